From an optimization exercise on the open Yosys and OpenROAD flow, aimed at small area, a short achievable clock period and few clock cycles per item; shortcuts taken in it are not production practice. RTL that was checked went through simulation tests only; none was proved equivalent to the original. Order is by start time. A run may have started before the one above it ended, and the first run may already hold edits. Not every run is shown, and edits may drop behaviour that the tests do not exercise. For runs 1 to 5, 9, 10, 15, 18 to 20 and 26, only the layout was checked, not whether the RTL still works. No activity file was given, so power comes from the tool's default toggle rates.

--- flow/config.mk ---
export PLATFORM = sky130hd
export DESIGN_NAME = add_up
export DESIGN_NICKNAME = add_up
export VERILOG_FILES = /design/flow/design.v
export SDC_FILE = /design/flow/constraint.sdc
export NUM_CORES = 8
export LEC_CHECK = 0
export CAP_MARGIN = 50
export CORE_MARGIN = 2
export CORE_UTILIZATION = 25
export SLEW_MARGIN = 50
--- flow/constraint.sdc ---
create_clock -name core_clock -period 9.0 [get_ports {clk}]
set_input_delay 1.8000 -clock core_clock [delete_from_list [all_inputs] [get_ports {clk}]]
set_output_delay 1.8000 -clock core_clock [all_outputs]
set_load 0.01 [all_outputs]
--- flow/design.v ---
module tab0_0(input [3:0] a, output [13:0] c);
  localparam [15:0] Tc0 = 16'h0116;
  assign c[0] = Tc0[a];
  localparam [15:0] Tc1 = 16'h0116;
  assign c[1] = Tc1[a];
  localparam [15:0] Tc2 = 16'h6880;
  assign c[2] = Tc2[a];
  localparam [15:0] Tc3 = 16'h7ee8;
  assign c[3] = Tc3[a];
  localparam [15:0] Tc4 = 16'he996;
  assign c[4] = Tc4[a];
  localparam [15:0] Tc5 = 16'h7ee8;
  assign c[5] = Tc5[a];
  localparam [15:0] Tc6 = 16'he996;
  assign c[6] = Tc6[a];
  localparam [15:0] Tc7 = 16'h177e;
  assign c[7] = Tc7[a];
  localparam [15:0] Tc8 = 16'h9668;
  assign c[8] = Tc8[a];
  localparam [15:0] Tc9 = 16'h8116;
  assign c[9] = Tc9[a];
  localparam [15:0] Tc10 = 16'h1668;
  assign c[10] = Tc10[a];
  localparam [15:0] Tc11 = 16'he880;
  assign c[11] = Tc11[a];
  localparam [15:0] Tc12 = 16'h0000;
  assign c[12] = Tc12[a];
  localparam [15:0] Tc13 = 16'h0000;
  assign c[13] = Tc13[a];
endmodule
module tab0_1(input [3:0] a, output [13:0] c);
  localparam [15:0] Tc0 = 16'h381c;
  assign c[0] = Tc0[a];
  localparam [15:0] Tc1 = 16'h65ba;
  assign c[1] = Tc1[a];
  localparam [15:0] Tc2 = 16'h20ba;
  assign c[2] = Tc2[a];
  localparam [15:0] Tc3 = 16'h1c86;
  assign c[3] = Tc3[a];
  localparam [15:0] Tc4 = 16'h5924;
  assign c[4] = Tc4[a];
  localparam [15:0] Tc5 = 16'h5d04;
  assign c[5] = Tc5[a];
  localparam [15:0] Tc6 = 16'h08ae;
  assign c[6] = Tc6[a];
  localparam [15:0] Tc7 = 16'h6138;
  assign c[7] = Tc7[a];
  localparam [15:0] Tc8 = 16'h7130;
  assign c[8] = Tc8[a];
  localparam [15:0] Tc9 = 16'h4d0c;
  assign c[9] = Tc9[a];
  localparam [15:0] Tc10 = 16'h18a6;
  assign c[10] = Tc10[a];
  localparam [15:0] Tc11 = 16'h08ae;
  assign c[11] = Tc11[a];
  localparam [15:0] Tc12 = 16'h08ae;
  assign c[12] = Tc12[a];
  localparam [15:0] Tc13 = 16'h08ae;
  assign c[13] = Tc13[a];
endmodule
module tab0_2(input [3:0] a, output [13:0] c);
  localparam [15:0] Tc0 = 16'h6996;
  assign c[0] = Tc0[a];
  localparam [15:0] Tc1 = 16'h2902;
  assign c[1] = Tc1[a];
  localparam [15:0] Tc2 = 16'h4094;
  assign c[2] = Tc2[a];
  localparam [15:0] Tc3 = 16'h42d4;
  assign c[3] = Tc3[a];
  localparam [15:0] Tc4 = 16'h2942;
  assign c[4] = Tc4[a];
  localparam [15:0] Tc5 = 16'h4294;
  assign c[5] = Tc5[a];
  localparam [15:0] Tc6 = 16'h2942;
  assign c[6] = Tc6[a];
  localparam [15:0] Tc7 = 16'h2b02;
  assign c[7] = Tc7[a];
  localparam [15:0] Tc8 = 16'h4294;
  assign c[8] = Tc8[a];
  localparam [15:0] Tc9 = 16'h2942;
  assign c[9] = Tc9[a];
  localparam [15:0] Tc10 = 16'h4294;
  assign c[10] = Tc10[a];
  localparam [15:0] Tc11 = 16'h40d4;
  assign c[11] = Tc11[a];
  localparam [15:0] Tc12 = 16'h40d4;
  assign c[12] = Tc12[a];
  localparam [15:0] Tc13 = 16'h40d4;
  assign c[13] = Tc13[a];
endmodule
module tab0_3(input [3:0] a, output [13:0] c);
  localparam [15:0] Tc0 = 16'h45a2;
  assign c[0] = Tc0[a];
  localparam [15:0] Tc1 = 16'h793c;
  assign c[1] = Tc1[a];
  localparam [15:0] Tc2 = 16'h7130;
  assign c[2] = Tc2[a];
  localparam [15:0] Tc3 = 16'h249a;
  assign c[3] = Tc3[a];
  localparam [15:0] Tc4 = 16'h1c86;
  assign c[4] = Tc4[a];
  localparam [15:0] Tc5 = 16'h0c8e;
  assign c[5] = Tc5[a];
  localparam [15:0] Tc6 = 16'h30b2;
  assign c[6] = Tc6[a];
  localparam [15:0] Tc7 = 16'h5924;
  assign c[7] = Tc7[a];
  localparam [15:0] Tc8 = 16'h5d04;
  assign c[8] = Tc8[a];
  localparam [15:0] Tc9 = 16'h08ae;
  assign c[9] = Tc9[a];
  localparam [15:0] Tc10 = 16'h3492;
  assign c[10] = Tc10[a];
  localparam [15:0] Tc11 = 16'h30b2;
  assign c[11] = Tc11[a];
  localparam [15:0] Tc12 = 16'h30b2;
  assign c[12] = Tc12[a];
  localparam [15:0] Tc13 = 16'h30b2;
  assign c[13] = Tc13[a];
endmodule
module tab2_0(input [3:0] a, output [13:0] c);
  localparam [15:0] Tc0 = 16'h3432;
  assign c[0] = Tc0[a];
  localparam [15:0] Tc1 = 16'h3032;
  assign c[1] = Tc1[a];
  localparam [15:0] Tc2 = 16'h3fc2;
  assign c[2] = Tc2[a];
  localparam [15:0] Tc3 = 16'h5964;
  assign c[3] = Tc3[a];
  localparam [15:0] Tc4 = 16'h52b4;
  assign c[4] = Tc4[a];
  localparam [15:0] Tc5 = 16'h5f04;
  assign c[5] = Tc5[a];
  localparam [15:0] Tc6 = 16'hc992;
  assign c[6] = Tc6[a];
  localparam [15:0] Tc7 = 16'h0b42;
  assign c[7] = Tc7[a];
  localparam [15:0] Tc8 = 16'h5158;
  assign c[8] = Tc8[a];
  localparam [15:0] Tc9 = 16'h9d9c;
  assign c[9] = Tc9[a];
  localparam [15:0] Tc10 = 16'h1ee0;
  assign c[10] = Tc10[a];
  localparam [15:0] Tc11 = 16'he000;
  assign c[11] = Tc11[a];
  localparam [15:0] Tc12 = 16'h0000;
  assign c[12] = Tc12[a];
  localparam [15:0] Tc13 = 16'h0000;
  assign c[13] = Tc13[a];
endmodule
module tab2_1(input [3:0] a, output [13:0] c);
  localparam [15:0] Tc0 = 16'h0ff0;
  assign c[0] = Tc0[a];
  localparam [15:0] Tc1 = 16'h0f00;
  assign c[1] = Tc1[a];
  localparam [15:0] Tc2 = 16'h3ccc;
  assign c[2] = Tc2[a];
  localparam [15:0] Tc3 = 16'h9a5a;
  assign c[3] = Tc3[a];
  localparam [15:0] Tc4 = 16'h239c;
  assign c[4] = Tc4[a];
  localparam [15:0] Tc5 = 16'hcc10;
  assign c[5] = Tc5[a];
  localparam [15:0] Tc6 = 16'ha54a;
  assign c[6] = Tc6[a];
  localparam [15:0] Tc7 = 16'h500a;
  assign c[7] = Tc7[a];
  localparam [15:0] Tc8 = 16'h0ffa;
  assign c[8] = Tc8[a];
  localparam [15:0] Tc9 = 16'h5550;
  assign c[9] = Tc9[a];
  localparam [15:0] Tc10 = 16'hcc36;
  assign c[10] = Tc10[a];
  localparam [15:0] Tc11 = 16'hccfe;
  assign c[11] = Tc11[a];
  localparam [15:0] Tc12 = 16'hccfe;
  assign c[12] = Tc12[a];
  localparam [15:0] Tc13 = 16'hccfe;
  assign c[13] = Tc13[a];
endmodule
module tab2_2(input [3:0] a, output [13:0] c);
  localparam [15:0] Tc0 = 16'h6666;
  assign c[0] = Tc0[a];
  localparam [15:0] Tc1 = 16'heeee;
  assign c[1] = Tc1[a];
  localparam [15:0] Tc2 = 16'hb4b4;
  assign c[2] = Tc2[a];
  localparam [15:0] Tc3 = 16'h37c8;
  assign c[3] = Tc3[a];
  localparam [15:0] Tc4 = 16'h6d5a;
  assign c[4] = Tc4[a];
  localparam [15:0] Tc5 = 16'h85a0;
  assign c[5] = Tc5[a];
  localparam [15:0] Tc6 = 16'h9c66;
  assign c[6] = Tc6[a];
  localparam [15:0] Tc7 = 16'h2644;
  assign c[7] = Tc7[a];
  localparam [15:0] Tc8 = 16'h6222;
  assign c[8] = Tc8[a];
  localparam [15:0] Tc9 = 16'hdd22;
  assign c[9] = Tc9[a];
  localparam [15:0] Tc10 = 16'h5a78;
  assign c[10] = Tc10[a];
  localparam [15:0] Tc11 = 16'h5070;
  assign c[11] = Tc11[a];
  localparam [15:0] Tc12 = 16'h5070;
  assign c[12] = Tc12[a];
  localparam [15:0] Tc13 = 16'h5070;
  assign c[13] = Tc13[a];
endmodule
module tab2_3(input [3:0] a, output [13:0] c);
  localparam [15:0] Tc0 = 16'h33cc;
  assign c[0] = Tc0[a];
  localparam [15:0] Tc1 = 16'hffcc;
  assign c[1] = Tc1[a];
  localparam [15:0] Tc2 = 16'h99aa;
  assign c[2] = Tc2[a];
  localparam [15:0] Tc3 = 16'h1ef0;
  assign c[3] = Tc3[a];
  localparam [15:0] Tc4 = 16'h8666;
  assign c[4] = Tc4[a];
  localparam [15:0] Tc5 = 16'he888;
  assign c[5] = Tc5[a];
  localparam [15:0] Tc6 = 16'hc33c;
  assign c[6] = Tc6[a];
  localparam [15:0] Tc7 = 16'hf330;
  assign c[7] = Tc7[a];
  localparam [15:0] Tc8 = 16'hc0fc;
  assign c[8] = Tc8[a];
  localparam [15:0] Tc9 = 16'h300c;
  assign c[9] = Tc9[a];
  localparam [15:0] Tc10 = 16'h969a;
  assign c[10] = Tc10[a];
  localparam [15:0] Tc11 = 16'hb2ba;
  assign c[11] = Tc11[a];
  localparam [15:0] Tc12 = 16'hb2ba;
  assign c[12] = Tc12[a];
  localparam [15:0] Tc13 = 16'hb2ba;
  assign c[13] = Tc13[a];
endmodule
module tab1_0(input [7:0] a, output [13:0] c);
  wire [13:0] h, l;
  localparam [15:0] Th0 = 16'h6996;
  assign h[0] = Th0[a[7:4]];
  localparam [15:0] Th1 = 16'h177e;
  assign h[1] = Th1[a[7:4]];
  localparam [15:0] Th2 = 16'hf00e;
  assign h[2] = Th2[a[7:4]];
  localparam [15:0] Th3 = 16'h9968;
  assign h[3] = Th3[a[7:4]];
  localparam [15:0] Th4 = 16'h4bda;
  assign h[4] = Th4[a[7:4]];
  localparam [15:0] Th5 = 16'ha1a0;
  assign h[5] = Th5[a[7:4]];
  localparam [15:0] Th6 = 16'hf1f0;
  assign h[6] = Th6[a[7:4]];
  localparam [15:0] Th7 = 16'h3d3c;
  assign h[7] = Th7[a[7:4]];
  localparam [15:0] Th8 = 16'h5756;
  assign h[8] = Th8[a[7:4]];
  localparam [15:0] Th9 = 16'hfffe;
  assign h[9] = Th9[a[7:4]];
  localparam [15:0] Th10 = 16'h9668;
  assign h[10] = Th10[a[7:4]];
  localparam [15:0] Th11 = 16'he880;
  assign h[11] = Th11[a[7:4]];
  localparam [15:0] Th12 = 16'h0000;
  assign h[12] = Th12[a[7:4]];
  localparam [15:0] Th13 = 16'h0000;
  assign h[13] = Th13[a[7:4]];
  localparam [15:0] Tl0 = 16'h33cc;
  assign l[0] = Tl0[a[3:0]];
  localparam [15:0] Tl1 = 16'h3cf0;
  assign l[1] = Tl1[a[3:0]];
  localparam [15:0] Tl2 = 16'h6aaa;
  assign l[2] = Tl2[a[3:0]];
  localparam [15:0] Tl3 = 16'hb3cc;
  assign l[3] = Tl3[a[3:0]];
  localparam [15:0] Tl4 = 16'hcc00;
  assign l[4] = Tl4[a[3:0]];
  localparam [15:0] Tl5 = 16'h9696;
  assign l[5] = Tl5[a[3:0]];
  localparam [15:0] Tl6 = 16'hb2b2;
  assign l[6] = Tl6[a[3:0]];
  localparam [15:0] Tl7 = 16'he718;
  assign l[7] = Tl7[a[3:0]];
  localparam [15:0] Tl8 = 16'hc4dc;
  assign l[8] = Tl8[a[3:0]];
  localparam [15:0] Tl9 = 16'h07e0;
  assign l[9] = Tl9[a[3:0]];
  localparam [15:0] Tl10 = 16'hf800;
  assign l[10] = Tl10[a[3:0]];
  localparam [15:0] Tl11 = 16'h0000;
  assign l[11] = Tl11[a[3:0]];
  localparam [15:0] Tl12 = 16'h0000;
  assign l[12] = Tl12[a[3:0]];
  localparam [15:0] Tl13 = 16'h0000;
  assign l[13] = Tl13[a[3:0]];
  assign c = h + l;
endmodule
module tab1_1(input [7:0] a, output [13:0] c);
  wire [13:0] h, l;
  localparam [15:0] Th0 = 16'h9966;
  assign h[0] = Th0[a[7:4]];
  localparam [15:0] Th1 = 16'h1188;
  assign h[1] = Th1[a[7:4]];
  localparam [15:0] Th2 = 16'h4b5a;
  assign h[2] = Th2[a[7:4]];
  localparam [15:0] Th3 = 16'h38c6;
  assign h[3] = Th3[a[7:4]];
  localparam [15:0] Th4 = 16'h6ea8;
  assign h[4] = Th4[a[7:4]];
  localparam [15:0] Th5 = 16'h1696;
  assign h[5] = Th5[a[7:4]];
  localparam [15:0] Th6 = 16'h54d4;
  assign h[6] = Th6[a[7:4]];
  localparam [15:0] Th7 = 16'h5b24;
  assign h[7] = Th7[a[7:4]];
  localparam [15:0] Th8 = 16'h93c8;
  assign h[8] = Th8[a[7:4]];
  localparam [15:0] Th9 = 16'h1300;
  assign h[9] = Th9[a[7:4]];
  localparam [15:0] Th10 = 16'h8a66;
  assign h[10] = Th10[a[7:4]];
  localparam [15:0] Th11 = 16'h8aee;
  assign h[11] = Th11[a[7:4]];
  localparam [15:0] Th12 = 16'h8aee;
  assign h[12] = Th12[a[7:4]];
  localparam [15:0] Th13 = 16'h8aee;
  assign h[13] = Th13[a[7:4]];
  localparam [15:0] Tl0 = 16'hc33c;
  assign l[0] = Tl0[a[3:0]];
  localparam [15:0] Tl1 = 16'h65a6;
  assign l[1] = Tl1[a[3:0]];
  localparam [15:0] Tl2 = 16'h89c8;
  assign l[2] = Tl2[a[3:0]];
  localparam [15:0] Tl3 = 16'hc23c;
  assign l[3] = Tl3[a[3:0]];
  localparam [15:0] Tl4 = 16'hcf0c;
  assign l[4] = Tl4[a[3:0]];
  localparam [15:0] Tl5 = 16'h9aa6;
  assign l[5] = Tl5[a[3:0]];
  localparam [15:0] Tl6 = 16'h75ae;
  assign l[6] = Tl6[a[3:0]];
  localparam [15:0] Tl7 = 16'h0f5e;
  assign l[7] = Tl7[a[3:0]];
  localparam [15:0] Tl8 = 16'hf00e;
  assign l[8] = Tl8[a[3:0]];
  localparam [15:0] Tl9 = 16'ha554;
  assign l[9] = Tl9[a[3:0]];
  localparam [15:0] Tl10 = 16'hc968;
  assign l[10] = Tl10[a[3:0]];
  localparam [15:0] Tl11 = 16'h0180;
  assign l[11] = Tl11[a[3:0]];
  localparam [15:0] Tl12 = 16'h0100;
  assign l[12] = Tl12[a[3:0]];
  localparam [15:0] Tl13 = 16'h0100;
  assign l[13] = Tl13[a[3:0]];
  assign c = h + l;
endmodule
module tab1_2(input [7:0] a, output [13:0] c);
  wire [13:0] h, l;
  localparam [15:0] Th0 = 16'h6996;
  assign h[0] = Th0[a[7:4]];
  localparam [15:0] Th1 = 16'h188e;
  assign h[1] = Th1[a[7:4]];
  localparam [15:0] Th2 = 16'ha224;
  assign h[2] = Th2[a[7:4]];
  localparam [15:0] Th3 = 16'h6992;
  assign h[3] = Th3[a[7:4]];
  localparam [15:0] Th4 = 16'he87e;
  assign h[4] = Th4[a[7:4]];
  localparam [15:0] Th5 = 16'h2432;
  assign h[5] = Th5[a[7:4]];
  localparam [15:0] Th6 = 16'hecfe;
  assign h[6] = Th6[a[7:4]];
  localparam [15:0] Th7 = 16'he30e;
  assign h[7] = Th7[a[7:4]];
  localparam [15:0] Th8 = 16'hdcc2;
  assign h[8] = Th8[a[7:4]];
  localparam [15:0] Th9 = 16'h33ce;
  assign h[9] = Th9[a[7:4]];
  localparam [15:0] Th10 = 16'h5a94;
  assign h[10] = Th10[a[7:4]];
  localparam [15:0] Th11 = 16'h50d4;
  assign h[11] = Th11[a[7:4]];
  localparam [15:0] Th12 = 16'h50d4;
  assign h[12] = Th12[a[7:4]];
  localparam [15:0] Th13 = 16'h50d4;
  assign h[13] = Th13[a[7:4]];
  localparam [15:0] Tl0 = 16'h5a5a;
  assign l[0] = Tl0[a[3:0]];
  localparam [15:0] Tl1 = 16'hc6c6;
  assign l[1] = Tl1[a[3:0]];
  localparam [15:0] Tl2 = 16'h0df2;
  assign l[2] = Tl2[a[3:0]];
  localparam [15:0] Tl3 = 16'h5558;
  assign l[3] = Tl3[a[3:0]];
  localparam [15:0] Tl4 = 16'h0f0a;
  assign l[4] = Tl4[a[3:0]];
  localparam [15:0] Tl5 = 16'h669c;
  assign l[5] = Tl5[a[3:0]];
  localparam [15:0] Tl6 = 16'hb42c;
  assign l[6] = Tl6[a[3:0]];
  localparam [15:0] Tl7 = 16'hfb0c;
  assign l[7] = Tl7[a[3:0]];
  localparam [15:0] Tl8 = 16'h55a6;
  assign l[8] = Tl8[a[3:0]];
  localparam [15:0] Tl9 = 16'h3362;
  assign l[9] = Tl9[a[3:0]];
  localparam [15:0] Tl10 = 16'h6978;
  assign l[10] = Tl10[a[3:0]];
  localparam [15:0] Tl11 = 16'h7170;
  assign l[11] = Tl11[a[3:0]];
  localparam [15:0] Tl12 = 16'h7170;
  assign l[12] = Tl12[a[3:0]];
  localparam [15:0] Tl13 = 16'h7170;
  assign l[13] = Tl13[a[3:0]];
  assign c = h + l;
endmodule
module tab1_3(input [7:0] a, output [13:0] c);
  wire [13:0] h, l;
  localparam [15:0] Th0 = 16'h6996;
  assign h[0] = Th0[a[7:4]];
  localparam [15:0] Th1 = 16'hb224;
  assign h[1] = Th1[a[7:4]];
  localparam [15:0] Th2 = 16'hccc8;
  assign h[2] = Th2[a[7:4]];
  localparam [15:0] Th3 = 16'h6996;
  assign h[3] = Th3[a[7:4]];
  localparam [15:0] Th4 = 16'h188e;
  assign h[4] = Th4[a[7:4]];
  localparam [15:0] Th5 = 16'h077e;
  assign h[5] = Th5[a[7:4]];
  localparam [15:0] Th6 = 16'h00fe;
  assign h[6] = Th6[a[7:4]];
  localparam [15:0] Th7 = 16'haa54;
  assign h[7] = Th7[a[7:4]];
  localparam [15:0] Th8 = 16'h0fa4;
  assign h[8] = Th8[a[7:4]];
  localparam [15:0] Th9 = 16'hf004;
  assign h[9] = Th9[a[7:4]];
  localparam [15:0] Th10 = 16'h9692;
  assign h[10] = Th10[a[7:4]];
  localparam [15:0] Th11 = 16'hb2b2;
  assign h[11] = Th11[a[7:4]];
  localparam [15:0] Th12 = 16'hb2b2;
  assign h[12] = Th12[a[7:4]];
  localparam [15:0] Th13 = 16'hb2b2;
  assign h[13] = Th13[a[7:4]];
  localparam [15:0] Tl0 = 16'h6666;
  assign l[0] = Tl0[a[3:0]];
  localparam [15:0] Tl1 = 16'h11ee;
  assign l[1] = Tl1[a[3:0]];
  localparam [15:0] Tl2 = 16'h5ab4;
  assign l[2] = Tl2[a[3:0]];
  localparam [15:0] Tl3 = 16'h6cc8;
  assign l[3] = Tl3[a[3:0]];
  localparam [15:0] Tl4 = 16'he666;
  assign l[4] = Tl4[a[3:0]];
  localparam [15:0] Tl5 = 16'h4bb4;
  assign l[5] = Tl5[a[3:0]];
  localparam [15:0] Tl6 = 16'h155e;
  assign l[6] = Tl6[a[3:0]];
  localparam [15:0] Tl7 = 16'hc3c2;
  assign l[7] = Tl7[a[3:0]];
  localparam [15:0] Tl8 = 16'hcfce;
  assign l[8] = Tl8[a[3:0]];
  localparam [15:0] Tl9 = 16'hfc02;
  assign l[9] = Tl9[a[3:0]];
  localparam [15:0] Tl10 = 16'h6664;
  assign l[10] = Tl10[a[3:0]];
  localparam [15:0] Tl11 = 16'h4444;
  assign l[11] = Tl11[a[3:0]];
  localparam [15:0] Tl12 = 16'h4444;
  assign l[12] = Tl12[a[3:0]];
  localparam [15:0] Tl13 = 16'h4444;
  assign l[13] = Tl13[a[3:0]];
  assign c = h + l;
endmodule
module tab3_0(input [7:0] a, output [13:0] c);
  wire [13:0] h, l;
  localparam [15:0] Th0 = 16'h0ff0;
  assign h[0] = Th0[a[7:4]];
  localparam [15:0] Th1 = 16'ha5aa;
  assign h[1] = Th1[a[7:4]];
  localparam [15:0] Th2 = 16'h9c66;
  assign h[2] = Th2[a[7:4]];
  localparam [15:0] Th3 = 16'hb0d2;
  assign h[3] = Th3[a[7:4]];
  localparam [15:0] Th4 = 16'hbf02;
  assign h[4] = Th4[a[7:4]];
  localparam [15:0] Th5 = 16'h2664;
  assign h[5] = Th5[a[7:4]];
  localparam [15:0] Th6 = 16'hfb44;
  assign h[6] = Th6[a[7:4]];
  localparam [15:0] Th7 = 16'hc378;
  assign h[7] = Th7[a[7:4]];
  localparam [15:0] Th8 = 16'h0380;
  assign h[8] = Th8[a[7:4]];
  localparam [15:0] Th9 = 16'h595a;
  assign h[9] = Th9[a[7:4]];
  localparam [15:0] Th10 = 16'hf40a;
  assign h[10] = Th10[a[7:4]];
  localparam [15:0] Th11 = 16'h000a;
  assign h[11] = Th11[a[7:4]];
  localparam [15:0] Th12 = 16'h000a;
  assign h[12] = Th12[a[7:4]];
  localparam [15:0] Th13 = 16'h000a;
  assign h[13] = Th13[a[7:4]];
  localparam [15:0] Tl0 = 16'h6996;
  assign l[0] = Tl0[a[3:0]];
  localparam [15:0] Tl1 = 16'hd442;
  assign l[1] = Tl1[a[3:0]];
  localparam [15:0] Tl2 = 16'hf0f2;
  assign l[2] = Tl2[a[3:0]];
  localparam [15:0] Tl3 = 16'h9964;
  assign l[3] = Tl3[a[3:0]];
  localparam [15:0] Tl4 = 16'hbb22;
  assign l[4] = Tl4[a[3:0]];
  localparam [15:0] Tl5 = 16'hdd44;
  assign l[5] = Tl5[a[3:0]];
  localparam [15:0] Tl6 = 16'h77ee;
  assign l[6] = Tl6[a[3:0]];
  localparam [15:0] Tl7 = 16'h00ee;
  assign l[7] = Tl7[a[3:0]];
  localparam [15:0] Tl8 = 16'h6688;
  assign l[8] = Tl8[a[3:0]];
  localparam [15:0] Tl9 = 16'h22aa;
  assign l[9] = Tl9[a[3:0]];
  localparam [15:0] Tl10 = 16'he196;
  assign l[10] = Tl10[a[3:0]];
  localparam [15:0] Tl11 = 16'h1f7e;
  assign l[11] = Tl11[a[3:0]];
  localparam [15:0] Tl12 = 16'hfffe;
  assign l[12] = Tl12[a[3:0]];
  localparam [15:0] Tl13 = 16'hfffe;
  assign l[13] = Tl13[a[3:0]];
  assign c = h + l;
endmodule
module tab3_1(input [7:0] a, output [13:0] c);
  wire [13:0] h, l;
  localparam [15:0] Th0 = 16'h33cc;
  assign h[0] = Th0[a[7:4]];
  localparam [15:0] Th1 = 16'hc3f0;
  assign h[1] = Th1[a[7:4]];
  localparam [15:0] Th2 = 16'h9596;
  assign h[2] = Th2[a[7:4]];
  localparam [15:0] Th3 = 16'h2ad4;
  assign h[3] = Th3[a[7:4]];
  localparam [15:0] Th4 = 16'h3318;
  assign h[4] = Th4[a[7:4]];
  localparam [15:0] Th5 = 16'h5a86;
  assign h[5] = Th5[a[7:4]];
  localparam [15:0] Th6 = 16'hc642;
  assign h[6] = Th6[a[7:4]];
  localparam [15:0] Th7 = 16'ha8a8;
  assign h[7] = Th7[a[7:4]];
  localparam [15:0] Th8 = 16'hff00;
  assign h[8] = Th8[a[7:4]];
  localparam [15:0] Th9 = 16'h0ff0;
  assign h[9] = Th9[a[7:4]];
  localparam [15:0] Th10 = 16'hcc3c;
  assign h[10] = Th10[a[7:4]];
  localparam [15:0] Th11 = 16'hccfc;
  assign h[11] = Th11[a[7:4]];
  localparam [15:0] Th12 = 16'hccfc;
  assign h[12] = Th12[a[7:4]];
  localparam [15:0] Th13 = 16'hccfc;
  assign h[13] = Th13[a[7:4]];
  localparam [15:0] Tl0 = 16'h6996;
  assign l[0] = Tl0[a[3:0]];
  localparam [15:0] Tl1 = 16'h2b42;
  assign l[1] = Tl1[a[3:0]];
  localparam [15:0] Tl2 = 16'hd402;
  assign l[2] = Tl2[a[3:0]];
  localparam [15:0] Tl3 = 16'h6994;
  assign l[3] = Tl3[a[3:0]];
  localparam [15:0] Tl4 = 16'he78e;
  assign l[4] = Tl4[a[3:0]];
  localparam [15:0] Tl5 = 16'h1f7e;
  assign l[5] = Tl5[a[3:0]];
  localparam [15:0] Tl6 = 16'h0f0e;
  assign l[6] = Tl6[a[3:0]];
  localparam [15:0] Tl7 = 16'h6968;
  assign l[7] = Tl7[a[3:0]];
  localparam [15:0] Tl8 = 16'hdbda;
  assign l[8] = Tl8[a[3:0]];
  localparam [15:0] Tl9 = 16'ha1a0;
  assign l[9] = Tl9[a[3:0]];
  localparam [15:0] Tl10 = 16'h9866;
  assign l[10] = Tl10[a[3:0]];
  localparam [15:0] Tl11 = 16'h88ee;
  assign l[11] = Tl11[a[3:0]];
  localparam [15:0] Tl12 = 16'h88ee;
  assign l[12] = Tl12[a[3:0]];
  localparam [15:0] Tl13 = 16'h88ee;
  assign l[13] = Tl13[a[3:0]];
  assign c = h + l;
endmodule
module tab3_2(input [7:0] a, output [13:0] c);
  wire [13:0] h, l;
  localparam [15:0] Th0 = 16'h9696;
  assign h[0] = Th0[a[7:4]];
  localparam [15:0] Th1 = 16'h17e8;
  assign h[1] = Th1[a[7:4]];
  localparam [15:0] Th2 = 16'h18f0;
  assign h[2] = Th2[a[7:4]];
  localparam [15:0] Th3 = 16'h8666;
  assign h[3] = Th3[a[7:4]];
  localparam [15:0] Th4 = 16'he888;
  assign h[4] = Th4[a[7:4]];
  localparam [15:0] Th5 = 16'h55aa;
  assign h[5] = Th5[a[7:4]];
  localparam [15:0] Th6 = 16'h5500;
  assign h[6] = Th6[a[7:4]];
  localparam [15:0] Th7 = 16'h99cc;
  assign h[7] = Th7[a[7:4]];
  localparam [15:0] Th8 = 16'hbbaa;
  assign h[8] = Th8[a[7:4]];
  localparam [15:0] Th9 = 16'h22cc;
  assign h[9] = Th9[a[7:4]];
  localparam [15:0] Th10 = 16'h3cf0;
  assign h[10] = Th10[a[7:4]];
  localparam [15:0] Th11 = 16'h30f0;
  assign h[11] = Th11[a[7:4]];
  localparam [15:0] Th12 = 16'h30f0;
  assign h[12] = Th12[a[7:4]];
  localparam [15:0] Th13 = 16'h30f0;
  assign h[13] = Th13[a[7:4]];
  localparam [15:0] Tl0 = 16'ha55a;
  assign l[0] = Tl0[a[3:0]];
  localparam [15:0] Tl1 = 16'h0a50;
  assign l[1] = Tl1[a[3:0]];
  localparam [15:0] Tl2 = 16'h339c;
  assign l[2] = Tl2[a[3:0]];
  localparam [15:0] Tl3 = 16'h694a;
  assign l[3] = Tl3[a[3:0]];
  localparam [15:0] Tl4 = 16'h24fa;
  assign l[4] = Tl4[a[3:0]];
  localparam [15:0] Tl5 = 16'he3c6;
  assign l[5] = Tl5[a[3:0]];
  localparam [15:0] Tl6 = 16'h10ce;
  assign l[6] = Tl6[a[3:0]];
  localparam [15:0] Tl7 = 16'h66a8;
  assign l[7] = Tl7[a[3:0]];
  localparam [15:0] Tl8 = 16'h78f0;
  assign l[8] = Tl8[a[3:0]];
  localparam [15:0] Tl9 = 16'h70f0;
  assign l[9] = Tl9[a[3:0]];
  localparam [15:0] Tl10 = 16'hd5aa;
  assign l[10] = Tl10[a[3:0]];
  localparam [15:0] Tl11 = 16'hffaa;
  assign l[11] = Tl11[a[3:0]];
  localparam [15:0] Tl12 = 16'hffaa;
  assign l[12] = Tl12[a[3:0]];
  localparam [15:0] Tl13 = 16'hffaa;
  assign l[13] = Tl13[a[3:0]];
  assign c = h + l;
endmodule
module tab3_3(input [7:0] a, output [13:0] c);
  wire [13:0] h, l;
  localparam [15:0] Th0 = 16'h5a5a;
  assign h[0] = Th0[a[7:4]];
  localparam [15:0] Th1 = 16'h3636;
  assign h[1] = Th1[a[7:4]];
  localparam [15:0] Th2 = 16'hcd32;
  assign h[2] = Th2[a[7:4]];
  localparam [15:0] Th3 = 16'h5a68;
  assign h[3] = Th3[a[7:4]];
  localparam [15:0] Th4 = 16'hfada;
  assign h[4] = Th4[a[7:4]];
  localparam [15:0] Th5 = 16'h39c6;
  assign h[5] = Th5[a[7:4]];
  localparam [15:0] Th6 = 16'h073e;
  assign h[6] = Th6[a[7:4]];
  localparam [15:0] Th7 = 16'haa54;
  assign h[7] = Th7[a[7:4]];
  localparam [15:0] Th8 = 16'h5a0e;
  assign h[8] = Th8[a[7:4]];
  localparam [15:0] Th9 = 16'h9c98;
  assign h[9] = Th9[a[7:4]];
  localparam [15:0] Th10 = 16'hbaba;
  assign h[10] = Th10[a[7:4]];
  localparam [15:0] Th11 = 16'hbaba;
  assign h[11] = Th11[a[7:4]];
  localparam [15:0] Th12 = 16'hbaba;
  assign h[12] = Th12[a[7:4]];
  localparam [15:0] Th13 = 16'hbaba;
  assign h[13] = Th13[a[7:4]];
  localparam [15:0] Tl0 = 16'h6996;
  assign l[0] = Tl0[a[3:0]];
  localparam [15:0] Tl1 = 16'h4d24;
  assign l[1] = Tl1[a[3:0]];
  localparam [15:0] Tl2 = 16'h2b62;
  assign l[2] = Tl2[a[3:0]];
  localparam [15:0] Tl3 = 16'h8e78;
  assign l[3] = Tl3[a[3:0]];
  localparam [15:0] Tl4 = 16'h33bc;
  assign l[4] = Tl4[a[3:0]];
  localparam [15:0] Tl5 = 16'hcc30;
  assign l[5] = Tl5[a[3:0]];
  localparam [15:0] Tl6 = 16'hccfc;
  assign l[6] = Tl6[a[3:0]];
  localparam [15:0] Tl7 = 16'h3c0c;
  assign l[7] = Tl7[a[3:0]];
  localparam [15:0] Tl8 = 16'hf30c;
  assign l[8] = Tl8[a[3:0]];
  localparam [15:0] Tl9 = 16'hff0c;
  assign l[9] = Tl9[a[3:0]];
  localparam [15:0] Tl10 = 16'h969a;
  assign l[10] = Tl10[a[3:0]];
  localparam [15:0] Tl11 = 16'hb2ba;
  assign l[11] = Tl11[a[3:0]];
  localparam [15:0] Tl12 = 16'hb2ba;
  assign l[12] = Tl12[a[3:0]];
  localparam [15:0] Tl13 = 16'hb2ba;
  assign l[13] = Tl13[a[3:0]];
  assign c = h + l;
endmodule
`timescale 1ns / 1ps
module add_up(
    input [14:0] in,
    output [17:0] out1,output [17:0] out2,
    output [17:0] out4,output [17:0] out3,
    input clk,
    input rst,
    input in_valid,
    output in_ready,
    output out_valid
    );
assign in_ready = 1'b1;
reg [14:0] in_r;
reg        v_r;
always @(posedge clk) begin
    in_r <= in;
    v_r  <= in_valid & ~rst;
end
reg  [3:0] cnt;      
reg        dir;      
reg        pact;     
reg  [3:0] pj;       
wire       shift = v_r | (pact & (cnt == 4'd0));
wire       pv    = shift & pact;
always @(posedge clk) begin
    if (rst) begin
        cnt <= 4'd0; dir <= 1'b0; pact <= 1'b0; pj <= 4'd0;
    end else begin
        if (pv) begin
            pj <= pj + 4'd1;
            if (pj == 4'd15) pact <= 1'b0;
        end
        if (v_r) begin
            cnt <= cnt + 4'd1;
            if (cnt == 4'd15) begin
                dir <= ~dir; pact <= 1'b1; pj <= 4'd0;
            end
        end
    end
end
reg  [15:0] M [0:15];
wire [15:0] inb;                   
genvar r, c;
generate
    for (c = 0; c < 16; c = c + 1) begin : ib
        if (c == 0) begin : z
            assign inb[c] = 1'b0;
        end else begin : b
            assign inb[c] = in_r[15 - c];
        end
    end
    for (r = 0; r < 16; r = r + 1) begin : row
        for (c = 0; c < 16; c = c + 1) begin : col
            wire dn = (r == 0) ? inb[c] : M[(r == 0) ? 0 : r - 1][c];
            wire rt = (c == 0) ? inb[r] : M[r][(c == 0) ? 0 : c - 1];
            always @(posedge clk)
                if (shift) M[r][c] <= dir ? rt : dn;
        end
    end
endgenerate
wire [15:0] p;
generate
    for (c = 0; c < 16; c = c + 1) begin : pl
        assign p[c] = dir ? M[15 - c][15] : M[15][15 - c];
    end
endgenerate
wire first_p = (pj == 4'd0);
reg  [7:0] cs, cd;           
reg  [3:0] c0, c2;           
wire [7:0] sb, db;
wire [7:0] cs_in = first_p ? 8'h00 : cs;
wire [7:0] cd_in = first_p ? 8'hff : cd;
wire [3:0] c0_in = first_p ? 4'h0 : c0;
wire [3:0] c2_in = first_p ? 4'hf : c2;
wire [3:0] x0b, x2b;
wire [7:0] ncs, ncd;
wire [3:0] nc0, nc2;
generate
    for (c = 0; c < 8; c = c + 1) begin : sa
        wire a = p[c], b = p[15 - c];
        assign sb[c]  = a ^ b ^ cs_in[c];
        assign ncs[c] = (a & b) | (a & cs_in[c]) | (b & cs_in[c]);
        assign db[c]  = a ^ ~b ^ cd_in[c];
        assign ncd[c] = (a & ~b) | (a & cd_in[c]) | (~b & cd_in[c]);
    end
    for (c = 0; c < 4; c = c + 1) begin : sb2
        wire a = sb[c], b = sb[7 - c];
        assign x0b[c] = a ^ b ^ c0_in[c];
        assign nc0[c] = (a & b) | (a & c0_in[c]) | (b & c0_in[c]);
        assign x2b[c] = a ^ ~b ^ c2_in[c];
        assign nc2[c] = (a & ~b) | (a & c2_in[c]) | (~b & c2_in[c]);
    end
endgenerate
always @(posedge clk)
    if (pv) begin
        cs <= ncs; cd <= ncd; c0 <= nc0; c2 <= nc2;
    end
wire [3:0] a0 = {x0b[0], x0b[1], x0b[2], x0b[3]};
wire [3:0] a2 = {x2b[0], x2b[1], x2b[2], x2b[3]};
wire [7:0] a1 = {db[0], db[1], db[2], db[3], db[4], db[5], db[6], db[7]};
reg  [7:0] XO [0:3];         
reg  [7:0] XE [0:4];         
reg  [4:0] V;                
reg  [3:0] J [0:4];          
integer i;
always @(posedge clk) begin
    XO[0] <= a1; XE[0] <= {a0, a2}; J[0] <= pj;
    for (i = 1; i < 4; i = i + 1) XO[i] <= XO[i - 1];
    for (i = 1; i < 5; i = i + 1) begin XE[i] <= XE[i - 1]; J[i] <= J[i - 1]; end
    if (rst) V <= 5'd0;
    else     V <= {V[3:0], pv};
end
wire [12:0] res [0:15];      
reg  [3:0]  fin;             
genvar k;
generate
    for (k = 0; k < 4; k = k + 1) begin : grp
        wire [13:0] c0w, c1w, c2w, c3w;
        reg  [13:0] c1r, c3r;
        if (k == 0) begin : t0
            tab0_0 u0(XE[1][7:4], c0w); tab1_0 u1(XO[0], c1w);
            tab2_0 u2(XE[1][3:0], c2w); tab3_0 u3(XO[0], c3w);
        end else if (k == 1) begin : t1
            tab0_1 u0(XE[2][7:4], c0w); tab1_1 u1(XO[1], c1w);
            tab2_1 u2(XE[2][3:0], c2w); tab3_1 u3(XO[1], c3w);
        end else if (k == 2) begin : t2
            tab0_2 u0(XE[3][7:4], c0w); tab1_2 u1(XO[2], c1w);
            tab2_2 u2(XE[3][3:0], c2w); tab3_2 u3(XO[2], c3w);
        end else begin : t3
            tab0_3 u0(XE[4][7:4], c0w); tab1_3 u1(XO[3], c1w);
            tab2_3 u2(XE[4][3:0], c2w); tab3_3 u3(XO[3], c3w);
        end
        always @(posedge clk) begin c1r <= c1w; c3r <= c3w; end
        wire        v     = V[k + 1];
        wire [3:0]  j     = J[k + 1];
        wire        first = (j == 4'd0);
        wire        last  = (j == 4'd15);
        wire [15:0] mask  = ~((16'd1 << (4'd15 - j)) - 16'd1);
        wire [13:0] cv [0:3];
        assign cv[0] = c0w; assign cv[1] = c1r; assign cv[2] = c2w; assign cv[3] = c3r;
        genvar l;
        for (l = 0; l < 4; l = l + 1) begin : ln
            reg  [15:0] R;
            wire [15:0] cx   = {{2{cv[l][13]}}, cv[l]};
            wire [15:0] opnd = last ? ~cx : (cx & mask);
            wire [15:0] base = first ? 16'd0 : {R[15], R[15:1]};
            wire [16:0] sum  = {base, last} + {opnd, last};    
            always @(posedge clk)
                if (v) R <= sum[16:1];
            assign res[4 * k + l] = R[12:0];
        end
        always @(posedge clk)
            if (rst) fin[k] <= 1'b0;
            else     fin[k] <= v & last;
    end
endgenerate
reg [12:0] o1, o2, o3, o4;
reg        ov;
always @(posedge clk) begin
    if (rst) ov <= 1'b0;
    else     ov <= |fin;
    o1 <= ({13{fin[0]}} & res[0])  | ({13{fin[1]}} & res[4])  | ({13{fin[2]}} & res[8])  | ({13{fin[3]}} & res[12]);
    o2 <= ({13{fin[0]}} & res[1])  | ({13{fin[1]}} & res[5])  | ({13{fin[2]}} & res[9])  | ({13{fin[3]}} & res[13]);
    o3 <= ({13{fin[0]}} & res[2])  | ({13{fin[1]}} & res[6])  | ({13{fin[2]}} & res[10]) | ({13{fin[3]}} & res[14]);
    o4 <= ({13{fin[0]}} & res[3])  | ({13{fin[1]}} & res[7])  | ({13{fin[2]}} & res[11]) | ({13{fin[3]}} & res[15]);
end
assign out_valid = ov;
assign out1 = {o1, 5'd0};
assign out2 = {o2, 5'd0};
assign out3 = {o3, 5'd0};
assign out4 = {o4, 5'd0};
endmodule
--- flow/run.sh ---
#!/bin/bash
# synth_recipe.tcl (not shown) runs the flow's synth.tcl, then flattens the netlist and writes it again
# the make line also repeats each setting of config.mk as NAME=value (left out here)
make -C /OpenROAD-flow-scripts/flow DESIGN_CONFIG=/design/flow/config.mk WORK_HOME=/design/flow/orfs CLKGATE_MAP_FILE= SYNTH_SCRIPT=/design/flow/synth_recipe.tcl finish
==> impl_results.md, run 1 <==
- Slowest cell delay on critical path: 710 ps
- Worst setup margin: 3350 ps
- Post-CTS sizing: 0
- Clock Path Buffers: 3
- HP Class: flop to flop
- Average cell area after synthesis: 10.0 um2
- Fin crit period: 5650 ps
- Critical path class: flop to flop
- Share of cells above drive strength 1: 10.5%
- Synth Register Bits: 821
- RSZ-0062 raised after global routing: false
- Worst Tran Pin Value: 741 ps
- Gpl congestion: 0.875
- Largest fanout on the critical path: 27
- DR pass1 iterations: 5
- Die ar.: 215000 um2
- Ant. Diodes: 0
- H-tree depth: 3
- Vias per inst: 4.71
- # IOs: 92
- Cells after Synth: 5287
- Yosys cell types: 83
- Num rows: 168
- Area leader, netlist: edfxtp_1
- Clock slew at reported path FFs: 70 ps
- Inst Count DP: 7970
- Slew HR: 50.5%
- Root buffer cell: clkbuf_16
- Antenna-violating nets left: 0
- First-pass GRT wire length: 214 mm
- Slowest CP cell: dfxtp_1
- Die Y: 464 um
- Vias in the first global route: 36900
- Outcome: finished clean
- Drt total wl: 138 mm
- Final slew viol count: 0
- Clock Skews: 43.6 ps
- Place WS: 3420 ps
- Average wire per standard cell: 17.0 um
- Worst Path Arrival: 6100 ps
- Post-synth top area share: 30.3%
- Ys flop type: edfxtp_1
- Worst-skew pair later-pin latency: 720 ps
- Leak: 24.2 nW
- Nets: 5770
- Core region area: 210000 um2
- Total track usage: 12.4%
- Max Cap Violations: 0
- Port Buffers: 70
- Final hold violations: 0
- Post-route setup TNS: 0 ps
- Power Density: 169 nW/um2
- Starting Density: 25.2%
- WP data required: 9450 ps
- Antenna violations before repair: 7
- Die width: 464 um
- VDD IR max: 0.145 mV
- Top cells by area, synth: edfxtp_1, dfxtp_1, ha_1
- TritonCTS Buffers: 90
- Area delta synth->final: 12.7%
- Crit path cell chain: and4_4 > clkinv_1 > ha_1 > a211o_1 > a31oi_1 > a21oi_1 > ha_1 > and2_1 > a221o_1 > a21oi_1 > o21ai_0 > a221o_1 > a21oi_1 > xnor2_1
- Crit path top cell by count: a21oi_1
- Mapped Area: 52900 um2
- CP Capture Type: flop
- Overflow after GRT: 0
- Post-synth ARST share: 0%
- DR vias: 38300
- TritonCTS Sinks: 821
- Fin cells: 8137
- Largest net degree at the start of global routing: 94
- DRC: 0
- Number of synthesized flops with an enable pin: 535
- Postcts setup bufs: 0
- Period utilization: 62.8%
- Yosys warnings: 9
- CP Launch Type: flop
- Max Freq: 177 MHz
- Register area share after synthesis: 41.2%
- Violation count after the first detailed-route iteration: 3122
- Detailed placer's ending HPWL: 102 mm
- Post-cts hold buffer count: 0
- Final setup viols: 0
- CTS tree: built
- Overall Power: 10.1 mW
-- Yosys cell counts, drive strengths merged, types with 49 or more instances --
cell and count:
edfxtp 535, ha 447, a21oi 386, nand2 380
nor2 377, o21ai 315, dfxtp 286, xnor2 285
mux2 275, inv 227, and2 200, clkbuf 193
a21o 127, xor2 125, nor2b 121, a22oi 112
mux2i 91, nand3 91, nand2b 73, buf 64
a211oi 49
-- sequential cells by signal, summed over array words and instances, names as in the netlist, 13 cells and up --
signal,cells
XO,32
J,20
o4,13
o1,13
o2,13
grp.ln.R,256
grp.c1r,53
M,255
o3,13
XE,40
in_r,15
grp.c3r,53
-- critical path, delay by kind of cell, from the launching register on --
kind                       cells  cell delay (ps)
DFF                            1              710
adders and majority gates      2              860
AOI/OAI and AO/OA              8             2410
buffers and inverters          1              530
xor gates and xnor gates       1               80
and+or+nand+nor                2              790
-- routing by layer --
| layer | GRT usage (%) | routed length (um) |
|---|---|---|
| met1 | 16.9 | 64200 |
| met2 | 20.1 | 62900 |
| met3 | 1.65 | 6260 |
| met4 | 4.55 | 4890 |
| met5 | 0 | 0 |
-- layout make-up --
type,count,area [um2]
Inverter,231,870
Fill cell,21700,150000
Sequential cell,821,21800
Tap cell,2805,3510
Multi-Input combinational cell,3997,29300
Timing Repair Buffer,116,1190
Clock buffer,119,2520
Clock inverter,48,413
-- through the flow --
| stage | cell area, um2 | util (%) | hold slack (ps) |
|---|---|---|---|
| 6_report | 59700 | 28.4 | 331 |
| 5_1_grt | 59700 | 28.4 | 342 |
| 4_1_cts | 59700 | 28.4 | 336 |
| 3_5_place_dp | 56700 | 27.0 | 321 |
| 3_3_place_gp | 56500 | 26.9 | 311 |
| 2_1_floorplan | 53000 | - | 310 |
-- cell usage in the layout, fill, tap and decap left out, types with 73 or more instances in the layout --
master / n
nand3_1: 91
nor2b_1: 121
xnor2_1: 285
clkbuf_16: 93
ha_1: 447
o21ai_0: 308
nor2_1: 377
xor2_1: 125
and2_1: 200
nand2_1: 378
a21o_1: 127
mux2i_1: 88
nand2b_1: 73
a21oi_1: 385
edfxtp_1: 535
inv_1: 224
dfxtp_1: 259
mux2_2: 275
a22oi_1: 112
-- kinds of logic (layout without fill, tap and decap cells) --
| family | Yosys count | count (layout) | synth area share, % |
|---|---|---|---|
| other cells | 2 | 21 | 0.0142 |
| xor+xnor | 410 | 410 | 6.78 |
| compound gates | 1313 | 1313 | 15.6 |
| buf+inv | 488 | 514 | 3.63 |
| mux | 372 | 372 | 7.82 |
| flops | 821 | 821 | 41.2 |
| simple gates | 1385 | 1385 | 12.6 |
| fa+ha+maj | 496 | 496 | 12.4 |
-- final timing paths --
check,start,slack (ps),cells past startpoint,endpoint
worst max-delay path,J[3][0],3350,14,grp[2].ln[2].R[15]
worst min-delay path,XE[0][0],330,0,XE[1][0]
worst min register to register,XE[0][0],330,0,XE[1][0]
worst max register to register,J[3][0],3350,14,grp[2].ln[2].R[15]
-- where the power goes --
group	switching, mW	internal, mW	total [mW]
Combinational	0.906	0.757	1.66
Sequential	0.380	4.33	4.71
Clock	1.63	2.10	3.74
==> run 2, diff against run 1 <==
--- a/flow/design.v
+++ b/flow/design.v
@@ -239,6 +239,5 @@
   assign c[13] = Tc13[a];
 endmodule
-module tab1_0(input [7:0] a, output [13:0] c);
-  wire [13:0] h, l;
+module tab1_0(input [7:0] a, output [13:0] h, output [13:0] l);
   localparam [15:0] Th0 = 16'h6996;
   assign h[0] = Th0[a[7:4]];
@@ -297,8 +296,6 @@
   localparam [15:0] Tl13 = 16'h0000;
   assign l[13] = Tl13[a[3:0]];
-  assign c = h + l;
 endmodule
-module tab1_1(input [7:0] a, output [13:0] c);
-  wire [13:0] h, l;
+module tab1_1(input [7:0] a, output [13:0] h, output [13:0] l);
   localparam [15:0] Th0 = 16'h9966;
   assign h[0] = Th0[a[7:4]];
@@ -357,8 +354,6 @@
   localparam [15:0] Tl13 = 16'h0100;
   assign l[13] = Tl13[a[3:0]];
-  assign c = h + l;
 endmodule
-module tab1_2(input [7:0] a, output [13:0] c);
-  wire [13:0] h, l;
+module tab1_2(input [7:0] a, output [13:0] h, output [13:0] l);
   localparam [15:0] Th0 = 16'h6996;
   assign h[0] = Th0[a[7:4]];
@@ -417,8 +412,6 @@
   localparam [15:0] Tl13 = 16'h7170;
   assign l[13] = Tl13[a[3:0]];
-  assign c = h + l;
 endmodule
-module tab1_3(input [7:0] a, output [13:0] c);
-  wire [13:0] h, l;
+module tab1_3(input [7:0] a, output [13:0] h, output [13:0] l);
   localparam [15:0] Th0 = 16'h6996;
   assign h[0] = Th0[a[7:4]];
@@ -477,8 +470,6 @@
   localparam [15:0] Tl13 = 16'h4444;
   assign l[13] = Tl13[a[3:0]];
-  assign c = h + l;
 endmodule
-module tab3_0(input [7:0] a, output [13:0] c);
-  wire [13:0] h, l;
+module tab3_0(input [7:0] a, output [13:0] h, output [13:0] l);
   localparam [15:0] Th0 = 16'h0ff0;
   assign h[0] = Th0[a[7:4]];
@@ -537,8 +528,6 @@
   localparam [15:0] Tl13 = 16'hfffe;
   assign l[13] = Tl13[a[3:0]];
-  assign c = h + l;
 endmodule
-module tab3_1(input [7:0] a, output [13:0] c);
-  wire [13:0] h, l;
+module tab3_1(input [7:0] a, output [13:0] h, output [13:0] l);
   localparam [15:0] Th0 = 16'h33cc;
   assign h[0] = Th0[a[7:4]];
@@ -597,8 +586,6 @@
   localparam [15:0] Tl13 = 16'h88ee;
   assign l[13] = Tl13[a[3:0]];
-  assign c = h + l;
 endmodule
-module tab3_2(input [7:0] a, output [13:0] c);
-  wire [13:0] h, l;
+module tab3_2(input [7:0] a, output [13:0] h, output [13:0] l);
   localparam [15:0] Th0 = 16'h9696;
   assign h[0] = Th0[a[7:4]];
@@ -657,8 +644,6 @@
   localparam [15:0] Tl13 = 16'hffaa;
   assign l[13] = Tl13[a[3:0]];
-  assign c = h + l;
 endmodule
-module tab3_3(input [7:0] a, output [13:0] c);
-  wire [13:0] h, l;
+module tab3_3(input [7:0] a, output [13:0] h, output [13:0] l);
   localparam [15:0] Th0 = 16'h5a5a;
   assign h[0] = Th0[a[7:4]];
@@ -717,5 +702,4 @@
   localparam [15:0] Tl13 = 16'hb2ba;
   assign l[13] = Tl13[a[3:0]];
-  assign c = h + l;
 endmodule
 `timescale 1ns / 1ps
@@ -731,34 +715,118 @@
     );
 assign in_ready = 1'b1;
-reg [14:0] in_r;
-reg        v_r;
+reg  [14:0] in_r;
+reg         v_r;         
+reg  [3:0]  cnt;         
+reg         dir;         
+reg         pact;        
+reg  [3:0]  pj;          
+reg         shift;       
+reg         pv;          
+reg  [3:0]  cnt_n, pj_n;
+reg         dir_n, pact_n, v_n;
+always @(*) begin
+    cnt_n = cnt; pj_n = pj; dir_n = dir; pact_n = pact;
+    v_n = in_valid & ~rst;
+    if (pv) begin
+        pj_n = pj + 4'd1;
+        if (pj == 4'd15) pact_n = 1'b0;
+    end
+    if (v_r) begin
+        cnt_n = cnt + 4'd1;
+        if (cnt == 4'd15) begin
+            dir_n = ~dir; pact_n = 1'b1; pj_n = 4'd0;
+        end
+    end
+    if (rst) begin
+        cnt_n = 4'd0; pj_n = 4'd0; dir_n = 1'b0; pact_n = 1'b0;
+    end
+end
+wire shift_n = v_n | (pact_n & (cnt_n == 4'd0));
 always @(posedge clk) begin
-    in_r <= in;
-    v_r  <= in_valid & ~rst;
+    in_r  <= in;
+    v_r   <= v_n;
+    cnt   <= cnt_n; pj <= pj_n; dir <= dir_n; pact <= pact_n;
+    shift <= shift_n;
+    pv    <= shift_n & pact_n;
 end
-reg  [3:0] cnt;      
-reg        dir;      
-reg        pact;     
-reg  [3:0] pj;       
-wire       shift = v_r | (pact & (cnt == 4'd0));
-wire       pv    = shift & pact;
+wire [15:0] p;           
+dct_array ua(.clk(clk), .shift(shift), .dir(dir), .smp(in_r), .p(p));
+wire [3:0] x0b, x2b;     
+wire [7:0] db;           
+dct_serial us(.clk(clk), .pv(pv), .first(pj == 4'd0), .p(p), .x0b(x0b), .x2b(x2b), .db(db));
+wire [3:0] a0 = {x0b[0], x0b[1], x0b[2], x0b[3]};      
+wire [3:0] a2 = {x2b[0], x2b[1], x2b[2], x2b[3]};
+wire [7:0] a1 = {db[0], db[1], db[2], db[3], db[4], db[5], db[6], db[7]};
+reg  [7:0] XO [0:3];     
+reg  [7:0] XE [0:3];     
+reg  [3:0] V;            
+reg  [3:0] J [0:3];      
+integer i;
 always @(posedge clk) begin
-    if (rst) begin
-        cnt <= 4'd0; dir <= 1'b0; pact <= 1'b0; pj <= 4'd0;
-    end else begin
-        if (pv) begin
-            pj <= pj + 4'd1;
-            if (pj == 4'd15) pact <= 1'b0;
+    XO[0] <= a1; XE[0] <= {a0, a2}; J[0] <= pj;
+    for (i = 1; i < 4; i = i + 1) begin XO[i] <= XO[i - 1]; XE[i] <= XE[i - 1]; J[i] <= J[i - 1]; end
+    if (rst) V <= 4'd0;
+    else     V <= {V[2:0], pv};
+end
+wire [12:0] res [0:15];  
+reg  [3:0]  fin;         
+genvar k;
+generate
+    for (k = 0; k < 4; k = k + 1) begin : grp
+        wire [13:0] c0w, c2w, h1, l1, h3, l3;
+        reg         first, last;
+        reg  [15:0] mask;                    
+        wire [3:0]  jp = (k == 0) ? pj : J[(k == 0) ? 0 : k - 1];
+        if (k == 0) begin : t0
+            tab0_0 u0(XE[0][7:4], c0w); tab1_0 u1(XO[0], h1, l1);
+            tab2_0 u2(XE[0][3:0], c2w); tab3_0 u3(XO[0], h3, l3);
+        end else if (k == 1) begin : t1
+            tab0_1 u0(XE[1][7:4], c0w); tab1_1 u1(XO[1], h1, l1);
+            tab2_1 u2(XE[1][3:0], c2w); tab3_1 u3(XO[1], h3, l3);
+        end else if (k == 2) begin : t2
+            tab0_2 u0(XE[2][7:4], c0w); tab1_2 u1(XO[2], h1, l1);
+            tab2_2 u2(XE[2][3:0], c2w); tab3_2 u3(XO[2], h3, l3);
+        end else begin : t3
+            tab0_3 u0(XE[3][7:4], c0w); tab1_3 u1(XO[3], h1, l1);
+            tab2_3 u2(XE[3][3:0], c2w); tab3_3 u3(XO[3], h3, l3);
         end
-        if (v_r) begin
-            cnt <= cnt + 4'd1;
-            if (cnt == 4'd15) begin
-                dir <= ~dir; pact <= 1'b1; pj <= 4'd0;
-            end
+        genvar b;
+        for (b = 0; b < 16; b = b + 1) begin : mk
+            always @(posedge clk) mask[b] <= (jp >= 15 - b);
         end
+        always @(posedge clk) begin
+            first <= (jp == 4'd0);
+            last  <= (jp == 4'd15);
+            if (rst) fin[k] <= 1'b0;
+            else     fin[k] <= V[k] & last;
+        end
+        dct_acc1 r0(.clk(clk), .v(V[k]), .first(first), .last(last), .mask(mask), .c(c0w), .res(res[4 * k + 0]));
+        dct_acc2 r1(.clk(clk), .v(V[k]), .first(first), .last(last), .mask(mask), .h(h1), .l(l1), .res(res[4 * k + 1]));
+        dct_acc1 r2(.clk(clk), .v(V[k]), .first(first), .last(last), .mask(mask), .c(c2w), .res(res[4 * k + 2]));
+        dct_acc2 r3(.clk(clk), .v(V[k]), .first(first), .last(last), .mask(mask), .h(h3), .l(l3), .res(res[4 * k + 3]));
     end
+endgenerate
+reg [12:0] o1, o2, o3, o4;
+reg        ov;
+always @(posedge clk) begin
+    if (rst) ov <= 1'b0;
+    else     ov <= |fin;
+    o1 <= ({13{fin[0]}} & res[0])  | ({13{fin[1]}} & res[4])  | ({13{fin[2]}} & res[8])  | ({13{fin[3]}} & res[12]);
+    o2 <= ({13{fin[0]}} & res[1])  | ({13{fin[1]}} & res[5])  | ({13{fin[2]}} & res[9])  | ({13{fin[3]}} & res[13]);
+    o3 <= ({13{fin[0]}} & res[2])  | ({13{fin[1]}} & res[6])  | ({13{fin[2]}} & res[10]) | ({13{fin[3]}} & res[14]);
+    o4 <= ({13{fin[0]}} & res[3])  | ({13{fin[1]}} & res[7])  | ({13{fin[2]}} & res[11]) | ({13{fin[3]}} & res[15]);
 end
+assign out_valid = ov;
+assign out1 = {o1, 5'd0};
+assign out2 = {o2, 5'd0};
+assign out3 = {o3, 5'd0};
+assign out4 = {o4, 5'd0};
+endmodule
+module dct_array(
+    input clk, input shift, input dir, input [14:0] smp,
+    output [15:0] p
+    );
 reg  [15:0] M [0:15];
-wire [15:0] inb;                   
+wire [15:0] inb;
 genvar r, c;
 generate
@@ -767,5 +835,5 @@
             assign inb[c] = 1'b0;
         end else begin : b
-            assign inb[c] = in_r[15 - c];
+            assign inb[c] = smp[15 - c];
         end
     end
@@ -778,36 +846,37 @@
         end
     end
-endgenerate
-wire [15:0] p;
-generate
     for (c = 0; c < 16; c = c + 1) begin : pl
         assign p[c] = dir ? M[15 - c][15] : M[15][15 - c];
     end
 endgenerate
-wire first_p = (pj == 4'd0);
-reg  [7:0] cs, cd;           
-reg  [3:0] c0, c2;           
-wire [7:0] sb, db;
-wire [7:0] cs_in = first_p ? 8'h00 : cs;
-wire [7:0] cd_in = first_p ? 8'hff : cd;
-wire [3:0] c0_in = first_p ? 4'h0 : c0;
-wire [3:0] c2_in = first_p ? 4'hf : c2;
-wire [3:0] x0b, x2b;
+endmodule
+module dct_serial(
+    input clk, input pv, input first, input [15:0] p,
+    output [3:0] x0b, output [3:0] x2b, output [7:0] db
+    );
+reg  [7:0] cs, cd;
+reg  [3:0] c0, c2;
+wire [7:0] sb;
+wire [7:0] cs_in = first ? 8'h00 : cs;
+wire [7:0] cd_in = first ? 8'hff : cd;
+wire [3:0] c0_in = first ? 4'h0 : c0;
+wire [3:0] c2_in = first ? 4'hf : c2;
 wire [7:0] ncs, ncd;
 wire [3:0] nc0, nc2;
+genvar m;
 generate
-    for (c = 0; c < 8; c = c + 1) begin : sa
-        wire a = p[c], b = p[15 - c];
-        assign sb[c]  = a ^ b ^ cs_in[c];
-        assign ncs[c] = (a & b) | (a & cs_in[c]) | (b & cs_in[c]);
-        assign db[c]  = a ^ ~b ^ cd_in[c];
-        assign ncd[c] = (a & ~b) | (a & cd_in[c]) | (~b & cd_in[c]);
+    for (m = 0; m < 8; m = m + 1) begin : sa
+        wire a = p[m], b = p[15 - m];
+        assign sb[m]  = a ^ b ^ cs_in[m];
+        assign ncs[m] = (a & b) | (a & cs_in[m]) | (b & cs_in[m]);
+        assign db[m]  = a ^ ~b ^ cd_in[m];
+        assign ncd[m] = (a & ~b) | (a & cd_in[m]) | (~b & cd_in[m]);
     end
-    for (c = 0; c < 4; c = c + 1) begin : sb2
-        wire a = sb[c], b = sb[7 - c];
-        assign x0b[c] = a ^ b ^ c0_in[c];
-        assign nc0[c] = (a & b) | (a & c0_in[c]) | (b & c0_in[c]);
-        assign x2b[c] = a ^ ~b ^ c2_in[c];
-        assign nc2[c] = (a & ~b) | (a & c2_in[c]) | (~b & c2_in[c]);
+    for (m = 0; m < 4; m = m + 1) begin : sb2
+        wire a = sb[m], b = sb[7 - m];
+        assign x0b[m] = a ^ b ^ c0_in[m];
+        assign nc0[m] = (a & b) | (a & c0_in[m]) | (b & c0_in[m]);
+        assign x2b[m] = a ^ ~b ^ c2_in[m];
+        assign nc2[m] = (a & ~b) | (a & c2_in[m]) | (~b & c2_in[m]);
     end
 endgenerate
@@ -816,77 +885,52 @@
         cs <= ncs; cd <= ncd; c0 <= nc0; c2 <= nc2;
     end
-wire [3:0] a0 = {x0b[0], x0b[1], x0b[2], x0b[3]};
-wire [3:0] a2 = {x2b[0], x2b[1], x2b[2], x2b[3]};
-wire [7:0] a1 = {db[0], db[1], db[2], db[3], db[4], db[5], db[6], db[7]};
-reg  [7:0] XO [0:3];         
-reg  [7:0] XE [0:4];         
-reg  [4:0] V;                
-reg  [3:0] J [0:4];          
-integer i;
-always @(posedge clk) begin
-    XO[0] <= a1; XE[0] <= {a0, a2}; J[0] <= pj;
-    for (i = 1; i < 4; i = i + 1) XO[i] <= XO[i - 1];
-    for (i = 1; i < 5; i = i + 1) begin XE[i] <= XE[i - 1]; J[i] <= J[i - 1]; end
-    if (rst) V <= 5'd0;
-    else     V <= {V[3:0], pv};
-end
-wire [12:0] res [0:15];      
-reg  [3:0]  fin;             
-genvar k;
-generate
-    for (k = 0; k < 4; k = k + 1) begin : grp
-        wire [13:0] c0w, c1w, c2w, c3w;
-        reg  [13:0] c1r, c3r;
-        if (k == 0) begin : t0
-            tab0_0 u0(XE[1][7:4], c0w); tab1_0 u1(XO[0], c1w);
-            tab2_0 u2(XE[1][3:0], c2w); tab3_0 u3(XO[0], c3w);
-        end else if (k == 1) begin : t1
-            tab0_1 u0(XE[2][7:4], c0w); tab1_1 u1(XO[1], c1w);
-            tab2_1 u2(XE[2][3:0], c2w); tab3_1 u3(XO[1], c3w);
-        end else if (k == 2) begin : t2
-            tab0_2 u0(XE[3][7:4], c0w); tab1_2 u1(XO[2], c1w);
-            tab2_2 u2(XE[3][3:0], c2w); tab3_2 u3(XO[2], c3w);
-        end else begin : t3
-            tab0_3 u0(XE[4][7:4], c0w); tab1_3 u1(XO[3], c1w);
-            tab2_3 u2(XE[4][3:0], c2w); tab3_3 u3(XO[3], c3w);
+endmodule
+module dct_acc1(
+    input clk, input v, input first, input last, input [15:0] mask,
+    input [13:0] c, output [12:0] res
+    );
+reg  [15:0] R;
+wire [15:0] cx   = {{2{c[13]}}, c} ^ {16{last}};
+wire [15:0] sum;
+dct_add16 ad(.a({R[15], R[15:1]}), .b(cx), .cin(last), .s(sum));
+always @(posedge clk)
+    if (v) R <= {first ? c[13] : sum[15], sum[14:0] & mask[14:0]};
+assign res = R[12:0];
+endmodule
+module dct_acc2(
+    input clk, input v, input first, input last, input [15:0] mask,
+    input [13:0] h, input [13:0] l, output [12:0] res
+    );
+reg  [15:0] R;
+wire [15:0] hx   = {{2{h[13]}}, h} ^ {16{last}};
+wire [15:0] lx   = {{2{l[13]}}, l} ^ {16{last}};
+wire [15:0] base = first ? 16'd0 : {R[15], R[15:1]};
+wire [15:0] s1   = base ^ hx ^ lx;
+wire [15:0] c1   = (base & hx) | (base & lx) | (hx & lx);
+wire [15:0] sum;
+dct_add16 ad(.a(s1), .b({c1[14:0], last}), .cin(last), .s(sum));    
+always @(posedge clk)
+    if (v) R <= sum & mask;
+assign res = R[12:0];
+endmodule
+module dct_add16(input [15:0] a, input [15:0] b, input cin, output [15:0] s);
+reg [15:0] g, pp;
+wire [15:0] p = a ^ b;
+integer i, d;
+always @(*) begin
+    g  = a & b;
+    g[0] = g[0] | (p[0] & cin);
+    pp = p;
+    for (d = 1; d < 16; d = d * 2)
+        for (i = 2 * d - 1; i < 16; i = i + 2 * d) begin
+            g[i]  = g[i] | (pp[i] & g[i - d]);
+            pp[i] = pp[i] & pp[i - d];
         end
-        always @(posedge clk) begin c1r <= c1w; c3r <= c3w; end
-        wire        v     = V[k + 1];
-        wire [3:0]  j     = J[k + 1];
-        wire        first = (j == 4'd0);
-        wire        last  = (j == 4'd15);
-        wire [15:0] mask  = ~((16'd1 << (4'd15 - j)) - 16'd1);
-        wire [13:0] cv [0:3];
-        assign cv[0] = c0w; assign cv[1] = c1r; assign cv[2] = c2w; assign cv[3] = c3r;
-        genvar l;
-        for (l = 0; l < 4; l = l + 1) begin : ln
-            reg  [15:0] R;
-            wire [15:0] cx   = {{2{cv[l][13]}}, cv[l]};
-            wire [15:0] opnd = last ? ~cx : (cx & mask);
-            wire [15:0] base = first ? 16'd0 : {R[15], R[15:1]};
-            wire [16:0] sum  = {base, last} + {opnd, last};    
-            always @(posedge clk)
-                if (v) R <= sum[16:1];
-            assign res[4 * k + l] = R[12:0];
+    for (d = 4; d >= 1; d = d / 2)
+        for (i = 3 * d - 1; i < 16; i = i + 2 * d) begin
+            g[i]  = g[i] | (pp[i] & g[i - d]);
+            pp[i] = pp[i] & pp[i - d];
         end
-        always @(posedge clk)
-            if (rst) fin[k] <= 1'b0;
-            else     fin[k] <= v & last;
-    end
-endgenerate
-reg [12:0] o1, o2, o3, o4;
-reg        ov;
-always @(posedge clk) begin
-    if (rst) ov <= 1'b0;
-    else     ov <= |fin;
-    o1 <= ({13{fin[0]}} & res[0])  | ({13{fin[1]}} & res[4])  | ({13{fin[2]}} & res[8])  | ({13{fin[3]}} & res[12]);
-    o2 <= ({13{fin[0]}} & res[1])  | ({13{fin[1]}} & res[5])  | ({13{fin[2]}} & res[9])  | ({13{fin[3]}} & res[13]);
-    o3 <= ({13{fin[0]}} & res[2])  | ({13{fin[1]}} & res[6])  | ({13{fin[2]}} & res[10]) | ({13{fin[3]}} & res[14]);
-    o4 <= ({13{fin[0]}} & res[3])  | ({13{fin[1]}} & res[7])  | ({13{fin[2]}} & res[11]) | ({13{fin[3]}} & res[15]);
 end
-assign out_valid = ov;
-assign out1 = {o1, 5'd0};
-assign out2 = {o2, 5'd0};
-assign out3 = {o3, 5'd0};
-assign out4 = {o4, 5'd0};
+assign s = p ^ {g[14:0], cin};
 endmodule
==> run 2 against run 1 <==
Compared with the run above: combinational power is 58% higher; critical path type unchanged; largest cell class unchanged; global-route usage is 0.55 points lower; total power is 1.3% higher; count of clock-buffer cells in the layout stayed put; critical endpoint is now grp[1].r1.R[13]; largest power group unchanged.
==> impl_results.md, run 2 <==
- Post-cts hold buffer count: 0 (unchanged)
- Cells after Synth: 4267 (was 5287)
- Ant. Diodes: 0 (unchanged)
- Core region area: 195000 um2 (was 210000 um2)
- Critical path class: flop to flop (unchanged)
- Yosys cell types: 63 (was 83)
- Reg with most FFs: ua.M (was grp.ln.R)
- HP Class: flop to flop (unchanged)
- Slew HR: 50.6% (was 50.5%)
- Area used by multi-input combinational logic: 26400 um2 (was 29300 um2)
- Max Cap Violations: 0 (unchanged)
- Drt total wl: 120 mm (was 138 mm)
- Synth Register Bits: 764 (was 821)
- Total track usage: 11.9% (was 12.4%)
- Violation count after the first detailed-route iteration: 2280 (was 3122)
- Num rows: 162 (was 168)
- Count leader, synth: edfxtp_1 (unchanged)
- Storage cell area: 20700 um2 (was 21800 um2)
- Post-synth top area share: 32.7% (was 30.3%)
- TritonCTS Sinks: 764 (was 821)
- Die ar.: 200000 um2 (was 215000 um2)
- Worst Path Arrival: 5450 ps (was 6100 ps)
- CP Capture Type: flop (unchanged)
- Period utilization: 55.7% (was 62.8%)
- Power Density: 184 nW/um2 (was 169 nW/um2)
- Average wire per standard cell: 17.2 um (was 17.0 um)
- Most frequent cells in the layout: edfxtp_1, xnor2_1, ha_1, inv_1, fa_1 (was edfxtp_1, ha_1, a21oi_1, nand2_1, nor2_1)
- Vias per inst: 4.38 (was 4.71)
- Nets: 4902 (was 5770)
- TritonCTS Buffers: 88 (was 90)
- Most common cell after layout, fill and taps aside: edfxtp_1 (unchanged)
- Post-route setup TNS: 0 ps (unchanged)
- Clock Skews: 42.1 ps (was 43.6 ps)
- Overall Power: 10.2 mW (was 10.1 mW)
- Clock Path Buffers: 3 (unchanged)
- Commonest cells in the netlist: edfxtp_1, xnor2_1, ha_1 (was edfxtp_1, ha_1, a21oi_1)
- Area delta synth->final: 13.1% (was 12.7%)
- CP Launch Type: flop (unchanged)
- Worst Tran Pin Value: 741 ps (about the same)
- Max Freq: 200 MHz (was 177 MHz)
- VDD IR max: 0.149 mV (was 0.145 mV)
- Postcts setup bufs: 0 (unchanged)
- Share of cells above drive strength 1: 11.7% (was 10.5%)
- Largest fanout on the critical path: 11 (was 27)
- # IOs: 92 (unchanged)
- Outcome: finished clean (unchanged)
- Number of synthesized flops with an enable pin: 535 (unchanged)
- Overflow after GRT: 0 (unchanged)
- H-tree depth: 3 (unchanged)
- Fin crit period: 5010 ps (was 5650 ps)
- Leak: 20.6 nW (was 24.2 nW)
- Die width: 447 um (was 464 um)
- Register area share after synthesis: 42.0% (was 41.2%)
- DRC: 0 (unchanged)
- CTS tree: built (unchanged)
- Port Buffers: 70 (unchanged)
- RSZ-0062 raised after global routing: false (unchanged)
- Final hold violations: 0 (unchanged)
- Clock slew at reported path FFs: 60 ps (was 70 ps)
- Worst-skew pair later-pin latency: 720 ps (about the same)
- WP data required: 9440 ps (was 9450 ps)
- Die Y: 447 um (was 464 um)
- Detailed placer's ending HPWL: 90.1 mm (was 102 mm)
- Largest register FFs: 255 (was 256)
- Antenna-violating nets left: 0 (unchanged)
- FILL cells: 20000 (was 21700)
- Post-synth ARST share: 0% (unchanged)
- Antenna violations before repair: 4 (was 7)
- Final slew viol count: 0 (unchanged)
- Gpl congestion: 0.884 (was 0.875)
- Final setup viols: 0 (unchanged)
- Mapped Area: 49100 um2 (was 52900 um2)
- Root buffer cell: clkbuf_16 (unchanged)
- Largest net degree at the start of global routing: 90 (was 94)
- DR vias: 30500 (was 38300)
- First-pass GRT wire length: 184 mm (was 214 mm)
- DR pass1 iterations: 6 (was 5)
- Area leader, netlist: edfxtp_1 (unchanged)
- Starting Density: 25.2% (about the same)
- Yosys warnings: 13 (was 9)
- Vias in the first global route: 31100 (was 36900)
- Post-CTS sizing: 0 (unchanged)
- Ys flop type: edfxtp_1 (unchanged)
- Average cell area after synthesis: 11.5 um2 (was 10.0 um2)
- Top cells by area, synth: edfxtp_1, fa_1, dfxtp_1 (was edfxtp_1, dfxtp_1, ha_1)
## run 2: per-stage QoR
step / worst slack [ps] / hold slack [ps] / std cells / util, % / cell area (um2)
after floorplan: 2500 / 326 / 4286 / - / 49200
after global placement: 4120 / 420 / 6802 / 26.9 / 52400
after detailed placement: 4050 / 421 / 6804 / 26.9 / 52500
after CTS: 4040 / 412 / 6968 / 28.4 / 55500
after global routing: 3590 / 439 / 6970 / 28.5 / 55500
final: 3990 / 413 / 6970 / 28.5 / 55500
## run 2: cell families after synthesis
kind of cell	count (synthesis)	synth area share, %
xor gates and xnor gates	427	7.64
and+or+nand+nor	938	9.96
DFF	764	42.0
AOI/OAI and AO/OA	673	8.41
adders and majority gates	612	19.7
buffers and inverters	511	4.42
other	2	0.0153
muxes	340	7.78
## run 2: worst paths after layout
kind / startpoint / end / slack (ps) / depth (start not counted)
max reg2reg: XO[1][5] / grp[1].r1.R[13] / 3990 / 16
min: XE[0][4] / XE[1][4] / 410 / 0
min reg2reg: XE[0][4] / XE[1][4] / 410 / 0
max: XO[1][5] / grp[1].r1.R[13] / 3990 / 16
## run 2: report_power, final
part	total, mW	switching, mW	internal (mW)	leakage, nW
Sequential	3.98	0.147	3.83	6.61
Clock	3.64	1.56	2.08	1.44
Combinational	2.62	1.45	1.18	12.5
Total	10.2	3.15	7.09	20.6
## run 2: worst max-delay path, cell delays in order, from the launching register on
cell and delay, ps:
dfxtp_1 660, inv_1 250, ha_1 440, nor2_1 350, a211oi_1 100, a21oi_1 180
xnor2_1 100, fa_1 530, inv_1 40, ha_1 330, a21oi_1 170, a21oi_1 120
a31oi_1 510, o21ai_0 220, fa_1 410, xor2_1 170, and2_1 150
## run 2: per-layer routing
metal	track usage, %	wire length (um)
met1	15.2	52200
met2	19.9	57300
met3	1.77	4610
met4	5.15	5540
met5	0	0
## run 2: area by class of cell
class                      count  share of cell area [%]
inverter                     301                    2.03
multi-input combinational   3011                    47.6
tap                         2624                    5.91
timing repair buffer         106                    1.94
clock buffer                 119                    4.47
clock inverter                45                   0.824
sequential                   764                    37.2
==> run 3, diff against run 2 <==
--- a/flow/config.mk
+++ b/flow/config.mk
@@ -6,6 +6,8 @@
 export NUM_CORES = 8
 export LEC_CHECK = 0
+export ABC_CLOCK_PERIOD_IN_PS = 3500
 export CAP_MARGIN = 50
 export CORE_MARGIN = 2
-export CORE_UTILIZATION = 25
+export CORE_UTILIZATION = 40
+export SETUP_SLACK_MARGIN = 5
 export SLEW_MARGIN = 50
==> run 3 against run 2 <==
Compared with the run above: synthesized cell count unchanged; design area increased by 2.4%; still clean on timing, DRC and antenna; total power is 4.3% higher; first-iteration DRC count grew 28%; sequential share of layout area decreased by 0.68 points; global-route usage is 7.4 points higher; clock skew down 5.3 ps; register-to-register slack improved by 970 ps; clock power is 3% higher; count of clock-buffer cells in the layout fell by 4.
==> impl_results.md, run 3 <==
- RSZ-0062 raised after global routing: true (was false)
- HP Class: flop to flop (unchanged)
- DR WL met3: 6.80 mm (was 4.61 mm)
- Outcome: finished clean (unchanged)
- Hold slack: 412 ps (was 413 ps)
- DR vias: 31400 (was 30500)
- Seq pwr share: 37.2% (was 38.9%)
- Sw Ratio: 31.5% (was 30.8%)
- Vias per inst: 5.17 (was 4.38)
- Area delta synth->final: 15.8% (was 13.1%)
- Core region area: 122000 um2 (was 195000 um2)
- Leak: 21.4 nW (was 20.6 nW)
- Critical path class: flop to flop (unchanged)
- Largest register FFs: 255 (unchanged)
- Vias in the first global route: 31000 (was 31100)
- Final slew viol count: 0 (unchanged)
- TritonCTS Buffers: 88 (unchanged)
- Synth Register Bits: 764 (unchanged)
- Top cells by area, synth: edfxtp_1, fa_1, dfxtp_1 (unchanged)
- Power Internal: 7.32 mW (was 7.09 mW)
- Largest fanout on the critical path: 4 (was 11)
- Die ar.: 126000 um2 (was 200000 um2)
- Area leader, netlist: edfxtp_1 (unchanged)
- Worst Tran Pin Value: 766 ps (was 741 ps)
- Yosys cell types: 63 (unchanged)
- Yosys warnings: 13 (unchanged)
- CTS tree: built (unchanged)
- Mapped Area: 49100 um2 (unchanged)
- Die Y: 354 um (was 447 um)
- Final setup viols: 0 (unchanged)
- FILL cells: 11000 (was 20000)
- Post-synth ARST share: 0% (unchanged)
- DRC: 0 (unchanged)
- Overflow after GRT: 0 (unchanged)
- Antenna violations before repair: 6 (was 4)
- Post-cts hold buffer count: 0 (unchanged)
- Ys flop type: edfxtp_1 (unchanged)
- Post-synth top area share: 32.7% (unchanged)
- Power Density: 188 nW/um2 (was 184 nW/um2)
- Detailed placer's ending HPWL: 88.1 mm (was 90.1 mm)
- Average cell area after synthesis: 11.5 um2 (unchanged)
- Fin crit period: 4040 ps (was 5010 ps)
- Most frequent cells in the layout: edfxtp_1, xnor2_1, ha_1, inv_1, mux2_2 (was edfxtp_1, xnor2_1, ha_1, inv_1, fa_1)
- Commonest cells in the netlist: edfxtp_1, xnor2_1, ha_1 (unchanged)
- Drt total wl: 122 mm (was 120 mm)
- DR pass1 iterations: 5 (was 6)
- WP data required: 9440 ps (about the same)
- Register area share after synthesis: 42.0% (unchanged)
- Inst Count DP: 5807 (was 6804)
- Place WS: 4250 ps (was 4050 ps)
- Fin cells: 6079 (was 6970)
- Count leader, synth: edfxtp_1 (unchanged)
- Violation count after the first detailed-route iteration: 2923 (was 2280)
- Most common cell after layout, fill and taps aside: edfxtp_1 (unchanged)
- Root buffer cell: clkbuf_16 (unchanged)
- Overall Power: 10.7 mW (was 10.2 mW)
- Port Buffers: 70 (unchanged)
- Max Freq: 248 MHz (was 200 MHz)
- Num rows: 128 (was 162)
- Reg with most FFs: ua.M (unchanged)
- Final hold violations: 0 (unchanged)
- Clock slew at reported path FFs: 70 ps (was 60 ps)
- Number of synthesized flops with an enable pin: 535 (unchanged)
- Starting Density: 40.3% (was 25.2%)
- Gpl congestion: 0.859 (was 0.884)
- Antenna-violating nets left: 0 (unchanged)
- Worst-skew pair later-pin latency: 690 ps (was 720 ps)
- Clock Skews: 36.8 ps (was 42.1 ps)
- VDD IR max: 0.150 mV (was 0.149 mV)
- Routed wl met2: 55.7 mm (was 57.3 mm)
- TritonCTS Sinks: 764 (unchanged)
- Clock Path Buffers: 3 (unchanged)
- Slew HR: 48.9% (was 50.6%)
- CP Launch Type: flop (unchanged)
- Total track usage: 19.3% (was 11.9%)
- H-tree depth: 3 (unchanged)
- Average wire per standard cell: 20.1 um (was 17.2 um)
- Period utilization: 44.9% (was 55.7%)
- Top layer in use: met4 (unchanged)
- Cells after Synth: 4267 (unchanged)
- Max Cap Violations: 0 (unchanged)
- Post-Route M1 WL: 56.3 mm (was 52.2 mm)
- Share of cells above drive strength 1: 19.1% (was 11.7%)
- Largest net degree at the start of global routing: 96 (was 90)
- Nets: 5010 (was 4902)
- Comb pwr share: 27.8% (was 25.6%)
- Switching power: 3.36 mW (was 3.15 mW)
- Worst setup margin: 4960 ps (was 3990 ps)
- # IOs: 92 (unchanged)
- Clock power share: 35.0% (was 35.5%)
- Ant. Diodes: 0 (unchanged)
- Die width: 354 um (was 447 um)
- Worst Path Arrival: 4480 ps (was 5450 ps)
- Post-route setup TNS: 0 ps (unchanged)
- CP Capture Type: flop (unchanged)
- First-pass GRT wire length: 187 mm (was 184 mm)
==> run 3: cell count changes in the layout (fill, tap and decap cells not counted), sizes merged <==
cell           delta
clkinvlp         +10
buf             +105
bufbuf            +1
clkdlybuf4s50     +1
clkinv            -4
inv               -4
bufinv            +2
clkbuf            -3
==> run 3: worst max-delay path, cell delays in order, from the launching register on <==
cell	delay, ps
dfxtp_4	390
clkinvlp_4	190
ha_4	310
buf_6	120
buf_6	120
nor3_4	190
a21oi_2	70
xnor2_2	180
fa_1	570
inv_2	50
ha_4	300
nand2_4	50
a21oi_4	160
a31oi_4	150
o31a_1	280
fa_1	370
xor2_1	160
xnor2_1	130
==> run 3: per-layer routing <==
layer	up-vias	track usage (%)
met5	-	0
met2	788	30.3
met3	166	3.08
met1	15600	27.5
met4	0	5.37
li1	14900	-
==> run 3: logic make-up (layout without fill, tap and decap cells) <==
family	Yosys count	in the layout	synth area share [%]
buffers and inverters	511	679	4.42
AND/OR/NAND/NOR	938	938	9.96
adder cells (fa/ha/maj)	612	612	19.7
multiplexers	340	340	7.78
AO/OA/AOI/OAI	673	673	8.41
XOR/XNOR	427	427	7.64
other	2	21	0.0153
flip-flops	764	764	42.0
==> run 3: worst paths after layout <==
path            start               to  slack (ps)  cells after the start
max          XO[1][0]  grp[1].r1.R[15]        4960                     17
min          XE[0][5]         XE[1][5]         410                      0
max reg2reg  XO[1][0]  grp[1].r1.R[15]        4960                     17
min reg2reg  XE[0][5]         XE[1][5]         410                      0
==> run 3: final cells by class <==
cell class                 count  area (um2)  area share [%]
multi-input combinational   3011       27700            48.7
sequential                   764       20800            36.6
clock buffer                 115        2430            4.27
timing repair buffer         214        2140            3.76
tap                         1625        2030            3.57
inverter                     301        1180            2.07
clock inverter                49         611            1.07
==> run 3: repair_timing <==
item                       4_1_cts  5_1_grt
setup endpoints to repair       95       86
gates cloned                     1        0
resized for setup              177      177
buffers inserted                58       47
pin swaps                       30       62
hold endpoints to repair         0        0
==> run 3: per-stage QoR <==
step	util, %	cell area (um2)
after floorplan	-	49300
after global placement	42.0	51200
after detailed placement	42.2	51400
after CTS	45.7	55700
after global routing	46.7	56900
final	46.7	56900
==> run 3: power groups by stage <==
stage	clock network, mW	logic (mW)	registers, mW
6_report	3.74	2.97	3.98
3_3_place_gp	0	2.53	4.06
4_1_cts	3.83	2.77	3.97
2_1_floorplan	0	2.12	3.98
5_1_grt	3.96	3.36	3.99
3_5_place_dp	0	2.59	4.06
==> run 4, diff against run 3 <==
--- a/flow/config.mk
+++ b/flow/config.mk
@@ -6,5 +6,5 @@
 export NUM_CORES = 8
 export LEC_CHECK = 0
-export ABC_CLOCK_PERIOD_IN_PS = 3500
+export ABC_CLOCK_PERIOD_IN_PS = 2500
 export CAP_MARGIN = 50
 export CORE_MARGIN = 2
==> run 4 against run 3 <==
Compared with the run above: still clean on timing, DRC and antenna; total power stayed put; via count stayed put; design area stayed put; die area stayed put; clock skew stayed put; non-clock buffer count stayed put; register-to-register slack hardly changed; cell count stayed put; critical endpoint unchanged.
==> impl_results.md, run 4 <==
- Port Buffers: 70 (unchanged)
- First-pass GRT wire length: 187 mm (unchanged)
- Violation count after the first detailed-route iteration: 2923 (unchanged)
- Post-synth top area share: 32.7% (unchanged)
- Drt total wl: 122 mm (unchanged)
- Starting Density: 40.3% (unchanged)
- Most frequent cells in the layout: edfxtp_1, xnor2_1, ha_1, inv_1, mux2_2 (unchanged)
- FILL cells: 11000 (unchanged)
- Fin crit period: 4040 ps (unchanged)
- CTS tree: built (unchanged)
- HP Class: flop to flop (unchanged)
- Storage cell area: 20800 um2 (unchanged)
- Met2 GRT Util: 30.3% (unchanged)
- Die ar.: 126000 um2 (unchanged)
- Place WS: 4250 ps (unchanged)
- Detailed placer's ending HPWL: 88.1 mm (unchanged)
- Hold path start: XE[0][5] (unchanged)
- TritonCTS Sinks: 764 (unchanged)
- Worst Reg-to-Reg Cells: 17 (unchanged)
- Top Usage Layer GRT: met2 (unchanged)
- DR vias: 31400 (unchanged)
- Cells after Synth: 4267 (unchanged)
- Largest fanout on the critical path: 4 (unchanged)
- Share of cells above drive strength 1: 19.1% (unchanged)
- Num rows: 128 (unchanged)
- Average wire per standard cell: 20.1 um (unchanged)
- Clock slew at reported path FFs: 70 ps (about the same)
- TritonCTS Buffers: 88 (unchanged)
- Area used by multi-input combinational logic: 27700 um2 (unchanged)
- Nets: 5010 (unchanged)
- Antenna-violating nets left: 0 (unchanged)
- Clock Skews: 36.8 ps (unchanged)
- Register area share after synthesis: 42.0% (unchanged)
- Area delta synth->final: 15.8% (unchanged)
- Reg with most FFs: ua.M (unchanged)
- Commonest cells in the netlist: edfxtp_1, xnor2_1, ha_1 (unchanged)
- Outcome: finished clean (unchanged)
- # IOs: 92 (unchanged)
- Period utilization: 44.9% (unchanged)
- Met3 usage: 3.08% (unchanged)
- Final setup viols: 0 (unchanged)
- Critical path class: flop to flop (unchanged)
- WP data required: 9440 ps (about the same)
- RSZ-0062 raised after global routing: true (unchanged)
- Met1 GRT Util: 27.5% (unchanged)
- Final core area utilization: 46.7% (unchanged)
- Clock Path Buffers: 3 (unchanged)
- Ys flop type: edfxtp_1 (unchanged)
- Final hold violations: 0 (unchanged)
- CP Capture Type: flop (unchanged)
- Post-route setup TNS: 0 ps (unchanged)
- Max Freq: 248 MHz (unchanged)
- DRC: 0 (unchanged)
- Reg-to-reg critical path endpoint: grp[1].r1.R[15] (unchanged)
- Worst Tran Pin Value: 766 ps (unchanged)
- CP Launch Type: flop (unchanged)
- Area leader, netlist: edfxtp_1 (unchanged)
- Average cell area after synthesis: 11.5 um2 (unchanged)
- Largest net degree at the start of global routing: 96 (unchanged)
- Die Y: 354 um (unchanged)
- Worst setup margin: 4960 ps (unchanged)
- Worst Path Arrival: 4480 ps (about the same)
- Number of synthesized flops with an enable pin: 535 (unchanged)
- Vias in the first global route: 31000 (unchanged)
- Gpl congestion: 0.859 (unchanged)
- Top cells by area, synth: edfxtp_1, fa_1, dfxtp_1 (unchanged)
- Worst R2R Start: XO[1][0] (unchanged)
- Synth Register Bits: 764 (unchanged)
- Root buffer cell: clkbuf_16 (unchanged)
- Yosys cell types: 63 (unchanged)
- Largest register FFs: 255 (unchanged)
- Die width: 354 um (unchanged)
- R2r setup slk: 4960 ps (about the same)
- Total track usage: 19.3% (unchanged)
- Leak: 21.4 nW (unchanged)
- Vias per inst: 5.17 (unchanged)
- Most common cell after layout, fill and taps aside: edfxtp_1 (unchanged)
- Count leader, synth: edfxtp_1 (unchanged)
- Final Cell Area: 56900 um2 (unchanged)
- DR pass1 iterations: 5 (unchanged)
- Mapped Area: 49100 um2 (unchanged)
- Final slew viol count: 0 (unchanged)
- Power Density: 188 nW/um2 (unchanged)
- VDD IR max: 0.150 mV (unchanged)
- Antenna violations before repair: 6 (unchanged)
- Max Cap Violations: 0 (unchanged)
- H-tree depth: 3 (unchanged)
- Core region area: 122000 um2 (unchanged)
- Hold EP: XE[1][5] (unchanged)
- Overflow after GRT: 0 (unchanged)
- Area post-placement: 51400 um2 (unchanged)
- Ant. Diodes: 0 (unchanged)
- Slew HR: 48.9% (unchanged)
- Hold path cells: 0 (unchanged)
- Yosys warnings: 13 (unchanged)
- Post-synth ARST share: 0% (unchanged)
- Worst-skew pair later-pin latency: 690 ps (about the same)
run 4: cell counts in the layout (fill, tap and decap cells not counted):
No cell type changed its count.
run 4: area by class of cell:
class                           count  share of cell area (%)
Clock inverter                     49                    1.07
Tap cell                         1625                    3.57
Timing Repair Buffer              214                    3.76
Clock buffer                      115                    4.27
Sequential cell                   764                    36.6
Inverter                          301                    2.07
Multi-Input combinational cell   3011                    48.7
run 4: critical path, stage by stage, from the launching register on:
cell and delay [ps]:
dfxtp_4 390, clkinvlp_4 190, ha_4 310, buf_6 120
buf_6 120, nor3_4 190, a21oi_2 70, xnor2_2 180
fa_1 570, inv_2 50, ha_4 300, nand2_4 50
a21oi_4 160, a31oi_4 150, o31a_1 280, fa_1 370
xor2_1 160, xnor2_1 130
run 4: worst max path at each step:
stage / from / endpoint / slack [ps] / cells after the start
floorplan: XO[1][5] / grp[1].r1.R[15] / 5000 / 16
global placement: XO[0][6] / grp[0].r3.R[15] / 4240 / 14
detailed placement: XO[1][5] / grp[1].r3.R[13] / 4250 / 16
CTS: XO[1][1] / grp[1].r3.R[13] / 4900 / 16
global route: XO[1][0] / grp[1].r1.R[15] / 4830 / 17
finish: XO[1][0] / grp[1].r1.R[15] / 4960 / 17
run 4: what timing repair did:
item                                    in CTS  in global routing
resized for setup                          177                177
setup buffers                               58                 47
pin swaps                                   30                 62
endpoints found under the setup margin      95                 86
gates cloned                                 1                  0
hold buffers                                 0                  0
run 4: cell families (layout without fill, tap and decap cells):
kind of cell             after synthesis  in the layout  synth area share, %
other                                  2             21               0.0153
buffers and inverters                511            679                 4.42
adder cells (fa/ha/maj)              612            612                 19.7
AO/OA/AOI/OAI                        673            673                 8.41
multiplexers                         340            340                 7.78
AND/OR/NAND/NOR                      938            938                 9.96
flip-flops                           764            764                 42.0
XOR/XNOR                             427            427                 7.64
run 4: report_power, final:
part / leakage [nW] / switching (mW) / internal, mW / total, mW
registers: 6.62 / 0.146 / 3.83 / 3.98
clock network: 1.47 / 1.61 / 2.13 / 3.74
logic: 13.3 / 1.61 / 1.36 / 2.97
run 4: metal layers:
layer	share of wire [%]	wire [um]	vias to the layer above
met5	0	0	-
met4	2.8	3460	0
met3	5.6	6800	166
met2	46	55700	788
met1	46	56300	15600
li1	-	-	14900
run 4: stage by stage:
step                      hold WS [ps]  total power, mW  cells
final                              412             10.7   6079
after global routing               429             11.3   6079
after CTS                          427             10.6   6030
after detailed placement           424             6.66   5807
after global placement             418             6.60   5798
after floorplan                    326             6.10   4286
==> run 5, diff against run 4 <==
--- a/flow/design.v
+++ b/flow/design.v
@@ -915,22 +915,5 @@
 endmodule
 module dct_add16(input [15:0] a, input [15:0] b, input cin, output [15:0] s);
-reg [15:0] g, pp;
-wire [15:0] p = a ^ b;
-integer i, d;
-always @(*) begin
-    g  = a & b;
-    g[0] = g[0] | (p[0] & cin);
-    pp = p;
-    for (d = 1; d < 16; d = d * 2)
-        for (i = 2 * d - 1; i < 16; i = i + 2 * d) begin
-            g[i]  = g[i] | (pp[i] & g[i - d]);
-            pp[i] = pp[i] & pp[i - d];
-        end
-    for (d = 4; d >= 1; d = d / 2)
-        for (i = 3 * d - 1; i < 16; i = i + 2 * d) begin
-            g[i]  = g[i] | (pp[i] & g[i - d]);
-            pp[i] = pp[i] & pp[i - d];
-        end
-end
-assign s = p ^ {g[14:0], cin};
+wire [16:0] t = {a, cin} + {b, cin};
+assign s = t[16:1];
 endmodule
--- a/flow/config.mk
+++ b/flow/config.mk
@@ -6,5 +6,5 @@
 export NUM_CORES = 8
 export LEC_CHECK = 0
-export ABC_CLOCK_PERIOD_IN_PS = 2500
+export ABC_CLOCK_PERIOD_IN_PS = 3500
 export CAP_MARGIN = 50
 export CORE_MARGIN = 2
==> run 5 against run 4 <==
Compared with the run above: critical path depth down 1; count of clock-buffer cells in the layout up 2; die area rose by 4.4%; global-route usage is 0.39 points higher; non-clock buffer count is 6 lower; area after synthesis rose by 4.5%; sequential power barely moved; cell count grew 11%; worst hold slack got worse by 18 ps; sequential cell count is the same; combinational power up 19%.
==> impl_results.md, run 5 <==
- Outcome: finished clean (unchanged)
- Largest fanout on the critical path: 5 (was 4)
- HP Class: flop to flop (unchanged)
- Total track usage: 19.7% (was 19.3%)
- Port Buffers: 70 (unchanged)
- Critical path class: flop to flop (unchanged)
- Yosys cell types: 81 (was 63)
- Clock Skews: 46.0 ps (was 36.8 ps)
- Compound-cell area share of the yosys netlist: 13.1% (was 8.41%)
- CP Capture Type: flop (unchanged)
- Number of synthesized flops with an enable pin: 535 (unchanged)
- Vias in the first global route: 34000 (was 31000)
- Die Y: 362 um (was 354 um)
- VDD IR max: 0.152 mV (was 0.150 mV)
- Slew HR: 48.3% (was 48.9%)
- DRC: 0 (unchanged)
- Violation count after the first detailed-route iteration: 2918 (was 2923)
- Vias per inst: 5.34 (was 5.17)
- Simple-gate share of the synthesized area: 11.4% (was 9.96%)
- Overflow after GRT: 0 (unchanged)
- Max Cap Violations: 0 (unchanged)
- TritonCTS Sinks: 764 (unchanged)
- Critical Path Source: XO[2][1] (was XO[1][0])
- Worst Path Arrival: 4420 ps (was 4480 ps)
- RSZ-0062 raised after global routing: true (unchanged)
- Area delta synth->final: 14.8% (was 15.8%)
- Fin crit period: 3970 ps (was 4040 ps)
- Die ar.: 131000 um2 (was 126000 um2)
- Detailed placer's ending HPWL: 96.5 mm (was 88.1 mm)
- Max Freq: 252 MHz (was 248 MHz)
- Num rows: 131 (was 128)
- Starting Density: 40.3% (about the same)
- Worst setup margin: 5030 ps (was 4960 ps)
- DR vias: 36000 (was 31400)
- Clock Path Buffers: 3 (unchanged)
- Ys flop type: edfxtp_1 (unchanged)
- # IOs: 92 (unchanged)
- CTS tree: built (unchanged)
- Top cells by area, synth: edfxtp_1, ha_1, dfxtp_1 (was edfxtp_1, fa_1, dfxtp_1)
- Cells after Synth: 4886 (was 4267)
- Reg with most FFs: ua.M (unchanged)
- Synth Register Bits: 764 (unchanged)
- Post-synth top area share: 31.3% (was 32.7%)
- H-tree depth: 3 (unchanged)
- Crit path cell chain: clkinvlp_4 > buf_4 > ha_2 > mux2i_1 > mux2i_1 > xnor2_1 > fa_1 > inv_1 > ha_1 > or3_4 > a211oi_4 > o31ai_2 > a21o_1 > o41ai_2 > xnor2_1 > and2_1 (was clkinvlp_4 > ha_4 > buf_6 > buf_6 > nor3_4 > a21oi_2 > xnor2_2 > fa_1 > inv_2 > ha_4 > nand2_4 > a21oi_4 > a31oi_4 > o31a_1 > fa_1 > xor2_1 > xnor2_1)
- Mapped Area: 51300 um2 (was 49100 um2)
- Antenna violations before repair: 1 (was 6)
- XOR/XNOR share of the synthesized area: 7.92% (was 7.64%)
- Commonest cells in the netlist: edfxtp_1, ha_1, inv_1 (was edfxtp_1, xnor2_1, ha_1)
- TritonCTS Buffers: 89 (was 88)
- Clock slew at reported path FFs: 70 ps (about the same)
- Most frequent cells in the layout: edfxtp_1, ha_1, inv_1, nand2_1, xnor2_1 (was edfxtp_1, xnor2_1, ha_1, inv_1, mux2_2)
- Period utilization: 44.1% (was 44.9%)
- Core region area: 128000 um2 (was 122000 um2)
- Worst R2R Start: XO[2][1] (was XO[1][0])
- Slowest CP cell: fa_1 (unchanged)
- Power Density: 191 nW/um2 (was 188 nW/um2)
- CP Launch Type: flop (unchanged)
- Final setup viols: 0 (unchanged)
- Nets: 5558 (was 5010)
- Mux contribution to synthesized area: 7.64% (was 7.78%)
- Largest register FFs: 255 (unchanged)
- Area leader, netlist: edfxtp_1 (unchanged)
- Register area share after synthesis: 40.2% (was 42.0%)
- Root buffer cell: clkbuf_16 (unchanged)
- Area post-placement: 53700 um2 (was 51400 um2)
- Worst-skew pair later-pin latency: 700 ps (was 690 ps)
- Largest family of logic cells by synthesized area: adder cells (unchanged)
- Slowest cell delay on critical path: 500 ps (was 570 ps)
- Count leader, synth: edfxtp_1 (unchanged)
- Average wire per standard cell: 19.8 um (was 20.1 um)
- Gpl congestion: 0.930 (was 0.859)
- Final hold violations: 0 (unchanged)
- First-pass GRT wire length: 200 mm (was 187 mm)
- Place WS: 4030 ps (was 4250 ps)
- Final slew viol count: 0 (unchanged)
- Worst Tran Pin Value: 775 ps (was 766 ps)
- Share of cells above drive strength 1: 15.7% (was 19.1%)
- Adder-Cell Fraction of Synth Area: 15.3% (was 19.7%)
- DR pass1 iterations: 7 (was 5)
- Average cell area after synthesis: 10.5 um2 (was 11.5 um2)
- Largest net degree at the start of global routing: 93 (was 96)
- Leak: 23.5 nW (was 21.4 nW)
- Post-route setup TNS: 0 ps (unchanged)
- Most common cell after layout, fill and taps aside: edfxtp_1 (unchanged)
- Antenna-violating nets left: 0 (unchanged)
- Drt total wl: 133 mm (was 122 mm)
- Hold path start: XE[2][5] (was XE[0][5])
- Die width: 362 um (was 354 um)
- Post-synth ARST share: 0% (unchanged)
- WP data required: 9450 ps (was 9440 ps)
- Final Cell Area: 58900 um2 (was 56900 um2)
- Yosys warnings: 12 (was 13)
## run 5: timing repair
action / in CTS / in global routing
buffers inserted: 28 / 71
pin swaps: 8 / 64
resized for setup: 132 / 182
setup endpoints to repair: 90 / 63
cloned: 0 / 1
hold buffers: 0 / 0
## run 5: routing by layer
layer | wire length [um] | up-vias | track usage [%]
li1 | - | 17400 | -
met1 | 60500 | 17400 | 27.5
met2 | 60700 | 946 | 31.1
met3 | 7720 | 212 | 3.00
met4 | 4520 | 0 | 6.39
met5 | 0 | - | 0
## run 5: critical path: cells and delay by family, from the launching register on
kind | cells | cell delay [ps]
AO/OA/AOI/OAI | 4 | 930
XOR/XNOR | 2 | 310
adder cells (fa/ha/maj) | 3 | 910
buffers and inverters | 3 | 340
flip-flops | 1 | 360
multiplexers | 2 | 330
AND/OR/NAND/NOR | 2 | 570
## run 5: final timing paths
kind	end	slack (ps)	cells after the start
worst min-delay path	XE[3][5]	390	0
worst min register to register	XE[3][5]	390	0
worst max-delay path	grp[2].r3.R[12]	5030	16
worst max register to register	grp[2].r3.R[12]	5030	16
## run 5: per-stage QoR
| step | std cells | total power [mW] | hold slack, ps | utilization [%] |
|---|---|---|---|---|
| floorplan | 4905 | 6.60 | 326 | - |
| global placement | 6461 | 7.20 | 401 | 42.0 |
| detailed placement | 6464 | 7.23 | 398 | 42.1 |
| CTS | 6658 | 11.1 | 394 | 45.0 |
| global route | 6733 | 11.9 | 400 | 46.2 |
| finish | 6734 | 11.2 | 393 | 46.2 |
## run 5: cell families (layout without fill, tap and decap cells)
kind of cell               Yosys count  after routing
DFF                                764            764
AOI/OAI and AO/OA                 1056           1056
buffers and inverters              574            740
adders and majority gates          544            544
and+or+nand+nor                   1126           1126
xor gates and xnor gates           462            462
other                                2             22
muxes                              358            358
## run 5: report_power, final
part | internal [mW] | switching (mW) | leakage [nW] | total (mW)
combinational | 1.57 | 1.97 | 15.4 | 3.54
sequential | 3.83 | 0.129 | 6.61 | 3.96
clock | 2.13 | 1.60 | 1.48 | 3.73
## run 5: final cells by class
cell class | count | area (um2)
Fill cell | 11700 | 68600
Multi-Input combinational cell | 3567 | 29600
Sequential cell | 764 | 20800
Clock buffer | 117 | 2530
Tap cell | 1662 | 2080
Timing Repair Buffer | 208 | 2010
Inverter | 366 | 1440
Clock inverter | 49 | 502
Antenna cell | 1 | 2.50
==> run 6, diff against run 5 <==
--- a/flow/design.v
+++ b/flow/design.v
@@ -471,4 +471,7 @@
   assign l[13] = Tl13[a[3:0]];
 endmodule
+module kfix1(input [3:0] sel, output [12:0] v);
+  assign v = ({13{sel[0]}} & 13'd2971) | ({13{sel[1]}} & 13'd7105) | ({13{sel[2]}} & 13'd7529) | ({13{sel[3]}} & 13'd7657);
+endmodule
 module tab3_0(input [7:0] a, output [13:0] h, output [13:0] l);
   localparam [15:0] Th0 = 16'h0ff0;
@@ -703,4 +706,7 @@
   assign l[13] = Tl13[a[3:0]];
 endmodule
+module kfix3(input [3:0] sel, output [12:0] v);
+  assign v = ({13{sel[0]}} & 13'd1763) | ({13{sel[1]}} & 13'd805) | ({13{sel[2]}} & 13'd581) | ({13{sel[3]}} & 13'd515);
+endmodule
 `timescale 1ns / 1ps
 module add_up(
@@ -715,41 +721,29 @@
     );
 assign in_ready = 1'b1;
-reg  [14:0] in_r;
-reg         v_r;         
 reg  [3:0]  cnt;         
 reg         dir;         
 reg         pact;        
 reg  [3:0]  pj;          
-reg         shift;       
-reg         pv;          
-reg  [3:0]  cnt_n, pj_n;
-reg         dir_n, pact_n, v_n;
-always @(*) begin
-    cnt_n = cnt; pj_n = pj; dir_n = dir; pact_n = pact;
-    v_n = in_valid & ~rst;
-    if (pv) begin
-        pj_n = pj + 4'd1;
-        if (pj == 4'd15) pact_n = 1'b0;
-    end
-    if (v_r) begin
-        cnt_n = cnt + 4'd1;
-        if (cnt == 4'd15) begin
-            dir_n = ~dir; pact_n = 1'b1; pj_n = 4'd0;
-        end
-    end
+wire        take  = in_valid & ~rst;
+wire        shift = take | (pact & (cnt == 4'd0));    
+wire        pv    = shift & pact;                     
+always @(posedge clk) begin
     if (rst) begin
-        cnt_n = 4'd0; pj_n = 4'd0; dir_n = 1'b0; pact_n = 1'b0;
+        cnt <= 4'd0; pj <= 4'd0; dir <= 1'b0; pact <= 1'b0;
+    end else begin
+        if (pv) begin
+            pj <= pj + 4'd1;
+            if (pj == 4'd15) pact <= 1'b0;
+        end
+        if (take) begin
+            cnt <= cnt + 4'd1;
+            if (cnt == 4'd15) begin
+                dir <= ~dir; pact <= 1'b1; pj <= 4'd0;
+            end
+        end
     end
 end
-wire shift_n = v_n | (pact_n & (cnt_n == 4'd0));
-always @(posedge clk) begin
-    in_r  <= in;
-    v_r   <= v_n;
-    cnt   <= cnt_n; pj <= pj_n; dir <= dir_n; pact <= pact_n;
-    shift <= shift_n;
-    pv    <= shift_n & pact_n;
-end
 wire [15:0] p;           
-dct_array ua(.clk(clk), .shift(shift), .dir(dir), .smp(in_r), .p(p));
+dct_array ua(.clk(clk), .shift(shift), .dir(dir), .smp(in), .p(p));
 wire [3:0] x0b, x2b;     
 wire [7:0] db;           
@@ -764,5 +758,5 @@
 integer i;
 always @(posedge clk) begin
-    XO[0] <= a1; XE[0] <= {a0, a2}; J[0] <= pj;
+    XO[0] <= (pj == 4'd15) ? ~a1 : a1; XE[0] <= {a0, a2}; J[0] <= pj;
     for (i = 1; i < 4; i = i + 1) begin XO[i] <= XO[i - 1]; XE[i] <= XE[i - 1]; J[i] <= J[i - 1]; end
     if (rst) V <= 4'd0;
@@ -775,6 +769,6 @@
     for (k = 0; k < 4; k = k + 1) begin : grp
         wire [13:0] c0w, c2w, h1, l1, h3, l3;
-        reg         first, last;
-        reg  [15:0] mask;                    
+        reg         first, ns, last;
+        wire [14:0] mask;
         wire [3:0]  jp = (k == 0) ? pj : J[(k == 0) ? 0 : k - 1];
         if (k == 0) begin : t0
@@ -792,19 +786,29 @@
         end
         genvar b;
-        for (b = 0; b < 16; b = b + 1) begin : mk
-            always @(posedge clk) mask[b] <= (jp >= 15 - b);
+        for (b = 0; b < 13; b = b + 1) begin : mk
+            assign mask[b] = (J[k] >= 15 - b);
         end
+        assign mask[13] = 1'b1;
+        assign mask[14] = (J[k] != 4'd0);
         always @(posedge clk) begin
             first <= (jp == 4'd0);
+            ns    <= (jp == 4'd1) | (jp == 4'd2);
             last  <= (jp == 4'd15);
             if (rst) fin[k] <= 1'b0;
             else     fin[k] <= V[k] & last;
         end
-        dct_acc1 r0(.clk(clk), .v(V[k]), .first(first), .last(last), .mask(mask), .c(c0w), .res(res[4 * k + 0]));
-        dct_acc2 r1(.clk(clk), .v(V[k]), .first(first), .last(last), .mask(mask), .h(h1), .l(l1), .res(res[4 * k + 1]));
-        dct_acc1 r2(.clk(clk), .v(V[k]), .first(first), .last(last), .mask(mask), .c(c2w), .res(res[4 * k + 2]));
-        dct_acc2 r3(.clk(clk), .v(V[k]), .first(first), .last(last), .mask(mask), .h(h3), .l(l3), .res(res[4 * k + 3]));
+        dct_acc_e r0(.clk(clk), .v(V[k]), .first(first), .ns(ns), .last(last), .mask(mask), .c(c0w), .res(res[4 * k + 0]));
+        dct_acc_o r1(.clk(clk), .v(V[k]), .first(first), .ns(ns), .mask(mask), .h(h1), .l(l1), .res(res[4 * k + 1]));
+        dct_acc_e r2(.clk(clk), .v(V[k]), .first(first), .ns(ns), .last(last), .mask(mask), .c(c2w), .res(res[4 * k + 2]));
+        dct_acc_o r3(.clk(clk), .v(V[k]), .first(first), .ns(ns), .mask(mask), .h(h3), .l(l3), .res(res[4 * k + 3]));
     end
 endgenerate
+wire [12:0] kf1, kf3;
+kfix1 uk1(fin, kf1);
+kfix3 uk3(fin, kf3);
+wire [12:0] r0 = ({13{fin[0]}} & res[0])  | ({13{fin[1]}} & res[4])  | ({13{fin[2]}} & res[8])  | ({13{fin[3]}} & res[12]);
+wire [12:0] r1 = ({13{fin[0]}} & res[1])  | ({13{fin[1]}} & res[5])  | ({13{fin[2]}} & res[9])  | ({13{fin[3]}} & res[13]);
+wire [12:0] r2 = ({13{fin[0]}} & res[2])  | ({13{fin[1]}} & res[6])  | ({13{fin[2]}} & res[10]) | ({13{fin[3]}} & res[14]);
+wire [12:0] r3 = ({13{fin[0]}} & res[3])  | ({13{fin[1]}} & res[7])  | ({13{fin[2]}} & res[11]) | ({13{fin[3]}} & res[15]);
 reg [12:0] o1, o2, o3, o4;
 reg        ov;
@@ -812,8 +816,8 @@
     if (rst) ov <= 1'b0;
     else     ov <= |fin;
-    o1 <= ({13{fin[0]}} & res[0])  | ({13{fin[1]}} & res[4])  | ({13{fin[2]}} & res[8])  | ({13{fin[3]}} & res[12]);
-    o2 <= ({13{fin[0]}} & res[1])  | ({13{fin[1]}} & res[5])  | ({13{fin[2]}} & res[9])  | ({13{fin[3]}} & res[13]);
-    o3 <= ({13{fin[0]}} & res[2])  | ({13{fin[1]}} & res[6])  | ({13{fin[2]}} & res[10]) | ({13{fin[3]}} & res[14]);
-    o4 <= ({13{fin[0]}} & res[3])  | ({13{fin[1]}} & res[7])  | ({13{fin[2]}} & res[11]) | ({13{fin[3]}} & res[15]);
+    o1 <= r0;
+    o2 <= r1 + kf1;
+    o3 <= r2;
+    o4 <= r3 + kf3;
 end
 assign out_valid = ov;
@@ -840,6 +844,7 @@
     for (r = 0; r < 16; r = r + 1) begin : row
         for (c = 0; c < 16; c = c + 1) begin : col
-            wire dn = (r == 0) ? inb[c] : M[(r == 0) ? 0 : r - 1][c];
-            wire rt = (c == 0) ? inb[r] : M[r][(c == 0) ? 0 : c - 1];
+            localparam P = (r + c) % 2;
+            wire dn = (r == 0) ? inb[c] ^ P : ~M[(r == 0) ? 0 : r - 1][c];
+            wire rt = (c == 0) ? inb[r] ^ P : ~M[r][(c == 0) ? 0 : c - 1];
             always @(posedge clk)
                 if (shift) M[r][c] <= dir ? rt : dn;
@@ -847,5 +852,6 @@
     end
     for (c = 0; c < 16; c = c + 1) begin : pl
-        assign p[c] = dir ? M[15 - c][15] : M[15][15 - c];
+        localparam P = c % 2;            
+        assign p[c] = (dir ? M[15 - c][15] : M[15][15 - c]) ^ P;
     end
 endgenerate
@@ -886,34 +892,55 @@
     end
 endmodule
-module dct_acc1(
-    input clk, input v, input first, input last, input [15:0] mask,
+module dct_base(input [14:0] R, input ns, output [14:0] base);
+assign base = {ns & R[14], ns ? R[13] : R[14], ~ns & R[13], R[12:1]};
+endmodule
+module dct_acc_e(
+    input clk, input v, input first, input ns, input last, input [14:0] mask,
     input [13:0] c, output [12:0] res
     );
-reg  [15:0] R;
-wire [15:0] cx   = {{2{c[13]}}, c} ^ {16{last}};
-wire [15:0] sum;
-dct_add16 ad(.a({R[15], R[15:1]}), .b(cx), .cin(last), .s(sum));
+reg  [14:0] R;
+wire [14:0] base, sum;
+dct_base bs(R, ns, base);
+wire [14:0] op = {1'b0, ~c[13], c[12:0] ^ {13{last}}};
+dct_add15 ad(.a(base), .b(op), .s(sum));
 always @(posedge clk)
-    if (v) R <= {first ? c[13] : sum[15], sum[14:0] & mask[14:0]};
+    if (v) R <= {sum[14] & mask[14], first ? ~c[13] : sum[13], sum[12:0] & mask[12:0]};
 assign res = R[12:0];
 endmodule
-module dct_acc2(
-    input clk, input v, input first, input last, input [15:0] mask,
+module dct_acc_o(
+    input clk, input v, input first, input ns, input [14:0] mask,
     input [13:0] h, input [13:0] l, output [12:0] res
     );
-reg  [15:0] R;
-wire [15:0] hx   = {{2{h[13]}}, h} ^ {16{last}};
-wire [15:0] lx   = {{2{l[13]}}, l} ^ {16{last}};
-wire [15:0] base = first ? 16'd0 : {R[15], R[15:1]};
-wire [15:0] s1   = base ^ hx ^ lx;
-wire [15:0] c1   = (base & hx) | (base & lx) | (hx & lx);
-wire [15:0] sum;
-dct_add16 ad(.a(s1), .b({c1[14:0], last}), .cin(last), .s(sum));    
+reg  [14:0] R;
+wire [14:0] bs0, sum;
+dct_base bs(R, ns, bs0);
+wire [14:0] base = first ? 15'd0 : bs0;
+wire [14:0] hx   = {1'b0, ~h[13], h[12:0]};
+wire [14:0] lx   = {l[13], l};
+wire [14:0] s1   = base ^ hx ^ lx;
+wire [14:0] c1   = (base & hx) | (base & lx) | (hx & lx);
+dct_add15 ad(.a(s1), .b({c1[13:0], 1'b0}), .s(sum));
 always @(posedge clk)
     if (v) R <= sum & mask;
 assign res = R[12:0];
 endmodule
-module dct_add16(input [15:0] a, input [15:0] b, input cin, output [15:0] s);
-wire [16:0] t = {a, cin} + {b, cin};
-assign s = t[16:1];
+module dct_add15(input [14:0] a, input [14:0] b, output [14:0] s);
+reg [14:0] g, pp;
+wire [14:0] p = a ^ b;
+integer i, d;
+always @(*) begin
+    g  = a & b;
+    pp = p;
+    for (d = 1; d < 15; d = d * 2)
+        for (i = 2 * d - 1; i < 15; i = i + 2 * d) begin
+            g[i]  = g[i] | (pp[i] & g[i - d]);
+            pp[i] = pp[i] & pp[i - d];
+        end
+    for (d = 4; d >= 1; d = d / 2)
+        for (i = 3 * d - 1; i < 15; i = i + 2 * d) begin
+            g[i]  = g[i] | (pp[i] & g[i - d]);
+            pp[i] = pp[i] & pp[i - d];
+        end
+end
+assign s = p ^ {g[13:0], 1'b0};
 endmodule
==> flow/flow/run.sh (new file) <==
#!/bin/bash
# Standard layout, with repair aiming at a 3 ns period and plain buffers on the ports.
set -o pipefail
bash standard.sh SETUP_SLACK_MARGIN=6 "BUFFER_PORTS_ARGS=-buffer_cell sky130_fd_sc_hd__buf_2" finish > standard.log 2>&1
==> flow/standard.sh (new file) <==
#!/bin/bash
# synth_recipe.tcl (not shown) runs the flow's synth.tcl, then flattens the netlist and writes it again
# the make line also repeats each setting of config.mk as NAME=value (left out here)
make -C /OpenROAD-flow-scripts/flow DESIGN_CONFIG=/design/flow/config.mk WORK_HOME=/design/flow/orfs CLKGATE_MAP_FILE= SYNTH_SCRIPT=/design/flow/synth_recipe.tcl "${@:-finish}"
removed: flow/run.sh
==> run 6 against run 5 <==
Compared with the run above: still clean; design area down 3.2%; critical path depth fell by 2; sequential power fell by 9.6%; largest cell class unchanged; largest power group is now combinational cells.
==> impl_results.md, run 6 <==
- Most common cell after layout, fill and taps aside: edfxtp_1 (unchanged)
- Area leader, netlist: edfxtp_1 (unchanged)
- Fin crit period: 3740 ps (was 3970 ps)
- Clock Path Buffers: 3 (unchanged)
- Gpl congestion: 0.883 (was 0.930)
- Adder-Cell Fraction of Synth Area: 20.6% (was 15.3%)
- Final slew viol count: 0 (unchanged)
- Switching power: 3.38 mW (was 3.70 mW)
- WP data required: 9500 ps (was 9450 ps)
- RSZ-0062 raised after global routing: true (unchanged)
- Worst-skew pair later-pin latency: 680 ps (was 700 ps)
- Overall Power: 10.5 mW (was 11.2 mW)
- Largest register FFs: 255 (unchanged)
- Count leader, synth: edfxtp_1 (unchanged)
- Area delta synth->final: 24.9% (was 14.8%)
- XOR/XNOR share of the synthesized area: 5.45% (was 7.92%)
- Mux contribution to synthesized area: 7.47% (was 7.64%)
- Core region area: 113000 um2 (was 128000 um2)
- R2r setup slk: 5260 ps (was 5030 ps)
- Cells after Synth: 4175 (was 4886)
- Detailed placer's ending HPWL: 85.6 mm (was 96.5 mm)
- Max Freq: 268 MHz (was 252 MHz)
- Worst Path Arrival: 4240 ps (was 4420 ps)
- Synth Register Bits: 682 (was 764)
- Compound-cell area share of the yosys netlist: 10.3% (was 13.1%)
- VDD IR max: 0.134 mV (was 0.152 mV)
- Starting Density: 40.5% (was 40.3%)
- Clock slew at reported path FFs: 60 ps (was 70 ps)
- DR vias: 32000 (was 36000)
- Post-synth top area share: 34.1% (was 31.3%)
- Num rows: 123 (was 131)
- Critical path class: flop to flop (unchanged)
- CTS tree: built (unchanged)
- Max Cap Violations: 0 (unchanged)
- Antenna-violating nets left: 0 (unchanged)
- Yosys warnings: 13 (was 12)
- Mapped Area: 45700 um2 (was 51300 um2)
- Power Internal: 7.14 mW (was 7.53 mW)
- Share of cells above drive strength 1: 28.0% (was 15.7%)
- Average cell area after synthesis: 10.9 um2 (was 10.5 um2)
- Largest net degree at the start of global routing: 84 (was 93)
- Ys flop type: edfxtp_1 (unchanged)
- Number of synthesized flops with an enable pin: 519 (was 535)
- Period utilization: 41.5% (was 44.1%)
- HP Class: flop to flop (unchanged)
- # IOs: 92 (unchanged)
- Die width: 342 um (was 362 um)
- Top cells by area, synth: edfxtp_1, fa_1, ha_1 (was edfxtp_1, ha_1, dfxtp_1)
- Post-synth ARST share: 0% (unchanged)
- Register area share after synthesis: 41.3% (was 40.2%)
- FILL cells: 9854 (was 11700)
- Overflow after GRT: 0 (unchanged)
- Most frequent cells in the layout: edfxtp_1, mux2i_1, nor2_1, inv_1, buf_4 (was edfxtp_1, ha_1, inv_1, nand2_1, xnor2_1)
- DR pass1 iterations: 6 (was 7)
- Reg with most FFs: ua.M (unchanged)
- Outcome: finished clean (unchanged)
- Post-route setup TNS: 0 ps (unchanged)
- Total track usage: 20.6% (was 19.7%)
- Commonest cells in the netlist: edfxtp_1, ha_1, inv_1 (unchanged)
- Final hold violations: 0 (unchanged)
- Sw Ratio: 32.2% (was 32.9%)
- Average wire per standard cell: 20.1 um (was 19.8 um)
- Clock Skews: 54.1 ps (was 46.0 ps)
- Comb pwr share: 34.6% (was 31.5%)
- First-pass GRT wire length: 186 mm (was 200 mm)
- Slew HR: 49.0% (was 48.3%)
- Largest fanout on the critical path: 6 (was 5)
- Vias in the first global route: 31900 (was 34000)
- Simple-gate share of the synthesized area: 10.2% (was 11.4%)
- DRC: 0 (unchanged)
- Leak: 21.8 nW (was 23.5 nW)
- Clock power share: 31.5% (was 33.2%)
- Power Density: 184 nW/um2 (was 191 nW/um2)
- Drt total wl: 122 mm (was 133 mm)
- TritonCTS Sinks: 682 (was 764)
- Worst Tran Pin Value: 766 ps (was 775 ps)
- Nets: 5138 (was 5558)
- Yosys cell types: 72 (was 81)
- CP Launch Type: flop (unchanged)
- CP Capture Type: flop (unchanged)
- Die ar.: 117000 um2 (was 131000 um2)
- H-tree depth: 3 (unchanged)
- Final setup viols: 0 (unchanged)
- Die Y: 342 um (was 362 um)
- Seq pwr share: 34.0% (was 35.3%)
- Largest family of logic cells by synthesized area: adder cells (unchanged)
- Vias per inst: 5.26 (was 5.34)
- TritonCTS Buffers: 80 (was 89)
- Violation count after the first detailed-route iteration: 2349 (was 2918)
- Root buffer cell: clkbuf_16 (unchanged)
- Port Buffers: 70 (unchanged)
- Antenna violations before repair: 1 (unchanged)
-- run 6: changes by cell type in the layout (fill, tap and decap cells not counted), sizes merged, moves of 57 or more --
cell           before  now
buf               134  417
mux2              264   28
mux2i              94  307
xnor2             298  158
nor2              199  331
a21oi             301  194
fa                140  238
and2              149   61
nand2b            164   92
clkdlybuf4s50      69    0
dfxtp             229  163
a21o               98   41
-- run 6: repair_timing --
item	4_1_cts	5_1_grt
endpoints found under the setup margin	243	251
gates resized for setup	427	256
gates cloned	5	1
pin swaps	248	217
hold buffers	0	0
setup buffers	223	87
-- run 6: through the flow --
step	setup WS, ps	instances	utilization [%]	hold WS [ps]	cell area, um2
global route	5170	6079	50.6	379	57000
detailed placement	4740	5614	43.4	348	49000
floorplan	1420	4194	-	329	47300
global placement	4500	5608	43.2	352	48800
CTS	5340	5991	49.0	368	55300
finish	5260	6080	50.6	365	57000
-- run 6: routing by layer --
| layer | wire length, um | track usage [%] | vias up |
|---|---|---|---|
| met5 | 0 | 0 | - |
| met4 | 4190 | 6.70 | 0 |
| met3 | 5160 | 2.37 | 201 |
| met2 | 59100 | 34.2 | 754 |
| met1 | 53900 | 27.9 | 15900 |
| li1 | - | - | 15200 |
-- run 6: layout make-up --
cell class / count / area, um2 / share of cell area [%]
multi-input combinational: 2966 / 28200 / 49.4
clock buffer: 111 / 2230 / 3.91
sequential: 682 / 19100 / 33.5
timing repair buffer: 424 / 3690 / 6.47
tap: 1500 / 1880 / 3.29
clock inverter: 38 / 447 / 0.783
antenna: 1 / 2.50 / 0.00439
inverter: 358 / 1540 / 2.70
-- run 6: cell families after synthesis --
logic type | count (synthesis)
other | 2
adder cells (fa/ha/maj) | 608
AO/OA/AOI/OAI | 736
AND/OR/NAND/NOR | 981
flip-flops | 682
multiplexers | 336
XOR/XNOR | 284
buffers and inverters | 546
-- run 6: final timing paths --
kind                 start               to  cells past startpoint
hold / removal     J[1][0]          J[2][0]                      0
setup / recovery  XO[1][5]  grp[1].r3.R[12]                     14
setup reg to reg  XO[1][5]  grp[1].r3.R[12]                     14
hold reg to reg    J[1][0]          J[2][0]                      0
-- run 6: critical path, cell delays in order, from the launching register on --
cell and delay [ps]:
dfxtp_4 400, inv_8 60, ha_4 260, or2_4 260
a21oi_2 140, a21oi_2 50, fa_1 610, ha_4 230
a211oi_2 220, o21ai_2 140, o31ai_4 320, nor2_2 90
a311oi_2 270, fa_1 450, nor2_1 90
-- run 6: power by group through the flow --
stage	Sequential (mW)	Combinational [mW]	Clock, mW
final	3.58	3.64	3.31
after global routing	3.59	4.03	3.50
after CTS	3.57	3.25	3.39
after detailed placement	3.67	2.66	0
after global placement	3.67	2.62	0
after floorplan	3.59	2.20	0
Testbench counts for the RTL of run 6, summed over its fixed seeds: cycles 5,296, blocks 320.
==> run 7, diff against run 6 <==
==> flow/run.sh (new file) <==
#!/bin/bash
# synth_recipe.tcl (not shown) runs the flow's synth.tcl, then flattens the netlist and writes it again
# the make line also repeats each setting of config.mk as NAME=value (left out here)
make -C /OpenROAD-flow-scripts/flow DESIGN_CONFIG=/design/flow/config.mk WORK_HOME=/design/flow/orfs CLKGATE_MAP_FILE= SYNTH_SCRIPT=/design/flow/synth_recipe.tcl finish
removed: flow/flow/run.sh
removed: flow/standard.sh
==> run 7 against run 6 <==
Compared with the run above: still clean on timing, DRC and antenna; area after synthesis unchanged; first-iteration DRC count decreased by 7.4%; non-clock buffer count decreased by 250; synthesized cell count unchanged; sequential share of layout area increased by 3.0 points; largest power group is now registers.
==> impl_results.md, run 7 <==
- Outcome: finished clean (unchanged)
- Max Freq: 251 MHz (was 268 MHz)
- Commonest cells in the netlist: edfxtp_1, ha_1, inv_1 (unchanged)
- Number of synthesized flops with an enable pin: 519 (unchanged)
- Storage cell area: 19000 um2 (was 19100 um2)
- Switching power: 3.00 mW (was 3.38 mW)
- RSZ-0062 raised after global routing: true (unchanged)
- H-tree depth: 3 (unchanged)
- Antenna violations before repair: 1 (unchanged)
- Area leader, netlist: edfxtp_1 (unchanged)
- Power Density: 185 nW/um2 (was 184 nW/um2)
- Post-synth ARST share: 0% (unchanged)
- Final slew viol count: 0 (unchanged)
- Drt total wl: 113 mm (was 122 mm)
- Root buffer cell: clkbuf_16 (unchanged)
- Synth Register Bits: 682 (unchanged)
- DR vias: 30600 (was 32000)
- Sw Ratio: 31.1% (was 32.2%)
- Num rows: 123 (unchanged)
- Register area share after synthesis: 41.3% (unchanged)
- Area used by multi-input combinational logic: 25400 um2 (was 28200 um2)
- CP Launch Type: flop (unchanged)
- Worst Path Arrival: 4480 ps (was 4240 ps)
- Port Buffers: 70 (unchanged)
- Max Cap Violations: 0 (unchanged)
- Post-route setup TNS: 0 ps (unchanged)
- First-pass GRT wire length: 172 mm (was 186 mm)
- Post-cts hold buffer count: 0 (unchanged)
- Average wire per standard cell: 19.4 um (was 20.1 um)
- DRC: 0 (unchanged)
- Count leader, synth: edfxtp_1 (unchanged)
- Antenna-violating nets left: 0 (unchanged)
- Worst Tran Pin Value: 701 ps (was 766 ps)
- Overall Power: 9.63 mW (was 10.5 mW)
- Clock Skews: 44.2 ps (was 54.1 ps)
- Top cells by area, synth: edfxtp_1, fa_1, ha_1 (unchanged)
- Post-synth top area share: 34.1% (unchanged)
- CTS tree: built (unchanged)
- Die width: 342 um (unchanged)
- Fin crit period: 3980 ps (was 3740 ps)
- Fin cells: 5829 (was 6080)
- Worst-skew pair later-pin latency: 670 ps (was 680 ps)
- Comb pwr share: 27.5% (was 34.6%)
- Yosys warnings: 13 (unchanged)
- CP Capture Type: flop (unchanged)
- Starting Density: 40.5% (unchanged)
- HP Class: flop to flop (unchanged)
- Largest net degree at the start of global routing: 96 (was 84)
- Ys flop type: edfxtp_1 (unchanged)
- Share of cells above drive strength 1: 11.4% (was 28.0%)
- Vias in the first global route: 29800 (was 31900)
- Nets: 4888 (was 5138)
- Clock Path Buffers: 3 (unchanged)
- Detailed placer's ending HPWL: 84.6 mm (was 85.6 mm)
- Average cell area after synthesis: 10.9 um2 (unchanged)
- Period utilization: 44.2% (was 41.5%)
- Die ar.: 117000 um2 (unchanged)
- Area delta synth->final: 14.0% (was 24.9%)
- Power Internal: 6.64 mW (was 7.14 mW)
- TritonCTS Sinks: 682 (unchanged)
- Yosys cell types: 72 (unchanged)
- WP data required: 9490 ps (was 9500 ps)
- Most frequent cells in the layout: edfxtp_1, ha_1, inv_1, nor2_1, mux2i_1 (was edfxtp_1, mux2i_1, nor2_1, inv_1, buf_4)
- Clock slew at reported path FFs: 70 ps (was 60 ps)
- Mapped Area: 45700 um2 (unchanged)
- # IOs: 92 (unchanged)
- Largest register FFs: 255 (unchanged)
- Most common cell after layout, fill and taps aside: edfxtp_1 (unchanged)
- Inst Count DP: 5614 (unchanged)
- Final setup viols: 0 (unchanged)
- Largest fanout on the critical path: 7 (was 6)
- Slew HR: 51.9% (was 49.0%)
- Core region area: 113000 um2 (unchanged)
- Vias per inst: 5.26 (about the same)
- Total track usage: 19.0% (was 20.6%)
- TritonCTS Buffers: 80 (unchanged)
- Overflow after GRT: 0 (unchanged)
- VDD IR max: 0.158 mV (was 0.134 mV)
- Gpl congestion: 0.904 (was 0.883)
- Reg with most FFs: ua.M (unchanged)
- Critical path class: flop to flop (unchanged)
- Violation count after the first detailed-route iteration: 2176 (was 2349)
- Seq pwr share: 37.2% (was 34.0%)
- Cells after Synth: 4175 (unchanged)
- Leak: 20.0 nW (was 21.8 nW)
- FILL cells: 10400 (was 9854)
- Clock power share: 35.3% (was 31.5%)
- Final hold violations: 0 (unchanged)
- DR pass1 iterations: 6 (unchanged)
- Die Y: 342 um (unchanged)
[run 7: cell counts after synthesis]
Identical to the previous run, type by type.
[run 7: path summary, 6_finish.rpt]
path              slack, ps  startpoint              end  cells after the start
setup / recovery       5020    XO[1][4]  grp[1].r3.R[12]                     15
hold / removal          350    XE[2][4]         XE[3][4]                      0
setup reg to reg       5020    XO[1][4]  grp[1].r3.R[12]                     15
hold reg to reg         350    XE[2][4]         XE[3][4]                      0
[run 7: per-stage QoR]
| step | area (um2) | utilization (%) | hold WS (ps) | setup slack [ps] |
|---|---|---|---|---|
| 2_1_floorplan | 45800 | - | 329 | 1420 |
| 3_3_place_gp | 47800 | 42.4 | 347 | 3980 |
| 3_5_place_dp | 48000 | 42.5 | 345 | 4280 |
| 4_1_cts | 51100 | 45.3 | 360 | 4920 |
| 5_1_grt | 52100 | 46.2 | 359 | 4860 |
| 6_report | 52100 | 46.2 | 352 | 5020 |
[run 7: power groups by stage]
| stage | clock [mW] | combinational, mW | sequential (mW) |
|---|---|---|---|
| after floorplan | 0 | 1.99 | 3.58 |
| after global placement | 0 | 2.41 | 3.65 |
| after detailed placement | 0 | 2.45 | 3.65 |
| after CTS | 3.48 | 2.52 | 3.59 |
| after global routing | 3.59 | 3.01 | 3.60 |
| final | 3.40 | 2.65 | 3.59 |
[run 7: per-layer routing]
layer,wire length [um],global-route usage [%]
met1,50400,25.9
met2,53600,31.3
met3,5390,2.33
met4,3480,6.22
met5,0,0
[run 7: cell type report]
type / count / area share, %
antenna: 1 / 0.00481
sequential: 682 / 36.5
clock buffer: 102 / 4.24
tap: 1500 / 3.60
timing repair buffer: 174 / 3.06
clock inverter: 46 / 1.11
multi-input combinational: 2966 / 48.9
inverter: 358 / 2.68
[run 7: cells by family after synthesis]
| kind of cell | synth area share, % |
|---|---|
| adder cells (fa/ha/maj) | 20.6 |
| flip-flops | 41.3 |
| AND/OR/NAND/NOR | 10.2 |
| AO/OA/AOI/OAI | 10.3 |
| multiplexers | 7.47 |
| other | 0.0164 |
| buffers and inverters | 4.76 |
| XOR/XNOR | 5.45 |
[run 7: timing repair]
item | in CTS | in global routing
gates resized for setup | 95 | 113
buffers inserted | 6 | 59
endpoints found under the setup margin | 73 | 56
pin swaps | 4 | 44
[run 7: critical path, stage by stage, from the launching register on]
cell	delay, ps
dfxtp_4	380
clkinvlp_4	150
ha_4	310
or2_2	320
a21oi_1	140
a21oi_1	80
fa_1	610
ha_4	220
a211oi_2	210
o21ai_2	100
o31ai_2	210
buf_4	170
nor2_2	50
a311oi_2	280
fa_1	460
nor2_1	120
==> run 8, diff against run 7 <==
==> flow/flow/run.sh (new file) <==
#!/bin/bash
# Standard layout, without full-adder cell extraction in synthesis and with
# plain buffers on the ports.
set -o pipefail
bash standard.sh ADDER_MAP_FILE= "BUFFER_PORTS_ARGS=-buffer_cell sky130_fd_sc_hd__buf_2" finish > standard.log 2>&1
==> flow/standard.sh (new file) <==
#!/bin/bash
# synth_recipe.tcl (not shown) runs the flow's synth.tcl, then flattens the netlist and writes it again
# the make line also repeats each setting of config.mk as NAME=value (left out here)
make -C /OpenROAD-flow-scripts/flow DESIGN_CONFIG=/design/flow/config.mk WORK_HOME=/design/flow/orfs CLKGATE_MAP_FILE= SYNTH_SCRIPT=/design/flow/synth_recipe.tcl "${@:-finish}"
removed: flow/run.sh
==> run 8 against run 7 <==
Compared with the run above: still clean; synthesized cell count increased by 20%; core utilization increased by 4.8 points; sequential power is essentially flat; register-to-register slack worse by 500 ps; critical endpoint is now grp[3].r2.R[14].
==> impl_results.md, run 8 <==
- Outcome: finished clean (unchanged)
- Post-route setup TNS: 0 ps (unchanged)
- Antenna violations before repair: 1 (unchanged)
- Starting Density: 40.3% (was 40.5%)
- Synth Register Bits: 682 (unchanged)
- CP Capture Type: flop (unchanged)
- Die ar.: 120000 um2 (was 117000 um2)
- Area used by multi-input combinational logic: 29700 um2 (was 25400 um2)
- Largest register FFs: 255 (unchanged)
- Cells after Synth: 5018 (was 4175)
- Count leader, synth: xnor2_1 (was edfxtp_1)
- Fin crit period: 4480 ps (was 3980 ps)
- Area leader, netlist: edfxtp_1 (unchanged)
- Slew HR: 41.8% (was 51.9%)
- Slowest cell delay on critical path: 380 ps (was 610 ps)
- Worst Tran Pin Value: 867 ps (was 701 ps)
- Slowest CP cell: maj3_4 (was fa_1)
- Mapped Area: 46800 um2 (was 45700 um2)
- Post-synth top area share: 33.3% (was 34.1%)
- Die width: 346 um (was 342 um)
- Worst-skew pair later-pin latency: 670 ps (about the same)
- DR pass1 iterations: 6 (unchanged)
- Final setup viols: 0 (unchanged)
- Largest fanout on the critical path: 6 (was 7)
- Share of cells above drive strength 1: 25.4% (was 11.4%)
- Total track usage: 21.8% (was 19.0%)
- Final slew viol count: 0 (unchanged)
- Area delta synth->final: 26.3% (was 14.0%)
- Leak: 20.5 nW (was 20.0 nW)
- Power Internal: 6.82 mW (was 6.64 mW)
- Post-synth ARST share: 0% (unchanged)
- R2r setup slk: 4520 ps (was 5020 ps)
- Comb pwr share: 28.8% (was 27.5%)
- TritonCTS Sinks: 682 (unchanged)
- Period utilization: 49.8% (was 44.2%)
- Most common cell after layout, fill and taps aside: xnor2_1 (was edfxtp_1)
- Root buffer cell: clkbuf_16 (unchanged)
- H-tree depth: 3 (unchanged)
- DRC: 0 (unchanged)
- Clock Path Buffers: 3 (unchanged)
- Critical path class: flop to flop (unchanged)
- CTS tree: built (unchanged)
- Switching power: 2.96 mW (was 3.00 mW)
- Number of synthesized flops with an enable pin: 519 (unchanged)
- Num rows: 125 (was 123)
- Yosys cell types: 104 (was 72)
- TritonCTS Buffers: 79 (was 80)
- Detailed placer's ending HPWL: 91.0 mm (was 84.6 mm)
- Average wire per standard cell: 19.9 um (was 19.4 um)
- Average cell area after synthesis: 9.33 um2 (was 10.9 um2)
- Worst Path Arrival: 4860 ps (was 4480 ps)
- Largest net degree at the start of global routing: 91 (was 96)
- HP Class: flop to flop (unchanged)
- Vias in the first global route: 36200 (was 29800)
- Violation count after the first detailed-route iteration: 3650 (was 2176)
- Antenna-violating nets left: 0 (unchanged)
- Seq pwr share: 36.4% (was 37.2%)
- DR vias: 39600 (was 30600)
- Gpl congestion: 0.894 (was 0.904)
- Core region area: 116000 um2 (was 113000 um2)
- WP data required: 9380 ps (was 9490 ps)
- RSZ-0062 raised after global routing: true (unchanged)
- Max Cap Violations: 0 (unchanged)
- Sw Ratio: 30.3% (was 31.1%)
- Clock Skews: 42.2 ps (was 44.2 ps)
- # IOs: 92 (unchanged)
- Die Y: 346 um (was 342 um)
- CP Launch Type: flop (unchanged)
- First-pass GRT wire length: 208 mm (was 172 mm)
- Drt total wl: 140 mm (was 113 mm)
- Hold slack: 408 ps (was 352 ps)
- VDD IR max: 0.159 mV (was 0.158 mV)
- Reg with most FFs: ua.M (unchanged)
- Port Buffers: 70 (unchanged)
- Final core area utilization: 50.9% (was 46.2%)
- Yosys warnings: 13 (unchanged)
- Fin cells: 7011 (was 5829)
- Inst Count DP: 6406 (was 5614)
- Nets: 5437 (was 4888)
- Most frequent cells in the layout: xnor2_1, nor2_1, edfxtp_1, buf_4, nand2_1 (was edfxtp_1, ha_1, inv_1, nor2_1, mux2i_1)
- Max Freq: 223 MHz (was 251 MHz)
- Commonest cells in the netlist: xnor2_1, nor2_1, edfxtp_1 (was edfxtp_1, ha_1, inv_1)
- Storage cell area: 19100 um2 (was 19000 um2)
- Clock slew at reported path FFs: 60 ps (was 70 ps)
- Final hold violations: 0 (unchanged)
- Power Density: 165 nW/um2 (was 185 nW/um2)
- Ys flop type: edfxtp_1 (unchanged)
- Register area share after synthesis: 40.3% (was 41.3%)
- Crit path top cell by count: maj3_2
- Overflow after GRT: 0 (unchanged)
- Vias per inst: 5.65 (was 5.26)
- Clock power share: 34.8% (was 35.3%)
- FILL cells: 10200 (was 10400)
- Top cells by area, synth: edfxtp_1, xnor2_1, dfxtp_1 (was edfxtp_1, fa_1, ha_1)
- Crit path cell chain: buf_12 > xor2_4 > o22ai_2 > a21oi_2 > maj3_2 > maj3_2 > maj3_2 > maj3_2 > maj3_2 > maj3_2 > a22o_4 > maj3_4 > maj3_2 > a21oi_2 > o21ai_1 > o31ai_2 > a22oi_2 (was clkinvlp_4 > ha_4 > or2_2 > a21oi_1 > a21oi_1 > fa_1 > ha_4 > a211oi_2 > o21ai_2 > o31ai_2 > buf_4 > nor2_2 > a311oi_2 > fa_1 > nor2_1)
==> run 8: changes by cell type in the layout (fill, tap and decap cells not counted), moves of 54 or more <==
| cell | previous run | this run |
|---|---|---|
| xnor2_1 | 154 | 524 |
| ha_1 | 350 | 0 |
| buf_4 | 91 | 405 |
| fa_1 | 236 | 0 |
| inv_1 | 333 | 130 |
| nor2_1 | 323 | 520 |
| nand2_1 | 253 | 371 |
| maj3_1 | 0 | 82 |
| buf_2 | 1 | 72 |
| clkdlybuf4s50_1 | 69 | 0 |
| o21ai_0 | 142 | 209 |
| maj3_2 | 0 | 64 |
| nor3_1 | 22 | 76 |
==> run 8: cells by family after synthesis <==
family / count (synthesis) / synth area share (%)
multiplexers: 310 / 6.66
AO/OA/AOI/OAI: 1117 / 15.6
XOR/XNOR: 758 / 14.7
AND/OR/NAND/NOR: 1584 / 15.9
flip-flops: 682 / 40.3
adder cells (fa/ha/maj): 148 / 3.23
other: 2 / 0.0160
buffers and inverters: 417 / 3.63
==> run 8: layout make-up <==
cell class | instances | area share [%]
tap | 1524 | 3.23
sequential | 682 | 32.3
timing repair buffer | 573 | 8.60
clock inverter | 42 | 0.808
antenna | 1 | 0.00423
multi-input combinational | 3938 | 50.2
inverter | 145 | 0.999
clock buffer | 106 | 3.86
==> run 8: stage by stage <==
step                      instance area (um2)  setup WS [ps]  power [mW]
after floorplan                         47700           1970        5.42
after global placement                  49000           3900        5.70
after detailed placement                49400           3880        5.74
after CTS                               56200           4510        9.49
after global routing                    59100           4330        10.2
final                                   59100           4520        9.78
==> run 8: path summary, 6_finish.rpt <==
check,startpoint,end,cells past startpoint
worst min-delay path,pj[3],J[0][3],0
worst min register to register,pj[3],J[0][3],0
worst max-delay path,grp[3].last,grp[3].r2.R[14],17
worst max register to register,grp[3].last,grp[3].r2.R[14],17
==> run 8: worst max-delay path, delay by kind of cell (launching register included) <==
| family | cells | cell delay (ps) |
|---|---|---|
| compound gates | 7 | 830 |
| buf+inv | 1 | 140 |
| flops | 1 | 350 |
| fa+ha+maj | 8 | 2740 |
| xor+xnor | 1 | 150 |
==> run 8: power by group through the flow <==
stage | clock network (mW) | logic, mW | registers [mW]
6_report | 3.40 | 2.82 | 3.56
5_1_grt | 3.59 | 3.05 | 3.57
4_1_cts | 3.47 | 2.46 | 3.56
3_5_place_dp | 0 | 2.09 | 3.65
3_3_place_gp | 0 | 2.05 | 3.65
2_1_floorplan | 0 | 1.86 | 3.56
==> run 8: per-layer routing <==
metal	routed length, um	part of all wire [%]	GRT usage [%]
met5	16	0.011	0
met4	7030	5.0	10.9
met3	8190	5.9	2.55
met2	66200	47	36.0
met1	58300	42	28.4
==> run 8: timing repair <==
item                                    in CTS  in global routing
pin swaps                                  185                221
gates cloned                                11                  4
setup buffers                              262                179
endpoints found under the setup margin      98                 73
hold buffers                                 0                  0
gates resized for setup                    420                307
==> run 9, diff against run 8 <==
--- a/flow/design.v
+++ b/flow/design.v
@@ -753,13 +753,14 @@
 wire [7:0] a1 = {db[0], db[1], db[2], db[3], db[4], db[5], db[6], db[7]};
 reg  [7:0] XO [0:3];     
-reg  [7:0] XE [0:3];     
-reg  [3:0] V;            
-reg  [3:0] J [0:3];      
+reg  [7:0] XE [0:4];     
+reg  [4:0] V;            
+reg  [3:0] J [0:4];      
 integer i;
 always @(posedge clk) begin
     XO[0] <= (pj == 4'd15) ? ~a1 : a1; XE[0] <= {a0, a2}; J[0] <= pj;
-    for (i = 1; i < 4; i = i + 1) begin XO[i] <= XO[i - 1]; XE[i] <= XE[i - 1]; J[i] <= J[i - 1]; end
-    if (rst) V <= 4'd0;
-    else     V <= {V[2:0], pv};
+    for (i = 1; i < 4; i = i + 1) XO[i] <= XO[i - 1];
+    for (i = 1; i < 5; i = i + 1) begin XE[i] <= XE[i - 1]; J[i] <= J[i - 1]; end
+    if (rst) V <= 5'd0;
+    else     V <= {V[3:0], pv};
 end
 wire [12:0] res [0:15];  
@@ -769,37 +770,39 @@
     for (k = 0; k < 4; k = k + 1) begin : grp
         wire [13:0] c0w, c2w, h1, l1, h3, l3;
+        reg  [13:0] c1, c3;
         reg         first, ns, last;
         wire [14:0] mask;
-        wire [3:0]  jp = (k == 0) ? pj : J[(k == 0) ? 0 : k - 1];
         if (k == 0) begin : t0
-            tab0_0 u0(XE[0][7:4], c0w); tab1_0 u1(XO[0], h1, l1);
-            tab2_0 u2(XE[0][3:0], c2w); tab3_0 u3(XO[0], h3, l3);
+            tab0_0 u0(XE[1][7:4], c0w); tab1_0 u1(XO[0], h1, l1);
+            tab2_0 u2(XE[1][3:0], c2w); tab3_0 u3(XO[0], h3, l3);
         end else if (k == 1) begin : t1
-            tab0_1 u0(XE[1][7:4], c0w); tab1_1 u1(XO[1], h1, l1);
-            tab2_1 u2(XE[1][3:0], c2w); tab3_1 u3(XO[1], h3, l3);
+            tab0_1 u0(XE[2][7:4], c0w); tab1_1 u1(XO[1], h1, l1);
+            tab2_1 u2(XE[2][3:0], c2w); tab3_1 u3(XO[1], h3, l3);
         end else if (k == 2) begin : t2
-            tab0_2 u0(XE[2][7:4], c0w); tab1_2 u1(XO[2], h1, l1);
-            tab2_2 u2(XE[2][3:0], c2w); tab3_2 u3(XO[2], h3, l3);
+            tab0_2 u0(XE[3][7:4], c0w); tab1_2 u1(XO[2], h1, l1);
+            tab2_2 u2(XE[3][3:0], c2w); tab3_2 u3(XO[2], h3, l3);
         end else begin : t3
-            tab0_3 u0(XE[3][7:4], c0w); tab1_3 u1(XO[3], h1, l1);
-            tab2_3 u2(XE[3][3:0], c2w); tab3_3 u3(XO[3], h3, l3);
+            tab0_3 u0(XE[4][7:4], c0w); tab1_3 u1(XO[3], h1, l1);
+            tab2_3 u2(XE[4][3:0], c2w); tab3_3 u3(XO[3], h3, l3);
         end
         genvar b;
         for (b = 0; b < 13; b = b + 1) begin : mk
-            assign mask[b] = (J[k] >= 15 - b);
+            assign mask[b] = (J[k + 1] >= 15 - b);
         end
         assign mask[13] = 1'b1;
-        assign mask[14] = (J[k] != 4'd0);
+        assign mask[14] = (J[k + 1] != 4'd0);
         always @(posedge clk) begin
-            first <= (jp == 4'd0);
-            ns    <= (jp == 4'd1) | (jp == 4'd2);
-            last  <= (jp == 4'd15);
+            c1    <= h1 + l1;
+            c3    <= h3 + l3;
+            first <= (J[k] == 4'd0);
+            ns    <= (J[k] == 4'd1) | (J[k] == 4'd2);
+            last  <= (J[k] == 4'd15);
             if (rst) fin[k] <= 1'b0;
-            else     fin[k] <= V[k] & last;
+            else     fin[k] <= V[k + 1] & last;
         end
-        dct_acc_e r0(.clk(clk), .v(V[k]), .first(first), .ns(ns), .last(last), .mask(mask), .c(c0w), .res(res[4 * k + 0]));
-        dct_acc_o r1(.clk(clk), .v(V[k]), .first(first), .ns(ns), .mask(mask), .h(h1), .l(l1), .res(res[4 * k + 1]));
-        dct_acc_e r2(.clk(clk), .v(V[k]), .first(first), .ns(ns), .last(last), .mask(mask), .c(c2w), .res(res[4 * k + 2]));
-        dct_acc_o r3(.clk(clk), .v(V[k]), .first(first), .ns(ns), .mask(mask), .h(h3), .l(l3), .res(res[4 * k + 3]));
+        dct_acc r0(.clk(clk), .v(V[k + 1]), .first(first), .ns(ns), .neg(last), .mask(mask), .c(c0w), .res(res[4 * k + 0]));
+        dct_acc r1(.clk(clk), .v(V[k + 1]), .first(first), .ns(ns), .neg(1'b0), .mask(mask), .c(c1),  .res(res[4 * k + 1]));
+        dct_acc r2(.clk(clk), .v(V[k + 1]), .first(first), .ns(ns), .neg(last), .mask(mask), .c(c2w), .res(res[4 * k + 2]));
+        dct_acc r3(.clk(clk), .v(V[k + 1]), .first(first), .ns(ns), .neg(1'b0), .mask(mask), .c(c3),  .res(res[4 * k + 3]));
     end
 endgenerate
@@ -895,6 +898,6 @@
 assign base = {ns & R[14], ns ? R[13] : R[14], ~ns & R[13], R[12:1]};
 endmodule
-module dct_acc_e(
-    input clk, input v, input first, input ns, input last, input [14:0] mask,
+module dct_acc(
+    input clk, input v, input first, input ns, input neg, input [14:0] mask,
     input [13:0] c, output [12:0] res
     );
@@ -902,5 +905,5 @@
 wire [14:0] base, sum;
 dct_base bs(R, ns, base);
-wire [14:0] op = {1'b0, ~c[13], c[12:0] ^ {13{last}}};
+wire [14:0] op = {1'b0, ~c[13], c[12:0] ^ {13{neg}}};
 dct_add15 ad(.a(base), .b(op), .s(sum));
 always @(posedge clk)
@@ -908,21 +911,4 @@
 assign res = R[12:0];
 endmodule
-module dct_acc_o(
-    input clk, input v, input first, input ns, input [14:0] mask,
-    input [13:0] h, input [13:0] l, output [12:0] res
-    );
-reg  [14:0] R;
-wire [14:0] bs0, sum;
-dct_base bs(R, ns, bs0);
-wire [14:0] base = first ? 15'd0 : bs0;
-wire [14:0] hx   = {1'b0, ~h[13], h[12:0]};
-wire [14:0] lx   = {l[13], l};
-wire [14:0] s1   = base ^ hx ^ lx;
-wire [14:0] c1   = (base & hx) | (base & lx) | (hx & lx);
-dct_add15 ad(.a(s1), .b({c1[13:0], 1'b0}), .s(sum));
-always @(posedge clk)
-    if (v) R <= sum & mask;
-assign res = R[12:0];
-endmodule
 module dct_add15(input [14:0] a, input [14:0] b, output [14:0] s);
 reg [14:0] g, pp;
==> flow/run.sh (new file) <==
#!/bin/bash
# synth_recipe.tcl (not shown) runs the flow's synth.tcl, then flattens the netlist and writes it again
# the make line also repeats each setting of config.mk as NAME=value (left out here)
make -C /OpenROAD-flow-scripts/flow DESIGN_CONFIG=/design/flow/config.mk WORK_HOME=/design/flow/orfs CLKGATE_MAP_FILE= SYNTH_SCRIPT=/design/flow/synth_recipe.tcl finish
removed: flow/flow/run.sh
removed: flow/standard.sh
==> run 9 against run 8 <==
Compared with the run above: still clean on timing, DRC and antenna; synthesized cell count shrank 12%; critical path depth shrank 3; maximum frequency grew 16%; register-to-register slack gained 620 ps; total power grew 24%; area after synthesis grew 3.7%; wire length shrank 17%; via count shrank 18%; critical endpoint is now grp[1].r0.R[12].
==> impl_results.md, run 9 <==
- Outcome: finished clean (unchanged)
- Root buffer cell: clkbuf_16 (unchanged)
- Post-synth top area share: 32.1% (was 33.3%)
- Die width: 352 um (was 346 um)
- Ys flop type: edfxtp_1 (unchanged)
- Total track usage: 18.5% (was 21.8%)
- Worst-skew pair later-pin latency: 680 ps (was 670 ps)
- Clock Path Buffers: 3 (unchanged)
- H-tree depth: 3 (unchanged)
- Post-cts hold buffer count: 0 (unchanged)
- Antenna-violating nets left: 0 (unchanged)
- Area delta synth->final: 12.5% (was 26.3%)
- Worst Path Arrival: 4400 ps (was 4860 ps)
- Largest register FFs: 255 (unchanged)
- Top cells by area, synth: edfxtp_1, dfxtp_1, ha_1 (was edfxtp_1, xnor2_1, dfxtp_1)
- Clock Skews: 27.1 ps (was 42.2 ps)
- Hold path cells: 0 (unchanged)
- Drt total wl: 116 mm (was 140 mm)
- TritonCTS Buffers: 90 (was 79)
- Yosys warnings: 12 (was 13)
- Gpl congestion: 0.907 (was 0.894)
- Place WS: 4300 ps (was 3880 ps)
- DRC: 0 (unchanged)
- Worst Reg-to-Reg Cells: 14 (was 17)
- Number of synthesized flops with an enable pin: 519 (unchanged)
- Average wire per standard cell: 18.9 um (was 19.9 um)
- Period utilization: 42.9% (was 49.8%)
- Fin crit period: 3860 ps (was 4480 ps)
- Synth Register Bits: 801 (was 682)
- WP data required: 9530 ps (was 9380 ps)
- Reg with most FFs: ua.M (unchanged)
- TritonCTS Sinks: 801 (was 682)
- Worst Tran Pin Value: 741 ps (was 867 ps)
- DR pass1 iterations: 8 (was 6)
- Num rows: 127 (was 125)
- Worst R2R Start: XE[2][4] (was grp[3].last)
- Antenna violations before repair: 4 (was 1)
- Slew HR: 50.6% (was 41.8%)
- Final slew viol count: 0 (unchanged)
- Cells after Synth: 4423 (was 5018)
- DR vias: 32500 (was 39600)
- First-pass GRT wire length: 180 mm (was 208 mm)
- CP Capture Type: flop (unchanged)
- VDD IR max: 0.154 mV (was 0.159 mV)
- CTS tree: built (unchanged)
- Post-route setup TNS: 0 ps (unchanged)
- Vias per inst: 5.26 (was 5.65)
- Mapped Area: 48500 um2 (was 46800 um2)
- Area leader, netlist: edfxtp_1 (unchanged)
- Hold path start: XE[0][3] (was pj[3])
- Max Cap Violations: 0 (unchanged)
- Register area share after synthesis: 43.7% (was 40.3%)
- R2r setup slk: 5140 ps (was 4520 ps)
- Critical path class: flop to flop (unchanged)
- Vias in the first global route: 31700 (was 36200)
- Worst setup margin: 5140 ps (was 4520 ps)
- RSZ-0062 raised after global routing: false (was true)
- Count leader, synth: edfxtp_1 (was xnor2_1)
- Final setup viols: 0 (unchanged)
- Largest net degree at the start of global routing: 73 (was 91)
- Max Freq: 259 MHz (was 223 MHz)
- Clock slew at reported path FFs: 60 ps (about the same)
- Final hold violations: 0 (unchanged)
- Starting Density: 40.4% (was 40.3%)
- Leak: 20.5 nW (about the same)
- Average cell area after synthesis: 11.0 um2 (was 9.33 um2)
- Most common cell after layout, fill and taps aside: edfxtp_1 (was xnor2_1)
- Reg-to-reg critical path endpoint: grp[1].r0.R[12] (was grp[3].r2.R[14])
- Commonest cells in the netlist: edfxtp_1, ha_1, mux2i_1 (was xnor2_1, nor2_1, edfxtp_1)
- Violation count after the first detailed-route iteration: 2493 (was 3650)
- Most frequent cells in the layout: edfxtp_1, ha_1, mux2i_1, nor2_1, a21oi_1 (was xnor2_1, nor2_1, edfxtp_1, buf_4, nand2_1)
- Overflow after GRT: 0 (unchanged)
- Largest fanout on the critical path: 9 (was 6)
- CP Launch Type: flop (unchanged)
- HP Class: flop to flop (unchanged)
- Power Density: 221 nW/um2 (was 165 nW/um2)
- Hold EP: XE[1][3] (was J[0][3])
- Yosys cell types: 81 (was 104)
- Port Buffers: 70 (unchanged)
- Detailed placer's ending HPWL: 86.8 mm (was 91.0 mm)
- Core region area: 120000 um2 (was 116000 um2)
- Post-synth ARST share: 0% (unchanged)
- Die Y: 352 um (was 346 um)
- Die ar.: 124000 um2 (was 120000 um2)
- Nets: 5091 (was 5437)
- # IOs: 92 (unchanged)
- Share of cells above drive strength 1: 7.97% (was 25.4%)
==> run 9: repair_timing <==
item / CTS / global route
resized for setup: 30 / 41
hold endpoints to repair: 0 / 0
setup endpoints to repair: 21 / 107
setup buffers: 5 / 16
pin swaps: 2 / 6
==> run 9: worst max-delay path by stage <==
stage                  start         endpoint  slack [ps]  cells past startpoint
floorplan           in_valid            pj[3]        2380                      8
detailed placement       rst       ua.M[0][3]        4300                      8
finish              XE[2][4]  grp[1].r0.R[12]        5140                     14
global placement         rst            pj[3]        4100                      9
global route        XE[2][4]  grp[1].r0.R[13]        4930                     16
CTS                 XE[2][4]  grp[1].r0.R[12]        5010                     15
==> run 9: where the power goes <==
part           switching, mW  total, mW  internal (mW)
Clock                   1.58       3.89           2.31
Combinational           1.92       3.62           1.70
Sequential             0.344       4.57           4.23
Total                   3.85       12.1           8.24
==> run 9: per-stage QoR <==
stage | power (mW) | cells | util [%] | cell area, um2 | hold slack [ps]
after global placement | 8.12 | 5967 | 42.3 | 50800 | 310
after CTS | 12.2 | 6148 | 45.2 | 54300 | 326
after floorplan | 7.35 | 4442 | - | 48700 | 310
after global routing | 12.9 | 6166 | 45.5 | 54600 | 329
final | 12.1 | 6167 | 45.5 | 54600 | 325
after detailed placement | 8.20 | 5974 | 42.5 | 51000 | 312
==> run 9: critical path: stages, from the launching register on <==
cell,delay [ps]
dfxtp_4,370
inv_1,180
ha_4,240
mux2i_1,190
a21oi_1,120
xnor2_1,310
ha_1,300
a21o_1,160
a22o_1,240
o41a_1,410
a31o_2,290
a21o_1,180
a21oi_1,180
fa_2,450
nor2_1,100
==> run 9: cells by family (layout without fill, tap and decap cells) <==
| kind of cell | after synthesis | after routing | share of synthesized area, % |
|---|---|---|---|
| simple gates | 1023 | 1023 | 10.1 |
| compound gates | 900 | 900 | 11.8 |
| flops | 801 | 801 | 43.7 |
| fa+ha+maj | 597 | 597 | 17.7 |
| buf+inv | 423 | 534 | 3.46 |
| mux | 340 | 340 | 7.10 |
| xor+xnor | 337 | 337 | 6.08 |
| other cells | 2 | 23 | 0.0155 |
==> run 9: routing by layer <==
metal,share of wire (%),global-route usage [%]
met5,0,0
met3,5.7,2.80
met2,46,30.0
met4,3.6,6.43
met1,45,25.1
==> run 9: final cells by class <==
type | count | area (um2)
timing repair buffer | 130 | 1320
inverter | 235 | 886
clock inverter | 44 | 556
clock buffer | 125 | 2620
multi-input combinational | 3218 | 25900
antenna | 2 | 5.00
sequential | 801 | 21300
fill | 11100 | 65500
tap | 1612 | 2020
==> run 10, diff against run 9 <==
==> flow/flow/run.sh (new file) <==
#!/bin/bash
# Standard layout, with plain buffers on the ports.
set -o pipefail
bash standard.sh "BUFFER_PORTS_ARGS=-buffer_cell sky130_fd_sc_hd__buf_2" finish > standard.log 2>&1
==> flow/standard.sh (new file) <==
#!/bin/bash
# synth_recipe.tcl (not shown) runs the flow's synth.tcl, then flattens the netlist and writes it again
# the make line also repeats each setting of config.mk as NAME=value (left out here)
make -C /OpenROAD-flow-scripts/flow DESIGN_CONFIG=/design/flow/config.mk WORK_HOME=/design/flow/orfs CLKGATE_MAP_FILE= SYNTH_SCRIPT=/design/flow/synth_recipe.tcl "${@:-finish}"
removed: flow/run.sh
==> run 10 against run 9 <==
Compared with the run above: still clean on timing, DRC and antenna; total power is essentially flat; non-clock buffer count shrank 12; wire length is essentially flat; setup slack gained 28 ps; clock power is essentially flat; core utilization shrank 0.35 points; clock skew grew 8.2 ps; maximum frequency grew 0.72%; sequential power is essentially flat.
==> impl_results.md, run 10 <==
- Hold slack: 320 ps (was 325 ps)
- Final setup viols: 0 (unchanged)
- Leak: 20.6 nW (was 20.5 nW)
- Port Buffers: 70 (unchanged)
- HP Class: flop to flop (unchanged)
- Slowest CP cell: fa_1 (was fa_2)
- WP data required: 9540 ps (was 9530 ps)
- Critical path class: flop to flop (unchanged)
- Hold EP: XE[1][2] (was XE[1][3])
- Slowest cell delay on critical path: 450 ps (about the same)
- Overflow after GRT: 0 (unchanged)
- Most frequent cells in the layout: edfxtp_1, ha_1, mux2i_1, nor2_1, a21oi_1 (unchanged)
- Final Cell Area: 54200 um2 (was 54600 um2)
- Hold path start: XE[0][2] (was XE[0][3])
- Reg with most FFs: ua.M (unchanged)
- Antenna-violating nets left: 0 (unchanged)
- WP buf/inv: 1 (unchanged)
- VDD IR max: 0.172 mV (was 0.154 mV)
- Seq pwr share: 37.9% (was 37.8%)
- Mapped Area: 48500 um2 (unchanged)
- Reg-to-reg critical path endpoint: grp[3].r0.R[12] (was grp[1].r0.R[12])
- Slew HR: 50.7% (was 50.6%)
- Ant. Diodes: 0 (was 2)
- DR vias: 32300 (was 32500)
- Synth Register Bits: 801 (unchanged)
- Top cells by area, synth: edfxtp_1, dfxtp_1, ha_1 (unchanged)
- Worst-skew pair later-pin latency: 690 ps (was 680 ps)
- Switching power: 3.89 mW (was 3.85 mW)
- Count leader, synth: edfxtp_1 (unchanged)
- Period utilization: 42.6% (was 42.9%)
- Worst Reg-to-Reg Cells: 16 (was 14)
- Average wire per standard cell: 18.9 um (about the same)
- Vias per inst: 5.25 (was 5.26)
- Crit path cell chain: inv_2 > ha_2 > nor2b_1 > nor3_1 > a31oi_1 > xor2_1 > ha_1 > fa_1 > a21o_1 > a41oi_2 > a21oi_2 > a31o_2 > a21o_1 > a21oi_1 > fa_1 > nor2_1 (was inv_1 > ha_4 > mux2i_1 > a21oi_1 > xnor2_1 > ha_1 > a21o_1 > a22o_1 > o41a_1 > a31o_2 > a21o_1 > a21oi_1 > fa_2 > nor2_1)
- Area delta synth->final: 11.6% (was 12.5%)
- Worst Path Arrival: 4380 ps (was 4400 ps)
- Cells after Synth: 4423 (unchanged)
- Clock slew at reported path FFs: 60 ps (about the same)
- TritonCTS Buffers: 91 (was 90)
- Register area share after synthesis: 43.7% (unchanged)
- Violation count after the first detailed-route iteration: 2269 (was 2493)
- Drt total wl: 116 mm (about the same)
- Vias in the first global route: 31600 (was 31700)
- Met1 GRT Util: 25.0% (was 25.1%)
- Die Y: 352 um (unchanged)
- Clock Skews: 35.3 ps (was 27.1 ps)
- Power Internal: 8.20 mW (was 8.24 mW)
- RSZ-0062 raised after global routing: true (was false)
- Starting Density: 40.4% (unchanged)
- Sw Ratio: 32.2% (was 31.8%)
- Worst path top cell family by delay: compound AO/OA/AOI/OAI gates (unchanged)
- Post-route setup TNS: 0 ps (unchanged)
- Final hold violations: 0 (unchanged)
- Commonest cells in the netlist: edfxtp_1, ha_1, mux2i_1 (unchanged)
- Nets: 5080 (was 5091)
- Gpl congestion: 0.885 (was 0.907)
- CP Launch Type: flop (unchanged)
- Yosys cell types: 81 (unchanged)
- Area leader, netlist: edfxtp_1 (unchanged)
- H-tree depth: 3 (unchanged)
- Power Density: 223 nW/um2 (was 221 nW/um2)
- TritonCTS Sinks: 801 (unchanged)
- Largest fanout on the critical path: 7 (was 9)
- Root buffer cell: clkbuf_16 (unchanged)
- Average cell area after synthesis: 11.0 um2 (unchanged)
- Max Cap Violations: 0 (unchanged)
- CTS tree: built (unchanged)
- Number of synthesized flops with an enable pin: 519 (unchanged)
- # IOs: 92 (unchanged)
- Yosys warnings: 12 (unchanged)
- Clock Path Buffers: 3 (unchanged)
- Outcome: finished clean (unchanged)
- Share of cells above drive strength 1: 9.36% (was 7.97%)
- DR pass1 iterations: 7 (was 8)
- First-pass GRT wire length: 181 mm (was 180 mm)
- Post-cts hold buffer count: 0 (unchanged)
- Die ar.: 124000 um2 (unchanged)
- Max Freq: 261 MHz (was 259 MHz)
- Ys flop type: edfxtp_1 (unchanged)
- Largest register FFs: 255 (unchanged)
- CP Capture Type: flop (unchanged)
- Hold path cells: 0 (unchanged)
- Core region area: 120000 um2 (unchanged)
- Num rows: 127 (unchanged)
- DRC: 0 (unchanged)
- Largest net degree at the start of global routing: 89 (was 73)
- Met3 usage: 2.20% (was 2.80%)
- Final slew viol count: 0 (unchanged)
- Antenna violations before repair: 1 (was 4)
- Worst R2R Start: XE[4][5] (was XE[2][4])
- Fin crit period: 3830 ps (was 3860 ps)
- Post-synth ARST share: 0% (unchanged)
- Top Usage Layer GRT: met2 (unchanged)
- Worst Tran Pin Value: 731 ps (was 741 ps)
- Area post-placement: 50600 um2 (was 51000 um2)
- Detailed placer's ending HPWL: 86.8 mm (about the same)
- Clock power share: 32.1% (was 32.2%)
- Total track usage: 18.5% (about the same)
- Most common cell after layout, fill and taps aside: edfxtp_1 (unchanged)
- Comb pwr share: 30.0% (about the same)
- Met2 GRT Util: 30.7% (was 30.0%)
- Post-synth top area share: 32.1% (unchanged)
- R2r setup slk: 5170 ps (was 5140 ps)
- Die width: 352 um (unchanged)
[run 10: cell counts after synthesis]
Identical to the previous run, type by type.
[run 10: repair_timing]
action                                  4_1_cts  5_1_grt
endpoints found under the setup margin       19       35
hold endpoints to repair                      0        0
resized for setup                            22       52
pin swaps                                     1        8
buffers inserted                              3       10
[run 10: cells by family (layout without fill, tap and decap cells)]
group           after synthesis  after routing  share of synthesized area [%]
simple gates               1023           1023                           10.1
compound gates              900            900                           11.8
flops                       801            801                           43.7
fa+ha+maj                   597            597                           17.7
buf+inv                     423            524                           3.46
mux                         340            340                           7.10
xor+xnor                    337            337                           6.08
other cells                   2             21                         0.0155
[run 10: power groups by stage]
stage	registers (mW)	clock network, mW	logic (mW)
global placement	4.66	0	3.48
finish	4.57	3.88	3.63
detailed placement	4.66	0	3.55
global route	4.61	4.12	4.17
CTS	4.59	3.97	3.60
floorplan	4.46	0	2.89
[run 10: area by class of cell]
cell class | count | area, um2
Tap cell | 1612 | 2020
Fill cell | 11300 | 65900
Clock buffer | 133 | 2720
Timing Repair Buffer | 118 | 858
Multi-Input combinational cell | 3218 | 25900
Sequential cell | 801 | 21300
Inverter | 235 | 890
Clock inverter | 38 | 473
[run 10: worst max-delay path by stage]
stage,startpoint,endpoint,slack (ps),cells past startpoint
after floorplan,in_valid,pj[3],2380,8
after global placement,rst,ua.M[0][2],4610,5
after detailed placement,XE[2][5],grp[1].r0.R[12],4650,15
after CTS,XE[4][6],grp[3].r0.R[12],5010,14
after global routing,XE[4][4],grp[3].r0.R[13],4950,16
final,XE[4][5],grp[3].r0.R[12],5170,16
[run 10: metal layers]
metal	up-vias	routed length (um)
met1	15500	52100
met5	-	0
met3	190	5480
met4	0	4300
met2	802	54300
li1	15800	-
[run 10: through the flow]
stage	std cells	worst slack, ps	utilization (%)	power, mW
3_3_place_gp	5965	4610	42.0	8.14
2_1_floorplan	4442	2380	-	7.35
5_1_grt	6155	4950	45.1	12.9
3_5_place_dp	5969	4650	42.1	8.21
4_1_cts	6143	5010	44.8	12.2
6_report	6155	5170	45.1	12.1
==> run 11, diff against run 10 <==
==> flow/design.v: back to that of run 6 <==
==> flow/flow/run.sh (replaced) <==
#!/bin/bash
# Standard layout, repair aiming at a 3.5 ns period, plain buffers on the ports.
set -o pipefail
bash standard.sh SETUP_SLACK_MARGIN=5.5 "BUFFER_PORTS_ARGS=-buffer_cell sky130_fd_sc_hd__buf_2" finish > standard.log 2>&1
==> run 11 against run 10 <==
Compared with the run above: cell count is 3.1% lower; critical path depth is 2 lower; die area is 5.8% lower; critical path type unchanged; still clean; sequential cell count is 119 lower; synthesized cell count is 5.6% lower; total power is 16% lower; clock power is 12% lower; combinational power is 12% lower; worst hold slack better by 36 ps; largest power group unchanged; global-route usage is 1.5 points higher; setup slack better by 71 ps.
==> impl_results.md, run 11 <==
- CP Launch Type: flop (unchanged)
- Most frequent cells in the layout: edfxtp_1, nor2_1, mux2i_1, inv_1, ha_1 (was edfxtp_1, ha_1, mux2i_1, nor2_1, a21oi_1)
- Slowest CP cell: fa_1 (unchanged)
- Synth Register Bits: 682 (was 801)
- Port Buffers: 70 (unchanged)
- VDD IR max: 0.143 mV (was 0.172 mV)
- Number of synthesized flops with an enable pin: 519 (unchanged)
- Area leader, netlist: edfxtp_1 (unchanged)
- Overall Power: 10.2 mW (was 12.1 mW)
- Yosys cell types: 72 (was 81)
- Antenna-violating nets left: 0 (unchanged)
- Die width: 342 um (was 352 um)
- Clock Path Buffers: 3 (unchanged)
- Root buffer cell: clkbuf_16 (unchanged)
- Nets: 5023 (was 5080)
- Antenna violations before repair: 4 (was 1)
- TritonCTS Buffers: 81 (was 91)
- Die Y: 342 um (was 352 um)
- Worst Path Arrival: 4270 ps (was 4380 ps)
- Gpl congestion: 0.912 (was 0.885)
- Place WS: 4630 ps (was 4650 ps)
- # IOs: 92 (unchanged)
- Period utilization: 41.8% (was 42.6%)
- DR pass1 iterations: 5 (was 7)
- Largest net degree at the start of global routing: 95 (was 89)
- Clock Skews: 49.1 ps (was 35.3 ps)
- Num rows: 123 (was 127)
- Ant. Diodes: 0 (unchanged)
- WP data required: 9510 ps (was 9540 ps)
- Largest register FFs: 255 (unchanged)
- Most common cell after layout, fill and taps aside: edfxtp_1 (unchanged)
- Fin crit period: 3760 ps (was 3830 ps)
- Detailed placer's ending HPWL: 85.9 mm (was 86.8 mm)
- Total track usage: 20.0% (was 18.5%)
- Overflow after GRT: 0 (unchanged)
- Leak: 21.0 nW (was 20.6 nW)
- FILL cells: 10100 (was 11300)
- Core region area: 113000 um2 (was 120000 um2)
- Hold slack: 356 ps (was 320 ps)
- Average wire per standard cell: 19.9 um (was 18.9 um)
- Largest fanout on the critical path: 7 (unchanged)
- Max Cap Violations: 0 (unchanged)
- Cells after Synth: 4175 (was 4423)
- HP Class: flop to flop (unchanged)
- Outcome: finished clean (unchanged)
- Post-cts hold buffer count: 0 (unchanged)
- Worst Tran Pin Value: 748 ps (was 731 ps)
- Count leader, synth: edfxtp_1 (unchanged)
- DRC: 0 (unchanged)
- Storage cell area: 19100 um2 (was 21300 um2)
- Die ar.: 117000 um2 (was 124000 um2)
- Drt total wl: 118 mm (was 116 mm)
- Final hold violations: 0 (unchanged)
- Clock slew at reported path FFs: 70 ps (was 60 ps)
- Final slew viol count: 0 (unchanged)
- DR vias: 31600 (was 32300)
- Reg with most FFs: ua.M (unchanged)
- Ys flop type: edfxtp_1 (unchanged)
- Average cell area after synthesis: 10.9 um2 (was 11.0 um2)
- Post-synth top area share: 34.1% (was 32.1%)
- First-pass GRT wire length: 181 mm (about the same)
- Post-route setup TNS: 0 ps (unchanged)
- Register area share after synthesis: 41.3% (was 43.7%)
- Worst path top cell family by delay: adder cells (was compound AO/OA/AOI/OAI gates)
- Worst setup margin: 5240 ps (was 5170 ps)
- Slowest cell delay on critical path: 600 ps (was 450 ps)
- Vias per inst: 5.29 (was 5.25)
- Mapped Area: 45700 um2 (was 48500 um2)
- Area used by multi-input combinational logic: 26900 um2 (was 25900 um2)
- Max Freq: 266 MHz (was 261 MHz)
- H-tree depth: 3 (unchanged)
- Top cells by area, synth: edfxtp_1, fa_1, ha_1 (was edfxtp_1, dfxtp_1, ha_1)
- Violation count after the first detailed-route iteration: 2349 (was 2269)
- Vias in the first global route: 31200 (was 31600)
- Area delta synth->final: 19.8% (was 11.6%)
- Slew HR: 50.1% (was 50.7%)
- Crit path cell chain: inv_6 > ha_4 > or2_4 > a21oi_2 > a21oi_2 > fa_1 > ha_4 > a211oi_2 > o21ai_2 > o31ai_4 > nor2_2 > a311oi_2 > fa_1 > nor2_1 (was inv_2 > ha_2 > nor2b_1 > nor3_1 > a31oi_1 > xor2_1 > ha_1 > fa_1 > a21o_1 > a41oi_2 > a21oi_2 > a31o_2 > a21o_1 > a21oi_1 > fa_1 > nor2_1)
- Final setup viols: 0 (unchanged)
- Power Density: 186 nW/um2 (was 223 nW/um2)
- Worst-skew pair later-pin latency: 670 ps (was 690 ps)
- Yosys warnings: 13 (was 12)
- Starting Density: 40.5% (was 40.4%)
- TritonCTS Sinks: 682 (was 801)
- RSZ-0062 raised after global routing: true (unchanged)
- Final Cell Area: 54700 um2 (was 54200 um2)
- Commonest cells in the netlist: edfxtp_1, ha_1, inv_1 (was edfxtp_1, ha_1, mux2i_1)
- Post-synth ARST share: 0% (unchanged)
- Critical path class: flop to flop (unchanged)
- Area post-placement: 48000 um2 (was 50600 um2)
- CP Capture Type: flop (unchanged)
- CTS tree: built (unchanged)
- Share of cells above drive strength 1: 21.2% (was 9.36%)
- WP buf/inv: 1 (unchanged)
==> run 11: cell count changes in the layout (fill, tap and decap cells not counted), moves of 58 or more <==
cell / previous run / this run
dfxtp_1: 239 / 91
o21ai_0: 186 / 104
a21oi_1: 261 / 153
xnor2_1: 238 / 140
inv_1: 226 / 300
ha_1: 446 / 291
fa_1: 143 / 201
ha_4: 2 / 61
buf_4: 29 / 185
==> run 11: repair_timing <==
action,in CTS,in global routing
setup buffers,110,86
gates resized for setup,302,290
cloned,1,0
setup endpoints to repair,129,183
pin swaps,112,168
==> run 11: path summary, 6_finish.rpt <==
kind	startpoint	endpoint	slack (ps)	cells past startpoint
setup / recovery	XO[1][5]	grp[1].r3.R[12]	5240	14
hold / removal	J[1][0]	J[2][0]	360	0
setup reg to reg	XO[1][5]	grp[1].r3.R[12]	5240	14
hold reg to reg	J[1][0]	J[2][0]	360	0
==> run 11: per-layer routing <==
| layer | vias to the layer above | wire length (um) | global-route usage (%) |
|---|---|---|---|
| met1 | 15600 | 51700 | 27.0 |
| met2 | 790 | 57600 | 33.5 |
| met5 | - | 11 | 0 |
| met4 | 2 | 3510 | 6.15 |
| met3 | 188 | 5520 | 2.40 |
| li1 | 15000 | - | - |
==> run 11: power by group <==
group	internal (mW)	leakage, nW	total [mW]	switching, mW
Clock	2.01	1.37	3.42	1.42
Combinational	1.49	13.8	3.19	1.70
Sequential	3.46	5.82	3.58	0.118
Total	6.95	21.0	10.2	3.24
==> run 11: cells by family (layout without fill, tap and decap cells) <==
family,after synthesis,in the layout,synth area share [%]
other,2,21,0.0164
muxes,336,336,7.47
and+or+nand+nor,981,981,10.2
adders and majority gates,608,608,20.6
xor gates and xnor gates,284,284,5.45
buffers and inverters,546,817,4.76
AOI/OAI and AO/OA,736,736,10.3
DFF,682,682,41.3
==> run 11: area by class of cell <==
type / instances / area share, %
Sequential cell: 682 / 34.9
Clock buffer: 106 / 4.14
Timing Repair Buffer: 308 / 4.55
Tap cell: 1500 / 3.43
Clock inverter: 45 / 1.04
Multi-Input combinational cell: 2966 / 49.3
Inverter: 358 / 2.72
==> run 11: worst register-to-register path, stage by stage (launching register included) <==
cell and delay, ps:
dfxtp_4 420, inv_6 60, ha_4 240, or2_4 260
a21oi_2 140, a21oi_2 60, fa_1 600, ha_4 220
a211oi_2 210, o21ai_2 120, o31ai_4 370, nor2_2 110
a311oi_2 280, fa_1 450, nor2_1 90
==> run 11: stage by stage <==
stage               util, %  cells
floorplan                 -   4194
global placement       42.3   5610
detailed placement     42.5   5617
CTS                    46.9   5879
global route           48.5   5965
finish                 48.5   5965
Testbench counts for the RTL of run 11, summed over its fixed seeds: cycles 5,296, blocks 320.
==> run 12, diff against run 11 <==
==> flow/flow/run.sh (replaced) <==
#!/bin/bash
# Standard layout, repair of the worst paths aiming at a 3 ns period, plain buffers on the ports.
set -o pipefail
bash standard.sh SETUP_SLACK_MARGIN=6 TNS_END_PERCENT=5 "BUFFER_PORTS_ARGS=-buffer_cell sky130_fd_sc_hd__buf_2" finish > standard.log 2>&1
==> run 12 against run 11 <==
Compared with the run above: non-clock buffer count down 38; sequential cell count stayed put; critical path depth up 1; cell count decreased by 0.59%; core utilization fell by 1.1 points; global-route usage is 0.22 points lower; combinational power shrank 6%; maximum frequency decreased by 1.4%; via count shrank 0.88%; critical endpoint is now grp[0].r3.R[11]; highest routed layer is now met4.
==> impl_results.md, run 12 <==
- Post-synth ARST share: 0% (unchanged)
- Clock Path Buffers: 3 (unchanged)
- DRC: 0 (unchanged)
- Post-cts hold buffer count: 0 (unchanged)
- HP Class: flop to flop (unchanged)
- Antenna violations before repair: 1 (was 4)
- Core region area: 113000 um2 (unchanged)
- Antenna-violating nets left: 0 (unchanged)
- VDD IR max: 0.132 mV (was 0.143 mV)
- Share of cells above drive strength 1: 18.7% (was 21.2%)
- TritonCTS Sinks: 682 (unchanged)
- Gpl congestion: 0.889 (was 0.912)
- Final slew viol count: 0 (unchanged)
- Slowest CP cell: fa_1 (unchanged)
- Largest net degree at the start of global routing: 89 (was 95)
- Commonest cells in the netlist: edfxtp_1, ha_1, inv_1 (unchanged)
- Average wire per standard cell: 19.7 um (was 19.9 um)
- Ys flop type: edfxtp_1 (unchanged)
- Synth Register Bits: 682 (unchanged)
- Hold path cells: 0 (unchanged)
- Total track usage: 19.7% (was 20.0%)
- Final core area utilization: 47.4% (was 48.5%)
- Root buffer cell: clkbuf_16 (unchanged)
- Nets: 4985 (was 5023)
- Count leader, synth: edfxtp_1 (unchanged)
- Die Y: 342 um (unchanged)
- Max Freq: 262 MHz (was 266 MHz)
- Most frequent cells in the layout: edfxtp_1, nor2_1, ha_1, inv_1, mux2i_1 (was edfxtp_1, nor2_1, mux2i_1, inv_1, ha_1)
- R2r setup slk: 5180 ps (was 5240 ps)
- Place WS: 4170 ps (was 4630 ps)
- DR pass1 iterations: 5 (unchanged)
- Post-route setup TNS: 0 ps (unchanged)
- Area delta synth->final: 17.1% (was 19.8%)
- FILL cells: 10200 (was 10100)
- Hold EP: J[2][0] (unchanged)
- Worst Reg-to-Reg Cells: 15 (was 14)
- TritonCTS Buffers: 81 (unchanged)
- Reg-to-reg critical path endpoint: grp[0].r3.R[11] (was grp[1].r3.R[12])
- Cells after Synth: 4175 (unchanged)
- Violation count after the first detailed-route iteration: 2203 (was 2349)
- Slowest cell delay on critical path: 470 ps (was 600 ps)
- Leak: 20.6 nW (was 21.0 nW)
- CTS tree: built (unchanged)
- WP data required: 9380 ps (was 9510 ps)
- Overflow after GRT: 0 (unchanged)
- First-pass GRT wire length: 179 mm (was 181 mm)
- Worst path top cell family by delay: adder cells (unchanged)
- CP Capture Type: flop (unchanged)
- Yosys warnings: 13 (unchanged)
- # IOs: 92 (unchanged)
- Area leader, netlist: edfxtp_1 (unchanged)
- Largest register FFs: 255 (unchanged)
- Port Buffers: 70 (unchanged)
- Worst setup margin: 5180 ps (was 5240 ps)
- Die width: 342 um (unchanged)
- Period utilization: 42.4% (was 41.8%)
- Power Density: 185 nW/um2 (was 186 nW/um2)
- Register area share after synthesis: 41.3% (unchanged)
- Average cell area after synthesis: 10.9 um2 (unchanged)
- Yosys cell types: 72 (unchanged)
- CP Launch Type: flop (unchanged)
- DR vias: 31300 (was 31600)
- Worst R2R Start: XO[0][4] (was XO[1][5])
- Inst Count DP: 5615 (was 5617)
- Drt total wl: 117 mm (was 118 mm)
- Fin crit period: 3820 ps (was 3760 ps)
- Slew HR: 53.1% (was 50.1%)
- Hold path start: J[1][0] (unchanged)
- Number of synthesized flops with an enable pin: 519 (unchanged)
- Starting Density: 40.5% (unchanged)
- Detailed placer's ending HPWL: 85.5 mm (was 85.9 mm)
- RSZ-0062 raised after global routing: true (unchanged)
- Crit path cell chain: buf_4 > buf_4 > ha_1 > mux2i_1 > fa_1 > inv_1 > ha_1 > a211oi_2 > o211a_1 > or2_2 > nor2_2 > a211oi_2 > fa_1 > xor2_1 > nor2_1 (was inv_6 > ha_4 > or2_4 > a21oi_2 > a21oi_2 > fa_1 > ha_4 > a211oi_2 > o21ai_2 > o31ai_4 > nor2_2 > a311oi_2 > fa_1 > nor2_1)
- Worst Tran Pin Value: 703 ps (was 748 ps)
- Final hold violations: 0 (unchanged)
- H-tree depth: 3 (unchanged)
- Most common cell after layout, fill and taps aside: edfxtp_1 (unchanged)
- Num rows: 123 (unchanged)
- Final setup viols: 0 (unchanged)
- Die ar.: 117000 um2 (unchanged)
- Largest fanout on the critical path: 5 (was 7)
- Clock Skews: 55.5 ps (was 49.1 ps)
- Top cells by area, synth: edfxtp_1, fa_1, ha_1 (unchanged)
- Worst Path Arrival: 4190 ps (was 4270 ps)
- Clock slew at reported path FFs: 70 ps (about the same)
- Outcome: finished clean (unchanged)
- Vias in the first global route: 30300 (was 31200)
- Mapped Area: 45700 um2 (unchanged)
- Worst-skew pair later-pin latency: 690 ps (was 670 ps)
- Post-synth top area share: 34.1% (unchanged)
- Fin cells: 5930 (was 5965)
- Max Cap Violations: 0 (unchanged)
- Vias per inst: 5.27 (was 5.29)
- Critical path class: flop to flop (unchanged)
- Reg with most FFs: ua.M (unchanged)
- WP buf/inv: 3 (was 1)
[run 12: changes by cell type in the layout (fill, tap and decap cells not counted), moves of 11 or more]
cell     change
buf_4       -11
ha_1        +21
o21ai_0     +20
o21ai_1     -16
buf_6       -14
a21oi_1     +14
a21oi_2     -13
fa_2        -19
ha_4        -18
fa_1        +19
[run 12: layout make-up]
class | instances | area, um2 | share of cell area, %
well taps | 1500 | 1880 | 3.51
diodes | 2 | 5.00 | 0.00936
clock inverters | 54 | 532 | 0.994
clock buffers | 98 | 2180 | 4.08
inverters | 358 | 1450 | 2.70
multi-input cells | 2966 | 26400 | 49.3
repair buffers | 270 | 2040 | 3.81
flip-flops and latches | 682 | 19100 | 35.6
[run 12: how the worst max path moves through the flow]
stage,start,end,depth (start not counted)
finish,XO[0][4],grp[0].r3.R[11],15
global route,XO[0][0],grp[0].r3.R[11],16
CTS,XO[3][0],grp[3].r1.R[10],12
detailed placement,XO[1][5],grp[1].r3.R[12],14
global placement,XO[1][6],grp[1].r3.R[12],14
floorplan,cnt[1],pj[3],9
[run 12: stage by stage]
| step | power [mW] | hold WS [ps] | cell area, um2 |
|---|---|---|---|
| finish | 9.89 | 345 | 53500 |
| global placement | 6.07 | 358 | 47500 |
| CTS | 9.65 | 350 | 51800 |
| detailed placement | 6.11 | 362 | 47700 |
| global route | 10.5 | 364 | 53500 |
| floorplan | 5.57 | 329 | 45800 |
[run 12: logic make-up after synthesis]
family | synth area share (%)
AND/OR/NAND/NOR | 10.2
AO/OA/AOI/OAI | 10.3
flip-flops | 41.3
adder cells (fa/ha/maj) | 20.6
buffers and inverters | 4.76
multiplexers | 7.47
XOR/XNOR | 5.45
other | 0.0164
[run 12: per-layer routing]
metal	share of wire [%]	track usage, %	vias up	routed length, um
met5	0	0	-	0
met2	48	32.3	741	55600
met1	44	27.3	15500	51700
li1	-	-	14900	-
met3	5.4	2.68	158	6350
met4	2.9	5.84	0	3390
[run 12: what timing repair did]
item | in CTS | in global routing
resized for setup | 236 | 242
hold endpoints to repair | 0 | 0
gates cloned | 0 | 0
setup endpoints to repair | 303 | 308
buffers inserted | 67 | 93
pin swaps | 77 | 128
[run 12: report_power, final]
group | switching [mW] | internal [mW]
registers | 0.123 | 3.46
clock network | 1.46 | 1.84
logic | 1.62 | 1.40
==> run 13, diff against run 12 <==
--- a/flow/design.v
+++ b/flow/design.v
@@ -754,12 +754,13 @@
 reg  [7:0] XO [0:3];     
 reg  [7:0] XE [0:3];     
-reg  [3:0] V;            
-reg  [3:0] J [0:3];      
+reg  [4:0] V;            
+reg  [3:0] J [0:4];      
 integer i;
 always @(posedge clk) begin
     XO[0] <= (pj == 4'd15) ? ~a1 : a1; XE[0] <= {a0, a2}; J[0] <= pj;
-    for (i = 1; i < 4; i = i + 1) begin XO[i] <= XO[i - 1]; XE[i] <= XE[i - 1]; J[i] <= J[i - 1]; end
-    if (rst) V <= 4'd0;
-    else     V <= {V[2:0], pv};
+    for (i = 1; i < 4; i = i + 1) begin XO[i] <= XO[i - 1]; XE[i] <= XE[i - 1]; end
+    for (i = 1; i < 5; i = i + 1) J[i] <= J[i - 1];
+    if (rst) V <= 5'd0;
+    else     V <= {V[3:0], pv};
 end
 wire [12:0] res [0:15];  
@@ -769,7 +770,7 @@
     for (k = 0; k < 4; k = k + 1) begin : grp
         wire [13:0] c0w, c2w, h1, l1, h3, l3;
+        reg  [13:0] c0, c1, c2, c3;
         reg         first, ns, last;
         wire [14:0] mask;
-        wire [3:0]  jp = (k == 0) ? pj : J[(k == 0) ? 0 : k - 1];
         if (k == 0) begin : t0
             tab0_0 u0(XE[0][7:4], c0w); tab1_0 u1(XO[0], h1, l1);
@@ -787,19 +788,23 @@
         genvar b;
         for (b = 0; b < 13; b = b + 1) begin : mk
-            assign mask[b] = (J[k] >= 15 - b);
+            assign mask[b] = (J[k + 1] >= 15 - b);
         end
         assign mask[13] = 1'b1;
-        assign mask[14] = (J[k] != 4'd0);
+        assign mask[14] = (J[k + 1] != 4'd0);
         always @(posedge clk) begin
-            first <= (jp == 4'd0);
-            ns    <= (jp == 4'd1) | (jp == 4'd2);
-            last  <= (jp == 4'd15);
+            c0    <= c0w;
+            c1    <= h1 + l1;
+            c2    <= c2w;
+            c3    <= h3 + l3;
+            first <= (J[k] == 4'd0);
+            ns    <= (J[k] == 4'd1) | (J[k] == 4'd2);
+            last  <= (J[k] == 4'd15);
             if (rst) fin[k] <= 1'b0;
-            else     fin[k] <= V[k] & last;
+            else     fin[k] <= V[k + 1] & last;
         end
-        dct_acc_e r0(.clk(clk), .v(V[k]), .first(first), .ns(ns), .last(last), .mask(mask), .c(c0w), .res(res[4 * k + 0]));
-        dct_acc_o r1(.clk(clk), .v(V[k]), .first(first), .ns(ns), .mask(mask), .h(h1), .l(l1), .res(res[4 * k + 1]));
-        dct_acc_e r2(.clk(clk), .v(V[k]), .first(first), .ns(ns), .last(last), .mask(mask), .c(c2w), .res(res[4 * k + 2]));
-        dct_acc_o r3(.clk(clk), .v(V[k]), .first(first), .ns(ns), .mask(mask), .h(h3), .l(l3), .res(res[4 * k + 3]));
+        dct_acc r0(.clk(clk), .v(V[k + 1]), .first(first), .ns(ns), .neg(last), .mask(mask), .c(c0),  .res(res[4 * k + 0]));
+        dct_acc r1(.clk(clk), .v(V[k + 1]), .first(first), .ns(ns), .neg(1'b0), .mask(mask), .c(c1),  .res(res[4 * k + 1]));
+        dct_acc r2(.clk(clk), .v(V[k + 1]), .first(first), .ns(ns), .neg(last), .mask(mask), .c(c2),  .res(res[4 * k + 2]));
+        dct_acc r3(.clk(clk), .v(V[k + 1]), .first(first), .ns(ns), .neg(1'b0), .mask(mask), .c(c3),  .res(res[4 * k + 3]));
     end
 endgenerate
@@ -895,6 +900,6 @@
 assign base = {ns & R[14], ns ? R[13] : R[14], ~ns & R[13], R[12:1]};
 endmodule
-module dct_acc_e(
-    input clk, input v, input first, input ns, input last, input [14:0] mask,
+module dct_acc(
+    input clk, input v, input first, input ns, input neg, input [14:0] mask,
     input [13:0] c, output [12:0] res
     );
@@ -902,5 +907,5 @@
 wire [14:0] base, sum;
 dct_base bs(R, ns, base);
-wire [14:0] op = {1'b0, ~c[13], c[12:0] ^ {13{last}}};
+wire [14:0] op = {1'b0, ~c[13], c[12:0] ^ {13{neg}}};
 dct_add15 ad(.a(base), .b(op), .s(sum));
 always @(posedge clk)
@@ -908,39 +913,5 @@
 assign res = R[12:0];
 endmodule
-module dct_acc_o(
-    input clk, input v, input first, input ns, input [14:0] mask,
-    input [13:0] h, input [13:0] l, output [12:0] res
-    );
-reg  [14:0] R;
-wire [14:0] bs0, sum;
-dct_base bs(R, ns, bs0);
-wire [14:0] base = first ? 15'd0 : bs0;
-wire [14:0] hx   = {1'b0, ~h[13], h[12:0]};
-wire [14:0] lx   = {l[13], l};
-wire [14:0] s1   = base ^ hx ^ lx;
-wire [14:0] c1   = (base & hx) | (base & lx) | (hx & lx);
-dct_add15 ad(.a(s1), .b({c1[13:0], 1'b0}), .s(sum));
-always @(posedge clk)
-    if (v) R <= sum & mask;
-assign res = R[12:0];
-endmodule
 module dct_add15(input [14:0] a, input [14:0] b, output [14:0] s);
-reg [14:0] g, pp;
-wire [14:0] p = a ^ b;
-integer i, d;
-always @(*) begin
-    g  = a & b;
-    pp = p;
-    for (d = 1; d < 15; d = d * 2)
-        for (i = 2 * d - 1; i < 15; i = i + 2 * d) begin
-            g[i]  = g[i] | (pp[i] & g[i - d]);
-            pp[i] = pp[i] & pp[i - d];
-        end
-    for (d = 4; d >= 1; d = d / 2)
-        for (i = 3 * d - 1; i < 15; i = i + 2 * d) begin
-            g[i]  = g[i] | (pp[i] & g[i - d]);
-            pp[i] = pp[i] & pp[i - d];
-        end
-end
-assign s = p ^ {g[13:0], 1'b0};
+assign s = a + b;
 endmodule
==> flow/run.sh (new file) <==
#!/bin/bash
# synth_recipe.tcl (not shown) runs the flow's synth.tcl, then flattens the netlist and writes it again
# the make line also repeats each setting of config.mk as NAME=value (left out here)
make -C /OpenROAD-flow-scripts/flow DESIGN_CONFIG=/design/flow/config.mk WORK_HOME=/design/flow/orfs CLKGATE_MAP_FILE= SYNTH_SCRIPT=/design/flow/synth_recipe.tcl finish
removed: flow/flow/run.sh
removed: flow/standard.sh
==> run 13 against run 12 <==
Compared with the run above: sequential share of layout area grew 4.2 points; die area grew 13%; total power grew 34%; critical endpoint is now o2[12]; largest power group unchanged.
==> impl_results.md, run 13 <==
- Outcome: finished clean (unchanged)
- Register area share after synthesis: 44.3% (was 41.3%)
- Ys flop type: edfxtp_1 (unchanged)
- Overall Power: 13.3 mW (was 9.89 mW)
- Ant. Diodes: 0 (was 2)
- # IOs: 92 (unchanged)
- Max Freq: 261 MHz (was 262 MHz)
- Largest fanout on the critical path: 31 (was 5)
- Critical path class: flop to flop (unchanged)
- Violation count after the first detailed-route iteration: 2583 (was 2203)
- Final Cell Area: 57400 um2 (was 53500 um2)
- Clock Skews: 35.4 ps (was 55.5 ps)
- Most common cell after layout, fill and taps aside: edfxtp_1 (unchanged)
- Hold slack: 373 ps (was 345 ps)
- R2r setup slk: 5170 ps (was 5180 ps)
- Die width: 363 um (was 342 um)
- Area post-placement: 54100 um2 (was 47700 um2)
- CTS tree: built (unchanged)
- RSZ-0062 raised after global routing: true (unchanged)
- WP data required: 9630 ps (was 9380 ps)
- Detailed placer's ending HPWL: 93.8 mm (was 85.5 mm)
- Storage cell area: 22900 um2 (was 19100 um2)
- VDD IR max: 0.167 mV (was 0.132 mV)
- FILL cells: 11900 (was 10200)
- Post-synth ARST share: 0% (unchanged)
- Antenna violations before repair: 2 (was 1)
- Area delta synth->final: 11.3% (was 17.1%)
- Drt total wl: 126 mm (was 117 mm)
- Post-cts hold buffer count: 0 (unchanged)
- Hold path start: J[0][2] (was J[1][0])
- Num rows: 131 (was 123)
- Nets: 5518 (was 4985)
- Inst Count DP: 6539 (was 5615)
- Final hold violations: 0 (unchanged)
- DR pass1 iterations: 6 (was 5)
- Fin cells: 6715 (was 5930)
- Slew HR: 50.7% (was 53.1%)
- Post-route setup TNS: 0 ps (unchanged)
- Worst Reg-to-Reg Cells: 13 (was 15)
- Area leader, netlist: edfxtp_1 (unchanged)
- Antenna-violating nets left: 0 (unchanged)
- Port Buffers: 70 (unchanged)
- TritonCTS Buffers: 93 (was 81)
- Root buffer cell: clkbuf_16 (unchanged)
- Power Density: 232 nW/um2 (was 185 nW/um2)
- Synth Register Bits: 880 (was 682)
- Max Cap Violations: 0 (unchanged)
- Clock Path Buffers: 3 (unchanged)
- Die ar.: 132000 um2 (was 117000 um2)
- DR vias: 36300 (was 31300)
- Final setup viols: 0 (unchanged)
- DRC: 0 (unchanged)
- Final core area utilization: 44.9% (was 47.4%)
- Count leader, synth: edfxtp_1 (unchanged)
- Final slew viol count: 0 (unchanged)
- CP Launch Type: flop (unchanged)
- Reg with most FFs: ua.M (unchanged)
- Top cells by area, synth: edfxtp_1, dfxtp_1, ha_1 (was edfxtp_1, fa_1, ha_1)
- Overflow after GRT: 0 (unchanged)
- Worst R2R Start: fin[1] (was XO[0][4])
- Worst Tran Pin Value: 735 ps (was 703 ps)
- Yosys warnings: 11 (was 13)
- Place WS: 4290 ps (was 4170 ps)
- Area used by multi-input combinational logic: 27200 um2 (was 26400 um2)
- Most frequent cells in the layout: edfxtp_1, ha_1, nor2_1, dfxtp_1, mux2i_1 (was edfxtp_1, nor2_1, ha_1, inv_1, mux2i_1)
- Mapped Area: 51500 um2 (was 45700 um2)
- CP Capture Type: flop (unchanged)
- Critical Path Source: fin[1] (was XO[0][4])
- Starting Density: 40.4% (was 40.5%)
- Largest net degree at the start of global routing: 92 (was 89)
- Die Y: 363 um (was 342 um)
- Cells after Synth: 4945 (was 4175)
- Worst setup margin: 5170 ps (was 5180 ps)
- Yosys cell types: 78 (was 72)
- Leak: 22.4 nW (was 20.6 nW)
- Core region area: 128000 um2 (was 113000 um2)
- Largest register FFs: 255 (unchanged)
- Hold path cells: 0 (unchanged)
- Total track usage: 18.7% (was 19.7%)
- Share of cells above drive strength 1: 6.25% (was 18.7%)
- Vias per inst: 5.40 (was 5.27)
- Period utilization: 42.6% (was 42.4%)
- Worst-skew pair later-pin latency: 720 ps (was 690 ps)
- H-tree depth: 3 (unchanged)
- Average wire per standard cell: 18.7 um (was 19.7 um)
- First-pass GRT wire length: 193 mm (was 179 mm)
- Vias in the first global route: 34300 (was 30300)
- Fin crit period: 3830 ps (was 3820 ps)
- Average cell area after synthesis: 10.4 um2 (was 10.9 um2)
- TritonCTS Sinks: 880 (was 682)
- HP Class: flop to flop (unchanged)
- Gpl congestion: 0.888 (was 0.889)
- Post-synth top area share: 30.2% (was 34.1%)
- Number of synthesized flops with an enable pin: 519 (unchanged)
- Clock slew at reported path FFs: 60 ps (was 70 ps)
- Worst Path Arrival: 4460 ps (was 4190 ps)
- Commonest cells in the netlist: edfxtp_1, ha_1, nor2_1 (was edfxtp_1, ha_1, inv_1)
## run 13: layout make-up
class | count | share of cell area, %
Multi-Input combinational cell | 3655 | 47.4
Sequential cell | 880 | 39.8
Clock buffer | 135 | 4.86
Tap cell | 1662 | 3.62
Timing Repair Buffer | 100 | 1.87
Inverter | 243 | 1.59
Clock inverter | 40 | 0.820
## run 13: path summary, 6_finish.rpt
kind	endpoint
setup / recovery	o2[12]
hold reg to reg	J[1][2]
setup reg to reg	o2[12]
hold / removal	J[1][2]
## run 13: metal layers
layer	track usage (%)	vias to the layer above	wire length, um
met2	31.4	744	60300
li1	-	18000	-
met1	24.7	17400	55900
met5	0	-	7
met4	5.81	2	3890
met3	2.79	185	5670
## run 13: repair_timing
item / CTS / global route
buffers inserted: 0 / 0
resized for setup: 0 / 11
endpoints found under the setup margin: 0 / 83
## run 13: logic make-up (layout without fill, tap and decap cells)
logic type	Yosys count	in the layout	share of synthesized area [%]
AO/OA/AOI/OAI	1189	1189	14.8
AND/OR/NAND/NOR	1198	1198	10.8
XOR/XNOR	359	359	6.10
flip-flops	880	880	44.3
multiplexers	361	361	7.21
buffers and inverters	429	518	3.28
other	2	21	0.0146
adder cells (fa/ha/maj)	527	527	13.5
## run 13: where the power goes
group | switching [mW] | internal [mW]
clock | 1.70 | 2.33
combinational | 2.34 | 1.87
sequential | 0.380 | 4.67
## run 13: critical path: stages (launching register included)
cell and delay, ps:
dfxtp_2 740, buf_4 510, nor2_1 150, nand2_1 370, ha_1 240, inv_1 50, fa_1 390, nand2b_1 160
a21oi_1 200, o211ai_1 140, a31oi_1 300, a221oi_1 150, o21bai_1 170, xor2_1 160
Testbench counts for the RTL of run 13, summed over its fixed seeds: cycles 5,304, blocks 320.
==> run 14, diff against run 13 <==
==> flow/flow/run.sh (new file) <==
#!/bin/bash
# Standard layout, with plain buffers on the ports.
set -o pipefail
bash standard.sh "BUFFER_PORTS_ARGS=-buffer_cell sky130_fd_sc_hd__buf_2" finish > standard.log 2>&1
==> flow/standard.sh (new file) <==
#!/bin/bash
# synth_recipe.tcl (not shown) runs the flow's synth.tcl, then flattens the netlist and writes it again
# the make line also repeats each setting of config.mk as NAME=value (left out here)
make -C /OpenROAD-flow-scripts/flow DESIGN_CONFIG=/design/flow/config.mk WORK_HOME=/design/flow/orfs CLKGATE_MAP_FILE= SYNTH_SCRIPT=/design/flow/synth_recipe.tcl "${@:-finish}"
removed: flow/run.sh
==> run 14 against run 13 <==
Compared with the run above: still clean on timing, DRC and antenna; worst hold slack worse by 17 ps; clock power hardly changed; die area stayed put; global-route usage is 0.073 points higher; design area is 0.64% lower; area after synthesis stayed put; non-clock buffer count is 1 higher; core utilization is 0.29 points lower; via count is 0.35% lower; count of clock-buffer cells in the layout is 9 lower; critical path depth is 1 lower; maximum frequency is 2.6% higher; critical endpoint is now grp[2].c3[12].
==> impl_results.md, run 14 <==
- VDD IR max: 0.166 mV (was 0.167 mV)
- WP buf/inv: 1 (was 2)
- Total track usage: 18.7% (about the same)
- Final setup viols: 0 (unchanged)
- First-pass GRT wire length: 194 mm (was 193 mm)
- Clock Skews: 47.6 ps (was 35.4 ps)
- Average cell area after synthesis: 10.4 um2 (unchanged)
- TritonCTS Buffers: 93 (unchanged)
- Area leader, netlist: edfxtp_1 (unchanged)
- Hold slack: 356 ps (was 373 ps)
- Met2 GRT Util: 31.0% (was 31.4%)
- HP Class: flop to flop (unchanged)
- Gpl congestion: 0.906 (was 0.888)
- Slew HR: 52.3% (was 50.7%)
- Storage cell area: 22900 um2 (about the same)
- Fin crit period: 3740 ps (was 3830 ps)
- Crit path cell chain: inv_1 > ha_1 > xor2_1 > ha_1 > fa_1 > a21o_1 > a21oi_1 > o21ai_0 > o211a_1 > o211a_1 > o21ai_0 > a31o_2 (was buf_4 > nor2_1 > nand2_1 > ha_1 > inv_1 > fa_1 > nand2b_1 > a21oi_1 > o211ai_1 > a31oi_1 > a221oi_1 > o21bai_1 > xor2_1)
- Mapped Area: 51500 um2 (unchanged)
- Post-route setup TNS: 0 ps (unchanged)
- Largest fanout on the critical path: 19 (was 31)
- Share of cells above drive strength 1: 7.52% (was 6.25%)
- DR vias: 36100 (was 36300)
- Synth Register Bits: 880 (unchanged)
- TritonCTS Sinks: 880 (unchanged)
- Leak: 22.5 nW (was 22.4 nW)
- Met3 usage: 2.42% (was 2.79%)
- Yosys warnings: 11 (unchanged)
- Yosys cell types: 78 (unchanged)
- Port Buffers: 70 (unchanged)
- WP data required: 9650 ps (was 9630 ps)
- Top cells by area, synth: edfxtp_1, dfxtp_1, ha_1 (unchanged)
- Antenna-violating nets left: 0 (unchanged)
- Root buffer cell: clkbuf_16 (unchanged)
- Drt total wl: 126 mm (about the same)
- Max Freq: 268 MHz (was 261 MHz)
- H-tree depth: 3 (unchanged)
- Overflow after GRT: 0 (unchanged)
- Critical path class: flop to flop (unchanged)
- Die ar.: 132000 um2 (unchanged)
- Met1 GRT Util: 25.0% (was 24.7%)
- Violation count after the first detailed-route iteration: 2585 (was 2583)
- Adder-Cell Fraction of Synth Area: 13.5% (unchanged)
- DRC: 0 (unchanged)
- Inst Count DP: 6540 (was 6539)
- Final slew viol count: 0 (unchanged)
- Overall Power: 13.3 mW (about the same)
- Post-cts hold buffer count: 0 (unchanged)
- Largest net degree at the start of global routing: 95 (was 92)
- Vias per inst: 5.38 (was 5.40)
- Vias in the first global route: 34400 (was 34300)
- Outcome: finished clean (unchanged)
- Clock Path Buffers: 3 (unchanged)
- Die width: 363 um (unchanged)
- Commonest cells in the netlist: edfxtp_1, ha_1, nor2_1 (unchanged)
- Slowest CP cell: dfxtp_1 (was dfxtp_2)
- CTS tree: built (unchanged)
- Largest register FFs: 255 (unchanged)
- Slowest cell delay on critical path: 720 ps (was 740 ps)
- CP Launch Type: flop (unchanged)
- Core region area: 128000 um2 (unchanged)
- Period utilization: 41.5% (was 42.6%)
- Die Y: 363 um (unchanged)
- Cells after Synth: 4945 (unchanged)
- DR pass1 iterations: 8 (was 6)
- Max Cap Violations: 0 (unchanged)
- Worst path top cell family by delay: compound AO/OA/AOI/OAI gates (unchanged)
- Largest family of logic cells by synthesized area: compound AO/OA/AOI/OAI gates (unchanged)
- Register area share after synthesis: 44.3% (unchanged)
- # IOs: 92 (unchanged)
- Area used by multi-input combinational logic: 27200 um2 (about the same)
- Worst Path Arrival: 4380 ps (was 4460 ps)
- R2r setup slk: 5260 ps (was 5170 ps)
- Most common cell after layout, fill and taps aside: edfxtp_1 (unchanged)
- Average wire per standard cell: 18.7 um (about the same)
- Number of synthesized flops with an enable pin: 519 (unchanged)
- Most frequent cells in the layout: edfxtp_1, ha_1, nor2_1, dfxtp_1, mux2i_1 (unchanged)
- Clock slew at reported path FFs: 70 ps (was 60 ps)
- Post-synth top area share: 30.2% (unchanged)
- Ys flop type: edfxtp_1 (unchanged)
- Count leader, synth: edfxtp_1 (unchanged)
- Worst Tran Pin Value: 708 ps (was 735 ps)
- Post-synth ARST share: 0% (unchanged)
- Area delta synth->final: 10.6% (was 11.3%)
- FILL cells: 11900 (about the same)
- XOR/XNOR share of the synthesized area: 6.10% (unchanged)
- Top Usage Layer GRT: met2 (unchanged)
- Worst-skew pair later-pin latency: 720 ps (about the same)
- Compound-cell area share of the yosys netlist: 14.8% (unchanged)
- CP Capture Type: flop (unchanged)
- Nets: 5519 (was 5518)
- RSZ-0062 raised after global routing: false (was true)
- Final hold violations: 0 (unchanged)
- Final core area utilization: 44.7% (was 44.9%)
- Detailed placer's ending HPWL: 93.9 mm (was 93.8 mm)
- Antenna violations before repair: 4 (was 2)
- Power Density: 233 nW/um2 (was 232 nW/um2)
- Simple-gate share of the synthesized area: 10.8% (unchanged)
- Mux contribution to synthesized area: 7.21% (unchanged)
- Fin cells: 6718 (was 6715)
- Num rows: 131 (unchanged)
- Starting Density: 40.4% (unchanged)
- Reg with most FFs: ua.M (unchanged)
==> run 14: changes by cell type in the layout (fill, tap and decap cells not counted), moves of 3 or more <==
| cell | change |
|---|---|
| clkbuf_16 | -4 |
| clkdlybuf4s50_1 | -70 |
| clkinvlp_4 | +3 |
| bufinv_16 | +3 |
| a2111oi_0 | +3 |
| clkinv_1 | +10 |
| clkinv_4 | -3 |
| clkbuf_8 | -3 |
| a2111oi_1 | -3 |
| buf_2 | +70 |
| buf_6 | +5 |
| clkinv_2 | -4 |
==> run 14: repair_timing <==
item                                    4_1_cts  5_1_grt
endpoints found under the setup margin        0        7
buffers inserted                              0        0
resized for setup                             0        6
==> run 14: cell type report <==
type                            instances  area share, %
Multi-Input combinational cell       3655           47.7
Sequential cell                       880           40.1
Clock buffer                          126           4.63
Tap cell                             1662           3.65
Inverter                              243           1.60
Timing Repair Buffer                  101           1.24
Clock inverter                         50           1.08
Antenna cell                            1        0.00439
==> run 14: power breakdown <==
group          internal (mW)  leakage [nW]  switching (mW)
registers               4.67          7.49           0.391
clock network           2.32          1.57            1.71
logic                   1.87          13.4            2.33
total                   8.86          22.5            4.43
==> run 14: worst register-to-register path: stages (launching register included) <==
cell and delay [ps]:
dfxtp_1 720, inv_1 380, ha_1 420, xor2_1 170, ha_1 230, fa_1 410, a21o_1 190, a21oi_1 250
o21ai_0 120, o211a_1 150, o211a_1 250, o21ai_0 210, a31o_2 180
==> run 14: kinds of logic (layout without fill, tap and decap cells) <==
logic type,after synthesis,count (layout)
simple gates,1198,1198
buf+inv,429,520
other cells,2,22
flops,880,880
compound gates,1189,1189
xor+xnor,359,359
fa+ha+maj,527,527
mux,361,361
==> run 14: metrics by stage <==
stage | worst slack (ps) | instance area (um2)
2_1_floorplan | 1400 | 51700
3_3_place_gp | 4780 | 53500
3_5_place_dp | 5020 | 53700
4_1_cts | 5040 | 56900
5_1_grt | 5020 | 57000
6_report | 5260 | 57000
==> run 14: worst paths after layout <==
path | from | to | cells past startpoint
worst min-delay path | J[0][2] | J[1][2] | 0
worst max-delay path | XO[2][2] | grp[2].c3[12] | 12
worst max register to register | XO[2][2] | grp[2].c3[12] | 12
worst min register to register | J[0][2] | J[1][2] | 0
==> run 14: per-layer routing <==
layer	up-vias	part of all wire (%)
li1	18000	-
met1	17200	45
met2	732	47
met3	204	4.4
met4	0	3.7
met5	-	0
==> run 15, diff against run 14 <==
--- a/flow/design.v
+++ b/flow/design.v
@@ -471,7 +471,4 @@
   assign l[13] = Tl13[a[3:0]];
 endmodule
-module kfix1(input [3:0] sel, output [12:0] v);
-  assign v = ({13{sel[0]}} & 13'd2971) | ({13{sel[1]}} & 13'd7105) | ({13{sel[2]}} & 13'd7529) | ({13{sel[3]}} & 13'd7657);
-endmodule
 module tab3_0(input [7:0] a, output [13:0] h, output [13:0] l);
   localparam [15:0] Th0 = 16'h0ff0;
@@ -706,7 +703,4 @@
   assign l[13] = Tl13[a[3:0]];
 endmodule
-module kfix3(input [3:0] sel, output [12:0] v);
-  assign v = ({13{sel[0]}} & 13'd1763) | ({13{sel[1]}} & 13'd805) | ({13{sel[2]}} & 13'd581) | ({13{sel[3]}} & 13'd515);
-endmodule
 `timescale 1ns / 1ps
 module add_up(
@@ -721,29 +715,41 @@
     );
 assign in_ready = 1'b1;
+reg  [14:0] in_r;
+reg         v_r;         
 reg  [3:0]  cnt;         
 reg         dir;         
 reg         pact;        
 reg  [3:0]  pj;          
-wire        take  = in_valid & ~rst;
-wire        shift = take | (pact & (cnt == 4'd0));    
-wire        pv    = shift & pact;                     
-always @(posedge clk) begin
-    if (rst) begin
-        cnt <= 4'd0; pj <= 4'd0; dir <= 1'b0; pact <= 1'b0;
-    end else begin
-        if (pv) begin
-            pj <= pj + 4'd1;
-            if (pj == 4'd15) pact <= 1'b0;
-        end
-        if (take) begin
-            cnt <= cnt + 4'd1;
-            if (cnt == 4'd15) begin
-                dir <= ~dir; pact <= 1'b1; pj <= 4'd0;
-            end
+reg         shift;       
+reg         pv;          
+reg  [3:0]  cnt_n, pj_n;
+reg         dir_n, pact_n, v_n;
+always @(*) begin
+    cnt_n = cnt; pj_n = pj; dir_n = dir; pact_n = pact;
+    v_n = in_valid & ~rst;
+    if (pv) begin
+        pj_n = pj + 4'd1;
+        if (pj == 4'd15) pact_n = 1'b0;
+    end
+    if (v_r) begin
+        cnt_n = cnt + 4'd1;
+        if (cnt == 4'd15) begin
+            dir_n = ~dir; pact_n = 1'b1; pj_n = 4'd0;
         end
     end
+    if (rst) begin
+        cnt_n = 4'd0; pj_n = 4'd0; dir_n = 1'b0; pact_n = 1'b0;
+    end
+end
+wire shift_n = v_n | (pact_n & (cnt_n == 4'd0));
+always @(posedge clk) begin
+    in_r  <= in;
+    v_r   <= v_n;
+    cnt   <= cnt_n; pj <= pj_n; dir <= dir_n; pact <= pact_n;
+    shift <= shift_n;
+    pv    <= shift_n & pact_n;
 end
 wire [15:0] p;           
-dct_array ua(.clk(clk), .shift(shift), .dir(dir), .smp(in), .p(p));
+dct_array ua(.clk(clk), .shift(shift), .dir(dir), .smp(in_r), .p(p));
 wire [3:0] x0b, x2b;     
 wire [7:0] db;           
@@ -758,5 +764,5 @@
 integer i;
 always @(posedge clk) begin
-    XO[0] <= (pj == 4'd15) ? ~a1 : a1; XE[0] <= {a0, a2}; J[0] <= pj;
+    XO[0] <= a1; XE[0] <= {a0, a2}; J[0] <= pj;
     for (i = 1; i < 4; i = i + 1) begin XO[i] <= XO[i - 1]; XE[i] <= XE[i - 1]; end
     for (i = 1; i < 5; i = i + 1) J[i] <= J[i - 1];
@@ -804,16 +810,9 @@
         end
         dct_acc r0(.clk(clk), .v(V[k + 1]), .first(first), .ns(ns), .neg(last), .mask(mask), .c(c0),  .res(res[4 * k + 0]));
-        dct_acc r1(.clk(clk), .v(V[k + 1]), .first(first), .ns(ns), .neg(1'b0), .mask(mask), .c(c1),  .res(res[4 * k + 1]));
+        dct_acc r1(.clk(clk), .v(V[k + 1]), .first(first), .ns(ns), .neg(last), .mask(mask), .c(c1),  .res(res[4 * k + 1]));
         dct_acc r2(.clk(clk), .v(V[k + 1]), .first(first), .ns(ns), .neg(last), .mask(mask), .c(c2),  .res(res[4 * k + 2]));
-        dct_acc r3(.clk(clk), .v(V[k + 1]), .first(first), .ns(ns), .neg(1'b0), .mask(mask), .c(c3),  .res(res[4 * k + 3]));
+        dct_acc r3(.clk(clk), .v(V[k + 1]), .first(first), .ns(ns), .neg(last), .mask(mask), .c(c3),  .res(res[4 * k + 3]));
     end
 endgenerate
-wire [12:0] kf1, kf3;
-kfix1 uk1(fin, kf1);
-kfix3 uk3(fin, kf3);
-wire [12:0] r0 = ({13{fin[0]}} & res[0])  | ({13{fin[1]}} & res[4])  | ({13{fin[2]}} & res[8])  | ({13{fin[3]}} & res[12]);
-wire [12:0] r1 = ({13{fin[0]}} & res[1])  | ({13{fin[1]}} & res[5])  | ({13{fin[2]}} & res[9])  | ({13{fin[3]}} & res[13]);
-wire [12:0] r2 = ({13{fin[0]}} & res[2])  | ({13{fin[1]}} & res[6])  | ({13{fin[2]}} & res[10]) | ({13{fin[3]}} & res[14]);
-wire [12:0] r3 = ({13{fin[0]}} & res[3])  | ({13{fin[1]}} & res[7])  | ({13{fin[2]}} & res[11]) | ({13{fin[3]}} & res[15]);
 reg [12:0] o1, o2, o3, o4;
 reg        ov;
@@ -821,8 +820,8 @@
     if (rst) ov <= 1'b0;
     else     ov <= |fin;
-    o1 <= r0;
-    o2 <= r1 + kf1;
-    o3 <= r2;
-    o4 <= r3 + kf3;
+    o1 <= ({13{fin[0]}} & res[0])  | ({13{fin[1]}} & res[4])  | ({13{fin[2]}} & res[8])  | ({13{fin[3]}} & res[12]);
+    o2 <= ({13{fin[0]}} & res[1])  | ({13{fin[1]}} & res[5])  | ({13{fin[2]}} & res[9])  | ({13{fin[3]}} & res[13]);
+    o3 <= ({13{fin[0]}} & res[2])  | ({13{fin[1]}} & res[6])  | ({13{fin[2]}} & res[10]) | ({13{fin[3]}} & res[14]);
+    o4 <= ({13{fin[0]}} & res[3])  | ({13{fin[1]}} & res[7])  | ({13{fin[2]}} & res[11]) | ({13{fin[3]}} & res[15]);
 end
 assign out_valid = ov;
==> flow/flow/run.sh (replaced) <==
#!/bin/bash
# Standard layout, repair of the worst paths aiming at a 3 ns period, plain buffers on the ports.
set -o pipefail
bash standard.sh SETUP_SLACK_MARGIN=6 TNS_END_PERCENT=5 "BUFFER_PORTS_ARGS=-buffer_cell sky130_fd_sc_hd__buf_2" finish > standard.log 2>&1
==> run 15 against run 14 <==
Compared with the run above: total power down 0.85%; die area down 0.29%; sequential cell count up 18; still clean on timing, DRC and antenna; count of clock-buffer cells in the layout up 21; area after synthesis down 0.29%; register-to-register slack better by 590 ps; clock power about the same; worst hold slack better by 38 ps; sequential share of layout area down 0.27 points; largest cell class unchanged; maximum frequency up 19%.
==> impl_results.md, run 15 <==
- Compound-cell area share of the yosys netlist: 13.6% (was 14.8%)
- Nets: 5492 (was 5519)
- WP data required: 9460 ps (was 9650 ps)
- Gpl congestion: 0.898 (was 0.906)
- CTS tree: built (unchanged)
- Share of cells above drive strength 1: 12.1% (was 7.52%)
- Starting Density: 40.3% (was 40.4%)
- Num rows: 131 (unchanged)
- Count leader, synth: edfxtp_1 (unchanged)
- FILL cells: 11800 (was 11900)
- Drt total wl: 130 mm (was 126 mm)
- First-pass GRT wire length: 196 mm (was 194 mm)
- Die ar.: 131000 um2 (was 132000 um2)
- Detailed placer's ending HPWL: 93.5 mm (was 93.9 mm)
- Post-synth ARST share: 0% (unchanged)
- Area leader, netlist: edfxtp_1 (unchanged)
- Area used by multi-input combinational logic: 27400 um2 (was 27200 um2)
- Worst Tran Pin Value: 782 ps (was 708 ps)
- TritonCTS Sinks: 898 (was 880)
- Area delta synth->final: 13.9% (was 10.6%)
- Core region area: 128000 um2 (about the same)
- Post-route setup TNS: 0 ps (unchanged)
- Clock slew at reported path FFs: 60 ps (was 70 ps)
- # IOs: 92 (unchanged)
- Largest net degree at the start of global routing: 95 (unchanged)
- Leak: 23.6 nW (was 22.5 nW)
- Synth Register Bits: 898 (was 880)
- DR vias: 36200 (was 36100)
- Worst Path Arrival: 3600 ps (was 4380 ps)
- Commonest cells in the netlist: edfxtp_1, ha_1, dfxtp_1 (was edfxtp_1, ha_1, nor2_1)
- Clock Skews: 27.7 ps (was 47.6 ps)
- Period utilization: 34.9% (was 41.5%)
- Average cell area after synthesis: 10.6 um2 (was 10.4 um2)
- Fin crit period: 3140 ps (was 3740 ps)
- RSZ-0062 raised after global routing: true (was false)
- Max Freq: 318 MHz (was 268 MHz)
- Storage cell area: 23300 um2 (was 22900 um2)
- Post-synth top area share: 30.3% (was 30.2%)
- Hold path cells: 0 (unchanged)
- DR pass1 iterations: 6 (was 8)
- Average wire per standard cell: 19.3 um (was 18.7 um)
- Final setup viols: 0 (unchanged)
- Vias in the first global route: 34800 (was 34400)
- Worst-skew pair later-pin latency: 730 ps (was 720 ps)
- Antenna violations before repair: 2 (was 4)
- CP Launch Type: flop (unchanged)
- Slowest CP cell: fa_1 (was dfxtp_1)
- Yosys warnings: 11 (unchanged)
- Adder-Cell Fraction of Synth Area: 12.9% (was 13.5%)
- Violation count after the first detailed-route iteration: 2642 (was 2585)
- Max Cap Violations: 0 (unchanged)
- Slew HR: 47.9% (was 52.3%)
- Crit path cell chain: buf_12 > xor2_1 > ha_1 > fa_1 > a21o_1 > a41oi_1 > o21ai_2 > o31ai_2 > o21bai_1 > a31oi_1 > mux2_2 (was inv_1 > ha_1 > xor2_1 > ha_1 > fa_1 > a21o_1 > a21oi_1 > o21ai_0 > o211a_1 > o211a_1 > o21ai_0 > a31o_2)
- Largest register FFs: 255 (unchanged)
- VDD IR max: 0.165 mV (was 0.166 mV)
- Power Density: 225 nW/um2 (was 233 nW/um2)
- Clock Path Buffers: 3 (unchanged)
- Port Buffers: 70 (unchanged)
- Top cells by area, synth: edfxtp_1, dfxtp_1, ha_1 (unchanged)
- Final hold violations: 0 (unchanged)
- Mux contribution to synthesized area: 7.00% (was 7.21%)
- Die width: 362 um (was 363 um)
- Outcome: finished clean (unchanged)
- Overflow after GRT: 0 (unchanged)
- Antenna-violating nets left: 0 (unchanged)
- HP Class: flop to flop (unchanged)
- Total track usage: 19.1% (was 18.7%)
- Reg with most FFs: ua.M (unchanged)
- Largest family of logic cells by synthesized area: compound AO/OA/AOI/OAI gates (unchanged)
- Register area share after synthesis: 45.1% (was 44.3%)
- TritonCTS Buffers: 99 (was 93)
- Most common cell after layout, fill and taps aside: edfxtp_1 (unchanged)
- Largest fanout on the critical path: 12 (was 19)
- Worst Reg-to-Reg Cells: 11 (was 12)
- Simple-gate share of the synthesized area: 10.5% (was 10.8%)
- Most frequent cells in the layout: edfxtp_1, ha_1, nor2_1, nand2_1, dfxtp_1 (was edfxtp_1, ha_1, nor2_1, dfxtp_1, mux2i_1)
- H-tree depth: 3 (unchanged)
- XOR/XNOR share of the synthesized area: 7.65% (was 6.10%)
- Ys flop type: edfxtp_1 (unchanged)
- Cells after Synth: 4867 (was 4945)
- CP Capture Type: flop (unchanged)
- DRC: 0 (unchanged)
- Mapped Area: 51400 um2 (was 51500 um2)
- Die Y: 362 um (was 363 um)
- Vias per inst: 5.39 (was 5.38)
- Slowest cell delay on critical path: 430 ps (was 720 ps)
- Final core area utilization: 45.9% (was 44.7%)
- Final slew viol count: 0 (unchanged)
- Critical path class: flop to flop (unchanged)
- Number of synthesized flops with an enable pin: 519 (unchanged)
- Root buffer cell: clkbuf_16 (unchanged)
- Yosys cell types: 86 (was 78)
-- run 15: cell count changes in the layout (fill, tap and decap cells not counted), sizes merged, moves of 25 or more --
| cell | previous run | this run |
|---|---|---|
| buf | 100 | 167 |
| a21o | 116 | 91 |
| nand2 | 308 | 333 |
| nor2 | 410 | 371 |
| inv | 246 | 214 |
| xor2 | 201 | 291 |
| nor3 | 111 | 72 |
| clkbuf | 127 | 153 |
-- run 15: worst max-delay path: cells and delay by family, from the launching register on --
kind | cells | cell delay, ps
compound gates | 6 | 1160
buf+inv | 1 | 170
fa+ha+maj | 2 | 680
mux | 1 | 340
flops | 1 | 370
xor+xnor | 1 | 170
-- run 15: path summary, 6_finish.rpt --
| check | to | from | slack (ps) |
|---|---|---|---|
| hold reg to reg | J[1][3] | J[0][3] | 390 |
| setup reg to reg | grp[2].r3.R[12] | grp[2].last | 5860 |
| setup / recovery | grp[2].r3.R[12] | grp[2].last | 5860 |
| hold / removal | J[1][3] | J[0][3] | 390 |
-- run 15: area by class of cell --
cell class / count / share of cell area, %
multi-input combinational: 3579 / 46.9
sequential: 898 / 39.8
clock buffer: 147 / 5.00
tap: 1662 / 3.55
timing repair buffer: 176 / 2.78
inverter: 217 / 1.45
clock inverter: 39 / 0.541
antenna: 1 / 0.00427
-- run 15: through the flow --
| step | worst slack, ps | cells | power [mW] | instance area [um2] | hold slack [ps] |
|---|---|---|---|---|---|
| 3_3_place_gp | 4960 | 6449 | 8.93 | 53300 | 397 |
| 3_5_place_dp | 5020 | 6457 | 8.98 | 53600 | 393 |
| 6_report | 5860 | 6719 | 13.2 | 58500 | 394 |
| 2_1_floorplan | 5350 | 4886 | 8.08 | 51500 | 326 |
| 5_1_grt | 5680 | 6718 | 14.0 | 58500 | 399 |
| 4_1_cts | 5810 | 6674 | 13.1 | 57500 | 400 |
-- run 15: routing by layer --
metal	GRT usage [%]	wire (um)
met1	24.2	55000
met2	32.7	63200
met3	2.66	6390
met4	7.61	5320
met5	0	0
-- run 15: what timing repair did --
item,in CTS,in global routing
gates cloned,3,6
pin swaps,12,51
resized for setup,92,129
hold buffers,0,0
buffers inserted,28,37
setup endpoints to repair,170,142
-- run 15: cells by family after synthesis --
kind of cell,after synthesis
adder cells (fa/ha/maj),503
XOR/XNOR,449
multiplexers,350
other,2
buffers and inverters,409
flip-flops,898
AND/OR/NAND/NOR,1158
AO/OA/AOI/OAI,1098
-- run 15: where the power goes --
| part | internal (mW) | switching, mW |
|---|---|---|
| clock | 2.32 | 1.73 |
| combinational | 1.80 | 2.24 |
| sequential | 4.76 | 0.338 |
| total | 8.88 | 4.31 |
==> run 16, diff against run 15 <==
==> flow/design.v: back to that of run 13 <==
==> run 16 against run 15 <==
Compared with the run above: clock skew down 4.0 ps; largest cell class unchanged; core utilization about the same; total power up 2.1%; count of clock-buffer cells in the layout down 20; still clean on timing, DRC and antenna; sequential power down 1%; maximum frequency up 2.8%; combinational power up 8.4%; non-clock buffer count unchanged; die area up 0.29%.
==> impl_results.md, run 16 <==
- Adder-Cell Fraction of Synth Area: 13.5% (was 12.9%)
- DR vias: 37000 (was 36200)
- Average wire per standard cell: 19.0 um (was 19.3 um)
- CP Launch Type: flop (unchanged)
- Clock slew at reported path FFs: 70 ps (was 60 ps)
- Slowest cell delay on critical path: 420 ps (was 430 ps)
- Worst Path Arrival: 3710 ps (was 3600 ps)
- Reg-to-reg critical path endpoint: grp[2].c3[12] (was grp[2].r3.R[12])
- Worst-skew pair later-pin latency: 720 ps (was 730 ps)
- DRC: 0 (unchanged)
- Hold slack: 382 ps (was 394 ps)
- Crit path cell chain: clkinvlp_4 > ha_1 > xor2_1 > ha_1 > fa_1 > a21o_1 > a21oi_2 > o21ai_0 > o211a_1 > o211a_1 > o21ai_1 > a31o_2 (was buf_12 > xor2_1 > ha_1 > fa_1 > a21o_1 > a41oi_1 > o21ai_2 > o31ai_2 > o21bai_1 > a31oi_1 > mux2_2)
- Power Density: 230 nW/um2 (was 225 nW/um2)
- Final setup viols: 0 (unchanged)
- Worst R2R Start: XO[2][0] (was grp[2].last)
- Ys flop type: edfxtp_1 (unchanged)
- Yosys warnings: 11 (unchanged)
- Hold EP: J[1][3] (unchanged)
- Antenna-violating nets left: 0 (unchanged)
- Number of synthesized flops with an enable pin: 519 (unchanged)
- TritonCTS Sinks: 880 (was 898)
- Final core area utilization: 45.9% (about the same)
- Vias in the first global route: 34700 (was 34800)
- RSZ-0062 raised after global routing: true (unchanged)
- Yosys cell types: 78 (was 86)
- Share of cells above drive strength 1: 11.5% (was 12.1%)
- Critical path class: flop to flop (unchanged)
- Overall Power: 13.5 mW (was 13.2 mW)
- Violation count after the first detailed-route iteration: 2903 (was 2642)
- Final slew viol count: 0 (unchanged)
- Worst Tran Pin Value: 775 ps (was 782 ps)
- Post-synth ARST share: 0% (unchanged)
- Vias per inst: 5.44 (was 5.39)
- H-tree depth: 3 (unchanged)
- Detailed placer's ending HPWL: 93.8 mm (was 93.5 mm)
- Simple-gate share of the synthesized area: 10.8% (was 10.5%)
- Largest register FFs: 255 (unchanged)
- Post-synth top area share: 30.2% (was 30.3%)
- Top cells by area, synth: edfxtp_1, dfxtp_1, ha_1 (unchanged)
- Largest family of logic cells by synthesized area: compound AO/OA/AOI/OAI gates (unchanged)
- Final hold violations: 0 (unchanged)
- VDD IR max: 0.175 mV (was 0.165 mV)
- Average cell area after synthesis: 10.4 um2 (was 10.6 um2)
- # IOs: 92 (unchanged)
- Starting Density: 40.4% (was 40.3%)
- Overflow after GRT: 0 (unchanged)
- Hold path cells: 0 (unchanged)
- Slowest CP cell: fa_1 (unchanged)
- Inst Count DP: 6540 (was 6457)
- Area leader, netlist: edfxtp_1 (unchanged)
- Worst Reg-to-Reg Cells: 12 (was 11)
- Mux contribution to synthesized area: 7.21% (was 7.00%)
- Synth Register Bits: 880 (was 898)
- Max Freq: 327 MHz (was 318 MHz)
- First-pass GRT wire length: 197 mm (was 196 mm)
- Largest net degree at the start of global routing: 65 (was 95)
- CP Capture Type: flop (unchanged)
- Core region area: 128000 um2 (about the same)
- Register area share after synthesis: 44.3% (was 45.1%)
- Hold path start: J[0][3] (unchanged)
- Area delta synth->final: 13.8% (was 13.9%)
- Antenna violations before repair: 2 (unchanged)
- Count leader, synth: edfxtp_1 (unchanged)
- XOR/XNOR share of the synthesized area: 6.10% (was 7.65%)
- Ant. Diodes: 0 (was 1)
- Slew HR: 48.0% (was 47.9%)
- DR pass1 iterations: 6 (unchanged)
- TritonCTS Buffers: 95 (was 99)
- Drt total wl: 129 mm (was 130 mm)
- R2r setup slk: 5940 ps (was 5860 ps)
- HP Class: flop to flop (unchanged)
- Port Buffers: 70 (unchanged)
- Most frequent cells in the layout: edfxtp_1, ha_1, nor2_1, mux2i_1, dfxtp_1 (was edfxtp_1, ha_1, nor2_1, nand2_1, dfxtp_1)
- Post-route setup TNS: 0 ps (unchanged)
- Largest fanout on the critical path: 4 (was 12)
- Num rows: 131 (unchanged)
- Clock Path Buffers: 3 (unchanged)
- Mapped Area: 51500 um2 (was 51400 um2)
- CTS tree: built (unchanged)
- Compound-cell area share of the yosys netlist: 14.8% (was 13.6%)
- Leak: 23.0 nW (was 23.6 nW)
- Gpl congestion: 0.906 (was 0.898)
- Root buffer cell: clkbuf_16 (unchanged)
- Die ar.: 132000 um2 (was 131000 um2)
- WP data required: 9660 ps (was 9460 ps)
- Reg with most FFs: ua.M (unchanged)
- Fin crit period: 3060 ps (was 3140 ps)
- Most common cell after layout, fill and taps aside: edfxtp_1 (unchanged)
- Clock Skews: 23.8 ps (was 27.7 ps)
- Total track usage: 19.0% (was 19.1%)
- Die width: 363 um (was 362 um)
- Fin cells: 6794 (was 6719)
- Period utilization: 34.0% (was 34.9%)
- Commonest cells in the netlist: edfxtp_1, ha_1, nor2_1 (was edfxtp_1, ha_1, dfxtp_1)
- Max Cap Violations: 0 (unchanged)
- Cells after Synth: 4945 (was 4867)
- Die Y: 363 um (was 362 um)
- Outcome: finished clean (unchanged)
- Nets: 5596 (was 5492)
run 16: cell types whose count changed after synthesis, sizes merged, moves of 17 or more:
| cell | change |
|---|---|
| dfxtp | -18 |
| buf | -19 |
| a21o | +25 |
| inv | +27 |
| nor3 | +39 |
| xor2 | -90 |
| nor2 | +39 |
| a211oi | +17 |
| nand2 | -25 |
| ha | +22 |
run 16: worst max path at each step:
stage                     start               to  slack (ps)  depth (start not counted)
global placement            rst       ua.M[0][2]        4860                          4
global route           XO[2][0]    grp[2].c3[12]        5830                         12
floorplan                cnt[1]            pj[3]        1400                          9
detailed placement          rst       ua.M[0][2]        4620                          6
finish                 XO[2][0]    grp[2].c3[12]        5940                         12
CTS                 grp[3].last  grp[3].r2.R[12]        5940                         12
run 16: cell families after synthesis:
group,Yosys count
simple gates,1198
buf+inv,429
xor+xnor,359
mux,361
fa+ha+maj,527
flops,880
compound gates,1189
other cells,2
run 16: power breakdown:
part | switching [mW] | internal (mW)
clock | 1.71 | 2.33
combinational | 2.42 | 1.96
sequential | 0.382 | 4.67
run 16: timing repair:
action | CTS | global route
gates resized for setup | 179 | 71
pin swaps | 12 | 20
endpoints found under the setup margin | 442 | 219
hold buffers | 0 | 0
cloned | 4 | 2
setup buffers | 42 | 28
run 16: final cells by class:
type / instances / area, um2
fillers: 11800 / 69000
well taps: 1662 / 2080
clock inverters: 51 / 523
multi-input cells: 3655 / 27800
inverters: 243 / 962
repair buffers: 176 / 1600
clock buffers: 127 / 2740
flip-flops and latches: 880 / 23000
run 16: through the flow:
step | instance area (um2) | setup WS (ps)
floorplan | 51700 | 1400
global placement | 53500 | 4860
detailed placement | 53700 | 4620
CTS | 58000 | 5940
global route | 58600 | 5830
finish | 58600 | 5940
run 16: layer usage:
metal | wire length (um) | GRT usage [%] | vias up
met5 | 0 | 0 | -
met1 | 57900 | 25.6 | 17800
li1 | - | - | 18200
met2 | 61500 | 31.8 | 838
met3 | 5740 | 2.16 | 192
met4 | 4080 | 6.17 | 0
run 16: critical path, delay by kind of cell (launching register included):
family / cells / cell delay (ps)
xor gates and xnor gates: 1 / 180
DFF: 1 / 380
buffers and inverters: 1 / 140
AOI/OAI and AO/OA: 7 / 1290
adders and majority gates: 3 / 1010
Testbench counts for the RTL of run 16, summed over its fixed seeds: cycles 5,304, blocks 320.
==> run 17, diff against run 16 <==
==> flow/flow/run.sh (replaced) <==
#!/bin/bash
# Standard layout, repair of the worst paths aiming at a 2.5 ns period, plain buffers on the ports.
set -o pipefail
bash standard.sh SETUP_SLACK_MARGIN=6.5 TNS_END_PERCENT=5 "BUFFER_PORTS_ARGS=-buffer_cell sky130_fd_sc_hd__buf_2" finish > standard.log 2>&1
==> run 17 against run 16 <==
Compared with the run above: via count increased by 2.1%; worst hold slack got worse by 11 ps; clock skew barely moved; still clean on timing, DRC and antenna; largest cell class unchanged; combinational power grew 5.0%; register-to-register slack improved by 60 ps; critical path type is now flop to output port; cell count increased by 1.7%; clock power about the same; area after synthesis did not move.
==> impl_results.md, run 17 <==
- WP data required: 7200 ps (was 9660 ps)
- Cells after Synth: 4945 (unchanged)
- Yosys cell types: 78 (unchanged)
- Clock Path Buffers: 3 (unchanged)
- Final hold violations: 0 (unchanged)
- Average wire per standard cell: 19.3 um (was 19.0 um)
- Most common cell after layout, fill and taps aside: edfxtp_1 (unchanged)
- Post-synth top area share: 30.2% (unchanged)
- Overflow after GRT: 0 (unchanged)
- Crit path cell chain: buf_6 (was clkinvlp_4 > ha_1 > xor2_1 > ha_1 > fa_1 > a21o_1 > a21oi_2 > o21ai_0 > o211a_1 > o211a_1 > o21ai_1 > a31o_2)
- Post-route setup TNS: 0 ps (unchanged)
- Total track usage: 19.4% (was 19.0%)
- Max Freq: 332 MHz (was 327 MHz)
- Drt total wl: 134 mm (was 129 mm)
- Leak: 23.8 nW (was 23.0 nW)
- # IOs: 92 (unchanged)
- Vias in the first global route: 35300 (was 34700)
- DR pass1 iterations: 7 (was 6)
- RSZ-0062 raised after global routing: true (unchanged)
- HP Class: flop to flop (unchanged)
- Post-synth ARST share: 0% (unchanged)
- TritonCTS Sinks: 880 (unchanged)
- Final setup viols: 0 (unchanged)
- Clock slew at reported path FFs: 60 ps (was 70 ps)
- Root buffer cell: clkbuf_16 (unchanged)
- Largest fanout on the critical path: 1 (was 4)
- Largest net degree at the start of global routing: 65 (unchanged)
- Register area share after synthesis: 44.3% (unchanged)
- Clock Skews: 23.9 ps (was 23.8 ps)
- Worst setup margin: 5990 ps (was 5940 ps)
- Mapped Area: 51500 um2 (unchanged)
- Area leader, netlist: edfxtp_1 (unchanged)
- Reg with most FFs: ua.M (unchanged)
- CP Capture Type: output port (was flop)
- Place WS: 4620 ps (unchanged)
- Final core area utilization: 47.5% (was 45.9%)
- Final slew viol count: 0 (unchanged)
- Max Cap Violations: 0 (unchanged)
- Antenna-violating nets left: 0 (unchanged)
- Commonest cells in the netlist: edfxtp_1, ha_1, nor2_1 (unchanged)
- Synth Register Bits: 880 (unchanged)
- DRC: 0 (unchanged)
- Core region area: 128000 um2 (unchanged)
- TritonCTS Buffers: 95 (unchanged)
- Most frequent cells in the layout: edfxtp_1, ha_1, nor2_1, mux2i_1, dfxtp_1 (unchanged)
- Slowest cell delay on critical path: 370 ps (was 420 ps)
- Violation count after the first detailed-route iteration: 3007 (was 2903)
- VDD IR max: 0.175 mV (about the same)
- CP Launch Type: flop (unchanged)
- Port Buffers: 70 (unchanged)
- Detailed placer's ending HPWL: 93.8 mm (unchanged)
- Gpl congestion: 0.906 (unchanged)
- CTS tree: built (unchanged)
- Area delta synth->final: 17.7% (was 13.8%)
- Worst path top cell family by delay: flip-flops (was compound AO/OA/AOI/OAI gates)
- Period utilization: 33.5% (was 34.0%)
- Yosys warnings: 11 (unchanged)
- Die ar.: 132000 um2 (unchanged)
- Largest register FFs: 255 (unchanged)
- H-tree depth: 3 (unchanged)
- WP buf/inv: 1 (unchanged)
- Critical path class: flop to output port (was flop to flop)
- First-pass GRT wire length: 201 mm (was 197 mm)
- Starting Density: 40.4% (unchanged)
- Worst-skew pair later-pin latency: 730 ps (was 720 ps)
- Die width: 363 um (unchanged)
- Fin crit period: 3010 ps (was 3060 ps)
- Power Density: 226 nW/um2 (was 230 nW/um2)
- Nets: 5711 (was 5596)
- Share of cells above drive strength 1: 16.0% (was 11.5%)
- Slowest CP cell: dfxtp_4 (was fa_1)
- Ys flop type: edfxtp_1 (unchanged)
- Worst Path Arrival: 1210 ps (was 3710 ps)
- Antenna violations before repair: 2 (unchanged)
- Slew HR: 48.5% (was 48.0%)
- Vias per inst: 5.46 (was 5.44)
- Post-cts hold buffer count: 0 (unchanged)
- Outcome: finished clean (unchanged)
- Average cell area after synthesis: 10.4 um2 (unchanged)
- Die Y: 363 um (unchanged)
- DR vias: 37700 (was 37000)
- Top cells by area, synth: edfxtp_1, dfxtp_1, ha_1 (unchanged)
- Number of synthesized flops with an enable pin: 519 (unchanged)
- Worst Tran Pin Value: 767 ps (was 775 ps)
- Num rows: 131 (unchanged)
- Count leader, synth: edfxtp_1 (unchanged)
run 17: worst paths after layout:
path	start	end	slack, ps	cells after the start
min reg2reg	J[0][3]	J[1][3]	370	0
min	J[0][3]	J[1][3]	370	0
max reg2reg	XO[0][1]	grp[0].c3[10]	6000	13
max	o2[12]	out2[17]	5990	1
run 17: what timing repair did:
| item | 4_1_cts | 5_1_grt |
|---|---|---|
| buffers inserted | 110 | 59 |
| setup endpoints to repair | 679 | 571 |
| hold endpoints to repair | 0 | 0 |
| pin swaps | 75 | 69 |
| gates resized for setup | 279 | 159 |
| gates cloned | 14 | 8 |
run 17: power breakdown:
group	total [mW]	internal, mW	switching [mW]
registers	5.06	4.67	0.393
clock network	4.05	2.33	1.72
logic	4.60	2.10	2.50
run 17: cell type report:
cell class | instances | area (um2)
fill | 11600 | 67000
clock inverter | 51 | 523
tap | 1662 | 2080
multi-input combinational | 3655 | 28500
clock buffer | 127 | 2740
timing repair buffer | 291 | 2900
antenna | 1 | 2.50
inverter | 243 | 975
sequential | 880 | 23000
run 17: cells by family (layout without fill, tap and decap cells):
family          count (synthesis)  count (layout)  synth area share (%)
compound gates               1189            1189                  14.8
simple gates                 1198            1198                  10.8
buf+inv                       429             712                  3.28
xor+xnor                      359             359                  6.10
other cells                     2              22                0.0146
mux                           361             361                  7.21
flops                         880             880                  44.3
fa+ha+maj                     527             527                  13.5
run 17: through the flow:
stage	instances	hold WS [ps]	cell area (um2)	total power, mW
2_1_floorplan	4964	329	51700	8.36
3_3_place_gp	6536	374	53500	9.25
3_5_place_dp	6540	380	53700	9.31
4_1_cts	6842	397	59300	13.6
5_1_grt	6909	398	60700	14.5
6_report	6910	371	60700	13.7
run 17: per-layer routing:
layer	track usage, %	wire, um	vias up
met5	0	0	-
met4	6.28	4060	0
met3	2.20	5990	200
met2	32.5	64200	923
met1	26.1	59400	18200
li1	-	-	18400
==> run 18, diff against run 17 <==
--- a/flow/design.v
+++ b/flow/design.v
@@ -752,59 +752,59 @@
 wire [3:0] a2 = {x2b[0], x2b[1], x2b[2], x2b[3]};
 wire [7:0] a1 = {db[0], db[1], db[2], db[3], db[4], db[5], db[6], db[7]};
-reg  [7:0] XO [0:3];     
-reg  [7:0] XE [0:3];     
-reg  [4:0] V;            
-reg  [3:0] J [0:4];      
-integer i;
+reg  [7:0] XO;           
+reg  [7:0] XE, XE1;      
+reg  [1:0] V;            
+reg  [3:0] J [0:1];      
+reg        first, ns, last, stale;
 always @(posedge clk) begin
-    XO[0] <= (pj == 4'd15) ? ~a1 : a1; XE[0] <= {a0, a2}; J[0] <= pj;
-    for (i = 1; i < 4; i = i + 1) begin XO[i] <= XO[i - 1]; XE[i] <= XE[i - 1]; end
-    for (i = 1; i < 5; i = i + 1) J[i] <= J[i - 1];
-    if (rst) V <= 5'd0;
-    else     V <= {V[3:0], pv};
+    XO <= (pj == 4'd15) ? ~a1 : a1; XE <= {a0, a2}; XE1 <= XE; J[0] <= pj; J[1] <= J[0];
+    if (rst) V <= 2'd0;
+    else     V <= {V[0], pv};
+    first <= (J[0] == 4'd0);
+    ns    <= (J[0] == 4'd1) | (J[0] == 4'd2);
+    stale <= (J[0] == 4'd1) | (J[0] == 4'd2) | (J[0] == 4'd3);
+    last  <= (J[0] == 4'd15);
 end
+wire [14:0] mask;
+genvar b;
+generate
+    for (b = 0; b < 13; b = b + 1) begin : mk
+        assign mask[b] = (J[1] >= 15 - b);
+    end
+endgenerate
+assign mask[13] = 1'b1;
+assign mask[14] = (J[1] != 4'd0);
+wire vl = V[1] & (J[1] > 4'd2);      
 wire [12:0] res [0:15];  
 reg  [3:0]  fin;         
+always @(posedge clk)
+    if (rst) fin <= 4'd0;
+    else     fin <= {fin[2:0], V[1] & last};
 genvar k;
 generate
     for (k = 0; k < 4; k = k + 1) begin : grp
         wire [13:0] c0w, c2w, h1, l1, h3, l3;
-        reg  [13:0] c0, c1, c2, c3;
-        reg         first, ns, last;
-        wire [14:0] mask;
+        reg  [13:0] c1, c3;
         if (k == 0) begin : t0
-            tab0_0 u0(XE[0][7:4], c0w); tab1_0 u1(XO[0], h1, l1);
-            tab2_0 u2(XE[0][3:0], c2w); tab3_0 u3(XO[0], h3, l3);
+            tab0_0 u0(XE1[7:4], c0w); tab1_0 u1(XO, h1, l1);
+            tab2_0 u2(XE1[3:0], c2w); tab3_0 u3(XO, h3, l3);
         end else if (k == 1) begin : t1
-            tab0_1 u0(XE[1][7:4], c0w); tab1_1 u1(XO[1], h1, l1);
-            tab2_1 u2(XE[1][3:0], c2w); tab3_1 u3(XO[1], h3, l3);
+            tab0_1 u0(XE1[7:4], c0w); tab1_1 u1(XO, h1, l1);
+            tab2_1 u2(XE1[3:0], c2w); tab3_1 u3(XO, h3, l3);
         end else if (k == 2) begin : t2
-            tab0_2 u0(XE[2][7:4], c0w); tab1_2 u1(XO[2], h1, l1);
-            tab2_2 u2(XE[2][3:0], c2w); tab3_2 u3(XO[2], h3, l3);
+            tab0_2 u0(XE1[7:4], c0w); tab1_2 u1(XO, h1, l1);
+            tab2_2 u2(XE1[3:0], c2w); tab3_2 u3(XO, h3, l3);
         end else begin : t3
-            tab0_3 u0(XE[3][7:4], c0w); tab1_3 u1(XO[3], h1, l1);
-            tab2_3 u2(XE[3][3:0], c2w); tab3_3 u3(XO[3], h3, l3);
+            tab0_3 u0(XE1[7:4], c0w); tab1_3 u1(XO, h1, l1);
+            tab2_3 u2(XE1[3:0], c2w); tab3_3 u3(XO, h3, l3);
         end
-        genvar b;
-        for (b = 0; b < 13; b = b + 1) begin : mk
-            assign mask[b] = (J[k + 1] >= 15 - b);
-        end
-        assign mask[13] = 1'b1;
-        assign mask[14] = (J[k + 1] != 4'd0);
         always @(posedge clk) begin
-            c0    <= c0w;
-            c1    <= h1 + l1;
-            c2    <= c2w;
-            c3    <= h3 + l3;
-            first <= (J[k] == 4'd0);
-            ns    <= (J[k] == 4'd1) | (J[k] == 4'd2);
-            last  <= (J[k] == 4'd15);
-            if (rst) fin[k] <= 1'b0;
-            else     fin[k] <= V[k + 1] & last;
+            c1 <= h1 + l1;
+            c3 <= h3 + l3;
         end
-        dct_acc r0(.clk(clk), .v(V[k + 1]), .first(first), .ns(ns), .neg(last), .mask(mask), .c(c0),  .res(res[4 * k + 0]));
-        dct_acc r1(.clk(clk), .v(V[k + 1]), .first(first), .ns(ns), .neg(1'b0), .mask(mask), .c(c1),  .res(res[4 * k + 1]));
-        dct_acc r2(.clk(clk), .v(V[k + 1]), .first(first), .ns(ns), .neg(last), .mask(mask), .c(c2),  .res(res[4 * k + 2]));
-        dct_acc r3(.clk(clk), .v(V[k + 1]), .first(first), .ns(ns), .neg(1'b0), .mask(mask), .c(c3),  .res(res[4 * k + 3]));
+        dct_acc r0(.clk(clk), .v(V[1]), .vl(vl), .first(first), .ns(ns), .stale(stale), .neg(last), .mask(mask), .c(c0w), .res(res[4 * k + 0]));
+        dct_acc r1(.clk(clk), .v(V[1]), .vl(vl), .first(first), .ns(ns), .stale(stale), .neg(1'b0), .mask(mask), .c(c1), .res(res[4 * k + 1]));
+        dct_acc r2(.clk(clk), .v(V[1]), .vl(vl), .first(first), .ns(ns), .stale(stale), .neg(last), .mask(mask), .c(c2w), .res(res[4 * k + 2]));
+        dct_acc r3(.clk(clk), .v(V[1]), .vl(vl), .first(first), .ns(ns), .stale(stale), .neg(1'b0), .mask(mask), .c(c3), .res(res[4 * k + 3]));
     end
 endgenerate
@@ -897,18 +897,20 @@
     end
 endmodule
-module dct_base(input [14:0] R, input ns, output [14:0] base);
-assign base = {ns & R[14], ns ? R[13] : R[14], ~ns & R[13], R[12:1]};
+module dct_base(input [14:0] R, input ns, input stale, output [14:0] base);
+assign base = {ns & R[14], ns ? R[13] : R[14], ~ns & R[13], R[12:1] & {12{~stale}}};
 endmodule
 module dct_acc(
-    input clk, input v, input first, input ns, input neg, input [14:0] mask,
+    input clk, input v, input vl, input first, input ns, input stale, input neg, input [14:0] mask,
     input [13:0] c, output [12:0] res
     );
 reg  [14:0] R;
 wire [14:0] base, sum;
-dct_base bs(R, ns, base);
+dct_base bs(R, ns, stale, base);
 wire [14:0] op = {1'b0, ~c[13], c[12:0] ^ {13{neg}}};
 dct_add15 ad(.a(base), .b(op), .s(sum));
-always @(posedge clk)
-    if (v) R <= {sum[14] & mask[14], first ? ~c[13] : sum[13], sum[12:0] & mask[12:0]};
+always @(posedge clk) begin
+    if (v)  R[14:13] <= {sum[14] & mask[14], first ? ~c[13] : sum[13]};
+    if (vl) R[12:0]  <= sum[12:0] & mask[12:0];
+end
 assign res = R[12:0];
 endmodule
==> flow/flow/run.sh (replaced) <==
#!/bin/bash
# Standard layout, repair of the worst paths aiming at a 3 ns period, plain buffers on the ports.
set -o pipefail
bash standard.sh SETUP_SLACK_MARGIN=6 TNS_END_PERCENT=5 "BUFFER_PORTS_ARGS=-buffer_cell sky130_fd_sc_hd__buf_2" finish > standard.log 2>&1
==> run 18 against run 17 <==
Compared with the run above: clock power is 11% lower; wire length rose by 3.5%; largest cell class unchanged; design area shrank 7.1%; critical endpoint is now grp[1].r0.R[10]; die area down 9.7%; sequential cell count shrank 150; combinational power is 32% lower; largest power group unchanged; maximum frequency decreased by 22%; highest routed layer is now met5; worst hold slack got worse by 46 ps.
==> impl_results.md, run 18 <==
- Outcome: finished clean (unchanged)
- Violation count after the first detailed-route iteration: 3319 (was 3007)
- Yosys warnings: 7 (was 11)
- DRC: 0 (unchanged)
- VDD IR max: 0.174 mV (was 0.175 mV)
- Worst path top cell family by delay: compound AO/OA/AOI/OAI gates (was flip-flops)
- Reg with most FFs: ua.M (unchanged)
- Antenna violations before repair: 4 (was 2)
- Hold path start: XE[6] (was J[0][3])
- TritonCTS Sinks: 730 (was 880)
- CP Launch Type: flop (unchanged)
- Worst Path Arrival: 4290 ps (was 1210 ps)
- # IOs: 92 (unchanged)
- Vias per inst: 5.55 (was 5.46)
- Final slew viol count: 0 (unchanged)
- Mux contribution to synthesized area: 7.23% (was 7.21%)
- Total track usage: 22.5% (was 19.4%)
- Drt total wl: 138 mm (was 134 mm)
- Critical Path Source: XE1[4] (was o2[12])
- Worst-skew pair later-pin latency: 690 ps (was 730 ps)
- Starting Density: 40.2% (was 40.4%)
- Hold slack: 325 ps (was 371 ps)
- HP Class: flop to flop (unchanged)
- Synth Register Bits: 730 (was 880)
- Overflow after GRT: 0 (unchanged)
- Top layer in use: met5 (was met4)
- Top cells by area, synth: edfxtp_1, ha_1, dfxtp_1 (was edfxtp_1, dfxtp_1, ha_1)
- Slew HR: 36.4% (was 48.5%)
- XOR/XNOR share of the synthesized area: 7.28% (was 6.10%)
- Die ar.: 119000 um2 (was 132000 um2)
- Post-synth ARST share: 0% (unchanged)
- Mapped Area: 46500 um2 (was 51500 um2)
- Final hold violations: 0 (unchanged)
- Crit path cell chain: clkinvlp_4 > ha_4 > buf_6 > buf_6 > mux4_2 > xnor2_2 > inv_2 > ha_4 > a21o_1 > a21oi_2 > buf_4 > o32ai_2 > o21ai_2 > a211oi_2 > a21oi_1 > mux2_1 (was buf_6)
- Hold EP: XE1[6] (was J[1][3])
- Register area share after synthesis: 42.6% (was 44.3%)
- Area delta synth->final: 21.3% (was 17.7%)
- Nets: 5297 (was 5711)
- DR pass1 iterations: 5 (was 7)
- WP data required: 9420 ps (was 7200 ps)
- Gpl congestion: 0.982 (was 0.906)
- Max Freq: 258 MHz (was 332 MHz)
- R2r setup slk: 5130 ps (was 6000 ps)
- Hold path cells: 0 (unchanged)
- FILL cells: 10500 (was 11600)
- Worst Reg-to-Reg Cells: 16 (was 13)
- Die width: 345 um (was 363 um)
- Fin crit period: 3870 ps (was 3010 ps)
- DR WL met3: 9.12 mm (was 5.99 mm)
- Largest register FFs: 255 (unchanged)
- CTS tree: built (unchanged)
- Die Y: 345 um (was 363 um)
- Post-Route M1 WL: 63.3 mm (was 59.4 mm)
- Power Density: 192 nW/um2 (was 226 nW/um2)
- Worst Tran Pin Value: 930 ps (was 767 ps)
- Slowest cell delay on critical path: 500 ps (was 370 ps)
- Most frequent cells in the layout: edfxtp_1, nor2_1, ha_1, nand2_1, mux2i_1 (was edfxtp_1, ha_1, nor2_1, mux2i_1, dfxtp_1)
- H-tree depth: 3 (unchanged)
- Detailed placer's ending HPWL: 94.1 mm (was 93.8 mm)
- TritonCTS Buffers: 86 (was 95)
- Area leader, netlist: edfxtp_1 (unchanged)
- Simple-gate share of the synthesized area: 12.9% (was 10.8%)
- Ys flop type: edfxtp_1 (unchanged)
- DR vias: 35700 (was 37700)
- Leak: 23.2 nW (was 23.8 nW)
- CP Capture Type: flop (was output port)
- RSZ-0062 raised after global routing: true (unchanged)
- Largest fanout on the critical path: 5 (was 1)
- Vias in the first global route: 33700 (was 35300)
- Port Buffers: 70 (unchanged)
- Routed wl met2: 60.7 mm (was 64.2 mm)
- Clock slew at reported path FFs: 60 ps (about the same)
- WP buf/inv: 5 (was 1)
- Worst R2R Start: XE1[4] (was XO[0][1])
- Average cell area after synthesis: 10.2 um2 (was 10.4 um2)
- Largest family of logic cells by synthesized area: compound AO/OA/AOI/OAI gates (unchanged)
- Antenna-violating nets left: 0 (unchanged)
- Number of synthesized flops with an enable pin: 519 (unchanged)
- Count leader, synth: edfxtp_1 (unchanged)
- Final setup viols: 0 (unchanged)
- Largest net degree at the start of global routing: 95 (was 65)
- Period utilization: 43.0% (was 33.5%)
- Cells after Synth: 4542 (was 4945)
- Most common cell after layout, fill and taps aside: edfxtp_1 (unchanged)
- Post-route setup TNS: 0 ps (unchanged)
- First-pass GRT wire length: 206 mm (was 201 mm)
- Root buffer cell: clkbuf_16 (unchanged)
- Core region area: 116000 um2 (was 128000 um2)
- Num rows: 125 (was 131)
- Yosys cell types: 87 (was 78)
- Overall Power: 10.8 mW (was 13.7 mW)
- Clock Path Buffers: 3 (unchanged)
- Post-cts hold buffer count: 0 (unchanged)
- Critical path class: flop to flop (was flop to output port)
- Commonest cells in the netlist: edfxtp_1, ha_1, nor2_1 (unchanged)
- Average wire per standard cell: 21.5 um (was 19.3 um)
- Post-synth top area share: 33.5% (was 30.2%)
- Reg-to-reg critical path endpoint: grp[1].r0.R[10] (was grp[0].c3[10])
- Adder-Cell Fraction of Synth Area: 12.9% (was 13.5%)
- Slowest CP cell: mux4_2 (was dfxtp_4)
- Clock Skews: 49.8 ps (was 23.9 ps)
- Compound-cell area share of the yosys netlist: 13.4% (was 14.8%)
- Max Cap Violations: 0 (unchanged)
- Share of cells above drive strength 1: 20.2% (was 16.0%)
## run 18: changes by cell type in the layout (fill, tap and decap cells not counted), moves of 76 or more
cell,before,now
o21ai_0,222,146
buf_4,165,246
a21oi_1,284,191
nor2b_1,66,228
dfxtp_1,304,181
ha_1,430,345
## run 18: how the worst max path moves through the flow
stage | end | slack (ps) | cells past startpoint
after floorplan | pj[3] | 1390 | 9
after global placement | grp[0].c3[10] | 3960 | 17
after detailed placement | grp[0].c3[10] | 4130 | 17
after CTS | grp[3].c1[12] | 5310 | 16
after global routing | grp[1].r0.R[10] | 5070 | 16
final | grp[1].r0.R[10] | 5130 | 16
## run 18: what timing repair did
action	CTS	global route
buffers inserted	175	86
pin swaps	117	160
gates cloned	12	3
setup endpoints to repair	492	444
gates resized for setup	313	267
endpoints found under the hold margin	0	0
## run 18: layout make-up
type	count	area, um2	share of cell area [%]
antenna	2	5.00	0.00888
clock buffer	107	2330	4.12
clock inverter	51	627	1.11
inverter	213	876	1.55
multi-input combinational	3402	27000	48.0
sequential	730	19900	35.3
tap	1524	1910	3.38
timing repair buffer	399	3710	6.58
timing repair inverter	1	5.00	0.00888
## run 18: stage by stage
step                area [um2]  utilization [%]  std cells  worst slack, ps
global placement         48300             41.8       5978             3960
finish                   56400             48.7       6429             5130
floorplan                46600                -       4561             1390
global route             56400             48.7       6427             5070
CTS                      54600             47.2       6338             5310
detailed placement       48700             42.1       5993             4130
## run 18: cell families (layout without fill, tap and decap cells)
logic type,Yosys count,in the layout
compound gates,971,971
xor+xnor,378,378
fa+ha+maj,450,450
buf+inv,429,771
flops,730,730
mux,326,326
other cells,2,23
simple gates,1256,1256
## run 18: power by group
group          switching [mW]  internal (mW)  leakage [nW]
combinational            1.77           1.37          14.7
clock                    1.53           2.09          1.43
sequential              0.187           3.88          7.07
## run 18: metal layers
metal,GRT usage [%],vias to the layer above
li1,-,16800
met1,32.1,17400
met2,34.4,1202
met3,3.90,273
met4,7.70,6
met5,0,-
==> run 19, diff against run 18 <==
==> flow/config.mk (replaced) <==
export PLATFORM = sky130hd
export DESIGN_NAME = add_up
export DESIGN_NICKNAME = add_up
export VERILOG_FILES = /design/flow/design.v
export SDC_FILE = /design/flow/constraint.sdc
export NUM_CORES = 8
export LEC_CHECK = 0
export CAP_MARGIN = 20
export CORE_MARGIN = 2
export CORE_UTILIZATION = 50
export SETUP_SLACK_MARGIN = 5
export SLEW_MARGIN = 20
==> run 19 against run 18 <==
Compared with the run above: non-clock buffer count rose by 113; critical endpoint is now grp[1].r0.R[12]; clock skew is 13 ps lower; die area fell by 20%; maximum frequency increased by 4.0%; critical path depth decreased by 2; still clean; setup slack improved by 150 ps; highest routed layer is now met4.
==> impl_results.md, run 19 <==
- Vias in the first global route: 34000 (was 33700)
- Area post-placement: 47900 um2 (was 48700 um2)
- Fin cells: 6255 (was 6429)
- Hold slack: 319 ps (was 325 ps)
- Final Cell Area: 57400 um2 (was 56400 um2)
- Critical path class: flop to flop (unchanged)
- Average wire per standard cell: 22.6 um (was 21.5 um)
- Slew HR: 23.5% (was 36.4%)
- Synth Register Bits: 730 (unchanged)
- Die ar.: 95400 um2 (was 119000 um2)
- CTS tree: built (unchanged)
- Most frequent cells in the layout: edfxtp_1, nor2_1, buf_4, ha_1, nand2_1 (was edfxtp_1, nor2_1, ha_1, nand2_1, mux2i_1)
- Outcome: finished clean (unchanged)
- Post-synth top area share: 33.5% (unchanged)
- Commonest cells in the netlist: edfxtp_1, ha_1, nor2_1 (unchanged)
- DR vias: 36200 (was 35700)
- Met2 GRT Util: 42.1% (was 34.4%)
- Area leader, netlist: edfxtp_1 (unchanged)
- Violation count after the first detailed-route iteration: 3663 (was 3319)
- VDD IR max: 0.147 mV (was 0.174 mV)
- Place WS: 3900 ps (was 4130 ps)
- TritonCTS Buffers: 82 (was 86)
- Die Y: 309 um (was 345 um)
- Worst setup margin: 5280 ps (was 5130 ps)
- Count leader, synth: edfxtp_1 (unchanged)
- Clock slew at reported path FFs: 70 ps (was 60 ps)
- WP data required: 9390 ps (was 9420 ps)
- Average cell area after synthesis: 10.2 um2 (unchanged)
- Total track usage: 28.3% (was 22.5%)
- TritonCTS Sinks: 730 (unchanged)
- Overflow after GRT: 0 (unchanged)
- HP Class: flop to flop (unchanged)
- Root buffer cell: clkbuf_16 (unchanged)
- Number of synthesized flops with an enable pin: 519 (unchanged)
- Area delta synth->final: 23.5% (was 21.3%)
- H-tree depth: 3 (unchanged)
- Inst Count DP: 5694 (was 5993)
- Power Density: 190 nW/um2 (was 192 nW/um2)
- Max Cap Violations: 0 (unchanged)
- First-pass GRT wire length: 206 mm (about the same)
- DRC: 0 (unchanged)
- Antenna violations before repair: 3 (was 4)
- Period utilization: 41.4% (was 43.0%)
- Core region area: 91900 um2 (was 116000 um2)
- Largest fanout on the critical path: 4 (was 5)
- Num rows: 111 (was 125)
- Final setup viols: 0 (unchanged)
- Top cells by area, synth: edfxtp_1, ha_1, dfxtp_1 (unchanged)
- Final core area utilization: 62.4% (was 48.7%)
- Nets: 5409 (was 5297)
- Reg with most FFs: ua.M (unchanged)
- Largest net degree at the start of global routing: 176 (was 95)
- Die width: 309 um (was 345 um)
- Port Buffers: 70 (unchanged)
- Register area share after synthesis: 42.6% (unchanged)
- Post-synth ARST share: 0% (unchanged)
- Starting Density: 50.5% (was 40.2%)
- Leak: 23.8 nW (was 23.2 nW)
- Final slew viol count: 0 (unchanged)
- Worst Path Arrival: 4120 ps (was 4290 ps)
- Share of cells above drive strength 1: 23.5% (was 20.2%)
- Max Freq: 269 MHz (was 258 MHz)
- Cells after Synth: 4542 (unchanged)
- Clock Skews: 36.8 ps (was 49.8 ps)
- Gpl congestion: 0.974 (was 0.982)
- Ys flop type: edfxtp_1 (unchanged)
- CP Capture Type: flop (unchanged)
- Vias per inst: 5.79 (was 5.55)
- Post-route setup TNS: 0 ps (unchanged)
- Detailed placer's ending HPWL: 90.4 mm (was 94.1 mm)
- Met3 usage: 4.04% (was 3.90%)
- Drt total wl: 142 mm (was 138 mm)
- RSZ-0062 raised after global routing: true (unchanged)
- Worst-skew pair later-pin latency: 680 ps (was 690 ps)
- Overall Power: 10.9 mW (was 10.8 mW)
- Fin crit period: 3720 ps (was 3870 ps)
- Clock Path Buffers: 3 (unchanged)
- CP Launch Type: flop (unchanged)
- Mapped Area: 46500 um2 (unchanged)
- Most common cell after layout, fill and taps aside: edfxtp_1 (unchanged)
- Yosys cell types: 87 (unchanged)
- Met1 GRT Util: 41.6% (was 32.1%)
- FILL cells: 7553 (was 10500)
- Final hold violations: 0 (unchanged)
- Largest register FFs: 255 (unchanged)
- Antenna-violating nets left: 0 (unchanged)
- DR pass1 iterations: 7 (was 5)
- Yosys warnings: 7 (unchanged)
- Worst Tran Pin Value: 1140 ps (was 930 ps)
- Top Usage Layer GRT: met2 (unchanged)
- # IOs: 92 (unchanged)
## run 19: cell counts after synthesis
No cell type changed its count.
## run 19: critical path: stages (launching register included)
cell and delay, ps:
dfxtp_4 360, buf_4 140, buf_4 140, ha_4 170, mux4_2 530, xnor2_4 180, buf_4 150, xnor2_1 360
a21oi_2 130, buf_4 160, o32ai_2 210, o21ai_1 130, a211oi_2 350, a21oi_1 120, mux2_1 320
## run 19: worst paths after layout
check,start,end,slack (ps),cells after the start
worst max-delay path,XE1[5],grp[1].r0.R[12],5280,14
worst min-delay path,XE[1],XE1[1],320,0
worst max register to register,XE1[5],grp[1].r0.R[12],5280,14
worst min register to register,XE[1],XE1[1],320,0
## run 19: per-layer routing
layer  vias to the layer above  share of wire (%)
li1                      17000                  -
met1                     17600                 45
met2                      1362                 43
met3                       290                7.8
met4                         0                4.1
met5                         -                  0
## run 19: power breakdown
| part | leakage (nW) | internal (mW) | switching (mW) | total, mW |
|---|---|---|---|---|
| clock | 1.35 | 2.00 | 1.44 | 3.45 |
| combinational | 15.4 | 1.50 | 1.82 | 3.32 |
| sequential | 7.07 | 3.88 | 0.242 | 4.12 |
## run 19: kinds of logic (layout without fill, tap and decap cells)
family | count (synthesis) | count (layout) | synth area share (%)
AOI/OAI and AO/OA | 971 | 971 | 13.4
xor gates and xnor gates | 378 | 378 | 7.28
adders and majority gates | 450 | 450 | 12.9
buffers and inverters | 429 | 878 | 3.73
DFF | 730 | 730 | 42.6
muxes | 326 | 326 | 7.23
other | 2 | 22 | 0.0162
and+or+nand+nor | 1256 | 1257 | 12.9
## run 19: area by class of cell
class	instances	area, um2	area share, %
Timing Repair Buffer	512	4710	8.22
Sequential cell	730	19900	34.7
Antenna cell	1	2.50	0.00436
Timing Repair inverter	3	17.5	0.0305
Tap cell	1243	1560	2.71
Inverter	213	881	1.54
Multi-Input combinational cell	3403	27600	48.0
Clock inverter	42	448	0.781
Clock buffer	108	2290	4.00
## run 19: timing repair
action	CTS	global route
hold endpoints to repair	0	0
buffers inserted	233	150
pin swaps	178	228
endpoints found under the setup margin	643	678
resized for setup	366	386
hold buffers	0	0
gates cloned	18	9
==> run 20, diff against run 19 <==
--- a/flow/design.v
+++ b/flow/design.v
@@ -753,10 +753,10 @@
 wire [7:0] a1 = {db[0], db[1], db[2], db[3], db[4], db[5], db[6], db[7]};
 reg  [7:0] XO;           
-reg  [7:0] XE, XE1;      
+reg  [7:0] XE;           
 reg  [1:0] V;            
 reg  [3:0] J [0:1];      
 reg        first, ns, last, stale;
 always @(posedge clk) begin
-    XO <= (pj == 4'd15) ? ~a1 : a1; XE <= {a0, a2}; XE1 <= XE; J[0] <= pj; J[1] <= J[0];
+    XO <= (pj == 4'd15) ? ~a1 : a1; XE <= {a0, a2}; J[0] <= pj; J[1] <= J[0];
     if (rst) V <= 2'd0;
     else     V <= {V[0], pv};
@@ -785,25 +785,27 @@
     for (k = 0; k < 4; k = k + 1) begin : grp
         wire [13:0] c0w, c2w, h1, l1, h3, l3;
-        reg  [13:0] c1, c3;
+        reg  [13:0] c0, c1, c2, c3;
         if (k == 0) begin : t0
-            tab0_0 u0(XE1[7:4], c0w); tab1_0 u1(XO, h1, l1);
-            tab2_0 u2(XE1[3:0], c2w); tab3_0 u3(XO, h3, l3);
+            tab0_0 u0(XE[7:4], c0w); tab1_0 u1(XO, h1, l1);
+            tab2_0 u2(XE[3:0], c2w); tab3_0 u3(XO, h3, l3);
         end else if (k == 1) begin : t1
-            tab0_1 u0(XE1[7:4], c0w); tab1_1 u1(XO, h1, l1);
-            tab2_1 u2(XE1[3:0], c2w); tab3_1 u3(XO, h3, l3);
+            tab0_1 u0(XE[7:4], c0w); tab1_1 u1(XO, h1, l1);
+            tab2_1 u2(XE[3:0], c2w); tab3_1 u3(XO, h3, l3);
         end else if (k == 2) begin : t2
-            tab0_2 u0(XE1[7:4], c0w); tab1_2 u1(XO, h1, l1);
-            tab2_2 u2(XE1[3:0], c2w); tab3_2 u3(XO, h3, l3);
+            tab0_2 u0(XE[7:4], c0w); tab1_2 u1(XO, h1, l1);
+            tab2_2 u2(XE[3:0], c2w); tab3_2 u3(XO, h3, l3);
         end else begin : t3
-            tab0_3 u0(XE1[7:4], c0w); tab1_3 u1(XO, h1, l1);
-            tab2_3 u2(XE1[3:0], c2w); tab3_3 u3(XO, h3, l3);
+            tab0_3 u0(XE[7:4], c0w); tab1_3 u1(XO, h1, l1);
+            tab2_3 u2(XE[3:0], c2w); tab3_3 u3(XO, h3, l3);
         end
         always @(posedge clk) begin
+            c0 <= c0w;
             c1 <= h1 + l1;
+            c2 <= c2w;
             c3 <= h3 + l3;
         end
-        dct_acc r0(.clk(clk), .v(V[1]), .vl(vl), .first(first), .ns(ns), .stale(stale), .neg(last), .mask(mask), .c(c0w), .res(res[4 * k + 0]));
+        dct_acc r0(.clk(clk), .v(V[1]), .vl(vl), .first(first), .ns(ns), .stale(stale), .neg(last), .mask(mask), .c(c0), .res(res[4 * k + 0]));
         dct_acc r1(.clk(clk), .v(V[1]), .vl(vl), .first(first), .ns(ns), .stale(stale), .neg(1'b0), .mask(mask), .c(c1), .res(res[4 * k + 1]));
-        dct_acc r2(.clk(clk), .v(V[1]), .vl(vl), .first(first), .ns(ns), .stale(stale), .neg(last), .mask(mask), .c(c2w), .res(res[4 * k + 2]));
+        dct_acc r2(.clk(clk), .v(V[1]), .vl(vl), .first(first), .ns(ns), .stale(stale), .neg(last), .mask(mask), .c(c2), .res(res[4 * k + 2]));
         dct_acc r3(.clk(clk), .v(V[1]), .vl(vl), .first(first), .ns(ns), .stale(stale), .neg(1'b0), .mask(mask), .c(c3), .res(res[4 * k + 3]));
     end
--- a/flow/config.mk
+++ b/flow/config.mk
@@ -6,7 +6,8 @@
 export NUM_CORES = 8
 export LEC_CHECK = 0
-export CAP_MARGIN = 20
+export ABC_CLOCK_PERIOD_IN_PS = 3500
+export CAP_MARGIN = 50
 export CORE_MARGIN = 2
-export CORE_UTILIZATION = 50
+export CORE_UTILIZATION = 40
 export SETUP_SLACK_MARGIN = 5
-export SLEW_MARGIN = 20
+export SLEW_MARGIN = 50
==> run 20 against run 19 <==
Compared with the run above: core utilization fell by 15 points; synthesized cell count rose by 5.3%; wire length fell by 0.51%; largest power group unchanged; global-route usage fell by 6.8 points; count of clock-buffer cells in the layout rose by 8; sequential cell count rose by 74; clock power rose by 6.1%; total power rose by 2.2%; sequential power rose by about 10%.
==> impl_results.md, run 20 <==
- Die Y: 355 um (was 309 um)
- Outcome: finished clean (unchanged)
- Num rows: 128 (was 111)
- Worst Tran Pin Value: 715 ps (was 1140 ps)
- Worst Path Arrival: 3940 ps (was 4120 ps)
- Clock slew at reported path FFs: 60 ps (was 70 ps)
- TritonCTS Sinks: 804 (was 730)
- Ys flop type: edfxtp_1 (unchanged)
- Fin crit period: 3380 ps (was 3720 ps)
- HP Class: flop to flop (unchanged)
- Met3 usage: 2.62% (was 4.04%)
- Yosys cell types: 87 (unchanged)
- H-tree depth: 3 (unchanged)
- VDD IR max: 0.167 mV (was 0.147 mV)
- DRC: 0 (unchanged)
- Area post-placement: 51500 um2 (was 47900 um2)
- Slew HR: 51.9% (was 23.5%)
- CP Launch Type: flop (unchanged)
- Gpl congestion: 0.947 (was 0.974)
- Slowest CP cell: dfxtp_4 (was mux4_2)
- Met2 GRT Util: 34.8% (was 42.1%)
- Core region area: 122000 um2 (was 91900 um2)
- Largest net degree at the start of global routing: 87 (was 176)
- Yosys warnings: 7 (unchanged)
- Fin cells: 6655 (was 6255)
- Reg with most FFs: ua.M (unchanged)
- Post-synth top area share: 31.7% (was 33.5%)
- Hold slack: 402 ps (was 319 ps)
- Commonest cells in the netlist: edfxtp_1, ha_1, nor2_1 (unchanged)
- Total track usage: 21.4% (was 28.3%)
- Vias per inst: 5.54 (was 5.79)
- Area delta synth->final: 16.4% (was 23.5%)
- Detailed placer's ending HPWL: 97.8 mm (was 90.4 mm)
- Nets: 5423 (was 5409)
- Count leader, synth: edfxtp_1 (unchanged)
- Area leader, netlist: edfxtp_1 (unchanged)
- Synth Register Bits: 804 (was 730)
- Inst Count DP: 6344 (was 5694)
- Port Buffers: 70 (unchanged)
- R2r setup slk: 5620 ps (was 5280 ps)
- Worst-skew pair later-pin latency: 680 ps (about the same)
- Average wire per standard cell: 21.2 um (was 22.6 um)
- Period utilization: 37.6% (was 41.4%)
- Crit path top cell by count: o21ai_2 (was buf_4)
- Critical path class: flop to flop (unchanged)
- Die width: 355 um (was 309 um)
- WP data required: 9560 ps (was 9390 ps)
- Clock Path Buffers: 3 (unchanged)
- Overall Power: 11.1 mW (was 10.9 mW)
- Top Usage Layer GRT: met2 (unchanged)
- Final setup viols: 0 (unchanged)
- Die ar.: 126000 um2 (was 95400 um2)
- Drt total wl: 141 mm (was 142 mm)
- Antenna violations before repair: 2 (was 3)
- Overflow after GRT: 0 (unchanged)
- Share of cells above drive strength 1: 14.2% (was 23.5%)
- Crit path cell chain: clkinvlp_4 > ha_4 > xor2_4 > xnor2_2 > ha_2 > inv_1 > fa_2 > nor2b_2 > o21ai_2 > a21boi_2 > o221ai_4 > a2111oi_4 > o21ai_2 > a31o_1 (was buf_4 > buf_4 > ha_4 > mux4_2 > xnor2_4 > buf_4 > xnor2_1 > a21oi_2 > buf_4 > o32ai_2 > o21ai_1 > a211oi_2 > a21oi_1 > mux2_1)
- Slowest cell delay on critical path: 380 ps (was 530 ps)
- Violation count after the first detailed-route iteration: 3195 (was 3663)
- CP Capture Type: flop (unchanged)
- First-pass GRT wire length: 211 mm (was 206 mm)
- Place WS: 4190 ps (was 3900 ps)
- Max Cap Violations: 0 (unchanged)
- CTS tree: built (unchanged)
- Final slew viol count: 0 (unchanged)
- Power Density: 195 nW/um2 (was 190 nW/um2)
- Antenna-violating nets left: 0 (unchanged)
- Top cells by area, synth: edfxtp_1, dfxtp_1, ha_1 (was edfxtp_1, ha_1, dfxtp_1)
- Met1 GRT Util: 29.5% (was 41.6%)
- Vias in the first global route: 35300 (was 34000)
- Number of synthesized flops with an enable pin: 519 (unchanged)
- Register area share after synthesis: 43.3% (was 42.6%)
- Max Freq: 296 MHz (was 269 MHz)
- Mapped Area: 49100 um2 (was 46500 um2)
- Leak: 23.6 nW (was 23.8 nW)
- Most common cell after layout, fill and taps aside: edfxtp_1 (unchanged)
- FILL cells: 11300 (was 7553)
- Final hold violations: 0 (unchanged)
- Most frequent cells in the layout: edfxtp_1, ha_1, nor2_1, nand2_1, mux2i_1 (was edfxtp_1, nor2_1, buf_4, ha_1, nand2_1)
- Average cell area after synthesis: 10.3 um2 (was 10.2 um2)
- Cells after Synth: 4782 (was 4542)
- Post-route setup TNS: 0 ps (unchanged)
- Worst setup margin: 5620 ps (was 5280 ps)
- DR pass1 iterations: 6 (was 7)
- Clock Skews: 38.3 ps (was 36.8 ps)
- Final Cell Area: 57200 um2 (was 57400 um2)
- Root buffer cell: clkbuf_16 (unchanged)
- TritonCTS Buffers: 90 (was 82)
- DR vias: 36900 (was 36200)
- Largest register FFs: 255 (unchanged)
- Post-synth ARST share: 0% (unchanged)
- Final core area utilization: 46.9% (was 62.4%)
- RSZ-0062 raised after global routing: true (unchanged)
- Starting Density: 40.3% (was 50.5%)
- # IOs: 92 (unchanged)
- Largest fanout on the critical path: 5 (was 4)
-- run 20: worst paths after layout --
path | end | start | depth (start not counted)
max reg2reg | grp[2].c1[12] | XO[4] | 14
min | J[1][3] | J[0][3] | 0
max | grp[2].c1[12] | XO[4] | 14
min reg2reg | J[1][3] | J[0][3] | 0
-- run 20: logic make-up (layout without fill, tap and decap cells) --
group | after synthesis | in the layout | share of synthesized area (%)
and+or+nand+nor | 1299 | 1299 | 13.1
buffers and inverters | 422 | 650 | 3.39
other | 2 | 22 | 0.0153
DFF | 804 | 804 | 43.3
xor gates and xnor gates | 325 | 325 | 5.79
adders and majority gates | 453 | 453 | 12.3
AOI/OAI and AO/OA | 1161 | 1161 | 15.6
muxes | 316 | 316 | 6.57
-- run 20: routing by layer --
metal,vias to the layer above,routed length (um)
li1,17700,-
met1,17900,63500
met2,1056,64500
met3,264,7360
met4,2,5430
met5,-,14
-- run 20: final cells by class --
class / instances / area (um2) / share of cell area, %
Antenna cell: 1 / 2.50 / 0.00437
Clock buffer: 116 / 2450 / 4.29
Clock inverter: 53 / 453 / 0.792
Inverter: 213 / 836 / 1.46
Multi-Input combinational cell: 3575 / 27400 / 47.9
Sequential cell: 804 / 21300 / 37.3
Tap cell: 1625 / 2030 / 3.55
Timing Repair Buffer: 267 / 2670 / 4.66
Timing Repair inverter: 1 / 5.00 / 0.00875
-- run 20: critical path: cells and delay by family, from the launching register on --
| kind | cells | cell delay (ps) |
|---|---|---|
| AND/OR/NAND/NOR | 1 | 130 |
| XOR/XNOR | 2 | 450 |
| AO/OA/AOI/OAI | 6 | 1140 |
| buffers and inverters | 2 | 210 |
| flip-flops | 1 | 380 |
| adder cells (fa/ha/maj) | 3 | 920 |
-- run 20: repair_timing --
action / in CTS / in global routing
hold endpoints to repair: 0 / 0
cloned: 9 / 8
resized for setup: 178 / 114
setup endpoints to repair: 282 / 340
buffers inserted: 79 / 43
hold buffers: 0 / 0
pin swaps: 46 / 53
-- run 20: power breakdown --
group          internal [mW]  total (mW)  switching [mW]
logic                   1.28        2.93            1.66
registers               4.30        4.54           0.236
clock network           2.06        3.66            1.61
==> run 21, diff against run 20 <==
==> flow/design.v: back to that of run 13 <==
--- a/flow/config.mk
+++ b/flow/config.mk
@@ -9,5 +9,5 @@
 export CAP_MARGIN = 50
 export CORE_MARGIN = 2
-export CORE_UTILIZATION = 40
+export CORE_UTILIZATION = 30
 export SETUP_SLACK_MARGIN = 5
 export SLEW_MARGIN = 50
==> run 21 against run 20 <==
Compared with the run above: still clean; count of clock-buffer cells in the layout rose by 14; synthesized cell count increased by 3.4%; design area grew 4.7%; combinational power up 52%; area after synthesis rose by 4.9%; sequential cell count increased by 76; largest power group unchanged.
==> impl_results.md, run 21 <==
- Final slew viol count: 0 (unchanged)
- Die Y: 419 um (was 355 um)
- Root buffer cell: clkbuf_16 (unchanged)
- Cells after Synth: 4945 (was 4782)
- Crit path cell chain: buf_2 (was clkinvlp_4 > ha_4 > xor2_4 > xnor2_2 > ha_2 > inv_1 > fa_2 > nor2b_2 > o21ai_2 > a21boi_2 > o221ai_4 > a2111oi_4 > o21ai_2 > a31o_1)
- HP Class: flop to flop (unchanged)
- Critical path class: flop to output port (was flop to flop)
- Sw Ratio: 33.8% (was 31.4%)
- Ys flop type: edfxtp_1 (unchanged)
- Final hold violations: 0 (unchanged)
- Yosys cell types: 78 (was 87)
- Die width: 419 um (was 355 um)
- Vias in the first global route: 35800 (was 35300)
- Area post-placement: 54400 um2 (was 51500 um2)
- Core region area: 171000 um2 (was 122000 um2)
- Switching power: 4.60 mW (was 3.50 mW)
- Post-synth ARST share: 0% (unchanged)
- WP data required: 7200 ps (was 9560 ps)
- Nets: 5637 (was 5423)
- Final setup viols: 0 (unchanged)
- Clock Path Buffers: 3 (unchanged)
- Top cells by area, synth: edfxtp_1, dfxtp_1, ha_1 (unchanged)
- DR pass1 iterations: 5 (was 6)
- Largest register FFs: 255 (unchanged)
- Detailed placer's ending HPWL: 97.9 mm (was 97.8 mm)
- CP Capture Type: output port (was flop)
- Seq pwr share: 36.9% (was 40.8%)
- Slowest CP cell: dfxtp_4 (unchanged)
- Fin crit period: 3070 ps (was 3380 ps)
- Yosys warnings: 11 (was 7)
- Area delta synth->final: 16.3% (was 16.4%)
- Antenna-violating nets left: 0 (unchanged)
- Leak: 23.2 nW (was 23.6 nW)
- Num rows: 152 (was 128)
- Average wire per standard cell: 18.2 um (was 21.2 um)
- Area leader, netlist: edfxtp_1 (unchanged)
- Outcome: finished clean (unchanged)
- Final core area utilization: 35.0% (was 46.9%)
- Starting Density: 30.1% (was 40.3%)
- Average cell area after synthesis: 10.4 um2 (was 10.3 um2)
- Commonest cells in the netlist: edfxtp_1, ha_1, nor2_1 (unchanged)
- Post-route setup TNS: 0 ps (unchanged)
- Clock Skews: 54.9 ps (was 38.3 ps)
- TritonCTS Buffers: 99 (was 90)
- Largest fanout on the critical path: 1 (was 5)
- Violation count after the first detailed-route iteration: 2532 (was 3195)
- Reg with most FFs: ua.M (unchanged)
- Max Cap Violations: 0 (unchanged)
- Worst Path Arrival: 1270 ps (was 3940 ps)
- CP Launch Type: flop (unchanged)
- # IOs: 92 (unchanged)
- Comb pwr share: 32.7% (was 26.3%)
- Clock power share: 30.4% (was 32.9%)
- DR vias: 37200 (was 36900)
- Count leader, synth: edfxtp_1 (unchanged)
- Share of cells above drive strength 1: 12.4% (was 14.2%)
- WP buf/inv: 1 (was 2)
- TritonCTS Sinks: 880 (was 804)
- Slew HR: 50.9% (was 51.9%)
- Clock slew at reported path FFs: 70 ps (was 60 ps)
- Antenna violations before repair: 5 (was 2)
- Register area share after synthesis: 44.3% (was 43.3%)
- Drt total wl: 135 mm (was 141 mm)
- Synth Register Bits: 880 (was 804)
- Port Buffers: 70 (unchanged)
- Mapped Area: 51500 um2 (was 49100 um2)
- Die ar.: 175000 um2 (was 126000 um2)
- Total track usage: 14.8% (was 21.4%)
- Number of synthesized flops with an enable pin: 519 (unchanged)
- First-pass GRT wire length: 203 mm (was 211 mm)
- Worst-skew pair later-pin latency: 750 ps (was 680 ps)
- Largest net degree at the start of global routing: 63 (was 87)
- Worst Tran Pin Value: 733 ps (was 715 ps)
- Power Internal: 9.02 mW (was 7.64 mW)
- Gpl congestion: 0.912 (was 0.947)
- H-tree depth: 3 (unchanged)
- Overflow after GRT: 0 (unchanged)
- VDD IR max: 0.171 mV (was 0.167 mV)
- Worst path top cell family by delay: flip-flops (was compound AO/OA/AOI/OAI gates)
- Vias per inst: 5.02 (was 5.54)
- Max Freq: 326 MHz (was 296 MHz)
- DRC: 0 (unchanged)
- Period utilization: 34.1% (was 37.6%)
- Final Cell Area: 59900 um2 (was 57200 um2)
- Slowest cell delay on critical path: 380 ps (about the same)
- RSZ-0062 raised after global routing: true (unchanged)
- Most frequent cells in the layout: edfxtp_1, ha_1, nor2_1, mux2i_1, dfxtp_1 (was edfxtp_1, ha_1, nor2_1, nand2_1, mux2i_1)
- Post-synth top area share: 30.2% (was 31.7%)
- Most common cell after layout, fill and taps aside: edfxtp_1 (unchanged)
- Power Density: 227 nW/um2 (was 195 nW/um2)
- CTS tree: built (unchanged)
-- run 21: final timing paths --
check        startpoint      endpoint  slack, ps  depth (start not counted)
max              o4[12]      out4[17]       5930                          1
min               pj[1]       J[0][1]        380                          0
min reg2reg       pj[1]       J[0][1]        380                          0
max reg2reg    XO[0][4]  grp[0].c1[4]       5980                         15
-- run 21: cell type report --
type                       instances  area (um2)
timing repair buffer             213        2000
clock buffer                     130        2660
multi-input combinational       3655       27900
clock inverter                    57         688
antenna                            4        10.0
fill                           17000      111000
inverter                         243         967
tap                             2233        2790
sequential                       880       23000
-- run 21: per-stage QoR --
step | hold slack (ps) | setup slack (ps) | instances | total power, mW
floorplan | 329 | 1400 | 4964 | 8.36
global placement | 371 | 4750 | 7108 | 9.25
detailed placement | 378 | 4530 | 7112 | 9.32
CTS | 392 | 5870 | 7349 | 13.6
global route | 407 | 5850 | 7413 | 14.5
finish | 381 | 5930 | 7415 | 13.6
-- run 21: kinds of logic after synthesis --
family,after synthesis,synth area share (%)
AO/OA/AOI/OAI,1189,14.8
XOR/XNOR,359,6.10
adder cells (fa/ha/maj),527,13.5
buffers and inverters,429,3.28
flip-flops,880,44.3
multiplexers,361,7.21
other,2,0.0146
AND/OR/NAND/NOR,1198,10.8
-- run 21: timing repair --
action	in CTS	in global routing
pin swaps	18	32
resized for setup	161	114
endpoints found under the setup margin	355	264
gates cloned	5	7
buffers inserted	45	55
hold buffers	0	0
-- run 21: power groups by stage --
| stage | sequential (mW) | combinational, mW | clock [mW] |
|---|---|---|---|
| finish | 5.03 | 4.45 | 4.15 |
| global route | 5.07 | 4.98 | 4.41 |
| CTS | 5.04 | 4.33 | 4.25 |
| detailed placement | 5.14 | 4.18 | 0 |
| global placement | 5.14 | 4.11 | 0 |
| floorplan | 4.92 | 3.44 | 0 |
-- run 21: routing by layer --
layer	share of wire, %	up-vias	GRT usage [%]
met5	0.017	-	0
met4	4.9	4	6.82
met3	4.4	254	1.81
met2	48	881	25.1
met1	43	17900	18.6
li1	-	18200	-
Testbench counts for the RTL of run 21, summed over its fixed seeds: cycles 5,304, blocks 320.
==> run 22, diff against run 21 <==
--- a/flow/config.mk
+++ b/flow/config.mk
@@ -7,7 +7,7 @@
 export LEC_CHECK = 0
 export ABC_CLOCK_PERIOD_IN_PS = 3500
-export CAP_MARGIN = 50
+export CAP_MARGIN = 0
 export CORE_MARGIN = 2
-export CORE_UTILIZATION = 30
+export CORE_UTILIZATION = 40
 export SETUP_SLACK_MARGIN = 5
-export SLEW_MARGIN = 50
+export SLEW_MARGIN = 0
==> run 22 against run 21 <==
Compared with the run above: synthesized cell count stayed put; highest routed layer unchanged; non-clock buffer count shrank 40; largest power group unchanged; global-route usage up 4.2 points; sequential cell count unchanged; sequential power about the same.
==> impl_results.md, run 22 <==
- Most common cell after layout, fill and taps aside: edfxtp_1 (unchanged)
- Post-synth top area share: 30.2% (unchanged)
- Critical path class: flop to output port (unchanged)
- Count leader, synth: edfxtp_1 (unchanged)
- RSZ-0062 raised after global routing: true (unchanged)
- Power Internal: 8.96 mW (was 9.02 mW)
- Nets: 5592 (was 5637)
- Average wire per standard cell: 19.1 um (was 18.2 um)
- Seq pwr share: 37.4% (was 36.9%)
- Die ar.: 132000 um2 (was 175000 um2)
- Root buffer cell: clkbuf_16 (unchanged)
- Final Cell Area: 58500 um2 (was 59900 um2)
- TritonCTS Sinks: 880 (unchanged)
- Share of cells above drive strength 1: 11.6% (was 12.4%)
- Critical path destination: out2[17] (was out4[17])
- Worst R2R Start: fin[0] (was XO[0][4])
- Ys flop type: edfxtp_1 (unchanged)
- Area leader, netlist: edfxtp_1 (unchanged)
- Worst Reg-to-Reg Cells: 13 (was 15)
- H-tree depth: 3 (unchanged)
- Register area share after synthesis: 44.3% (unchanged)
- Post-synth ARST share: 0% (unchanged)
- Yosys warnings: 11 (unchanged)
- CP Depth: 1 (unchanged)
- Antenna-violating nets left: 0 (unchanged)
- Reg with most FFs: ua.M (unchanged)
- Area delta synth->final: 13.4% (was 16.3%)
- Power Density: 231 nW/um2 (was 227 nW/um2)
- Antenna violations before repair: 2 (was 5)
- DR pass1 iterations: 8 (was 5)
- Synth Register Bits: 880 (unchanged)
- Post-route setup TNS: 0 ps (unchanged)
- Max Freq: 322 MHz (was 326 MHz)
- Crit path cell chain: buf_2 (unchanged)
- Largest net degree at the start of global routing: 106 (was 63)
- Die Y: 363 um (was 419 um)
- Vias in the first global route: 34900 (was 35800)
- Top cells by area, synth: edfxtp_1, dfxtp_1, ha_1 (unchanged)
- Starting Density: 40.4% (was 30.1%)
- Storage cell area: 22900 um2 (was 23000 um2)
- FILL cells: 11800 (was 17000)
- Die width: 363 um (was 419 um)
- Slowest cell delay on critical path: 420 ps (was 380 ps)
- Slowest CP cell: dfxtp_1 (was dfxtp_4)
- Clock slew at reported path FFs: 60 ps (was 70 ps)
- Commonest cells in the netlist: edfxtp_1, ha_1, nor2_1 (unchanged)
- Critical Path Source: o2[12] (was o4[12])
- DR vias: 37000 (was 37200)
- Switching power: 4.54 mW (was 4.60 mW)
- Max Cap Violations: 0 (unchanged)
- Clock Path Buffers: 3 (unchanged)
- Worst-skew pair later-pin latency: 720 ps (was 750 ps)
- Clock Skews: 28.9 ps (was 54.9 ps)
- Final hold violations: 0 (unchanged)
- DRC: 0 (unchanged)
- WP buf/inv: 1 (unchanged)
- Largest register FFs: 255 (unchanged)
- Worst Tran Pin Value: 1320 ps (was 733 ps)
- Worst Path Arrival: 1300 ps (was 1270 ps)
- Outcome: finished clean (unchanged)
- Core region area: 128000 um2 (was 171000 um2)
- Comb pwr share: 32.5% (was 32.7%)
- Hold path start: J[0][3] (was pj[1])
- Detailed placer's ending HPWL: 93.4 mm (was 97.9 mm)
- Vias per inst: 5.45 (was 5.02)
- Area used by multi-input combinational logic: 27800 um2 (was 27900 um2)
- First-pass GRT wire length: 196 mm (was 203 mm)
- Port Buffers: 70 (unchanged)
- TritonCTS Buffers: 94 (was 99)
- R2r setup slk: 6000 ps (was 5980 ps)
- Post-cts hold buffer count: 0 (unchanged)
- Violation count after the first detailed-route iteration: 2954 (was 2532)
- Reg-to-reg critical path endpoint: o2[12] (was grp[0].c1[4])
- Fin crit period: 3100 ps (was 3070 ps)
- CP Launch Type: flop (unchanged)
- Gpl congestion: 0.906 (was 0.912)
- Num rows: 131 (was 152)
- Leak: 22.9 nW (was 23.2 nW)
- Drt total wl: 129 mm (was 135 mm)
- Worst path top cell family by delay: flip-flops (unchanged)
- WP data required: 7200 ps (about the same)
- Period utilization: 34.5% (was 34.1%)
- Clock power share: 30.0% (was 30.4%)
- Final setup viols: 0 (unchanged)
- Overall Power: 13.5 mW (was 13.6 mW)
- Largest fanout on the critical path: 1 (unchanged)
- # IOs: 92 (unchanged)
- Number of synthesized flops with an enable pin: 519 (unchanged)
- Mapped Area: 51500 um2 (unchanged)
- Sw Ratio: 33.6% (was 33.8%)
- Overflow after GRT: 0 (unchanged)
- Area post-placement: 53500 um2 (was 54400 um2)
- Final slew viol count: 0 (unchanged)
- VDD IR max: 0.177 mV (was 0.171 mV)
- CTS tree: built (unchanged)
- Yosys cell types: 78 (unchanged)
- Cells after Synth: 4945 (unchanged)
- Most frequent cells in the layout: edfxtp_1, ha_1, nor2_1, dfxtp_1, mux2i_1 (was edfxtp_1, ha_1, nor2_1, mux2i_1, dfxtp_1)
- Slew HR: 11.1% (was 50.9%)
- HP Class: flop to flop (unchanged)
- CP Capture Type: output port (unchanged)
- Total track usage: 19.0% (was 14.8%)
- Average cell area after synthesis: 10.4 um2 (unchanged)
==> run 22: cell counts after synthesis <==
No cell type changed its count.
==> run 22: metal layers <==
layer	routed length, um	share of wire (%)	track usage, %	vias to the layer above
met4	4290	3.3	6.53	2
li1	-	-	-	18100
met2	61700	48	31.6	856
met5	13	0.010	0	-
met1	57500	44	25.6	17800
met3	5900	4.6	2.11	201
==> run 22: through the flow <==
step | worst slack, ps | hold WS [ps] | util (%) | instances
final | 5900 | 395 | 45.8 | 6789
after global routing | 5860 | 401 | 45.8 | 6788
after CTS | 5720 | 400 | 45.1 | 6747
after detailed placement | 4830 | 385 | 41.9 | 6536
after global placement | 4860 | 374 | 41.9 | 6536
after floorplan | 1400 | 329 | - | 4964
==> run 22: area by class of cell <==
type | instances | area share [%]
antenna | 1 | 0.00428
inverter | 243 | 1.66
clock inverter | 50 | 1.00
clock buffer | 125 | 4.54
multi-input combinational | 3655 | 47.6
tap | 1662 | 3.56
sequential | 880 | 39.2
timing repair buffer | 173 | 2.39
==> run 22: worst min path at each step <==
stage,to,cells after the start,slack (ps)
detailed placement,J[0][1],0,380
finish,J[1][3],0,390
floorplan,J[2][1],0,330
global placement,J[1][3],0,370
CTS,J[0][3],0,400
global route,J[1][2],0,400
==> run 22: cell families after synthesis <==
kind of cell / after synthesis / share of synthesized area [%]
AO/OA/AOI/OAI: 1189 / 14.8
AND/OR/NAND/NOR: 1198 / 10.8
multiplexers: 361 / 7.21
adder cells (fa/ha/maj): 527 / 13.5
flip-flops: 880 / 44.3
other: 2 / 0.0146
buffers and inverters: 429 / 3.28
XOR/XNOR: 359 / 6.10
==> run 22: timing repair <==
| action | 4_1_cts | 5_1_grt |
|---|---|---|
| setup buffers | 34 | 38 |
| endpoints found under the setup margin | 526 | 530 |
| gates cloned | 2 | 3 |
| pin swaps | 15 | 30 |
| gates resized for setup | 146 | 136 |
==> run 22: power groups by stage <==
stage               Clock [mW]  Combinational [mW]  Sequential [mW]
floorplan                    0                3.44             4.92
global placement             0                4.09             5.17
detailed placement           0                4.14             5.17
CTS                       4.15                4.26             5.07
global route              4.29                4.93             5.09
finish                    4.05                4.39             5.05
==> run 23, diff against run 22 <==
--- a/flow/config.mk
+++ b/flow/config.mk
@@ -7,7 +7,7 @@
 export LEC_CHECK = 0
 export ABC_CLOCK_PERIOD_IN_PS = 3500
-export CAP_MARGIN = 0
+export CAP_MARGIN = 20
 export CORE_MARGIN = 2
-export CORE_UTILIZATION = 40
+export CORE_UTILIZATION = 55
 export SETUP_SLACK_MARGIN = 5
-export SLEW_MARGIN = 0
+export SLEW_MARGIN = 20
==> run 23 against run 22 <==
Compared with the run above: maximum frequency grew 0.86%; clock skew grew 2.3 ps; critical path depth grew 3; design area grew 0.22%; non-clock buffer count grew 48; count of clock-buffer cells in the layout grew 3; core utilization grew 17 points; synthesized cell count is the same; combinational power grew 2%; largest cell class unchanged.
==> impl_results.md, run 23 <==
- Place WS: 4980 ps (was 4830 ps)
- Die Y: 310 um (was 363 um)
- Period utilization: 34.2% (was 34.5%)
- Mapped Area: 51500 um2 (unchanged)
- Post-cts hold buffer count: 0 (unchanged)
- Fin cells: 6439 (was 6789)
- Outcome: finished clean (unchanged)
- Number of synthesized flops with an enable pin: 519 (unchanged)
- Largest net degree at the start of global routing: 162 (was 106)
- Worst Reg-to-Reg Cells: 13 (unchanged)
- H-tree depth: 3 (unchanged)
- Violation count after the first detailed-route iteration: 2776 (was 2954)
- Critical path class: primary input to flop (was flop to output port)
- RSZ-0062 raised after global routing: true (unchanged)
- Final hold violations: 0 (unchanged)
- Register area share after synthesis: 44.3% (unchanged)
- Clock slew at reported path FFs: 60 ps (about the same)
- HP Class: flop to flop (unchanged)
- Slowest cell delay on critical path: 560 ps (was 420 ps)
- Ys flop type: edfxtp_1 (unchanged)
- Hold slack: 388 ps (was 395 ps)
- Area leader, netlist: edfxtp_1 (unchanged)
- Antenna-violating nets left: 0 (unchanged)
- First-pass GRT wire length: 200 mm (was 196 mm)
- Overflow after GRT: 0 (unchanged)
- Most common cell after layout, fill and taps aside: edfxtp_1 (unchanged)
- Reg-to-reg critical path endpoint: grp[0].c1[12] (was o2[12])
- Gpl congestion: 0.909 (was 0.906)
- Post-route setup TNS: 0 ps (unchanged)
- VDD IR max: 0.161 mV (was 0.177 mV)
- Average wire per standard cell: 20.7 um (was 19.1 um)
- Synth Register Bits: 880 (unchanged)
- Yosys cell types: 78 (unchanged)
- Slew HR: 18.9% (was 11.1%)
- Commonest cells in the netlist: edfxtp_1, ha_1, nor2_1 (unchanged)
- Total track usage: 27.0% (was 19.0%)
- Inst Count DP: 6132 (was 6536)
- Reg with most FFs: ua.M (unchanged)
- Starting Density: 55.4% (was 40.4%)
- TritonCTS Buffers: 98 (was 94)
- Port Buffers: 70 (unchanged)
- FILL cells: 7728 (was 11800)
- WP buf/inv: 3 (was 1)
- CTS tree: built (unchanged)
- Area delta synth->final: 13.7% (was 13.4%)
- Worst Tran Pin Value: 1220 ps (was 1320 ps)
- Die width: 310 um (was 363 um)
- R2r setup slk: 5950 ps (was 6000 ps)
- Fin crit period: 3080 ps (was 3100 ps)
- Leak: 23.2 nW (was 22.9 nW)
- Count leader, synth: edfxtp_1 (unchanged)
- Most frequent cells in the layout: edfxtp_1, ha_1, nor2_1, dfxtp_1, mux2i_1 (unchanged)
- Hold path cells: 0 (unchanged)
- Root buffer cell: clkbuf_16 (unchanged)
- Worst setup margin: 5920 ps (was 5900 ps)
- Clock Skews: 31.2 ps (was 28.9 ps)
- Num rows: 112 (was 131)
- CP Launch Type: primary input (was flop)
- DR pass1 iterations: 6 (was 8)
- Top cells by area, synth: edfxtp_1, dfxtp_1, ha_1 (unchanged)
- Vias per inst: 5.76 (was 5.45)
- # IOs: 92 (unchanged)
- WP data required: 9320 ps (was 7200 ps)
- TritonCTS Sinks: 880 (unchanged)
- Vias in the first global route: 35000 (was 34900)
- Power Density: 234 nW/um2 (was 231 nW/um2)
- Largest register FFs: 255 (unchanged)
- Detailed placer's ending HPWL: 96.8 mm (was 93.4 mm)
- Post-synth top area share: 30.2% (unchanged)
- Worst path top cell family by delay: buffers and inverters (was flip-flops)
- Largest fanout on the critical path: 161 (was 1)
- Average cell area after synthesis: 10.4 um2 (unchanged)
- Final setup viols: 0 (unchanged)
- CP Capture Type: flop (was output port)
- Max Cap Violations: 0 (unchanged)
- Worst-skew pair later-pin latency: 700 ps (was 720 ps)
- Crit path cell chain: buf_2 > o32ai_4 > buf_4 > buf_12 (was buf_2)
- Worst R2R Start: XO[0][5] (was fin[0])
- Drt total wl: 133 mm (was 129 mm)
- Antenna violations before repair: 2 (unchanged)
- Max Freq: 325 MHz (was 322 MHz)
- Clock Path Buffers: 3 (unchanged)
- Cells after Synth: 4945 (unchanged)
- Yosys warnings: 11 (unchanged)
- Worst Path Arrival: 3400 ps (was 1300 ps)
- DRC: 0 (unchanged)
- Post-synth ARST share: 0% (unchanged)
- Die ar.: 96200 um2 (was 132000 um2)
- Nets: 5644 (was 5592)
- Core region area: 93000 um2 (was 128000 um2)
- Hold path start: J[0][3] (unchanged)
- Share of cells above drive strength 1: 12.9% (was 11.6%)
- Slowest CP cell: buf_12 (was dfxtp_1)
- Final slew viol count: 0 (unchanged)
- Hold EP: J[1][3] (unchanged)
- DR vias: 37100 (was 37000)
[run 23: cell counts after synthesis]
No cell type changed its count.
[run 23: worst max-delay path by stage]
| stage | from | endpoint | slack (ps) | cells past startpoint |
|---|---|---|---|---|
| floorplan | cnt[1] | pj[3] | 1400 | 9 |
| global placement | XO[0][6] | grp[0].c3[10] | 5050 | 12 |
| detailed placement | XO[0][6] | grp[0].c3[10] | 4980 | 12 |
| CTS | grp[2].last | grp[2].r2.R[13] | 5900 | 10 |
| global route | XO[1][7] | grp[1].c3[12] | 5830 | 12 |
| finish | rst | ua.M[7][3] | 5920 | 4 |
[run 23: final cells by class]
cell class,instances,area (um2),area share (%)
Clock buffer,128,2820,4.82
Sequential cell,880,22900,39.2
Tap cell,1254,1570,2.68
Timing Repair Buffer,221,1780,3.04
Multi-Input combinational cell,3655,27900,47.6
Antenna cell,1,2.50,0.00427
Clock inverter,57,574,0.980
Inverter,243,982,1.68
[run 23: stage by stage]
step,util (%),cell area [um2],power [mW]
2_1_floorplan,-,51700,8.36
3_3_place_gp,57.0,53100,9.31
3_5_place_dp,57.0,53100,9.33
4_1_cts,61.7,57400,13.6
5_1_grt,63.0,58600,14.5
6_report,63.0,58600,13.7
[run 23: worst register-to-register path, stage by stage, from the launching register on]
cell	delay, ps
dfxtp_4	430
clkinvlp_4	150
ha_4	310
and2_4	150
nor2_2	30
ha_2	180
fa_2	340
a21o_1	200
a21oi_2	160
nor2_2	60
o31a_1	250
o41a_1	360
a211oi_2	230
nor3_1	60
[run 23: timing repair]
action / in CTS / in global routing
gates cloned: 1 / 4
setup buffers: 43 / 73
pin swaps: 21 / 61
setup endpoints to repair: 426 / 267
resized for setup: 177 / 123
[run 23: cells by family (layout without fill, tap and decap cells)]
kind of cell | Yosys count | count (layout) | synth area share, %
simple gates | 1198 | 1198 | 10.8
compound gates | 1189 | 1189 | 14.8
flops | 880 | 880 | 44.3
fa+ha+maj | 527 | 527 | 13.5
buf+inv | 429 | 649 | 3.28
mux | 361 | 361 | 7.21
xor+xnor | 359 | 359 | 6.10
other cells | 2 | 22 | 0.0146
[run 23: report_power, final]
group | switching [mW] | internal (mW) | total, mW
registers | 0.391 | 4.67 | 5.06
clock network | 1.73 | 2.43 | 4.16
logic | 2.47 | 2.01 | 4.49
total | 4.59 | 9.11 | 13.7
[run 23: layer usage]
layer  wire (um)  GRT usage, %  up-vias  share of wire, %
li1            -             -    18200                 -
met1       57400          35.0    17700                43
met2       65000          46.7      892                49
met3        5720          3.13      238               4.3
met4        5220          9.37        0               3.9
met5           0             0        -                 0
==> run 24, diff against run 23 <==
--- a/flow/config.mk
+++ b/flow/config.mk
@@ -9,5 +9,5 @@
 export CAP_MARGIN = 20
 export CORE_MARGIN = 2
-export CORE_UTILIZATION = 55
+export CORE_UTILIZATION = 40
 export SETUP_SLACK_MARGIN = 5
 export SLEW_MARGIN = 20
==> run 24 against run 23 <==
Compared with the run above: via count is 0.66% lower; cell count increased by 5.6%; clock skew is 5.1 ps higher; register-to-register slack improved by 60 ps; design area down 0.24%; critical endpoint is now out2[17].
==> impl_results.md, run 24 <==
- Period utilization: 34.2% (about the same)
- Final setup viols: 0 (unchanged)
- Cells after Synth: 4945 (unchanged)
- Slowest CP cell: dfxtp_1 (was buf_12)
- Max Cap Violations: 0 (unchanged)
- Worst Reg-to-Reg Cells: 13 (unchanged)
- Critical path class: flop to output port (was primary input to flop)
- Area leader, netlist: edfxtp_1 (unchanged)
- Total track usage: 19.0% (was 27.0%)
- Count leader, synth: edfxtp_1 (unchanged)
- Die width: 363 um (was 310 um)
- Max Freq: 325 MHz (about the same)
- Mapped Area: 51500 um2 (unchanged)
- Worst path top cell family by delay: flip-flops (was buffers and inverters)
- Leak: 22.9 nW (was 23.2 nW)
- Overall Power: 13.4 mW (was 13.7 mW)
- Largest net degree at the start of global routing: 106 (was 162)
- CP Depth: 1 (was 4)
- Average cell area after synthesis: 10.4 um2 (unchanged)
- Crit path cell chain: buf_2 (was buf_2 > o32ai_4 > buf_4 > buf_12)
- Share of cells above drive strength 1: 11.8% (was 12.9%)
- Ys flop type: edfxtp_1 (unchanged)
- Post-synth ARST share: 0% (unchanged)
- Clock slew at reported path FFs: 60 ps (about the same)
- Ant. Diodes: 0 (was 1)
- CP Launch Type: flop (was primary input)
- DR pass1 iterations: 6 (unchanged)
- VDD IR max: 0.176 mV (was 0.161 mV)
- Fin crit period: 3080 ps (about the same)
- Nets: 5606 (was 5644)
- Antenna-violating nets left: 0 (unchanged)
- Largest fanout on the critical path: 1 (was 161)
- Root buffer cell: clkbuf_16 (unchanged)
- DRC: 0 (unchanged)
- Detailed placer's ending HPWL: 93.4 mm (was 96.8 mm)
- Outcome: finished clean (unchanged)
- Commonest cells in the netlist: edfxtp_1, ha_1, nor2_1 (unchanged)
- Post-route setup TNS: 0 ps (unchanged)
- Slew HR: 23.6% (was 18.9%)
- RSZ-0062 raised after global routing: true (unchanged)
- Average wire per standard cell: 19.0 um (was 20.7 um)
- Vias in the first global route: 34900 (was 35000)
- Slowest cell delay on critical path: 410 ps (was 560 ps)
- TritonCTS Buffers: 94 (was 98)
- Register area share after synthesis: 44.3% (unchanged)
- Most common cell after layout, fill and taps aside: edfxtp_1 (unchanged)
- Worst Tran Pin Value: 1130 ps (was 1220 ps)
- Top cells by area, synth: edfxtp_1, dfxtp_1, ha_1 (unchanged)
- CP Capture Type: output port (was flop)
- WP buf/inv: 1 (was 3)
- Antenna violations before repair: 3 (was 2)
- First-pass GRT wire length: 197 mm (was 200 mm)
- Drt total wl: 129 mm (was 133 mm)
- Hold path cells: 0 (unchanged)
- Num rows: 131 (was 112)
- Area delta synth->final: 13.4% (was 13.7%)
- Worst-skew pair later-pin latency: 720 ps (was 700 ps)
- Violation count after the first detailed-route iteration: 2834 (was 2776)
- Overflow after GRT: 0 (unchanged)
- Fin cells: 6802 (was 6439)
- Final hold violations: 0 (unchanged)
- Area post-placement: 53500 um2 (was 53100 um2)
- Final Cell Area: 58400 um2 (was 58600 um2)
- TritonCTS Sinks: 880 (unchanged)
- H-tree depth: 3 (unchanged)
- HP Class: flop to flop (unchanged)
- CTS tree: built (unchanged)
- Clock Skews: 36.4 ps (was 31.2 ps)
- Most frequent cells in the layout: edfxtp_1, ha_1, nor2_1, dfxtp_1, mux2i_1 (unchanged)
- Clock Path Buffers: 3 (unchanged)
- Inst Count DP: 6537 (was 6132)
- Yosys cell types: 78 (unchanged)
- Number of synthesized flops with an enable pin: 519 (unchanged)
- Synth Register Bits: 880 (unchanged)
- # IOs: 92 (unchanged)
- Yosys warnings: 11 (unchanged)
- DR vias: 36800 (was 37100)
- Reg with most FFs: ua.M (unchanged)
- Core region area: 128000 um2 (was 93000 um2)
- Worst Path Arrival: 1280 ps (was 3400 ps)
- Power Density: 228 nW/um2 (was 234 nW/um2)
- Vias per inst: 5.41 (was 5.76)
- Gpl congestion: 0.906 (was 0.909)
- Starting Density: 40.4% (was 55.4%)
- WP data required: 7200 ps (was 9320 ps)
- Port Buffers: 70 (unchanged)
- Die ar.: 132000 um2 (was 96200 um2)
- Final slew viol count: 0 (unchanged)
- Post-synth top area share: 30.2% (unchanged)
- Largest register FFs: 255 (unchanged)
- Die Y: 363 um (was 310 um)
## run 24: area by class of cell
cell class | instances | area [um2]
multi-input cells | 3655 | 27800
clock buffers | 126 | 2620
clock inverters | 49 | 508
repair buffers | 187 | 1490
fillers | 11800 | 69200
flip-flops and latches | 880 | 22900
well taps | 1662 | 2080
inverters | 243 | 968
## run 24: cell families after synthesis
kind of cell | Yosys count | synth area share (%)
simple gates | 1198 | 10.8
compound gates | 1189 | 14.8
flops | 880 | 44.3
fa+ha+maj | 527 | 13.5
buf+inv | 429 | 3.28
mux | 361 | 7.21
xor+xnor | 359 | 6.10
other cells | 2 | 0.0146
## run 24: per-stage QoR
stage / hold slack (ps) / setup WS [ps] / utilization [%]
global placement: 374 / 4860 / 41.9
detailed placement: 378 / 4820 / 41.9
floorplan: 329 / 1400 / -
CTS: 373 / 5730 / 45.1
finish: 361 / 5920 / 45.8
global route: 369 / 5850 / 45.8
## run 24: timing repair
| action | 4_1_cts | 5_1_grt |
|---|---|---|
| cloned | 2 | 2 |
| hold endpoints to repair | 0 | 0 |
| setup endpoints to repair | 526 | 535 |
| hold buffers | 0 | 0 |
| pin swaps | 13 | 35 |
| buffers inserted | 49 | 37 |
| resized for setup | 154 | 136 |
## run 24: final timing paths
check	to	startpoint	slack, ps
max	out2[17]	o2[12]	5920
min reg2reg	J[1][3]	J[0][3]	360
min	J[1][3]	J[0][3]	360
max reg2reg	grp[0].c3[10]	XO[0][1]	6010
## run 24: power by group
group / total [mW] / switching [mW] / internal, mW
clock network: 3.89 / 1.71 / 2.19
logic: 4.40 / 2.42 / 1.98
registers: 5.06 / 0.386 / 4.67
total: 13.4 / 4.52 / 8.83
## run 24: per-layer routing
metal	routed length (um)	vias to the layer above	track usage (%)
li1	-	18200	-
met1	57900	17700	25.7
met2	61400	820	31.7
met3	5890	183	2.47
met4	3950	0	5.99
met5	0	-	0
==> run 25, diff against run 24 <==
--- a/flow/config.mk
+++ b/flow/config.mk
@@ -10,4 +10,5 @@
 export CORE_MARGIN = 2
 export CORE_UTILIZATION = 40
+export CTS_BUF_LIST = sky130_fd_sc_hd__clkbuf_8
 export SETUP_SLACK_MARGIN = 5
 export SLEW_MARGIN = 20
==> run 25 against run 24 <==
Compared with the run above: setup slack got worse by 94 ps; still clean on timing, DRC and antenna; sequential share of layout area increased by 0.24 points; largest cell class unchanged; first-iteration DRC count increased by 1.4%; wire length increased by 0.41%; clock skew increased by 8.9 ps.
==> impl_results.md, run 25 <==
- Outcome: finished clean (unchanged)
- Worst Path Arrival: 1370 ps (was 1280 ps)
- Post-route setup TNS: 0 ps (unchanged)
- Num rows: 131 (unchanged)
- Most common cell after layout, fill and taps aside: edfxtp_1 (unchanged)
- Hold slack: 382 ps (was 361 ps)
- Gpl congestion: 0.906 (unchanged)
- First-pass GRT wire length: 198 mm (was 197 mm)
- VDD IR max: 0.177 mV (was 0.176 mV)
- Mapped Area: 51500 um2 (unchanged)
- DR vias: 37300 (was 36800)
- Power Density: 226 nW/um2 (was 228 nW/um2)
- TritonCTS Sinks: 880 (unchanged)
- Largest fanout on the critical path: 1 (unchanged)
- Slowest cell delay on critical path: 360 ps (was 410 ps)
- Die ar.: 132000 um2 (unchanged)
- Yosys warnings: 11 (unchanged)
- DR pass1 iterations: 6 (unchanged)
- Drt total wl: 130 mm (was 129 mm)
- Post-synth top area share: 30.2% (unchanged)
- Clock slew at reported path FFs: 70 ps (was 60 ps)
- Critical path destination: out4[17] (was out2[17])
- Most frequent cells in the layout: edfxtp_1, ha_1, nor2_1, dfxtp_1, mux2i_1 (unchanged)
- Overflow after GRT: 0 (unchanged)
- CP Launch Type: flop (unchanged)
- Root buffer cell: clkbuf_8 (was clkbuf_16)
- DRC: 0 (unchanged)
- Area leader, netlist: edfxtp_1 (unchanged)
- Worst R2R Start: dir (was XO[0][1])
- Worst Reg-to-Reg Cells: 6 (was 13)
- Slew HR: 25.2% (was 23.6%)
- Synth Register Bits: 880 (unchanged)
- Average cell area after synthesis: 10.4 um2 (unchanged)
- HP Class: flop to flop (unchanged)
- Max Cap Violations: 0 (unchanged)
- Violation count after the first detailed-route iteration: 2874 (was 2834)
- R2r setup slk: 5890 ps (was 6010 ps)
- Detailed placer's ending HPWL: 93.4 mm (unchanged)
- Inst Count DP: 6537 (unchanged)
- Average wire per standard cell: 18.8 um (was 19.0 um)
- CTS tree: built (unchanged)
- Max Freq: 315 MHz (was 325 MHz)
- Vias per inst: 5.41 (about the same)
- WP data required: 7200 ps (about the same)
- Top cells by area, synth: edfxtp_1, dfxtp_1, ha_1 (unchanged)
- Number of synthesized flops with an enable pin: 519 (unchanged)
- Core region area: 128000 um2 (unchanged)
- Area delta synth->final: 12.7% (was 13.4%)
- Count leader, synth: edfxtp_1 (unchanged)
- Share of cells above drive strength 1: 12.0% (was 11.8%)
- Cells after Synth: 4945 (unchanged)
- Antenna violations before repair: 4 (was 3)
- Overall Power: 13.1 mW (was 13.4 mW)
- Fin cells: 6898 (was 6802)
- Die Y: 363 um (unchanged)
- Critical path class: flop to output port (unchanged)
- Final setup viols: 0 (unchanged)
- Fin crit period: 3170 ps (was 3080 ps)
- Reg with most FFs: ua.M (unchanged)
- Nets: 5653 (was 5606)
- Worst-skew pair later-pin latency: 890 ps (was 720 ps)
- RSZ-0062 raised after global routing: true (unchanged)
- Leak: 23.1 nW (was 22.9 nW)
- Worst Tran Pin Value: 1110 ps (was 1130 ps)
- Worst setup margin: 5830 ps (was 5920 ps)
- Total track usage: 19.2% (was 19.0%)
- Starting Density: 40.4% (unchanged)
- Die width: 363 um (unchanged)
- H-tree depth: 4 (was 3)
- TritonCTS Buffers: 152 (was 94)
- Period utilization: 35.3% (was 34.2%)
- Yosys cell types: 78 (unchanged)
- Register area share after synthesis: 44.3% (unchanged)
- Crit path cell chain: buf_2 (unchanged)
- Port Buffers: 70 (unchanged)
- Worst path top cell family by delay: flip-flops (unchanged)
- Ys flop type: edfxtp_1 (unchanged)
- Final hold violations: 0 (unchanged)
- # IOs: 92 (unchanged)
- Clock Path Buffers: 3 (unchanged)
- Place WS: 4820 ps (unchanged)
- Slowest CP cell: dfxtp_1 (unchanged)
- CP Capture Type: output port (unchanged)
- WP buf/inv: 1 (unchanged)
- CP Depth: 1 (unchanged)
- Reg-to-reg critical path endpoint: XE[0][4] (was grp[0].c3[10])
- Commonest cells in the netlist: edfxtp_1, ha_1, nor2_1 (unchanged)
- Vias in the first global route: 35400 (was 34900)
- Post-synth ARST share: 0% (unchanged)
- Critical Path Source: o4[12] (was o2[12])
- Antenna-violating nets left: 0 (unchanged)
- Largest register FFs: 255 (unchanged)
- Clock Skews: 45.2 ps (was 36.4 ps)
- Final slew viol count: 0 (unchanged)
- Largest net degree at the start of global routing: 211 (was 106)
==> run 25: final cells by class <==
| class | instances | area, um2 |
|---|---|---|
| clock inverter | 96 | 608 |
| timing repair buffer | 176 | 1370 |
| tap | 1662 | 2080 |
| fill | 11900 | 69600 |
| sequential | 880 | 22900 |
| antenna | 5 | 12.5 |
| multi-input combinational | 3655 | 27600 |
| clock buffer | 181 | 2490 |
| inverter | 243 | 961 |
==> run 25: what timing repair did <==
item | CTS | global route
resized for setup | 159 | 66
buffers inserted | 43 | 33
pin swaps | 15 | 14
hold buffers | 0 | 0
cloned | 1 | 2
endpoints found under the setup margin | 545 | 534
==> run 25: worst min path at each step <==
| stage | start | end | slack [ps] | cells past startpoint |
|---|---|---|---|---|
| 2_1_floorplan | J[1][1] | J[2][1] | 330 | 0 |
| 3_3_place_gp | J[0][3] | J[1][3] | 370 | 0 |
| 3_5_place_dp | J[0][3] | J[1][3] | 380 | 0 |
| 4_1_cts | J[0][3] | J[1][3] | 380 | 0 |
| 5_1_grt | J[0][2] | J[1][2] | 390 | 0 |
| 6_report | J[0][3] | J[1][3] | 380 | 0 |
==> run 25: routing by layer <==
| metal | part of all wire [%] | vias up | track usage [%] |
|---|---|---|---|
| met5 | 0 | - | 0 |
| met4 | 3.3 | 0 | 7.22 |
| met3 | 4.8 | 223 | 2.76 |
| met2 | 47 | 920 | 31.5 |
| met1 | 45 | 17900 | 25.6 |
| li1 | - | 18300 | - |
==> run 25: cells by family after synthesis <==
kind of cell	synth area share, %
flops	44.3
buf+inv	3.28
xor+xnor	6.10
mux	7.21
simple gates	10.8
fa+ha+maj	13.5
other cells	0.0146
compound gates	14.8
==> run 25: stage by stage <==
step	cell area, um2	util, %
after floorplan	51700	-
after global placement	53500	41.9
after detailed placement	53500	41.9
after CTS	57500	45.0
after global routing	58100	45.5
final	58100	45.5
==> run 25: report_power, final <==
part / total [mW] / internal [mW] / switching (mW)
sequential: 5.06 / 4.67 / 0.385
clock: 3.70 / 1.96 / 1.74
combinational: 4.35 / 1.95 / 2.40
==> run 26, diff against run 25 <==
--- a/flow/design.v
+++ b/flow/design.v
@@ -914,4 +914,26 @@
 endmodule
 module dct_add15(input [14:0] a, input [14:0] b, output [14:0] s);
-assign s = a + b;
+reg [14:0] g, pp, g1, p1;
+wire [14:0] p = a ^ b;
+integer i, d;
+always @(*) begin
+    g  = a & b;
+    pp = p;
+    for (i = 1; i < 15; i = i + 2) begin
+        g[i]  = g[i] | (pp[i] & g[i - 1]);
+        pp[i] = pp[i] & pp[i - 1];
+    end
+    for (d = 2; d < 15; d = d * 2) begin
+        g1 = g; p1 = pp;
+        for (i = 1; i < 15; i = i + 2)
+            if (i >= d + 1) begin
+                g1[i] = g[i] | (pp[i] & g[i - d]);
+                p1[i] = pp[i] & pp[i - d];
+            end
+        g = g1; pp = p1;
+    end
+    for (i = 2; i < 15; i = i + 2)
+        g[i] = g[i] | (pp[i] & g[i - 1]);
+end
+assign s = p ^ {g[13:0], 1'b0};
 endmodule
--- a/flow/config.mk
+++ b/flow/config.mk
@@ -10,5 +10,4 @@
 export CORE_MARGIN = 2
 export CORE_UTILIZATION = 40
-export CTS_BUF_LIST = sky130_fd_sc_hd__clkbuf_8
 export SETUP_SLACK_MARGIN = 5
 export SLEW_MARGIN = 20
==> run 26 against run 25 <==
Compared with the run above: non-clock buffer count up 29; cell count is 6.3% lower; clock power rose by 15%; sequential cell count stayed put; die area decreased by 2.3%.
==> impl_results.md, run 26 <==
- RSZ-0062 raised after global routing: true (unchanged)
- Post-synth ARST share: 0% (unchanged)
- Comb pwr share: 28.5% (was 33.2%)
- Detailed placer's ending HPWL: 86.4 mm (was 93.4 mm)
- Drt total wl: 119 mm (was 130 mm)
- Critical path class: flop to flop (was flop to output port)
- Count leader, synth: edfxtp_1 (unchanged)
- DR pass1 iterations: 6 (unchanged)
- Largest fanout on the critical path: 6 (was 1)
- Area leader, netlist: edfxtp_1 (unchanged)
- Post-cts hold buffer count: 0 (unchanged)
- DRC: 0 (unchanged)
- Reg with most FFs: ua.M (unchanged)
- Ys flop type: edfxtp_1 (unchanged)
- Number of synthesized flops with an enable pin: 519 (unchanged)
- Period utilization: 36.0% (was 35.3%)
- Violation count after the first detailed-route iteration: 2338 (was 2874)
- Hold path start: J[0][2] (was J[0][3])
- Critical Path Source: grp[1].last (was o4[12])
- Cells after Synth: 4582 (was 4945)
- FILL cells: 11600 (was 11900)
- Power Density: 225 nW/um2 (was 226 nW/um2)
- Die Y: 359 um (was 363 um)
- Crit path top cell by count: a21o_1
- Fin crit period: 3240 ps (was 3170 ps)
- Reg-to-reg critical path endpoint: grp[1].r0.R[13] (was XE[0][4])
- Root buffer cell: clkbuf_16 (was clkbuf_8)
- Die ar.: 129000 um2 (was 132000 um2)
- Post-route setup TNS: 0 ps (unchanged)
- Worst Reg-to-Reg Cells: 12 (was 6)
- Average wire per standard cell: 18.5 um (was 18.8 um)
- Power Internal: 8.93 mW (was 8.58 mW)
- Slowest CP cell: or4_1 (was dfxtp_1)
- Mapped Area: 50400 um2 (was 51500 um2)
- Synth Register Bits: 880 (unchanged)
- Slowest cell delay on critical path: 580 ps (was 360 ps)
- Clock Path Buffers: 3 (unchanged)
- Switching power: 4.13 mW (was 4.53 mW)
- Clock power share: 32.5% (was 28.2%)
- HP Class: flop to flop (unchanged)
- Slew HR: 30.3% (was 25.2%)
- Num rows: 130 (was 131)
- TritonCTS Buffers: 96 (was 152)
- Inst Count DP: 6171 (was 6537)
- TritonCTS Sinks: 880 (unchanged)
- First-pass GRT wire length: 183 mm (was 198 mm)
- Commonest cells in the netlist: edfxtp_1, ha_1, dfxtp_1 (was edfxtp_1, ha_1, nor2_1)
- WP buf/inv: 1 (unchanged)
- Worst path top cell family by delay: simple AND/OR/NAND/NOR gates (was flip-flops)
- Starting Density: 40.2% (was 40.4%)
- Hold EP: J[1][2] (was J[1][3])
- CP Launch Type: flop (unchanged)
- Worst R2R Start: grp[1].last (was dir)
- Leak: 23.0 nW (was 23.1 nW)
- Ant. Diodes: 0 (was 5)
- Fin cells: 6460 (was 6898)
- Outcome: finished clean (unchanged)
- Post-synth top area share: 30.9% (was 30.2%)
- Final slew viol count: 0 (unchanged)
- Clock slew at reported path FFs: 60 ps (was 70 ps)
- Nets: 5351 (was 5653)
- Most common cell after layout, fill and taps aside: edfxtp_1 (unchanged)
- Yosys cell types: 75 (was 78)
- Clock Skews: 36.1 ps (was 45.2 ps)
- Vias in the first global route: 32500 (was 35400)
- Top cells by area, synth: edfxtp_1, dfxtp_1, ha_1 (unchanged)
- Worst Tran Pin Value: 1030 ps (was 1110 ps)
- Average cell area after synthesis: 11.0 um2 (was 10.4 um2)
- # IOs: 92 (unchanged)
- R2r setup slk: 5760 ps (was 5890 ps)
- Total track usage: 18.0% (was 19.2%)
- Most frequent cells in the layout: edfxtp_1, ha_1, nor2_1, dfxtp_1, mux2i_1 (unchanged)
- Antenna violations before repair: 0 (was 4)
- Hold path cells: 0 (unchanged)
- Core region area: 125000 um2 (was 128000 um2)
- Yosys warnings: 12 (was 11)
- Antenna-violating nets left: 0 (unchanged)
- Sw Ratio: 31.6% (was 34.5%)
- DR vias: 33600 (was 37300)
- Max Freq: 309 MHz (was 315 MHz)
- Vias per inst: 5.20 (was 5.41)
- Max Cap Violations: 0 (unchanged)
- Die width: 359 um (was 363 um)
- Gpl congestion: 0.868 (was 0.906)
- Area delta synth->final: 15.1% (was 12.7%)
- CP Capture Type: flop (was output port)
- Seq pwr share: 39.0% (was 38.6%)
- Largest register FFs: 255 (unchanged)
- WP data required: 9450 ps (was 7200 ps)
- Largest net degree at the start of global routing: 153 (was 211)
- Final setup viols: 0 (unchanged)
- Register area share after synthesis: 45.3% (was 44.3%)
- Crit path cell chain: buf_12 > xor2_2 > ha_1 > or4_1 > o21ai_1 > nand2_1 > a21o_1 > a21o_1 > fa_1 > xor2_1 > nor2_1 > a21oi_1 (was buf_2)
- H-tree depth: 3 (was 4)
- Final hold violations: 0 (unchanged)
- Port Buffers: 70 (unchanged)
- VDD IR max: 0.169 mV (was 0.177 mV)
- Share of cells above drive strength 1: 13.5% (was 12.0%)
- Worst-skew pair later-pin latency: 720 ps (was 890 ps)
- Overflow after GRT: 0 (unchanged)
- CTS tree: built (unchanged)
- Worst Path Arrival: 3690 ps (was 1370 ps)
- Hold slack: 373 ps (was 382 ps)
## run 26: cell families (layout without fill, tap and decap cells)
group,after synthesis,count (layout),synth area share (%)
other cells,2,21,0.0149
xor+xnor,337,337,5.86
mux,341,341,6.90
fa+ha+maj,606,606,17.2
flops,880,880,45.3
simple gates,1031,1031,9.56
compound gates,906,906,11.4
buf+inv,479,688,3.73
## run 26: worst register-to-register path, stage by stage (launching register included)
cell and delay [ps]:
dfxtp_4 380, buf_12 150, xor2_2 210, ha_1 270
or4_1 580, o21ai_1 220, nand2_1 130, a21o_1 190
a21o_1 180, fa_1 370, xor2_1 170, nor2_1 90
a21oi_1 50
## run 26: per-stage QoR
stage | worst slack (ps) | power [mW] | instance area (um2) | utilization [%]
5_1_grt | 5650 | 13.9 | 58000 | 46.3
2_1_floorplan | 1400 | 7.78 | 50500 | -
3_3_place_gp | 4700 | 8.56 | 52400 | 41.8
4_1_cts | 5730 | 13.0 | 56800 | 45.3
6_report | 5760 | 13.1 | 58000 | 46.3
3_5_place_dp | 4670 | 8.64 | 52400 | 41.8
## run 26: final cells by class
| class | instances | area (um2) | area share (%) |
|---|---|---|---|
| multi-input cells | 3242 | 26600 | 45.9 |
| clock inverters | 52 | 646 | 1.11 |
| well taps | 1650 | 2060 | 3.56 |
| clock buffers | 129 | 2850 | 4.92 |
| flip-flops and latches | 880 | 22900 | 39.6 |
| inverters | 302 | 1170 | 2.02 |
| repair buffers | 205 | 1720 | 2.96 |
## run 26: power groups by stage
stage          logic [mW]  registers, mW  clock network (mW)
2_1_floorplan        2.83           4.95                   0
3_3_place_gp         3.37           5.19                   0
3_5_place_dp         3.46           5.19                   0
4_1_cts              3.58           5.11                4.34
5_1_grt              4.25           5.14                4.50
6_report             3.72           5.09                4.24
## run 26: timing repair
item                                    4_1_cts  5_1_grt
gates cloned                                  1        7
buffers inserted                             37       63
endpoints found under the setup margin      366      343
gates resized for setup                     163      133
pin swaps                                    35       60
## run 26: how the worst max path moves through the flow
stage,end,slack (ps),cells past startpoint
detailed placement,ua.M[0][1],4670,4
global placement,ua.M[1][4],4700,4
global route,grp[3].r3.R[13],5650,12
floorplan,pj[3],1400,9
finish,grp[1].r0.R[13],5760,12
CTS,grp[1].c1[12],5730,14
## run 26: routing by layer
| metal | part of all wire (%) | track usage [%] |
|---|---|---|
| met5 | 0 | 0 |
| met4 | 3.5 | 6.55 |
| met3 | 4.5 | 2.21 |
| met2 | 48 | 30.3 |
| met1 | 44 | 23.8 |
==> run 27, diff against run 26 <==
--- a/flow/design.v
+++ b/flow/design.v
@@ -914,26 +914,4 @@
 endmodule
 module dct_add15(input [14:0] a, input [14:0] b, output [14:0] s);
-reg [14:0] g, pp, g1, p1;
-wire [14:0] p = a ^ b;
-integer i, d;
-always @(*) begin
-    g  = a & b;
-    pp = p;
-    for (i = 1; i < 15; i = i + 2) begin
-        g[i]  = g[i] | (pp[i] & g[i - 1]);
-        pp[i] = pp[i] & pp[i - 1];
-    end
-    for (d = 2; d < 15; d = d * 2) begin
-        g1 = g; p1 = pp;
-        for (i = 1; i < 15; i = i + 2)
-            if (i >= d + 1) begin
-                g1[i] = g[i] | (pp[i] & g[i - d]);
-                p1[i] = pp[i] & pp[i - d];
-            end
-        g = g1; pp = p1;
-    end
-    for (i = 2; i < 15; i = i + 2)
-        g[i] = g[i] | (pp[i] & g[i - 1]);
-end
-assign s = p ^ {g[13:0], 1'b0};
+assign s = a + b;
 endmodule
==> flow/flow/run.sh (replaced) <==
#!/bin/bash
# Standard layout, repair of the worst paths aiming at a 3 ns period, plain buffers on the ports.
set -o pipefail
bash standard.sh SETUP_SLACK_MARGIN=6 TNS_END_PERCENT=20 "BUFFER_PORTS_ARGS=-buffer_cell sky130_fd_sc_hd__buf_2" finish > standard.log 2>&1
==> run 27 against run 26 <==
Compared with the run above: still clean on timing, DRC and antenna; clock power fell by 5.2%; total power rose by 3.4%; critical endpoint is now out2[13]; non-clock buffer count rose by 3; count of clock-buffer cells in the layout did not move; register-to-register slack improved by 200 ps; die area rose by 2.3%; cell count rose by 5.6%; sequential power fell by 0.8%; sequential cell count did not move; setup slack improved by 180 ps; highest routed layer unchanged.
==> impl_results.md, run 27 <==
- CP Launch Type: flop (unchanged)
- RSZ-0062 raised after global routing: true (unchanged)
- Slew HR: 29.1% (was 30.3%)
- Cells after Synth: 4945 (was 4582)
- Core region area: 128000 um2 (was 125000 um2)
- Register area share after synthesis: 44.3% (was 45.3%)
- First-pass GRT wire length: 196 mm (was 183 mm)
- Yosys cell types: 78 (was 75)
- WP buf/inv: 1 (unchanged)
- CTS tree: built (unchanged)
- CP Capture Type: output port (was flop)
- HP Class: flop to flop (unchanged)
- Slowest CP cell: dfxtp_1 (was or4_1)
- Comb pwr share: 32.9% (was 28.5%)
- Clock Path Buffers: 3 (unchanged)
- Most frequent cells in the layout: edfxtp_1, ha_1, nor2_1, dfxtp_1, mux2i_1 (unchanged)
- Largest fanout on the critical path: 1 (was 6)
- Root buffer cell: clkbuf_16 (unchanged)
- Worst Tran Pin Value: 1050 ps (was 1030 ps)
- Share of cells above drive strength 1: 12.6% (was 13.5%)
- Vias per inst: 5.42 (was 5.20)
- Overflow after GRT: 0 (unchanged)
- Most common cell after layout, fill and taps aside: edfxtp_1 (unchanged)
- DR pass1 iterations: 5 (was 6)
- Max Cap Violations: 0 (unchanged)
- Outcome: finished clean (unchanged)
- Clock Skews: 28.3 ps (was 36.1 ps)
- Area delta synth->final: 14.2% (was 15.1%)
- Num rows: 131 (was 130)
- Total track usage: 19.0% (was 18.0%)
- Post-synth top area share: 30.2% (was 30.9%)
- Synth Register Bits: 880 (unchanged)
- Final setup viols: 0 (unchanged)
- Worst Reg-to-Reg Cells: 13 (was 12)
- Post-cts hold buffer count: 0 (unchanged)
- Final core area utilization: 46.1% (was 46.3%)
- TritonCTS Buffers: 94 (was 96)
- Count leader, synth: edfxtp_1 (unchanged)
- Worst path top cell family by delay: flip-flops (was simple AND/OR/NAND/NOR gates)
- Reg with most FFs: ua.M (unchanged)
- Max Freq: 328 MHz (was 309 MHz)
- Largest register FFs: 255 (unchanged)
- Largest net degree at the start of global routing: 99 (was 153)
- Power Internal: 8.99 mW (was 8.93 mW)
- Nets: 5627 (was 5351)
- Area leader, netlist: edfxtp_1 (unchanged)
- Critical Path Source: o2[8] (was grp[1].last)
- Worst Path Arrival: 1250 ps (was 3690 ps)
- TritonCTS Sinks: 880 (unchanged)
- Commonest cells in the netlist: edfxtp_1, ha_1, nor2_1 (was edfxtp_1, ha_1, dfxtp_1)
- Gpl congestion: 0.906 (was 0.868)
- Violation count after the first detailed-route iteration: 2674 (was 2338)
- DRC: 0 (unchanged)
- Mapped Area: 51500 um2 (was 50400 um2)
- Hold path cells: 0 (unchanged)
- Starting Density: 40.4% (was 40.2%)
- Hold path start: J[0][3] (was J[0][2])
- Post-synth ARST share: 0% (unchanged)
- Final slew viol count: 0 (unchanged)
- FILL cells: 11700 (was 11600)
- Detailed placer's ending HPWL: 93.4 mm (was 86.4 mm)
- Worst-skew pair later-pin latency: 710 ps (was 720 ps)
- Antenna violations before repair: 2 (was 0)
- Switching power: 4.52 mW (was 4.13 mW)
- Number of synthesized flops with an enable pin: 519 (unchanged)
- Period utilization: 33.9% (was 36.0%)
- Average cell area after synthesis: 10.4 um2 (was 11.0 um2)
- Power Density: 229 nW/um2 (was 225 nW/um2)
- Die width: 363 um (was 359 um)
- Die ar.: 132000 um2 (was 129000 um2)
- WP data required: 7200 ps (was 9450 ps)
- Critical path class: flop to output port (was flop to flop)
- Clock power share: 29.8% (was 32.5%)
- Clock slew at reported path FFs: 60 ps (about the same)
- Average wire per standard cell: 19.1 um (was 18.5 um)
- Antenna-violating nets left: 0 (unchanged)
- Final hold violations: 0 (unchanged)
- DR vias: 37000 (was 33600)
- Leak: 23.1 nW (was 23.0 nW)
- Drt total wl: 131 mm (was 119 mm)
- Top cells by area, synth: edfxtp_1, dfxtp_1, ha_1 (unchanged)
- Ant. Diodes: 0 (unchanged)
- H-tree depth: 3 (unchanged)
- VDD IR max: 0.148 mV (was 0.169 mV)
- Crit path cell chain: buf_2 (was buf_12 > xor2_2 > ha_1 > or4_1 > o21ai_1 > nand2_1 > a21o_1 > a21o_1 > fa_1 > xor2_1 > nor2_1 > a21oi_1)
- Sw Ratio: 33.4% (was 31.6%)
- Slowest cell delay on critical path: 390 ps (was 580 ps)
- CP Depth: 1 (was 12)
- Seq pwr share: 37.4% (was 39.0%)
- Worst R2R Start: XO[0][1] (was grp[1].last)
- # IOs: 92 (unchanged)
- Die Y: 363 um (was 359 um)
- Vias in the first global route: 34600 (was 32500)
- Port Buffers: 70 (unchanged)
- Fin crit period: 3050 ps (was 3240 ps)
- Yosys warnings: 11 (was 12)
- Post-route setup TNS: 0 ps (unchanged)
- Ys flop type: edfxtp_1 (unchanged)
[run 27: logic make-up (layout without fill, tap and decap cells)]
logic type      Yosys count  count (layout)  share of synthesized area, %
buf+inv                 429             627                          3.28
simple gates           1198            1198                          10.8
fa+ha+maj               527             527                          13.5
flops                   880             880                          44.3
other cells               2              21                        0.0146
mux                     361             361                          7.21
xor+xnor                359             359                          6.10
compound gates         1189            1189                          14.8
[run 27: final timing paths]
check	endpoint	slack, ps
max	out2[13]	5950
min	J[1][3]	360
max reg2reg	grp[0].c3[10]	5960
min reg2reg	J[1][3]	360
[run 27: cell type report]
type / instances / area [um2] / area share, %
clock buffers: 129 / 2670 / 4.53
clock inverters: 47 / 562 / 0.954
inverters: 243 / 968 / 1.64
multi-input cells: 3655 / 28000 / 47.5
flip-flops and latches: 880 / 22900 / 39.0
well taps: 1662 / 2080 / 3.53
repair buffers: 208 / 1680 / 2.86
[run 27: metal layers]
layer | GRT usage, % | vias to the layer above | part of all wire, %
li1 | - | 18200 | -
met5 | 0 | - | 0
met4 | 6.79 | 0 | 3.6
met1 | 25.5 | 17700 | 44
met3 | 2.25 | 215 | 4.9
met2 | 31.7 | 874 | 48
[run 27: timing repair]
action / CTS / global route
cloned: 2 / 6
gates resized for setup: 152 / 154
setup buffers: 40 / 63
pin swaps: 10 / 57
setup endpoints to repair: 331 / 323
[run 27: stage by stage]
stage | setup slack [ps] | power [mW] | hold slack, ps | area, um2 | std cells
floorplan | 1400 | 8.36 | 329 | 51700 | 4964
global placement | 4780 | 9.26 | 376 | 53500 | 6537
detailed placement | 4750 | 9.31 | 377 | 53500 | 6537
CTS | 5870 | 13.4 | 356 | 57600 | 6755
global route | 5820 | 14.3 | 370 | 58900 | 6824
finish | 5950 | 13.5 | 362 | 58900 | 6824
[run 27: power groups by stage]
| stage | clock, mW | sequential [mW] | combinational (mW) |
|---|---|---|---|
| 2_1_floorplan | 0 | 4.92 | 3.44 |
| 3_3_place_gp | 0 | 5.17 | 4.10 |
| 3_5_place_dp | 0 | 5.16 | 4.14 |
| 4_1_cts | 4.11 | 5.07 | 4.27 |
| 5_1_grt | 4.25 | 5.09 | 4.98 |
| 6_report | 4.02 | 5.05 | 4.44 |
Testbench counts for the RTL of run 27, summed over its fixed seeds: cycles 5,304, blocks 320.
==> run 28, diff against run 27 <==
==> flow/flow/run.sh (replaced) <==
#!/bin/bash
# Standard layout, repair of the worst paths aiming at a 3 ns period, plain buffers on the ports.
set -o pipefail
bash standard.sh SETUP_SLACK_MARGIN=6 TNS_END_PERCENT=5 "BUFFER_PORTS_ARGS=-buffer_cell sky130_fd_sc_hd__buf_2" finish > standard.log 2>&1
--- a/flow/config.mk
+++ b/flow/config.mk
@@ -10,4 +10,5 @@
 export CORE_MARGIN = 2
 export CORE_UTILIZATION = 40
+export GPL_TIMING_DRIVEN = 1
 export SETUP_SLACK_MARGIN = 5
 export SLEW_MARGIN = 20
==> run 28 against run 27 <==
Compared with the run above: register-to-register slack better by 50 ps; cell count is 0.32% lower; via count down 0.38%; first-iteration DRC count is 6.0% higher; wire length decreased by 1.2%; design area decreased by 0.73%; global-route usage barely moved; worst hold slack worse by 0.54 ps; clock power is 3% lower; synthesized cell count is the same.
==> impl_results.md, run 28 <==
- Outcome: finished clean (unchanged)
- Overall Power: 13.4 mW (was 13.5 mW)
- Clock slew at reported path FFs: 60 ps (about the same)
- WP buf/inv: 1 (unchanged)
- Max Cap Violations: 0 (unchanged)
- Number of synthesized flops with an enable pin: 519 (unchanged)
- Adder-Cell Fraction of Synth Area: 13.5% (unchanged)
- H-tree depth: 3 (unchanged)
- Drt total wl: 129 mm (was 131 mm)
- FILL cells: 11800 (was 11700)
- Register area share after synthesis: 44.3% (unchanged)
- Gpl congestion: 0.906 (about the same)
- TritonCTS Buffers: 94 (unchanged)
- TritonCTS Sinks: 880 (unchanged)
- CTS tree: built (unchanged)
- Worst Path Arrival: 1280 ps (was 1250 ps)
- Die width: 363 um (unchanged)
- Largest net degree at the start of global routing: 106 (was 99)
- Top layer in use: met4 (unchanged)
- Die Y: 363 um (unchanged)
- Most common cell after layout, fill and taps aside: edfxtp_1 (unchanged)
- Slew HR: 23.6% (was 29.1%)
- Largest family of logic cells by synthesized area: compound AO/OA/AOI/OAI gates (unchanged)
- Final core area utilization: 45.8% (was 46.1%)
- Mapped Area: 51500 um2 (unchanged)
- HP Class: flop to flop (unchanged)
- Final setup viols: 0 (unchanged)
- Top cells by area, synth: edfxtp_1, dfxtp_1, ha_1 (unchanged)
- # IOs: 92 (unchanged)
- Average wire per standard cell: 19.0 um (was 19.1 um)
- Ys flop type: edfxtp_1 (unchanged)
- Synth Register Bits: 880 (unchanged)
- Area leader, netlist: edfxtp_1 (unchanged)
- Routed wl met2: 61.4 mm (was 62.1 mm)
- Crit path cell chain: buf_2 (unchanged)
- DR vias: 36800 (was 37000)
- Largest register FFs: 255 (unchanged)
- Port Buffers: 70 (unchanged)
- Count leader, synth: edfxtp_1 (unchanged)
- Worst-skew pair later-pin latency: 720 ps (was 710 ps)
- RSZ-0062 raised after global routing: true (unchanged)
- Mux contribution to synthesized area: 7.21% (unchanged)
- Detailed placer's ending HPWL: 93.4 mm (about the same)
- Average cell area after synthesis: 10.4 um2 (unchanged)
- Final slew viol count: 0 (unchanged)
- Post-route setup TNS: 0 ps (unchanged)
- DR WL met3: 5.89 mm (was 6.38 mm)
- Leak: 22.9 nW (was 23.1 nW)
- Reg with most FFs: ua.M (unchanged)
- XOR/XNOR share of the synthesized area: 6.10% (unchanged)
- Die ar.: 132000 um2 (unchanged)
- Nets: 5606 (was 5627)
- Overflow after GRT: 0 (unchanged)
- Yosys cell types: 78 (unchanged)
- CP Capture Type: output port (unchanged)
- Share of cells above drive strength 1: 11.8% (was 12.6%)
- VDD IR max: 0.176 mV (was 0.148 mV)
- Post-synth ARST share: 0% (unchanged)
- Post-synth top area share: 30.2% (unchanged)
- Clock Skews: 36.4 ps (was 28.3 ps)
- Fin crit period: 3080 ps (was 3050 ps)
- Yosys warnings: 11 (unchanged)
- Vias per inst: 5.41 (was 5.42)
- Worst path top cell family by delay: flip-flops (unchanged)
- First-pass GRT wire length: 197 mm (was 196 mm)
- Worst Tran Pin Value: 1130 ps (was 1050 ps)
- Most frequent cells in the layout: edfxtp_1, ha_1, nor2_1, dfxtp_1, mux2i_1 (unchanged)
- CP Launch Type: flop (unchanged)
- Cells after Synth: 4945 (unchanged)
- Period utilization: 34.2% (was 33.9%)
- Largest fanout on the critical path: 1 (unchanged)
- Post-Route M1 WL: 57.9 mm (was 57.4 mm)
- Violation count after the first detailed-route iteration: 2834 (was 2674)
- Vias in the first global route: 34900 (was 34600)
- Compound-cell area share of the yosys netlist: 14.8% (unchanged)
- DR pass1 iterations: 6 (was 5)
- Slowest CP cell: dfxtp_1 (unchanged)
- Core region area: 128000 um2 (unchanged)
- Clock Path Buffers: 3 (unchanged)
- Final hold violations: 0 (unchanged)
- DRC: 0 (unchanged)
- Antenna-violating nets left: 0 (unchanged)
- Commonest cells in the netlist: edfxtp_1, ha_1, nor2_1 (unchanged)
- Slowest cell delay on critical path: 410 ps (was 390 ps)
- Ant. Diodes: 0 (unchanged)
- WP data required: 7200 ps (about the same)
- Power Density: 228 nW/um2 (was 229 nW/um2)
- Area delta synth->final: 13.4% (was 14.2%)
- Starting Density: 40.4% (unchanged)
- Max Freq: 325 MHz (was 328 MHz)
- Root buffer cell: clkbuf_16 (unchanged)
- Hold slack: 361 ps (was 362 ps)
- Total track usage: 19.0% (about the same)
- Num rows: 131 (unchanged)
- Antenna violations before repair: 3 (was 2)
- Critical path class: flop to output port (unchanged)
- Simple-gate share of the synthesized area: 10.8% (unchanged)
-- run 28: final cells by class --
class,instances,area [um2],area share [%]
Clock buffer,126,2620,4.47
Sequential cell,880,22900,39.3
Multi-Input combinational cell,3655,27800,47.6
Inverter,243,968,1.66
Tap cell,1662,2080,3.56
Clock inverter,49,508,0.869
Timing Repair Buffer,187,1490,2.54
-- run 28: timing repair --
action / 4_1_cts / 5_1_grt
gates cloned: 2 / 2
buffers inserted: 49 / 37
gates resized for setup: 154 / 136
hold endpoints to repair: 0 / 0
pin swaps: 13 / 35
endpoints found under the setup margin: 526 / 535
hold buffers: 0 / 0
-- run 28: metal layers --
metal | track usage (%) | vias to the layer above
li1 | - | 18200
met4 | 5.99 | 0
met5 | 0 | -
met3 | 2.47 | 183
met2 | 31.7 | 820
met1 | 25.7 | 17700
-- run 28: per-stage QoR --
step,cells,instance area [um2],setup slack [ps]
finish,6802,58400,5920
global route,6802,58400,5850
CTS,6763,57600,5730
detailed placement,6537,53500,4820
global placement,6536,53500,4860
floorplan,4964,51700,1400
-- run 28: path summary, 6_finish.rpt --
kind	startpoint	to	slack (ps)	cells after the start
worst max-delay path	o2[12]	out2[17]	5920	1
worst max register to register	XO[0][1]	grp[0].c3[10]	6010	13
worst min register to register	J[0][3]	J[1][3]	360	0
worst min-delay path	J[0][3]	J[1][3]	360	0
-- run 28: cells by family (layout without fill, tap and decap cells) --
group           count (synthesis)  count (layout)
other cells                     2              21
xor+xnor                      359             359
fa+ha+maj                     527             527
simple gates                 1198            1198
compound gates               1189            1189
buf+inv                       429             605
mux                           361             361
flops                         880             880
-- run 28: power by group --
group	internal [mW]	switching, mW	leakage, nW	total (mW)
Combinational	1.98	2.42	13.9	4.40
Sequential	4.67	0.386	7.50	5.06
Clock	2.19	1.71	1.52	3.89
==> run 29, diff against run 28 <==
--- a/flow/config.mk
+++ b/flow/config.mk
@@ -10,5 +10,5 @@
 export CORE_MARGIN = 2
 export CORE_UTILIZATION = 40
-export GPL_TIMING_DRIVEN = 1
+export PLACE_DENSITY = 0.75
 export SETUP_SLACK_MARGIN = 5
 export SLEW_MARGIN = 20
==> run 29 against run 28 <==
Compared with the run above: total power down 0.36%; first-iteration DRC count is 20% higher; cell count down 0.35%; area after synthesis unchanged; critical path type unchanged; synthesized cell count unchanged; largest power group unchanged; maximum frequency fell by 0.68%; still clean; clock power is 1% lower; die area unchanged.
==> impl_results.md, run 29 <==
- Slowest cell delay on critical path: 430 ps (was 410 ps)
- Commonest cells in the netlist: edfxtp_1, ha_1, nor2_1 (unchanged)
- Clock slew at reported path FFs: 60 ps (about the same)
- Port Buffers: 70 (unchanged)
- Reg-to-reg critical path endpoint: o2[11] (was grp[0].c3[10])
- Die ar.: 132000 um2 (unchanged)
- Ant. Diodes: 0 (unchanged)
- Final setup viols: 0 (unchanged)
- Critical Path Source: o2[10] (was o2[12])
- Critical path class: flop to output port (unchanged)
- Crit path cell chain: buf_2 (unchanged)
- Mapped Area: 51500 um2 (unchanged)
- Max Cap Violations: 0 (unchanged)
- Post-synth top area share: 30.2% (unchanged)
- Final slew viol count: 0 (unchanged)
- Largest net degree at the start of global routing: 91 (was 106)
- Vias per inst: 5.56 (was 5.41)
- Area delta synth->final: 12.7% (was 13.4%)
- Top cells by area, synth: edfxtp_1, dfxtp_1, ha_1 (unchanged)
- Register area share after synthesis: 44.3% (unchanged)
- CP Depth: 1 (unchanged)
- Nets: 5585 (was 5606)
- Synth Register Bits: 880 (unchanged)
- Cells after Synth: 4945 (unchanged)
- Clock Skews: 59.0 ps (was 36.4 ps)
- Core region area: 128000 um2 (unchanged)
- Drt total wl: 126 mm (was 129 mm)
- Overflow after GRT: 0 (unchanged)
- Critical path destination: out2[15] (was out2[17])
- Hold slack: 354 ps (was 361 ps)
- Worst Path Arrival: 1300 ps (was 1280 ps)
- DRC: 0 (unchanged)
- Violation count after the first detailed-route iteration: 3396 (was 2834)
- Slowest CP cell: dfxtp_1 (unchanged)
- RSZ-0062 raised after global routing: true (unchanged)
- H-tree depth: 3 (unchanged)
- R2r setup slk: 5900 ps (was 6010 ps)
- First-pass GRT wire length: 193 mm (was 197 mm)
- Post-synth ARST share: 0% (unchanged)
- Largest fanout on the critical path: 1 (unchanged)
- Reg with most FFs: ua.M (unchanged)
- Number of synthesized flops with an enable pin: 519 (unchanged)
- CP Capture Type: output port (unchanged)
- Slew HR: 19.8% (was 23.6%)
- Detailed placer's ending HPWL: 90.7 mm (was 93.4 mm)
- Starting Density: 40.4% (unchanged)
- Final core area utilization: 45.5% (was 45.8%)
- Fin cells: 6778 (was 6802)
- Area leader, netlist: edfxtp_1 (unchanged)
- Worst R2R Start: fin[1] (was XO[0][1])
- Die width: 363 um (unchanged)
- Max Freq: 322 MHz (was 325 MHz)
- Antenna-violating nets left: 0 (unchanged)
- Worst path top cell family by delay: flip-flops (unchanged)
- Period utilization: 34.5% (was 34.2%)
- Average wire per standard cell: 18.6 um (was 19.0 um)
- Largest register FFs: 255 (unchanged)
- Most common cell after layout, fill and taps aside: edfxtp_1 (unchanged)
- Inst Count DP: 6532 (was 6537)
- Post-route setup TNS: 0 ps (unchanged)
- Post-cts hold buffer count: 0 (unchanged)
- Yosys cell types: 78 (unchanged)
- Worst Reg-to-Reg Cells: 10 (was 13)
- Final Cell Area: 58100 um2 (was 58400 um2)
- Most frequent cells in the layout: edfxtp_1, ha_1, nor2_1, dfxtp_1, mux2i_1 (unchanged)
- Area post-placement: 53500 um2 (about the same)
- Final hold violations: 0 (unchanged)
- Antenna violations before repair: 0 (was 3)
- Ys flop type: edfxtp_1 (unchanged)
- Clock Path Buffers: 3 (unchanged)
- Outcome: finished clean (unchanged)
- Num rows: 131 (unchanged)
- Root buffer cell: clkbuf_16 (unchanged)
- Vias in the first global route: 35800 (was 34900)
- # IOs: 92 (unchanged)
- Share of cells above drive strength 1: 10.9% (was 11.8%)
- Average cell area after synthesis: 10.4 um2 (unchanged)
- Power Density: 229 nW/um2 (was 228 nW/um2)
- TritonCTS Buffers: 89 (was 94)
- HP Class: flop to flop (unchanged)
- CTS tree: built (unchanged)
- WP data required: 7200 ps (about the same)
- Leak: 22.8 nW (was 22.9 nW)
- Gpl congestion: 0.944 (was 0.906)
- Total track usage: 18.4% (was 19.0%)
- DR pass1 iterations: 6 (unchanged)
- Die Y: 363 um (unchanged)
- Worst Tran Pin Value: 1190 ps (was 1130 ps)
- Yosys warnings: 11 (unchanged)
- VDD IR max: 0.196 mV (was 0.176 mV)
- Count leader, synth: edfxtp_1 (unchanged)
- CP Launch Type: flop (unchanged)
- WP buf/inv: 1 (unchanged)
- DR vias: 37700 (was 36800)
- Worst-skew pair later-pin latency: 730 ps (was 720 ps)
- TritonCTS Sinks: 880 (unchanged)
- Fin crit period: 3100 ps (was 3080 ps)
-- run 29: cell count changes in the layout (fill, tap and decap cells not counted), sizes merged --
cell / before / now
clkinv: 37 / 39
clkbuf: 128 / 114
inv: 234 / 241
buf: 183 / 166
clkinvlp: 17 / 14
bufbuf: 2 / 1
bufinv: 4 / 6
-- run 29: layer usage --
metal,vias up,GRT usage (%),part of all wire [%]
met4,0,7.24,4.2
met2,1234,30.8,48
met5,-,0,0
li1,18100,-,-
met3,252,2.72,6.6
met1,18100,23.7,42
-- run 29: final cells by class --
class                   instances  area [um2]
clock buffers                 110        2450
clock inverters                57         644
fillers                     11500       69600
inverters                     243         961
multi-input cells            3655       27700
flip-flops and latches        880       22900
well taps                    1662        2080
repair buffers                171        1320
-- run 29: logic make-up after synthesis --
logic type,synth area share [%]
adder cells (fa/ha/maj),13.5
buffers and inverters,3.28
flip-flops,44.3
multiplexers,7.21
other,0.0146
AND/OR/NAND/NOR,10.8
XOR/XNOR,6.10
AO/OA/AOI/OAI,14.8
-- run 29: worst min-delay path by stage --
stage               startpoint       to  slack [ps]  cells after the start
floorplan              J[1][1]  J[2][1]         330                      0
global placement       J[0][3]  J[1][3]         370                      0
detailed placement     J[0][2]  J[1][2]         380                      0
CTS                    J[0][2]  J[1][2]         360                      0
global route           J[0][2]  J[1][2]         370                      0
finish                 J[0][3]  J[1][3]         350                      0
-- run 29: per-stage QoR --
stage / setup WS [ps] / total power, mW
2_1_floorplan: 1400 / 8.36
3_3_place_gp: 4680 / 9.15
3_5_place_dp: 4650 / 9.28
4_1_cts: 5830 / 13.2
5_1_grt: 5760 / 14.1
6_report: 5900 / 13.3
-- run 29: where the power goes --
group	internal (mW)	switching, mW
Sequential	4.67	0.372
Clock	2.15	1.70
Combinational	1.95	2.45
Total	8.77	4.53
-- run 29: timing repair --
item / 4_1_cts / 5_1_grt
setup buffers: 39 / 35
endpoints found under the setup margin: 318 / 243
gates cloned: 1 / 4
gates resized for setup: 151 / 91
pin swaps: 11 / 8
==> run 30, diff against run 29 <==
--- a/flow/config.mk
+++ b/flow/config.mk
@@ -10,5 +10,5 @@
 export CORE_MARGIN = 2
 export CORE_UTILIZATION = 40
-export PLACE_DENSITY = 0.75
+export CTS_CLUSTER_SIZE = 40
 export SETUP_SLACK_MARGIN = 5
 export SLEW_MARGIN = 20
==> run 30 against run 29 <==
Compared with the run above: sequential share of layout area shrank 0.25 points; critical endpoint is now out2[17]; total power grew 0.36%; design area grew 0.63%; largest cell class unchanged.
==> impl_results.md, run 30 <==
- Fin cells: 6802 (was 6778)
- Most frequent cells in the layout: edfxtp_1, ha_1, nor2_1, dfxtp_1, mux2i_1 (unchanged)
- DR vias: 36800 (was 37700)
- VDD IR max: 0.176 mV (was 0.196 mV)
- Antenna violations before repair: 3 (was 0)
- Post-synth ARST share: 0% (unchanged)
- Root buffer cell: clkbuf_16 (unchanged)
- Commonest cells in the netlist: edfxtp_1, ha_1, nor2_1 (unchanged)
- Inst Count DP: 6537 (was 6532)
- Top cells by area, synth: edfxtp_1, dfxtp_1, ha_1 (unchanged)
- Period utilization: 34.2% (was 34.5%)
- WP buf/inv: 1 (unchanged)
- Gpl congestion: 0.906 (was 0.944)
- Worst-skew pair later-pin latency: 720 ps (was 730 ps)
- Area delta synth->final: 13.4% (was 12.7%)
- Synth Register Bits: 880 (unchanged)
- Clock slew at reported path FFs: 60 ps (about the same)
- Power Internal: 8.83 mW (was 8.77 mW)
- Ant. Diodes: 0 (unchanged)
- FILL cells: 11800 (was 11500)
- Critical path class: flop to output port (unchanged)
- Reg with most FFs: ua.M (unchanged)
- Post-route setup TNS: 0 ps (unchanged)
- Violation count after the first detailed-route iteration: 2834 (was 3396)
- Overflow after GRT: 0 (unchanged)
- WP data required: 7200 ps (about the same)
- Power Density: 228 nW/um2 (was 229 nW/um2)
- Die ar.: 132000 um2 (unchanged)
- Area leader, netlist: edfxtp_1 (unchanged)
- Slew HR: 23.6% (was 19.8%)
- DR WL met3: 5.89 mm (was 8.37 mm)
- Register area share after synthesis: 44.3% (unchanged)
- Top layer in use: met4 (unchanged)
- TritonCTS Buffers: 94 (was 89)
- Vias in the first global route: 34900 (was 35800)
- Nets: 5606 (was 5585)
- Worst Tran Pin Value: 1130 ps (was 1190 ps)
- Clock Skews: 36.4 ps (was 59.0 ps)
- Outcome: finished clean (unchanged)
- Hold slack: 361 ps (was 354 ps)
- Average wire per standard cell: 19.0 um (was 18.6 um)
- Max Cap Violations: 0 (unchanged)
- Worst Path Arrival: 1280 ps (was 1300 ps)
- Detailed placer's ending HPWL: 93.4 mm (was 90.7 mm)
- DR pass1 iterations: 6 (unchanged)
- Ys flop type: edfxtp_1 (unchanged)
- Crit path cell chain: buf_2 (unchanged)
- Vias per inst: 5.41 (was 5.56)
- Largest fanout on the critical path: 1 (unchanged)
- Area used by multi-input combinational logic: 27800 um2 (was 27700 um2)
- Clock power share: 29.1% (was 29.0%)
- Starting Density: 40.4% (unchanged)
- Final Cell Area: 58400 um2 (was 58100 um2)
- Worst path top cell family by delay: flip-flops (unchanged)
- Switching power: 4.52 mW (was 4.53 mW)
- Routed wl met2: 61.4 mm (was 60.0 mm)
- Die Y: 363 um (unchanged)
- Antenna-violating nets left: 0 (unchanged)
- HP Class: flop to flop (unchanged)
- Leak: 22.9 nW (was 22.8 nW)
- Post-synth top area share: 30.2% (unchanged)
- Total track usage: 19.0% (was 18.4%)
- RSZ-0062 raised after global routing: true (unchanged)
- Area post-placement: 53500 um2 (about the same)
- Mapped Area: 51500 um2 (unchanged)
- Die width: 363 um (unchanged)
- Yosys warnings: 11 (unchanged)
- Slowest CP cell: dfxtp_1 (unchanged)
- Number of synthesized flops with an enable pin: 519 (unchanged)
- Cells after Synth: 4945 (unchanged)
- Sw Ratio: 33.8% (was 34.0%)
- Largest register FFs: 255 (unchanged)
- Overall Power: 13.4 mW (was 13.3 mW)
- Port Buffers: 70 (unchanged)
- Final setup viols: 0 (unchanged)
- CTS tree: built (unchanged)
- Largest net degree at the start of global routing: 106 (was 91)
- Share of cells above drive strength 1: 11.8% (was 10.9%)
- Comb pwr share: 33.0% (was 33.1%)
- DRC: 0 (unchanged)
- Average cell area after synthesis: 10.4 um2 (unchanged)
- CP Launch Type: flop (unchanged)
- R2r setup slk: 6010 ps (was 5900 ps)
- Yosys cell types: 78 (unchanged)
- Most common cell after layout, fill and taps aside: edfxtp_1 (unchanged)
- Storage cell area: 22900 um2 (unchanged)
- Slowest cell delay on critical path: 410 ps (was 430 ps)
- Max Freq: 325 MHz (was 322 MHz)
- Drt total wl: 129 mm (was 126 mm)
- TritonCTS Sinks: 880 (unchanged)
- Fin crit period: 3080 ps (was 3100 ps)
- H-tree depth: 3 (unchanged)
- Clock Path Buffers: 3 (unchanged)
- Num rows: 131 (unchanged)
- CP Capture Type: output port (unchanged)
- First-pass GRT wire length: 197 mm (was 193 mm)
- Count leader, synth: edfxtp_1 (unchanged)
- # IOs: 92 (unchanged)
- Final hold violations: 0 (unchanged)
- Post-Route M1 WL: 57.9 mm (was 52.3 mm)
- Seq pwr share: 37.9% (about the same)
- Core region area: 128000 um2 (unchanged)
- Final slew viol count: 0 (unchanged)
run 30: cell counts after synthesis:
Identical to the previous run, type by type.
run 30: cells by family after synthesis:
family | share of synthesized area [%]
adders and majority gates | 13.5
AOI/OAI and AO/OA | 14.8
DFF | 44.3
and+or+nand+nor | 10.8
xor gates and xnor gates | 6.10
muxes | 7.21
other | 0.0146
buffers and inverters | 3.28
run 30: final timing paths:
check	start	endpoint	cells after the start
worst min-delay path	J[0][3]	J[1][3]	0
worst max-delay path	o2[12]	out2[17]	1
worst max register to register	XO[0][1]	grp[0].c3[10]	13
worst min register to register	J[0][3]	J[1][3]	0
run 30: metrics by stage:
stage / worst slack (ps) / util (%)
floorplan: 1400 / -
global placement: 4860 / 41.9
detailed placement: 4820 / 41.9
CTS: 5730 / 45.1
global route: 5850 / 45.8
finish: 5920 / 45.8
run 30: what timing repair did:
action                                  4_1_cts  5_1_grt
resized for setup                           154      136
hold buffers                                  0        0
pin swaps                                    13       35
endpoints found under the setup margin      526      535
gates cloned                                  2        2
buffers inserted                             49       37
run 30: final cells by class:
class / instances / share of cell area, %
sequential: 880 / 39.3
multi-input combinational: 3655 / 47.6
tap: 1662 / 3.56
inverter: 243 / 1.66
timing repair buffer: 187 / 2.54
clock buffer: 126 / 4.47
clock inverter: 49 / 0.869
run 30: per-layer routing:
| layer | up-vias | track usage, % |
|---|---|---|
| li1 | 18200 | - |
| met1 | 17700 | 25.7 |
| met2 | 820 | 31.7 |
| met3 | 183 | 2.47 |
| met4 | 0 | 5.99 |
| met5 | - | 0 |
run 30: power groups by stage:
stage	Clock (mW)	Sequential [mW]	Combinational [mW]
2_1_floorplan	0	4.92	3.44
3_3_place_gp	0	5.17	4.09
3_5_place_dp	0	5.17	4.14
4_1_cts	3.99	5.07	4.27
5_1_grt	4.15	5.10	4.94
6_report	3.89	5.06	4.40
==> run 31, diff against run 30 <==
--- a/flow/config.mk
+++ b/flow/config.mk
@@ -10,5 +10,6 @@
 export CORE_MARGIN = 2
 export CORE_UTILIZATION = 40
-export CTS_CLUSTER_SIZE = 40
+export CTS_CLUSTER_DIAMETER = 100
+export CTS_CLUSTER_SIZE = 30
 export SETUP_SLACK_MARGIN = 5
 export SLEW_MARGIN = 20
==> run 31 against run 30 <==
Compared with the run above: global-route usage decreased by 0.31 points; design area is 3.2% lower; critical path type unchanged; non-clock buffer count down 6; via count shrank 0.74%; combinational power is essentially flat; still clean on timing, DRC and antenna.
==> impl_results.md, run 31 <==
- Outcome: finished clean (unchanged)
- WP data required: 7200 ps (about the same)
- Worst Tran Pin Value: 1140 ps (was 1130 ps)
- Post-synth top area share: 30.2% (unchanged)
- Largest fanout on the critical path: 1 (unchanged)
- Clock Skews: 48.0 ps (was 36.4 ps)
- Nets: 5545 (was 5606)
- Average wire per standard cell: 19.0 um (about the same)
- Gpl congestion: 0.906 (unchanged)
- Post-synth ARST share: 0% (unchanged)
- Violation count after the first detailed-route iteration: 2743 (was 2834)
- Count leader, synth: edfxtp_1 (unchanged)
- Area delta synth->final: 9.70% (was 13.4%)
- DR vias: 36600 (was 36800)
- Vias per inst: 5.46 (was 5.41)
- Clock Path Buffers: 3 (unchanged)
- Final slew viol count: 0 (unchanged)
- Max Cap Violations: 0 (unchanged)
- Power Density: 206 nW/um2 (was 228 nW/um2)
- Most common cell after layout, fill and taps aside: edfxtp_1 (unchanged)
- Slowest cell delay on critical path: 440 ps (was 410 ps)
- Clock slew at reported path FFs: 110 ps (was 60 ps)
- Num rows: 131 (unchanged)
- Post-route setup TNS: 0 ps (unchanged)
- Mapped Area: 51500 um2 (unchanged)
- Vias in the first global route: 34400 (was 34900)
- WP buf/inv: 1 (unchanged)
- Worst Path Arrival: 1260 ps (was 1280 ps)
- Overflow after GRT: 0 (unchanged)
- Die Y: 363 um (unchanged)
- Reg with most FFs: ua.M (unchanged)
- Place WS: 4820 ps (unchanged)
- Largest net degree at the start of global routing: 106 (unchanged)
- CP Depth: 1 (unchanged)
- Worst-skew pair later-pin latency: 670 ps (was 720 ps)
- HP Class: flop to flop (unchanged)
- Largest family of logic cells by synthesized area: compound AO/OA/AOI/OAI gates (unchanged)
- Port Buffers: 70 (unchanged)
- Critical path class: flop to output port (unchanged)
- Simple-gate share of the synthesized area: 10.8% (unchanged)
- Antenna violations before repair: 2 (was 3)
- Share of cells above drive strength 1: 9.86% (was 11.8%)
- Die width: 363 um (unchanged)
- Drt total wl: 127 mm (was 129 mm)
- H-tree depth: 2 (was 3)
- Antenna-violating nets left: 0 (unchanged)
- Leak: 22.0 nW (was 22.9 nW)
- CP Launch Type: flop (unchanged)
- Yosys cell types: 78 (unchanged)
- CTS tree: built (unchanged)
- Ys flop type: edfxtp_1 (unchanged)
- Mux contribution to synthesized area: 7.21% (unchanged)
- Die ar.: 132000 um2 (unchanged)
- Register area share after synthesis: 44.3% (unchanged)
- Final hold violations: 0 (unchanged)
- Worst Reg-to-Reg Cells: 13 (unchanged)
- Core region area: 128000 um2 (unchanged)
- DRC: 0 (unchanged)
- Slowest CP cell: dfxtp_1 (unchanged)
- Area leader, netlist: edfxtp_1 (unchanged)
- VDD IR max: 0.126 mV (was 0.176 mV)
- Most frequent cells in the layout: edfxtp_1, ha_1, nor2_1, dfxtp_1, mux2i_1 (unchanged)
- Detailed placer's ending HPWL: 93.4 mm (unchanged)
- Period utilization: 34.0% (was 34.2%)
- First-pass GRT wire length: 195 mm (was 197 mm)
- RSZ-0062 raised after global routing: true (unchanged)
- TritonCTS Sinks: 880 (unchanged)
- Cells after Synth: 4945 (unchanged)
- Crit path cell chain: buf_2 (unchanged)
- CP Capture Type: output port (unchanged)
- Compound-cell area share of the yosys netlist: 14.8% (unchanged)
- XOR/XNOR share of the synthesized area: 6.10% (unchanged)
- Root buffer cell: clkbuf_16 (unchanged)
- Hold path cells: 0 (unchanged)
- Largest register FFs: 255 (unchanged)
- Average cell area after synthesis: 10.4 um2 (unchanged)
- TritonCTS Buffers: 39 (was 94)
- Max Freq: 327 MHz (was 325 MHz)
- Fin crit period: 3060 ps (was 3080 ps)
- Synth Register Bits: 880 (unchanged)
- Commonest cells in the netlist: edfxtp_1, ha_1, nor2_1 (unchanged)
- Worst path top cell family by delay: flip-flops (unchanged)
- Starting Density: 40.4% (unchanged)
- Worst setup margin: 5940 ps (was 5920 ps)
- Final setup viols: 0 (unchanged)
- Ant. Diodes: 0 (unchanged)
- Total track usage: 18.7% (was 19.0%)
- Number of synthesized flops with an enable pin: 519 (unchanged)
- Yosys warnings: 11 (unchanged)
- Top cells by area, synth: edfxtp_1, dfxtp_1, ha_1 (unchanged)
- DR pass1 iterations: 7 (was 6)
- Slew HR: 23.3% (was 23.6%)
- Adder-Cell Fraction of Synth Area: 13.5% (unchanged)
- # IOs: 92 (unchanged)
==> run 31: timing repair <==
action                                  CTS  global route
pin swaps                                 9            29
endpoints found under the hold margin     0             0
setup buffers                            43            36
gates cloned                              3             2
hold buffers                              0             0
endpoints found under the setup margin  530           508
resized for setup                       148           133
==> run 31: area by class of cell <==
class                      count  area, um2
clock inverter                13        198
clock buffer                  58       1070
multi-input combinational   3655      27800
timing repair buffer         181       1490
fill                       12000      71100
sequential                   880      22900
inverter                     243        957
tap                         1662       2080
==> run 31: report_power, final <==
part,internal (mW),switching (mW),leakage [nW]
registers,4.66,0.380,7.50
logic,1.96,2.42,13.9
clock network,0.885,1.36,0.601
==> run 31: metal layers <==
layer	GRT usage, %	vias to the layer above	wire [um]
met5	0	-	0
met4	5.88	0	4030
met3	1.43	154	5660
met2	31.6	868	60500
met1	25.6	17600	57200
li1	-	18000	-
==> run 31: final timing paths <==
| path | from | endpoint | slack (ps) |
|---|---|---|---|
| worst min register to register | J[0][3] | J[1][3] | 390 |
| worst max-delay path | o2[8] | out2[13] | 5940 |
| worst min-delay path | J[0][3] | J[1][3] | 390 |
| worst max register to register | XO[0][4] | grp[0].c1[12] | 5970 |
==> run 31: through the flow <==
| stage | hold slack [ps] | utilization [%] | instance area, um2 | power [mW] | instances |
|---|---|---|---|---|---|
| floorplan | 329 | - | 51700 | 8.36 | 4964 |
| global placement | 374 | 41.9 | 53500 | 9.25 | 6536 |
| detailed placement | 378 | 41.9 | 53500 | 9.31 | 6537 |
| CTS | 395 | 43.6 | 55700 | 11.6 | 6654 |
| global route | 403 | 44.3 | 56500 | 12.4 | 6692 |
| finish | 393 | 44.3 | 56500 | 11.7 | 6692 |
==> run 31: cell families after synthesis <==
group / count (synthesis)
simple gates: 1198
compound gates: 1189
flops: 880
fa+ha+maj: 527
buf+inv: 429
mux: 361
xor+xnor: 359
other cells: 2
==> run 32, diff against run 31 <==
--- a/flow/config.mk
+++ b/flow/config.mk
@@ -10,5 +10,5 @@
 export CORE_MARGIN = 2
 export CORE_UTILIZATION = 40
-export CTS_CLUSTER_DIAMETER = 100
+export CTS_CLUSTER_DIAMETER = 80
 export CTS_CLUSTER_SIZE = 30
 export SETUP_SLACK_MARGIN = 5
==> run 32 against run 31 <==
Compared with the run above: area after synthesis did not move; total power rose by 2.9%; design area rose by 0.85%; non-clock buffer count rose by 19; critical path depth did not move; die area did not move; count of clock-buffer cells in the layout fell by 4; via count rose by 0.34%; largest cell class unchanged; highest routed layer unchanged.
==> impl_results.md, run 32 <==
- TritonCTS Sinks: 880 (unchanged)
- Worst path top cell family by delay: flip-flops (unchanged)
- Worst-skew pair later-pin latency: 700 ps (was 670 ps)
- Overflow after GRT: 0 (unchanged)
- Overall Power: 12.0 mW (was 11.7 mW)
- Critical path class: flop to output port (unchanged)
- WP buf/inv: 1 (unchanged)
- Reg-to-reg critical path endpoint: grp[0].c1[12] (unchanged)
- Final setup viols: 0 (unchanged)
- TritonCTS Buffers: 45 (was 39)
- First-pass GRT wire length: 195 mm (about the same)
- H-tree depth: 2 (unchanged)
- Worst R2R Start: XO[0][4] (unchanged)
- Cells after Synth: 4945 (unchanged)
- Commonest cells in the netlist: edfxtp_1, ha_1, nor2_1 (unchanged)
- DR vias: 36700 (was 36600)
- Die ar.: 132000 um2 (unchanged)
- Vias per inst: 5.46 (about the same)
- Most common cell after layout, fill and taps aside: edfxtp_1 (unchanged)
- Average cell area after synthesis: 10.4 um2 (unchanged)
- DRC: 0 (unchanged)
- Starting Density: 40.4% (unchanged)
- Adder-Cell Fraction of Synth Area: 13.5% (unchanged)
- Synth Register Bits: 880 (unchanged)
- Antenna-violating nets left: 0 (unchanged)
- Number of synthesized flops with an enable pin: 519 (unchanged)
- Largest fanout on the critical path: 1 (unchanged)
- CTS tree: built (unchanged)
- Final hold violations: 0 (unchanged)
- Period utilization: 34.2% (was 34.0%)
- Port Buffers: 70 (unchanged)
- Critical path destination: out2[13] (unchanged)
- Most frequent cells in the layout: edfxtp_1, ha_1, nor2_1, dfxtp_1, mux2i_1 (unchanged)
- Crit path cell chain: buf_2 (unchanged)
- Vias in the first global route: 34500 (was 34400)
- Antenna violations before repair: 2 (unchanged)
- CP Capture Type: output port (unchanged)
- Total track usage: 18.7% (about the same)
- Count leader, synth: edfxtp_1 (unchanged)
- Fin crit period: 3080 ps (was 3060 ps)
- R2r setup slk: 5980 ps (was 5970 ps)
- CP Depth: 1 (unchanged)
- Worst Tran Pin Value: 1210 ps (was 1140 ps)
- Worst Reg-to-Reg Cells: 13 (unchanged)
- Nets: 5570 (was 5545)
- Power Density: 211 nW/um2 (was 206 nW/um2)
- HP Class: flop to flop (unchanged)
- Register area share after synthesis: 44.3% (unchanged)
- Outcome: finished clean (unchanged)
- Clock Path Buffers: 3 (unchanged)
- Worst Path Arrival: 1280 ps (was 1260 ps)
- Violation count after the first detailed-route iteration: 2884 (was 2743)
- Max Cap Violations: 0 (unchanged)
- Area leader, netlist: edfxtp_1 (unchanged)
- DR pass1 iterations: 5 (was 7)
- Area delta synth->final: 10.6% (was 9.70%)
- Post-route setup TNS: 0 ps (unchanged)
- Clock slew at reported path FFs: 110 ps (about the same)
- Die width: 363 um (unchanged)
- Largest net degree at the start of global routing: 106 (unchanged)
- Simple-gate share of the synthesized area: 10.8% (unchanged)
- Final core area utilization: 44.7% (was 44.3%)
- Post-synth top area share: 30.2% (unchanged)
- Top cells by area, synth: edfxtp_1, dfxtp_1, ha_1 (unchanged)
- Yosys warnings: 11 (unchanged)
- VDD IR max: 0.173 mV (was 0.126 mV)
- Slew HR: 18.7% (was 23.3%)
- Core region area: 128000 um2 (unchanged)
- Gpl congestion: 0.906 (unchanged)
- XOR/XNOR share of the synthesized area: 6.10% (unchanged)
- Drt total wl: 128 mm (was 127 mm)
- Detailed placer's ending HPWL: 93.4 mm (unchanged)
- Post-synth ARST share: 0% (unchanged)
- RSZ-0062 raised after global routing: true (unchanged)
- Num rows: 131 (unchanged)
- Max Freq: 325 MHz (was 327 MHz)
- Clock Skews: 54.1 ps (was 48.0 ps)
- # IOs: 92 (unchanged)
- Critical Path Source: o2[8] (unchanged)
- Slowest CP cell: dfxtp_1 (unchanged)
- Average wire per standard cell: 19.0 um (about the same)
- Mapped Area: 51500 um2 (unchanged)
- Compound-cell area share of the yosys netlist: 14.8% (unchanged)
- Slowest cell delay on critical path: 440 ps (about the same)
- Root buffer cell: clkbuf_16 (unchanged)
- Mux contribution to synthesized area: 7.21% (unchanged)
- Final slew viol count: 0 (unchanged)
- Share of cells above drive strength 1: 10.7% (was 9.86%)
- Ys flop type: edfxtp_1 (unchanged)
- CP Launch Type: flop (unchanged)
- Post-cts hold buffer count: 0 (unchanged)
- Leak: 22.2 nW (was 22.0 nW)
- Yosys cell types: 78 (unchanged)
- Largest family of logic cells by synthesized area: compound AO/OA/AOI/OAI gates (unchanged)
- WP data required: 7200 ps (about the same)
- Reg with most FFs: ua.M (unchanged)
- Largest register FFs: 255 (unchanged)
- Ant. Diodes: 0 (unchanged)
- Die Y: 363 um (unchanged)
[run 32: power breakdown]
part / total (mW) / leakage, nW / switching, mW / internal [mW]
Sequential: 5.04 / 7.50 / 0.381 / 4.66
Combinational: 4.40 / 13.9 / 2.42 / 1.98
Clock: 2.57 / 0.777 / 1.52 / 1.05
[run 32: final cells by class]
type | count | area (um2)
repair buffers | 200 | 1570
fillers | 11900 | 70700
well taps | 1662 | 2080
clock buffers | 54 | 1180
multi-input cells | 3655 | 27800
clock inverters | 30 | 439
flip-flops and latches | 880 | 22900
inverters | 243 | 965
[run 32: worst min-delay path by stage]
| stage | endpoint | from | cells after the start |
|---|---|---|---|
| after global placement | J[1][3] | J[0][3] | 0 |
| after floorplan | J[2][1] | J[1][1] | 0 |
| after CTS | J[1][3] | J[0][3] | 0 |
| after detailed placement | J[1][3] | J[0][3] | 0 |
| final | J[1][3] | J[0][3] | 0 |
| after global routing | J[1][3] | J[0][3] | 0 |
[run 32: kinds of logic after synthesis]
logic type,count (synthesis)
AND/OR/NAND/NOR,1198
AO/OA/AOI/OAI,1189
flip-flops,880
adder cells (fa/ha/maj),527
buffers and inverters,429
multiplexers,361
XOR/XNOR,359
other,2
[run 32: stage by stage]
step                      std cells  worst slack (ps)  hold slack [ps]  instance area, um2
final                          6724              5920              392               57000
after global routing           6724              5830              403               57000
after CTS                      6671              5770              393               56100
after detailed placement       6537              4820              378               53500
after global placement         6536              4860              374               53500
after floorplan                4964              1400              329               51700
[run 32: repair_timing]
action                     4_1_cts  5_1_grt
setup endpoints to repair      528      513
pin swaps                       11       42
gates cloned                     2        1
resized for setup              158      129
setup buffers                   48       52
[run 32: worst reg2reg max path, cell delays in order, from the launching register on]
cell        delay [ps]
dfxtp_4            370
clkinvlp_4         120
ha_4               310
and2_4             140
nor2_1              50
ha_1               220
fa_2               360
a21o_1             200
a21oi_2            160
nor2_1              80
o31a_1             270
o41a_1             360
a211oi_2           230
nor3_1              70
[run 32: routing by layer]
metal	vias to the layer above	part of all wire, %	wire length [um]	global-route usage [%]
li1	18000	-	-	-
met4	0	3.3	4190	5.99
met1	17700	45	57400	25.6
met3	168	4.1	5280	1.50
met2	791	48	60700	31.5
met5	-	0	0	0
==> run 33, diff against run 32 <==
--- a/flow/config.mk
+++ b/flow/config.mk
@@ -10,6 +10,6 @@
 export CORE_MARGIN = 2
 export CORE_UTILIZATION = 40
-export CTS_CLUSTER_DIAMETER = 80
-export CTS_CLUSTER_SIZE = 30
+export CTS_CLUSTER_DIAMETER = 100
+export CTS_CLUSTER_SIZE = 20
 export SETUP_SLACK_MARGIN = 5
 export SLEW_MARGIN = 20
==> run 33 against run 32 <==
Compared with the run above: clock power is 2% lower; register-to-register slack hardly changed; design area is 0.21% lower; setup slack worse by 7.6 ps; non-clock buffer count is 5 lower; count of clock-buffer cells in the layout is 33 higher; area after synthesis stayed put; still clean on timing, DRC and antenna; combinational power hardly changed; critical path type unchanged; sequential share of layout area is 0.087 points higher; die area stayed put; worst hold slack hardly changed.
==> impl_results.md, run 33 <==
- Yosys warnings: 11 (unchanged)
- WP buf/inv: 1 (unchanged)
- Largest register FFs: 255 (unchanged)
- CP Launch Type: flop (unchanged)
- Fin cells: 6730 (was 6724)
- DR pass1 iterations: 6 (was 5)
- Clock power share: 21.1% (was 21.4%)
- HP Class: flop to flop (unchanged)
- Leak: 22.1 nW (was 22.2 nW)
- First-pass GRT wire length: 195 mm (about the same)
- Synth Register Bits: 880 (unchanged)
- Worst setup margin: 5910 ps (was 5920 ps)
- Vias per inst: 5.43 (was 5.46)
- Drt total wl: 128 mm (about the same)
- Sw Ratio: 35.1% (was 36.0%)
- Die width: 363 um (unchanged)
- Worst Path Arrival: 1290 ps (was 1280 ps)
- Ant. Diodes: 0 (unchanged)
- Worst path top cell family by delay: flip-flops (unchanged)
- Post-synth top area share: 30.2% (unchanged)
- Hold path cells: 0 (unchanged)
- Violation count after the first detailed-route iteration: 2848 (was 2884)
- Place WS: 4820 ps (unchanged)
- Starting Density: 40.4% (unchanged)
- Number of synthesized flops with an enable pin: 519 (unchanged)
- Average wire per standard cell: 19.0 um (about the same)
- Most frequent cells in the layout: edfxtp_1, ha_1, nor2_1, dfxtp_1, mux2i_1 (unchanged)
- # IOs: 92 (unchanged)
- Critical path class: flop to output port (unchanged)
- Ys flop type: edfxtp_1 (unchanged)
- Total track usage: 18.8% (was 18.7%)
- Switching power: 4.20 mW (was 4.32 mW)
- Worst Reg-to-Reg Cells: 12 (was 13)
- Port Buffers: 70 (unchanged)
- TritonCTS Sinks: 880 (unchanged)
- Post-route setup TNS: 0 ps (unchanged)
- DR vias: 36600 (was 36700)
- Detailed placer's ending HPWL: 93.4 mm (unchanged)
- Final setup viols: 0 (unchanged)
- Die ar.: 132000 um2 (unchanged)
- Hold slack: 393 ps (was 392 ps)
- Largest net degree at the start of global routing: 106 (unchanged)
- Clock slew at reported path FFs: 90 ps (was 110 ps)
- Average cell area after synthesis: 10.4 um2 (unchanged)
- DRC: 0 (unchanged)
- Seq pwr share: 42.1% (was 42.0%)
- Largest fanout on the critical path: 1 (unchanged)
- Worst Tran Pin Value: 1130 ps (was 1210 ps)
- Most common cell after layout, fill and taps aside: edfxtp_1 (unchanged)
- Period utilization: 34.3% (was 34.2%)
- Slew HR: 24.1% (was 18.7%)
- Post-synth ARST share: 0% (unchanged)
- Share of cells above drive strength 1: 10.2% (was 10.7%)
- Cells after Synth: 4945 (unchanged)
- CTS tree: built (unchanged)
- Outcome: finished clean (unchanged)
- Max Freq: 324 MHz (was 325 MHz)
- Slowest CP cell: dfxtp_1 (unchanged)
- Register area share after synthesis: 44.3% (unchanged)
- Area leader, netlist: edfxtp_1 (unchanged)
- Power Internal: 7.77 mW (was 7.69 mW)
- Antenna-violating nets left: 0 (unchanged)
- RSZ-0062 raised after global routing: true (unchanged)
- Worst-skew pair later-pin latency: 700 ps (about the same)
- CP Capture Type: output port (unchanged)
- Max Cap Violations: 0 (unchanged)
- Comb pwr share: 36.8% (was 36.6%)
- Count leader, synth: edfxtp_1 (unchanged)
- Core region area: 128000 um2 (unchanged)
- Num rows: 131 (unchanged)
- Final core area utilization: 44.6% (was 44.7%)
- TritonCTS Buffers: 51 (was 45)
- Final slew viol count: 0 (unchanged)
- Inst Count DP: 6537 (unchanged)
- Root buffer cell: clkbuf_16 (unchanged)
- Area delta synth->final: 10.4% (was 10.6%)
- Die Y: 363 um (unchanged)
- H-tree depth: 2 (unchanged)
- VDD IR max: 0.159 mV (was 0.173 mV)
- Gpl congestion: 0.906 (unchanged)
- Vias in the first global route: 34500 (about the same)
- CP Depth: 1 (unchanged)
- Commonest cells in the netlist: edfxtp_1, ha_1, nor2_1 (unchanged)
- Overflow after GRT: 0 (unchanged)
- Clock Skews: 52.9 ps (was 54.1 ps)
- Clock Path Buffers: 3 (unchanged)
- Crit path cell chain: buf_2 (unchanged)
- Reg with most FFs: ua.M (unchanged)
- Power Density: 210 nW/um2 (was 211 nW/um2)
- Slowest cell delay on critical path: 440 ps (about the same)
- Yosys cell types: 78 (unchanged)
- Mapped Area: 51500 um2 (unchanged)
- Top cells by area, synth: edfxtp_1, dfxtp_1, ha_1 (unchanged)
- Fin crit period: 3090 ps (was 3080 ps)
- WP data required: 7200 ps (about the same)
- Antenna violations before repair: 2 (unchanged)
- Final hold violations: 0 (unchanged)
- Nets: 5571 (was 5570)
-- run 33: changes by cell type in the layout (fill, tap and decap cells not counted), moves of 4 or more --
cell and change:
xor2_2 -4, xor2_1 +4, clkinv_4 -5, clkbuf_16 +5, inv_12 -8, ha_1 +4, clkbuf_1 +27
-- run 33: power by group through the flow --
stage | Clock (mW) | Combinational (mW) | Sequential (mW)
floorplan | 0 | 3.44 | 4.92
global placement | 0 | 4.09 | 5.17
detailed placement | 0 | 4.14 | 5.17
CTS | 2.61 | 4.26 | 5.07
global route | 2.73 | 4.94 | 5.09
finish | 2.52 | 4.40 | 5.04
-- run 33: through the flow --
stage,cell area [um2],power (mW)
global route,56900,12.8
floorplan,51700,8.36
CTS,56000,11.9
detailed placement,53500,9.31
global placement,53500,9.25
finish,56900,12.0
-- run 33: worst paths after layout --
check	startpoint	endpoint	slack (ps)
max	o2[8]	out2[13]	5910
min	J[0][2]	J[1][2]	390
max reg2reg	XO[0][1]	grp[0].c1[12]	5990
min reg2reg	J[0][2]	J[1][2]	390
-- run 33: area by class of cell --
cell class	instances	area [um2]
clock buffers	87	1420
clock inverters	8	154
flip-flops and latches	880	22900
well taps	1662	2080
fillers	11900	70800
multi-input cells	3655	27800
repair buffers	195	1530
inverters	243	971
-- run 33: repair_timing --
action / in CTS / in global routing
hold buffers: 0 / 0
resized for setup: 156 / 123
cloned: 2 / 1
buffers inserted: 46 / 49
endpoints found under the setup margin: 527 / 510
pin swaps: 12 / 32
-- run 33: routing by layer --
metal,GRT usage [%],vias to the layer above,routed length [um]
met5,0,-,0
met4,5.51,0,3990
met3,1.59,160,5430
met2,31.7,761,60900
met1,25.6,17600,57500
li1,-,18000,-
-- run 33: cells by family after synthesis --
group	count (synthesis)	share of synthesized area [%]
adders and majority gates	527	13.5
muxes	361	7.21
and+or+nand+nor	1198	10.8
other	2	0.0146
AOI/OAI and AO/OA	1189	14.8
buffers and inverters	429	3.28
DFF	880	44.3
xor gates and xnor gates	359	6.10
==> run 34, diff against run 33 <==
--- a/flow/config.mk
+++ b/flow/config.mk
@@ -10,5 +10,5 @@
 export CORE_MARGIN = 2
 export CORE_UTILIZATION = 40
-export CTS_CLUSTER_DIAMETER = 100
+export CTS_CLUSTER_DIAMETER = 150
 export CTS_CLUSTER_SIZE = 20
 export SETUP_SLACK_MARGIN = 5
==> run 34 against run 33 <==
Compared with the run above: still clean on timing, DRC and antenna; via count about the same; maximum frequency is 0.31% lower; sequential cell count did not move; setup slack worse by 9.5 ps; clock skew fell by 1.5 ps; total power is 0.55% lower; design area shrank 0.20%; register-to-register slack barely moved; cell count is 0.10% lower; worst hold slack lost 0.52 ps.
==> impl_results.md, run 34 <==
- Outcome: finished clean (unchanged)
- Cells after Synth: 4945 (unchanged)
- Final core area utilization: 44.5% (was 44.6%)
- RSZ-0062 raised after global routing: true (unchanged)
- DRC: 0 (unchanged)
- VDD IR max: 0.169 mV (was 0.159 mV)
- CP Launch Type: flop (unchanged)
- Commonest cells in the netlist: edfxtp_1, ha_1, nor2_1 (unchanged)
- Critical path class: flop to output port (unchanged)
- Fin crit period: 3100 ps (was 3090 ps)
- # IOs: 92 (unchanged)
- Overflow after GRT: 0 (unchanged)
- Clock slew at reported path FFs: 90 ps (about the same)
- Ys flop type: edfxtp_1 (unchanged)
- WP data required: 7200 ps (about the same)
- Post-cts hold buffer count: 0 (unchanged)
- Area post-placement: 53500 um2 (unchanged)
- Yosys warnings: 11 (unchanged)
- Top cells by area, synth: edfxtp_1, dfxtp_1, ha_1 (unchanged)
- Max Cap Violations: 0 (unchanged)
- Largest register FFs: 255 (unchanged)
- Seq pwr share: 42.4% (was 42.1%)
- Period utilization: 34.4% (was 34.3%)
- Worst Reg-to-Reg Cells: 13 (was 12)
- Crit path cell chain: buf_2 (unchanged)
- Total track usage: 18.7% (was 18.8%)
- Post-route setup TNS: 0 ps (unchanged)
- Number of synthesized flops with an enable pin: 519 (unchanged)
- Power Density: 210 nW/um2 (about the same)
- CP Capture Type: output port (unchanged)
- Average wire per standard cell: 19.0 um (about the same)
- Worst R2R Start: XO[3][1] (was XO[0][1])
- Power Internal: 7.71 mW (was 7.77 mW)
- WP buf/inv: 1 (unchanged)
- Reg-to-reg critical path endpoint: grp[3].c3[12] (was grp[0].c1[12])
- Most frequent cells in the layout: edfxtp_1, ha_1, nor2_1, dfxtp_1, mux2i_1 (unchanged)
- Ant. Diodes: 0 (unchanged)
- Port Buffers: 70 (unchanged)
- Num rows: 131 (unchanged)
- Place WS: 4820 ps (unchanged)
- Post-synth top area share: 30.2% (unchanged)
- Leak: 22.1 nW (about the same)
- First-pass GRT wire length: 195 mm (about the same)
- Overall Power: 11.9 mW (was 12.0 mW)
- Count leader, synth: edfxtp_1 (unchanged)
- Critical path destination: out2[13] (unchanged)
- Area leader, netlist: edfxtp_1 (unchanged)
- R2r setup slk: 5990 ps (about the same)
- Core region area: 128000 um2 (unchanged)
- Antenna-violating nets left: 0 (unchanged)
- Gpl congestion: 0.906 (unchanged)
- Final slew viol count: 0 (unchanged)
- DR pass1 iterations: 6 (unchanged)
- Worst setup margin: 5900 ps (was 5910 ps)
- Largest net degree at the start of global routing: 106 (unchanged)
- Violation count after the first detailed-route iteration: 2846 (was 2848)
- Clock Skews: 51.4 ps (was 52.9 ps)
- Die ar.: 132000 um2 (unchanged)
- Average cell area after synthesis: 10.4 um2 (unchanged)
- Antenna violations before repair: 2 (unchanged)
- Final setup viols: 0 (unchanged)
- Starting Density: 40.4% (unchanged)
- Slew HR: 25.9% (was 24.1%)
- CP Depth: 1 (unchanged)
- Die width: 363 um (unchanged)
- Slowest cell delay on critical path: 440 ps (about the same)
- Slowest CP cell: dfxtp_1 (unchanged)
- Clock Path Buffers: 3 (unchanged)
- Nets: 5566 (was 5571)
- Critical Path Source: o2[8] (unchanged)
- Area delta synth->final: 10.2% (was 10.4%)
- DR vias: 36500 (was 36600)
- Reg with most FFs: ua.M (unchanged)
- H-tree depth: 2 (unchanged)
- Drt total wl: 128 mm (about the same)
- Worst Tran Pin Value: 1100 ps (was 1130 ps)
- Vias per inst: 5.44 (was 5.43)
- CTS tree: built (unchanged)
- Yosys cell types: 78 (unchanged)
- Worst Path Arrival: 1300 ps (was 1290 ps)
- Mapped Area: 51500 um2 (unchanged)
- Detailed placer's ending HPWL: 93.4 mm (unchanged)
- HP Class: flop to flop (unchanged)
- Register area share after synthesis: 44.3% (unchanged)
- TritonCTS Sinks: 880 (unchanged)
- Post-synth ARST share: 0% (unchanged)
- Most common cell after layout, fill and taps aside: edfxtp_1 (unchanged)
- TritonCTS Buffers: 50 (was 51)
- Share of cells above drive strength 1: 9.98% (was 10.2%)
- Root buffer cell: clkbuf_16 (unchanged)
- Worst-skew pair later-pin latency: 700 ps (about the same)
- FILL cells: 11900 (about the same)
- Max Freq: 323 MHz (was 324 MHz)
- Sw Ratio: 35.2% (was 35.1%)
- Final hold violations: 0 (unchanged)
- Final Cell Area: 56800 um2 (was 56900 um2)
- Largest fanout on the critical path: 1 (unchanged)
- Switching power: 4.19 mW (was 4.20 mW)
- Comb pwr share: 36.9% (was 36.8%)
- Worst path top cell family by delay: flip-flops (unchanged)
- Hold path start: J[0][2] (unchanged)
- Vias in the first global route: 34500 (about the same)
- Die Y: 363 um (unchanged)
- Clock power share: 20.8% (was 21.1%)
- Synth Register Bits: 880 (unchanged)
## run 34: cell counts after synthesis
Identical to the previous run, type by type.
## run 34: power by group through the flow
stage	registers (mW)	logic [mW]	clock network [mW]
after CTS	5.07	4.26	2.55
after global placement	5.17	4.09	0
after global routing	5.09	4.92	2.67
after detailed placement	5.17	4.14	0
final	5.04	4.39	2.47
after floorplan	4.92	3.44	0
## run 34: cells by family (layout without fill, tap and decap cells)
group	after synthesis	count (layout)	share of synthesized area, %
other	2	21	0.0146
and+or+nand+nor	1198	1198	10.8
xor gates and xnor gates	359	359	6.10
muxes	361	361	7.21
AOI/OAI and AO/OA	1189	1189	14.8
adders and majority gates	527	527	13.5
DFF	880	880	44.3
buffers and inverters	429	526	3.28
## run 34: what timing repair did
| item | 4_1_cts | 5_1_grt |
|---|---|---|
| buffers inserted | 42 | 48 |
| endpoints found under the setup margin | 526 | 514 |
| hold endpoints to repair | 0 | 0 |
| gates cloned | 2 | 2 |
| gates resized for setup | 158 | 117 |
| pin swaps | 15 | 28 |
## run 34: worst min path at each step
stage	to	slack, ps	depth (start not counted)
5_1_grt	J[1][2]	400	0
6_report	J[1][2]	390	0
3_3_place_gp	J[1][3]	370	0
2_1_floorplan	J[2][1]	330	0
3_5_place_dp	J[1][3]	380	0
4_1_cts	J[1][3]	390	0
## run 34: per-layer routing
layer | share of wire, % | GRT usage, %
met5 | 0 | 0
met4 | 3.1 | 5.70
met3 | 4.5 | 1.54
met2 | 48 | 31.6
met1 | 45 | 25.6
## run 34: metrics by stage
| step | cells | hold WS, ps |
|---|---|---|
| 2_1_floorplan | 4964 | 329 |
| 3_3_place_gp | 6536 | 374 |
| 3_5_place_dp | 6537 | 378 |
| 4_1_cts | 6673 | 391 |
| 5_1_grt | 6723 | 396 |
| 6_report | 6723 | 392 |
## run 34: worst register-to-register path, cell delays in order, from the launching register on
cell        delay (ps)
dfxtp_4            370
clkinvlp_4         160
ha_4               210
or2_2              280
nand3_1             80
o21ai_1             90
ha_1               340
a21o_1             120
a21oi_1             80
nor2b_1            190
o221ai_2           200
a2111oi_4          440
o21ai_2            100
a31o_2             240
## run 34: cell type report
cell class,instances,area [um2],share of cell area [%]
timing repair buffer,191,1520,2.68
tap,1662,2080,3.66
sequential,880,22900,40.4
inverter,243,967,1.70
clock inverter,5,108,0.189
multi-input combinational,3655,27800,48.9
clock buffer,87,1390,2.45
==> run 35, diff against run 34 <==
==> flow/flow/run.sh (replaced) <==
#!/bin/bash
# Standard layout, repair of the worst paths aiming at a 3 ns period, plain buffers on the ports.
set -o pipefail
bash standard.sh SETUP_SLACK_MARGIN=6 TNS_END_PERCENT=5 "BUFFER_PORTS_ARGS=-buffer_cell sky130_fd_sc_hd__buf_4" finish > standard.log 2>&1
--- a/flow/config.mk
+++ b/flow/config.mk
@@ -10,5 +10,5 @@
 export CORE_MARGIN = 2
 export CORE_UTILIZATION = 40
-export CTS_CLUSTER_DIAMETER = 150
+export CTS_CLUSTER_DIAMETER = 100
 export CTS_CLUSTER_SIZE = 20
 export SETUP_SLACK_MARGIN = 5
==> run 35 against run 34 <==
Compared with the run above: non-clock buffer count fell by 8; synthesized cell count did not move; combinational power barely moved; sequential share of layout area fell by 0.12 points; die area did not move; design area rose by 0.28%; clock power rose by 2%; via count rose by 0.24%; critical endpoint unchanged; largest power group unchanged.
==> impl_results.md, run 35 <==
- Storage cell area: 22900 um2 (about the same)
- Post-synth ARST share: 0% (unchanged)
- Count leader, synth: edfxtp_1 (unchanged)
- RSZ-0062 raised after global routing: true (unchanged)
- FILL cells: 11900 (about the same)
- Die width: 363 um (unchanged)
- HP Class: flop to flop (unchanged)
- Post-route setup TNS: 0 ps (unchanged)
- Outcome: finished clean (unchanged)
- Violation count after the first detailed-route iteration: 2762 (was 2846)
- Num rows: 131 (unchanged)
- Fin crit period: 3080 ps (was 3100 ps)
- Root buffer cell: clkbuf_16 (unchanged)
- Starting Density: 40.4% (unchanged)
- R2r setup slk: 5940 ps (was 5990 ps)
- DRC: 0 (unchanged)
- Antenna-violating nets left: 0 (unchanged)
- Largest fanout on the critical path: 1 (unchanged)
- Cells after Synth: 4945 (unchanged)
- Final slew viol count: 0 (unchanged)
- Crit path cell chain: buf_4 (was buf_2)
- Reg-to-reg critical path endpoint: grp[3].c1[9] (was grp[3].c3[12])
- Final core area utilization: 44.6% (was 44.5%)
- Reg with most FFs: ua.M (unchanged)
- Post-cts hold buffer count: 0 (unchanged)
- Worst R2R Start: XO[3][0] (was XO[3][1])
- Mapped Area: 51500 um2 (unchanged)
- Hold path start: J[0][3] (was J[0][2])
- Nets: 5559 (was 5566)
- Gpl congestion: 0.906 (about the same)
- Largest net degree at the start of global routing: 185 (was 106)
- Area delta synth->final: 10.5% (was 10.2%)
- Worst Tran Pin Value: 1070 ps (was 1100 ps)
- CP Launch Type: flop (unchanged)
- H-tree depth: 2 (unchanged)
- Slowest cell delay on critical path: 450 ps (was 440 ps)
- Area leader, netlist: edfxtp_1 (unchanged)
- Worst path top cell family by delay: flip-flops (unchanged)
- Die ar.: 132000 um2 (unchanged)
- Post-synth top area share: 30.2% (unchanged)
- Period utilization: 34.3% (was 34.4%)
- Ys flop type: edfxtp_1 (unchanged)
- Vias per inst: 5.45 (was 5.44)
- Most frequent cells in the layout: edfxtp_1, ha_1, nor2_1, dfxtp_1, mux2i_1 (unchanged)
- Worst Path Arrival: 1280 ps (was 1300 ps)
- Max Freq: 324 MHz (was 323 MHz)
- Seq pwr share: 42.1% (was 42.4%)
- CTS tree: built (unchanged)
- DR pass1 iterations: 5 (was 6)
- DR vias: 36600 (was 36500)
- Most common cell after layout, fill and taps aside: edfxtp_1 (unchanged)
- Average cell area after synthesis: 10.4 um2 (unchanged)
- Commonest cells in the netlist: edfxtp_1, ha_1, nor2_1 (unchanged)
- Final setup viols: 0 (unchanged)
- Top cells by area, synth: edfxtp_1, dfxtp_1, ha_1 (unchanged)
- Worst setup margin: 5920 ps (was 5900 ps)
- Critical path class: flop to output port (unchanged)
- Yosys cell types: 78 (unchanged)
- Slew HR: 28.1% (was 25.9%)
- Die Y: 363 um (unchanged)
- Overflow after GRT: 0 (unchanged)
- Slowest CP cell: dfxtp_1 (unchanged)
- Power Density: 210 nW/um2 (about the same)
- Hold EP: J[1][3] (was J[1][2])
- Switching power: 4.20 mW (was 4.19 mW)
- TritonCTS Sinks: 880 (unchanged)
- Hold slack: 393 ps (was 392 ps)
- Fin cells: 6719 (was 6723)
- Share of cells above drive strength 1: 9.83% (was 9.98%)
- Detailed placer's ending HPWL: 94.0 mm (was 93.4 mm)
- Clock Path Buffers: 3 (unchanged)
- Power Internal: 7.77 mW (was 7.71 mW)
- Vias in the first global route: 34500 (about the same)
- TritonCTS Buffers: 51 (was 50)
- Final hold violations: 0 (unchanged)
- Clock slew at reported path FFs: 80 ps (was 90 ps)
- Antenna violations before repair: 4 (was 2)
- Hold path cells: 0 (unchanged)
- WP buf/inv: 1 (unchanged)
- Max Cap Violations: 0 (unchanged)
- CP Capture Type: output port (unchanged)
- # IOs: 92 (unchanged)
- Area used by multi-input combinational logic: 27800 um2 (about the same)
- Clock Skews: 37.8 ps (was 51.4 ps)
- Leak: 22.1 nW (about the same)
- Port Buffers: 70 (unchanged)
- Clock power share: 21.2% (was 20.8%)
- VDD IR max: 0.159 mV (was 0.169 mV)
- Place WS: 4780 ps (was 4820 ps)
- Register area share after synthesis: 44.3% (unchanged)
- Number of synthesized flops with an enable pin: 519 (unchanged)
- Worst Reg-to-Reg Cells: 12 (was 13)
- Worst-skew pair later-pin latency: 700 ps (about the same)
- First-pass GRT wire length: 194 mm (was 195 mm)
- Inst Count DP: 6534 (was 6537)
- WP data required: 7200 ps (about the same)
- Total track usage: 18.7% (about the same)
- Yosys warnings: 11 (unchanged)
- Average wire per standard cell: 19.2 um (was 19.0 um)
- Core region area: 128000 um2 (unchanged)
- Synth Register Bits: 880 (unchanged)
- Comb pwr share: 36.7% (was 36.9%)
- Sw Ratio: 35.1% (was 35.2%)
- Largest register FFs: 255 (unchanged)
- Drt total wl: 129 mm (was 128 mm)
run 35: cell counts after synthesis:
No cell type changed its count.
run 35: how the worst max path moves through the flow:
stage                      from               to  slack, ps  cells after the start
floorplan                cnt[1]            pj[3]       1400                      9
CTS                 grp[3].last  grp[3].r2.R[12]       5740                     12
global route        grp[3].last  grp[3].r2.R[12]       5800                     12
detailed placement          rst       ua.M[1][2]       4780                      4
finish                    o2[8]         out2[13]       5920                      1
global placement            rst       ua.M[0][2]       4810                      4
run 35: logic make-up after synthesis:
group,synth area share (%)
muxes,7.21
DFF,44.3
xor gates and xnor gates,6.10
adders and majority gates,13.5
and+or+nand+nor,10.8
buffers and inverters,3.28
AOI/OAI and AO/OA,14.8
other,0.0146
run 35: area by class of cell:
type / count / area share [%]
multi-input combinational: 3655 / 48.7
sequential: 880 / 40.3
tap: 1662 / 3.65
timing repair buffer: 183 / 2.84
clock buffer: 88 / 2.50
inverter: 243 / 1.70
clock inverter: 7 / 0.266
antenna: 1 / 0.00439
run 35: timing repair:
action,in CTS,in global routing
pin swaps,9,39
gates resized for setup,137,126
endpoints found under the setup margin,423,336
cloned,1,3
buffers inserted,41,44
run 35: power groups by stage:
stage | clock, mW | combinational [mW] | sequential [mW]
final | 2.53 | 4.39 | 5.04
after global routing | 2.75 | 4.93 | 5.08
after CTS | 2.62 | 4.26 | 5.06
after detailed placement | 0 | 4.14 | 5.16
after global placement | 0 | 4.09 | 5.17
after floorplan | 0 | 3.44 | 4.92
run 35: metrics by stage:
step	total power [mW]	instance area (um2)
2_1_floorplan	8.36	51700
3_3_place_gp	9.26	53700
3_5_place_dp	9.31	53700
4_1_cts	11.9	56100
5_1_grt	12.8	56900
6_report	12.0	56900
run 35: layer usage:
metal  part of all wire, %  global-route usage (%)  routed length, um  up-vias
met2                    47                    31.1              60600      776
met1                    45                    25.0              57400    17600
met5                     0                       0                  0        -
met4                   4.0                    7.20               5160        0
met3                   4.4                    1.99               5670      218
li1                      -                       -                  -    18000
==> run 36, diff against run 35 <==
==> flow/flow/run.sh (replaced) <==
#!/bin/bash
# Standard layout, repair of the worst paths aiming at a 3 ns period, plain buffers on the ports.
set -o pipefail
bash standard.sh SETUP_SLACK_MARGIN=6.2 TNS_END_PERCENT=5 "BUFFER_PORTS_ARGS=-buffer_cell sky130_fd_sc_hd__buf_2" finish > standard.log 2>&1
==> run 36 against run 35 <==
Compared with the run above: setup slack improved by 120 ps; wire length rose by 1.1%; global-route usage rose by 0.28 points; die area did not move; area after synthesis did not move; highest routed layer unchanged; total power rose by 1.9%; non-clock buffer count rose by 81; combinational power rose by 5.2%; critical path type unchanged; register-to-register slack improved by 100 ps.
==> impl_results.md, run 36 <==
- Outcome: finished clean (unchanged)
- WP data required: 7200 ps (about the same)
- Antenna violations before repair: 2 (was 4)
- Crit path cell chain: buf_6 (was buf_4)
- DRC: 0 (unchanged)
- Die width: 363 um (unchanged)
- Simple-gate share of the synthesized area: 10.8% (unchanged)
- Mux contribution to synthesized area: 7.21% (unchanged)
- Worst-skew pair later-pin latency: 700 ps (about the same)
- Register area share after synthesis: 44.3% (unchanged)
- Largest family of logic cells by synthesized area: compound AO/OA/AOI/OAI gates (unchanged)
- Worst Path Arrival: 1170 ps (was 1280 ps)
- Gpl congestion: 0.906 (about the same)
- Worst path top cell family by delay: flip-flops (unchanged)
- Num rows: 131 (unchanged)
- CP Capture Type: output port (unchanged)
- Yosys warnings: 11 (unchanged)
- Leak: 22.6 nW (was 22.1 nW)
- Area leader, netlist: edfxtp_1 (unchanged)
- HP Class: flop to flop (unchanged)
- Adder-Cell Fraction of Synth Area: 13.5% (unchanged)
- Worst R2R Start: XO[0][1] (was XO[3][0])
- Most common cell after layout, fill and taps aside: edfxtp_1 (unchanged)
- Cells after Synth: 4945 (unchanged)
- Clock Skews: 54.6 ps (was 37.8 ps)
- CTS tree: built (unchanged)
- Power Density: 209 nW/um2 (was 210 nW/um2)
- Commonest cells in the netlist: edfxtp_1, ha_1, nor2_1 (unchanged)
- Post-cts hold buffer count: 0 (unchanged)
- TritonCTS Buffers: 51 (unchanged)
- H-tree depth: 2 (unchanged)
- Hold path start: J[0][3] (unchanged)
- Reg with most FFs: ua.M (unchanged)
- WP buf/inv: 1 (unchanged)
- FILL cells: 11800 (was 11900)
- Power Internal: 7.90 mW (was 7.77 mW)
- First-pass GRT wire length: 197 mm (was 194 mm)
- Critical Path Source: o2[8] (unchanged)
- Top cells by area, synth: edfxtp_1, dfxtp_1, ha_1 (unchanged)
- # IOs: 92 (unchanged)
- VDD IR max: 0.159 mV (about the same)
- Final Cell Area: 58300 um2 (was 56900 um2)
- Post-synth top area share: 30.2% (unchanged)
- Final hold violations: 0 (unchanged)
- Clock power share: 20.7% (was 21.2%)
- Nets: 5640 (was 5559)
- Seq pwr share: 41.4% (was 42.1%)
- Slowest cell delay on critical path: 380 ps (was 450 ps)
- Largest net degree at the start of global routing: 106 (was 185)
- Comb pwr share: 37.9% (was 36.7%)
- RSZ-0062 raised after global routing: true (unchanged)
- Detailed placer's ending HPWL: 93.4 mm (was 94.0 mm)
- Fin crit period: 2970 ps (was 3080 ps)
- CP Launch Type: flop (unchanged)
- Core region area: 128000 um2 (unchanged)
- Drt total wl: 130 mm (was 129 mm)
- Antenna-violating nets left: 0 (unchanged)
- Vias per inst: 5.46 (was 5.45)
- Switching power: 4.29 mW (was 4.20 mW)
- Overflow after GRT: 0 (unchanged)
- Critical path class: flop to output port (unchanged)
- Slew HR: 23.6% (was 28.1%)
- Slowest CP cell: dfxtp_4 (was dfxtp_1)
- Ys flop type: edfxtp_1 (unchanged)
- Die Y: 363 um (unchanged)
- Final slew viol count: 0 (unchanged)
- Vias in the first global route: 35000 (was 34500)
- Total track usage: 19.0% (was 18.7%)
- Sw Ratio: 35.2% (was 35.1%)
- Max Freq: 337 MHz (was 324 MHz)
- Largest fanout on the critical path: 1 (unchanged)
- Starting Density: 40.4% (unchanged)
- Count leader, synth: edfxtp_1 (unchanged)
- Yosys cell types: 78 (unchanged)
- Area delta synth->final: 13.0% (was 10.5%)
- Average wire per standard cell: 19.2 um (about the same)
- Worst Tran Pin Value: 1130 ps (was 1070 ps)
- Post-route setup TNS: 0 ps (unchanged)
- Most frequent cells in the layout: edfxtp_1, ha_1, nor2_1, mux2i_1, dfxtp_1 (was edfxtp_1, ha_1, nor2_1, dfxtp_1, mux2i_1)
- DR pass1 iterations: 5 (unchanged)
- Die ar.: 132000 um2 (unchanged)
- Post-synth ARST share: 0% (unchanged)
- Root buffer cell: clkbuf_16 (unchanged)
- Clock slew at reported path FFs: 90 ps (was 80 ps)
- TritonCTS Sinks: 880 (unchanged)
- XOR/XNOR share of the synthesized area: 6.10% (unchanged)
- DR vias: 37100 (was 36600)
- Mapped Area: 51500 um2 (unchanged)
- Max Cap Violations: 0 (unchanged)
- Violation count after the first detailed-route iteration: 2677 (was 2762)
- Clock Path Buffers: 3 (unchanged)
- Final setup viols: 0 (unchanged)
- Average cell area after synthesis: 10.4 um2 (unchanged)
- Compound-cell area share of the yosys netlist: 14.8% (unchanged)
- Largest register FFs: 255 (unchanged)
- Share of cells above drive strength 1: 13.6% (was 9.83%)
- Period utilization: 32.9% (was 34.3%)
- Area post-placement: 53500 um2 (was 53700 um2)
- Number of synthesized flops with an enable pin: 519 (unchanged)
- Synth Register Bits: 880 (unchanged)
- Port Buffers: 70 (unchanged)
run 36: layer usage:
| layer | GRT usage (%) | routed length [um] | up-vias |
|---|---|---|---|
| met1 | 25.8 | 58300 | 18000 |
| met2 | 32.0 | 62300 | 812 |
| met4 | 5.85 | 4260 | 0 |
| met3 | 1.65 | 5330 | 171 |
| met5 | 0 | 0 | - |
| li1 | - | - | 18200 |
run 36: layout make-up:
| type | count | area, um2 | share of cell area (%) |
|---|---|---|---|
| clock buffer | 87 | 1420 | 2.44 |
| timing repair buffer | 264 | 2260 | 3.88 |
| clock inverter | 8 | 154 | 0.264 |
| inverter | 243 | 977 | 1.68 |
| multi-input combinational | 3655 | 28400 | 48.7 |
| sequential | 880 | 23000 | 39.4 |
| tap | 1662 | 2080 | 3.57 |
| antenna | 1 | 2.50 | 0.00430 |
run 36: power groups by stage:
stage               sequential (mW)  combinational [mW]  clock (mW)
floorplan                      4.92                3.44           0
finish                         5.05                4.62        2.52
global route                   5.09                5.15        2.73
CTS                            5.06                4.36        2.60
global placement               5.17                4.09           0
detailed placement             5.17                4.14           0
run 36: metrics by stage:
| stage | hold WS, ps | cells | setup slack (ps) | total power [mW] | util, % |
|---|---|---|---|---|---|
| after floorplan | 329 | 4964 | 1400 | 8.36 | - |
| after global placement | 374 | 6536 | 4860 | 9.25 | 41.9 |
| after detailed placement | 378 | 6537 | 4820 | 9.31 | 41.9 |
| after CTS | 391 | 6726 | 5980 | 12.0 | 44.5 |
| after global routing | 398 | 6799 | 5900 | 13.0 | 45.6 |
| final | 390 | 6800 | 6030 | 12.2 | 45.6 |
run 36: logic make-up (layout without fill, tap and decap cells):
| kind of cell | count (synthesis) | count (layout) |
|---|---|---|
| adder cells (fa/ha/maj) | 527 | 527 |
| AND/OR/NAND/NOR | 1198 | 1198 |
| multiplexers | 361 | 361 |
| buffers and inverters | 429 | 602 |
| XOR/XNOR | 359 | 359 |
| AO/OA/AOI/OAI | 1189 | 1189 |
| other | 2 | 22 |
| flip-flops | 880 | 880 |
run 36: final timing paths:
path | endpoint | slack, ps | cells past startpoint
worst max-delay path | out2[13] | 6030 | 1
worst min-delay path | J[1][3] | 390 | 0
worst max register to register | grp[0].c3[10] | 6040 | 13
worst min register to register | J[1][3] | 390 | 0
run 36: repair_timing:
action / CTS / global route
buffers inserted: 91 / 65
cloned: 3 / 8
resized for setup: 261 / 187
pin swaps: 61 / 88
setup endpoints to repair: 622 / 587

==> separate check: timing with driven ports <==
No port has a modelled driver above. Below, the same layouts with a new extraction and two added sets of constraints. Step 1, drivers: a clkbuf_16 drives clk and a buf_2 each remaining input, both assumed. Step 2 times the ports against the registers' clock, not the clock port: input delays grow and output delays shrink by t, the midpoint of the rising clock arrivals with the driver on. a / b / c = ideal / step 1 / step 2; a / b = the first two.
| run | t, ns | setup slack, ns | hold slack, ns |
|---|---|---|---|
| run 1 | 0.776 | 3.350 / 3.350 / 3.350 | 0.331 / 0.331 / 0.331 |
| run 2 | 0.764 | 3.991 / 3.991 / 3.991 | 0.413 / 0.413 / 0.413 |
| run 3 | 0.742 | 4.961 / 4.961 / 4.961 | 0.412 / 0.412 / 0.412 |
| run 4 | 0.742 | 4.961 / 4.961 / 4.961 | 0.412 / 0.412 / 0.412 |
| run 5 | 0.748 | 5.029 / 5.029 / 5.029 | 0.393 / 0.393 / 0.393 |
| run 6 | 0.714 | 5.264 / 5.264 / 5.264 | 0.365 / 0.365 / 0.365 |
| run 7 | 0.714 | 5.020 / 5.020 / 4.788 | 0.352 / 0.352 / 0.352 |
| run 8 | 0.720 | 4.516 / 4.516 / 4.516 | 0.408 / 0.408 / 0.408 |
| run 9 | 0.736 | 5.139 / 5.139 / 4.582 | 0.325 / 0.325 / 0.325 |
| run 10 | 0.742 | 5.166 / 5.166 / 5.166 | 0.320 / 0.320 / 0.320 |
| run 11 | 0.726 | 5.237 / 5.237 / 5.035 | 0.356 / 0.356 / 0.356 |
| run 12 | 0.725 | 5.182 / 5.182 / 5.078 | 0.345 / 0.345 / 0.345 |
| run 13 | 0.768 | 5.166 / 5.166 / 4.521 | 0.373 / 0.373 / 0.373 |
| run 14 | 0.776 | 5.264 / 5.264 / 5.166 | 0.356 / 0.356 / 0.356 |
| run 15 | 0.780 | 5.857 / 5.857 / 5.857 | 0.394 / 0.394 / 0.394 |
| run 16 | 0.782 | 5.944 / 5.895 / 5.222 | 0.382 / 0.382 / 0.382 |
| run 17 | 0.786 | 5.989 / 5.918 / 5.545 | 0.371 / 0.371 / 0.371 |
| run 18 | 0.736 | 5.129 / 5.129 / 4.664 | 0.325 / 0.325 / 0.325 |
| run 19 | 0.720 | 5.276 / 5.276 / 4.666 | 0.319 / 0.319 / 0.319 |
| run 20 | 0.740 | 5.619 / 5.619 / 5.281 | 0.402 / 0.402 / 0.402 |
| run 21 | 0.800 | 5.929 / 5.855 / 5.208 | 0.381 / 0.381 / 0.381 |
| run 22 | 0.774 | 5.896 / 5.828 / 5.380 | 0.395 / 0.395 / 0.395 |
| run 23 | 0.754 | 5.922 / 5.853 / 5.219 | 0.388 / 0.388 / 0.388 |
| run 24 | 0.771 | 5.920 / 5.851 / 5.370 | 0.361 / 0.361 / 0.361 |
| run 25 | 0.932 | 5.826 / 5.761 / 5.021 | 0.382 / 0.382 / 0.382 |
| run 26 | 0.775 | 5.763 / 5.763 / 5.115 | 0.373 / 0.373 / 0.373 |
| run 27 | 0.775 | 5.947 / 5.872 / 5.348 | 0.362 / 0.362 / 0.362 |
| run 28 | 0.771 | 5.920 / 5.851 / 5.370 | 0.361 / 0.361 / 0.361 |
| run 29 | 0.760 | 5.899 / 5.834 / 5.276 | 0.354 / 0.354 / 0.354 |
| run 30 | 0.771 | 5.920 / 5.851 / 5.370 | 0.361 / 0.361 / 0.361 |
| run 31 | 0.716 | 5.943 / 5.869 / 5.377 | 0.393 / 0.393 / 0.393 |
| run 32 | 0.742 | 5.921 / 5.845 / 5.421 | 0.392 / 0.392 / 0.392 |
| run 33 | 0.746 | 5.913 / 5.841 / 5.377 | 0.393 / 0.393 / 0.393 |
| run 34 | 0.750 | 5.903 / 5.831 / 5.389 | 0.392 / 0.392 / 0.392 |
| run 35 | 0.749 | 5.916 / 5.848 / 5.322 | 0.393 / 0.393 / 0.393 |
| run 36 | 0.744 | 6.035 / 5.963 / 5.514 | 0.390 / 0.390 / 0.390 |
After both steps setup and hold are still met in every run listed. The setup slack of run 25, which loses most, moves by -0.065 ns with the drivers and by -0.805 ns with both steps.
